Context: an optimization exercise on an open-source flow, tuned for small area, a short achievable clock period and few clock cycles per item. The choices shown serve that exercise and are no tape-out recipe. Only simulation tests tie the RTL to the original design; equivalence was not proved. The runs stand in the order in which they began. Some may have run side by side, so a run need not build on the results above it, and the first need not be the original design. The series may have gaps, and a smaller design here may also do less where the tests do not look. Power figures rest on the tool's default switching activity, not on a simulated workload.

==> design/flow/design.v <==
module mul_s1 (
	input  [52:0] ma,
	input  [52:0] mb,
	output [407:0] cs
);
	wire one0 = mb[0] ^ 1'b0;
	wire two0 = (mb[1] & ~mb[0] & ~1'b0) | (~mb[1] & mb[0] & 1'b0);
	wire neg0 = mb[1];
	wire [53:0] pp0;
	assign pp0[0] = ((one0 & ma[0])) ^ neg0;
	assign pp0[1] = ((one0 & ma[1]) | (two0 & ma[0])) ^ neg0;
	assign pp0[2] = ((one0 & ma[2]) | (two0 & ma[1])) ^ neg0;
	assign pp0[3] = ((one0 & ma[3]) | (two0 & ma[2])) ^ neg0;
	assign pp0[4] = ((one0 & ma[4]) | (two0 & ma[3])) ^ neg0;
	assign pp0[5] = ((one0 & ma[5]) | (two0 & ma[4])) ^ neg0;
	assign pp0[6] = ((one0 & ma[6]) | (two0 & ma[5])) ^ neg0;
	assign pp0[7] = ((one0 & ma[7]) | (two0 & ma[6])) ^ neg0;
	assign pp0[8] = ((one0 & ma[8]) | (two0 & ma[7])) ^ neg0;
	assign pp0[9] = ((one0 & ma[9]) | (two0 & ma[8])) ^ neg0;
	assign pp0[10] = ((one0 & ma[10]) | (two0 & ma[9])) ^ neg0;
	assign pp0[11] = ((one0 & ma[11]) | (two0 & ma[10])) ^ neg0;
	assign pp0[12] = ((one0 & ma[12]) | (two0 & ma[11])) ^ neg0;
	assign pp0[13] = ((one0 & ma[13]) | (two0 & ma[12])) ^ neg0;
	assign pp0[14] = ((one0 & ma[14]) | (two0 & ma[13])) ^ neg0;
	assign pp0[15] = ((one0 & ma[15]) | (two0 & ma[14])) ^ neg0;
	assign pp0[16] = ((one0 & ma[16]) | (two0 & ma[15])) ^ neg0;
	assign pp0[17] = ((one0 & ma[17]) | (two0 & ma[16])) ^ neg0;
	assign pp0[18] = ((one0 & ma[18]) | (two0 & ma[17])) ^ neg0;
	assign pp0[19] = ((one0 & ma[19]) | (two0 & ma[18])) ^ neg0;
	assign pp0[20] = ((one0 & ma[20]) | (two0 & ma[19])) ^ neg0;
	assign pp0[21] = ((one0 & ma[21]) | (two0 & ma[20])) ^ neg0;
	assign pp0[22] = ((one0 & ma[22]) | (two0 & ma[21])) ^ neg0;
	assign pp0[23] = ((one0 & ma[23]) | (two0 & ma[22])) ^ neg0;
	assign pp0[24] = ((one0 & ma[24]) | (two0 & ma[23])) ^ neg0;
	assign pp0[25] = ((one0 & ma[25]) | (two0 & ma[24])) ^ neg0;
	assign pp0[26] = ((one0 & ma[26]) | (two0 & ma[25])) ^ neg0;
	assign pp0[27] = ((one0 & ma[27]) | (two0 & ma[26])) ^ neg0;
	assign pp0[28] = ((one0 & ma[28]) | (two0 & ma[27])) ^ neg0;
	assign pp0[29] = ((one0 & ma[29]) | (two0 & ma[28])) ^ neg0;
	assign pp0[30] = ((one0 & ma[30]) | (two0 & ma[29])) ^ neg0;
	assign pp0[31] = ((one0 & ma[31]) | (two0 & ma[30])) ^ neg0;
	assign pp0[32] = ((one0 & ma[32]) | (two0 & ma[31])) ^ neg0;
	assign pp0[33] = ((one0 & ma[33]) | (two0 & ma[32])) ^ neg0;
	assign pp0[34] = ((one0 & ma[34]) | (two0 & ma[33])) ^ neg0;
	assign pp0[35] = ((one0 & ma[35]) | (two0 & ma[34])) ^ neg0;
	assign pp0[36] = ((one0 & ma[36]) | (two0 & ma[35])) ^ neg0;
	assign pp0[37] = ((one0 & ma[37]) | (two0 & ma[36])) ^ neg0;
	assign pp0[38] = ((one0 & ma[38]) | (two0 & ma[37])) ^ neg0;
	assign pp0[39] = ((one0 & ma[39]) | (two0 & ma[38])) ^ neg0;
	assign pp0[40] = ((one0 & ma[40]) | (two0 & ma[39])) ^ neg0;
	assign pp0[41] = ((one0 & ma[41]) | (two0 & ma[40])) ^ neg0;
	assign pp0[42] = ((one0 & ma[42]) | (two0 & ma[41])) ^ neg0;
	assign pp0[43] = ((one0 & ma[43]) | (two0 & ma[42])) ^ neg0;
	assign pp0[44] = ((one0 & ma[44]) | (two0 & ma[43])) ^ neg0;
	assign pp0[45] = ((one0 & ma[45]) | (two0 & ma[44])) ^ neg0;
	assign pp0[46] = ((one0 & ma[46]) | (two0 & ma[45])) ^ neg0;
	assign pp0[47] = ((one0 & ma[47]) | (two0 & ma[46])) ^ neg0;
	assign pp0[48] = ((one0 & ma[48]) | (two0 & ma[47])) ^ neg0;
	assign pp0[49] = ((one0 & ma[49]) | (two0 & ma[48])) ^ neg0;
	assign pp0[50] = ((one0 & ma[50]) | (two0 & ma[49])) ^ neg0;
	assign pp0[51] = ((one0 & ma[51]) | (two0 & ma[50])) ^ neg0;
	assign pp0[52] = ((one0 & ma[52]) | (two0 & ma[51])) ^ neg0;
	assign pp0[53] = ((two0 & ma[52])) ^ neg0;
	wire one1 = mb[2] ^ mb[1];
	wire two1 = (mb[3] & ~mb[2] & ~mb[1]) | (~mb[3] & mb[2] & mb[1]);
	wire neg1 = mb[3];
	wire [53:0] pp1;
	assign pp1[0] = ((one1 & ma[0])) ^ neg1;
	assign pp1[1] = ((one1 & ma[1]) | (two1 & ma[0])) ^ neg1;
	assign pp1[2] = ((one1 & ma[2]) | (two1 & ma[1])) ^ neg1;
	assign pp1[3] = ((one1 & ma[3]) | (two1 & ma[2])) ^ neg1;
	assign pp1[4] = ((one1 & ma[4]) | (two1 & ma[3])) ^ neg1;
	assign pp1[5] = ((one1 & ma[5]) | (two1 & ma[4])) ^ neg1;
	assign pp1[6] = ((one1 & ma[6]) | (two1 & ma[5])) ^ neg1;
	assign pp1[7] = ((one1 & ma[7]) | (two1 & ma[6])) ^ neg1;
	assign pp1[8] = ((one1 & ma[8]) | (two1 & ma[7])) ^ neg1;
	assign pp1[9] = ((one1 & ma[9]) | (two1 & ma[8])) ^ neg1;
	assign pp1[10] = ((one1 & ma[10]) | (two1 & ma[9])) ^ neg1;
	assign pp1[11] = ((one1 & ma[11]) | (two1 & ma[10])) ^ neg1;
	assign pp1[12] = ((one1 & ma[12]) | (two1 & ma[11])) ^ neg1;
	assign pp1[13] = ((one1 & ma[13]) | (two1 & ma[12])) ^ neg1;
	assign pp1[14] = ((one1 & ma[14]) | (two1 & ma[13])) ^ neg1;
	assign pp1[15] = ((one1 & ma[15]) | (two1 & ma[14])) ^ neg1;
	assign pp1[16] = ((one1 & ma[16]) | (two1 & ma[15])) ^ neg1;
	assign pp1[17] = ((one1 & ma[17]) | (two1 & ma[16])) ^ neg1;
	assign pp1[18] = ((one1 & ma[18]) | (two1 & ma[17])) ^ neg1;
	assign pp1[19] = ((one1 & ma[19]) | (two1 & ma[18])) ^ neg1;
	assign pp1[20] = ((one1 & ma[20]) | (two1 & ma[19])) ^ neg1;
	assign pp1[21] = ((one1 & ma[21]) | (two1 & ma[20])) ^ neg1;
	assign pp1[22] = ((one1 & ma[22]) | (two1 & ma[21])) ^ neg1;
	assign pp1[23] = ((one1 & ma[23]) | (two1 & ma[22])) ^ neg1;
	assign pp1[24] = ((one1 & ma[24]) | (two1 & ma[23])) ^ neg1;
	assign pp1[25] = ((one1 & ma[25]) | (two1 & ma[24])) ^ neg1;
	assign pp1[26] = ((one1 & ma[26]) | (two1 & ma[25])) ^ neg1;
	assign pp1[27] = ((one1 & ma[27]) | (two1 & ma[26])) ^ neg1;
	assign pp1[28] = ((one1 & ma[28]) | (two1 & ma[27])) ^ neg1;
	assign pp1[29] = ((one1 & ma[29]) | (two1 & ma[28])) ^ neg1;
	assign pp1[30] = ((one1 & ma[30]) | (two1 & ma[29])) ^ neg1;
	assign pp1[31] = ((one1 & ma[31]) | (two1 & ma[30])) ^ neg1;
	assign pp1[32] = ((one1 & ma[32]) | (two1 & ma[31])) ^ neg1;
	assign pp1[33] = ((one1 & ma[33]) | (two1 & ma[32])) ^ neg1;
	assign pp1[34] = ((one1 & ma[34]) | (two1 & ma[33])) ^ neg1;
	assign pp1[35] = ((one1 & ma[35]) | (two1 & ma[34])) ^ neg1;
	assign pp1[36] = ((one1 & ma[36]) | (two1 & ma[35])) ^ neg1;
	assign pp1[37] = ((one1 & ma[37]) | (two1 & ma[36])) ^ neg1;
	assign pp1[38] = ((one1 & ma[38]) | (two1 & ma[37])) ^ neg1;
	assign pp1[39] = ((one1 & ma[39]) | (two1 & ma[38])) ^ neg1;
	assign pp1[40] = ((one1 & ma[40]) | (two1 & ma[39])) ^ neg1;
	assign pp1[41] = ((one1 & ma[41]) | (two1 & ma[40])) ^ neg1;
	assign pp1[42] = ((one1 & ma[42]) | (two1 & ma[41])) ^ neg1;
	assign pp1[43] = ((one1 & ma[43]) | (two1 & ma[42])) ^ neg1;
	assign pp1[44] = ((one1 & ma[44]) | (two1 & ma[43])) ^ neg1;
	assign pp1[45] = ((one1 & ma[45]) | (two1 & ma[44])) ^ neg1;
	assign pp1[46] = ((one1 & ma[46]) | (two1 & ma[45])) ^ neg1;
	assign pp1[47] = ((one1 & ma[47]) | (two1 & ma[46])) ^ neg1;
	assign pp1[48] = ((one1 & ma[48]) | (two1 & ma[47])) ^ neg1;
	assign pp1[49] = ((one1 & ma[49]) | (two1 & ma[48])) ^ neg1;
	assign pp1[50] = ((one1 & ma[50]) | (two1 & ma[49])) ^ neg1;
	assign pp1[51] = ((one1 & ma[51]) | (two1 & ma[50])) ^ neg1;
	assign pp1[52] = ((one1 & ma[52]) | (two1 & ma[51])) ^ neg1;
	assign pp1[53] = ((two1 & ma[52])) ^ neg1;
	wire one2 = mb[4] ^ mb[3];
	wire two2 = (mb[5] & ~mb[4] & ~mb[3]) | (~mb[5] & mb[4] & mb[3]);
	wire neg2 = mb[5];
	wire [53:0] pp2;
	assign pp2[0] = ((one2 & ma[0])) ^ neg2;
	assign pp2[1] = ((one2 & ma[1]) | (two2 & ma[0])) ^ neg2;
	assign pp2[2] = ((one2 & ma[2]) | (two2 & ma[1])) ^ neg2;
	assign pp2[3] = ((one2 & ma[3]) | (two2 & ma[2])) ^ neg2;
	assign pp2[4] = ((one2 & ma[4]) | (two2 & ma[3])) ^ neg2;
	assign pp2[5] = ((one2 & ma[5]) | (two2 & ma[4])) ^ neg2;
	assign pp2[6] = ((one2 & ma[6]) | (two2 & ma[5])) ^ neg2;
	assign pp2[7] = ((one2 & ma[7]) | (two2 & ma[6])) ^ neg2;
	assign pp2[8] = ((one2 & ma[8]) | (two2 & ma[7])) ^ neg2;
	assign pp2[9] = ((one2 & ma[9]) | (two2 & ma[8])) ^ neg2;
	assign pp2[10] = ((one2 & ma[10]) | (two2 & ma[9])) ^ neg2;
	assign pp2[11] = ((one2 & ma[11]) | (two2 & ma[10])) ^ neg2;
	assign pp2[12] = ((one2 & ma[12]) | (two2 & ma[11])) ^ neg2;
	assign pp2[13] = ((one2 & ma[13]) | (two2 & ma[12])) ^ neg2;
	assign pp2[14] = ((one2 & ma[14]) | (two2 & ma[13])) ^ neg2;
	assign pp2[15] = ((one2 & ma[15]) | (two2 & ma[14])) ^ neg2;
	assign pp2[16] = ((one2 & ma[16]) | (two2 & ma[15])) ^ neg2;
	assign pp2[17] = ((one2 & ma[17]) | (two2 & ma[16])) ^ neg2;
	assign pp2[18] = ((one2 & ma[18]) | (two2 & ma[17])) ^ neg2;
	assign pp2[19] = ((one2 & ma[19]) | (two2 & ma[18])) ^ neg2;
	assign pp2[20] = ((one2 & ma[20]) | (two2 & ma[19])) ^ neg2;
	assign pp2[21] = ((one2 & ma[21]) | (two2 & ma[20])) ^ neg2;
	assign pp2[22] = ((one2 & ma[22]) | (two2 & ma[21])) ^ neg2;
	assign pp2[23] = ((one2 & ma[23]) | (two2 & ma[22])) ^ neg2;
	assign pp2[24] = ((one2 & ma[24]) | (two2 & ma[23])) ^ neg2;
	assign pp2[25] = ((one2 & ma[25]) | (two2 & ma[24])) ^ neg2;
	assign pp2[26] = ((one2 & ma[26]) | (two2 & ma[25])) ^ neg2;
	assign pp2[27] = ((one2 & ma[27]) | (two2 & ma[26])) ^ neg2;
	assign pp2[28] = ((one2 & ma[28]) | (two2 & ma[27])) ^ neg2;
	assign pp2[29] = ((one2 & ma[29]) | (two2 & ma[28])) ^ neg2;
	assign pp2[30] = ((one2 & ma[30]) | (two2 & ma[29])) ^ neg2;
	assign pp2[31] = ((one2 & ma[31]) | (two2 & ma[30])) ^ neg2;
	assign pp2[32] = ((one2 & ma[32]) | (two2 & ma[31])) ^ neg2;
	assign pp2[33] = ((one2 & ma[33]) | (two2 & ma[32])) ^ neg2;
	assign pp2[34] = ((one2 & ma[34]) | (two2 & ma[33])) ^ neg2;
	assign pp2[35] = ((one2 & ma[35]) | (two2 & ma[34])) ^ neg2;
	assign pp2[36] = ((one2 & ma[36]) | (two2 & ma[35])) ^ neg2;
	assign pp2[37] = ((one2 & ma[37]) | (two2 & ma[36])) ^ neg2;
	assign pp2[38] = ((one2 & ma[38]) | (two2 & ma[37])) ^ neg2;
	assign pp2[39] = ((one2 & ma[39]) | (two2 & ma[38])) ^ neg2;
	assign pp2[40] = ((one2 & ma[40]) | (two2 & ma[39])) ^ neg2;
	assign pp2[41] = ((one2 & ma[41]) | (two2 & ma[40])) ^ neg2;
	assign pp2[42] = ((one2 & ma[42]) | (two2 & ma[41])) ^ neg2;
	assign pp2[43] = ((one2 & ma[43]) | (two2 & ma[42])) ^ neg2;
	assign pp2[44] = ((one2 & ma[44]) | (two2 & ma[43])) ^ neg2;
	assign pp2[45] = ((one2 & ma[45]) | (two2 & ma[44])) ^ neg2;
	assign pp2[46] = ((one2 & ma[46]) | (two2 & ma[45])) ^ neg2;
	assign pp2[47] = ((one2 & ma[47]) | (two2 & ma[46])) ^ neg2;
	assign pp2[48] = ((one2 & ma[48]) | (two2 & ma[47])) ^ neg2;
	assign pp2[49] = ((one2 & ma[49]) | (two2 & ma[48])) ^ neg2;
	assign pp2[50] = ((one2 & ma[50]) | (two2 & ma[49])) ^ neg2;
	assign pp2[51] = ((one2 & ma[51]) | (two2 & ma[50])) ^ neg2;
	assign pp2[52] = ((one2 & ma[52]) | (two2 & ma[51])) ^ neg2;
	assign pp2[53] = ((two2 & ma[52])) ^ neg2;
	wire one3 = mb[6] ^ mb[5];
	wire two3 = (mb[7] & ~mb[6] & ~mb[5]) | (~mb[7] & mb[6] & mb[5]);
	wire neg3 = mb[7];
	wire [53:0] pp3;
	assign pp3[0] = ((one3 & ma[0])) ^ neg3;
	assign pp3[1] = ((one3 & ma[1]) | (two3 & ma[0])) ^ neg3;
	assign pp3[2] = ((one3 & ma[2]) | (two3 & ma[1])) ^ neg3;
	assign pp3[3] = ((one3 & ma[3]) | (two3 & ma[2])) ^ neg3;
	assign pp3[4] = ((one3 & ma[4]) | (two3 & ma[3])) ^ neg3;
	assign pp3[5] = ((one3 & ma[5]) | (two3 & ma[4])) ^ neg3;
	assign pp3[6] = ((one3 & ma[6]) | (two3 & ma[5])) ^ neg3;
	assign pp3[7] = ((one3 & ma[7]) | (two3 & ma[6])) ^ neg3;
	assign pp3[8] = ((one3 & ma[8]) | (two3 & ma[7])) ^ neg3;
	assign pp3[9] = ((one3 & ma[9]) | (two3 & ma[8])) ^ neg3;
	assign pp3[10] = ((one3 & ma[10]) | (two3 & ma[9])) ^ neg3;
	assign pp3[11] = ((one3 & ma[11]) | (two3 & ma[10])) ^ neg3;
	assign pp3[12] = ((one3 & ma[12]) | (two3 & ma[11])) ^ neg3;
	assign pp3[13] = ((one3 & ma[13]) | (two3 & ma[12])) ^ neg3;
	assign pp3[14] = ((one3 & ma[14]) | (two3 & ma[13])) ^ neg3;
	assign pp3[15] = ((one3 & ma[15]) | (two3 & ma[14])) ^ neg3;
	assign pp3[16] = ((one3 & ma[16]) | (two3 & ma[15])) ^ neg3;
	assign pp3[17] = ((one3 & ma[17]) | (two3 & ma[16])) ^ neg3;
	assign pp3[18] = ((one3 & ma[18]) | (two3 & ma[17])) ^ neg3;
	assign pp3[19] = ((one3 & ma[19]) | (two3 & ma[18])) ^ neg3;
	assign pp3[20] = ((one3 & ma[20]) | (two3 & ma[19])) ^ neg3;
	assign pp3[21] = ((one3 & ma[21]) | (two3 & ma[20])) ^ neg3;
	assign pp3[22] = ((one3 & ma[22]) | (two3 & ma[21])) ^ neg3;
	assign pp3[23] = ((one3 & ma[23]) | (two3 & ma[22])) ^ neg3;
	assign pp3[24] = ((one3 & ma[24]) | (two3 & ma[23])) ^ neg3;
	assign pp3[25] = ((one3 & ma[25]) | (two3 & ma[24])) ^ neg3;
	assign pp3[26] = ((one3 & ma[26]) | (two3 & ma[25])) ^ neg3;
	assign pp3[27] = ((one3 & ma[27]) | (two3 & ma[26])) ^ neg3;
	assign pp3[28] = ((one3 & ma[28]) | (two3 & ma[27])) ^ neg3;
	assign pp3[29] = ((one3 & ma[29]) | (two3 & ma[28])) ^ neg3;
	assign pp3[30] = ((one3 & ma[30]) | (two3 & ma[29])) ^ neg3;
	assign pp3[31] = ((one3 & ma[31]) | (two3 & ma[30])) ^ neg3;
	assign pp3[32] = ((one3 & ma[32]) | (two3 & ma[31])) ^ neg3;
	assign pp3[33] = ((one3 & ma[33]) | (two3 & ma[32])) ^ neg3;
	assign pp3[34] = ((one3 & ma[34]) | (two3 & ma[33])) ^ neg3;
	assign pp3[35] = ((one3 & ma[35]) | (two3 & ma[34])) ^ neg3;
	assign pp3[36] = ((one3 & ma[36]) | (two3 & ma[35])) ^ neg3;
	assign pp3[37] = ((one3 & ma[37]) | (two3 & ma[36])) ^ neg3;
	assign pp3[38] = ((one3 & ma[38]) | (two3 & ma[37])) ^ neg3;
	assign pp3[39] = ((one3 & ma[39]) | (two3 & ma[38])) ^ neg3;
	assign pp3[40] = ((one3 & ma[40]) | (two3 & ma[39])) ^ neg3;
	assign pp3[41] = ((one3 & ma[41]) | (two3 & ma[40])) ^ neg3;
	assign pp3[42] = ((one3 & ma[42]) | (two3 & ma[41])) ^ neg3;
	assign pp3[43] = ((one3 & ma[43]) | (two3 & ma[42])) ^ neg3;
	assign pp3[44] = ((one3 & ma[44]) | (two3 & ma[43])) ^ neg3;
	assign pp3[45] = ((one3 & ma[45]) | (two3 & ma[44])) ^ neg3;
	assign pp3[46] = ((one3 & ma[46]) | (two3 & ma[45])) ^ neg3;
	assign pp3[47] = ((one3 & ma[47]) | (two3 & ma[46])) ^ neg3;
	assign pp3[48] = ((one3 & ma[48]) | (two3 & ma[47])) ^ neg3;
	assign pp3[49] = ((one3 & ma[49]) | (two3 & ma[48])) ^ neg3;
	assign pp3[50] = ((one3 & ma[50]) | (two3 & ma[49])) ^ neg3;
	assign pp3[51] = ((one3 & ma[51]) | (two3 & ma[50])) ^ neg3;
	assign pp3[52] = ((one3 & ma[52]) | (two3 & ma[51])) ^ neg3;
	assign pp3[53] = ((two3 & ma[52])) ^ neg3;
	wire one4 = mb[8] ^ mb[7];
	wire two4 = (mb[9] & ~mb[8] & ~mb[7]) | (~mb[9] & mb[8] & mb[7]);
	wire neg4 = mb[9];
	wire [53:0] pp4;
	assign pp4[0] = ((one4 & ma[0])) ^ neg4;
	assign pp4[1] = ((one4 & ma[1]) | (two4 & ma[0])) ^ neg4;
	assign pp4[2] = ((one4 & ma[2]) | (two4 & ma[1])) ^ neg4;
	assign pp4[3] = ((one4 & ma[3]) | (two4 & ma[2])) ^ neg4;
	assign pp4[4] = ((one4 & ma[4]) | (two4 & ma[3])) ^ neg4;
	assign pp4[5] = ((one4 & ma[5]) | (two4 & ma[4])) ^ neg4;
	assign pp4[6] = ((one4 & ma[6]) | (two4 & ma[5])) ^ neg4;
	assign pp4[7] = ((one4 & ma[7]) | (two4 & ma[6])) ^ neg4;
	assign pp4[8] = ((one4 & ma[8]) | (two4 & ma[7])) ^ neg4;
	assign pp4[9] = ((one4 & ma[9]) | (two4 & ma[8])) ^ neg4;
	assign pp4[10] = ((one4 & ma[10]) | (two4 & ma[9])) ^ neg4;
	assign pp4[11] = ((one4 & ma[11]) | (two4 & ma[10])) ^ neg4;
	assign pp4[12] = ((one4 & ma[12]) | (two4 & ma[11])) ^ neg4;
	assign pp4[13] = ((one4 & ma[13]) | (two4 & ma[12])) ^ neg4;
	assign pp4[14] = ((one4 & ma[14]) | (two4 & ma[13])) ^ neg4;
	assign pp4[15] = ((one4 & ma[15]) | (two4 & ma[14])) ^ neg4;
	assign pp4[16] = ((one4 & ma[16]) | (two4 & ma[15])) ^ neg4;
	assign pp4[17] = ((one4 & ma[17]) | (two4 & ma[16])) ^ neg4;
	assign pp4[18] = ((one4 & ma[18]) | (two4 & ma[17])) ^ neg4;
	assign pp4[19] = ((one4 & ma[19]) | (two4 & ma[18])) ^ neg4;
	assign pp4[20] = ((one4 & ma[20]) | (two4 & ma[19])) ^ neg4;
	assign pp4[21] = ((one4 & ma[21]) | (two4 & ma[20])) ^ neg4;
	assign pp4[22] = ((one4 & ma[22]) | (two4 & ma[21])) ^ neg4;
	assign pp4[23] = ((one4 & ma[23]) | (two4 & ma[22])) ^ neg4;
	assign pp4[24] = ((one4 & ma[24]) | (two4 & ma[23])) ^ neg4;
	assign pp4[25] = ((one4 & ma[25]) | (two4 & ma[24])) ^ neg4;
	assign pp4[26] = ((one4 & ma[26]) | (two4 & ma[25])) ^ neg4;
	assign pp4[27] = ((one4 & ma[27]) | (two4 & ma[26])) ^ neg4;
	assign pp4[28] = ((one4 & ma[28]) | (two4 & ma[27])) ^ neg4;
	assign pp4[29] = ((one4 & ma[29]) | (two4 & ma[28])) ^ neg4;
	assign pp4[30] = ((one4 & ma[30]) | (two4 & ma[29])) ^ neg4;
	assign pp4[31] = ((one4 & ma[31]) | (two4 & ma[30])) ^ neg4;
	assign pp4[32] = ((one4 & ma[32]) | (two4 & ma[31])) ^ neg4;
	assign pp4[33] = ((one4 & ma[33]) | (two4 & ma[32])) ^ neg4;
	assign pp4[34] = ((one4 & ma[34]) | (two4 & ma[33])) ^ neg4;
	assign pp4[35] = ((one4 & ma[35]) | (two4 & ma[34])) ^ neg4;
	assign pp4[36] = ((one4 & ma[36]) | (two4 & ma[35])) ^ neg4;
	assign pp4[37] = ((one4 & ma[37]) | (two4 & ma[36])) ^ neg4;
	assign pp4[38] = ((one4 & ma[38]) | (two4 & ma[37])) ^ neg4;
	assign pp4[39] = ((one4 & ma[39]) | (two4 & ma[38])) ^ neg4;
	assign pp4[40] = ((one4 & ma[40]) | (two4 & ma[39])) ^ neg4;
	assign pp4[41] = ((one4 & ma[41]) | (two4 & ma[40])) ^ neg4;
	assign pp4[42] = ((one4 & ma[42]) | (two4 & ma[41])) ^ neg4;
	assign pp4[43] = ((one4 & ma[43]) | (two4 & ma[42])) ^ neg4;
	assign pp4[44] = ((one4 & ma[44]) | (two4 & ma[43])) ^ neg4;
	assign pp4[45] = ((one4 & ma[45]) | (two4 & ma[44])) ^ neg4;
	assign pp4[46] = ((one4 & ma[46]) | (two4 & ma[45])) ^ neg4;
	assign pp4[47] = ((one4 & ma[47]) | (two4 & ma[46])) ^ neg4;
	assign pp4[48] = ((one4 & ma[48]) | (two4 & ma[47])) ^ neg4;
	assign pp4[49] = ((one4 & ma[49]) | (two4 & ma[48])) ^ neg4;
	assign pp4[50] = ((one4 & ma[50]) | (two4 & ma[49])) ^ neg4;
	assign pp4[51] = ((one4 & ma[51]) | (two4 & ma[50])) ^ neg4;
	assign pp4[52] = ((one4 & ma[52]) | (two4 & ma[51])) ^ neg4;
	assign pp4[53] = ((two4 & ma[52])) ^ neg4;
	wire one5 = mb[10] ^ mb[9];
	wire two5 = (mb[11] & ~mb[10] & ~mb[9]) | (~mb[11] & mb[10] & mb[9]);
	wire neg5 = mb[11];
	wire [53:0] pp5;
	assign pp5[0] = ((one5 & ma[0])) ^ neg5;
	assign pp5[1] = ((one5 & ma[1]) | (two5 & ma[0])) ^ neg5;
	assign pp5[2] = ((one5 & ma[2]) | (two5 & ma[1])) ^ neg5;
	assign pp5[3] = ((one5 & ma[3]) | (two5 & ma[2])) ^ neg5;
	assign pp5[4] = ((one5 & ma[4]) | (two5 & ma[3])) ^ neg5;
	assign pp5[5] = ((one5 & ma[5]) | (two5 & ma[4])) ^ neg5;
	assign pp5[6] = ((one5 & ma[6]) | (two5 & ma[5])) ^ neg5;
	assign pp5[7] = ((one5 & ma[7]) | (two5 & ma[6])) ^ neg5;
	assign pp5[8] = ((one5 & ma[8]) | (two5 & ma[7])) ^ neg5;
	assign pp5[9] = ((one5 & ma[9]) | (two5 & ma[8])) ^ neg5;
	assign pp5[10] = ((one5 & ma[10]) | (two5 & ma[9])) ^ neg5;
	assign pp5[11] = ((one5 & ma[11]) | (two5 & ma[10])) ^ neg5;
	assign pp5[12] = ((one5 & ma[12]) | (two5 & ma[11])) ^ neg5;
	assign pp5[13] = ((one5 & ma[13]) | (two5 & ma[12])) ^ neg5;
	assign pp5[14] = ((one5 & ma[14]) | (two5 & ma[13])) ^ neg5;
	assign pp5[15] = ((one5 & ma[15]) | (two5 & ma[14])) ^ neg5;
	assign pp5[16] = ((one5 & ma[16]) | (two5 & ma[15])) ^ neg5;
	assign pp5[17] = ((one5 & ma[17]) | (two5 & ma[16])) ^ neg5;
	assign pp5[18] = ((one5 & ma[18]) | (two5 & ma[17])) ^ neg5;
	assign pp5[19] = ((one5 & ma[19]) | (two5 & ma[18])) ^ neg5;
	assign pp5[20] = ((one5 & ma[20]) | (two5 & ma[19])) ^ neg5;
	assign pp5[21] = ((one5 & ma[21]) | (two5 & ma[20])) ^ neg5;
	assign pp5[22] = ((one5 & ma[22]) | (two5 & ma[21])) ^ neg5;
	assign pp5[23] = ((one5 & ma[23]) | (two5 & ma[22])) ^ neg5;
	assign pp5[24] = ((one5 & ma[24]) | (two5 & ma[23])) ^ neg5;
	assign pp5[25] = ((one5 & ma[25]) | (two5 & ma[24])) ^ neg5;
	assign pp5[26] = ((one5 & ma[26]) | (two5 & ma[25])) ^ neg5;
	assign pp5[27] = ((one5 & ma[27]) | (two5 & ma[26])) ^ neg5;
	assign pp5[28] = ((one5 & ma[28]) | (two5 & ma[27])) ^ neg5;
	assign pp5[29] = ((one5 & ma[29]) | (two5 & ma[28])) ^ neg5;
	assign pp5[30] = ((one5 & ma[30]) | (two5 & ma[29])) ^ neg5;
	assign pp5[31] = ((one5 & ma[31]) | (two5 & ma[30])) ^ neg5;
	assign pp5[32] = ((one5 & ma[32]) | (two5 & ma[31])) ^ neg5;
	assign pp5[33] = ((one5 & ma[33]) | (two5 & ma[32])) ^ neg5;
	assign pp5[34] = ((one5 & ma[34]) | (two5 & ma[33])) ^ neg5;
	assign pp5[35] = ((one5 & ma[35]) | (two5 & ma[34])) ^ neg5;
	assign pp5[36] = ((one5 & ma[36]) | (two5 & ma[35])) ^ neg5;
	assign pp5[37] = ((one5 & ma[37]) | (two5 & ma[36])) ^ neg5;
	assign pp5[38] = ((one5 & ma[38]) | (two5 & ma[37])) ^ neg5;
	assign pp5[39] = ((one5 & ma[39]) | (two5 & ma[38])) ^ neg5;
	assign pp5[40] = ((one5 & ma[40]) | (two5 & ma[39])) ^ neg5;
	assign pp5[41] = ((one5 & ma[41]) | (two5 & ma[40])) ^ neg5;
	assign pp5[42] = ((one5 & ma[42]) | (two5 & ma[41])) ^ neg5;
	assign pp5[43] = ((one5 & ma[43]) | (two5 & ma[42])) ^ neg5;
	assign pp5[44] = ((one5 & ma[44]) | (two5 & ma[43])) ^ neg5;
	assign pp5[45] = ((one5 & ma[45]) | (two5 & ma[44])) ^ neg5;
	assign pp5[46] = ((one5 & ma[46]) | (two5 & ma[45])) ^ neg5;
	assign pp5[47] = ((one5 & ma[47]) | (two5 & ma[46])) ^ neg5;
	assign pp5[48] = ((one5 & ma[48]) | (two5 & ma[47])) ^ neg5;
	assign pp5[49] = ((one5 & ma[49]) | (two5 & ma[48])) ^ neg5;
	assign pp5[50] = ((one5 & ma[50]) | (two5 & ma[49])) ^ neg5;
	assign pp5[51] = ((one5 & ma[51]) | (two5 & ma[50])) ^ neg5;
	assign pp5[52] = ((one5 & ma[52]) | (two5 & ma[51])) ^ neg5;
	assign pp5[53] = ((two5 & ma[52])) ^ neg5;
	wire one6 = mb[12] ^ mb[11];
	wire two6 = (mb[13] & ~mb[12] & ~mb[11]) | (~mb[13] & mb[12] & mb[11]);
	wire neg6 = mb[13];
	wire [53:0] pp6;
	assign pp6[0] = ((one6 & ma[0])) ^ neg6;
	assign pp6[1] = ((one6 & ma[1]) | (two6 & ma[0])) ^ neg6;
	assign pp6[2] = ((one6 & ma[2]) | (two6 & ma[1])) ^ neg6;
	assign pp6[3] = ((one6 & ma[3]) | (two6 & ma[2])) ^ neg6;
	assign pp6[4] = ((one6 & ma[4]) | (two6 & ma[3])) ^ neg6;
	assign pp6[5] = ((one6 & ma[5]) | (two6 & ma[4])) ^ neg6;
	assign pp6[6] = ((one6 & ma[6]) | (two6 & ma[5])) ^ neg6;
	assign pp6[7] = ((one6 & ma[7]) | (two6 & ma[6])) ^ neg6;
	assign pp6[8] = ((one6 & ma[8]) | (two6 & ma[7])) ^ neg6;
	assign pp6[9] = ((one6 & ma[9]) | (two6 & ma[8])) ^ neg6;
	assign pp6[10] = ((one6 & ma[10]) | (two6 & ma[9])) ^ neg6;
	assign pp6[11] = ((one6 & ma[11]) | (two6 & ma[10])) ^ neg6;
	assign pp6[12] = ((one6 & ma[12]) | (two6 & ma[11])) ^ neg6;
	assign pp6[13] = ((one6 & ma[13]) | (two6 & ma[12])) ^ neg6;
	assign pp6[14] = ((one6 & ma[14]) | (two6 & ma[13])) ^ neg6;
	assign pp6[15] = ((one6 & ma[15]) | (two6 & ma[14])) ^ neg6;
	assign pp6[16] = ((one6 & ma[16]) | (two6 & ma[15])) ^ neg6;
	assign pp6[17] = ((one6 & ma[17]) | (two6 & ma[16])) ^ neg6;
	assign pp6[18] = ((one6 & ma[18]) | (two6 & ma[17])) ^ neg6;
	assign pp6[19] = ((one6 & ma[19]) | (two6 & ma[18])) ^ neg6;
	assign pp6[20] = ((one6 & ma[20]) | (two6 & ma[19])) ^ neg6;
	assign pp6[21] = ((one6 & ma[21]) | (two6 & ma[20])) ^ neg6;
	assign pp6[22] = ((one6 & ma[22]) | (two6 & ma[21])) ^ neg6;
	assign pp6[23] = ((one6 & ma[23]) | (two6 & ma[22])) ^ neg6;
	assign pp6[24] = ((one6 & ma[24]) | (two6 & ma[23])) ^ neg6;
	assign pp6[25] = ((one6 & ma[25]) | (two6 & ma[24])) ^ neg6;
	assign pp6[26] = ((one6 & ma[26]) | (two6 & ma[25])) ^ neg6;
	assign pp6[27] = ((one6 & ma[27]) | (two6 & ma[26])) ^ neg6;
	assign pp6[28] = ((one6 & ma[28]) | (two6 & ma[27])) ^ neg6;
	assign pp6[29] = ((one6 & ma[29]) | (two6 & ma[28])) ^ neg6;
	assign pp6[30] = ((one6 & ma[30]) | (two6 & ma[29])) ^ neg6;
	assign pp6[31] = ((one6 & ma[31]) | (two6 & ma[30])) ^ neg6;
	assign pp6[32] = ((one6 & ma[32]) | (two6 & ma[31])) ^ neg6;
	assign pp6[33] = ((one6 & ma[33]) | (two6 & ma[32])) ^ neg6;
	assign pp6[34] = ((one6 & ma[34]) | (two6 & ma[33])) ^ neg6;
	assign pp6[35] = ((one6 & ma[35]) | (two6 & ma[34])) ^ neg6;
	assign pp6[36] = ((one6 & ma[36]) | (two6 & ma[35])) ^ neg6;
	assign pp6[37] = ((one6 & ma[37]) | (two6 & ma[36])) ^ neg6;
	assign pp6[38] = ((one6 & ma[38]) | (two6 & ma[37])) ^ neg6;
	assign pp6[39] = ((one6 & ma[39]) | (two6 & ma[38])) ^ neg6;
	assign pp6[40] = ((one6 & ma[40]) | (two6 & ma[39])) ^ neg6;
	assign pp6[41] = ((one6 & ma[41]) | (two6 & ma[40])) ^ neg6;
	assign pp6[42] = ((one6 & ma[42]) | (two6 & ma[41])) ^ neg6;
	assign pp6[43] = ((one6 & ma[43]) | (two6 & ma[42])) ^ neg6;
	assign pp6[44] = ((one6 & ma[44]) | (two6 & ma[43])) ^ neg6;
	assign pp6[45] = ((one6 & ma[45]) | (two6 & ma[44])) ^ neg6;
	assign pp6[46] = ((one6 & ma[46]) | (two6 & ma[45])) ^ neg6;
	assign pp6[47] = ((one6 & ma[47]) | (two6 & ma[46])) ^ neg6;
	assign pp6[48] = ((one6 & ma[48]) | (two6 & ma[47])) ^ neg6;
	assign pp6[49] = ((one6 & ma[49]) | (two6 & ma[48])) ^ neg6;
	assign pp6[50] = ((one6 & ma[50]) | (two6 & ma[49])) ^ neg6;
	assign pp6[51] = ((one6 & ma[51]) | (two6 & ma[50])) ^ neg6;
	assign pp6[52] = ((one6 & ma[52]) | (two6 & ma[51])) ^ neg6;
	assign pp6[53] = ((two6 & ma[52])) ^ neg6;
	wire one7 = mb[14] ^ mb[13];
	wire two7 = (mb[15] & ~mb[14] & ~mb[13]) | (~mb[15] & mb[14] & mb[13]);
	wire neg7 = mb[15];
	wire [53:0] pp7;
	assign pp7[0] = ((one7 & ma[0])) ^ neg7;
	assign pp7[1] = ((one7 & ma[1]) | (two7 & ma[0])) ^ neg7;
	assign pp7[2] = ((one7 & ma[2]) | (two7 & ma[1])) ^ neg7;
	assign pp7[3] = ((one7 & ma[3]) | (two7 & ma[2])) ^ neg7;
	assign pp7[4] = ((one7 & ma[4]) | (two7 & ma[3])) ^ neg7;
	assign pp7[5] = ((one7 & ma[5]) | (two7 & ma[4])) ^ neg7;
	assign pp7[6] = ((one7 & ma[6]) | (two7 & ma[5])) ^ neg7;
	assign pp7[7] = ((one7 & ma[7]) | (two7 & ma[6])) ^ neg7;
	assign pp7[8] = ((one7 & ma[8]) | (two7 & ma[7])) ^ neg7;
	assign pp7[9] = ((one7 & ma[9]) | (two7 & ma[8])) ^ neg7;
	assign pp7[10] = ((one7 & ma[10]) | (two7 & ma[9])) ^ neg7;
	assign pp7[11] = ((one7 & ma[11]) | (two7 & ma[10])) ^ neg7;
	assign pp7[12] = ((one7 & ma[12]) | (two7 & ma[11])) ^ neg7;
	assign pp7[13] = ((one7 & ma[13]) | (two7 & ma[12])) ^ neg7;
	assign pp7[14] = ((one7 & ma[14]) | (two7 & ma[13])) ^ neg7;
	assign pp7[15] = ((one7 & ma[15]) | (two7 & ma[14])) ^ neg7;
	assign pp7[16] = ((one7 & ma[16]) | (two7 & ma[15])) ^ neg7;
	assign pp7[17] = ((one7 & ma[17]) | (two7 & ma[16])) ^ neg7;
	assign pp7[18] = ((one7 & ma[18]) | (two7 & ma[17])) ^ neg7;
	assign pp7[19] = ((one7 & ma[19]) | (two7 & ma[18])) ^ neg7;
	assign pp7[20] = ((one7 & ma[20]) | (two7 & ma[19])) ^ neg7;
	assign pp7[21] = ((one7 & ma[21]) | (two7 & ma[20])) ^ neg7;
	assign pp7[22] = ((one7 & ma[22]) | (two7 & ma[21])) ^ neg7;
	assign pp7[23] = ((one7 & ma[23]) | (two7 & ma[22])) ^ neg7;
	assign pp7[24] = ((one7 & ma[24]) | (two7 & ma[23])) ^ neg7;
	assign pp7[25] = ((one7 & ma[25]) | (two7 & ma[24])) ^ neg7;
	assign pp7[26] = ((one7 & ma[26]) | (two7 & ma[25])) ^ neg7;
	assign pp7[27] = ((one7 & ma[27]) | (two7 & ma[26])) ^ neg7;
	assign pp7[28] = ((one7 & ma[28]) | (two7 & ma[27])) ^ neg7;
	assign pp7[29] = ((one7 & ma[29]) | (two7 & ma[28])) ^ neg7;
	assign pp7[30] = ((one7 & ma[30]) | (two7 & ma[29])) ^ neg7;
	assign pp7[31] = ((one7 & ma[31]) | (two7 & ma[30])) ^ neg7;
	assign pp7[32] = ((one7 & ma[32]) | (two7 & ma[31])) ^ neg7;
	assign pp7[33] = ((one7 & ma[33]) | (two7 & ma[32])) ^ neg7;
	assign pp7[34] = ((one7 & ma[34]) | (two7 & ma[33])) ^ neg7;
	assign pp7[35] = ((one7 & ma[35]) | (two7 & ma[34])) ^ neg7;
	assign pp7[36] = ((one7 & ma[36]) | (two7 & ma[35])) ^ neg7;
	assign pp7[37] = ((one7 & ma[37]) | (two7 & ma[36])) ^ neg7;
	assign pp7[38] = ((one7 & ma[38]) | (two7 & ma[37])) ^ neg7;
	assign pp7[39] = ((one7 & ma[39]) | (two7 & ma[38])) ^ neg7;
	assign pp7[40] = ((one7 & ma[40]) | (two7 & ma[39])) ^ neg7;
	assign pp7[41] = ((one7 & ma[41]) | (two7 & ma[40])) ^ neg7;
	assign pp7[42] = ((one7 & ma[42]) | (two7 & ma[41])) ^ neg7;
	assign pp7[43] = ((one7 & ma[43]) | (two7 & ma[42])) ^ neg7;
	assign pp7[44] = ((one7 & ma[44]) | (two7 & ma[43])) ^ neg7;
	assign pp7[45] = ((one7 & ma[45]) | (two7 & ma[44])) ^ neg7;
	assign pp7[46] = ((one7 & ma[46]) | (two7 & ma[45])) ^ neg7;
	assign pp7[47] = ((one7 & ma[47]) | (two7 & ma[46])) ^ neg7;
	assign pp7[48] = ((one7 & ma[48]) | (two7 & ma[47])) ^ neg7;
	assign pp7[49] = ((one7 & ma[49]) | (two7 & ma[48])) ^ neg7;
	assign pp7[50] = ((one7 & ma[50]) | (two7 & ma[49])) ^ neg7;
	assign pp7[51] = ((one7 & ma[51]) | (two7 & ma[50])) ^ neg7;
	assign pp7[52] = ((one7 & ma[52]) | (two7 & ma[51])) ^ neg7;
	assign pp7[53] = ((two7 & ma[52])) ^ neg7;
	wire one8 = mb[16] ^ mb[15];
	wire two8 = (mb[17] & ~mb[16] & ~mb[15]) | (~mb[17] & mb[16] & mb[15]);
	wire neg8 = mb[17];
	wire [53:0] pp8;
	assign pp8[0] = ((one8 & ma[0])) ^ neg8;
	assign pp8[1] = ((one8 & ma[1]) | (two8 & ma[0])) ^ neg8;
	assign pp8[2] = ((one8 & ma[2]) | (two8 & ma[1])) ^ neg8;
	assign pp8[3] = ((one8 & ma[3]) | (two8 & ma[2])) ^ neg8;
	assign pp8[4] = ((one8 & ma[4]) | (two8 & ma[3])) ^ neg8;
	assign pp8[5] = ((one8 & ma[5]) | (two8 & ma[4])) ^ neg8;
	assign pp8[6] = ((one8 & ma[6]) | (two8 & ma[5])) ^ neg8;
	assign pp8[7] = ((one8 & ma[7]) | (two8 & ma[6])) ^ neg8;
	assign pp8[8] = ((one8 & ma[8]) | (two8 & ma[7])) ^ neg8;
	assign pp8[9] = ((one8 & ma[9]) | (two8 & ma[8])) ^ neg8;
	assign pp8[10] = ((one8 & ma[10]) | (two8 & ma[9])) ^ neg8;
	assign pp8[11] = ((one8 & ma[11]) | (two8 & ma[10])) ^ neg8;
	assign pp8[12] = ((one8 & ma[12]) | (two8 & ma[11])) ^ neg8;
	assign pp8[13] = ((one8 & ma[13]) | (two8 & ma[12])) ^ neg8;
	assign pp8[14] = ((one8 & ma[14]) | (two8 & ma[13])) ^ neg8;
	assign pp8[15] = ((one8 & ma[15]) | (two8 & ma[14])) ^ neg8;
	assign pp8[16] = ((one8 & ma[16]) | (two8 & ma[15])) ^ neg8;
	assign pp8[17] = ((one8 & ma[17]) | (two8 & ma[16])) ^ neg8;
	assign pp8[18] = ((one8 & ma[18]) | (two8 & ma[17])) ^ neg8;
	assign pp8[19] = ((one8 & ma[19]) | (two8 & ma[18])) ^ neg8;
	assign pp8[20] = ((one8 & ma[20]) | (two8 & ma[19])) ^ neg8;
	assign pp8[21] = ((one8 & ma[21]) | (two8 & ma[20])) ^ neg8;
	assign pp8[22] = ((one8 & ma[22]) | (two8 & ma[21])) ^ neg8;
	assign pp8[23] = ((one8 & ma[23]) | (two8 & ma[22])) ^ neg8;
	assign pp8[24] = ((one8 & ma[24]) | (two8 & ma[23])) ^ neg8;
	assign pp8[25] = ((one8 & ma[25]) | (two8 & ma[24])) ^ neg8;
	assign pp8[26] = ((one8 & ma[26]) | (two8 & ma[25])) ^ neg8;
	assign pp8[27] = ((one8 & ma[27]) | (two8 & ma[26])) ^ neg8;
	assign pp8[28] = ((one8 & ma[28]) | (two8 & ma[27])) ^ neg8;
	assign pp8[29] = ((one8 & ma[29]) | (two8 & ma[28])) ^ neg8;
	assign pp8[30] = ((one8 & ma[30]) | (two8 & ma[29])) ^ neg8;
	assign pp8[31] = ((one8 & ma[31]) | (two8 & ma[30])) ^ neg8;
	assign pp8[32] = ((one8 & ma[32]) | (two8 & ma[31])) ^ neg8;
	assign pp8[33] = ((one8 & ma[33]) | (two8 & ma[32])) ^ neg8;
	assign pp8[34] = ((one8 & ma[34]) | (two8 & ma[33])) ^ neg8;
	assign pp8[35] = ((one8 & ma[35]) | (two8 & ma[34])) ^ neg8;
	assign pp8[36] = ((one8 & ma[36]) | (two8 & ma[35])) ^ neg8;
	assign pp8[37] = ((one8 & ma[37]) | (two8 & ma[36])) ^ neg8;
	assign pp8[38] = ((one8 & ma[38]) | (two8 & ma[37])) ^ neg8;
	assign pp8[39] = ((one8 & ma[39]) | (two8 & ma[38])) ^ neg8;
	assign pp8[40] = ((one8 & ma[40]) | (two8 & ma[39])) ^ neg8;
	assign pp8[41] = ((one8 & ma[41]) | (two8 & ma[40])) ^ neg8;
	assign pp8[42] = ((one8 & ma[42]) | (two8 & ma[41])) ^ neg8;
	assign pp8[43] = ((one8 & ma[43]) | (two8 & ma[42])) ^ neg8;
	assign pp8[44] = ((one8 & ma[44]) | (two8 & ma[43])) ^ neg8;
	assign pp8[45] = ((one8 & ma[45]) | (two8 & ma[44])) ^ neg8;
	assign pp8[46] = ((one8 & ma[46]) | (two8 & ma[45])) ^ neg8;
	assign pp8[47] = ((one8 & ma[47]) | (two8 & ma[46])) ^ neg8;
	assign pp8[48] = ((one8 & ma[48]) | (two8 & ma[47])) ^ neg8;
	assign pp8[49] = ((one8 & ma[49]) | (two8 & ma[48])) ^ neg8;
	assign pp8[50] = ((one8 & ma[50]) | (two8 & ma[49])) ^ neg8;
	assign pp8[51] = ((one8 & ma[51]) | (two8 & ma[50])) ^ neg8;
	assign pp8[52] = ((one8 & ma[52]) | (two8 & ma[51])) ^ neg8;
	assign pp8[53] = ((two8 & ma[52])) ^ neg8;
	wire one9 = mb[18] ^ mb[17];
	wire two9 = (mb[19] & ~mb[18] & ~mb[17]) | (~mb[19] & mb[18] & mb[17]);
	wire neg9 = mb[19];
	wire [53:0] pp9;
	assign pp9[0] = ((one9 & ma[0])) ^ neg9;
	assign pp9[1] = ((one9 & ma[1]) | (two9 & ma[0])) ^ neg9;
	assign pp9[2] = ((one9 & ma[2]) | (two9 & ma[1])) ^ neg9;
	assign pp9[3] = ((one9 & ma[3]) | (two9 & ma[2])) ^ neg9;
	assign pp9[4] = ((one9 & ma[4]) | (two9 & ma[3])) ^ neg9;
	assign pp9[5] = ((one9 & ma[5]) | (two9 & ma[4])) ^ neg9;
	assign pp9[6] = ((one9 & ma[6]) | (two9 & ma[5])) ^ neg9;
	assign pp9[7] = ((one9 & ma[7]) | (two9 & ma[6])) ^ neg9;
	assign pp9[8] = ((one9 & ma[8]) | (two9 & ma[7])) ^ neg9;
	assign pp9[9] = ((one9 & ma[9]) | (two9 & ma[8])) ^ neg9;
	assign pp9[10] = ((one9 & ma[10]) | (two9 & ma[9])) ^ neg9;
	assign pp9[11] = ((one9 & ma[11]) | (two9 & ma[10])) ^ neg9;
	assign pp9[12] = ((one9 & ma[12]) | (two9 & ma[11])) ^ neg9;
	assign pp9[13] = ((one9 & ma[13]) | (two9 & ma[12])) ^ neg9;
	assign pp9[14] = ((one9 & ma[14]) | (two9 & ma[13])) ^ neg9;
	assign pp9[15] = ((one9 & ma[15]) | (two9 & ma[14])) ^ neg9;
	assign pp9[16] = ((one9 & ma[16]) | (two9 & ma[15])) ^ neg9;
	assign pp9[17] = ((one9 & ma[17]) | (two9 & ma[16])) ^ neg9;
	assign pp9[18] = ((one9 & ma[18]) | (two9 & ma[17])) ^ neg9;
	assign pp9[19] = ((one9 & ma[19]) | (two9 & ma[18])) ^ neg9;
	assign pp9[20] = ((one9 & ma[20]) | (two9 & ma[19])) ^ neg9;
	assign pp9[21] = ((one9 & ma[21]) | (two9 & ma[20])) ^ neg9;
	assign pp9[22] = ((one9 & ma[22]) | (two9 & ma[21])) ^ neg9;
	assign pp9[23] = ((one9 & ma[23]) | (two9 & ma[22])) ^ neg9;
	assign pp9[24] = ((one9 & ma[24]) | (two9 & ma[23])) ^ neg9;
	assign pp9[25] = ((one9 & ma[25]) | (two9 & ma[24])) ^ neg9;
	assign pp9[26] = ((one9 & ma[26]) | (two9 & ma[25])) ^ neg9;
	assign pp9[27] = ((one9 & ma[27]) | (two9 & ma[26])) ^ neg9;
	assign pp9[28] = ((one9 & ma[28]) | (two9 & ma[27])) ^ neg9;
	assign pp9[29] = ((one9 & ma[29]) | (two9 & ma[28])) ^ neg9;
	assign pp9[30] = ((one9 & ma[30]) | (two9 & ma[29])) ^ neg9;
	assign pp9[31] = ((one9 & ma[31]) | (two9 & ma[30])) ^ neg9;
	assign pp9[32] = ((one9 & ma[32]) | (two9 & ma[31])) ^ neg9;
	assign pp9[33] = ((one9 & ma[33]) | (two9 & ma[32])) ^ neg9;
	assign pp9[34] = ((one9 & ma[34]) | (two9 & ma[33])) ^ neg9;
	assign pp9[35] = ((one9 & ma[35]) | (two9 & ma[34])) ^ neg9;
	assign pp9[36] = ((one9 & ma[36]) | (two9 & ma[35])) ^ neg9;
	assign pp9[37] = ((one9 & ma[37]) | (two9 & ma[36])) ^ neg9;
	assign pp9[38] = ((one9 & ma[38]) | (two9 & ma[37])) ^ neg9;
	assign pp9[39] = ((one9 & ma[39]) | (two9 & ma[38])) ^ neg9;
	assign pp9[40] = ((one9 & ma[40]) | (two9 & ma[39])) ^ neg9;
	assign pp9[41] = ((one9 & ma[41]) | (two9 & ma[40])) ^ neg9;
	assign pp9[42] = ((one9 & ma[42]) | (two9 & ma[41])) ^ neg9;
	assign pp9[43] = ((one9 & ma[43]) | (two9 & ma[42])) ^ neg9;
	assign pp9[44] = ((one9 & ma[44]) | (two9 & ma[43])) ^ neg9;
	assign pp9[45] = ((one9 & ma[45]) | (two9 & ma[44])) ^ neg9;
	assign pp9[46] = ((one9 & ma[46]) | (two9 & ma[45])) ^ neg9;
	assign pp9[47] = ((one9 & ma[47]) | (two9 & ma[46])) ^ neg9;
	assign pp9[48] = ((one9 & ma[48]) | (two9 & ma[47])) ^ neg9;
	assign pp9[49] = ((one9 & ma[49]) | (two9 & ma[48])) ^ neg9;
	assign pp9[50] = ((one9 & ma[50]) | (two9 & ma[49])) ^ neg9;
	assign pp9[51] = ((one9 & ma[51]) | (two9 & ma[50])) ^ neg9;
	assign pp9[52] = ((one9 & ma[52]) | (two9 & ma[51])) ^ neg9;
	assign pp9[53] = ((two9 & ma[52])) ^ neg9;
	wire one10 = mb[20] ^ mb[19];
	wire two10 = (mb[21] & ~mb[20] & ~mb[19]) | (~mb[21] & mb[20] & mb[19]);
	wire neg10 = mb[21];
	wire [53:0] pp10;
	assign pp10[0] = ((one10 & ma[0])) ^ neg10;
	assign pp10[1] = ((one10 & ma[1]) | (two10 & ma[0])) ^ neg10;
	assign pp10[2] = ((one10 & ma[2]) | (two10 & ma[1])) ^ neg10;
	assign pp10[3] = ((one10 & ma[3]) | (two10 & ma[2])) ^ neg10;
	assign pp10[4] = ((one10 & ma[4]) | (two10 & ma[3])) ^ neg10;
	assign pp10[5] = ((one10 & ma[5]) | (two10 & ma[4])) ^ neg10;
	assign pp10[6] = ((one10 & ma[6]) | (two10 & ma[5])) ^ neg10;
	assign pp10[7] = ((one10 & ma[7]) | (two10 & ma[6])) ^ neg10;
	assign pp10[8] = ((one10 & ma[8]) | (two10 & ma[7])) ^ neg10;
	assign pp10[9] = ((one10 & ma[9]) | (two10 & ma[8])) ^ neg10;
	assign pp10[10] = ((one10 & ma[10]) | (two10 & ma[9])) ^ neg10;
	assign pp10[11] = ((one10 & ma[11]) | (two10 & ma[10])) ^ neg10;
	assign pp10[12] = ((one10 & ma[12]) | (two10 & ma[11])) ^ neg10;
	assign pp10[13] = ((one10 & ma[13]) | (two10 & ma[12])) ^ neg10;
	assign pp10[14] = ((one10 & ma[14]) | (two10 & ma[13])) ^ neg10;
	assign pp10[15] = ((one10 & ma[15]) | (two10 & ma[14])) ^ neg10;
	assign pp10[16] = ((one10 & ma[16]) | (two10 & ma[15])) ^ neg10;
	assign pp10[17] = ((one10 & ma[17]) | (two10 & ma[16])) ^ neg10;
	assign pp10[18] = ((one10 & ma[18]) | (two10 & ma[17])) ^ neg10;
	assign pp10[19] = ((one10 & ma[19]) | (two10 & ma[18])) ^ neg10;
	assign pp10[20] = ((one10 & ma[20]) | (two10 & ma[19])) ^ neg10;
	assign pp10[21] = ((one10 & ma[21]) | (two10 & ma[20])) ^ neg10;
	assign pp10[22] = ((one10 & ma[22]) | (two10 & ma[21])) ^ neg10;
	assign pp10[23] = ((one10 & ma[23]) | (two10 & ma[22])) ^ neg10;
	assign pp10[24] = ((one10 & ma[24]) | (two10 & ma[23])) ^ neg10;
	assign pp10[25] = ((one10 & ma[25]) | (two10 & ma[24])) ^ neg10;
	assign pp10[26] = ((one10 & ma[26]) | (two10 & ma[25])) ^ neg10;
	assign pp10[27] = ((one10 & ma[27]) | (two10 & ma[26])) ^ neg10;
	assign pp10[28] = ((one10 & ma[28]) | (two10 & ma[27])) ^ neg10;
	assign pp10[29] = ((one10 & ma[29]) | (two10 & ma[28])) ^ neg10;
	assign pp10[30] = ((one10 & ma[30]) | (two10 & ma[29])) ^ neg10;
	assign pp10[31] = ((one10 & ma[31]) | (two10 & ma[30])) ^ neg10;
	assign pp10[32] = ((one10 & ma[32]) | (two10 & ma[31])) ^ neg10;
	assign pp10[33] = ((one10 & ma[33]) | (two10 & ma[32])) ^ neg10;
	assign pp10[34] = ((one10 & ma[34]) | (two10 & ma[33])) ^ neg10;
	assign pp10[35] = ((one10 & ma[35]) | (two10 & ma[34])) ^ neg10;
	assign pp10[36] = ((one10 & ma[36]) | (two10 & ma[35])) ^ neg10;
	assign pp10[37] = ((one10 & ma[37]) | (two10 & ma[36])) ^ neg10;
	assign pp10[38] = ((one10 & ma[38]) | (two10 & ma[37])) ^ neg10;
	assign pp10[39] = ((one10 & ma[39]) | (two10 & ma[38])) ^ neg10;
	assign pp10[40] = ((one10 & ma[40]) | (two10 & ma[39])) ^ neg10;
	assign pp10[41] = ((one10 & ma[41]) | (two10 & ma[40])) ^ neg10;
	assign pp10[42] = ((one10 & ma[42]) | (two10 & ma[41])) ^ neg10;
	assign pp10[43] = ((one10 & ma[43]) | (two10 & ma[42])) ^ neg10;
	assign pp10[44] = ((one10 & ma[44]) | (two10 & ma[43])) ^ neg10;
	assign pp10[45] = ((one10 & ma[45]) | (two10 & ma[44])) ^ neg10;
	assign pp10[46] = ((one10 & ma[46]) | (two10 & ma[45])) ^ neg10;
	assign pp10[47] = ((one10 & ma[47]) | (two10 & ma[46])) ^ neg10;
	assign pp10[48] = ((one10 & ma[48]) | (two10 & ma[47])) ^ neg10;
	assign pp10[49] = ((one10 & ma[49]) | (two10 & ma[48])) ^ neg10;
	assign pp10[50] = ((one10 & ma[50]) | (two10 & ma[49])) ^ neg10;
	assign pp10[51] = ((one10 & ma[51]) | (two10 & ma[50])) ^ neg10;
	assign pp10[52] = ((one10 & ma[52]) | (two10 & ma[51])) ^ neg10;
	assign pp10[53] = ((two10 & ma[52])) ^ neg10;
	wire one11 = mb[22] ^ mb[21];
	wire two11 = (mb[23] & ~mb[22] & ~mb[21]) | (~mb[23] & mb[22] & mb[21]);
	wire neg11 = mb[23];
	wire [53:0] pp11;
	assign pp11[0] = ((one11 & ma[0])) ^ neg11;
	assign pp11[1] = ((one11 & ma[1]) | (two11 & ma[0])) ^ neg11;
	assign pp11[2] = ((one11 & ma[2]) | (two11 & ma[1])) ^ neg11;
	assign pp11[3] = ((one11 & ma[3]) | (two11 & ma[2])) ^ neg11;
	assign pp11[4] = ((one11 & ma[4]) | (two11 & ma[3])) ^ neg11;
	assign pp11[5] = ((one11 & ma[5]) | (two11 & ma[4])) ^ neg11;
	assign pp11[6] = ((one11 & ma[6]) | (two11 & ma[5])) ^ neg11;
	assign pp11[7] = ((one11 & ma[7]) | (two11 & ma[6])) ^ neg11;
	assign pp11[8] = ((one11 & ma[8]) | (two11 & ma[7])) ^ neg11;
	assign pp11[9] = ((one11 & ma[9]) | (two11 & ma[8])) ^ neg11;
	assign pp11[10] = ((one11 & ma[10]) | (two11 & ma[9])) ^ neg11;
	assign pp11[11] = ((one11 & ma[11]) | (two11 & ma[10])) ^ neg11;
	assign pp11[12] = ((one11 & ma[12]) | (two11 & ma[11])) ^ neg11;
	assign pp11[13] = ((one11 & ma[13]) | (two11 & ma[12])) ^ neg11;
	assign pp11[14] = ((one11 & ma[14]) | (two11 & ma[13])) ^ neg11;
	assign pp11[15] = ((one11 & ma[15]) | (two11 & ma[14])) ^ neg11;
	assign pp11[16] = ((one11 & ma[16]) | (two11 & ma[15])) ^ neg11;
	assign pp11[17] = ((one11 & ma[17]) | (two11 & ma[16])) ^ neg11;
	assign pp11[18] = ((one11 & ma[18]) | (two11 & ma[17])) ^ neg11;
	assign pp11[19] = ((one11 & ma[19]) | (two11 & ma[18])) ^ neg11;
	assign pp11[20] = ((one11 & ma[20]) | (two11 & ma[19])) ^ neg11;
	assign pp11[21] = ((one11 & ma[21]) | (two11 & ma[20])) ^ neg11;
	assign pp11[22] = ((one11 & ma[22]) | (two11 & ma[21])) ^ neg11;
	assign pp11[23] = ((one11 & ma[23]) | (two11 & ma[22])) ^ neg11;
	assign pp11[24] = ((one11 & ma[24]) | (two11 & ma[23])) ^ neg11;
	assign pp11[25] = ((one11 & ma[25]) | (two11 & ma[24])) ^ neg11;
	assign pp11[26] = ((one11 & ma[26]) | (two11 & ma[25])) ^ neg11;
	assign pp11[27] = ((one11 & ma[27]) | (two11 & ma[26])) ^ neg11;
	assign pp11[28] = ((one11 & ma[28]) | (two11 & ma[27])) ^ neg11;
	assign pp11[29] = ((one11 & ma[29]) | (two11 & ma[28])) ^ neg11;
	assign pp11[30] = ((one11 & ma[30]) | (two11 & ma[29])) ^ neg11;
	assign pp11[31] = ((one11 & ma[31]) | (two11 & ma[30])) ^ neg11;
	assign pp11[32] = ((one11 & ma[32]) | (two11 & ma[31])) ^ neg11;
	assign pp11[33] = ((one11 & ma[33]) | (two11 & ma[32])) ^ neg11;
	assign pp11[34] = ((one11 & ma[34]) | (two11 & ma[33])) ^ neg11;
	assign pp11[35] = ((one11 & ma[35]) | (two11 & ma[34])) ^ neg11;
	assign pp11[36] = ((one11 & ma[36]) | (two11 & ma[35])) ^ neg11;
	assign pp11[37] = ((one11 & ma[37]) | (two11 & ma[36])) ^ neg11;
	assign pp11[38] = ((one11 & ma[38]) | (two11 & ma[37])) ^ neg11;
	assign pp11[39] = ((one11 & ma[39]) | (two11 & ma[38])) ^ neg11;
	assign pp11[40] = ((one11 & ma[40]) | (two11 & ma[39])) ^ neg11;
	assign pp11[41] = ((one11 & ma[41]) | (two11 & ma[40])) ^ neg11;
	assign pp11[42] = ((one11 & ma[42]) | (two11 & ma[41])) ^ neg11;
	assign pp11[43] = ((one11 & ma[43]) | (two11 & ma[42])) ^ neg11;
	assign pp11[44] = ((one11 & ma[44]) | (two11 & ma[43])) ^ neg11;
	assign pp11[45] = ((one11 & ma[45]) | (two11 & ma[44])) ^ neg11;
	assign pp11[46] = ((one11 & ma[46]) | (two11 & ma[45])) ^ neg11;
	assign pp11[47] = ((one11 & ma[47]) | (two11 & ma[46])) ^ neg11;
	assign pp11[48] = ((one11 & ma[48]) | (two11 & ma[47])) ^ neg11;
	assign pp11[49] = ((one11 & ma[49]) | (two11 & ma[48])) ^ neg11;
	assign pp11[50] = ((one11 & ma[50]) | (two11 & ma[49])) ^ neg11;
	assign pp11[51] = ((one11 & ma[51]) | (two11 & ma[50])) ^ neg11;
	assign pp11[52] = ((one11 & ma[52]) | (two11 & ma[51])) ^ neg11;
	assign pp11[53] = ((two11 & ma[52])) ^ neg11;
	wire one12 = mb[24] ^ mb[23];
	wire two12 = (mb[25] & ~mb[24] & ~mb[23]) | (~mb[25] & mb[24] & mb[23]);
	wire neg12 = mb[25];
	wire [53:0] pp12;
	assign pp12[0] = ((one12 & ma[0])) ^ neg12;
	assign pp12[1] = ((one12 & ma[1]) | (two12 & ma[0])) ^ neg12;
	assign pp12[2] = ((one12 & ma[2]) | (two12 & ma[1])) ^ neg12;
	assign pp12[3] = ((one12 & ma[3]) | (two12 & ma[2])) ^ neg12;
	assign pp12[4] = ((one12 & ma[4]) | (two12 & ma[3])) ^ neg12;
	assign pp12[5] = ((one12 & ma[5]) | (two12 & ma[4])) ^ neg12;
	assign pp12[6] = ((one12 & ma[6]) | (two12 & ma[5])) ^ neg12;
	assign pp12[7] = ((one12 & ma[7]) | (two12 & ma[6])) ^ neg12;
	assign pp12[8] = ((one12 & ma[8]) | (two12 & ma[7])) ^ neg12;
	assign pp12[9] = ((one12 & ma[9]) | (two12 & ma[8])) ^ neg12;
	assign pp12[10] = ((one12 & ma[10]) | (two12 & ma[9])) ^ neg12;
	assign pp12[11] = ((one12 & ma[11]) | (two12 & ma[10])) ^ neg12;
	assign pp12[12] = ((one12 & ma[12]) | (two12 & ma[11])) ^ neg12;
	assign pp12[13] = ((one12 & ma[13]) | (two12 & ma[12])) ^ neg12;
	assign pp12[14] = ((one12 & ma[14]) | (two12 & ma[13])) ^ neg12;
	assign pp12[15] = ((one12 & ma[15]) | (two12 & ma[14])) ^ neg12;
	assign pp12[16] = ((one12 & ma[16]) | (two12 & ma[15])) ^ neg12;
	assign pp12[17] = ((one12 & ma[17]) | (two12 & ma[16])) ^ neg12;
	assign pp12[18] = ((one12 & ma[18]) | (two12 & ma[17])) ^ neg12;
	assign pp12[19] = ((one12 & ma[19]) | (two12 & ma[18])) ^ neg12;
	assign pp12[20] = ((one12 & ma[20]) | (two12 & ma[19])) ^ neg12;
	assign pp12[21] = ((one12 & ma[21]) | (two12 & ma[20])) ^ neg12;
	assign pp12[22] = ((one12 & ma[22]) | (two12 & ma[21])) ^ neg12;
	assign pp12[23] = ((one12 & ma[23]) | (two12 & ma[22])) ^ neg12;
	assign pp12[24] = ((one12 & ma[24]) | (two12 & ma[23])) ^ neg12;
	assign pp12[25] = ((one12 & ma[25]) | (two12 & ma[24])) ^ neg12;
	assign pp12[26] = ((one12 & ma[26]) | (two12 & ma[25])) ^ neg12;
	assign pp12[27] = ((one12 & ma[27]) | (two12 & ma[26])) ^ neg12;
	assign pp12[28] = ((one12 & ma[28]) | (two12 & ma[27])) ^ neg12;
	assign pp12[29] = ((one12 & ma[29]) | (two12 & ma[28])) ^ neg12;
	assign pp12[30] = ((one12 & ma[30]) | (two12 & ma[29])) ^ neg12;
	assign pp12[31] = ((one12 & ma[31]) | (two12 & ma[30])) ^ neg12;
	assign pp12[32] = ((one12 & ma[32]) | (two12 & ma[31])) ^ neg12;
	assign pp12[33] = ((one12 & ma[33]) | (two12 & ma[32])) ^ neg12;
	assign pp12[34] = ((one12 & ma[34]) | (two12 & ma[33])) ^ neg12;
	assign pp12[35] = ((one12 & ma[35]) | (two12 & ma[34])) ^ neg12;
	assign pp12[36] = ((one12 & ma[36]) | (two12 & ma[35])) ^ neg12;
	assign pp12[37] = ((one12 & ma[37]) | (two12 & ma[36])) ^ neg12;
	assign pp12[38] = ((one12 & ma[38]) | (two12 & ma[37])) ^ neg12;
	assign pp12[39] = ((one12 & ma[39]) | (two12 & ma[38])) ^ neg12;
	assign pp12[40] = ((one12 & ma[40]) | (two12 & ma[39])) ^ neg12;
	assign pp12[41] = ((one12 & ma[41]) | (two12 & ma[40])) ^ neg12;
	assign pp12[42] = ((one12 & ma[42]) | (two12 & ma[41])) ^ neg12;
	assign pp12[43] = ((one12 & ma[43]) | (two12 & ma[42])) ^ neg12;
	assign pp12[44] = ((one12 & ma[44]) | (two12 & ma[43])) ^ neg12;
	assign pp12[45] = ((one12 & ma[45]) | (two12 & ma[44])) ^ neg12;
	assign pp12[46] = ((one12 & ma[46]) | (two12 & ma[45])) ^ neg12;
	assign pp12[47] = ((one12 & ma[47]) | (two12 & ma[46])) ^ neg12;
	assign pp12[48] = ((one12 & ma[48]) | (two12 & ma[47])) ^ neg12;
	assign pp12[49] = ((one12 & ma[49]) | (two12 & ma[48])) ^ neg12;
	assign pp12[50] = ((one12 & ma[50]) | (two12 & ma[49])) ^ neg12;
	assign pp12[51] = ((one12 & ma[51]) | (two12 & ma[50])) ^ neg12;
	assign pp12[52] = ((one12 & ma[52]) | (two12 & ma[51])) ^ neg12;
	assign pp12[53] = ((two12 & ma[52])) ^ neg12;
	wire one13 = mb[26] ^ mb[25];
	wire two13 = (mb[27] & ~mb[26] & ~mb[25]) | (~mb[27] & mb[26] & mb[25]);
	wire neg13 = mb[27];
	wire [53:0] pp13;
	assign pp13[0] = ((one13 & ma[0])) ^ neg13;
	assign pp13[1] = ((one13 & ma[1]) | (two13 & ma[0])) ^ neg13;
	assign pp13[2] = ((one13 & ma[2]) | (two13 & ma[1])) ^ neg13;
	assign pp13[3] = ((one13 & ma[3]) | (two13 & ma[2])) ^ neg13;
	assign pp13[4] = ((one13 & ma[4]) | (two13 & ma[3])) ^ neg13;
	assign pp13[5] = ((one13 & ma[5]) | (two13 & ma[4])) ^ neg13;
	assign pp13[6] = ((one13 & ma[6]) | (two13 & ma[5])) ^ neg13;
	assign pp13[7] = ((one13 & ma[7]) | (two13 & ma[6])) ^ neg13;
	assign pp13[8] = ((one13 & ma[8]) | (two13 & ma[7])) ^ neg13;
	assign pp13[9] = ((one13 & ma[9]) | (two13 & ma[8])) ^ neg13;
	assign pp13[10] = ((one13 & ma[10]) | (two13 & ma[9])) ^ neg13;
	assign pp13[11] = ((one13 & ma[11]) | (two13 & ma[10])) ^ neg13;
	assign pp13[12] = ((one13 & ma[12]) | (two13 & ma[11])) ^ neg13;
	assign pp13[13] = ((one13 & ma[13]) | (two13 & ma[12])) ^ neg13;
	assign pp13[14] = ((one13 & ma[14]) | (two13 & ma[13])) ^ neg13;
	assign pp13[15] = ((one13 & ma[15]) | (two13 & ma[14])) ^ neg13;
	assign pp13[16] = ((one13 & ma[16]) | (two13 & ma[15])) ^ neg13;
	assign pp13[17] = ((one13 & ma[17]) | (two13 & ma[16])) ^ neg13;
	assign pp13[18] = ((one13 & ma[18]) | (two13 & ma[17])) ^ neg13;
	assign pp13[19] = ((one13 & ma[19]) | (two13 & ma[18])) ^ neg13;
	assign pp13[20] = ((one13 & ma[20]) | (two13 & ma[19])) ^ neg13;
	assign pp13[21] = ((one13 & ma[21]) | (two13 & ma[20])) ^ neg13;
	assign pp13[22] = ((one13 & ma[22]) | (two13 & ma[21])) ^ neg13;
	assign pp13[23] = ((one13 & ma[23]) | (two13 & ma[22])) ^ neg13;
	assign pp13[24] = ((one13 & ma[24]) | (two13 & ma[23])) ^ neg13;
	assign pp13[25] = ((one13 & ma[25]) | (two13 & ma[24])) ^ neg13;
	assign pp13[26] = ((one13 & ma[26]) | (two13 & ma[25])) ^ neg13;
	assign pp13[27] = ((one13 & ma[27]) | (two13 & ma[26])) ^ neg13;
	assign pp13[28] = ((one13 & ma[28]) | (two13 & ma[27])) ^ neg13;
	assign pp13[29] = ((one13 & ma[29]) | (two13 & ma[28])) ^ neg13;
	assign pp13[30] = ((one13 & ma[30]) | (two13 & ma[29])) ^ neg13;
	assign pp13[31] = ((one13 & ma[31]) | (two13 & ma[30])) ^ neg13;
	assign pp13[32] = ((one13 & ma[32]) | (two13 & ma[31])) ^ neg13;
	assign pp13[33] = ((one13 & ma[33]) | (two13 & ma[32])) ^ neg13;
	assign pp13[34] = ((one13 & ma[34]) | (two13 & ma[33])) ^ neg13;
	assign pp13[35] = ((one13 & ma[35]) | (two13 & ma[34])) ^ neg13;
	assign pp13[36] = ((one13 & ma[36]) | (two13 & ma[35])) ^ neg13;
	assign pp13[37] = ((one13 & ma[37]) | (two13 & ma[36])) ^ neg13;
	assign pp13[38] = ((one13 & ma[38]) | (two13 & ma[37])) ^ neg13;
	assign pp13[39] = ((one13 & ma[39]) | (two13 & ma[38])) ^ neg13;
	assign pp13[40] = ((one13 & ma[40]) | (two13 & ma[39])) ^ neg13;
	assign pp13[41] = ((one13 & ma[41]) | (two13 & ma[40])) ^ neg13;
	assign pp13[42] = ((one13 & ma[42]) | (two13 & ma[41])) ^ neg13;
	assign pp13[43] = ((one13 & ma[43]) | (two13 & ma[42])) ^ neg13;
	assign pp13[44] = ((one13 & ma[44]) | (two13 & ma[43])) ^ neg13;
	assign pp13[45] = ((one13 & ma[45]) | (two13 & ma[44])) ^ neg13;
	assign pp13[46] = ((one13 & ma[46]) | (two13 & ma[45])) ^ neg13;
	assign pp13[47] = ((one13 & ma[47]) | (two13 & ma[46])) ^ neg13;
	assign pp13[48] = ((one13 & ma[48]) | (two13 & ma[47])) ^ neg13;
	assign pp13[49] = ((one13 & ma[49]) | (two13 & ma[48])) ^ neg13;
	assign pp13[50] = ((one13 & ma[50]) | (two13 & ma[49])) ^ neg13;
	assign pp13[51] = ((one13 & ma[51]) | (two13 & ma[50])) ^ neg13;
	assign pp13[52] = ((one13 & ma[52]) | (two13 & ma[51])) ^ neg13;
	assign pp13[53] = ((two13 & ma[52])) ^ neg13;
	wire one14 = mb[28] ^ mb[27];
	wire two14 = (mb[29] & ~mb[28] & ~mb[27]) | (~mb[29] & mb[28] & mb[27]);
	wire neg14 = mb[29];
	wire [53:0] pp14;
	assign pp14[0] = ((one14 & ma[0])) ^ neg14;
	assign pp14[1] = ((one14 & ma[1]) | (two14 & ma[0])) ^ neg14;
	assign pp14[2] = ((one14 & ma[2]) | (two14 & ma[1])) ^ neg14;
	assign pp14[3] = ((one14 & ma[3]) | (two14 & ma[2])) ^ neg14;
	assign pp14[4] = ((one14 & ma[4]) | (two14 & ma[3])) ^ neg14;
	assign pp14[5] = ((one14 & ma[5]) | (two14 & ma[4])) ^ neg14;
	assign pp14[6] = ((one14 & ma[6]) | (two14 & ma[5])) ^ neg14;
	assign pp14[7] = ((one14 & ma[7]) | (two14 & ma[6])) ^ neg14;
	assign pp14[8] = ((one14 & ma[8]) | (two14 & ma[7])) ^ neg14;
	assign pp14[9] = ((one14 & ma[9]) | (two14 & ma[8])) ^ neg14;
	assign pp14[10] = ((one14 & ma[10]) | (two14 & ma[9])) ^ neg14;
	assign pp14[11] = ((one14 & ma[11]) | (two14 & ma[10])) ^ neg14;
	assign pp14[12] = ((one14 & ma[12]) | (two14 & ma[11])) ^ neg14;
	assign pp14[13] = ((one14 & ma[13]) | (two14 & ma[12])) ^ neg14;
	assign pp14[14] = ((one14 & ma[14]) | (two14 & ma[13])) ^ neg14;
	assign pp14[15] = ((one14 & ma[15]) | (two14 & ma[14])) ^ neg14;
	assign pp14[16] = ((one14 & ma[16]) | (two14 & ma[15])) ^ neg14;
	assign pp14[17] = ((one14 & ma[17]) | (two14 & ma[16])) ^ neg14;
	assign pp14[18] = ((one14 & ma[18]) | (two14 & ma[17])) ^ neg14;
	assign pp14[19] = ((one14 & ma[19]) | (two14 & ma[18])) ^ neg14;
	assign pp14[20] = ((one14 & ma[20]) | (two14 & ma[19])) ^ neg14;
	assign pp14[21] = ((one14 & ma[21]) | (two14 & ma[20])) ^ neg14;
	assign pp14[22] = ((one14 & ma[22]) | (two14 & ma[21])) ^ neg14;
	assign pp14[23] = ((one14 & ma[23]) | (two14 & ma[22])) ^ neg14;
	assign pp14[24] = ((one14 & ma[24]) | (two14 & ma[23])) ^ neg14;
	assign pp14[25] = ((one14 & ma[25]) | (two14 & ma[24])) ^ neg14;
	assign pp14[26] = ((one14 & ma[26]) | (two14 & ma[25])) ^ neg14;
	assign pp14[27] = ((one14 & ma[27]) | (two14 & ma[26])) ^ neg14;
	assign pp14[28] = ((one14 & ma[28]) | (two14 & ma[27])) ^ neg14;
	assign pp14[29] = ((one14 & ma[29]) | (two14 & ma[28])) ^ neg14;
	assign pp14[30] = ((one14 & ma[30]) | (two14 & ma[29])) ^ neg14;
	assign pp14[31] = ((one14 & ma[31]) | (two14 & ma[30])) ^ neg14;
	assign pp14[32] = ((one14 & ma[32]) | (two14 & ma[31])) ^ neg14;
	assign pp14[33] = ((one14 & ma[33]) | (two14 & ma[32])) ^ neg14;
	assign pp14[34] = ((one14 & ma[34]) | (two14 & ma[33])) ^ neg14;
	assign pp14[35] = ((one14 & ma[35]) | (two14 & ma[34])) ^ neg14;
	assign pp14[36] = ((one14 & ma[36]) | (two14 & ma[35])) ^ neg14;
	assign pp14[37] = ((one14 & ma[37]) | (two14 & ma[36])) ^ neg14;
	assign pp14[38] = ((one14 & ma[38]) | (two14 & ma[37])) ^ neg14;
	assign pp14[39] = ((one14 & ma[39]) | (two14 & ma[38])) ^ neg14;
	assign pp14[40] = ((one14 & ma[40]) | (two14 & ma[39])) ^ neg14;
	assign pp14[41] = ((one14 & ma[41]) | (two14 & ma[40])) ^ neg14;
	assign pp14[42] = ((one14 & ma[42]) | (two14 & ma[41])) ^ neg14;
	assign pp14[43] = ((one14 & ma[43]) | (two14 & ma[42])) ^ neg14;
	assign pp14[44] = ((one14 & ma[44]) | (two14 & ma[43])) ^ neg14;
	assign pp14[45] = ((one14 & ma[45]) | (two14 & ma[44])) ^ neg14;
	assign pp14[46] = ((one14 & ma[46]) | (two14 & ma[45])) ^ neg14;
	assign pp14[47] = ((one14 & ma[47]) | (two14 & ma[46])) ^ neg14;
	assign pp14[48] = ((one14 & ma[48]) | (two14 & ma[47])) ^ neg14;
	assign pp14[49] = ((one14 & ma[49]) | (two14 & ma[48])) ^ neg14;
	assign pp14[50] = ((one14 & ma[50]) | (two14 & ma[49])) ^ neg14;
	assign pp14[51] = ((one14 & ma[51]) | (two14 & ma[50])) ^ neg14;
	assign pp14[52] = ((one14 & ma[52]) | (two14 & ma[51])) ^ neg14;
	assign pp14[53] = ((two14 & ma[52])) ^ neg14;
	wire one15 = mb[30] ^ mb[29];
	wire two15 = (mb[31] & ~mb[30] & ~mb[29]) | (~mb[31] & mb[30] & mb[29]);
	wire neg15 = mb[31];
	wire [53:0] pp15;
	assign pp15[0] = ((one15 & ma[0])) ^ neg15;
	assign pp15[1] = ((one15 & ma[1]) | (two15 & ma[0])) ^ neg15;
	assign pp15[2] = ((one15 & ma[2]) | (two15 & ma[1])) ^ neg15;
	assign pp15[3] = ((one15 & ma[3]) | (two15 & ma[2])) ^ neg15;
	assign pp15[4] = ((one15 & ma[4]) | (two15 & ma[3])) ^ neg15;
	assign pp15[5] = ((one15 & ma[5]) | (two15 & ma[4])) ^ neg15;
	assign pp15[6] = ((one15 & ma[6]) | (two15 & ma[5])) ^ neg15;
	assign pp15[7] = ((one15 & ma[7]) | (two15 & ma[6])) ^ neg15;
	assign pp15[8] = ((one15 & ma[8]) | (two15 & ma[7])) ^ neg15;
	assign pp15[9] = ((one15 & ma[9]) | (two15 & ma[8])) ^ neg15;
	assign pp15[10] = ((one15 & ma[10]) | (two15 & ma[9])) ^ neg15;
	assign pp15[11] = ((one15 & ma[11]) | (two15 & ma[10])) ^ neg15;
	assign pp15[12] = ((one15 & ma[12]) | (two15 & ma[11])) ^ neg15;
	assign pp15[13] = ((one15 & ma[13]) | (two15 & ma[12])) ^ neg15;
	assign pp15[14] = ((one15 & ma[14]) | (two15 & ma[13])) ^ neg15;
	assign pp15[15] = ((one15 & ma[15]) | (two15 & ma[14])) ^ neg15;
	assign pp15[16] = ((one15 & ma[16]) | (two15 & ma[15])) ^ neg15;
	assign pp15[17] = ((one15 & ma[17]) | (two15 & ma[16])) ^ neg15;
	assign pp15[18] = ((one15 & ma[18]) | (two15 & ma[17])) ^ neg15;
	assign pp15[19] = ((one15 & ma[19]) | (two15 & ma[18])) ^ neg15;
	assign pp15[20] = ((one15 & ma[20]) | (two15 & ma[19])) ^ neg15;
	assign pp15[21] = ((one15 & ma[21]) | (two15 & ma[20])) ^ neg15;
	assign pp15[22] = ((one15 & ma[22]) | (two15 & ma[21])) ^ neg15;
	assign pp15[23] = ((one15 & ma[23]) | (two15 & ma[22])) ^ neg15;
	assign pp15[24] = ((one15 & ma[24]) | (two15 & ma[23])) ^ neg15;
	assign pp15[25] = ((one15 & ma[25]) | (two15 & ma[24])) ^ neg15;
	assign pp15[26] = ((one15 & ma[26]) | (two15 & ma[25])) ^ neg15;
	assign pp15[27] = ((one15 & ma[27]) | (two15 & ma[26])) ^ neg15;
	assign pp15[28] = ((one15 & ma[28]) | (two15 & ma[27])) ^ neg15;
	assign pp15[29] = ((one15 & ma[29]) | (two15 & ma[28])) ^ neg15;
	assign pp15[30] = ((one15 & ma[30]) | (two15 & ma[29])) ^ neg15;
	assign pp15[31] = ((one15 & ma[31]) | (two15 & ma[30])) ^ neg15;
	assign pp15[32] = ((one15 & ma[32]) | (two15 & ma[31])) ^ neg15;
	assign pp15[33] = ((one15 & ma[33]) | (two15 & ma[32])) ^ neg15;
	assign pp15[34] = ((one15 & ma[34]) | (two15 & ma[33])) ^ neg15;
	assign pp15[35] = ((one15 & ma[35]) | (two15 & ma[34])) ^ neg15;
	assign pp15[36] = ((one15 & ma[36]) | (two15 & ma[35])) ^ neg15;
	assign pp15[37] = ((one15 & ma[37]) | (two15 & ma[36])) ^ neg15;
	assign pp15[38] = ((one15 & ma[38]) | (two15 & ma[37])) ^ neg15;
	assign pp15[39] = ((one15 & ma[39]) | (two15 & ma[38])) ^ neg15;
	assign pp15[40] = ((one15 & ma[40]) | (two15 & ma[39])) ^ neg15;
	assign pp15[41] = ((one15 & ma[41]) | (two15 & ma[40])) ^ neg15;
	assign pp15[42] = ((one15 & ma[42]) | (two15 & ma[41])) ^ neg15;
	assign pp15[43] = ((one15 & ma[43]) | (two15 & ma[42])) ^ neg15;
	assign pp15[44] = ((one15 & ma[44]) | (two15 & ma[43])) ^ neg15;
	assign pp15[45] = ((one15 & ma[45]) | (two15 & ma[44])) ^ neg15;
	assign pp15[46] = ((one15 & ma[46]) | (two15 & ma[45])) ^ neg15;
	assign pp15[47] = ((one15 & ma[47]) | (two15 & ma[46])) ^ neg15;
	assign pp15[48] = ((one15 & ma[48]) | (two15 & ma[47])) ^ neg15;
	assign pp15[49] = ((one15 & ma[49]) | (two15 & ma[48])) ^ neg15;
	assign pp15[50] = ((one15 & ma[50]) | (two15 & ma[49])) ^ neg15;
	assign pp15[51] = ((one15 & ma[51]) | (two15 & ma[50])) ^ neg15;
	assign pp15[52] = ((one15 & ma[52]) | (two15 & ma[51])) ^ neg15;
	assign pp15[53] = ((two15 & ma[52])) ^ neg15;
	wire one16 = mb[32] ^ mb[31];
	wire two16 = (mb[33] & ~mb[32] & ~mb[31]) | (~mb[33] & mb[32] & mb[31]);
	wire neg16 = mb[33];
	wire [53:0] pp16;
	assign pp16[0] = ((one16 & ma[0])) ^ neg16;
	assign pp16[1] = ((one16 & ma[1]) | (two16 & ma[0])) ^ neg16;
	assign pp16[2] = ((one16 & ma[2]) | (two16 & ma[1])) ^ neg16;
	assign pp16[3] = ((one16 & ma[3]) | (two16 & ma[2])) ^ neg16;
	assign pp16[4] = ((one16 & ma[4]) | (two16 & ma[3])) ^ neg16;
	assign pp16[5] = ((one16 & ma[5]) | (two16 & ma[4])) ^ neg16;
	assign pp16[6] = ((one16 & ma[6]) | (two16 & ma[5])) ^ neg16;
	assign pp16[7] = ((one16 & ma[7]) | (two16 & ma[6])) ^ neg16;
	assign pp16[8] = ((one16 & ma[8]) | (two16 & ma[7])) ^ neg16;
	assign pp16[9] = ((one16 & ma[9]) | (two16 & ma[8])) ^ neg16;
	assign pp16[10] = ((one16 & ma[10]) | (two16 & ma[9])) ^ neg16;
	assign pp16[11] = ((one16 & ma[11]) | (two16 & ma[10])) ^ neg16;
	assign pp16[12] = ((one16 & ma[12]) | (two16 & ma[11])) ^ neg16;
	assign pp16[13] = ((one16 & ma[13]) | (two16 & ma[12])) ^ neg16;
	assign pp16[14] = ((one16 & ma[14]) | (two16 & ma[13])) ^ neg16;
	assign pp16[15] = ((one16 & ma[15]) | (two16 & ma[14])) ^ neg16;
	assign pp16[16] = ((one16 & ma[16]) | (two16 & ma[15])) ^ neg16;
	assign pp16[17] = ((one16 & ma[17]) | (two16 & ma[16])) ^ neg16;
	assign pp16[18] = ((one16 & ma[18]) | (two16 & ma[17])) ^ neg16;
	assign pp16[19] = ((one16 & ma[19]) | (two16 & ma[18])) ^ neg16;
	assign pp16[20] = ((one16 & ma[20]) | (two16 & ma[19])) ^ neg16;
	assign pp16[21] = ((one16 & ma[21]) | (two16 & ma[20])) ^ neg16;
	assign pp16[22] = ((one16 & ma[22]) | (two16 & ma[21])) ^ neg16;
	assign pp16[23] = ((one16 & ma[23]) | (two16 & ma[22])) ^ neg16;
	assign pp16[24] = ((one16 & ma[24]) | (two16 & ma[23])) ^ neg16;
	assign pp16[25] = ((one16 & ma[25]) | (two16 & ma[24])) ^ neg16;
	assign pp16[26] = ((one16 & ma[26]) | (two16 & ma[25])) ^ neg16;
	assign pp16[27] = ((one16 & ma[27]) | (two16 & ma[26])) ^ neg16;
	assign pp16[28] = ((one16 & ma[28]) | (two16 & ma[27])) ^ neg16;
	assign pp16[29] = ((one16 & ma[29]) | (two16 & ma[28])) ^ neg16;
	assign pp16[30] = ((one16 & ma[30]) | (two16 & ma[29])) ^ neg16;
	assign pp16[31] = ((one16 & ma[31]) | (two16 & ma[30])) ^ neg16;
	assign pp16[32] = ((one16 & ma[32]) | (two16 & ma[31])) ^ neg16;
	assign pp16[33] = ((one16 & ma[33]) | (two16 & ma[32])) ^ neg16;
	assign pp16[34] = ((one16 & ma[34]) | (two16 & ma[33])) ^ neg16;
	assign pp16[35] = ((one16 & ma[35]) | (two16 & ma[34])) ^ neg16;
	assign pp16[36] = ((one16 & ma[36]) | (two16 & ma[35])) ^ neg16;
	assign pp16[37] = ((one16 & ma[37]) | (two16 & ma[36])) ^ neg16;
	assign pp16[38] = ((one16 & ma[38]) | (two16 & ma[37])) ^ neg16;
	assign pp16[39] = ((one16 & ma[39]) | (two16 & ma[38])) ^ neg16;
	assign pp16[40] = ((one16 & ma[40]) | (two16 & ma[39])) ^ neg16;
	assign pp16[41] = ((one16 & ma[41]) | (two16 & ma[40])) ^ neg16;
	assign pp16[42] = ((one16 & ma[42]) | (two16 & ma[41])) ^ neg16;
	assign pp16[43] = ((one16 & ma[43]) | (two16 & ma[42])) ^ neg16;
	assign pp16[44] = ((one16 & ma[44]) | (two16 & ma[43])) ^ neg16;
	assign pp16[45] = ((one16 & ma[45]) | (two16 & ma[44])) ^ neg16;
	assign pp16[46] = ((one16 & ma[46]) | (two16 & ma[45])) ^ neg16;
	assign pp16[47] = ((one16 & ma[47]) | (two16 & ma[46])) ^ neg16;
	assign pp16[48] = ((one16 & ma[48]) | (two16 & ma[47])) ^ neg16;
	assign pp16[49] = ((one16 & ma[49]) | (two16 & ma[48])) ^ neg16;
	assign pp16[50] = ((one16 & ma[50]) | (two16 & ma[49])) ^ neg16;
	assign pp16[51] = ((one16 & ma[51]) | (two16 & ma[50])) ^ neg16;
	assign pp16[52] = ((one16 & ma[52]) | (two16 & ma[51])) ^ neg16;
	assign pp16[53] = ((two16 & ma[52])) ^ neg16;
	wire one17 = mb[34] ^ mb[33];
	wire two17 = (mb[35] & ~mb[34] & ~mb[33]) | (~mb[35] & mb[34] & mb[33]);
	wire neg17 = mb[35];
	wire [53:0] pp17;
	assign pp17[0] = ((one17 & ma[0])) ^ neg17;
	assign pp17[1] = ((one17 & ma[1]) | (two17 & ma[0])) ^ neg17;
	assign pp17[2] = ((one17 & ma[2]) | (two17 & ma[1])) ^ neg17;
	assign pp17[3] = ((one17 & ma[3]) | (two17 & ma[2])) ^ neg17;
	assign pp17[4] = ((one17 & ma[4]) | (two17 & ma[3])) ^ neg17;
	assign pp17[5] = ((one17 & ma[5]) | (two17 & ma[4])) ^ neg17;
	assign pp17[6] = ((one17 & ma[6]) | (two17 & ma[5])) ^ neg17;
	assign pp17[7] = ((one17 & ma[7]) | (two17 & ma[6])) ^ neg17;
	assign pp17[8] = ((one17 & ma[8]) | (two17 & ma[7])) ^ neg17;
	assign pp17[9] = ((one17 & ma[9]) | (two17 & ma[8])) ^ neg17;
	assign pp17[10] = ((one17 & ma[10]) | (two17 & ma[9])) ^ neg17;
	assign pp17[11] = ((one17 & ma[11]) | (two17 & ma[10])) ^ neg17;
	assign pp17[12] = ((one17 & ma[12]) | (two17 & ma[11])) ^ neg17;
	assign pp17[13] = ((one17 & ma[13]) | (two17 & ma[12])) ^ neg17;
	assign pp17[14] = ((one17 & ma[14]) | (two17 & ma[13])) ^ neg17;
	assign pp17[15] = ((one17 & ma[15]) | (two17 & ma[14])) ^ neg17;
	assign pp17[16] = ((one17 & ma[16]) | (two17 & ma[15])) ^ neg17;
	assign pp17[17] = ((one17 & ma[17]) | (two17 & ma[16])) ^ neg17;
	assign pp17[18] = ((one17 & ma[18]) | (two17 & ma[17])) ^ neg17;
	assign pp17[19] = ((one17 & ma[19]) | (two17 & ma[18])) ^ neg17;
	assign pp17[20] = ((one17 & ma[20]) | (two17 & ma[19])) ^ neg17;
	assign pp17[21] = ((one17 & ma[21]) | (two17 & ma[20])) ^ neg17;
	assign pp17[22] = ((one17 & ma[22]) | (two17 & ma[21])) ^ neg17;
	assign pp17[23] = ((one17 & ma[23]) | (two17 & ma[22])) ^ neg17;
	assign pp17[24] = ((one17 & ma[24]) | (two17 & ma[23])) ^ neg17;
	assign pp17[25] = ((one17 & ma[25]) | (two17 & ma[24])) ^ neg17;
	assign pp17[26] = ((one17 & ma[26]) | (two17 & ma[25])) ^ neg17;
	assign pp17[27] = ((one17 & ma[27]) | (two17 & ma[26])) ^ neg17;
	assign pp17[28] = ((one17 & ma[28]) | (two17 & ma[27])) ^ neg17;
	assign pp17[29] = ((one17 & ma[29]) | (two17 & ma[28])) ^ neg17;
	assign pp17[30] = ((one17 & ma[30]) | (two17 & ma[29])) ^ neg17;
	assign pp17[31] = ((one17 & ma[31]) | (two17 & ma[30])) ^ neg17;
	assign pp17[32] = ((one17 & ma[32]) | (two17 & ma[31])) ^ neg17;
	assign pp17[33] = ((one17 & ma[33]) | (two17 & ma[32])) ^ neg17;
	assign pp17[34] = ((one17 & ma[34]) | (two17 & ma[33])) ^ neg17;
	assign pp17[35] = ((one17 & ma[35]) | (two17 & ma[34])) ^ neg17;
	assign pp17[36] = ((one17 & ma[36]) | (two17 & ma[35])) ^ neg17;
	assign pp17[37] = ((one17 & ma[37]) | (two17 & ma[36])) ^ neg17;
	assign pp17[38] = ((one17 & ma[38]) | (two17 & ma[37])) ^ neg17;
	assign pp17[39] = ((one17 & ma[39]) | (two17 & ma[38])) ^ neg17;
	assign pp17[40] = ((one17 & ma[40]) | (two17 & ma[39])) ^ neg17;
	assign pp17[41] = ((one17 & ma[41]) | (two17 & ma[40])) ^ neg17;
	assign pp17[42] = ((one17 & ma[42]) | (two17 & ma[41])) ^ neg17;
	assign pp17[43] = ((one17 & ma[43]) | (two17 & ma[42])) ^ neg17;
	assign pp17[44] = ((one17 & ma[44]) | (two17 & ma[43])) ^ neg17;
	assign pp17[45] = ((one17 & ma[45]) | (two17 & ma[44])) ^ neg17;
	assign pp17[46] = ((one17 & ma[46]) | (two17 & ma[45])) ^ neg17;
	assign pp17[47] = ((one17 & ma[47]) | (two17 & ma[46])) ^ neg17;
	assign pp17[48] = ((one17 & ma[48]) | (two17 & ma[47])) ^ neg17;
	assign pp17[49] = ((one17 & ma[49]) | (two17 & ma[48])) ^ neg17;
	assign pp17[50] = ((one17 & ma[50]) | (two17 & ma[49])) ^ neg17;
	assign pp17[51] = ((one17 & ma[51]) | (two17 & ma[50])) ^ neg17;
	assign pp17[52] = ((one17 & ma[52]) | (two17 & ma[51])) ^ neg17;
	assign pp17[53] = ((two17 & ma[52])) ^ neg17;
	wire one18 = mb[36] ^ mb[35];
	wire two18 = (mb[37] & ~mb[36] & ~mb[35]) | (~mb[37] & mb[36] & mb[35]);
	wire neg18 = mb[37];
	wire [53:0] pp18;
	assign pp18[0] = ((one18 & ma[0])) ^ neg18;
	assign pp18[1] = ((one18 & ma[1]) | (two18 & ma[0])) ^ neg18;
	assign pp18[2] = ((one18 & ma[2]) | (two18 & ma[1])) ^ neg18;
	assign pp18[3] = ((one18 & ma[3]) | (two18 & ma[2])) ^ neg18;
	assign pp18[4] = ((one18 & ma[4]) | (two18 & ma[3])) ^ neg18;
	assign pp18[5] = ((one18 & ma[5]) | (two18 & ma[4])) ^ neg18;
	assign pp18[6] = ((one18 & ma[6]) | (two18 & ma[5])) ^ neg18;
	assign pp18[7] = ((one18 & ma[7]) | (two18 & ma[6])) ^ neg18;
	assign pp18[8] = ((one18 & ma[8]) | (two18 & ma[7])) ^ neg18;
	assign pp18[9] = ((one18 & ma[9]) | (two18 & ma[8])) ^ neg18;
	assign pp18[10] = ((one18 & ma[10]) | (two18 & ma[9])) ^ neg18;
	assign pp18[11] = ((one18 & ma[11]) | (two18 & ma[10])) ^ neg18;
	assign pp18[12] = ((one18 & ma[12]) | (two18 & ma[11])) ^ neg18;
	assign pp18[13] = ((one18 & ma[13]) | (two18 & ma[12])) ^ neg18;
	assign pp18[14] = ((one18 & ma[14]) | (two18 & ma[13])) ^ neg18;
	assign pp18[15] = ((one18 & ma[15]) | (two18 & ma[14])) ^ neg18;
	assign pp18[16] = ((one18 & ma[16]) | (two18 & ma[15])) ^ neg18;
	assign pp18[17] = ((one18 & ma[17]) | (two18 & ma[16])) ^ neg18;
	assign pp18[18] = ((one18 & ma[18]) | (two18 & ma[17])) ^ neg18;
	assign pp18[19] = ((one18 & ma[19]) | (two18 & ma[18])) ^ neg18;
	assign pp18[20] = ((one18 & ma[20]) | (two18 & ma[19])) ^ neg18;
	assign pp18[21] = ((one18 & ma[21]) | (two18 & ma[20])) ^ neg18;
	assign pp18[22] = ((one18 & ma[22]) | (two18 & ma[21])) ^ neg18;
	assign pp18[23] = ((one18 & ma[23]) | (two18 & ma[22])) ^ neg18;
	assign pp18[24] = ((one18 & ma[24]) | (two18 & ma[23])) ^ neg18;
	assign pp18[25] = ((one18 & ma[25]) | (two18 & ma[24])) ^ neg18;
	assign pp18[26] = ((one18 & ma[26]) | (two18 & ma[25])) ^ neg18;
	assign pp18[27] = ((one18 & ma[27]) | (two18 & ma[26])) ^ neg18;
	assign pp18[28] = ((one18 & ma[28]) | (two18 & ma[27])) ^ neg18;
	assign pp18[29] = ((one18 & ma[29]) | (two18 & ma[28])) ^ neg18;
	assign pp18[30] = ((one18 & ma[30]) | (two18 & ma[29])) ^ neg18;
	assign pp18[31] = ((one18 & ma[31]) | (two18 & ma[30])) ^ neg18;
	assign pp18[32] = ((one18 & ma[32]) | (two18 & ma[31])) ^ neg18;
	assign pp18[33] = ((one18 & ma[33]) | (two18 & ma[32])) ^ neg18;
	assign pp18[34] = ((one18 & ma[34]) | (two18 & ma[33])) ^ neg18;
	assign pp18[35] = ((one18 & ma[35]) | (two18 & ma[34])) ^ neg18;
	assign pp18[36] = ((one18 & ma[36]) | (two18 & ma[35])) ^ neg18;
	assign pp18[37] = ((one18 & ma[37]) | (two18 & ma[36])) ^ neg18;
	assign pp18[38] = ((one18 & ma[38]) | (two18 & ma[37])) ^ neg18;
	assign pp18[39] = ((one18 & ma[39]) | (two18 & ma[38])) ^ neg18;
	assign pp18[40] = ((one18 & ma[40]) | (two18 & ma[39])) ^ neg18;
	assign pp18[41] = ((one18 & ma[41]) | (two18 & ma[40])) ^ neg18;
	assign pp18[42] = ((one18 & ma[42]) | (two18 & ma[41])) ^ neg18;
	assign pp18[43] = ((one18 & ma[43]) | (two18 & ma[42])) ^ neg18;
	assign pp18[44] = ((one18 & ma[44]) | (two18 & ma[43])) ^ neg18;
	assign pp18[45] = ((one18 & ma[45]) | (two18 & ma[44])) ^ neg18;
	assign pp18[46] = ((one18 & ma[46]) | (two18 & ma[45])) ^ neg18;
	assign pp18[47] = ((one18 & ma[47]) | (two18 & ma[46])) ^ neg18;
	assign pp18[48] = ((one18 & ma[48]) | (two18 & ma[47])) ^ neg18;
	assign pp18[49] = ((one18 & ma[49]) | (two18 & ma[48])) ^ neg18;
	assign pp18[50] = ((one18 & ma[50]) | (two18 & ma[49])) ^ neg18;
	assign pp18[51] = ((one18 & ma[51]) | (two18 & ma[50])) ^ neg18;
	assign pp18[52] = ((one18 & ma[52]) | (two18 & ma[51])) ^ neg18;
	assign pp18[53] = ((two18 & ma[52])) ^ neg18;
	wire one19 = mb[38] ^ mb[37];
	wire two19 = (mb[39] & ~mb[38] & ~mb[37]) | (~mb[39] & mb[38] & mb[37]);
	wire neg19 = mb[39];
	wire [53:0] pp19;
	assign pp19[0] = ((one19 & ma[0])) ^ neg19;
	assign pp19[1] = ((one19 & ma[1]) | (two19 & ma[0])) ^ neg19;
	assign pp19[2] = ((one19 & ma[2]) | (two19 & ma[1])) ^ neg19;
	assign pp19[3] = ((one19 & ma[3]) | (two19 & ma[2])) ^ neg19;
	assign pp19[4] = ((one19 & ma[4]) | (two19 & ma[3])) ^ neg19;
	assign pp19[5] = ((one19 & ma[5]) | (two19 & ma[4])) ^ neg19;
	assign pp19[6] = ((one19 & ma[6]) | (two19 & ma[5])) ^ neg19;
	assign pp19[7] = ((one19 & ma[7]) | (two19 & ma[6])) ^ neg19;
	assign pp19[8] = ((one19 & ma[8]) | (two19 & ma[7])) ^ neg19;
	assign pp19[9] = ((one19 & ma[9]) | (two19 & ma[8])) ^ neg19;
	assign pp19[10] = ((one19 & ma[10]) | (two19 & ma[9])) ^ neg19;
	assign pp19[11] = ((one19 & ma[11]) | (two19 & ma[10])) ^ neg19;
	assign pp19[12] = ((one19 & ma[12]) | (two19 & ma[11])) ^ neg19;
	assign pp19[13] = ((one19 & ma[13]) | (two19 & ma[12])) ^ neg19;
	assign pp19[14] = ((one19 & ma[14]) | (two19 & ma[13])) ^ neg19;
	assign pp19[15] = ((one19 & ma[15]) | (two19 & ma[14])) ^ neg19;
	assign pp19[16] = ((one19 & ma[16]) | (two19 & ma[15])) ^ neg19;
	assign pp19[17] = ((one19 & ma[17]) | (two19 & ma[16])) ^ neg19;
	assign pp19[18] = ((one19 & ma[18]) | (two19 & ma[17])) ^ neg19;
	assign pp19[19] = ((one19 & ma[19]) | (two19 & ma[18])) ^ neg19;
	assign pp19[20] = ((one19 & ma[20]) | (two19 & ma[19])) ^ neg19;
	assign pp19[21] = ((one19 & ma[21]) | (two19 & ma[20])) ^ neg19;
	assign pp19[22] = ((one19 & ma[22]) | (two19 & ma[21])) ^ neg19;
	assign pp19[23] = ((one19 & ma[23]) | (two19 & ma[22])) ^ neg19;
	assign pp19[24] = ((one19 & ma[24]) | (two19 & ma[23])) ^ neg19;
	assign pp19[25] = ((one19 & ma[25]) | (two19 & ma[24])) ^ neg19;
	assign pp19[26] = ((one19 & ma[26]) | (two19 & ma[25])) ^ neg19;
	assign pp19[27] = ((one19 & ma[27]) | (two19 & ma[26])) ^ neg19;
	assign pp19[28] = ((one19 & ma[28]) | (two19 & ma[27])) ^ neg19;
	assign pp19[29] = ((one19 & ma[29]) | (two19 & ma[28])) ^ neg19;
	assign pp19[30] = ((one19 & ma[30]) | (two19 & ma[29])) ^ neg19;
	assign pp19[31] = ((one19 & ma[31]) | (two19 & ma[30])) ^ neg19;
	assign pp19[32] = ((one19 & ma[32]) | (two19 & ma[31])) ^ neg19;
	assign pp19[33] = ((one19 & ma[33]) | (two19 & ma[32])) ^ neg19;
	assign pp19[34] = ((one19 & ma[34]) | (two19 & ma[33])) ^ neg19;
	assign pp19[35] = ((one19 & ma[35]) | (two19 & ma[34])) ^ neg19;
	assign pp19[36] = ((one19 & ma[36]) | (two19 & ma[35])) ^ neg19;
	assign pp19[37] = ((one19 & ma[37]) | (two19 & ma[36])) ^ neg19;
	assign pp19[38] = ((one19 & ma[38]) | (two19 & ma[37])) ^ neg19;
	assign pp19[39] = ((one19 & ma[39]) | (two19 & ma[38])) ^ neg19;
	assign pp19[40] = ((one19 & ma[40]) | (two19 & ma[39])) ^ neg19;
	assign pp19[41] = ((one19 & ma[41]) | (two19 & ma[40])) ^ neg19;
	assign pp19[42] = ((one19 & ma[42]) | (two19 & ma[41])) ^ neg19;
	assign pp19[43] = ((one19 & ma[43]) | (two19 & ma[42])) ^ neg19;
	assign pp19[44] = ((one19 & ma[44]) | (two19 & ma[43])) ^ neg19;
	assign pp19[45] = ((one19 & ma[45]) | (two19 & ma[44])) ^ neg19;
	assign pp19[46] = ((one19 & ma[46]) | (two19 & ma[45])) ^ neg19;
	assign pp19[47] = ((one19 & ma[47]) | (two19 & ma[46])) ^ neg19;
	assign pp19[48] = ((one19 & ma[48]) | (two19 & ma[47])) ^ neg19;
	assign pp19[49] = ((one19 & ma[49]) | (two19 & ma[48])) ^ neg19;
	assign pp19[50] = ((one19 & ma[50]) | (two19 & ma[49])) ^ neg19;
	assign pp19[51] = ((one19 & ma[51]) | (two19 & ma[50])) ^ neg19;
	assign pp19[52] = ((one19 & ma[52]) | (two19 & ma[51])) ^ neg19;
	assign pp19[53] = ((two19 & ma[52])) ^ neg19;
	wire one20 = mb[40] ^ mb[39];
	wire two20 = (mb[41] & ~mb[40] & ~mb[39]) | (~mb[41] & mb[40] & mb[39]);
	wire neg20 = mb[41];
	wire [53:0] pp20;
	assign pp20[0] = ((one20 & ma[0])) ^ neg20;
	assign pp20[1] = ((one20 & ma[1]) | (two20 & ma[0])) ^ neg20;
	assign pp20[2] = ((one20 & ma[2]) | (two20 & ma[1])) ^ neg20;
	assign pp20[3] = ((one20 & ma[3]) | (two20 & ma[2])) ^ neg20;
	assign pp20[4] = ((one20 & ma[4]) | (two20 & ma[3])) ^ neg20;
	assign pp20[5] = ((one20 & ma[5]) | (two20 & ma[4])) ^ neg20;
	assign pp20[6] = ((one20 & ma[6]) | (two20 & ma[5])) ^ neg20;
	assign pp20[7] = ((one20 & ma[7]) | (two20 & ma[6])) ^ neg20;
	assign pp20[8] = ((one20 & ma[8]) | (two20 & ma[7])) ^ neg20;
	assign pp20[9] = ((one20 & ma[9]) | (two20 & ma[8])) ^ neg20;
	assign pp20[10] = ((one20 & ma[10]) | (two20 & ma[9])) ^ neg20;
	assign pp20[11] = ((one20 & ma[11]) | (two20 & ma[10])) ^ neg20;
	assign pp20[12] = ((one20 & ma[12]) | (two20 & ma[11])) ^ neg20;
	assign pp20[13] = ((one20 & ma[13]) | (two20 & ma[12])) ^ neg20;
	assign pp20[14] = ((one20 & ma[14]) | (two20 & ma[13])) ^ neg20;
	assign pp20[15] = ((one20 & ma[15]) | (two20 & ma[14])) ^ neg20;
	assign pp20[16] = ((one20 & ma[16]) | (two20 & ma[15])) ^ neg20;
	assign pp20[17] = ((one20 & ma[17]) | (two20 & ma[16])) ^ neg20;
	assign pp20[18] = ((one20 & ma[18]) | (two20 & ma[17])) ^ neg20;
	assign pp20[19] = ((one20 & ma[19]) | (two20 & ma[18])) ^ neg20;
	assign pp20[20] = ((one20 & ma[20]) | (two20 & ma[19])) ^ neg20;
	assign pp20[21] = ((one20 & ma[21]) | (two20 & ma[20])) ^ neg20;
	assign pp20[22] = ((one20 & ma[22]) | (two20 & ma[21])) ^ neg20;
	assign pp20[23] = ((one20 & ma[23]) | (two20 & ma[22])) ^ neg20;
	assign pp20[24] = ((one20 & ma[24]) | (two20 & ma[23])) ^ neg20;
	assign pp20[25] = ((one20 & ma[25]) | (two20 & ma[24])) ^ neg20;
	assign pp20[26] = ((one20 & ma[26]) | (two20 & ma[25])) ^ neg20;
	assign pp20[27] = ((one20 & ma[27]) | (two20 & ma[26])) ^ neg20;
	assign pp20[28] = ((one20 & ma[28]) | (two20 & ma[27])) ^ neg20;
	assign pp20[29] = ((one20 & ma[29]) | (two20 & ma[28])) ^ neg20;
	assign pp20[30] = ((one20 & ma[30]) | (two20 & ma[29])) ^ neg20;
	assign pp20[31] = ((one20 & ma[31]) | (two20 & ma[30])) ^ neg20;
	assign pp20[32] = ((one20 & ma[32]) | (two20 & ma[31])) ^ neg20;
	assign pp20[33] = ((one20 & ma[33]) | (two20 & ma[32])) ^ neg20;
	assign pp20[34] = ((one20 & ma[34]) | (two20 & ma[33])) ^ neg20;
	assign pp20[35] = ((one20 & ma[35]) | (two20 & ma[34])) ^ neg20;
	assign pp20[36] = ((one20 & ma[36]) | (two20 & ma[35])) ^ neg20;
	assign pp20[37] = ((one20 & ma[37]) | (two20 & ma[36])) ^ neg20;
	assign pp20[38] = ((one20 & ma[38]) | (two20 & ma[37])) ^ neg20;
	assign pp20[39] = ((one20 & ma[39]) | (two20 & ma[38])) ^ neg20;
	assign pp20[40] = ((one20 & ma[40]) | (two20 & ma[39])) ^ neg20;
	assign pp20[41] = ((one20 & ma[41]) | (two20 & ma[40])) ^ neg20;
	assign pp20[42] = ((one20 & ma[42]) | (two20 & ma[41])) ^ neg20;
	assign pp20[43] = ((one20 & ma[43]) | (two20 & ma[42])) ^ neg20;
	assign pp20[44] = ((one20 & ma[44]) | (two20 & ma[43])) ^ neg20;
	assign pp20[45] = ((one20 & ma[45]) | (two20 & ma[44])) ^ neg20;
	assign pp20[46] = ((one20 & ma[46]) | (two20 & ma[45])) ^ neg20;
	assign pp20[47] = ((one20 & ma[47]) | (two20 & ma[46])) ^ neg20;
	assign pp20[48] = ((one20 & ma[48]) | (two20 & ma[47])) ^ neg20;
	assign pp20[49] = ((one20 & ma[49]) | (two20 & ma[48])) ^ neg20;
	assign pp20[50] = ((one20 & ma[50]) | (two20 & ma[49])) ^ neg20;
	assign pp20[51] = ((one20 & ma[51]) | (two20 & ma[50])) ^ neg20;
	assign pp20[52] = ((one20 & ma[52]) | (two20 & ma[51])) ^ neg20;
	assign pp20[53] = ((two20 & ma[52])) ^ neg20;
	wire one21 = mb[42] ^ mb[41];
	wire two21 = (mb[43] & ~mb[42] & ~mb[41]) | (~mb[43] & mb[42] & mb[41]);
	wire neg21 = mb[43];
	wire [53:0] pp21;
	assign pp21[0] = ((one21 & ma[0])) ^ neg21;
	assign pp21[1] = ((one21 & ma[1]) | (two21 & ma[0])) ^ neg21;
	assign pp21[2] = ((one21 & ma[2]) | (two21 & ma[1])) ^ neg21;
	assign pp21[3] = ((one21 & ma[3]) | (two21 & ma[2])) ^ neg21;
	assign pp21[4] = ((one21 & ma[4]) | (two21 & ma[3])) ^ neg21;
	assign pp21[5] = ((one21 & ma[5]) | (two21 & ma[4])) ^ neg21;
	assign pp21[6] = ((one21 & ma[6]) | (two21 & ma[5])) ^ neg21;
	assign pp21[7] = ((one21 & ma[7]) | (two21 & ma[6])) ^ neg21;
	assign pp21[8] = ((one21 & ma[8]) | (two21 & ma[7])) ^ neg21;
	assign pp21[9] = ((one21 & ma[9]) | (two21 & ma[8])) ^ neg21;
	assign pp21[10] = ((one21 & ma[10]) | (two21 & ma[9])) ^ neg21;
	assign pp21[11] = ((one21 & ma[11]) | (two21 & ma[10])) ^ neg21;
	assign pp21[12] = ((one21 & ma[12]) | (two21 & ma[11])) ^ neg21;
	assign pp21[13] = ((one21 & ma[13]) | (two21 & ma[12])) ^ neg21;
	assign pp21[14] = ((one21 & ma[14]) | (two21 & ma[13])) ^ neg21;
	assign pp21[15] = ((one21 & ma[15]) | (two21 & ma[14])) ^ neg21;
	assign pp21[16] = ((one21 & ma[16]) | (two21 & ma[15])) ^ neg21;
	assign pp21[17] = ((one21 & ma[17]) | (two21 & ma[16])) ^ neg21;
	assign pp21[18] = ((one21 & ma[18]) | (two21 & ma[17])) ^ neg21;
	assign pp21[19] = ((one21 & ma[19]) | (two21 & ma[18])) ^ neg21;
	assign pp21[20] = ((one21 & ma[20]) | (two21 & ma[19])) ^ neg21;
	assign pp21[21] = ((one21 & ma[21]) | (two21 & ma[20])) ^ neg21;
	assign pp21[22] = ((one21 & ma[22]) | (two21 & ma[21])) ^ neg21;
	assign pp21[23] = ((one21 & ma[23]) | (two21 & ma[22])) ^ neg21;
	assign pp21[24] = ((one21 & ma[24]) | (two21 & ma[23])) ^ neg21;
	assign pp21[25] = ((one21 & ma[25]) | (two21 & ma[24])) ^ neg21;
	assign pp21[26] = ((one21 & ma[26]) | (two21 & ma[25])) ^ neg21;
	assign pp21[27] = ((one21 & ma[27]) | (two21 & ma[26])) ^ neg21;
	assign pp21[28] = ((one21 & ma[28]) | (two21 & ma[27])) ^ neg21;
	assign pp21[29] = ((one21 & ma[29]) | (two21 & ma[28])) ^ neg21;
	assign pp21[30] = ((one21 & ma[30]) | (two21 & ma[29])) ^ neg21;
	assign pp21[31] = ((one21 & ma[31]) | (two21 & ma[30])) ^ neg21;
	assign pp21[32] = ((one21 & ma[32]) | (two21 & ma[31])) ^ neg21;
	assign pp21[33] = ((one21 & ma[33]) | (two21 & ma[32])) ^ neg21;
	assign pp21[34] = ((one21 & ma[34]) | (two21 & ma[33])) ^ neg21;
	assign pp21[35] = ((one21 & ma[35]) | (two21 & ma[34])) ^ neg21;
	assign pp21[36] = ((one21 & ma[36]) | (two21 & ma[35])) ^ neg21;
	assign pp21[37] = ((one21 & ma[37]) | (two21 & ma[36])) ^ neg21;
	assign pp21[38] = ((one21 & ma[38]) | (two21 & ma[37])) ^ neg21;
	assign pp21[39] = ((one21 & ma[39]) | (two21 & ma[38])) ^ neg21;
	assign pp21[40] = ((one21 & ma[40]) | (two21 & ma[39])) ^ neg21;
	assign pp21[41] = ((one21 & ma[41]) | (two21 & ma[40])) ^ neg21;
	assign pp21[42] = ((one21 & ma[42]) | (two21 & ma[41])) ^ neg21;
	assign pp21[43] = ((one21 & ma[43]) | (two21 & ma[42])) ^ neg21;
	assign pp21[44] = ((one21 & ma[44]) | (two21 & ma[43])) ^ neg21;
	assign pp21[45] = ((one21 & ma[45]) | (two21 & ma[44])) ^ neg21;
	assign pp21[46] = ((one21 & ma[46]) | (two21 & ma[45])) ^ neg21;
	assign pp21[47] = ((one21 & ma[47]) | (two21 & ma[46])) ^ neg21;
	assign pp21[48] = ((one21 & ma[48]) | (two21 & ma[47])) ^ neg21;
	assign pp21[49] = ((one21 & ma[49]) | (two21 & ma[48])) ^ neg21;
	assign pp21[50] = ((one21 & ma[50]) | (two21 & ma[49])) ^ neg21;
	assign pp21[51] = ((one21 & ma[51]) | (two21 & ma[50])) ^ neg21;
	assign pp21[52] = ((one21 & ma[52]) | (two21 & ma[51])) ^ neg21;
	assign pp21[53] = ((two21 & ma[52])) ^ neg21;
	wire one22 = mb[44] ^ mb[43];
	wire two22 = (mb[45] & ~mb[44] & ~mb[43]) | (~mb[45] & mb[44] & mb[43]);
	wire neg22 = mb[45];
	wire [53:0] pp22;
	assign pp22[0] = ((one22 & ma[0])) ^ neg22;
	assign pp22[1] = ((one22 & ma[1]) | (two22 & ma[0])) ^ neg22;
	assign pp22[2] = ((one22 & ma[2]) | (two22 & ma[1])) ^ neg22;
	assign pp22[3] = ((one22 & ma[3]) | (two22 & ma[2])) ^ neg22;
	assign pp22[4] = ((one22 & ma[4]) | (two22 & ma[3])) ^ neg22;
	assign pp22[5] = ((one22 & ma[5]) | (two22 & ma[4])) ^ neg22;
	assign pp22[6] = ((one22 & ma[6]) | (two22 & ma[5])) ^ neg22;
	assign pp22[7] = ((one22 & ma[7]) | (two22 & ma[6])) ^ neg22;
	assign pp22[8] = ((one22 & ma[8]) | (two22 & ma[7])) ^ neg22;
	assign pp22[9] = ((one22 & ma[9]) | (two22 & ma[8])) ^ neg22;
	assign pp22[10] = ((one22 & ma[10]) | (two22 & ma[9])) ^ neg22;
	assign pp22[11] = ((one22 & ma[11]) | (two22 & ma[10])) ^ neg22;
	assign pp22[12] = ((one22 & ma[12]) | (two22 & ma[11])) ^ neg22;
	assign pp22[13] = ((one22 & ma[13]) | (two22 & ma[12])) ^ neg22;
	assign pp22[14] = ((one22 & ma[14]) | (two22 & ma[13])) ^ neg22;
	assign pp22[15] = ((one22 & ma[15]) | (two22 & ma[14])) ^ neg22;
	assign pp22[16] = ((one22 & ma[16]) | (two22 & ma[15])) ^ neg22;
	assign pp22[17] = ((one22 & ma[17]) | (two22 & ma[16])) ^ neg22;
	assign pp22[18] = ((one22 & ma[18]) | (two22 & ma[17])) ^ neg22;
	assign pp22[19] = ((one22 & ma[19]) | (two22 & ma[18])) ^ neg22;
	assign pp22[20] = ((one22 & ma[20]) | (two22 & ma[19])) ^ neg22;
	assign pp22[21] = ((one22 & ma[21]) | (two22 & ma[20])) ^ neg22;
	assign pp22[22] = ((one22 & ma[22]) | (two22 & ma[21])) ^ neg22;
	assign pp22[23] = ((one22 & ma[23]) | (two22 & ma[22])) ^ neg22;
	assign pp22[24] = ((one22 & ma[24]) | (two22 & ma[23])) ^ neg22;
	assign pp22[25] = ((one22 & ma[25]) | (two22 & ma[24])) ^ neg22;
	assign pp22[26] = ((one22 & ma[26]) | (two22 & ma[25])) ^ neg22;
	assign pp22[27] = ((one22 & ma[27]) | (two22 & ma[26])) ^ neg22;
	assign pp22[28] = ((one22 & ma[28]) | (two22 & ma[27])) ^ neg22;
	assign pp22[29] = ((one22 & ma[29]) | (two22 & ma[28])) ^ neg22;
	assign pp22[30] = ((one22 & ma[30]) | (two22 & ma[29])) ^ neg22;
	assign pp22[31] = ((one22 & ma[31]) | (two22 & ma[30])) ^ neg22;
	assign pp22[32] = ((one22 & ma[32]) | (two22 & ma[31])) ^ neg22;
	assign pp22[33] = ((one22 & ma[33]) | (two22 & ma[32])) ^ neg22;
	assign pp22[34] = ((one22 & ma[34]) | (two22 & ma[33])) ^ neg22;
	assign pp22[35] = ((one22 & ma[35]) | (two22 & ma[34])) ^ neg22;
	assign pp22[36] = ((one22 & ma[36]) | (two22 & ma[35])) ^ neg22;
	assign pp22[37] = ((one22 & ma[37]) | (two22 & ma[36])) ^ neg22;
	assign pp22[38] = ((one22 & ma[38]) | (two22 & ma[37])) ^ neg22;
	assign pp22[39] = ((one22 & ma[39]) | (two22 & ma[38])) ^ neg22;
	assign pp22[40] = ((one22 & ma[40]) | (two22 & ma[39])) ^ neg22;
	assign pp22[41] = ((one22 & ma[41]) | (two22 & ma[40])) ^ neg22;
	assign pp22[42] = ((one22 & ma[42]) | (two22 & ma[41])) ^ neg22;
	assign pp22[43] = ((one22 & ma[43]) | (two22 & ma[42])) ^ neg22;
	assign pp22[44] = ((one22 & ma[44]) | (two22 & ma[43])) ^ neg22;
	assign pp22[45] = ((one22 & ma[45]) | (two22 & ma[44])) ^ neg22;
	assign pp22[46] = ((one22 & ma[46]) | (two22 & ma[45])) ^ neg22;
	assign pp22[47] = ((one22 & ma[47]) | (two22 & ma[46])) ^ neg22;
	assign pp22[48] = ((one22 & ma[48]) | (two22 & ma[47])) ^ neg22;
	assign pp22[49] = ((one22 & ma[49]) | (two22 & ma[48])) ^ neg22;
	assign pp22[50] = ((one22 & ma[50]) | (two22 & ma[49])) ^ neg22;
	assign pp22[51] = ((one22 & ma[51]) | (two22 & ma[50])) ^ neg22;
	assign pp22[52] = ((one22 & ma[52]) | (two22 & ma[51])) ^ neg22;
	assign pp22[53] = ((two22 & ma[52])) ^ neg22;
	wire one23 = mb[46] ^ mb[45];
	wire two23 = (mb[47] & ~mb[46] & ~mb[45]) | (~mb[47] & mb[46] & mb[45]);
	wire neg23 = mb[47];
	wire [53:0] pp23;
	assign pp23[0] = ((one23 & ma[0])) ^ neg23;
	assign pp23[1] = ((one23 & ma[1]) | (two23 & ma[0])) ^ neg23;
	assign pp23[2] = ((one23 & ma[2]) | (two23 & ma[1])) ^ neg23;
	assign pp23[3] = ((one23 & ma[3]) | (two23 & ma[2])) ^ neg23;
	assign pp23[4] = ((one23 & ma[4]) | (two23 & ma[3])) ^ neg23;
	assign pp23[5] = ((one23 & ma[5]) | (two23 & ma[4])) ^ neg23;
	assign pp23[6] = ((one23 & ma[6]) | (two23 & ma[5])) ^ neg23;
	assign pp23[7] = ((one23 & ma[7]) | (two23 & ma[6])) ^ neg23;
	assign pp23[8] = ((one23 & ma[8]) | (two23 & ma[7])) ^ neg23;
	assign pp23[9] = ((one23 & ma[9]) | (two23 & ma[8])) ^ neg23;
	assign pp23[10] = ((one23 & ma[10]) | (two23 & ma[9])) ^ neg23;
	assign pp23[11] = ((one23 & ma[11]) | (two23 & ma[10])) ^ neg23;
	assign pp23[12] = ((one23 & ma[12]) | (two23 & ma[11])) ^ neg23;
	assign pp23[13] = ((one23 & ma[13]) | (two23 & ma[12])) ^ neg23;
	assign pp23[14] = ((one23 & ma[14]) | (two23 & ma[13])) ^ neg23;
	assign pp23[15] = ((one23 & ma[15]) | (two23 & ma[14])) ^ neg23;
	assign pp23[16] = ((one23 & ma[16]) | (two23 & ma[15])) ^ neg23;
	assign pp23[17] = ((one23 & ma[17]) | (two23 & ma[16])) ^ neg23;
	assign pp23[18] = ((one23 & ma[18]) | (two23 & ma[17])) ^ neg23;
	assign pp23[19] = ((one23 & ma[19]) | (two23 & ma[18])) ^ neg23;
	assign pp23[20] = ((one23 & ma[20]) | (two23 & ma[19])) ^ neg23;
	assign pp23[21] = ((one23 & ma[21]) | (two23 & ma[20])) ^ neg23;
	assign pp23[22] = ((one23 & ma[22]) | (two23 & ma[21])) ^ neg23;
	assign pp23[23] = ((one23 & ma[23]) | (two23 & ma[22])) ^ neg23;
	assign pp23[24] = ((one23 & ma[24]) | (two23 & ma[23])) ^ neg23;
	assign pp23[25] = ((one23 & ma[25]) | (two23 & ma[24])) ^ neg23;
	assign pp23[26] = ((one23 & ma[26]) | (two23 & ma[25])) ^ neg23;
	assign pp23[27] = ((one23 & ma[27]) | (two23 & ma[26])) ^ neg23;
	assign pp23[28] = ((one23 & ma[28]) | (two23 & ma[27])) ^ neg23;
	assign pp23[29] = ((one23 & ma[29]) | (two23 & ma[28])) ^ neg23;
	assign pp23[30] = ((one23 & ma[30]) | (two23 & ma[29])) ^ neg23;
	assign pp23[31] = ((one23 & ma[31]) | (two23 & ma[30])) ^ neg23;
	assign pp23[32] = ((one23 & ma[32]) | (two23 & ma[31])) ^ neg23;
	assign pp23[33] = ((one23 & ma[33]) | (two23 & ma[32])) ^ neg23;
	assign pp23[34] = ((one23 & ma[34]) | (two23 & ma[33])) ^ neg23;
	assign pp23[35] = ((one23 & ma[35]) | (two23 & ma[34])) ^ neg23;
	assign pp23[36] = ((one23 & ma[36]) | (two23 & ma[35])) ^ neg23;
	assign pp23[37] = ((one23 & ma[37]) | (two23 & ma[36])) ^ neg23;
	assign pp23[38] = ((one23 & ma[38]) | (two23 & ma[37])) ^ neg23;
	assign pp23[39] = ((one23 & ma[39]) | (two23 & ma[38])) ^ neg23;
	assign pp23[40] = ((one23 & ma[40]) | (two23 & ma[39])) ^ neg23;
	assign pp23[41] = ((one23 & ma[41]) | (two23 & ma[40])) ^ neg23;
	assign pp23[42] = ((one23 & ma[42]) | (two23 & ma[41])) ^ neg23;
	assign pp23[43] = ((one23 & ma[43]) | (two23 & ma[42])) ^ neg23;
	assign pp23[44] = ((one23 & ma[44]) | (two23 & ma[43])) ^ neg23;
	assign pp23[45] = ((one23 & ma[45]) | (two23 & ma[44])) ^ neg23;
	assign pp23[46] = ((one23 & ma[46]) | (two23 & ma[45])) ^ neg23;
	assign pp23[47] = ((one23 & ma[47]) | (two23 & ma[46])) ^ neg23;
	assign pp23[48] = ((one23 & ma[48]) | (two23 & ma[47])) ^ neg23;
	assign pp23[49] = ((one23 & ma[49]) | (two23 & ma[48])) ^ neg23;
	assign pp23[50] = ((one23 & ma[50]) | (two23 & ma[49])) ^ neg23;
	assign pp23[51] = ((one23 & ma[51]) | (two23 & ma[50])) ^ neg23;
	assign pp23[52] = ((one23 & ma[52]) | (two23 & ma[51])) ^ neg23;
	assign pp23[53] = ((two23 & ma[52])) ^ neg23;
	wire one24 = mb[48] ^ mb[47];
	wire two24 = (mb[49] & ~mb[48] & ~mb[47]) | (~mb[49] & mb[48] & mb[47]);
	wire neg24 = mb[49];
	wire [53:0] pp24;
	assign pp24[0] = ((one24 & ma[0])) ^ neg24;
	assign pp24[1] = ((one24 & ma[1]) | (two24 & ma[0])) ^ neg24;
	assign pp24[2] = ((one24 & ma[2]) | (two24 & ma[1])) ^ neg24;
	assign pp24[3] = ((one24 & ma[3]) | (two24 & ma[2])) ^ neg24;
	assign pp24[4] = ((one24 & ma[4]) | (two24 & ma[3])) ^ neg24;
	assign pp24[5] = ((one24 & ma[5]) | (two24 & ma[4])) ^ neg24;
	assign pp24[6] = ((one24 & ma[6]) | (two24 & ma[5])) ^ neg24;
	assign pp24[7] = ((one24 & ma[7]) | (two24 & ma[6])) ^ neg24;
	assign pp24[8] = ((one24 & ma[8]) | (two24 & ma[7])) ^ neg24;
	assign pp24[9] = ((one24 & ma[9]) | (two24 & ma[8])) ^ neg24;
	assign pp24[10] = ((one24 & ma[10]) | (two24 & ma[9])) ^ neg24;
	assign pp24[11] = ((one24 & ma[11]) | (two24 & ma[10])) ^ neg24;
	assign pp24[12] = ((one24 & ma[12]) | (two24 & ma[11])) ^ neg24;
	assign pp24[13] = ((one24 & ma[13]) | (two24 & ma[12])) ^ neg24;
	assign pp24[14] = ((one24 & ma[14]) | (two24 & ma[13])) ^ neg24;
	assign pp24[15] = ((one24 & ma[15]) | (two24 & ma[14])) ^ neg24;
	assign pp24[16] = ((one24 & ma[16]) | (two24 & ma[15])) ^ neg24;
	assign pp24[17] = ((one24 & ma[17]) | (two24 & ma[16])) ^ neg24;
	assign pp24[18] = ((one24 & ma[18]) | (two24 & ma[17])) ^ neg24;
	assign pp24[19] = ((one24 & ma[19]) | (two24 & ma[18])) ^ neg24;
	assign pp24[20] = ((one24 & ma[20]) | (two24 & ma[19])) ^ neg24;
	assign pp24[21] = ((one24 & ma[21]) | (two24 & ma[20])) ^ neg24;
	assign pp24[22] = ((one24 & ma[22]) | (two24 & ma[21])) ^ neg24;
	assign pp24[23] = ((one24 & ma[23]) | (two24 & ma[22])) ^ neg24;
	assign pp24[24] = ((one24 & ma[24]) | (two24 & ma[23])) ^ neg24;
	assign pp24[25] = ((one24 & ma[25]) | (two24 & ma[24])) ^ neg24;
	assign pp24[26] = ((one24 & ma[26]) | (two24 & ma[25])) ^ neg24;
	assign pp24[27] = ((one24 & ma[27]) | (two24 & ma[26])) ^ neg24;
	assign pp24[28] = ((one24 & ma[28]) | (two24 & ma[27])) ^ neg24;
	assign pp24[29] = ((one24 & ma[29]) | (two24 & ma[28])) ^ neg24;
	assign pp24[30] = ((one24 & ma[30]) | (two24 & ma[29])) ^ neg24;
	assign pp24[31] = ((one24 & ma[31]) | (two24 & ma[30])) ^ neg24;
	assign pp24[32] = ((one24 & ma[32]) | (two24 & ma[31])) ^ neg24;
	assign pp24[33] = ((one24 & ma[33]) | (two24 & ma[32])) ^ neg24;
	assign pp24[34] = ((one24 & ma[34]) | (two24 & ma[33])) ^ neg24;
	assign pp24[35] = ((one24 & ma[35]) | (two24 & ma[34])) ^ neg24;
	assign pp24[36] = ((one24 & ma[36]) | (two24 & ma[35])) ^ neg24;
	assign pp24[37] = ((one24 & ma[37]) | (two24 & ma[36])) ^ neg24;
	assign pp24[38] = ((one24 & ma[38]) | (two24 & ma[37])) ^ neg24;
	assign pp24[39] = ((one24 & ma[39]) | (two24 & ma[38])) ^ neg24;
	assign pp24[40] = ((one24 & ma[40]) | (two24 & ma[39])) ^ neg24;
	assign pp24[41] = ((one24 & ma[41]) | (two24 & ma[40])) ^ neg24;
	assign pp24[42] = ((one24 & ma[42]) | (two24 & ma[41])) ^ neg24;
	assign pp24[43] = ((one24 & ma[43]) | (two24 & ma[42])) ^ neg24;
	assign pp24[44] = ((one24 & ma[44]) | (two24 & ma[43])) ^ neg24;
	assign pp24[45] = ((one24 & ma[45]) | (two24 & ma[44])) ^ neg24;
	assign pp24[46] = ((one24 & ma[46]) | (two24 & ma[45])) ^ neg24;
	assign pp24[47] = ((one24 & ma[47]) | (two24 & ma[46])) ^ neg24;
	assign pp24[48] = ((one24 & ma[48]) | (two24 & ma[47])) ^ neg24;
	assign pp24[49] = ((one24 & ma[49]) | (two24 & ma[48])) ^ neg24;
	assign pp24[50] = ((one24 & ma[50]) | (two24 & ma[49])) ^ neg24;
	assign pp24[51] = ((one24 & ma[51]) | (two24 & ma[50])) ^ neg24;
	assign pp24[52] = ((one24 & ma[52]) | (two24 & ma[51])) ^ neg24;
	assign pp24[53] = ((two24 & ma[52])) ^ neg24;
	wire one25 = mb[50] ^ mb[49];
	wire two25 = (mb[51] & ~mb[50] & ~mb[49]) | (~mb[51] & mb[50] & mb[49]);
	wire neg25 = mb[51];
	wire [53:0] pp25;
	assign pp25[0] = ((one25 & ma[0])) ^ neg25;
	assign pp25[1] = ((one25 & ma[1]) | (two25 & ma[0])) ^ neg25;
	assign pp25[2] = ((one25 & ma[2]) | (two25 & ma[1])) ^ neg25;
	assign pp25[3] = ((one25 & ma[3]) | (two25 & ma[2])) ^ neg25;
	assign pp25[4] = ((one25 & ma[4]) | (two25 & ma[3])) ^ neg25;
	assign pp25[5] = ((one25 & ma[5]) | (two25 & ma[4])) ^ neg25;
	assign pp25[6] = ((one25 & ma[6]) | (two25 & ma[5])) ^ neg25;
	assign pp25[7] = ((one25 & ma[7]) | (two25 & ma[6])) ^ neg25;
	assign pp25[8] = ((one25 & ma[8]) | (two25 & ma[7])) ^ neg25;
	assign pp25[9] = ((one25 & ma[9]) | (two25 & ma[8])) ^ neg25;
	assign pp25[10] = ((one25 & ma[10]) | (two25 & ma[9])) ^ neg25;
	assign pp25[11] = ((one25 & ma[11]) | (two25 & ma[10])) ^ neg25;
	assign pp25[12] = ((one25 & ma[12]) | (two25 & ma[11])) ^ neg25;
	assign pp25[13] = ((one25 & ma[13]) | (two25 & ma[12])) ^ neg25;
	assign pp25[14] = ((one25 & ma[14]) | (two25 & ma[13])) ^ neg25;
	assign pp25[15] = ((one25 & ma[15]) | (two25 & ma[14])) ^ neg25;
	assign pp25[16] = ((one25 & ma[16]) | (two25 & ma[15])) ^ neg25;
	assign pp25[17] = ((one25 & ma[17]) | (two25 & ma[16])) ^ neg25;
	assign pp25[18] = ((one25 & ma[18]) | (two25 & ma[17])) ^ neg25;
	assign pp25[19] = ((one25 & ma[19]) | (two25 & ma[18])) ^ neg25;
	assign pp25[20] = ((one25 & ma[20]) | (two25 & ma[19])) ^ neg25;
	assign pp25[21] = ((one25 & ma[21]) | (two25 & ma[20])) ^ neg25;
	assign pp25[22] = ((one25 & ma[22]) | (two25 & ma[21])) ^ neg25;
	assign pp25[23] = ((one25 & ma[23]) | (two25 & ma[22])) ^ neg25;
	assign pp25[24] = ((one25 & ma[24]) | (two25 & ma[23])) ^ neg25;
	assign pp25[25] = ((one25 & ma[25]) | (two25 & ma[24])) ^ neg25;
	assign pp25[26] = ((one25 & ma[26]) | (two25 & ma[25])) ^ neg25;
	assign pp25[27] = ((one25 & ma[27]) | (two25 & ma[26])) ^ neg25;
	assign pp25[28] = ((one25 & ma[28]) | (two25 & ma[27])) ^ neg25;
	assign pp25[29] = ((one25 & ma[29]) | (two25 & ma[28])) ^ neg25;
	assign pp25[30] = ((one25 & ma[30]) | (two25 & ma[29])) ^ neg25;
	assign pp25[31] = ((one25 & ma[31]) | (two25 & ma[30])) ^ neg25;
	assign pp25[32] = ((one25 & ma[32]) | (two25 & ma[31])) ^ neg25;
	assign pp25[33] = ((one25 & ma[33]) | (two25 & ma[32])) ^ neg25;
	assign pp25[34] = ((one25 & ma[34]) | (two25 & ma[33])) ^ neg25;
	assign pp25[35] = ((one25 & ma[35]) | (two25 & ma[34])) ^ neg25;
	assign pp25[36] = ((one25 & ma[36]) | (two25 & ma[35])) ^ neg25;
	assign pp25[37] = ((one25 & ma[37]) | (two25 & ma[36])) ^ neg25;
	assign pp25[38] = ((one25 & ma[38]) | (two25 & ma[37])) ^ neg25;
	assign pp25[39] = ((one25 & ma[39]) | (two25 & ma[38])) ^ neg25;
	assign pp25[40] = ((one25 & ma[40]) | (two25 & ma[39])) ^ neg25;
	assign pp25[41] = ((one25 & ma[41]) | (two25 & ma[40])) ^ neg25;
	assign pp25[42] = ((one25 & ma[42]) | (two25 & ma[41])) ^ neg25;
	assign pp25[43] = ((one25 & ma[43]) | (two25 & ma[42])) ^ neg25;
	assign pp25[44] = ((one25 & ma[44]) | (two25 & ma[43])) ^ neg25;
	assign pp25[45] = ((one25 & ma[45]) | (two25 & ma[44])) ^ neg25;
	assign pp25[46] = ((one25 & ma[46]) | (two25 & ma[45])) ^ neg25;
	assign pp25[47] = ((one25 & ma[47]) | (two25 & ma[46])) ^ neg25;
	assign pp25[48] = ((one25 & ma[48]) | (two25 & ma[47])) ^ neg25;
	assign pp25[49] = ((one25 & ma[49]) | (two25 & ma[48])) ^ neg25;
	assign pp25[50] = ((one25 & ma[50]) | (two25 & ma[49])) ^ neg25;
	assign pp25[51] = ((one25 & ma[51]) | (two25 & ma[50])) ^ neg25;
	assign pp25[52] = ((one25 & ma[52]) | (two25 & ma[51])) ^ neg25;
	assign pp25[53] = ((two25 & ma[52])) ^ neg25;
	wire one26 = mb[52] ^ mb[51];
	wire two26 = (1'b0 & ~mb[52] & ~mb[51]) | (~1'b0 & mb[52] & mb[51]);
	wire [53:0] pp26;
	assign pp26[0] = (one26 & ma[0]);
	assign pp26[1] = (one26 & ma[1]) | (two26 & ma[0]);
	assign pp26[2] = (one26 & ma[2]) | (two26 & ma[1]);
	assign pp26[3] = (one26 & ma[3]) | (two26 & ma[2]);
	assign pp26[4] = (one26 & ma[4]) | (two26 & ma[3]);
	assign pp26[5] = (one26 & ma[5]) | (two26 & ma[4]);
	assign pp26[6] = (one26 & ma[6]) | (two26 & ma[5]);
	assign pp26[7] = (one26 & ma[7]) | (two26 & ma[6]);
	assign pp26[8] = (one26 & ma[8]) | (two26 & ma[7]);
	assign pp26[9] = (one26 & ma[9]) | (two26 & ma[8]);
	assign pp26[10] = (one26 & ma[10]) | (two26 & ma[9]);
	assign pp26[11] = (one26 & ma[11]) | (two26 & ma[10]);
	assign pp26[12] = (one26 & ma[12]) | (two26 & ma[11]);
	assign pp26[13] = (one26 & ma[13]) | (two26 & ma[12]);
	assign pp26[14] = (one26 & ma[14]) | (two26 & ma[13]);
	assign pp26[15] = (one26 & ma[15]) | (two26 & ma[14]);
	assign pp26[16] = (one26 & ma[16]) | (two26 & ma[15]);
	assign pp26[17] = (one26 & ma[17]) | (two26 & ma[16]);
	assign pp26[18] = (one26 & ma[18]) | (two26 & ma[17]);
	assign pp26[19] = (one26 & ma[19]) | (two26 & ma[18]);
	assign pp26[20] = (one26 & ma[20]) | (two26 & ma[19]);
	assign pp26[21] = (one26 & ma[21]) | (two26 & ma[20]);
	assign pp26[22] = (one26 & ma[22]) | (two26 & ma[21]);
	assign pp26[23] = (one26 & ma[23]) | (two26 & ma[22]);
	assign pp26[24] = (one26 & ma[24]) | (two26 & ma[23]);
	assign pp26[25] = (one26 & ma[25]) | (two26 & ma[24]);
	assign pp26[26] = (one26 & ma[26]) | (two26 & ma[25]);
	assign pp26[27] = (one26 & ma[27]) | (two26 & ma[26]);
	assign pp26[28] = (one26 & ma[28]) | (two26 & ma[27]);
	assign pp26[29] = (one26 & ma[29]) | (two26 & ma[28]);
	assign pp26[30] = (one26 & ma[30]) | (two26 & ma[29]);
	assign pp26[31] = (one26 & ma[31]) | (two26 & ma[30]);
	assign pp26[32] = (one26 & ma[32]) | (two26 & ma[31]);
	assign pp26[33] = (one26 & ma[33]) | (two26 & ma[32]);
	assign pp26[34] = (one26 & ma[34]) | (two26 & ma[33]);
	assign pp26[35] = (one26 & ma[35]) | (two26 & ma[34]);
	assign pp26[36] = (one26 & ma[36]) | (two26 & ma[35]);
	assign pp26[37] = (one26 & ma[37]) | (two26 & ma[36]);
	assign pp26[38] = (one26 & ma[38]) | (two26 & ma[37]);
	assign pp26[39] = (one26 & ma[39]) | (two26 & ma[38]);
	assign pp26[40] = (one26 & ma[40]) | (two26 & ma[39]);
	assign pp26[41] = (one26 & ma[41]) | (two26 & ma[40]);
	assign pp26[42] = (one26 & ma[42]) | (two26 & ma[41]);
	assign pp26[43] = (one26 & ma[43]) | (two26 & ma[42]);
	assign pp26[44] = (one26 & ma[44]) | (two26 & ma[43]);
	assign pp26[45] = (one26 & ma[45]) | (two26 & ma[44]);
	assign pp26[46] = (one26 & ma[46]) | (two26 & ma[45]);
	assign pp26[47] = (one26 & ma[47]) | (two26 & ma[46]);
	assign pp26[48] = (one26 & ma[48]) | (two26 & ma[47]);
	assign pp26[49] = (one26 & ma[49]) | (two26 & ma[48]);
	assign pp26[50] = (one26 & ma[50]) | (two26 & ma[49]);
	assign pp26[51] = (one26 & ma[51]) | (two26 & ma[50]);
	assign pp26[52] = (one26 & ma[52]) | (two26 & ma[51]);
	assign pp26[53] = (two26 & ma[52]);
	wire t1 = pp0[36] ^ pp1[34];
	wire t2 = pp0[36] & pp1[34];
	wire t3 = pp0[37] ^ pp1[35];
	wire t4 = pp0[37] & pp1[35];
	wire t5 = pp0[38] ^ pp1[36] ^ pp2[34];
	wire t6 = (pp0[38] & pp1[36]) | (pp0[38] & pp2[34]) | (pp1[36] & pp2[34]);
	wire t7 = pp3[32] ^ pp4[30];
	wire t8 = pp3[32] & pp4[30];
	wire t9 = pp0[39] ^ pp1[37] ^ pp2[35];
	wire t10 = (pp0[39] & pp1[37]) | (pp0[39] & pp2[35]) | (pp1[37] & pp2[35]);
	wire t11 = pp3[33] ^ pp4[31];
	wire t12 = pp3[33] & pp4[31];
	wire t13 = pp0[40] ^ pp1[38] ^ pp2[36];
	wire t14 = (pp0[40] & pp1[38]) | (pp0[40] & pp2[36]) | (pp1[38] & pp2[36]);
	wire t15 = pp3[34] ^ pp4[32] ^ pp5[30];
	wire t16 = (pp3[34] & pp4[32]) | (pp3[34] & pp5[30]) | (pp4[32] & pp5[30]);
	wire t17 = pp6[28] ^ pp7[26];
	wire t18 = pp6[28] & pp7[26];
	wire t19 = pp0[41] ^ pp1[39] ^ pp2[37];
	wire t20 = (pp0[41] & pp1[39]) | (pp0[41] & pp2[37]) | (pp1[39] & pp2[37]);
	wire t21 = pp3[35] ^ pp4[33] ^ pp5[31];
	wire t22 = (pp3[35] & pp4[33]) | (pp3[35] & pp5[31]) | (pp4[33] & pp5[31]);
	wire t23 = pp6[29] ^ pp7[27];
	wire t24 = pp6[29] & pp7[27];
	wire t25 = pp0[42] ^ pp1[40] ^ pp2[38];
	wire t26 = (pp0[42] & pp1[40]) | (pp0[42] & pp2[38]) | (pp1[40] & pp2[38]);
	wire t27 = pp3[36] ^ pp4[34] ^ pp5[32];
	wire t28 = (pp3[36] & pp4[34]) | (pp3[36] & pp5[32]) | (pp4[34] & pp5[32]);
	wire t29 = pp6[30] ^ pp7[28] ^ pp8[26];
	wire t30 = (pp6[30] & pp7[28]) | (pp6[30] & pp8[26]) | (pp7[28] & pp8[26]);
	wire t31 = pp9[24] ^ pp10[22];
	wire t32 = pp9[24] & pp10[22];
	wire t33 = pp0[43] ^ pp1[41] ^ pp2[39];
	wire t34 = (pp0[43] & pp1[41]) | (pp0[43] & pp2[39]) | (pp1[41] & pp2[39]);
	wire t35 = pp3[37] ^ pp4[35] ^ pp5[33];
	wire t36 = (pp3[37] & pp4[35]) | (pp3[37] & pp5[33]) | (pp4[35] & pp5[33]);
	wire t37 = pp6[31] ^ pp7[29] ^ pp8[27];
	wire t38 = (pp6[31] & pp7[29]) | (pp6[31] & pp8[27]) | (pp7[29] & pp8[27]);
	wire t39 = pp9[25] ^ pp10[23];
	wire t40 = pp9[25] & pp10[23];
	wire t41 = pp0[44] ^ pp1[42] ^ pp2[40];
	wire t42 = (pp0[44] & pp1[42]) | (pp0[44] & pp2[40]) | (pp1[42] & pp2[40]);
	wire t43 = pp3[38] ^ pp4[36] ^ pp5[34];
	wire t44 = (pp3[38] & pp4[36]) | (pp3[38] & pp5[34]) | (pp4[36] & pp5[34]);
	wire t45 = pp6[32] ^ pp7[30] ^ pp8[28];
	wire t46 = (pp6[32] & pp7[30]) | (pp6[32] & pp8[28]) | (pp7[30] & pp8[28]);
	wire t47 = pp9[26] ^ pp10[24] ^ pp11[22];
	wire t48 = (pp9[26] & pp10[24]) | (pp9[26] & pp11[22]) | (pp10[24] & pp11[22]);
	wire t49 = pp12[20] ^ pp13[18];
	wire t50 = pp12[20] & pp13[18];
	wire t51 = pp0[45] ^ pp1[43] ^ pp2[41];
	wire t52 = (pp0[45] & pp1[43]) | (pp0[45] & pp2[41]) | (pp1[43] & pp2[41]);
	wire t53 = pp3[39] ^ pp4[37] ^ pp5[35];
	wire t54 = (pp3[39] & pp4[37]) | (pp3[39] & pp5[35]) | (pp4[37] & pp5[35]);
	wire t55 = pp6[33] ^ pp7[31] ^ pp8[29];
	wire t56 = (pp6[33] & pp7[31]) | (pp6[33] & pp8[29]) | (pp7[31] & pp8[29]);
	wire t57 = pp9[27] ^ pp10[25] ^ pp11[23];
	wire t58 = (pp9[27] & pp10[25]) | (pp9[27] & pp11[23]) | (pp10[25] & pp11[23]);
	wire t59 = pp12[21] ^ pp13[19];
	wire t60 = pp12[21] & pp13[19];
	wire t61 = pp0[46] ^ pp1[44] ^ pp2[42];
	wire t62 = (pp0[46] & pp1[44]) | (pp0[46] & pp2[42]) | (pp1[44] & pp2[42]);
	wire t63 = pp3[40] ^ pp4[38] ^ pp5[36];
	wire t64 = (pp3[40] & pp4[38]) | (pp3[40] & pp5[36]) | (pp4[38] & pp5[36]);
	wire t65 = pp6[34] ^ pp7[32] ^ pp8[30];
	wire t66 = (pp6[34] & pp7[32]) | (pp6[34] & pp8[30]) | (pp7[32] & pp8[30]);
	wire t67 = pp9[28] ^ pp10[26] ^ pp11[24];
	wire t68 = (pp9[28] & pp10[26]) | (pp9[28] & pp11[24]) | (pp10[26] & pp11[24]);
	wire t69 = pp12[22] ^ pp13[20] ^ pp14[18];
	wire t70 = (pp12[22] & pp13[20]) | (pp12[22] & pp14[18]) | (pp13[20] & pp14[18]);
	wire t71 = pp15[16] ^ pp16[14];
	wire t72 = pp15[16] & pp16[14];
	wire t73 = pp0[47] ^ pp1[45] ^ pp2[43];
	wire t74 = (pp0[47] & pp1[45]) | (pp0[47] & pp2[43]) | (pp1[45] & pp2[43]);
	wire t75 = pp3[41] ^ pp4[39] ^ pp5[37];
	wire t76 = (pp3[41] & pp4[39]) | (pp3[41] & pp5[37]) | (pp4[39] & pp5[37]);
	wire t77 = pp6[35] ^ pp7[33] ^ pp8[31];
	wire t78 = (pp6[35] & pp7[33]) | (pp6[35] & pp8[31]) | (pp7[33] & pp8[31]);
	wire t79 = pp9[29] ^ pp10[27] ^ pp11[25];
	wire t80 = (pp9[29] & pp10[27]) | (pp9[29] & pp11[25]) | (pp10[27] & pp11[25]);
	wire t81 = pp12[23] ^ pp13[21] ^ pp14[19];
	wire t82 = (pp12[23] & pp13[21]) | (pp12[23] & pp14[19]) | (pp13[21] & pp14[19]);
	wire t83 = pp15[17] ^ pp16[15];
	wire t84 = pp15[17] & pp16[15];
	wire t85 = pp0[48] ^ pp1[46] ^ pp2[44];
	wire t86 = (pp0[48] & pp1[46]) | (pp0[48] & pp2[44]) | (pp1[46] & pp2[44]);
	wire t87 = pp3[42] ^ pp4[40] ^ pp5[38];
	wire t88 = (pp3[42] & pp4[40]) | (pp3[42] & pp5[38]) | (pp4[40] & pp5[38]);
	wire t89 = pp6[36] ^ pp7[34] ^ pp8[32];
	wire t90 = (pp6[36] & pp7[34]) | (pp6[36] & pp8[32]) | (pp7[34] & pp8[32]);
	wire t91 = pp9[30] ^ pp10[28] ^ pp11[26];
	wire t92 = (pp9[30] & pp10[28]) | (pp9[30] & pp11[26]) | (pp10[28] & pp11[26]);
	wire t93 = pp12[24] ^ pp13[22] ^ pp14[20];
	wire t94 = (pp12[24] & pp13[22]) | (pp12[24] & pp14[20]) | (pp13[22] & pp14[20]);
	wire t95 = pp15[18] ^ pp16[16] ^ pp17[14];
	wire t96 = (pp15[18] & pp16[16]) | (pp15[18] & pp17[14]) | (pp16[16] & pp17[14]);
	wire t97 = pp18[12] ^ pp19[10];
	wire t98 = pp18[12] & pp19[10];
	wire t99 = pp0[49] ^ pp1[47] ^ pp2[45];
	wire t100 = (pp0[49] & pp1[47]) | (pp0[49] & pp2[45]) | (pp1[47] & pp2[45]);
	wire t101 = pp3[43] ^ pp4[41] ^ pp5[39];
	wire t102 = (pp3[43] & pp4[41]) | (pp3[43] & pp5[39]) | (pp4[41] & pp5[39]);
	wire t103 = pp6[37] ^ pp7[35] ^ pp8[33];
	wire t104 = (pp6[37] & pp7[35]) | (pp6[37] & pp8[33]) | (pp7[35] & pp8[33]);
	wire t105 = pp9[31] ^ pp10[29] ^ pp11[27];
	wire t106 = (pp9[31] & pp10[29]) | (pp9[31] & pp11[27]) | (pp10[29] & pp11[27]);
	wire t107 = pp12[25] ^ pp13[23] ^ pp14[21];
	wire t108 = (pp12[25] & pp13[23]) | (pp12[25] & pp14[21]) | (pp13[23] & pp14[21]);
	wire t109 = pp15[19] ^ pp16[17] ^ pp17[15];
	wire t110 = (pp15[19] & pp16[17]) | (pp15[19] & pp17[15]) | (pp16[17] & pp17[15]);
	wire t111 = pp18[13] ^ pp19[11];
	wire t112 = pp18[13] & pp19[11];
	wire t113 = pp0[50] ^ pp1[48] ^ pp2[46];
	wire t114 = (pp0[50] & pp1[48]) | (pp0[50] & pp2[46]) | (pp1[48] & pp2[46]);
	wire t115 = pp3[44] ^ pp4[42] ^ pp5[40];
	wire t116 = (pp3[44] & pp4[42]) | (pp3[44] & pp5[40]) | (pp4[42] & pp5[40]);
	wire t117 = pp6[38] ^ pp7[36] ^ pp8[34];
	wire t118 = (pp6[38] & pp7[36]) | (pp6[38] & pp8[34]) | (pp7[36] & pp8[34]);
	wire t119 = pp9[32] ^ pp10[30] ^ pp11[28];
	wire t120 = (pp9[32] & pp10[30]) | (pp9[32] & pp11[28]) | (pp10[30] & pp11[28]);
	wire t121 = pp12[26] ^ pp13[24] ^ pp14[22];
	wire t122 = (pp12[26] & pp13[24]) | (pp12[26] & pp14[22]) | (pp13[24] & pp14[22]);
	wire t123 = pp15[20] ^ pp16[18] ^ pp17[16];
	wire t124 = (pp15[20] & pp16[18]) | (pp15[20] & pp17[16]) | (pp16[18] & pp17[16]);
	wire t125 = pp18[14] ^ pp19[12] ^ pp20[10];
	wire t126 = (pp18[14] & pp19[12]) | (pp18[14] & pp20[10]) | (pp19[12] & pp20[10]);
	wire t127 = pp21[8] ^ pp22[6];
	wire t128 = pp21[8] & pp22[6];
	wire t129 = pp0[51] ^ pp1[49] ^ pp2[47];
	wire t130 = (pp0[51] & pp1[49]) | (pp0[51] & pp2[47]) | (pp1[49] & pp2[47]);
	wire t131 = pp3[45] ^ pp4[43] ^ pp5[41];
	wire t132 = (pp3[45] & pp4[43]) | (pp3[45] & pp5[41]) | (pp4[43] & pp5[41]);
	wire t133 = pp6[39] ^ pp7[37] ^ pp8[35];
	wire t134 = (pp6[39] & pp7[37]) | (pp6[39] & pp8[35]) | (pp7[37] & pp8[35]);
	wire t135 = pp9[33] ^ pp10[31] ^ pp11[29];
	wire t136 = (pp9[33] & pp10[31]) | (pp9[33] & pp11[29]) | (pp10[31] & pp11[29]);
	wire t137 = pp12[27] ^ pp13[25] ^ pp14[23];
	wire t138 = (pp12[27] & pp13[25]) | (pp12[27] & pp14[23]) | (pp13[25] & pp14[23]);
	wire t139 = pp15[21] ^ pp16[19] ^ pp17[17];
	wire t140 = (pp15[21] & pp16[19]) | (pp15[21] & pp17[17]) | (pp16[19] & pp17[17]);
	wire t141 = pp18[15] ^ pp19[13] ^ pp20[11];
	wire t142 = (pp18[15] & pp19[13]) | (pp18[15] & pp20[11]) | (pp19[13] & pp20[11]);
	wire t143 = pp21[9] ^ pp22[7];
	wire t144 = pp21[9] & pp22[7];
	wire t145 = pp0[52] ^ pp1[50] ^ pp2[48];
	wire t146 = (pp0[52] & pp1[50]) | (pp0[52] & pp2[48]) | (pp1[50] & pp2[48]);
	wire t147 = pp3[46] ^ pp4[44] ^ pp5[42];
	wire t148 = (pp3[46] & pp4[44]) | (pp3[46] & pp5[42]) | (pp4[44] & pp5[42]);
	wire t149 = pp6[40] ^ pp7[38] ^ pp8[36];
	wire t150 = (pp6[40] & pp7[38]) | (pp6[40] & pp8[36]) | (pp7[38] & pp8[36]);
	wire t151 = pp9[34] ^ pp10[32] ^ pp11[30];
	wire t152 = (pp9[34] & pp10[32]) | (pp9[34] & pp11[30]) | (pp10[32] & pp11[30]);
	wire t153 = pp12[28] ^ pp13[26] ^ pp14[24];
	wire t154 = (pp12[28] & pp13[26]) | (pp12[28] & pp14[24]) | (pp13[26] & pp14[24]);
	wire t155 = pp15[22] ^ pp16[20] ^ pp17[18];
	wire t156 = (pp15[22] & pp16[20]) | (pp15[22] & pp17[18]) | (pp16[20] & pp17[18]);
	wire t157 = pp18[16] ^ pp19[14] ^ pp20[12];
	wire t158 = (pp18[16] & pp19[14]) | (pp18[16] & pp20[12]) | (pp19[14] & pp20[12]);
	wire t159 = pp21[10] ^ pp22[8] ^ pp23[6];
	wire t160 = (pp21[10] & pp22[8]) | (pp21[10] & pp23[6]) | (pp22[8] & pp23[6]);
	wire t161 = pp0[53] ^ pp1[51] ^ pp2[49];
	wire t162 = (pp0[53] & pp1[51]) | (pp0[53] & pp2[49]) | (pp1[51] & pp2[49]);
	wire t163 = pp3[47] ^ pp4[45] ^ pp5[43];
	wire t164 = (pp3[47] & pp4[45]) | (pp3[47] & pp5[43]) | (pp4[45] & pp5[43]);
	wire t165 = pp6[41] ^ pp7[39] ^ pp8[37];
	wire t166 = (pp6[41] & pp7[39]) | (pp6[41] & pp8[37]) | (pp7[39] & pp8[37]);
	wire t167 = pp9[35] ^ pp10[33] ^ pp11[31];
	wire t168 = (pp9[35] & pp10[33]) | (pp9[35] & pp11[31]) | (pp10[33] & pp11[31]);
	wire t169 = pp12[29] ^ pp13[27] ^ pp14[25];
	wire t170 = (pp12[29] & pp13[27]) | (pp12[29] & pp14[25]) | (pp13[27] & pp14[25]);
	wire t171 = pp15[23] ^ pp16[21] ^ pp17[19];
	wire t172 = (pp15[23] & pp16[21]) | (pp15[23] & pp17[19]) | (pp16[21] & pp17[19]);
	wire t173 = pp18[17] ^ pp19[15] ^ pp20[13];
	wire t174 = (pp18[17] & pp19[15]) | (pp18[17] & pp20[13]) | (pp19[15] & pp20[13]);
	wire t175 = pp21[11] ^ pp22[9] ^ pp23[7];
	wire t176 = (pp21[11] & pp22[9]) | (pp21[11] & pp23[7]) | (pp22[9] & pp23[7]);
	wire t177 = neg0 ^ pp1[52] ^ pp2[50];
	wire t178 = (neg0 & pp1[52]) | (neg0 & pp2[50]) | (pp1[52] & pp2[50]);
	wire t179 = pp3[48] ^ pp4[46] ^ pp5[44];
	wire t180 = (pp3[48] & pp4[46]) | (pp3[48] & pp5[44]) | (pp4[46] & pp5[44]);
	wire t181 = pp6[42] ^ pp7[40] ^ pp8[38];
	wire t182 = (pp6[42] & pp7[40]) | (pp6[42] & pp8[38]) | (pp7[40] & pp8[38]);
	wire t183 = pp9[36] ^ pp10[34] ^ pp11[32];
	wire t184 = (pp9[36] & pp10[34]) | (pp9[36] & pp11[32]) | (pp10[34] & pp11[32]);
	wire t185 = pp12[30] ^ pp13[28] ^ pp14[26];
	wire t186 = (pp12[30] & pp13[28]) | (pp12[30] & pp14[26]) | (pp13[28] & pp14[26]);
	wire t187 = pp15[24] ^ pp16[22] ^ pp17[20];
	wire t188 = (pp15[24] & pp16[22]) | (pp15[24] & pp17[20]) | (pp16[22] & pp17[20]);
	wire t189 = pp18[18] ^ pp19[16] ^ pp20[14];
	wire t190 = (pp18[18] & pp19[16]) | (pp18[18] & pp20[14]) | (pp19[16] & pp20[14]);
	wire t191 = pp21[12] ^ pp22[10] ^ pp23[8];
	wire t192 = (pp21[12] & pp22[10]) | (pp21[12] & pp23[8]) | (pp22[10] & pp23[8]);
	wire t193 = neg0 ^ pp1[53] ^ pp2[51];
	wire t194 = (neg0 & pp1[53]) | (neg0 & pp2[51]) | (pp1[53] & pp2[51]);
	wire t195 = pp3[49] ^ pp4[47] ^ pp5[45];
	wire t196 = (pp3[49] & pp4[47]) | (pp3[49] & pp5[45]) | (pp4[47] & pp5[45]);
	wire t197 = pp6[43] ^ pp7[41] ^ pp8[39];
	wire t198 = (pp6[43] & pp7[41]) | (pp6[43] & pp8[39]) | (pp7[41] & pp8[39]);
	wire t199 = pp9[37] ^ pp10[35] ^ pp11[33];
	wire t200 = (pp9[37] & pp10[35]) | (pp9[37] & pp11[33]) | (pp10[35] & pp11[33]);
	wire t201 = pp12[31] ^ pp13[29] ^ pp14[27];
	wire t202 = (pp12[31] & pp13[29]) | (pp12[31] & pp14[27]) | (pp13[29] & pp14[27]);
	wire t203 = pp15[25] ^ pp16[23] ^ pp17[21];
	wire t204 = (pp15[25] & pp16[23]) | (pp15[25] & pp17[21]) | (pp16[23] & pp17[21]);
	wire t205 = pp18[19] ^ pp19[17] ^ pp20[15];
	wire t206 = (pp18[19] & pp19[17]) | (pp18[19] & pp20[15]) | (pp19[17] & pp20[15]);
	wire t207 = pp21[13] ^ pp22[11] ^ pp23[9];
	wire t208 = (pp21[13] & pp22[11]) | (pp21[13] & pp23[9]) | (pp22[11] & pp23[9]);
	wire t209 = ~neg0 ^ ~neg1 ^ pp2[52];
	wire t210 = (~neg0 & ~neg1) | (~neg0 & pp2[52]) | (~neg1 & pp2[52]);
	wire t211 = pp3[50] ^ pp4[48] ^ pp5[46];
	wire t212 = (pp3[50] & pp4[48]) | (pp3[50] & pp5[46]) | (pp4[48] & pp5[46]);
	wire t213 = pp6[44] ^ pp7[42] ^ pp8[40];
	wire t214 = (pp6[44] & pp7[42]) | (pp6[44] & pp8[40]) | (pp7[42] & pp8[40]);
	wire t215 = pp9[38] ^ pp10[36] ^ pp11[34];
	wire t216 = (pp9[38] & pp10[36]) | (pp9[38] & pp11[34]) | (pp10[36] & pp11[34]);
	wire t217 = pp12[32] ^ pp13[30] ^ pp14[28];
	wire t218 = (pp12[32] & pp13[30]) | (pp12[32] & pp14[28]) | (pp13[30] & pp14[28]);
	wire t219 = pp15[26] ^ pp16[24] ^ pp17[22];
	wire t220 = (pp15[26] & pp16[24]) | (pp15[26] & pp17[22]) | (pp16[24] & pp17[22]);
	wire t221 = pp18[20] ^ pp19[18] ^ pp20[16];
	wire t222 = (pp18[20] & pp19[18]) | (pp18[20] & pp20[16]) | (pp19[18] & pp20[16]);
	wire t223 = pp21[14] ^ pp22[12] ^ pp23[10];
	wire t224 = (pp21[14] & pp22[12]) | (pp21[14] & pp23[10]) | (pp22[12] & pp23[10]);
	wire t225 = ~(pp2[53] ^ pp3[51]);
	wire t226 = pp2[53] | pp3[51];
	wire t227 = pp4[49] ^ pp5[47] ^ pp6[45];
	wire t228 = (pp4[49] & pp5[47]) | (pp4[49] & pp6[45]) | (pp5[47] & pp6[45]);
	wire t229 = pp7[43] ^ pp8[41] ^ pp9[39];
	wire t230 = (pp7[43] & pp8[41]) | (pp7[43] & pp9[39]) | (pp8[41] & pp9[39]);
	wire t231 = pp10[37] ^ pp11[35] ^ pp12[33];
	wire t232 = (pp10[37] & pp11[35]) | (pp10[37] & pp12[33]) | (pp11[35] & pp12[33]);
	wire t233 = pp13[31] ^ pp14[29] ^ pp15[27];
	wire t234 = (pp13[31] & pp14[29]) | (pp13[31] & pp15[27]) | (pp14[29] & pp15[27]);
	wire t235 = pp16[25] ^ pp17[23] ^ pp18[21];
	wire t236 = (pp16[25] & pp17[23]) | (pp16[25] & pp18[21]) | (pp17[23] & pp18[21]);
	wire t237 = pp19[19] ^ pp20[17] ^ pp21[15];
	wire t238 = (pp19[19] & pp20[17]) | (pp19[19] & pp21[15]) | (pp20[17] & pp21[15]);
	wire t239 = pp22[13] ^ pp23[11];
	wire t240 = pp22[13] & pp23[11];
	wire t241 = ~neg2 ^ pp3[52] ^ pp4[50];
	wire t242 = (~neg2 & pp3[52]) | (~neg2 & pp4[50]) | (pp3[52] & pp4[50]);
	wire t243 = pp5[48] ^ pp6[46] ^ pp7[44];
	wire t244 = (pp5[48] & pp6[46]) | (pp5[48] & pp7[44]) | (pp6[46] & pp7[44]);
	wire t245 = pp8[42] ^ pp9[40] ^ pp10[38];
	wire t246 = (pp8[42] & pp9[40]) | (pp8[42] & pp10[38]) | (pp9[40] & pp10[38]);
	wire t247 = pp11[36] ^ pp12[34] ^ pp13[32];
	wire t248 = (pp11[36] & pp12[34]) | (pp11[36] & pp13[32]) | (pp12[34] & pp13[32]);
	wire t249 = pp14[30] ^ pp15[28] ^ pp16[26];
	wire t250 = (pp14[30] & pp15[28]) | (pp14[30] & pp16[26]) | (pp15[28] & pp16[26]);
	wire t251 = pp17[24] ^ pp18[22] ^ pp19[20];
	wire t252 = (pp17[24] & pp18[22]) | (pp17[24] & pp19[20]) | (pp18[22] & pp19[20]);
	wire t253 = pp20[18] ^ pp21[16] ^ pp22[14];
	wire t254 = (pp20[18] & pp21[16]) | (pp20[18] & pp22[14]) | (pp21[16] & pp22[14]);
	wire t255 = ~(pp3[53] ^ pp4[51]);
	wire t256 = pp3[53] | pp4[51];
	wire t257 = pp5[49] ^ pp6[47] ^ pp7[45];
	wire t258 = (pp5[49] & pp6[47]) | (pp5[49] & pp7[45]) | (pp6[47] & pp7[45]);
	wire t259 = pp8[43] ^ pp9[41] ^ pp10[39];
	wire t260 = (pp8[43] & pp9[41]) | (pp8[43] & pp10[39]) | (pp9[41] & pp10[39]);
	wire t261 = pp11[37] ^ pp12[35] ^ pp13[33];
	wire t262 = (pp11[37] & pp12[35]) | (pp11[37] & pp13[33]) | (pp12[35] & pp13[33]);
	wire t263 = pp14[31] ^ pp15[29] ^ pp16[27];
	wire t264 = (pp14[31] & pp15[29]) | (pp14[31] & pp16[27]) | (pp15[29] & pp16[27]);
	wire t265 = pp17[25] ^ pp18[23] ^ pp19[21];
	wire t266 = (pp17[25] & pp18[23]) | (pp17[25] & pp19[21]) | (pp18[23] & pp19[21]);
	wire t267 = pp20[19] ^ pp21[17];
	wire t268 = pp20[19] & pp21[17];
	wire t269 = ~neg3 ^ pp4[52] ^ pp5[50];
	wire t270 = (~neg3 & pp4[52]) | (~neg3 & pp5[50]) | (pp4[52] & pp5[50]);
	wire t271 = pp6[48] ^ pp7[46] ^ pp8[44];
	wire t272 = (pp6[48] & pp7[46]) | (pp6[48] & pp8[44]) | (pp7[46] & pp8[44]);
	wire t273 = pp9[42] ^ pp10[40] ^ pp11[38];
	wire t274 = (pp9[42] & pp10[40]) | (pp9[42] & pp11[38]) | (pp10[40] & pp11[38]);
	wire t275 = pp12[36] ^ pp13[34] ^ pp14[32];
	wire t276 = (pp12[36] & pp13[34]) | (pp12[36] & pp14[32]) | (pp13[34] & pp14[32]);
	wire t277 = pp15[30] ^ pp16[28] ^ pp17[26];
	wire t278 = (pp15[30] & pp16[28]) | (pp15[30] & pp17[26]) | (pp16[28] & pp17[26]);
	wire t279 = pp18[24] ^ pp19[22] ^ pp20[20];
	wire t280 = (pp18[24] & pp19[22]) | (pp18[24] & pp20[20]) | (pp19[22] & pp20[20]);
	wire t281 = ~(pp4[53] ^ pp5[51]);
	wire t282 = pp4[53] | pp5[51];
	wire t283 = pp6[49] ^ pp7[47] ^ pp8[45];
	wire t284 = (pp6[49] & pp7[47]) | (pp6[49] & pp8[45]) | (pp7[47] & pp8[45]);
	wire t285 = pp9[43] ^ pp10[41] ^ pp11[39];
	wire t286 = (pp9[43] & pp10[41]) | (pp9[43] & pp11[39]) | (pp10[41] & pp11[39]);
	wire t287 = pp12[37] ^ pp13[35] ^ pp14[33];
	wire t288 = (pp12[37] & pp13[35]) | (pp12[37] & pp14[33]) | (pp13[35] & pp14[33]);
	wire t289 = pp15[31] ^ pp16[29] ^ pp17[27];
	wire t290 = (pp15[31] & pp16[29]) | (pp15[31] & pp17[27]) | (pp16[29] & pp17[27]);
	wire t291 = pp18[25] ^ pp19[23];
	wire t292 = pp18[25] & pp19[23];
	wire t293 = ~neg4 ^ pp5[52] ^ pp6[50];
	wire t294 = (~neg4 & pp5[52]) | (~neg4 & pp6[50]) | (pp5[52] & pp6[50]);
	wire t295 = pp7[48] ^ pp8[46] ^ pp9[44];
	wire t296 = (pp7[48] & pp8[46]) | (pp7[48] & pp9[44]) | (pp8[46] & pp9[44]);
	wire t297 = pp10[42] ^ pp11[40] ^ pp12[38];
	wire t298 = (pp10[42] & pp11[40]) | (pp10[42] & pp12[38]) | (pp11[40] & pp12[38]);
	wire t299 = pp13[36] ^ pp14[34] ^ pp15[32];
	wire t300 = (pp13[36] & pp14[34]) | (pp13[36] & pp15[32]) | (pp14[34] & pp15[32]);
	wire t301 = pp16[30] ^ pp17[28] ^ pp18[26];
	wire t302 = (pp16[30] & pp17[28]) | (pp16[30] & pp18[26]) | (pp17[28] & pp18[26]);
	wire t303 = ~(pp5[53] ^ pp6[51]);
	wire t304 = pp5[53] | pp6[51];
	wire t305 = pp7[49] ^ pp8[47] ^ pp9[45];
	wire t306 = (pp7[49] & pp8[47]) | (pp7[49] & pp9[45]) | (pp8[47] & pp9[45]);
	wire t307 = pp10[43] ^ pp11[41] ^ pp12[39];
	wire t308 = (pp10[43] & pp11[41]) | (pp10[43] & pp12[39]) | (pp11[41] & pp12[39]);
	wire t309 = pp13[37] ^ pp14[35] ^ pp15[33];
	wire t310 = (pp13[37] & pp14[35]) | (pp13[37] & pp15[33]) | (pp14[35] & pp15[33]);
	wire t311 = pp16[31] ^ pp17[29];
	wire t312 = pp16[31] & pp17[29];
	wire t313 = ~neg5 ^ pp6[52] ^ pp7[50];
	wire t314 = (~neg5 & pp6[52]) | (~neg5 & pp7[50]) | (pp6[52] & pp7[50]);
	wire t315 = pp8[48] ^ pp9[46] ^ pp10[44];
	wire t316 = (pp8[48] & pp9[46]) | (pp8[48] & pp10[44]) | (pp9[46] & pp10[44]);
	wire t317 = pp11[42] ^ pp12[40] ^ pp13[38];
	wire t318 = (pp11[42] & pp12[40]) | (pp11[42] & pp13[38]) | (pp12[40] & pp13[38]);
	wire t319 = pp14[36] ^ pp15[34] ^ pp16[32];
	wire t320 = (pp14[36] & pp15[34]) | (pp14[36] & pp16[32]) | (pp15[34] & pp16[32]);
	wire t321 = ~(pp6[53] ^ pp7[51]);
	wire t322 = pp6[53] | pp7[51];
	wire t323 = pp8[49] ^ pp9[47] ^ pp10[45];
	wire t324 = (pp8[49] & pp9[47]) | (pp8[49] & pp10[45]) | (pp9[47] & pp10[45]);
	wire t325 = pp11[43] ^ pp12[41] ^ pp13[39];
	wire t326 = (pp11[43] & pp12[41]) | (pp11[43] & pp13[39]) | (pp12[41] & pp13[39]);
	wire t327 = pp14[37] ^ pp15[35];
	wire t328 = pp14[37] & pp15[35];
	wire t329 = ~neg6 ^ pp7[52] ^ pp8[50];
	wire t330 = (~neg6 & pp7[52]) | (~neg6 & pp8[50]) | (pp7[52] & pp8[50]);
	wire t331 = pp9[48] ^ pp10[46] ^ pp11[44];
	wire t332 = (pp9[48] & pp10[46]) | (pp9[48] & pp11[44]) | (pp10[46] & pp11[44]);
	wire t333 = pp12[42] ^ pp13[40] ^ pp14[38];
	wire t334 = (pp12[42] & pp13[40]) | (pp12[42] & pp14[38]) | (pp13[40] & pp14[38]);
	wire t335 = ~(pp7[53] ^ pp8[51]);
	wire t336 = pp7[53] | pp8[51];
	wire t337 = pp9[49] ^ pp10[47] ^ pp11[45];
	wire t338 = (pp9[49] & pp10[47]) | (pp9[49] & pp11[45]) | (pp10[47] & pp11[45]);
	wire t339 = pp12[43] ^ pp13[41];
	wire t340 = pp12[43] & pp13[41];
	wire t341 = ~neg7 ^ pp8[52] ^ pp9[50];
	wire t342 = (~neg7 & pp8[52]) | (~neg7 & pp9[50]) | (pp8[52] & pp9[50]);
	wire t343 = pp10[48] ^ pp11[46] ^ pp12[44];
	wire t344 = (pp10[48] & pp11[46]) | (pp10[48] & pp12[44]) | (pp11[46] & pp12[44]);
	wire t345 = ~(pp8[53] ^ pp9[51]);
	wire t346 = pp8[53] | pp9[51];
	wire t347 = pp10[49] ^ pp11[47];
	wire t348 = pp10[49] & pp11[47];
	wire t349 = ~neg8 ^ pp9[52] ^ pp10[50];
	wire t350 = (~neg8 & pp9[52]) | (~neg8 & pp10[50]) | (pp9[52] & pp10[50]);
	wire t351 = ~pp9[53];
	wire t352 = pp0[24] ^ pp1[22];
	wire t353 = pp0[24] & pp1[22];
	wire t354 = pp0[25] ^ pp1[23];
	wire t355 = pp0[25] & pp1[23];
	wire t356 = pp0[26] ^ pp1[24] ^ pp2[22];
	wire t357 = (pp0[26] & pp1[24]) | (pp0[26] & pp2[22]) | (pp1[24] & pp2[22]);
	wire t358 = pp3[20] ^ pp4[18];
	wire t359 = pp3[20] & pp4[18];
	wire t360 = pp0[27] ^ pp1[25] ^ pp2[23];
	wire t361 = (pp0[27] & pp1[25]) | (pp0[27] & pp2[23]) | (pp1[25] & pp2[23]);
	wire t362 = pp3[21] ^ pp4[19];
	wire t363 = pp3[21] & pp4[19];
	wire t364 = pp0[28] ^ pp1[26] ^ pp2[24];
	wire t365 = (pp0[28] & pp1[26]) | (pp0[28] & pp2[24]) | (pp1[26] & pp2[24]);
	wire t366 = pp3[22] ^ pp4[20] ^ pp5[18];
	wire t367 = (pp3[22] & pp4[20]) | (pp3[22] & pp5[18]) | (pp4[20] & pp5[18]);
	wire t368 = pp6[16] ^ pp7[14];
	wire t369 = pp6[16] & pp7[14];
	wire t370 = pp0[29] ^ pp1[27] ^ pp2[25];
	wire t371 = (pp0[29] & pp1[27]) | (pp0[29] & pp2[25]) | (pp1[27] & pp2[25]);
	wire t372 = pp3[23] ^ pp4[21] ^ pp5[19];
	wire t373 = (pp3[23] & pp4[21]) | (pp3[23] & pp5[19]) | (pp4[21] & pp5[19]);
	wire t374 = pp6[17] ^ pp7[15];
	wire t375 = pp6[17] & pp7[15];
	wire t376 = pp0[30] ^ pp1[28] ^ pp2[26];
	wire t377 = (pp0[30] & pp1[28]) | (pp0[30] & pp2[26]) | (pp1[28] & pp2[26]);
	wire t378 = pp3[24] ^ pp4[22] ^ pp5[20];
	wire t379 = (pp3[24] & pp4[22]) | (pp3[24] & pp5[20]) | (pp4[22] & pp5[20]);
	wire t380 = pp6[18] ^ pp7[16] ^ pp8[14];
	wire t381 = (pp6[18] & pp7[16]) | (pp6[18] & pp8[14]) | (pp7[16] & pp8[14]);
	wire t382 = pp9[12] ^ pp10[10];
	wire t383 = pp9[12] & pp10[10];
	wire t384 = pp0[31] ^ pp1[29] ^ pp2[27];
	wire t385 = (pp0[31] & pp1[29]) | (pp0[31] & pp2[27]) | (pp1[29] & pp2[27]);
	wire t386 = pp3[25] ^ pp4[23] ^ pp5[21];
	wire t387 = (pp3[25] & pp4[23]) | (pp3[25] & pp5[21]) | (pp4[23] & pp5[21]);
	wire t388 = pp6[19] ^ pp7[17] ^ pp8[15];
	wire t389 = (pp6[19] & pp7[17]) | (pp6[19] & pp8[15]) | (pp7[17] & pp8[15]);
	wire t390 = pp9[13] ^ pp10[11];
	wire t391 = pp9[13] & pp10[11];
	wire t392 = pp0[32] ^ pp1[30] ^ pp2[28];
	wire t393 = (pp0[32] & pp1[30]) | (pp0[32] & pp2[28]) | (pp1[30] & pp2[28]);
	wire t394 = pp3[26] ^ pp4[24] ^ pp5[22];
	wire t395 = (pp3[26] & pp4[24]) | (pp3[26] & pp5[22]) | (pp4[24] & pp5[22]);
	wire t396 = pp6[20] ^ pp7[18] ^ pp8[16];
	wire t397 = (pp6[20] & pp7[18]) | (pp6[20] & pp8[16]) | (pp7[18] & pp8[16]);
	wire t398 = pp9[14] ^ pp10[12] ^ pp11[10];
	wire t399 = (pp9[14] & pp10[12]) | (pp9[14] & pp11[10]) | (pp10[12] & pp11[10]);
	wire t400 = pp12[8] ^ pp13[6];
	wire t401 = pp12[8] & pp13[6];
	wire t402 = pp0[33] ^ pp1[31] ^ pp2[29];
	wire t403 = (pp0[33] & pp1[31]) | (pp0[33] & pp2[29]) | (pp1[31] & pp2[29]);
	wire t404 = pp3[27] ^ pp4[25] ^ pp5[23];
	wire t405 = (pp3[27] & pp4[25]) | (pp3[27] & pp5[23]) | (pp4[25] & pp5[23]);
	wire t406 = pp6[21] ^ pp7[19] ^ pp8[17];
	wire t407 = (pp6[21] & pp7[19]) | (pp6[21] & pp8[17]) | (pp7[19] & pp8[17]);
	wire t408 = pp9[15] ^ pp10[13] ^ pp11[11];
	wire t409 = (pp9[15] & pp10[13]) | (pp9[15] & pp11[11]) | (pp10[13] & pp11[11]);
	wire t410 = pp12[9] ^ pp13[7];
	wire t411 = pp12[9] & pp13[7];
	wire t412 = pp0[34] ^ pp1[32] ^ pp2[30];
	wire t413 = (pp0[34] & pp1[32]) | (pp0[34] & pp2[30]) | (pp1[32] & pp2[30]);
	wire t414 = pp3[28] ^ pp4[26] ^ pp5[24];
	wire t415 = (pp3[28] & pp4[26]) | (pp3[28] & pp5[24]) | (pp4[26] & pp5[24]);
	wire t416 = pp6[22] ^ pp7[20] ^ pp8[18];
	wire t417 = (pp6[22] & pp7[20]) | (pp6[22] & pp8[18]) | (pp7[20] & pp8[18]);
	wire t418 = pp9[16] ^ pp10[14] ^ pp11[12];
	wire t419 = (pp9[16] & pp10[14]) | (pp9[16] & pp11[12]) | (pp10[14] & pp11[12]);
	wire t420 = pp12[10] ^ pp13[8] ^ pp14[6];
	wire t421 = (pp12[10] & pp13[8]) | (pp12[10] & pp14[6]) | (pp13[8] & pp14[6]);
	wire t422 = pp15[4] ^ pp16[2];
	wire t423 = pp15[4] & pp16[2];
	wire t424 = pp0[35] ^ pp1[33] ^ pp2[31];
	wire t425 = (pp0[35] & pp1[33]) | (pp0[35] & pp2[31]) | (pp1[33] & pp2[31]);
	wire t426 = pp3[29] ^ pp4[27] ^ pp5[25];
	wire t427 = (pp3[29] & pp4[27]) | (pp3[29] & pp5[25]) | (pp4[27] & pp5[25]);
	wire t428 = pp6[23] ^ pp7[21] ^ pp8[19];
	wire t429 = (pp6[23] & pp7[21]) | (pp6[23] & pp8[19]) | (pp7[21] & pp8[19]);
	wire t430 = pp9[17] ^ pp10[15] ^ pp11[13];
	wire t431 = (pp9[17] & pp10[15]) | (pp9[17] & pp11[13]) | (pp10[15] & pp11[13]);
	wire t432 = pp12[11] ^ pp13[9] ^ pp14[7];
	wire t433 = (pp12[11] & pp13[9]) | (pp12[11] & pp14[7]) | (pp13[9] & pp14[7]);
	wire t434 = pp15[5] ^ pp16[3];
	wire t435 = pp15[5] & pp16[3];
	wire t436 = pp2[32] ^ pp3[30] ^ pp4[28];
	wire t437 = (pp2[32] & pp3[30]) | (pp2[32] & pp4[28]) | (pp3[30] & pp4[28]);
	wire t438 = pp5[26] ^ pp6[24] ^ pp7[22];
	wire t439 = (pp5[26] & pp6[24]) | (pp5[26] & pp7[22]) | (pp6[24] & pp7[22]);
	wire t440 = pp8[20] ^ pp9[18] ^ pp10[16];
	wire t441 = (pp8[20] & pp9[18]) | (pp8[20] & pp10[16]) | (pp9[18] & pp10[16]);
	wire t442 = pp11[14] ^ pp12[12] ^ pp13[10];
	wire t443 = (pp11[14] & pp12[12]) | (pp11[14] & pp13[10]) | (pp12[12] & pp13[10]);
	wire t444 = pp14[8] ^ pp15[6] ^ pp16[4];
	wire t445 = (pp14[8] & pp15[6]) | (pp14[8] & pp16[4]) | (pp15[6] & pp16[4]);
	wire t446 = pp17[2] ^ pp18[0] ^ neg18;
	wire t447 = (pp17[2] & pp18[0]) | (pp17[2] & neg18) | (pp18[0] & neg18);
	wire t448 = pp2[33] ^ pp3[31] ^ pp4[29];
	wire t449 = (pp2[33] & pp3[31]) | (pp2[33] & pp4[29]) | (pp3[31] & pp4[29]);
	wire t450 = pp5[27] ^ pp6[25] ^ pp7[23];
	wire t451 = (pp5[27] & pp6[25]) | (pp5[27] & pp7[23]) | (pp6[25] & pp7[23]);
	wire t452 = pp8[21] ^ pp9[19] ^ pp10[17];
	wire t453 = (pp8[21] & pp9[19]) | (pp8[21] & pp10[17]) | (pp9[19] & pp10[17]);
	wire t454 = pp11[15] ^ pp12[13] ^ pp13[11];
	wire t455 = (pp11[15] & pp12[13]) | (pp11[15] & pp13[11]) | (pp12[13] & pp13[11]);
	wire t456 = pp14[9] ^ pp15[7] ^ pp16[5];
	wire t457 = (pp14[9] & pp15[7]) | (pp14[9] & pp16[5]) | (pp15[7] & pp16[5]);
	wire t458 = pp17[3] ^ pp18[1] ^ t2;
	wire t459 = (pp17[3] & pp18[1]) | (pp17[3] & t2) | (pp18[1] & t2);
	wire t460 = pp5[28] ^ pp6[26] ^ pp7[24];
	wire t461 = (pp5[28] & pp6[26]) | (pp5[28] & pp7[24]) | (pp6[26] & pp7[24]);
	wire t462 = pp8[22] ^ pp9[20] ^ pp10[18];
	wire t463 = (pp8[22] & pp9[20]) | (pp8[22] & pp10[18]) | (pp9[20] & pp10[18]);
	wire t464 = pp11[16] ^ pp12[14] ^ pp13[12];
	wire t465 = (pp11[16] & pp12[14]) | (pp11[16] & pp13[12]) | (pp12[14] & pp13[12]);
	wire t466 = pp14[10] ^ pp15[8] ^ pp16[6];
	wire t467 = (pp14[10] & pp15[8]) | (pp14[10] & pp16[6]) | (pp15[8] & pp16[6]);
	wire t468 = pp17[4] ^ pp18[2] ^ pp19[0];
	wire t469 = (pp17[4] & pp18[2]) | (pp17[4] & pp19[0]) | (pp18[2] & pp19[0]);
	wire t470 = neg19 ^ t4 ^ t5;
	wire t471 = (neg19 & t4) | (neg19 & t5) | (t4 & t5);
	wire t472 = pp5[29] ^ pp6[27] ^ pp7[25];
	wire t473 = (pp5[29] & pp6[27]) | (pp5[29] & pp7[25]) | (pp6[27] & pp7[25]);
	wire t474 = pp8[23] ^ pp9[21] ^ pp10[19];
	wire t475 = (pp8[23] & pp9[21]) | (pp8[23] & pp10[19]) | (pp9[21] & pp10[19]);
	wire t476 = pp11[17] ^ pp12[15] ^ pp13[13];
	wire t477 = (pp11[17] & pp12[15]) | (pp11[17] & pp13[13]) | (pp12[15] & pp13[13]);
	wire t478 = pp14[11] ^ pp15[9] ^ pp16[7];
	wire t479 = (pp14[11] & pp15[9]) | (pp14[11] & pp16[7]) | (pp15[9] & pp16[7]);
	wire t480 = pp17[5] ^ pp18[3] ^ pp19[1];
	wire t481 = (pp17[5] & pp18[3]) | (pp17[5] & pp19[1]) | (pp18[3] & pp19[1]);
	wire t482 = t6 ^ t8 ^ t9;
	wire t483 = (t6 & t8) | (t6 & t9) | (t8 & t9);
	wire t484 = pp8[24] ^ pp9[22] ^ pp10[20];
	wire t485 = (pp8[24] & pp9[22]) | (pp8[24] & pp10[20]) | (pp9[22] & pp10[20]);
	wire t486 = pp11[18] ^ pp12[16] ^ pp13[14];
	wire t487 = (pp11[18] & pp12[16]) | (pp11[18] & pp13[14]) | (pp12[16] & pp13[14]);
	wire t488 = pp14[12] ^ pp15[10] ^ pp16[8];
	wire t489 = (pp14[12] & pp15[10]) | (pp14[12] & pp16[8]) | (pp15[10] & pp16[8]);
	wire t490 = pp17[6] ^ pp18[4] ^ pp19[2];
	wire t491 = (pp17[6] & pp18[4]) | (pp17[6] & pp19[2]) | (pp18[4] & pp19[2]);
	wire t492 = pp20[0] ^ neg20 ^ t10;
	wire t493 = (pp20[0] & neg20) | (pp20[0] & t10) | (neg20 & t10);
	wire t494 = t12 ^ t13 ^ t15;
	wire t495 = (t12 & t13) | (t12 & t15) | (t13 & t15);
	wire t496 = pp8[25] ^ pp9[23] ^ pp10[21];
	wire t497 = (pp8[25] & pp9[23]) | (pp8[25] & pp10[21]) | (pp9[23] & pp10[21]);
	wire t498 = pp11[19] ^ pp12[17] ^ pp13[15];
	wire t499 = (pp11[19] & pp12[17]) | (pp11[19] & pp13[15]) | (pp12[17] & pp13[15]);
	wire t500 = pp14[13] ^ pp15[11] ^ pp16[9];
	wire t501 = (pp14[13] & pp15[11]) | (pp14[13] & pp16[9]) | (pp15[11] & pp16[9]);
	wire t502 = pp17[7] ^ pp18[5] ^ pp19[3];
	wire t503 = (pp17[7] & pp18[5]) | (pp17[7] & pp19[3]) | (pp18[5] & pp19[3]);
	wire t504 = pp20[1] ^ t14 ^ t16;
	wire t505 = (pp20[1] & t14) | (pp20[1] & t16) | (t14 & t16);
	wire t506 = t18 ^ t19 ^ t21;
	wire t507 = (t18 & t19) | (t18 & t21) | (t19 & t21);
	wire t508 = pp11[20] ^ pp12[18] ^ pp13[16];
	wire t509 = (pp11[20] & pp12[18]) | (pp11[20] & pp13[16]) | (pp12[18] & pp13[16]);
	wire t510 = pp14[14] ^ pp15[12] ^ pp16[10];
	wire t511 = (pp14[14] & pp15[12]) | (pp14[14] & pp16[10]) | (pp15[12] & pp16[10]);
	wire t512 = pp17[8] ^ pp18[6] ^ pp19[4];
	wire t513 = (pp17[8] & pp18[6]) | (pp17[8] & pp19[4]) | (pp18[6] & pp19[4]);
	wire t514 = pp20[2] ^ pp21[0] ^ neg21;
	wire t515 = (pp20[2] & pp21[0]) | (pp20[2] & neg21) | (pp21[0] & neg21);
	wire t516 = t20 ^ t22 ^ t24;
	wire t517 = (t20 & t22) | (t20 & t24) | (t22 & t24);
	wire t518 = t25 ^ t27 ^ t29;
	wire t519 = (t25 & t27) | (t25 & t29) | (t27 & t29);
	wire t520 = pp11[21] ^ pp12[19] ^ pp13[17];
	wire t521 = (pp11[21] & pp12[19]) | (pp11[21] & pp13[17]) | (pp12[19] & pp13[17]);
	wire t522 = pp14[15] ^ pp15[13] ^ pp16[11];
	wire t523 = (pp14[15] & pp15[13]) | (pp14[15] & pp16[11]) | (pp15[13] & pp16[11]);
	wire t524 = pp17[9] ^ pp18[7] ^ pp19[5];
	wire t525 = (pp17[9] & pp18[7]) | (pp17[9] & pp19[5]) | (pp18[7] & pp19[5]);
	wire t526 = pp20[3] ^ pp21[1] ^ t26;
	wire t527 = (pp20[3] & pp21[1]) | (pp20[3] & t26) | (pp21[1] & t26);
	wire t528 = t28 ^ t30 ^ t32;
	wire t529 = (t28 & t30) | (t28 & t32) | (t30 & t32);
	wire t530 = t33 ^ t35 ^ t37;
	wire t531 = (t33 & t35) | (t33 & t37) | (t35 & t37);
	wire t532 = pp14[16] ^ pp15[14] ^ pp16[12];
	wire t533 = (pp14[16] & pp15[14]) | (pp14[16] & pp16[12]) | (pp15[14] & pp16[12]);
	wire t534 = pp17[10] ^ pp18[8] ^ pp19[6];
	wire t535 = (pp17[10] & pp18[8]) | (pp17[10] & pp19[6]) | (pp18[8] & pp19[6]);
	wire t536 = pp20[4] ^ pp21[2] ^ pp22[0];
	wire t537 = (pp20[4] & pp21[2]) | (pp20[4] & pp22[0]) | (pp21[2] & pp22[0]);
	wire t538 = neg22 ^ t34 ^ t36;
	wire t539 = (neg22 & t34) | (neg22 & t36) | (t34 & t36);
	wire t540 = t38 ^ t40 ^ t41;
	wire t541 = (t38 & t40) | (t38 & t41) | (t40 & t41);
	wire t542 = t43 ^ t45 ^ t47;
	wire t543 = (t43 & t45) | (t43 & t47) | (t45 & t47);
	wire t544 = pp14[17] ^ pp15[15] ^ pp16[13];
	wire t545 = (pp14[17] & pp15[15]) | (pp14[17] & pp16[13]) | (pp15[15] & pp16[13]);
	wire t546 = pp17[11] ^ pp18[9] ^ pp19[7];
	wire t547 = (pp17[11] & pp18[9]) | (pp17[11] & pp19[7]) | (pp18[9] & pp19[7]);
	wire t548 = pp20[5] ^ pp21[3] ^ pp22[1];
	wire t549 = (pp20[5] & pp21[3]) | (pp20[5] & pp22[1]) | (pp21[3] & pp22[1]);
	wire t550 = t42 ^ t44 ^ t46;
	wire t551 = (t42 & t44) | (t42 & t46) | (t44 & t46);
	wire t552 = t48 ^ t50 ^ t51;
	wire t553 = (t48 & t50) | (t48 & t51) | (t50 & t51);
	wire t554 = t53 ^ t55 ^ t57;
	wire t555 = (t53 & t55) | (t53 & t57) | (t55 & t57);
	wire t556 = pp17[12] ^ pp18[10] ^ pp19[8];
	wire t557 = (pp17[12] & pp18[10]) | (pp17[12] & pp19[8]) | (pp18[10] & pp19[8]);
	wire t558 = pp20[6] ^ pp21[4] ^ pp22[2];
	wire t559 = (pp20[6] & pp21[4]) | (pp20[6] & pp22[2]) | (pp21[4] & pp22[2]);
	wire t560 = pp23[0] ^ neg23 ^ t52;
	wire t561 = (pp23[0] & neg23) | (pp23[0] & t52) | (neg23 & t52);
	wire t562 = t54 ^ t56 ^ t58;
	wire t563 = (t54 & t56) | (t54 & t58) | (t56 & t58);
	wire t564 = t60 ^ t61 ^ t63;
	wire t565 = (t60 & t61) | (t60 & t63) | (t61 & t63);
	wire t566 = t65 ^ t67 ^ t69;
	wire t567 = (t65 & t67) | (t65 & t69) | (t67 & t69);
	wire t568 = pp17[13] ^ pp18[11] ^ pp19[9];
	wire t569 = (pp17[13] & pp18[11]) | (pp17[13] & pp19[9]) | (pp18[11] & pp19[9]);
	wire t570 = pp20[7] ^ pp21[5] ^ pp22[3];
	wire t571 = (pp20[7] & pp21[5]) | (pp20[7] & pp22[3]) | (pp21[5] & pp22[3]);
	wire t572 = pp23[1] ^ t62 ^ t64;
	wire t573 = (pp23[1] & t62) | (pp23[1] & t64) | (t62 & t64);
	wire t574 = t66 ^ t68 ^ t70;
	wire t575 = (t66 & t68) | (t66 & t70) | (t68 & t70);
	wire t576 = t72 ^ t73 ^ t75;
	wire t577 = (t72 & t73) | (t72 & t75) | (t73 & t75);
	wire t578 = t77 ^ t79 ^ t81;
	wire t579 = (t77 & t79) | (t77 & t81) | (t79 & t81);
	wire t580 = pp20[8] ^ pp21[6] ^ pp22[4];
	wire t581 = (pp20[8] & pp21[6]) | (pp20[8] & pp22[4]) | (pp21[6] & pp22[4]);
	wire t582 = pp23[2] ^ pp24[0] ^ neg24;
	wire t583 = (pp23[2] & pp24[0]) | (pp23[2] & neg24) | (pp24[0] & neg24);
	wire t584 = t74 ^ t76 ^ t78;
	wire t585 = (t74 & t76) | (t74 & t78) | (t76 & t78);
	wire t586 = t80 ^ t82 ^ t84;
	wire t587 = (t80 & t82) | (t80 & t84) | (t82 & t84);
	wire t588 = t85 ^ t87 ^ t89;
	wire t589 = (t85 & t87) | (t85 & t89) | (t87 & t89);
	wire t590 = t91 ^ t93 ^ t95;
	wire t591 = (t91 & t93) | (t91 & t95) | (t93 & t95);
	wire t592 = pp20[9] ^ pp21[7] ^ pp22[5];
	wire t593 = (pp20[9] & pp21[7]) | (pp20[9] & pp22[5]) | (pp21[7] & pp22[5]);
	wire t594 = pp23[3] ^ pp24[1] ^ t86;
	wire t595 = (pp23[3] & pp24[1]) | (pp23[3] & t86) | (pp24[1] & t86);
	wire t596 = t88 ^ t90 ^ t92;
	wire t597 = (t88 & t90) | (t88 & t92) | (t90 & t92);
	wire t598 = t94 ^ t96 ^ t98;
	wire t599 = (t94 & t96) | (t94 & t98) | (t96 & t98);
	wire t600 = t99 ^ t101 ^ t103;
	wire t601 = (t99 & t101) | (t99 & t103) | (t101 & t103);
	wire t602 = t105 ^ t107 ^ t109;
	wire t603 = (t105 & t107) | (t105 & t109) | (t107 & t109);
	wire t604 = pp23[4] ^ pp24[2] ^ pp25[0];
	wire t605 = (pp23[4] & pp24[2]) | (pp23[4] & pp25[0]) | (pp24[2] & pp25[0]);
	wire t606 = neg25 ^ t100 ^ t102;
	wire t607 = (neg25 & t100) | (neg25 & t102) | (t100 & t102);
	wire t608 = t104 ^ t106 ^ t108;
	wire t609 = (t104 & t106) | (t104 & t108) | (t106 & t108);
	wire t610 = t110 ^ t112 ^ t113;
	wire t611 = (t110 & t112) | (t110 & t113) | (t112 & t113);
	wire t612 = t115 ^ t117 ^ t119;
	wire t613 = (t115 & t117) | (t115 & t119) | (t117 & t119);
	wire t614 = t121 ^ t123 ^ t125;
	wire t615 = (t121 & t123) | (t121 & t125) | (t123 & t125);
	wire t616 = pp23[5] ^ pp24[3] ^ pp25[1];
	wire t617 = (pp23[5] & pp24[3]) | (pp23[5] & pp25[1]) | (pp24[3] & pp25[1]);
	wire t618 = t114 ^ t116 ^ t118;
	wire t619 = (t114 & t116) | (t114 & t118) | (t116 & t118);
	wire t620 = t120 ^ t122 ^ t124;
	wire t621 = (t120 & t122) | (t120 & t124) | (t122 & t124);
	wire t622 = t126 ^ t128 ^ t129;
	wire t623 = (t126 & t128) | (t126 & t129) | (t128 & t129);
	wire t624 = t131 ^ t133 ^ t135;
	wire t625 = (t131 & t133) | (t131 & t135) | (t133 & t135);
	wire t626 = t137 ^ t139 ^ t141;
	wire t627 = (t137 & t139) | (t137 & t141) | (t139 & t141);
	wire t628 = pp24[4] ^ pp25[2] ^ pp26[0];
	wire t629 = (pp24[4] & pp25[2]) | (pp24[4] & pp26[0]) | (pp25[2] & pp26[0]);
	wire t630 = t130 ^ t132 ^ t134;
	wire t631 = (t130 & t132) | (t130 & t134) | (t132 & t134);
	wire t632 = t136 ^ t138 ^ t140;
	wire t633 = (t136 & t138) | (t136 & t140) | (t138 & t140);
	wire t634 = t142 ^ t144 ^ t145;
	wire t635 = (t142 & t144) | (t142 & t145) | (t144 & t145);
	wire t636 = t147 ^ t149 ^ t151;
	wire t637 = (t147 & t149) | (t147 & t151) | (t149 & t151);
	wire t638 = t153 ^ t155 ^ t157;
	wire t639 = (t153 & t155) | (t153 & t157) | (t155 & t157);
	wire t640 = pp24[5] ^ pp25[3] ^ pp26[1];
	wire t641 = (pp24[5] & pp25[3]) | (pp24[5] & pp26[1]) | (pp25[3] & pp26[1]);
	wire t642 = t146 ^ t148 ^ t150;
	wire t643 = (t146 & t148) | (t146 & t150) | (t148 & t150);
	wire t644 = t152 ^ t154 ^ t156;
	wire t645 = (t152 & t154) | (t152 & t156) | (t154 & t156);
	wire t646 = t158 ^ t160 ^ t161;
	wire t647 = (t158 & t160) | (t158 & t161) | (t160 & t161);
	wire t648 = t163 ^ t165 ^ t167;
	wire t649 = (t163 & t165) | (t163 & t167) | (t165 & t167);
	wire t650 = t169 ^ t171 ^ t173;
	wire t651 = (t169 & t171) | (t169 & t173) | (t171 & t173);
	wire t652 = pp24[6] ^ pp25[4] ^ pp26[2];
	wire t653 = (pp24[6] & pp25[4]) | (pp24[6] & pp26[2]) | (pp25[4] & pp26[2]);
	wire t654 = t162 ^ t164 ^ t166;
	wire t655 = (t162 & t164) | (t162 & t166) | (t164 & t166);
	wire t656 = t168 ^ t170 ^ t172;
	wire t657 = (t168 & t170) | (t168 & t172) | (t170 & t172);
	wire t658 = t174 ^ t176 ^ t177;
	wire t659 = (t174 & t176) | (t174 & t177) | (t176 & t177);
	wire t660 = t179 ^ t181 ^ t183;
	wire t661 = (t179 & t181) | (t179 & t183) | (t181 & t183);
	wire t662 = t185 ^ t187 ^ t189;
	wire t663 = (t185 & t187) | (t185 & t189) | (t187 & t189);
	wire t664 = pp24[7] ^ pp25[5] ^ pp26[3];
	wire t665 = (pp24[7] & pp25[5]) | (pp24[7] & pp26[3]) | (pp25[5] & pp26[3]);
	wire t666 = t178 ^ t180 ^ t182;
	wire t667 = (t178 & t180) | (t178 & t182) | (t180 & t182);
	wire t668 = t184 ^ t186 ^ t188;
	wire t669 = (t184 & t186) | (t184 & t188) | (t186 & t188);
	wire t670 = t190 ^ t192 ^ t193;
	wire t671 = (t190 & t192) | (t190 & t193) | (t192 & t193);
	wire t672 = t195 ^ t197 ^ t199;
	wire t673 = (t195 & t197) | (t195 & t199) | (t197 & t199);
	wire t674 = t201 ^ t203 ^ t205;
	wire t675 = (t201 & t203) | (t201 & t205) | (t203 & t205);
	wire t676 = pp24[8] ^ pp25[6] ^ pp26[4];
	wire t677 = (pp24[8] & pp25[6]) | (pp24[8] & pp26[4]) | (pp25[6] & pp26[4]);
	wire t678 = t194 ^ t196 ^ t198;
	wire t679 = (t194 & t196) | (t194 & t198) | (t196 & t198);
	wire t680 = t200 ^ t202 ^ t204;
	wire t681 = (t200 & t202) | (t200 & t204) | (t202 & t204);
	wire t682 = t206 ^ t208 ^ t209;
	wire t683 = (t206 & t208) | (t206 & t209) | (t208 & t209);
	wire t684 = t211 ^ t213 ^ t215;
	wire t685 = (t211 & t213) | (t211 & t215) | (t213 & t215);
	wire t686 = t217 ^ t219 ^ t221;
	wire t687 = (t217 & t219) | (t217 & t221) | (t219 & t221);
	wire t688 = pp24[9] ^ pp25[7] ^ pp26[5];
	wire t689 = (pp24[9] & pp25[7]) | (pp24[9] & pp26[5]) | (pp25[7] & pp26[5]);
	wire t690 = t210 ^ t212 ^ t214;
	wire t691 = (t210 & t212) | (t210 & t214) | (t212 & t214);
	wire t692 = t216 ^ t218 ^ t220;
	wire t693 = (t216 & t218) | (t216 & t220) | (t218 & t220);
	wire t694 = t222 ^ t224 ^ t225;
	wire t695 = (t222 & t224) | (t222 & t225) | (t224 & t225);
	wire t696 = t227 ^ t229 ^ t231;
	wire t697 = (t227 & t229) | (t227 & t231) | (t229 & t231);
	wire t698 = t233 ^ t235 ^ t237;
	wire t699 = (t233 & t235) | (t233 & t237) | (t235 & t237);
	wire t700 = pp23[12] ^ pp24[10] ^ pp25[8];
	wire t701 = (pp23[12] & pp24[10]) | (pp23[12] & pp25[8]) | (pp24[10] & pp25[8]);
	wire t702 = pp26[6] ^ t226 ^ t228;
	wire t703 = (pp26[6] & t226) | (pp26[6] & t228) | (t226 & t228);
	wire t704 = t230 ^ t232 ^ t234;
	wire t705 = (t230 & t232) | (t230 & t234) | (t232 & t234);
	wire t706 = t236 ^ t238 ^ t240;
	wire t707 = (t236 & t238) | (t236 & t240) | (t238 & t240);
	wire t708 = t241 ^ t243 ^ t245;
	wire t709 = (t241 & t243) | (t241 & t245) | (t243 & t245);
	wire t710 = t247 ^ t249 ^ t251;
	wire t711 = (t247 & t249) | (t247 & t251) | (t249 & t251);
	wire t712 = pp22[15] ^ pp23[13] ^ pp24[11];
	wire t713 = (pp22[15] & pp23[13]) | (pp22[15] & pp24[11]) | (pp23[13] & pp24[11]);
	wire t714 = pp25[9] ^ pp26[7] ^ t242;
	wire t715 = (pp25[9] & pp26[7]) | (pp25[9] & t242) | (pp26[7] & t242);
	wire t716 = t244 ^ t246 ^ t248;
	wire t717 = (t244 & t246) | (t244 & t248) | (t246 & t248);
	wire t718 = t250 ^ t252 ^ t254;
	wire t719 = (t250 & t252) | (t250 & t254) | (t252 & t254);
	wire t720 = t255 ^ t257 ^ t259;
	wire t721 = (t255 & t257) | (t255 & t259) | (t257 & t259);
	wire t722 = t261 ^ t263 ^ t265;
	wire t723 = (t261 & t263) | (t261 & t265) | (t263 & t265);
	wire t724 = pp21[18] ^ pp22[16] ^ pp23[14];
	wire t725 = (pp21[18] & pp22[16]) | (pp21[18] & pp23[14]) | (pp22[16] & pp23[14]);
	wire t726 = pp24[12] ^ pp25[10] ^ pp26[8];
	wire t727 = (pp24[12] & pp25[10]) | (pp24[12] & pp26[8]) | (pp25[10] & pp26[8]);
	wire t728 = t256 ^ t258 ^ t260;
	wire t729 = (t256 & t258) | (t256 & t260) | (t258 & t260);
	wire t730 = t262 ^ t264 ^ t266;
	wire t731 = (t262 & t264) | (t262 & t266) | (t264 & t266);
	wire t732 = t268 ^ t269 ^ t271;
	wire t733 = (t268 & t269) | (t268 & t271) | (t269 & t271);
	wire t734 = t273 ^ t275 ^ t277;
	wire t735 = (t273 & t275) | (t273 & t277) | (t275 & t277);
	wire t736 = pp20[21] ^ pp21[19] ^ pp22[17];
	wire t737 = (pp20[21] & pp21[19]) | (pp20[21] & pp22[17]) | (pp21[19] & pp22[17]);
	wire t738 = pp23[15] ^ pp24[13] ^ pp25[11];
	wire t739 = (pp23[15] & pp24[13]) | (pp23[15] & pp25[11]) | (pp24[13] & pp25[11]);
	wire t740 = pp26[9] ^ t270 ^ t272;
	wire t741 = (pp26[9] & t270) | (pp26[9] & t272) | (t270 & t272);
	wire t742 = t274 ^ t276 ^ t278;
	wire t743 = (t274 & t276) | (t274 & t278) | (t276 & t278);
	wire t744 = t280 ^ t281 ^ t283;
	wire t745 = (t280 & t281) | (t280 & t283) | (t281 & t283);
	wire t746 = t285 ^ t287 ^ t289;
	wire t747 = (t285 & t287) | (t285 & t289) | (t287 & t289);
	wire t748 = pp19[24] ^ pp20[22] ^ pp21[20];
	wire t749 = (pp19[24] & pp20[22]) | (pp19[24] & pp21[20]) | (pp20[22] & pp21[20]);
	wire t750 = pp22[18] ^ pp23[16] ^ pp24[14];
	wire t751 = (pp22[18] & pp23[16]) | (pp22[18] & pp24[14]) | (pp23[16] & pp24[14]);
	wire t752 = pp25[12] ^ pp26[10] ^ t282;
	wire t753 = (pp25[12] & pp26[10]) | (pp25[12] & t282) | (pp26[10] & t282);
	wire t754 = t284 ^ t286 ^ t288;
	wire t755 = (t284 & t286) | (t284 & t288) | (t286 & t288);
	wire t756 = t290 ^ t292 ^ t293;
	wire t757 = (t290 & t292) | (t290 & t293) | (t292 & t293);
	wire t758 = t295 ^ t297 ^ t299;
	wire t759 = (t295 & t297) | (t295 & t299) | (t297 & t299);
	wire t760 = pp18[27] ^ pp19[25] ^ pp20[23];
	wire t761 = (pp18[27] & pp19[25]) | (pp18[27] & pp20[23]) | (pp19[25] & pp20[23]);
	wire t762 = pp21[21] ^ pp22[19] ^ pp23[17];
	wire t763 = (pp21[21] & pp22[19]) | (pp21[21] & pp23[17]) | (pp22[19] & pp23[17]);
	wire t764 = pp24[15] ^ pp25[13] ^ pp26[11];
	wire t765 = (pp24[15] & pp25[13]) | (pp24[15] & pp26[11]) | (pp25[13] & pp26[11]);
	wire t766 = t294 ^ t296 ^ t298;
	wire t767 = (t294 & t296) | (t294 & t298) | (t296 & t298);
	wire t768 = t300 ^ t302 ^ t303;
	wire t769 = (t300 & t302) | (t300 & t303) | (t302 & t303);
	wire t770 = t305 ^ t307 ^ t309;
	wire t771 = (t305 & t307) | (t305 & t309) | (t307 & t309);
	wire t772 = pp17[30] ^ pp18[28] ^ pp19[26];
	wire t773 = (pp17[30] & pp18[28]) | (pp17[30] & pp19[26]) | (pp18[28] & pp19[26]);
	wire t774 = pp20[24] ^ pp21[22] ^ pp22[20];
	wire t775 = (pp20[24] & pp21[22]) | (pp20[24] & pp22[20]) | (pp21[22] & pp22[20]);
	wire t776 = pp23[18] ^ pp24[16] ^ pp25[14];
	wire t777 = (pp23[18] & pp24[16]) | (pp23[18] & pp25[14]) | (pp24[16] & pp25[14]);
	wire t778 = pp26[12] ^ t304 ^ t306;
	wire t779 = (pp26[12] & t304) | (pp26[12] & t306) | (t304 & t306);
	wire t780 = t308 ^ t310 ^ t312;
	wire t781 = (t308 & t310) | (t308 & t312) | (t310 & t312);
	wire t782 = t313 ^ t315 ^ t317;
	wire t783 = (t313 & t315) | (t313 & t317) | (t315 & t317);
	wire t784 = pp16[33] ^ pp17[31] ^ pp18[29];
	wire t785 = (pp16[33] & pp17[31]) | (pp16[33] & pp18[29]) | (pp17[31] & pp18[29]);
	wire t786 = pp19[27] ^ pp20[25] ^ pp21[23];
	wire t787 = (pp19[27] & pp20[25]) | (pp19[27] & pp21[23]) | (pp20[25] & pp21[23]);
	wire t788 = pp22[21] ^ pp23[19] ^ pp24[17];
	wire t789 = (pp22[21] & pp23[19]) | (pp22[21] & pp24[17]) | (pp23[19] & pp24[17]);
	wire t790 = pp25[15] ^ pp26[13] ^ t314;
	wire t791 = (pp25[15] & pp26[13]) | (pp25[15] & t314) | (pp26[13] & t314);
	wire t792 = t316 ^ t318 ^ t320;
	wire t793 = (t316 & t318) | (t316 & t320) | (t318 & t320);
	wire t794 = t321 ^ t323 ^ t325;
	wire t795 = (t321 & t323) | (t321 & t325) | (t323 & t325);
	wire t796 = pp15[36] ^ pp16[34] ^ pp17[32];
	wire t797 = (pp15[36] & pp16[34]) | (pp15[36] & pp17[32]) | (pp16[34] & pp17[32]);
	wire t798 = pp18[30] ^ pp19[28] ^ pp20[26];
	wire t799 = (pp18[30] & pp19[28]) | (pp18[30] & pp20[26]) | (pp19[28] & pp20[26]);
	wire t800 = pp21[24] ^ pp22[22] ^ pp23[20];
	wire t801 = (pp21[24] & pp22[22]) | (pp21[24] & pp23[20]) | (pp22[22] & pp23[20]);
	wire t802 = pp24[18] ^ pp25[16] ^ pp26[14];
	wire t803 = (pp24[18] & pp25[16]) | (pp24[18] & pp26[14]) | (pp25[16] & pp26[14]);
	wire t804 = t322 ^ t324 ^ t326;
	wire t805 = (t322 & t324) | (t322 & t326) | (t324 & t326);
	wire t806 = t328 ^ t329 ^ t331;
	wire t807 = (t328 & t329) | (t328 & t331) | (t329 & t331);
	wire t808 = pp14[39] ^ pp15[37] ^ pp16[35];
	wire t809 = (pp14[39] & pp15[37]) | (pp14[39] & pp16[35]) | (pp15[37] & pp16[35]);
	wire t810 = pp17[33] ^ pp18[31] ^ pp19[29];
	wire t811 = (pp17[33] & pp18[31]) | (pp17[33] & pp19[29]) | (pp18[31] & pp19[29]);
	wire t812 = pp20[27] ^ pp21[25] ^ pp22[23];
	wire t813 = (pp20[27] & pp21[25]) | (pp20[27] & pp22[23]) | (pp21[25] & pp22[23]);
	wire t814 = pp23[21] ^ pp24[19] ^ pp25[17];
	wire t815 = (pp23[21] & pp24[19]) | (pp23[21] & pp25[17]) | (pp24[19] & pp25[17]);
	wire t816 = pp26[15] ^ t330 ^ t332;
	wire t817 = (pp26[15] & t330) | (pp26[15] & t332) | (t330 & t332);
	wire t818 = t334 ^ t335 ^ t337;
	wire t819 = (t334 & t335) | (t334 & t337) | (t335 & t337);
	wire t820 = pp13[42] ^ pp14[40] ^ pp15[38];
	wire t821 = (pp13[42] & pp14[40]) | (pp13[42] & pp15[38]) | (pp14[40] & pp15[38]);
	wire t822 = pp16[36] ^ pp17[34] ^ pp18[32];
	wire t823 = (pp16[36] & pp17[34]) | (pp16[36] & pp18[32]) | (pp17[34] & pp18[32]);
	wire t824 = pp19[30] ^ pp20[28] ^ pp21[26];
	wire t825 = (pp19[30] & pp20[28]) | (pp19[30] & pp21[26]) | (pp20[28] & pp21[26]);
	wire t826 = pp22[24] ^ pp23[22] ^ pp24[20];
	wire t827 = (pp22[24] & pp23[22]) | (pp22[24] & pp24[20]) | (pp23[22] & pp24[20]);
	wire t828 = pp25[18] ^ pp26[16] ^ t336;
	wire t829 = (pp25[18] & pp26[16]) | (pp25[18] & t336) | (pp26[16] & t336);
	wire t830 = t338 ^ t340 ^ t341;
	wire t831 = (t338 & t340) | (t338 & t341) | (t340 & t341);
	wire t832 = pp12[45] ^ pp13[43] ^ pp14[41];
	wire t833 = (pp12[45] & pp13[43]) | (pp12[45] & pp14[41]) | (pp13[43] & pp14[41]);
	wire t834 = pp15[39] ^ pp16[37] ^ pp17[35];
	wire t835 = (pp15[39] & pp16[37]) | (pp15[39] & pp17[35]) | (pp16[37] & pp17[35]);
	wire t836 = pp18[33] ^ pp19[31] ^ pp20[29];
	wire t837 = (pp18[33] & pp19[31]) | (pp18[33] & pp20[29]) | (pp19[31] & pp20[29]);
	wire t838 = pp21[27] ^ pp22[25] ^ pp23[23];
	wire t839 = (pp21[27] & pp22[25]) | (pp21[27] & pp23[23]) | (pp22[25] & pp23[23]);
	wire t840 = pp24[21] ^ pp25[19] ^ pp26[17];
	wire t841 = (pp24[21] & pp25[19]) | (pp24[21] & pp26[17]) | (pp25[19] & pp26[17]);
	wire t842 = t342 ^ t344 ^ t345;
	wire t843 = (t342 & t344) | (t342 & t345) | (t344 & t345);
	wire t844 = pp11[48] ^ pp12[46] ^ pp13[44];
	wire t845 = (pp11[48] & pp12[46]) | (pp11[48] & pp13[44]) | (pp12[46] & pp13[44]);
	wire t846 = pp14[42] ^ pp15[40] ^ pp16[38];
	wire t847 = (pp14[42] & pp15[40]) | (pp14[42] & pp16[38]) | (pp15[40] & pp16[38]);
	wire t848 = pp17[36] ^ pp18[34] ^ pp19[32];
	wire t849 = (pp17[36] & pp18[34]) | (pp17[36] & pp19[32]) | (pp18[34] & pp19[32]);
	wire t850 = pp20[30] ^ pp21[28] ^ pp22[26];
	wire t851 = (pp20[30] & pp21[28]) | (pp20[30] & pp22[26]) | (pp21[28] & pp22[26]);
	wire t852 = pp23[24] ^ pp24[22] ^ pp25[20];
	wire t853 = (pp23[24] & pp24[22]) | (pp23[24] & pp25[20]) | (pp24[22] & pp25[20]);
	wire t854 = pp26[18] ^ t346 ^ t348;
	wire t855 = (pp26[18] & t346) | (pp26[18] & t348) | (t346 & t348);
	wire t856 = pp10[51] ^ pp11[49] ^ pp12[47];
	wire t857 = (pp10[51] & pp11[49]) | (pp10[51] & pp12[47]) | (pp11[49] & pp12[47]);
	wire t858 = pp13[45] ^ pp14[43] ^ pp15[41];
	wire t859 = (pp13[45] & pp14[43]) | (pp13[45] & pp15[41]) | (pp14[43] & pp15[41]);
	wire t860 = pp16[39] ^ pp17[37] ^ pp18[35];
	wire t861 = (pp16[39] & pp17[37]) | (pp16[39] & pp18[35]) | (pp17[37] & pp18[35]);
	wire t862 = pp19[33] ^ pp20[31] ^ pp21[29];
	wire t863 = (pp19[33] & pp20[31]) | (pp19[33] & pp21[29]) | (pp20[31] & pp21[29]);
	wire t864 = pp22[27] ^ pp23[25] ^ pp24[23];
	wire t865 = (pp22[27] & pp23[25]) | (pp22[27] & pp24[23]) | (pp23[25] & pp24[23]);
	wire t866 = pp25[21] ^ pp26[19] ^ t350;
	wire t867 = (pp25[21] & pp26[19]) | (pp25[21] & t350) | (pp26[19] & t350);
	wire t868 = ~neg9 ^ pp10[52] ^ pp11[50];
	wire t869 = (~neg9 & pp10[52]) | (~neg9 & pp11[50]) | (pp10[52] & pp11[50]);
	wire t870 = pp12[48] ^ pp13[46] ^ pp14[44];
	wire t871 = (pp12[48] & pp13[46]) | (pp12[48] & pp14[44]) | (pp13[46] & pp14[44]);
	wire t872 = pp15[42] ^ pp16[40] ^ pp17[38];
	wire t873 = (pp15[42] & pp16[40]) | (pp15[42] & pp17[38]) | (pp16[40] & pp17[38]);
	wire t874 = pp18[36] ^ pp19[34] ^ pp20[32];
	wire t875 = (pp18[36] & pp19[34]) | (pp18[36] & pp20[32]) | (pp19[34] & pp20[32]);
	wire t876 = pp21[30] ^ pp22[28] ^ pp23[26];
	wire t877 = (pp21[30] & pp22[28]) | (pp21[30] & pp23[26]) | (pp22[28] & pp23[26]);
	wire t878 = pp24[24] ^ pp25[22] ^ pp26[20];
	wire t879 = (pp24[24] & pp25[22]) | (pp24[24] & pp26[20]) | (pp25[22] & pp26[20]);
	wire t880 = ~(pp10[53] ^ pp11[51]);
	wire t881 = pp10[53] | pp11[51];
	wire t882 = pp12[49] ^ pp13[47] ^ pp14[45];
	wire t883 = (pp12[49] & pp13[47]) | (pp12[49] & pp14[45]) | (pp13[47] & pp14[45]);
	wire t884 = pp15[43] ^ pp16[41] ^ pp17[39];
	wire t885 = (pp15[43] & pp16[41]) | (pp15[43] & pp17[39]) | (pp16[41] & pp17[39]);
	wire t886 = pp18[37] ^ pp19[35] ^ pp20[33];
	wire t887 = (pp18[37] & pp19[35]) | (pp18[37] & pp20[33]) | (pp19[35] & pp20[33]);
	wire t888 = pp21[31] ^ pp22[29] ^ pp23[27];
	wire t889 = (pp21[31] & pp22[29]) | (pp21[31] & pp23[27]) | (pp22[29] & pp23[27]);
	wire t890 = pp24[25] ^ pp25[23];
	wire t891 = pp24[25] & pp25[23];
	wire t892 = ~neg10 ^ pp11[52] ^ pp12[50];
	wire t893 = (~neg10 & pp11[52]) | (~neg10 & pp12[50]) | (pp11[52] & pp12[50]);
	wire t894 = pp13[48] ^ pp14[46] ^ pp15[44];
	wire t895 = (pp13[48] & pp14[46]) | (pp13[48] & pp15[44]) | (pp14[46] & pp15[44]);
	wire t896 = pp16[42] ^ pp17[40] ^ pp18[38];
	wire t897 = (pp16[42] & pp17[40]) | (pp16[42] & pp18[38]) | (pp17[40] & pp18[38]);
	wire t898 = pp19[36] ^ pp20[34] ^ pp21[32];
	wire t899 = (pp19[36] & pp20[34]) | (pp19[36] & pp21[32]) | (pp20[34] & pp21[32]);
	wire t900 = pp22[30] ^ pp23[28] ^ pp24[26];
	wire t901 = (pp22[30] & pp23[28]) | (pp22[30] & pp24[26]) | (pp23[28] & pp24[26]);
	wire t902 = ~(pp11[53] ^ pp12[51]);
	wire t903 = pp11[53] | pp12[51];
	wire t904 = pp13[49] ^ pp14[47] ^ pp15[45];
	wire t905 = (pp13[49] & pp14[47]) | (pp13[49] & pp15[45]) | (pp14[47] & pp15[45]);
	wire t906 = pp16[43] ^ pp17[41] ^ pp18[39];
	wire t907 = (pp16[43] & pp17[41]) | (pp16[43] & pp18[39]) | (pp17[41] & pp18[39]);
	wire t908 = pp19[37] ^ pp20[35] ^ pp21[33];
	wire t909 = (pp19[37] & pp20[35]) | (pp19[37] & pp21[33]) | (pp20[35] & pp21[33]);
	wire t910 = pp22[31] ^ pp23[29];
	wire t911 = pp22[31] & pp23[29];
	wire t912 = ~neg11 ^ pp12[52] ^ pp13[50];
	wire t913 = (~neg11 & pp12[52]) | (~neg11 & pp13[50]) | (pp12[52] & pp13[50]);
	wire t914 = pp14[48] ^ pp15[46] ^ pp16[44];
	wire t915 = (pp14[48] & pp15[46]) | (pp14[48] & pp16[44]) | (pp15[46] & pp16[44]);
	wire t916 = pp17[42] ^ pp18[40] ^ pp19[38];
	wire t917 = (pp17[42] & pp18[40]) | (pp17[42] & pp19[38]) | (pp18[40] & pp19[38]);
	wire t918 = pp20[36] ^ pp21[34] ^ pp22[32];
	wire t919 = (pp20[36] & pp21[34]) | (pp20[36] & pp22[32]) | (pp21[34] & pp22[32]);
	wire t920 = ~(pp12[53] ^ pp13[51]);
	wire t921 = pp12[53] | pp13[51];
	wire t922 = pp14[49] ^ pp15[47] ^ pp16[45];
	wire t923 = (pp14[49] & pp15[47]) | (pp14[49] & pp16[45]) | (pp15[47] & pp16[45]);
	wire t924 = pp17[43] ^ pp18[41] ^ pp19[39];
	wire t925 = (pp17[43] & pp18[41]) | (pp17[43] & pp19[39]) | (pp18[41] & pp19[39]);
	wire t926 = pp20[37] ^ pp21[35];
	wire t927 = pp20[37] & pp21[35];
	wire t928 = ~neg12 ^ pp13[52] ^ pp14[50];
	wire t929 = (~neg12 & pp13[52]) | (~neg12 & pp14[50]) | (pp13[52] & pp14[50]);
	wire t930 = pp15[48] ^ pp16[46] ^ pp17[44];
	wire t931 = (pp15[48] & pp16[46]) | (pp15[48] & pp17[44]) | (pp16[46] & pp17[44]);
	wire t932 = pp18[42] ^ pp19[40] ^ pp20[38];
	wire t933 = (pp18[42] & pp19[40]) | (pp18[42] & pp20[38]) | (pp19[40] & pp20[38]);
	wire t934 = ~(pp13[53] ^ pp14[51]);
	wire t935 = pp13[53] | pp14[51];
	wire t936 = pp15[49] ^ pp16[47] ^ pp17[45];
	wire t937 = (pp15[49] & pp16[47]) | (pp15[49] & pp17[45]) | (pp16[47] & pp17[45]);
	wire t938 = pp18[43] ^ pp19[41];
	wire t939 = pp18[43] & pp19[41];
	wire t940 = ~neg13 ^ pp14[52] ^ pp15[50];
	wire t941 = (~neg13 & pp14[52]) | (~neg13 & pp15[50]) | (pp14[52] & pp15[50]);
	wire t942 = pp16[48] ^ pp17[46] ^ pp18[44];
	wire t943 = (pp16[48] & pp17[46]) | (pp16[48] & pp18[44]) | (pp17[46] & pp18[44]);
	wire t944 = ~(pp14[53] ^ pp15[51]);
	wire t945 = pp14[53] | pp15[51];
	wire t946 = pp16[49] ^ pp17[47];
	wire t947 = pp16[49] & pp17[47];
	wire t948 = ~neg14 ^ pp15[52] ^ pp16[50];
	wire t949 = (~neg14 & pp15[52]) | (~neg14 & pp16[50]) | (pp15[52] & pp16[50]);
	wire t950 = ~pp15[53];
	wire t951 = pp0[16] ^ pp1[14];
	wire t952 = pp0[16] & pp1[14];
	wire t953 = pp0[17] ^ pp1[15];
	wire t954 = pp0[17] & pp1[15];
	wire t955 = pp0[18] ^ pp1[16] ^ pp2[14];
	wire t956 = (pp0[18] & pp1[16]) | (pp0[18] & pp2[14]) | (pp1[16] & pp2[14]);
	wire t957 = pp3[12] ^ pp4[10];
	wire t958 = pp3[12] & pp4[10];
	wire t959 = pp0[19] ^ pp1[17] ^ pp2[15];
	wire t960 = (pp0[19] & pp1[17]) | (pp0[19] & pp2[15]) | (pp1[17] & pp2[15]);
	wire t961 = pp3[13] ^ pp4[11];
	wire t962 = pp3[13] & pp4[11];
	wire t963 = pp0[20] ^ pp1[18] ^ pp2[16];
	wire t964 = (pp0[20] & pp1[18]) | (pp0[20] & pp2[16]) | (pp1[18] & pp2[16]);
	wire t965 = pp3[14] ^ pp4[12] ^ pp5[10];
	wire t966 = (pp3[14] & pp4[12]) | (pp3[14] & pp5[10]) | (pp4[12] & pp5[10]);
	wire t967 = pp6[8] ^ pp7[6];
	wire t968 = pp6[8] & pp7[6];
	wire t969 = pp0[21] ^ pp1[19] ^ pp2[17];
	wire t970 = (pp0[21] & pp1[19]) | (pp0[21] & pp2[17]) | (pp1[19] & pp2[17]);
	wire t971 = pp3[15] ^ pp4[13] ^ pp5[11];
	wire t972 = (pp3[15] & pp4[13]) | (pp3[15] & pp5[11]) | (pp4[13] & pp5[11]);
	wire t973 = pp6[9] ^ pp7[7];
	wire t974 = pp6[9] & pp7[7];
	wire t975 = pp0[22] ^ pp1[20] ^ pp2[18];
	wire t976 = (pp0[22] & pp1[20]) | (pp0[22] & pp2[18]) | (pp1[20] & pp2[18]);
	wire t977 = pp3[16] ^ pp4[14] ^ pp5[12];
	wire t978 = (pp3[16] & pp4[14]) | (pp3[16] & pp5[12]) | (pp4[14] & pp5[12]);
	wire t979 = pp6[10] ^ pp7[8] ^ pp8[6];
	wire t980 = (pp6[10] & pp7[8]) | (pp6[10] & pp8[6]) | (pp7[8] & pp8[6]);
	wire t981 = pp9[4] ^ pp10[2];
	wire t982 = pp9[4] & pp10[2];
	wire t983 = pp0[23] ^ pp1[21] ^ pp2[19];
	wire t984 = (pp0[23] & pp1[21]) | (pp0[23] & pp2[19]) | (pp1[21] & pp2[19]);
	wire t985 = pp3[17] ^ pp4[15] ^ pp5[13];
	wire t986 = (pp3[17] & pp4[15]) | (pp3[17] & pp5[13]) | (pp4[15] & pp5[13]);
	wire t987 = pp6[11] ^ pp7[9] ^ pp8[7];
	wire t988 = (pp6[11] & pp7[9]) | (pp6[11] & pp8[7]) | (pp7[9] & pp8[7]);
	wire t989 = pp9[5] ^ pp10[3];
	wire t990 = pp9[5] & pp10[3];
	wire t991 = pp2[20] ^ pp3[18] ^ pp4[16];
	wire t992 = (pp2[20] & pp3[18]) | (pp2[20] & pp4[16]) | (pp3[18] & pp4[16]);
	wire t993 = pp5[14] ^ pp6[12] ^ pp7[10];
	wire t994 = (pp5[14] & pp6[12]) | (pp5[14] & pp7[10]) | (pp6[12] & pp7[10]);
	wire t995 = pp8[8] ^ pp9[6] ^ pp10[4];
	wire t996 = (pp8[8] & pp9[6]) | (pp8[8] & pp10[4]) | (pp9[6] & pp10[4]);
	wire t997 = pp11[2] ^ pp12[0] ^ neg12;
	wire t998 = (pp11[2] & pp12[0]) | (pp11[2] & neg12) | (pp12[0] & neg12);
	wire t999 = pp2[21] ^ pp3[19] ^ pp4[17];
	wire t1000 = (pp2[21] & pp3[19]) | (pp2[21] & pp4[17]) | (pp3[19] & pp4[17]);
	wire t1001 = pp5[15] ^ pp6[13] ^ pp7[11];
	wire t1002 = (pp5[15] & pp6[13]) | (pp5[15] & pp7[11]) | (pp6[13] & pp7[11]);
	wire t1003 = pp8[9] ^ pp9[7] ^ pp10[5];
	wire t1004 = (pp8[9] & pp9[7]) | (pp8[9] & pp10[5]) | (pp9[7] & pp10[5]);
	wire t1005 = pp11[3] ^ pp12[1] ^ t353;
	wire t1006 = (pp11[3] & pp12[1]) | (pp11[3] & t353) | (pp12[1] & t353);
	wire t1007 = pp5[16] ^ pp6[14] ^ pp7[12];
	wire t1008 = (pp5[16] & pp6[14]) | (pp5[16] & pp7[12]) | (pp6[14] & pp7[12]);
	wire t1009 = pp8[10] ^ pp9[8] ^ pp10[6];
	wire t1010 = (pp8[10] & pp9[8]) | (pp8[10] & pp10[6]) | (pp9[8] & pp10[6]);
	wire t1011 = pp11[4] ^ pp12[2] ^ pp13[0];
	wire t1012 = (pp11[4] & pp12[2]) | (pp11[4] & pp13[0]) | (pp12[2] & pp13[0]);
	wire t1013 = neg13 ^ t355 ^ t356;
	wire t1014 = (neg13 & t355) | (neg13 & t356) | (t355 & t356);
	wire t1015 = pp5[17] ^ pp6[15] ^ pp7[13];
	wire t1016 = (pp5[17] & pp6[15]) | (pp5[17] & pp7[13]) | (pp6[15] & pp7[13]);
	wire t1017 = pp8[11] ^ pp9[9] ^ pp10[7];
	wire t1018 = (pp8[11] & pp9[9]) | (pp8[11] & pp10[7]) | (pp9[9] & pp10[7]);
	wire t1019 = pp11[5] ^ pp12[3] ^ pp13[1];
	wire t1020 = (pp11[5] & pp12[3]) | (pp11[5] & pp13[1]) | (pp12[3] & pp13[1]);
	wire t1021 = t357 ^ t359 ^ t360;
	wire t1022 = (t357 & t359) | (t357 & t360) | (t359 & t360);
	wire t1023 = pp8[12] ^ pp9[10] ^ pp10[8];
	wire t1024 = (pp8[12] & pp9[10]) | (pp8[12] & pp10[8]) | (pp9[10] & pp10[8]);
	wire t1025 = pp11[6] ^ pp12[4] ^ pp13[2];
	wire t1026 = (pp11[6] & pp12[4]) | (pp11[6] & pp13[2]) | (pp12[4] & pp13[2]);
	wire t1027 = pp14[0] ^ neg14 ^ t361;
	wire t1028 = (pp14[0] & neg14) | (pp14[0] & t361) | (neg14 & t361);
	wire t1029 = t363 ^ t364 ^ t366;
	wire t1030 = (t363 & t364) | (t363 & t366) | (t364 & t366);
	wire t1031 = pp8[13] ^ pp9[11] ^ pp10[9];
	wire t1032 = (pp8[13] & pp9[11]) | (pp8[13] & pp10[9]) | (pp9[11] & pp10[9]);
	wire t1033 = pp11[7] ^ pp12[5] ^ pp13[3];
	wire t1034 = (pp11[7] & pp12[5]) | (pp11[7] & pp13[3]) | (pp12[5] & pp13[3]);
	wire t1035 = pp14[1] ^ t365 ^ t367;
	wire t1036 = (pp14[1] & t365) | (pp14[1] & t367) | (t365 & t367);
	wire t1037 = t369 ^ t370 ^ t372;
	wire t1038 = (t369 & t370) | (t369 & t372) | (t370 & t372);
	wire t1039 = pp11[8] ^ pp12[6] ^ pp13[4];
	wire t1040 = (pp11[8] & pp12[6]) | (pp11[8] & pp13[4]) | (pp12[6] & pp13[4]);
	wire t1041 = pp14[2] ^ pp15[0] ^ neg15;
	wire t1042 = (pp14[2] & pp15[0]) | (pp14[2] & neg15) | (pp15[0] & neg15);
	wire t1043 = t371 ^ t373 ^ t375;
	wire t1044 = (t371 & t373) | (t371 & t375) | (t373 & t375);
	wire t1045 = t376 ^ t378 ^ t380;
	wire t1046 = (t376 & t378) | (t376 & t380) | (t378 & t380);
	wire t1047 = pp11[9] ^ pp12[7] ^ pp13[5];
	wire t1048 = (pp11[9] & pp12[7]) | (pp11[9] & pp13[5]) | (pp12[7] & pp13[5]);
	wire t1049 = pp14[3] ^ pp15[1] ^ t377;
	wire t1050 = (pp14[3] & pp15[1]) | (pp14[3] & t377) | (pp15[1] & t377);
	wire t1051 = t379 ^ t381 ^ t383;
	wire t1052 = (t379 & t381) | (t379 & t383) | (t381 & t383);
	wire t1053 = t384 ^ t386 ^ t388;
	wire t1054 = (t384 & t386) | (t384 & t388) | (t386 & t388);
	wire t1055 = pp14[4] ^ pp15[2] ^ pp16[0];
	wire t1056 = (pp14[4] & pp15[2]) | (pp14[4] & pp16[0]) | (pp15[2] & pp16[0]);
	wire t1057 = neg16 ^ t385 ^ t387;
	wire t1058 = (neg16 & t385) | (neg16 & t387) | (t385 & t387);
	wire t1059 = t389 ^ t391 ^ t392;
	wire t1060 = (t389 & t391) | (t389 & t392) | (t391 & t392);
	wire t1061 = t394 ^ t396 ^ t398;
	wire t1062 = (t394 & t396) | (t394 & t398) | (t396 & t398);
	wire t1063 = pp14[5] ^ pp15[3] ^ pp16[1];
	wire t1064 = (pp14[5] & pp15[3]) | (pp14[5] & pp16[1]) | (pp15[3] & pp16[1]);
	wire t1065 = t393 ^ t395 ^ t397;
	wire t1066 = (t393 & t395) | (t393 & t397) | (t395 & t397);
	wire t1067 = t399 ^ t401 ^ t402;
	wire t1068 = (t399 & t401) | (t399 & t402) | (t401 & t402);
	wire t1069 = t404 ^ t406 ^ t408;
	wire t1070 = (t404 & t406) | (t404 & t408) | (t406 & t408);
	wire t1071 = pp17[0] ^ neg17 ^ t403;
	wire t1072 = (pp17[0] & neg17) | (pp17[0] & t403) | (neg17 & t403);
	wire t1073 = t405 ^ t407 ^ t409;
	wire t1074 = (t405 & t407) | (t405 & t409) | (t407 & t409);
	wire t1075 = t411 ^ t412 ^ t414;
	wire t1076 = (t411 & t412) | (t411 & t414) | (t412 & t414);
	wire t1077 = t416 ^ t418 ^ t420;
	wire t1078 = (t416 & t418) | (t416 & t420) | (t418 & t420);
	wire t1079 = pp17[1] ^ t413 ^ t415;
	wire t1080 = (pp17[1] & t413) | (pp17[1] & t415) | (t413 & t415);
	wire t1081 = t417 ^ t419 ^ t421;
	wire t1082 = (t417 & t419) | (t417 & t421) | (t419 & t421);
	wire t1083 = t423 ^ t424 ^ t426;
	wire t1084 = (t423 & t424) | (t423 & t426) | (t424 & t426);
	wire t1085 = t428 ^ t430 ^ t432;
	wire t1086 = (t428 & t430) | (t428 & t432) | (t430 & t432);
	wire t1087 = t425 ^ t427 ^ t429;
	wire t1088 = (t425 & t427) | (t425 & t429) | (t427 & t429);
	wire t1089 = t431 ^ t433 ^ t435;
	wire t1090 = (t431 & t433) | (t431 & t435) | (t433 & t435);
	wire t1091 = t436 ^ t438 ^ t440;
	wire t1092 = (t436 & t438) | (t436 & t440) | (t438 & t440);
	wire t1093 = t442 ^ t444 ^ t446;
	wire t1094 = (t442 & t444) | (t442 & t446) | (t444 & t446);
	wire t1095 = t437 ^ t439 ^ t441;
	wire t1096 = (t437 & t439) | (t437 & t441) | (t439 & t441);
	wire t1097 = t443 ^ t445 ^ t447;
	wire t1098 = (t443 & t445) | (t443 & t447) | (t445 & t447);
	wire t1099 = t448 ^ t450 ^ t452;
	wire t1100 = (t448 & t450) | (t448 & t452) | (t450 & t452);
	wire t1101 = t454 ^ t456 ^ t3;
	wire t1102 = (t454 & t456) | (t454 & t3) | (t456 & t3);
	wire t1103 = t449 ^ t451 ^ t453;
	wire t1104 = (t449 & t451) | (t449 & t453) | (t451 & t453);
	wire t1105 = t455 ^ t457 ^ t460;
	wire t1106 = (t455 & t457) | (t455 & t460) | (t457 & t460);
	wire t1107 = t462 ^ t464 ^ t466;
	wire t1108 = (t462 & t464) | (t462 & t466) | (t464 & t466);
	wire t1109 = t468 ^ t7 ^ t459;
	wire t1110 = (t468 & t7) | (t468 & t459) | (t7 & t459);
	wire t1111 = t461 ^ t463 ^ t465;
	wire t1112 = (t461 & t463) | (t461 & t465) | (t463 & t465);
	wire t1113 = t467 ^ t469 ^ t472;
	wire t1114 = (t467 & t469) | (t467 & t472) | (t469 & t472);
	wire t1115 = t474 ^ t476 ^ t478;
	wire t1116 = (t474 & t476) | (t474 & t478) | (t476 & t478);
	wire t1117 = t480 ^ t11 ^ t471;
	wire t1118 = (t480 & t11) | (t480 & t471) | (t11 & t471);
	wire t1119 = t473 ^ t475 ^ t477;
	wire t1120 = (t473 & t475) | (t473 & t477) | (t475 & t477);
	wire t1121 = t479 ^ t481 ^ t484;
	wire t1122 = (t479 & t481) | (t479 & t484) | (t481 & t484);
	wire t1123 = t486 ^ t488 ^ t490;
	wire t1124 = (t486 & t488) | (t486 & t490) | (t488 & t490);
	wire t1125 = t17 ^ t483 ^ t492;
	wire t1126 = (t17 & t483) | (t17 & t492) | (t483 & t492);
	wire t1127 = t485 ^ t487 ^ t489;
	wire t1128 = (t485 & t487) | (t485 & t489) | (t487 & t489);
	wire t1129 = t491 ^ t496 ^ t498;
	wire t1130 = (t491 & t496) | (t491 & t498) | (t496 & t498);
	wire t1131 = t500 ^ t502 ^ t23;
	wire t1132 = (t500 & t502) | (t500 & t23) | (t502 & t23);
	wire t1133 = t493 ^ t495 ^ t504;
	wire t1134 = (t493 & t495) | (t493 & t504) | (t495 & t504);
	wire t1135 = t497 ^ t499 ^ t501;
	wire t1136 = (t497 & t499) | (t497 & t501) | (t499 & t501);
	wire t1137 = t503 ^ t508 ^ t510;
	wire t1138 = (t503 & t508) | (t503 & t510) | (t508 & t510);
	wire t1139 = t512 ^ t514 ^ t31;
	wire t1140 = (t512 & t514) | (t512 & t31) | (t514 & t31);
	wire t1141 = t505 ^ t507 ^ t516;
	wire t1142 = (t505 & t507) | (t505 & t516) | (t507 & t516);
	wire t1143 = t509 ^ t511 ^ t513;
	wire t1144 = (t509 & t511) | (t509 & t513) | (t511 & t513);
	wire t1145 = t515 ^ t520 ^ t522;
	wire t1146 = (t515 & t520) | (t515 & t522) | (t520 & t522);
	wire t1147 = t524 ^ t39 ^ t517;
	wire t1148 = (t524 & t39) | (t524 & t517) | (t39 & t517);
	wire t1149 = t519 ^ t526 ^ t528;
	wire t1150 = (t519 & t526) | (t519 & t528) | (t526 & t528);
	wire t1151 = t521 ^ t523 ^ t525;
	wire t1152 = (t521 & t523) | (t521 & t525) | (t523 & t525);
	wire t1153 = t532 ^ t534 ^ t536;
	wire t1154 = (t532 & t534) | (t532 & t536) | (t534 & t536);
	wire t1155 = t49 ^ t527 ^ t529;
	wire t1156 = (t49 & t527) | (t49 & t529) | (t527 & t529);
	wire t1157 = t531 ^ t538 ^ t540;
	wire t1158 = (t531 & t538) | (t531 & t540) | (t538 & t540);
	wire t1159 = t533 ^ t535 ^ t537;
	wire t1160 = (t533 & t535) | (t533 & t537) | (t535 & t537);
	wire t1161 = t544 ^ t546 ^ t548;
	wire t1162 = (t544 & t546) | (t544 & t548) | (t546 & t548);
	wire t1163 = t59 ^ t539 ^ t541;
	wire t1164 = (t59 & t539) | (t59 & t541) | (t539 & t541);
	wire t1165 = t543 ^ t550 ^ t552;
	wire t1166 = (t543 & t550) | (t543 & t552) | (t550 & t552);
	wire t1167 = t545 ^ t547 ^ t549;
	wire t1168 = (t545 & t547) | (t545 & t549) | (t547 & t549);
	wire t1169 = t556 ^ t558 ^ t71;
	wire t1170 = (t556 & t558) | (t556 & t71) | (t558 & t71);
	wire t1171 = t551 ^ t553 ^ t555;
	wire t1172 = (t551 & t553) | (t551 & t555) | (t553 & t555);
	wire t1173 = t560 ^ t562 ^ t564;
	wire t1174 = (t560 & t562) | (t560 & t564) | (t562 & t564);
	wire t1175 = t557 ^ t559 ^ t568;
	wire t1176 = (t557 & t559) | (t557 & t568) | (t559 & t568);
	wire t1177 = t570 ^ t83 ^ t561;
	wire t1178 = (t570 & t83) | (t570 & t561) | (t83 & t561);
	wire t1179 = t563 ^ t565 ^ t567;
	wire t1180 = (t563 & t565) | (t563 & t567) | (t565 & t567);
	wire t1181 = t572 ^ t574 ^ t576;
	wire t1182 = (t572 & t574) | (t572 & t576) | (t574 & t576);
	wire t1183 = t569 ^ t571 ^ t580;
	wire t1184 = (t569 & t571) | (t569 & t580) | (t571 & t580);
	wire t1185 = t582 ^ t97 ^ t573;
	wire t1186 = (t582 & t97) | (t582 & t573) | (t97 & t573);
	wire t1187 = t575 ^ t577 ^ t579;
	wire t1188 = (t575 & t577) | (t575 & t579) | (t577 & t579);
	wire t1189 = t584 ^ t586 ^ t588;
	wire t1190 = (t584 & t586) | (t584 & t588) | (t586 & t588);
	wire t1191 = t581 ^ t583 ^ t592;
	wire t1192 = (t581 & t583) | (t581 & t592) | (t583 & t592);
	wire t1193 = t111 ^ t585 ^ t587;
	wire t1194 = (t111 & t585) | (t111 & t587) | (t585 & t587);
	wire t1195 = t589 ^ t591 ^ t594;
	wire t1196 = (t589 & t591) | (t589 & t594) | (t591 & t594);
	wire t1197 = t596 ^ t598 ^ t600;
	wire t1198 = (t596 & t598) | (t596 & t600) | (t598 & t600);
	wire t1199 = t593 ^ t604 ^ t127;
	wire t1200 = (t593 & t604) | (t593 & t127) | (t604 & t127);
	wire t1201 = t595 ^ t597 ^ t599;
	wire t1202 = (t595 & t597) | (t595 & t599) | (t597 & t599);
	wire t1203 = t601 ^ t603 ^ t606;
	wire t1204 = (t601 & t603) | (t601 & t606) | (t603 & t606);
	wire t1205 = t608 ^ t610 ^ t612;
	wire t1206 = (t608 & t610) | (t608 & t612) | (t610 & t612);
	wire t1207 = t605 ^ t616 ^ t143;
	wire t1208 = (t605 & t616) | (t605 & t143) | (t616 & t143);
	wire t1209 = t607 ^ t609 ^ t611;
	wire t1210 = (t607 & t609) | (t607 & t611) | (t609 & t611);
	wire t1211 = t613 ^ t615 ^ t618;
	wire t1212 = (t613 & t615) | (t613 & t618) | (t615 & t618);
	wire t1213 = t620 ^ t622 ^ t624;
	wire t1214 = (t620 & t622) | (t620 & t624) | (t622 & t624);
	wire t1215 = t617 ^ t628 ^ t159;
	wire t1216 = (t617 & t628) | (t617 & t159) | (t628 & t159);
	wire t1217 = t619 ^ t621 ^ t623;
	wire t1218 = (t619 & t621) | (t619 & t623) | (t621 & t623);
	wire t1219 = t625 ^ t627 ^ t630;
	wire t1220 = (t625 & t627) | (t625 & t630) | (t627 & t630);
	wire t1221 = t632 ^ t634 ^ t636;
	wire t1222 = (t632 & t634) | (t632 & t636) | (t634 & t636);
	wire t1223 = t629 ^ t640 ^ t175;
	wire t1224 = (t629 & t640) | (t629 & t175) | (t640 & t175);
	wire t1225 = t631 ^ t633 ^ t635;
	wire t1226 = (t631 & t633) | (t631 & t635) | (t633 & t635);
	wire t1227 = t637 ^ t639 ^ t642;
	wire t1228 = (t637 & t639) | (t637 & t642) | (t639 & t642);
	wire t1229 = t644 ^ t646 ^ t648;
	wire t1230 = (t644 & t646) | (t644 & t648) | (t646 & t648);
	wire t1231 = t641 ^ t652 ^ t191;
	wire t1232 = (t641 & t652) | (t641 & t191) | (t652 & t191);
	wire t1233 = t643 ^ t645 ^ t647;
	wire t1234 = (t643 & t645) | (t643 & t647) | (t645 & t647);
	wire t1235 = t649 ^ t651 ^ t654;
	wire t1236 = (t649 & t651) | (t649 & t654) | (t651 & t654);
	wire t1237 = t656 ^ t658 ^ t660;
	wire t1238 = (t656 & t658) | (t656 & t660) | (t658 & t660);
	wire t1239 = t653 ^ t664 ^ t207;
	wire t1240 = (t653 & t664) | (t653 & t207) | (t664 & t207);
	wire t1241 = t655 ^ t657 ^ t659;
	wire t1242 = (t655 & t657) | (t655 & t659) | (t657 & t659);
	wire t1243 = t661 ^ t663 ^ t666;
	wire t1244 = (t661 & t663) | (t661 & t666) | (t663 & t666);
	wire t1245 = t668 ^ t670 ^ t672;
	wire t1246 = (t668 & t670) | (t668 & t672) | (t670 & t672);
	wire t1247 = t665 ^ t676 ^ t223;
	wire t1248 = (t665 & t676) | (t665 & t223) | (t676 & t223);
	wire t1249 = t667 ^ t669 ^ t671;
	wire t1250 = (t667 & t669) | (t667 & t671) | (t669 & t671);
	wire t1251 = t673 ^ t675 ^ t678;
	wire t1252 = (t673 & t675) | (t673 & t678) | (t675 & t678);
	wire t1253 = t680 ^ t682 ^ t684;
	wire t1254 = (t680 & t682) | (t680 & t684) | (t682 & t684);
	wire t1255 = t677 ^ t688 ^ t239;
	wire t1256 = (t677 & t688) | (t677 & t239) | (t688 & t239);
	wire t1257 = t679 ^ t681 ^ t683;
	wire t1258 = (t679 & t681) | (t679 & t683) | (t681 & t683);
	wire t1259 = t685 ^ t687 ^ t690;
	wire t1260 = (t685 & t687) | (t685 & t690) | (t687 & t690);
	wire t1261 = t692 ^ t694 ^ t696;
	wire t1262 = (t692 & t694) | (t692 & t696) | (t694 & t696);
	wire t1263 = t689 ^ t700 ^ t253;
	wire t1264 = (t689 & t700) | (t689 & t253) | (t700 & t253);
	wire t1265 = t691 ^ t693 ^ t695;
	wire t1266 = (t691 & t693) | (t691 & t695) | (t693 & t695);
	wire t1267 = t697 ^ t699 ^ t702;
	wire t1268 = (t697 & t699) | (t697 & t702) | (t699 & t702);
	wire t1269 = t704 ^ t706 ^ t708;
	wire t1270 = (t704 & t706) | (t704 & t708) | (t706 & t708);
	wire t1271 = t701 ^ t712 ^ t267;
	wire t1272 = (t701 & t712) | (t701 & t267) | (t712 & t267);
	wire t1273 = t703 ^ t705 ^ t707;
	wire t1274 = (t703 & t705) | (t703 & t707) | (t705 & t707);
	wire t1275 = t709 ^ t711 ^ t714;
	wire t1276 = (t709 & t711) | (t709 & t714) | (t711 & t714);
	wire t1277 = t716 ^ t718 ^ t720;
	wire t1278 = (t716 & t718) | (t716 & t720) | (t718 & t720);
	wire t1279 = t713 ^ t724 ^ t726;
	wire t1280 = (t713 & t724) | (t713 & t726) | (t724 & t726);
	wire t1281 = t279 ^ t715 ^ t717;
	wire t1282 = (t279 & t715) | (t279 & t717) | (t715 & t717);
	wire t1283 = t719 ^ t721 ^ t723;
	wire t1284 = (t719 & t721) | (t719 & t723) | (t721 & t723);
	wire t1285 = t728 ^ t730 ^ t732;
	wire t1286 = (t728 & t730) | (t728 & t732) | (t730 & t732);
	wire t1287 = t725 ^ t727 ^ t736;
	wire t1288 = (t725 & t727) | (t725 & t736) | (t727 & t736);
	wire t1289 = t738 ^ t291 ^ t729;
	wire t1290 = (t738 & t291) | (t738 & t729) | (t291 & t729);
	wire t1291 = t731 ^ t733 ^ t735;
	wire t1292 = (t731 & t733) | (t731 & t735) | (t733 & t735);
	wire t1293 = t740 ^ t742 ^ t744;
	wire t1294 = (t740 & t742) | (t740 & t744) | (t742 & t744);
	wire t1295 = t737 ^ t739 ^ t748;
	wire t1296 = (t737 & t739) | (t737 & t748) | (t739 & t748);
	wire t1297 = t750 ^ t301 ^ t741;
	wire t1298 = (t750 & t301) | (t750 & t741) | (t301 & t741);
	wire t1299 = t743 ^ t745 ^ t747;
	wire t1300 = (t743 & t745) | (t743 & t747) | (t745 & t747);
	wire t1301 = t752 ^ t754 ^ t756;
	wire t1302 = (t752 & t754) | (t752 & t756) | (t754 & t756);
	wire t1303 = t749 ^ t751 ^ t760;
	wire t1304 = (t749 & t751) | (t749 & t760) | (t751 & t760);
	wire t1305 = t762 ^ t764 ^ t311;
	wire t1306 = (t762 & t764) | (t762 & t311) | (t764 & t311);
	wire t1307 = t753 ^ t755 ^ t757;
	wire t1308 = (t753 & t755) | (t753 & t757) | (t755 & t757);
	wire t1309 = t759 ^ t766 ^ t768;
	wire t1310 = (t759 & t766) | (t759 & t768) | (t766 & t768);
	wire t1311 = t761 ^ t763 ^ t765;
	wire t1312 = (t761 & t763) | (t761 & t765) | (t763 & t765);
	wire t1313 = t772 ^ t774 ^ t776;
	wire t1314 = (t772 & t774) | (t772 & t776) | (t774 & t776);
	wire t1315 = t319 ^ t767 ^ t769;
	wire t1316 = (t319 & t767) | (t319 & t769) | (t767 & t769);
	wire t1317 = t771 ^ t778 ^ t780;
	wire t1318 = (t771 & t778) | (t771 & t780) | (t778 & t780);
	wire t1319 = t773 ^ t775 ^ t777;
	wire t1320 = (t773 & t775) | (t773 & t777) | (t775 & t777);
	wire t1321 = t784 ^ t786 ^ t788;
	wire t1322 = (t784 & t786) | (t784 & t788) | (t786 & t788);
	wire t1323 = t327 ^ t779 ^ t781;
	wire t1324 = (t327 & t779) | (t327 & t781) | (t779 & t781);
	wire t1325 = t783 ^ t790 ^ t792;
	wire t1326 = (t783 & t790) | (t783 & t792) | (t790 & t792);
	wire t1327 = t785 ^ t787 ^ t789;
	wire t1328 = (t785 & t787) | (t785 & t789) | (t787 & t789);
	wire t1329 = t796 ^ t798 ^ t800;
	wire t1330 = (t796 & t798) | (t796 & t800) | (t798 & t800);
	wire t1331 = t802 ^ t333 ^ t791;
	wire t1332 = (t802 & t333) | (t802 & t791) | (t333 & t791);
	wire t1333 = t793 ^ t795 ^ t804;
	wire t1334 = (t793 & t795) | (t793 & t804) | (t795 & t804);
	wire t1335 = t797 ^ t799 ^ t801;
	wire t1336 = (t797 & t799) | (t797 & t801) | (t799 & t801);
	wire t1337 = t803 ^ t808 ^ t810;
	wire t1338 = (t803 & t808) | (t803 & t810) | (t808 & t810);
	wire t1339 = t812 ^ t814 ^ t339;
	wire t1340 = (t812 & t814) | (t812 & t339) | (t814 & t339);
	wire t1341 = t805 ^ t807 ^ t816;
	wire t1342 = (t805 & t807) | (t805 & t816) | (t807 & t816);
	wire t1343 = t809 ^ t811 ^ t813;
	wire t1344 = (t809 & t811) | (t809 & t813) | (t811 & t813);
	wire t1345 = t815 ^ t820 ^ t822;
	wire t1346 = (t815 & t820) | (t815 & t822) | (t820 & t822);
	wire t1347 = t824 ^ t826 ^ t343;
	wire t1348 = (t824 & t826) | (t824 & t343) | (t826 & t343);
	wire t1349 = t817 ^ t819 ^ t828;
	wire t1350 = (t817 & t819) | (t817 & t828) | (t819 & t828);
	wire t1351 = t821 ^ t823 ^ t825;
	wire t1352 = (t821 & t823) | (t821 & t825) | (t823 & t825);
	wire t1353 = t827 ^ t832 ^ t834;
	wire t1354 = (t827 & t832) | (t827 & t834) | (t832 & t834);
	wire t1355 = t836 ^ t838 ^ t840;
	wire t1356 = (t836 & t838) | (t836 & t840) | (t838 & t840);
	wire t1357 = t347 ^ t829 ^ t831;
	wire t1358 = (t347 & t829) | (t347 & t831) | (t829 & t831);
	wire t1359 = t833 ^ t835 ^ t837;
	wire t1360 = (t833 & t835) | (t833 & t837) | (t835 & t837);
	wire t1361 = t839 ^ t841 ^ t844;
	wire t1362 = (t839 & t841) | (t839 & t844) | (t841 & t844);
	wire t1363 = t846 ^ t848 ^ t850;
	wire t1364 = (t846 & t848) | (t846 & t850) | (t848 & t850);
	wire t1365 = t852 ^ t349 ^ t843;
	wire t1366 = (t852 & t349) | (t852 & t843) | (t349 & t843);
	wire t1367 = t845 ^ t847 ^ t849;
	wire t1368 = (t845 & t847) | (t845 & t849) | (t847 & t849);
	wire t1369 = t851 ^ t853 ^ t856;
	wire t1370 = (t851 & t853) | (t851 & t856) | (t853 & t856);
	wire t1371 = t858 ^ t860 ^ t862;
	wire t1372 = (t858 & t860) | (t858 & t862) | (t860 & t862);
	wire t1373 = t864 ^ t351 ^ t855;
	wire t1374 = (t864 & t351) | (t864 & t855) | (t351 & t855);
	wire t1375 = t857 ^ t859 ^ t861;
	wire t1376 = (t857 & t859) | (t857 & t861) | (t859 & t861);
	wire t1377 = t863 ^ t865 ^ t868;
	wire t1378 = (t863 & t865) | (t863 & t868) | (t865 & t868);
	wire t1379 = t870 ^ t872 ^ t874;
	wire t1380 = (t870 & t872) | (t870 & t874) | (t872 & t874);
	wire t1381 = t876 ^ t878 ^ pp9[53];
	wire t1382 = (t876 & t878) | (t876 & pp9[53]) | (t878 & pp9[53]);
	wire t1383 = pp26[21] ^ t869 ^ t871;
	wire t1384 = (pp26[21] & t869) | (pp26[21] & t871) | (t869 & t871);
	wire t1385 = t873 ^ t875 ^ t877;
	wire t1386 = (t873 & t875) | (t873 & t877) | (t875 & t877);
	wire t1387 = t879 ^ t880 ^ t882;
	wire t1388 = (t879 & t880) | (t879 & t882) | (t880 & t882);
	wire t1389 = t884 ^ t886 ^ t888;
	wire t1390 = (t884 & t886) | (t884 & t888) | (t886 & t888);
	wire t1391 = pp25[24] ^ pp26[22] ^ t881;
	wire t1392 = (pp25[24] & pp26[22]) | (pp25[24] & t881) | (pp26[22] & t881);
	wire t1393 = t883 ^ t885 ^ t887;
	wire t1394 = (t883 & t885) | (t883 & t887) | (t885 & t887);
	wire t1395 = t889 ^ t891 ^ t892;
	wire t1396 = (t889 & t891) | (t889 & t892) | (t891 & t892);
	wire t1397 = t894 ^ t896 ^ t898;
	wire t1398 = (t894 & t896) | (t894 & t898) | (t896 & t898);
	wire t1399 = pp24[27] ^ pp25[25] ^ pp26[23];
	wire t1400 = (pp24[27] & pp25[25]) | (pp24[27] & pp26[23]) | (pp25[25] & pp26[23]);
	wire t1401 = t893 ^ t895 ^ t897;
	wire t1402 = (t893 & t895) | (t893 & t897) | (t895 & t897);
	wire t1403 = t899 ^ t901 ^ t902;
	wire t1404 = (t899 & t901) | (t899 & t902) | (t901 & t902);
	wire t1405 = t904 ^ t906 ^ t908;
	wire t1406 = (t904 & t906) | (t904 & t908) | (t906 & t908);
	wire t1407 = pp23[30] ^ pp24[28] ^ pp25[26];
	wire t1408 = (pp23[30] & pp24[28]) | (pp23[30] & pp25[26]) | (pp24[28] & pp25[26]);
	wire t1409 = pp26[24] ^ t903 ^ t905;
	wire t1410 = (pp26[24] & t903) | (pp26[24] & t905) | (t903 & t905);
	wire t1411 = t907 ^ t909 ^ t911;
	wire t1412 = (t907 & t909) | (t907 & t911) | (t909 & t911);
	wire t1413 = t912 ^ t914 ^ t916;
	wire t1414 = (t912 & t914) | (t912 & t916) | (t914 & t916);
	wire t1415 = pp22[33] ^ pp23[31] ^ pp24[29];
	wire t1416 = (pp22[33] & pp23[31]) | (pp22[33] & pp24[29]) | (pp23[31] & pp24[29]);
	wire t1417 = pp25[27] ^ pp26[25] ^ t913;
	wire t1418 = (pp25[27] & pp26[25]) | (pp25[27] & t913) | (pp26[25] & t913);
	wire t1419 = t915 ^ t917 ^ t919;
	wire t1420 = (t915 & t917) | (t915 & t919) | (t917 & t919);
	wire t1421 = t920 ^ t922 ^ t924;
	wire t1422 = (t920 & t922) | (t920 & t924) | (t922 & t924);
	wire t1423 = pp21[36] ^ pp22[34] ^ pp23[32];
	wire t1424 = (pp21[36] & pp22[34]) | (pp21[36] & pp23[32]) | (pp22[34] & pp23[32]);
	wire t1425 = pp24[30] ^ pp25[28] ^ pp26[26];
	wire t1426 = (pp24[30] & pp25[28]) | (pp24[30] & pp26[26]) | (pp25[28] & pp26[26]);
	wire t1427 = t921 ^ t923 ^ t925;
	wire t1428 = (t921 & t923) | (t921 & t925) | (t923 & t925);
	wire t1429 = t927 ^ t928 ^ t930;
	wire t1430 = (t927 & t928) | (t927 & t930) | (t928 & t930);
	wire t1431 = pp20[39] ^ pp21[37] ^ pp22[35];
	wire t1432 = (pp20[39] & pp21[37]) | (pp20[39] & pp22[35]) | (pp21[37] & pp22[35]);
	wire t1433 = pp23[33] ^ pp24[31] ^ pp25[29];
	wire t1434 = (pp23[33] & pp24[31]) | (pp23[33] & pp25[29]) | (pp24[31] & pp25[29]);
	wire t1435 = pp26[27] ^ t929 ^ t931;
	wire t1436 = (pp26[27] & t929) | (pp26[27] & t931) | (t929 & t931);
	wire t1437 = t933 ^ t934 ^ t936;
	wire t1438 = (t933 & t934) | (t933 & t936) | (t934 & t936);
	wire t1439 = pp19[42] ^ pp20[40] ^ pp21[38];
	wire t1440 = (pp19[42] & pp20[40]) | (pp19[42] & pp21[38]) | (pp20[40] & pp21[38]);
	wire t1441 = pp22[36] ^ pp23[34] ^ pp24[32];
	wire t1442 = (pp22[36] & pp23[34]) | (pp22[36] & pp24[32]) | (pp23[34] & pp24[32]);
	wire t1443 = pp25[30] ^ pp26[28] ^ t935;
	wire t1444 = (pp25[30] & pp26[28]) | (pp25[30] & t935) | (pp26[28] & t935);
	wire t1445 = t937 ^ t939 ^ t940;
	wire t1446 = (t937 & t939) | (t937 & t940) | (t939 & t940);
	wire t1447 = pp18[45] ^ pp19[43] ^ pp20[41];
	wire t1448 = (pp18[45] & pp19[43]) | (pp18[45] & pp20[41]) | (pp19[43] & pp20[41]);
	wire t1449 = pp21[39] ^ pp22[37] ^ pp23[35];
	wire t1450 = (pp21[39] & pp22[37]) | (pp21[39] & pp23[35]) | (pp22[37] & pp23[35]);
	wire t1451 = pp24[33] ^ pp25[31] ^ pp26[29];
	wire t1452 = (pp24[33] & pp25[31]) | (pp24[33] & pp26[29]) | (pp25[31] & pp26[29]);
	wire t1453 = t941 ^ t943 ^ t944;
	wire t1454 = (t941 & t943) | (t941 & t944) | (t943 & t944);
	wire t1455 = pp17[48] ^ pp18[46] ^ pp19[44];
	wire t1456 = (pp17[48] & pp18[46]) | (pp17[48] & pp19[44]) | (pp18[46] & pp19[44]);
	wire t1457 = pp20[42] ^ pp21[40] ^ pp22[38];
	wire t1458 = (pp20[42] & pp21[40]) | (pp20[42] & pp22[38]) | (pp21[40] & pp22[38]);
	wire t1459 = pp23[36] ^ pp24[34] ^ pp25[32];
	wire t1460 = (pp23[36] & pp24[34]) | (pp23[36] & pp25[32]) | (pp24[34] & pp25[32]);
	wire t1461 = pp26[30] ^ t945 ^ t947;
	wire t1462 = (pp26[30] & t945) | (pp26[30] & t947) | (t945 & t947);
	wire t1463 = pp16[51] ^ pp17[49] ^ pp18[47];
	wire t1464 = (pp16[51] & pp17[49]) | (pp16[51] & pp18[47]) | (pp17[49] & pp18[47]);
	wire t1465 = pp19[45] ^ pp20[43] ^ pp21[41];
	wire t1466 = (pp19[45] & pp20[43]) | (pp19[45] & pp21[41]) | (pp20[43] & pp21[41]);
	wire t1467 = pp22[39] ^ pp23[37] ^ pp24[35];
	wire t1468 = (pp22[39] & pp23[37]) | (pp22[39] & pp24[35]) | (pp23[37] & pp24[35]);
	wire t1469 = pp25[33] ^ pp26[31] ^ t949;
	wire t1470 = (pp25[33] & pp26[31]) | (pp25[33] & t949) | (pp26[31] & t949);
	wire t1471 = ~neg15 ^ pp16[52] ^ pp17[50];
	wire t1472 = (~neg15 & pp16[52]) | (~neg15 & pp17[50]) | (pp16[52] & pp17[50]);
	wire t1473 = pp18[48] ^ pp19[46] ^ pp20[44];
	wire t1474 = (pp18[48] & pp19[46]) | (pp18[48] & pp20[44]) | (pp19[46] & pp20[44]);
	wire t1475 = pp21[42] ^ pp22[40] ^ pp23[38];
	wire t1476 = (pp21[42] & pp22[40]) | (pp21[42] & pp23[38]) | (pp22[40] & pp23[38]);
	wire t1477 = pp24[36] ^ pp25[34] ^ pp26[32];
	wire t1478 = (pp24[36] & pp25[34]) | (pp24[36] & pp26[32]) | (pp25[34] & pp26[32]);
	wire t1479 = ~(pp16[53] ^ pp17[51]);
	wire t1480 = pp16[53] | pp17[51];
	wire t1481 = pp18[49] ^ pp19[47] ^ pp20[45];
	wire t1482 = (pp18[49] & pp19[47]) | (pp18[49] & pp20[45]) | (pp19[47] & pp20[45]);
	wire t1483 = pp21[43] ^ pp22[41] ^ pp23[39];
	wire t1484 = (pp21[43] & pp22[41]) | (pp21[43] & pp23[39]) | (pp22[41] & pp23[39]);
	wire t1485 = pp24[37] ^ pp25[35];
	wire t1486 = pp24[37] & pp25[35];
	wire t1487 = ~neg16 ^ pp17[52] ^ pp18[50];
	wire t1488 = (~neg16 & pp17[52]) | (~neg16 & pp18[50]) | (pp17[52] & pp18[50]);
	wire t1489 = pp19[48] ^ pp20[46] ^ pp21[44];
	wire t1490 = (pp19[48] & pp20[46]) | (pp19[48] & pp21[44]) | (pp20[46] & pp21[44]);
	wire t1491 = pp22[42] ^ pp23[40] ^ pp24[38];
	wire t1492 = (pp22[42] & pp23[40]) | (pp22[42] & pp24[38]) | (pp23[40] & pp24[38]);
	wire t1493 = ~(pp17[53] ^ pp18[51]);
	wire t1494 = pp17[53] | pp18[51];
	wire t1495 = pp19[49] ^ pp20[47] ^ pp21[45];
	wire t1496 = (pp19[49] & pp20[47]) | (pp19[49] & pp21[45]) | (pp20[47] & pp21[45]);
	wire t1497 = pp22[43] ^ pp23[41];
	wire t1498 = pp22[43] & pp23[41];
	wire t1499 = ~neg17 ^ pp18[52] ^ pp19[50];
	wire t1500 = (~neg17 & pp18[52]) | (~neg17 & pp19[50]) | (pp18[52] & pp19[50]);
	wire t1501 = pp20[48] ^ pp21[46] ^ pp22[44];
	wire t1502 = (pp20[48] & pp21[46]) | (pp20[48] & pp22[44]) | (pp21[46] & pp22[44]);
	wire t1503 = ~(pp18[53] ^ pp19[51]);
	wire t1504 = pp18[53] | pp19[51];
	wire t1505 = pp20[49] ^ pp21[47];
	wire t1506 = pp20[49] & pp21[47];
	wire t1507 = ~neg18 ^ pp19[52] ^ pp20[50];
	wire t1508 = (~neg18 & pp19[52]) | (~neg18 & pp20[50]) | (pp19[52] & pp20[50]);
	wire t1509 = ~pp19[53];
	wire t1510 = pp0[10] ^ pp1[8];
	wire t1511 = pp0[10] & pp1[8];
	wire t1512 = pp0[11] ^ pp1[9];
	wire t1513 = pp0[11] & pp1[9];
	wire t1514 = pp0[12] ^ pp1[10] ^ pp2[8];
	wire t1515 = (pp0[12] & pp1[10]) | (pp0[12] & pp2[8]) | (pp1[10] & pp2[8]);
	wire t1516 = pp3[6] ^ pp4[4];
	wire t1517 = pp3[6] & pp4[4];
	wire t1518 = pp0[13] ^ pp1[11] ^ pp2[9];
	wire t1519 = (pp0[13] & pp1[11]) | (pp0[13] & pp2[9]) | (pp1[11] & pp2[9]);
	wire t1520 = pp3[7] ^ pp4[5];
	wire t1521 = pp3[7] & pp4[5];
	wire t1522 = pp0[14] ^ pp1[12] ^ pp2[10];
	wire t1523 = (pp0[14] & pp1[12]) | (pp0[14] & pp2[10]) | (pp1[12] & pp2[10]);
	wire t1524 = pp3[8] ^ pp4[6] ^ pp5[4];
	wire t1525 = (pp3[8] & pp4[6]) | (pp3[8] & pp5[4]) | (pp4[6] & pp5[4]);
	wire t1526 = pp6[2] ^ pp7[0];
	wire t1527 = pp6[2] & pp7[0];
	wire t1528 = pp0[15] ^ pp1[13] ^ pp2[11];
	wire t1529 = (pp0[15] & pp1[13]) | (pp0[15] & pp2[11]) | (pp1[13] & pp2[11]);
	wire t1530 = pp3[9] ^ pp4[7] ^ pp5[5];
	wire t1531 = (pp3[9] & pp4[7]) | (pp3[9] & pp5[5]) | (pp4[7] & pp5[5]);
	wire t1532 = pp6[3] ^ pp7[1];
	wire t1533 = pp6[3] & pp7[1];
	wire t1534 = pp2[12] ^ pp3[10] ^ pp4[8];
	wire t1535 = (pp2[12] & pp3[10]) | (pp2[12] & pp4[8]) | (pp3[10] & pp4[8]);
	wire t1536 = pp5[6] ^ pp6[4] ^ pp7[2];
	wire t1537 = (pp5[6] & pp6[4]) | (pp5[6] & pp7[2]) | (pp6[4] & pp7[2]);
	wire t1538 = pp8[0] ^ neg8 ^ t951;
	wire t1539 = (pp8[0] & neg8) | (pp8[0] & t951) | (neg8 & t951);
	wire t1540 = pp2[13] ^ pp3[11] ^ pp4[9];
	wire t1541 = (pp2[13] & pp3[11]) | (pp2[13] & pp4[9]) | (pp3[11] & pp4[9]);
	wire t1542 = pp5[7] ^ pp6[5] ^ pp7[3];
	wire t1543 = (pp5[7] & pp6[5]) | (pp5[7] & pp7[3]) | (pp6[5] & pp7[3]);
	wire t1544 = pp8[1] ^ t952 ^ t953;
	wire t1545 = (pp8[1] & t952) | (pp8[1] & t953) | (t952 & t953);
	wire t1546 = pp5[8] ^ pp6[6] ^ pp7[4];
	wire t1547 = (pp5[8] & pp6[6]) | (pp5[8] & pp7[4]) | (pp6[6] & pp7[4]);
	wire t1548 = pp8[2] ^ pp9[0] ^ neg9;
	wire t1549 = (pp8[2] & pp9[0]) | (pp8[2] & neg9) | (pp9[0] & neg9);
	wire t1550 = t954 ^ t955 ^ t957;
	wire t1551 = (t954 & t955) | (t954 & t957) | (t955 & t957);
	wire t1552 = pp5[9] ^ pp6[7] ^ pp7[5];
	wire t1553 = (pp5[9] & pp6[7]) | (pp5[9] & pp7[5]) | (pp6[7] & pp7[5]);
	wire t1554 = pp8[3] ^ pp9[1] ^ t956;
	wire t1555 = (pp8[3] & pp9[1]) | (pp8[3] & t956) | (pp9[1] & t956);
	wire t1556 = t958 ^ t959 ^ t961;
	wire t1557 = (t958 & t959) | (t958 & t961) | (t959 & t961);
	wire t1558 = pp8[4] ^ pp9[2] ^ pp10[0];
	wire t1559 = (pp8[4] & pp9[2]) | (pp8[4] & pp10[0]) | (pp9[2] & pp10[0]);
	wire t1560 = neg10 ^ t960 ^ t962;
	wire t1561 = (neg10 & t960) | (neg10 & t962) | (t960 & t962);
	wire t1562 = t963 ^ t965 ^ t967;
	wire t1563 = (t963 & t965) | (t963 & t967) | (t965 & t967);
	wire t1564 = pp8[5] ^ pp9[3] ^ pp10[1];
	wire t1565 = (pp8[5] & pp9[3]) | (pp8[5] & pp10[1]) | (pp9[3] & pp10[1]);
	wire t1566 = t964 ^ t966 ^ t968;
	wire t1567 = (t964 & t966) | (t964 & t968) | (t966 & t968);
	wire t1568 = t969 ^ t971 ^ t973;
	wire t1569 = (t969 & t971) | (t969 & t973) | (t971 & t973);
	wire t1570 = pp11[0] ^ neg11 ^ t970;
	wire t1571 = (pp11[0] & neg11) | (pp11[0] & t970) | (neg11 & t970);
	wire t1572 = t972 ^ t974 ^ t975;
	wire t1573 = (t972 & t974) | (t972 & t975) | (t974 & t975);
	wire t1574 = t977 ^ t979 ^ t981;
	wire t1575 = (t977 & t979) | (t977 & t981) | (t979 & t981);
	wire t1576 = pp11[1] ^ t976 ^ t978;
	wire t1577 = (pp11[1] & t976) | (pp11[1] & t978) | (t976 & t978);
	wire t1578 = t980 ^ t982 ^ t983;
	wire t1579 = (t980 & t982) | (t980 & t983) | (t982 & t983);
	wire t1580 = t985 ^ t987 ^ t989;
	wire t1581 = (t985 & t987) | (t985 & t989) | (t987 & t989);
	wire t1582 = t984 ^ t986 ^ t988;
	wire t1583 = (t984 & t986) | (t984 & t988) | (t986 & t988);
	wire t1584 = t990 ^ t991 ^ t993;
	wire t1585 = (t990 & t991) | (t990 & t993) | (t991 & t993);
	wire t1586 = t995 ^ t997 ^ t352;
	wire t1587 = (t995 & t997) | (t995 & t352) | (t997 & t352);
	wire t1588 = t992 ^ t994 ^ t996;
	wire t1589 = (t992 & t994) | (t992 & t996) | (t994 & t996);
	wire t1590 = t998 ^ t999 ^ t1001;
	wire t1591 = (t998 & t999) | (t998 & t1001) | (t999 & t1001);
	wire t1592 = t1003 ^ t354 ^ t1005;
	wire t1593 = (t1003 & t354) | (t1003 & t1005) | (t354 & t1005);
	wire t1594 = t1000 ^ t1002 ^ t1004;
	wire t1595 = (t1000 & t1002) | (t1000 & t1004) | (t1002 & t1004);
	wire t1596 = t1007 ^ t1009 ^ t1011;
	wire t1597 = (t1007 & t1009) | (t1007 & t1011) | (t1009 & t1011);
	wire t1598 = t358 ^ t1006 ^ t1013;
	wire t1599 = (t358 & t1006) | (t358 & t1013) | (t1006 & t1013);
	wire t1600 = t1008 ^ t1010 ^ t1012;
	wire t1601 = (t1008 & t1010) | (t1008 & t1012) | (t1010 & t1012);
	wire t1602 = t1015 ^ t1017 ^ t1019;
	wire t1603 = (t1015 & t1017) | (t1015 & t1019) | (t1017 & t1019);
	wire t1604 = t362 ^ t1014 ^ t1021;
	wire t1605 = (t362 & t1014) | (t362 & t1021) | (t1014 & t1021);
	wire t1606 = t1016 ^ t1018 ^ t1020;
	wire t1607 = (t1016 & t1018) | (t1016 & t1020) | (t1018 & t1020);
	wire t1608 = t1023 ^ t1025 ^ t368;
	wire t1609 = (t1023 & t1025) | (t1023 & t368) | (t1025 & t368);
	wire t1610 = t1022 ^ t1027 ^ t1029;
	wire t1611 = (t1022 & t1027) | (t1022 & t1029) | (t1027 & t1029);
	wire t1612 = t1024 ^ t1026 ^ t1031;
	wire t1613 = (t1024 & t1026) | (t1024 & t1031) | (t1026 & t1031);
	wire t1614 = t1033 ^ t374 ^ t1028;
	wire t1615 = (t1033 & t374) | (t1033 & t1028) | (t374 & t1028);
	wire t1616 = t1030 ^ t1035 ^ t1037;
	wire t1617 = (t1030 & t1035) | (t1030 & t1037) | (t1035 & t1037);
	wire t1618 = t1032 ^ t1034 ^ t1039;
	wire t1619 = (t1032 & t1034) | (t1032 & t1039) | (t1034 & t1039);
	wire t1620 = t1041 ^ t382 ^ t1036;
	wire t1621 = (t1041 & t382) | (t1041 & t1036) | (t382 & t1036);
	wire t1622 = t1038 ^ t1043 ^ t1045;
	wire t1623 = (t1038 & t1043) | (t1038 & t1045) | (t1043 & t1045);
	wire t1624 = t1040 ^ t1042 ^ t1047;
	wire t1625 = (t1040 & t1042) | (t1040 & t1047) | (t1042 & t1047);
	wire t1626 = t390 ^ t1044 ^ t1046;
	wire t1627 = (t390 & t1044) | (t390 & t1046) | (t1044 & t1046);
	wire t1628 = t1049 ^ t1051 ^ t1053;
	wire t1629 = (t1049 & t1051) | (t1049 & t1053) | (t1051 & t1053);
	wire t1630 = t1048 ^ t1055 ^ t400;
	wire t1631 = (t1048 & t1055) | (t1048 & t400) | (t1055 & t400);
	wire t1632 = t1050 ^ t1052 ^ t1054;
	wire t1633 = (t1050 & t1052) | (t1050 & t1054) | (t1052 & t1054);
	wire t1634 = t1057 ^ t1059 ^ t1061;
	wire t1635 = (t1057 & t1059) | (t1057 & t1061) | (t1059 & t1061);
	wire t1636 = t1056 ^ t1063 ^ t410;
	wire t1637 = (t1056 & t1063) | (t1056 & t410) | (t1063 & t410);
	wire t1638 = t1058 ^ t1060 ^ t1062;
	wire t1639 = (t1058 & t1060) | (t1058 & t1062) | (t1060 & t1062);
	wire t1640 = t1065 ^ t1067 ^ t1069;
	wire t1641 = (t1065 & t1067) | (t1065 & t1069) | (t1067 & t1069);
	wire t1642 = t1064 ^ t422 ^ t1066;
	wire t1643 = (t1064 & t422) | (t1064 & t1066) | (t422 & t1066);
	wire t1644 = t1068 ^ t1070 ^ t1071;
	wire t1645 = (t1068 & t1070) | (t1068 & t1071) | (t1070 & t1071);
	wire t1646 = t1073 ^ t1075 ^ t1077;
	wire t1647 = (t1073 & t1075) | (t1073 & t1077) | (t1075 & t1077);
	wire t1648 = t434 ^ t1072 ^ t1074;
	wire t1649 = (t434 & t1072) | (t434 & t1074) | (t1072 & t1074);
	wire t1650 = t1076 ^ t1078 ^ t1079;
	wire t1651 = (t1076 & t1078) | (t1076 & t1079) | (t1078 & t1079);
	wire t1652 = t1081 ^ t1083 ^ t1085;
	wire t1653 = (t1081 & t1083) | (t1081 & t1085) | (t1083 & t1085);
	wire t1654 = t1 ^ t1080 ^ t1082;
	wire t1655 = (t1 & t1080) | (t1 & t1082) | (t1080 & t1082);
	wire t1656 = t1084 ^ t1086 ^ t1087;
	wire t1657 = (t1084 & t1086) | (t1084 & t1087) | (t1086 & t1087);
	wire t1658 = t1089 ^ t1091 ^ t1093;
	wire t1659 = (t1089 & t1091) | (t1089 & t1093) | (t1091 & t1093);
	wire t1660 = t1088 ^ t1090 ^ t1092;
	wire t1661 = (t1088 & t1090) | (t1088 & t1092) | (t1090 & t1092);
	wire t1662 = t1094 ^ t1095 ^ t1097;
	wire t1663 = (t1094 & t1095) | (t1094 & t1097) | (t1095 & t1097);
	wire t1664 = t1099 ^ t1101 ^ t458;
	wire t1665 = (t1099 & t1101) | (t1099 & t458) | (t1101 & t458);
	wire t1666 = t1096 ^ t1098 ^ t1100;
	wire t1667 = (t1096 & t1098) | (t1096 & t1100) | (t1098 & t1100);
	wire t1668 = t1102 ^ t1103 ^ t1105;
	wire t1669 = (t1102 & t1103) | (t1102 & t1105) | (t1103 & t1105);
	wire t1670 = t1107 ^ t470 ^ t1109;
	wire t1671 = (t1107 & t470) | (t1107 & t1109) | (t470 & t1109);
	wire t1672 = t1104 ^ t1106 ^ t1108;
	wire t1673 = (t1104 & t1106) | (t1104 & t1108) | (t1106 & t1108);
	wire t1674 = t1111 ^ t1113 ^ t1115;
	wire t1675 = (t1111 & t1113) | (t1111 & t1115) | (t1113 & t1115);
	wire t1676 = t482 ^ t1110 ^ t1117;
	wire t1677 = (t482 & t1110) | (t482 & t1117) | (t1110 & t1117);
	wire t1678 = t1112 ^ t1114 ^ t1116;
	wire t1679 = (t1112 & t1114) | (t1112 & t1116) | (t1114 & t1116);
	wire t1680 = t1119 ^ t1121 ^ t1123;
	wire t1681 = (t1119 & t1121) | (t1119 & t1123) | (t1121 & t1123);
	wire t1682 = t494 ^ t1118 ^ t1125;
	wire t1683 = (t494 & t1118) | (t494 & t1125) | (t1118 & t1125);
	wire t1684 = t1120 ^ t1122 ^ t1124;
	wire t1685 = (t1120 & t1122) | (t1120 & t1124) | (t1122 & t1124);
	wire t1686 = t1127 ^ t1129 ^ t1131;
	wire t1687 = (t1127 & t1129) | (t1127 & t1131) | (t1129 & t1131);
	wire t1688 = t506 ^ t1126 ^ t1133;
	wire t1689 = (t506 & t1126) | (t506 & t1133) | (t1126 & t1133);
	wire t1690 = t1128 ^ t1130 ^ t1132;
	wire t1691 = (t1128 & t1130) | (t1128 & t1132) | (t1130 & t1132);
	wire t1692 = t1135 ^ t1137 ^ t1139;
	wire t1693 = (t1135 & t1137) | (t1135 & t1139) | (t1137 & t1139);
	wire t1694 = t518 ^ t1134 ^ t1141;
	wire t1695 = (t518 & t1134) | (t518 & t1141) | (t1134 & t1141);
	wire t1696 = t1136 ^ t1138 ^ t1140;
	wire t1697 = (t1136 & t1138) | (t1136 & t1140) | (t1138 & t1140);
	wire t1698 = t1143 ^ t1145 ^ t530;
	wire t1699 = (t1143 & t1145) | (t1143 & t530) | (t1145 & t530);
	wire t1700 = t1142 ^ t1147 ^ t1149;
	wire t1701 = (t1142 & t1147) | (t1142 & t1149) | (t1147 & t1149);
	wire t1702 = t1144 ^ t1146 ^ t1151;
	wire t1703 = (t1144 & t1146) | (t1144 & t1151) | (t1146 & t1151);
	wire t1704 = t1153 ^ t542 ^ t1148;
	wire t1705 = (t1153 & t542) | (t1153 & t1148) | (t542 & t1148);
	wire t1706 = t1150 ^ t1155 ^ t1157;
	wire t1707 = (t1150 & t1155) | (t1150 & t1157) | (t1155 & t1157);
	wire t1708 = t1152 ^ t1154 ^ t1159;
	wire t1709 = (t1152 & t1154) | (t1152 & t1159) | (t1154 & t1159);
	wire t1710 = t1161 ^ t554 ^ t1156;
	wire t1711 = (t1161 & t554) | (t1161 & t1156) | (t554 & t1156);
	wire t1712 = t1158 ^ t1163 ^ t1165;
	wire t1713 = (t1158 & t1163) | (t1158 & t1165) | (t1163 & t1165);
	wire t1714 = t1160 ^ t1162 ^ t1167;
	wire t1715 = (t1160 & t1162) | (t1160 & t1167) | (t1162 & t1167);
	wire t1716 = t1169 ^ t566 ^ t1164;
	wire t1717 = (t1169 & t566) | (t1169 & t1164) | (t566 & t1164);
	wire t1718 = t1166 ^ t1171 ^ t1173;
	wire t1719 = (t1166 & t1171) | (t1166 & t1173) | (t1171 & t1173);
	wire t1720 = t1168 ^ t1170 ^ t1175;
	wire t1721 = (t1168 & t1170) | (t1168 & t1175) | (t1170 & t1175);
	wire t1722 = t578 ^ t1172 ^ t1174;
	wire t1723 = (t578 & t1172) | (t578 & t1174) | (t1172 & t1174);
	wire t1724 = t1177 ^ t1179 ^ t1181;
	wire t1725 = (t1177 & t1179) | (t1177 & t1181) | (t1179 & t1181);
	wire t1726 = t1176 ^ t1183 ^ t590;
	wire t1727 = (t1176 & t1183) | (t1176 & t590) | (t1183 & t590);
	wire t1728 = t1178 ^ t1180 ^ t1182;
	wire t1729 = (t1178 & t1180) | (t1178 & t1182) | (t1180 & t1182);
	wire t1730 = t1185 ^ t1187 ^ t1189;
	wire t1731 = (t1185 & t1187) | (t1185 & t1189) | (t1187 & t1189);
	wire t1732 = t1184 ^ t1191 ^ t602;
	wire t1733 = (t1184 & t1191) | (t1184 & t602) | (t1191 & t602);
	wire t1734 = t1186 ^ t1188 ^ t1190;
	wire t1735 = (t1186 & t1188) | (t1186 & t1190) | (t1188 & t1190);
	wire t1736 = t1193 ^ t1195 ^ t1197;
	wire t1737 = (t1193 & t1195) | (t1193 & t1197) | (t1195 & t1197);
	wire t1738 = t1192 ^ t1199 ^ t614;
	wire t1739 = (t1192 & t1199) | (t1192 & t614) | (t1199 & t614);
	wire t1740 = t1194 ^ t1196 ^ t1198;
	wire t1741 = (t1194 & t1196) | (t1194 & t1198) | (t1196 & t1198);
	wire t1742 = t1201 ^ t1203 ^ t1205;
	wire t1743 = (t1201 & t1203) | (t1201 & t1205) | (t1203 & t1205);
	wire t1744 = t1200 ^ t1207 ^ t626;
	wire t1745 = (t1200 & t1207) | (t1200 & t626) | (t1207 & t626);
	wire t1746 = t1202 ^ t1204 ^ t1206;
	wire t1747 = (t1202 & t1204) | (t1202 & t1206) | (t1204 & t1206);
	wire t1748 = t1209 ^ t1211 ^ t1213;
	wire t1749 = (t1209 & t1211) | (t1209 & t1213) | (t1211 & t1213);
	wire t1750 = t1208 ^ t1215 ^ t638;
	wire t1751 = (t1208 & t1215) | (t1208 & t638) | (t1215 & t638);
	wire t1752 = t1210 ^ t1212 ^ t1214;
	wire t1753 = (t1210 & t1212) | (t1210 & t1214) | (t1212 & t1214);
	wire t1754 = t1217 ^ t1219 ^ t1221;
	wire t1755 = (t1217 & t1219) | (t1217 & t1221) | (t1219 & t1221);
	wire t1756 = t1216 ^ t1223 ^ t650;
	wire t1757 = (t1216 & t1223) | (t1216 & t650) | (t1223 & t650);
	wire t1758 = t1218 ^ t1220 ^ t1222;
	wire t1759 = (t1218 & t1220) | (t1218 & t1222) | (t1220 & t1222);
	wire t1760 = t1225 ^ t1227 ^ t1229;
	wire t1761 = (t1225 & t1227) | (t1225 & t1229) | (t1227 & t1229);
	wire t1762 = t1224 ^ t1231 ^ t662;
	wire t1763 = (t1224 & t1231) | (t1224 & t662) | (t1231 & t662);
	wire t1764 = t1226 ^ t1228 ^ t1230;
	wire t1765 = (t1226 & t1228) | (t1226 & t1230) | (t1228 & t1230);
	wire t1766 = t1233 ^ t1235 ^ t1237;
	wire t1767 = (t1233 & t1235) | (t1233 & t1237) | (t1235 & t1237);
	wire t1768 = t1232 ^ t1239 ^ t674;
	wire t1769 = (t1232 & t1239) | (t1232 & t674) | (t1239 & t674);
	wire t1770 = t1234 ^ t1236 ^ t1238;
	wire t1771 = (t1234 & t1236) | (t1234 & t1238) | (t1236 & t1238);
	wire t1772 = t1241 ^ t1243 ^ t1245;
	wire t1773 = (t1241 & t1243) | (t1241 & t1245) | (t1243 & t1245);
	wire t1774 = t1240 ^ t1247 ^ t686;
	wire t1775 = (t1240 & t1247) | (t1240 & t686) | (t1247 & t686);
	wire t1776 = t1242 ^ t1244 ^ t1246;
	wire t1777 = (t1242 & t1244) | (t1242 & t1246) | (t1244 & t1246);
	wire t1778 = t1249 ^ t1251 ^ t1253;
	wire t1779 = (t1249 & t1251) | (t1249 & t1253) | (t1251 & t1253);
	wire t1780 = t1248 ^ t1255 ^ t698;
	wire t1781 = (t1248 & t1255) | (t1248 & t698) | (t1255 & t698);
	wire t1782 = t1250 ^ t1252 ^ t1254;
	wire t1783 = (t1250 & t1252) | (t1250 & t1254) | (t1252 & t1254);
	wire t1784 = t1257 ^ t1259 ^ t1261;
	wire t1785 = (t1257 & t1259) | (t1257 & t1261) | (t1259 & t1261);
	wire t1786 = t1256 ^ t1263 ^ t710;
	wire t1787 = (t1256 & t1263) | (t1256 & t710) | (t1263 & t710);
	wire t1788 = t1258 ^ t1260 ^ t1262;
	wire t1789 = (t1258 & t1260) | (t1258 & t1262) | (t1260 & t1262);
	wire t1790 = t1265 ^ t1267 ^ t1269;
	wire t1791 = (t1265 & t1267) | (t1265 & t1269) | (t1267 & t1269);
	wire t1792 = t1264 ^ t1271 ^ t722;
	wire t1793 = (t1264 & t1271) | (t1264 & t722) | (t1271 & t722);
	wire t1794 = t1266 ^ t1268 ^ t1270;
	wire t1795 = (t1266 & t1268) | (t1266 & t1270) | (t1268 & t1270);
	wire t1796 = t1273 ^ t1275 ^ t1277;
	wire t1797 = (t1273 & t1275) | (t1273 & t1277) | (t1275 & t1277);
	wire t1798 = t1272 ^ t1279 ^ t734;
	wire t1799 = (t1272 & t1279) | (t1272 & t734) | (t1279 & t734);
	wire t1800 = t1274 ^ t1276 ^ t1278;
	wire t1801 = (t1274 & t1276) | (t1274 & t1278) | (t1276 & t1278);
	wire t1802 = t1281 ^ t1283 ^ t1285;
	wire t1803 = (t1281 & t1283) | (t1281 & t1285) | (t1283 & t1285);
	wire t1804 = t1280 ^ t1287 ^ t746;
	wire t1805 = (t1280 & t1287) | (t1280 & t746) | (t1287 & t746);
	wire t1806 = t1282 ^ t1284 ^ t1286;
	wire t1807 = (t1282 & t1284) | (t1282 & t1286) | (t1284 & t1286);
	wire t1808 = t1289 ^ t1291 ^ t1293;
	wire t1809 = (t1289 & t1291) | (t1289 & t1293) | (t1291 & t1293);
	wire t1810 = t1288 ^ t1295 ^ t758;
	wire t1811 = (t1288 & t1295) | (t1288 & t758) | (t1295 & t758);
	wire t1812 = t1290 ^ t1292 ^ t1294;
	wire t1813 = (t1290 & t1292) | (t1290 & t1294) | (t1292 & t1294);
	wire t1814 = t1297 ^ t1299 ^ t1301;
	wire t1815 = (t1297 & t1299) | (t1297 & t1301) | (t1299 & t1301);
	wire t1816 = t1296 ^ t1303 ^ t1305;
	wire t1817 = (t1296 & t1303) | (t1296 & t1305) | (t1303 & t1305);
	wire t1818 = t770 ^ t1298 ^ t1300;
	wire t1819 = (t770 & t1298) | (t770 & t1300) | (t1298 & t1300);
	wire t1820 = t1302 ^ t1307 ^ t1309;
	wire t1821 = (t1302 & t1307) | (t1302 & t1309) | (t1307 & t1309);
	wire t1822 = t1304 ^ t1306 ^ t1311;
	wire t1823 = (t1304 & t1306) | (t1304 & t1311) | (t1306 & t1311);
	wire t1824 = t1313 ^ t782 ^ t1308;
	wire t1825 = (t1313 & t782) | (t1313 & t1308) | (t782 & t1308);
	wire t1826 = t1310 ^ t1315 ^ t1317;
	wire t1827 = (t1310 & t1315) | (t1310 & t1317) | (t1315 & t1317);
	wire t1828 = t1312 ^ t1314 ^ t1319;
	wire t1829 = (t1312 & t1314) | (t1312 & t1319) | (t1314 & t1319);
	wire t1830 = t1321 ^ t794 ^ t1316;
	wire t1831 = (t1321 & t794) | (t1321 & t1316) | (t794 & t1316);
	wire t1832 = t1318 ^ t1323 ^ t1325;
	wire t1833 = (t1318 & t1323) | (t1318 & t1325) | (t1323 & t1325);
	wire t1834 = t1320 ^ t1322 ^ t1327;
	wire t1835 = (t1320 & t1322) | (t1320 & t1327) | (t1322 & t1327);
	wire t1836 = t1329 ^ t806 ^ t1324;
	wire t1837 = (t1329 & t806) | (t1329 & t1324) | (t806 & t1324);
	wire t1838 = t1326 ^ t1331 ^ t1333;
	wire t1839 = (t1326 & t1331) | (t1326 & t1333) | (t1331 & t1333);
	wire t1840 = t1328 ^ t1330 ^ t1335;
	wire t1841 = (t1328 & t1330) | (t1328 & t1335) | (t1330 & t1335);
	wire t1842 = t1337 ^ t1339 ^ t818;
	wire t1843 = (t1337 & t1339) | (t1337 & t818) | (t1339 & t818);
	wire t1844 = t1332 ^ t1334 ^ t1341;
	wire t1845 = (t1332 & t1334) | (t1332 & t1341) | (t1334 & t1341);
	wire t1846 = t1336 ^ t1338 ^ t1340;
	wire t1847 = (t1336 & t1338) | (t1336 & t1340) | (t1338 & t1340);
	wire t1848 = t1343 ^ t1345 ^ t1347;
	wire t1849 = (t1343 & t1345) | (t1343 & t1347) | (t1345 & t1347);
	wire t1850 = t830 ^ t1342 ^ t1349;
	wire t1851 = (t830 & t1342) | (t830 & t1349) | (t1342 & t1349);
	wire t1852 = t1344 ^ t1346 ^ t1348;
	wire t1853 = (t1344 & t1346) | (t1344 & t1348) | (t1346 & t1348);
	wire t1854 = t1351 ^ t1353 ^ t1355;
	wire t1855 = (t1351 & t1353) | (t1351 & t1355) | (t1353 & t1355);
	wire t1856 = t842 ^ t1350 ^ t1357;
	wire t1857 = (t842 & t1350) | (t842 & t1357) | (t1350 & t1357);
	wire t1858 = t1352 ^ t1354 ^ t1356;
	wire t1859 = (t1352 & t1354) | (t1352 & t1356) | (t1354 & t1356);
	wire t1860 = t1359 ^ t1361 ^ t1363;
	wire t1861 = (t1359 & t1361) | (t1359 & t1363) | (t1361 & t1363);
	wire t1862 = t854 ^ t1358 ^ t1365;
	wire t1863 = (t854 & t1358) | (t854 & t1365) | (t1358 & t1365);
	wire t1864 = t1360 ^ t1362 ^ t1364;
	wire t1865 = (t1360 & t1362) | (t1360 & t1364) | (t1362 & t1364);
	wire t1866 = t1367 ^ t1369 ^ t1371;
	wire t1867 = (t1367 & t1369) | (t1367 & t1371) | (t1369 & t1371);
	wire t1868 = t866 ^ t1366 ^ t1373;
	wire t1869 = (t866 & t1366) | (t866 & t1373) | (t1366 & t1373);
	wire t1870 = t1368 ^ t1370 ^ t1372;
	wire t1871 = (t1368 & t1370) | (t1368 & t1372) | (t1370 & t1372);
	wire t1872 = t1375 ^ t1377 ^ t1379;
	wire t1873 = (t1375 & t1377) | (t1375 & t1379) | (t1377 & t1379);
	wire t1874 = t1381 ^ t867 ^ t1374;
	wire t1875 = (t1381 & t867) | (t1381 & t1374) | (t867 & t1374);
	wire t1876 = t890 ^ t1376 ^ t1378;
	wire t1877 = (t890 & t1376) | (t890 & t1378) | (t1376 & t1378);
	wire t1878 = t1380 ^ t1382 ^ t1383;
	wire t1879 = (t1380 & t1382) | (t1380 & t1383) | (t1382 & t1383);
	wire t1880 = t1385 ^ t1387 ^ t1389;
	wire t1881 = (t1385 & t1387) | (t1385 & t1389) | (t1387 & t1389);
	wire t1882 = t900 ^ t1384 ^ t1386;
	wire t1883 = (t900 & t1384) | (t900 & t1386) | (t1384 & t1386);
	wire t1884 = t1388 ^ t1390 ^ t1391;
	wire t1885 = (t1388 & t1390) | (t1388 & t1391) | (t1390 & t1391);
	wire t1886 = t1393 ^ t1395 ^ t1397;
	wire t1887 = (t1393 & t1395) | (t1393 & t1397) | (t1395 & t1397);
	wire t1888 = t1399 ^ t910 ^ t1392;
	wire t1889 = (t1399 & t910) | (t1399 & t1392) | (t910 & t1392);
	wire t1890 = t1394 ^ t1396 ^ t1398;
	wire t1891 = (t1394 & t1396) | (t1394 & t1398) | (t1396 & t1398);
	wire t1892 = t1401 ^ t1403 ^ t1405;
	wire t1893 = (t1401 & t1403) | (t1401 & t1405) | (t1403 & t1405);
	wire t1894 = t1400 ^ t1407 ^ t918;
	wire t1895 = (t1400 & t1407) | (t1400 & t918) | (t1407 & t918);
	wire t1896 = t1402 ^ t1404 ^ t1406;
	wire t1897 = (t1402 & t1404) | (t1402 & t1406) | (t1404 & t1406);
	wire t1898 = t1409 ^ t1411 ^ t1413;
	wire t1899 = (t1409 & t1411) | (t1409 & t1413) | (t1411 & t1413);
	wire t1900 = t1408 ^ t1415 ^ t926;
	wire t1901 = (t1408 & t1415) | (t1408 & t926) | (t1415 & t926);
	wire t1902 = t1410 ^ t1412 ^ t1414;
	wire t1903 = (t1410 & t1412) | (t1410 & t1414) | (t1412 & t1414);
	wire t1904 = t1417 ^ t1419 ^ t1421;
	wire t1905 = (t1417 & t1419) | (t1417 & t1421) | (t1419 & t1421);
	wire t1906 = t1416 ^ t1423 ^ t1425;
	wire t1907 = (t1416 & t1423) | (t1416 & t1425) | (t1423 & t1425);
	wire t1908 = t932 ^ t1418 ^ t1420;
	wire t1909 = (t932 & t1418) | (t932 & t1420) | (t1418 & t1420);
	wire t1910 = t1422 ^ t1427 ^ t1429;
	wire t1911 = (t1422 & t1427) | (t1422 & t1429) | (t1427 & t1429);
	wire t1912 = t1424 ^ t1426 ^ t1431;
	wire t1913 = (t1424 & t1426) | (t1424 & t1431) | (t1426 & t1431);
	wire t1914 = t1433 ^ t938 ^ t1428;
	wire t1915 = (t1433 & t938) | (t1433 & t1428) | (t938 & t1428);
	wire t1916 = t1430 ^ t1435 ^ t1437;
	wire t1917 = (t1430 & t1435) | (t1430 & t1437) | (t1435 & t1437);
	wire t1918 = t1432 ^ t1434 ^ t1439;
	wire t1919 = (t1432 & t1434) | (t1432 & t1439) | (t1434 & t1439);
	wire t1920 = t1441 ^ t942 ^ t1436;
	wire t1921 = (t1441 & t942) | (t1441 & t1436) | (t942 & t1436);
	wire t1922 = t1438 ^ t1443 ^ t1445;
	wire t1923 = (t1438 & t1443) | (t1438 & t1445) | (t1443 & t1445);
	wire t1924 = t1440 ^ t1442 ^ t1447;
	wire t1925 = (t1440 & t1442) | (t1440 & t1447) | (t1442 & t1447);
	wire t1926 = t1449 ^ t1451 ^ t946;
	wire t1927 = (t1449 & t1451) | (t1449 & t946) | (t1451 & t946);
	wire t1928 = t1444 ^ t1446 ^ t1453;
	wire t1929 = (t1444 & t1446) | (t1444 & t1453) | (t1446 & t1453);
	wire t1930 = t1448 ^ t1450 ^ t1452;
	wire t1931 = (t1448 & t1450) | (t1448 & t1452) | (t1450 & t1452);
	wire t1932 = t1455 ^ t1457 ^ t1459;
	wire t1933 = (t1455 & t1457) | (t1455 & t1459) | (t1457 & t1459);
	wire t1934 = t948 ^ t1454 ^ t1461;
	wire t1935 = (t948 & t1454) | (t948 & t1461) | (t1454 & t1461);
	wire t1936 = t1456 ^ t1458 ^ t1460;
	wire t1937 = (t1456 & t1458) | (t1456 & t1460) | (t1458 & t1460);
	wire t1938 = t1463 ^ t1465 ^ t1467;
	wire t1939 = (t1463 & t1465) | (t1463 & t1467) | (t1465 & t1467);
	wire t1940 = t950 ^ t1462 ^ t1469;
	wire t1941 = (t950 & t1462) | (t950 & t1469) | (t1462 & t1469);
	wire t1942 = t1464 ^ t1466 ^ t1468;
	wire t1943 = (t1464 & t1466) | (t1464 & t1468) | (t1466 & t1468);
	wire t1944 = t1471 ^ t1473 ^ t1475;
	wire t1945 = (t1471 & t1473) | (t1471 & t1475) | (t1473 & t1475);
	wire t1946 = t1477 ^ pp15[53] ^ t1470;
	wire t1947 = (t1477 & pp15[53]) | (t1477 & t1470) | (pp15[53] & t1470);
	wire t1948 = pp26[33] ^ t1472 ^ t1474;
	wire t1949 = (pp26[33] & t1472) | (pp26[33] & t1474) | (t1472 & t1474);
	wire t1950 = t1476 ^ t1478 ^ t1479;
	wire t1951 = (t1476 & t1478) | (t1476 & t1479) | (t1478 & t1479);
	wire t1952 = t1481 ^ t1483 ^ t1485;
	wire t1953 = (t1481 & t1483) | (t1481 & t1485) | (t1483 & t1485);
	wire t1954 = pp25[36] ^ pp26[34] ^ t1480;
	wire t1955 = (pp25[36] & pp26[34]) | (pp25[36] & t1480) | (pp26[34] & t1480);
	wire t1956 = t1482 ^ t1484 ^ t1486;
	wire t1957 = (t1482 & t1484) | (t1482 & t1486) | (t1484 & t1486);
	wire t1958 = t1487 ^ t1489 ^ t1491;
	wire t1959 = (t1487 & t1489) | (t1487 & t1491) | (t1489 & t1491);
	wire t1960 = pp24[39] ^ pp25[37] ^ pp26[35];
	wire t1961 = (pp24[39] & pp25[37]) | (pp24[39] & pp26[35]) | (pp25[37] & pp26[35]);
	wire t1962 = t1488 ^ t1490 ^ t1492;
	wire t1963 = (t1488 & t1490) | (t1488 & t1492) | (t1490 & t1492);
	wire t1964 = t1493 ^ t1495 ^ t1497;
	wire t1965 = (t1493 & t1495) | (t1493 & t1497) | (t1495 & t1497);
	wire t1966 = pp23[42] ^ pp24[40] ^ pp25[38];
	wire t1967 = (pp23[42] & pp24[40]) | (pp23[42] & pp25[38]) | (pp24[40] & pp25[38]);
	wire t1968 = pp26[36] ^ t1494 ^ t1496;
	wire t1969 = (pp26[36] & t1494) | (pp26[36] & t1496) | (t1494 & t1496);
	wire t1970 = t1498 ^ t1499 ^ t1501;
	wire t1971 = (t1498 & t1499) | (t1498 & t1501) | (t1499 & t1501);
	wire t1972 = pp22[45] ^ pp23[43] ^ pp24[41];
	wire t1973 = (pp22[45] & pp23[43]) | (pp22[45] & pp24[41]) | (pp23[43] & pp24[41]);
	wire t1974 = pp25[39] ^ pp26[37] ^ t1500;
	wire t1975 = (pp25[39] & pp26[37]) | (pp25[39] & t1500) | (pp26[37] & t1500);
	wire t1976 = t1502 ^ t1503 ^ t1505;
	wire t1977 = (t1502 & t1503) | (t1502 & t1505) | (t1503 & t1505);
	wire t1978 = pp21[48] ^ pp22[46] ^ pp23[44];
	wire t1979 = (pp21[48] & pp22[46]) | (pp21[48] & pp23[44]) | (pp22[46] & pp23[44]);
	wire t1980 = pp24[42] ^ pp25[40] ^ pp26[38];
	wire t1981 = (pp24[42] & pp25[40]) | (pp24[42] & pp26[38]) | (pp25[40] & pp26[38]);
	wire t1982 = t1504 ^ t1506 ^ t1507;
	wire t1983 = (t1504 & t1506) | (t1504 & t1507) | (t1506 & t1507);
	wire t1984 = pp20[51] ^ pp21[49] ^ pp22[47];
	wire t1985 = (pp20[51] & pp21[49]) | (pp20[51] & pp22[47]) | (pp21[49] & pp22[47]);
	wire t1986 = pp23[45] ^ pp24[43] ^ pp25[41];
	wire t1987 = (pp23[45] & pp24[43]) | (pp23[45] & pp25[41]) | (pp24[43] & pp25[41]);
	wire t1988 = pp26[39] ^ t1508 ^ t1509;
	wire t1989 = (pp26[39] & t1508) | (pp26[39] & t1509) | (t1508 & t1509);
	wire t1990 = ~neg19 ^ pp20[52] ^ pp21[50];
	wire t1991 = (~neg19 & pp20[52]) | (~neg19 & pp21[50]) | (pp20[52] & pp21[50]);
	wire t1992 = pp22[48] ^ pp23[46] ^ pp24[44];
	wire t1993 = (pp22[48] & pp23[46]) | (pp22[48] & pp24[44]) | (pp23[46] & pp24[44]);
	wire t1994 = pp25[42] ^ pp26[40] ^ pp19[53];
	wire t1995 = (pp25[42] & pp26[40]) | (pp25[42] & pp19[53]) | (pp26[40] & pp19[53]);
	wire t1996 = ~(pp20[53] ^ pp21[51]);
	wire t1997 = pp20[53] | pp21[51];
	wire t1998 = pp22[49] ^ pp23[47] ^ pp24[45];
	wire t1999 = (pp22[49] & pp23[47]) | (pp22[49] & pp24[45]) | (pp23[47] & pp24[45]);
	wire t2000 = pp25[43] ^ pp26[41];
	wire t2001 = pp25[43] & pp26[41];
	wire t2002 = ~neg20 ^ pp21[52] ^ pp22[50];
	wire t2003 = (~neg20 & pp21[52]) | (~neg20 & pp22[50]) | (pp21[52] & pp22[50]);
	wire t2004 = pp23[48] ^ pp24[46] ^ pp25[44];
	wire t2005 = (pp23[48] & pp24[46]) | (pp23[48] & pp25[44]) | (pp24[46] & pp25[44]);
	wire t2006 = ~(pp21[53] ^ pp22[51]);
	wire t2007 = pp21[53] | pp22[51];
	wire t2008 = pp23[49] ^ pp24[47];
	wire t2009 = pp23[49] & pp24[47];
	wire t2010 = ~neg21 ^ pp22[52] ^ pp23[50];
	wire t2011 = (~neg21 & pp22[52]) | (~neg21 & pp23[50]) | (pp22[52] & pp23[50]);
	wire t2012 = ~pp22[53];
	wire t2013 = pp0[6] ^ pp1[4];
	wire t2014 = pp0[6] & pp1[4];
	wire t2015 = pp0[7] ^ pp1[5];
	wire t2016 = pp0[7] & pp1[5];
	wire t2017 = pp0[8] ^ pp1[6] ^ pp2[4];
	wire t2018 = (pp0[8] & pp1[6]) | (pp0[8] & pp2[4]) | (pp1[6] & pp2[4]);
	wire t2019 = pp3[2] ^ pp4[0];
	wire t2020 = pp3[2] & pp4[0];
	wire t2021 = pp0[9] ^ pp1[7] ^ pp2[5];
	wire t2022 = (pp0[9] & pp1[7]) | (pp0[9] & pp2[5]) | (pp1[7] & pp2[5]);
	wire t2023 = pp3[3] ^ pp4[1];
	wire t2024 = pp3[3] & pp4[1];
	wire t2025 = pp2[6] ^ pp3[4] ^ pp4[2];
	wire t2026 = (pp2[6] & pp3[4]) | (pp2[6] & pp4[2]) | (pp3[4] & pp4[2]);
	wire t2027 = pp5[0] ^ neg5 ^ t1510;
	wire t2028 = (pp5[0] & neg5) | (pp5[0] & t1510) | (neg5 & t1510);
	wire t2029 = pp2[7] ^ pp3[5] ^ pp4[3];
	wire t2030 = (pp2[7] & pp3[5]) | (pp2[7] & pp4[3]) | (pp3[5] & pp4[3]);
	wire t2031 = pp5[1] ^ t1511 ^ t1512;
	wire t2032 = (pp5[1] & t1511) | (pp5[1] & t1512) | (t1511 & t1512);
	wire t2033 = pp5[2] ^ pp6[0] ^ neg6;
	wire t2034 = (pp5[2] & pp6[0]) | (pp5[2] & neg6) | (pp6[0] & neg6);
	wire t2035 = t1513 ^ t1514 ^ t1516;
	wire t2036 = (t1513 & t1514) | (t1513 & t1516) | (t1514 & t1516);
	wire t2037 = pp5[3] ^ pp6[1] ^ t1515;
	wire t2038 = (pp5[3] & pp6[1]) | (pp5[3] & t1515) | (pp6[1] & t1515);
	wire t2039 = t1517 ^ t1518 ^ t1520;
	wire t2040 = (t1517 & t1518) | (t1517 & t1520) | (t1518 & t1520);
	wire t2041 = neg7 ^ t1519 ^ t1521;
	wire t2042 = (neg7 & t1519) | (neg7 & t1521) | (t1519 & t1521);
	wire t2043 = t1522 ^ t1524 ^ t1526;
	wire t2044 = (t1522 & t1524) | (t1522 & t1526) | (t1524 & t1526);
	wire t2045 = t1523 ^ t1525 ^ t1527;
	wire t2046 = (t1523 & t1525) | (t1523 & t1527) | (t1525 & t1527);
	wire t2047 = t1528 ^ t1530 ^ t1532;
	wire t2048 = (t1528 & t1530) | (t1528 & t1532) | (t1530 & t1532);
	wire t2049 = t1529 ^ t1531 ^ t1533;
	wire t2050 = (t1529 & t1531) | (t1529 & t1533) | (t1531 & t1533);
	wire t2051 = t1534 ^ t1536 ^ t1538;
	wire t2052 = (t1534 & t1536) | (t1534 & t1538) | (t1536 & t1538);
	wire t2053 = t1535 ^ t1537 ^ t1540;
	wire t2054 = (t1535 & t1537) | (t1535 & t1540) | (t1537 & t1540);
	wire t2055 = t1542 ^ t1539 ^ t1544;
	wire t2056 = (t1542 & t1539) | (t1542 & t1544) | (t1539 & t1544);
	wire t2057 = t1541 ^ t1543 ^ t1546;
	wire t2058 = (t1541 & t1543) | (t1541 & t1546) | (t1543 & t1546);
	wire t2059 = t1548 ^ t1545 ^ t1550;
	wire t2060 = (t1548 & t1545) | (t1548 & t1550) | (t1545 & t1550);
	wire t2061 = t1547 ^ t1549 ^ t1552;
	wire t2062 = (t1547 & t1549) | (t1547 & t1552) | (t1549 & t1552);
	wire t2063 = t1551 ^ t1554 ^ t1556;
	wire t2064 = (t1551 & t1554) | (t1551 & t1556) | (t1554 & t1556);
	wire t2065 = t1553 ^ t1558 ^ t1555;
	wire t2066 = (t1553 & t1558) | (t1553 & t1555) | (t1558 & t1555);
	wire t2067 = t1557 ^ t1560 ^ t1562;
	wire t2068 = (t1557 & t1560) | (t1557 & t1562) | (t1560 & t1562);
	wire t2069 = t1559 ^ t1564 ^ t1561;
	wire t2070 = (t1559 & t1564) | (t1559 & t1561) | (t1564 & t1561);
	wire t2071 = t1563 ^ t1566 ^ t1568;
	wire t2072 = (t1563 & t1566) | (t1563 & t1568) | (t1566 & t1568);
	wire t2073 = t1565 ^ t1567 ^ t1569;
	wire t2074 = (t1565 & t1567) | (t1565 & t1569) | (t1567 & t1569);
	wire t2075 = t1570 ^ t1572 ^ t1574;
	wire t2076 = (t1570 & t1572) | (t1570 & t1574) | (t1572 & t1574);
	wire t2077 = t1571 ^ t1573 ^ t1575;
	wire t2078 = (t1571 & t1573) | (t1571 & t1575) | (t1573 & t1575);
	wire t2079 = t1576 ^ t1578 ^ t1580;
	wire t2080 = (t1576 & t1578) | (t1576 & t1580) | (t1578 & t1580);
	wire t2081 = t1577 ^ t1579 ^ t1581;
	wire t2082 = (t1577 & t1579) | (t1577 & t1581) | (t1579 & t1581);
	wire t2083 = t1582 ^ t1584 ^ t1586;
	wire t2084 = (t1582 & t1584) | (t1582 & t1586) | (t1584 & t1586);
	wire t2085 = t1583 ^ t1585 ^ t1587;
	wire t2086 = (t1583 & t1585) | (t1583 & t1587) | (t1585 & t1587);
	wire t2087 = t1588 ^ t1590 ^ t1592;
	wire t2088 = (t1588 & t1590) | (t1588 & t1592) | (t1590 & t1592);
	wire t2089 = t1589 ^ t1591 ^ t1594;
	wire t2090 = (t1589 & t1591) | (t1589 & t1594) | (t1591 & t1594);
	wire t2091 = t1596 ^ t1593 ^ t1598;
	wire t2092 = (t1596 & t1593) | (t1596 & t1598) | (t1593 & t1598);
	wire t2093 = t1595 ^ t1597 ^ t1600;
	wire t2094 = (t1595 & t1597) | (t1595 & t1600) | (t1597 & t1600);
	wire t2095 = t1602 ^ t1599 ^ t1604;
	wire t2096 = (t1602 & t1599) | (t1602 & t1604) | (t1599 & t1604);
	wire t2097 = t1601 ^ t1603 ^ t1606;
	wire t2098 = (t1601 & t1603) | (t1601 & t1606) | (t1603 & t1606);
	wire t2099 = t1608 ^ t1605 ^ t1610;
	wire t2100 = (t1608 & t1605) | (t1608 & t1610) | (t1605 & t1610);
	wire t2101 = t1607 ^ t1609 ^ t1612;
	wire t2102 = (t1607 & t1609) | (t1607 & t1612) | (t1609 & t1612);
	wire t2103 = t1611 ^ t1614 ^ t1616;
	wire t2104 = (t1611 & t1614) | (t1611 & t1616) | (t1614 & t1616);
	wire t2105 = t1613 ^ t1618 ^ t1615;
	wire t2106 = (t1613 & t1618) | (t1613 & t1615) | (t1618 & t1615);
	wire t2107 = t1617 ^ t1620 ^ t1622;
	wire t2108 = (t1617 & t1620) | (t1617 & t1622) | (t1620 & t1622);
	wire t2109 = t1619 ^ t1624 ^ t1621;
	wire t2110 = (t1619 & t1624) | (t1619 & t1621) | (t1624 & t1621);
	wire t2111 = t1623 ^ t1626 ^ t1628;
	wire t2112 = (t1623 & t1626) | (t1623 & t1628) | (t1626 & t1628);
	wire t2113 = t1625 ^ t1630 ^ t1627;
	wire t2114 = (t1625 & t1630) | (t1625 & t1627) | (t1630 & t1627);
	wire t2115 = t1629 ^ t1632 ^ t1634;
	wire t2116 = (t1629 & t1632) | (t1629 & t1634) | (t1632 & t1634);
	wire t2117 = t1631 ^ t1636 ^ t1633;
	wire t2118 = (t1631 & t1636) | (t1631 & t1633) | (t1636 & t1633);
	wire t2119 = t1635 ^ t1638 ^ t1640;
	wire t2120 = (t1635 & t1638) | (t1635 & t1640) | (t1638 & t1640);
	wire t2121 = t1637 ^ t1639 ^ t1641;
	wire t2122 = (t1637 & t1639) | (t1637 & t1641) | (t1639 & t1641);
	wire t2123 = t1642 ^ t1644 ^ t1646;
	wire t2124 = (t1642 & t1644) | (t1642 & t1646) | (t1644 & t1646);
	wire t2125 = t1643 ^ t1645 ^ t1647;
	wire t2126 = (t1643 & t1645) | (t1643 & t1647) | (t1645 & t1647);
	wire t2127 = t1648 ^ t1650 ^ t1652;
	wire t2128 = (t1648 & t1650) | (t1648 & t1652) | (t1650 & t1652);
	wire t2129 = t1649 ^ t1651 ^ t1653;
	wire t2130 = (t1649 & t1651) | (t1649 & t1653) | (t1651 & t1653);
	wire t2131 = t1654 ^ t1656 ^ t1658;
	wire t2132 = (t1654 & t1656) | (t1654 & t1658) | (t1656 & t1658);
	wire t2133 = t1655 ^ t1657 ^ t1659;
	wire t2134 = (t1655 & t1657) | (t1655 & t1659) | (t1657 & t1659);
	wire t2135 = t1660 ^ t1662 ^ t1664;
	wire t2136 = (t1660 & t1662) | (t1660 & t1664) | (t1662 & t1664);
	wire t2137 = t1661 ^ t1663 ^ t1665;
	wire t2138 = (t1661 & t1663) | (t1661 & t1665) | (t1663 & t1665);
	wire t2139 = t1666 ^ t1668 ^ t1670;
	wire t2140 = (t1666 & t1668) | (t1666 & t1670) | (t1668 & t1670);
	wire t2141 = t1667 ^ t1669 ^ t1672;
	wire t2142 = (t1667 & t1669) | (t1667 & t1672) | (t1669 & t1672);
	wire t2143 = t1674 ^ t1671 ^ t1676;
	wire t2144 = (t1674 & t1671) | (t1674 & t1676) | (t1671 & t1676);
	wire t2145 = t1673 ^ t1675 ^ t1678;
	wire t2146 = (t1673 & t1675) | (t1673 & t1678) | (t1675 & t1678);
	wire t2147 = t1680 ^ t1677 ^ t1682;
	wire t2148 = (t1680 & t1677) | (t1680 & t1682) | (t1677 & t1682);
	wire t2149 = t1679 ^ t1681 ^ t1684;
	wire t2150 = (t1679 & t1681) | (t1679 & t1684) | (t1681 & t1684);
	wire t2151 = t1686 ^ t1683 ^ t1688;
	wire t2152 = (t1686 & t1683) | (t1686 & t1688) | (t1683 & t1688);
	wire t2153 = t1685 ^ t1687 ^ t1690;
	wire t2154 = (t1685 & t1687) | (t1685 & t1690) | (t1687 & t1690);
	wire t2155 = t1692 ^ t1689 ^ t1694;
	wire t2156 = (t1692 & t1689) | (t1692 & t1694) | (t1689 & t1694);
	wire t2157 = t1691 ^ t1693 ^ t1696;
	wire t2158 = (t1691 & t1693) | (t1691 & t1696) | (t1693 & t1696);
	wire t2159 = t1698 ^ t1695 ^ t1700;
	wire t2160 = (t1698 & t1695) | (t1698 & t1700) | (t1695 & t1700);
	wire t2161 = t1697 ^ t1699 ^ t1702;
	wire t2162 = (t1697 & t1699) | (t1697 & t1702) | (t1699 & t1702);
	wire t2163 = t1701 ^ t1704 ^ t1706;
	wire t2164 = (t1701 & t1704) | (t1701 & t1706) | (t1704 & t1706);
	wire t2165 = t1703 ^ t1708 ^ t1705;
	wire t2166 = (t1703 & t1708) | (t1703 & t1705) | (t1708 & t1705);
	wire t2167 = t1707 ^ t1710 ^ t1712;
	wire t2168 = (t1707 & t1710) | (t1707 & t1712) | (t1710 & t1712);
	wire t2169 = t1709 ^ t1714 ^ t1711;
	wire t2170 = (t1709 & t1714) | (t1709 & t1711) | (t1714 & t1711);
	wire t2171 = t1713 ^ t1716 ^ t1718;
	wire t2172 = (t1713 & t1716) | (t1713 & t1718) | (t1716 & t1718);
	wire t2173 = t1715 ^ t1720 ^ t1717;
	wire t2174 = (t1715 & t1720) | (t1715 & t1717) | (t1720 & t1717);
	wire t2175 = t1719 ^ t1722 ^ t1724;
	wire t2176 = (t1719 & t1722) | (t1719 & t1724) | (t1722 & t1724);
	wire t2177 = t1721 ^ t1726 ^ t1723;
	wire t2178 = (t1721 & t1726) | (t1721 & t1723) | (t1726 & t1723);
	wire t2179 = t1725 ^ t1728 ^ t1730;
	wire t2180 = (t1725 & t1728) | (t1725 & t1730) | (t1728 & t1730);
	wire t2181 = t1727 ^ t1732 ^ t1729;
	wire t2182 = (t1727 & t1732) | (t1727 & t1729) | (t1732 & t1729);
	wire t2183 = t1731 ^ t1734 ^ t1736;
	wire t2184 = (t1731 & t1734) | (t1731 & t1736) | (t1734 & t1736);
	wire t2185 = t1733 ^ t1738 ^ t1735;
	wire t2186 = (t1733 & t1738) | (t1733 & t1735) | (t1738 & t1735);
	wire t2187 = t1737 ^ t1740 ^ t1742;
	wire t2188 = (t1737 & t1740) | (t1737 & t1742) | (t1740 & t1742);
	wire t2189 = t1739 ^ t1744 ^ t1741;
	wire t2190 = (t1739 & t1744) | (t1739 & t1741) | (t1744 & t1741);
	wire t2191 = t1743 ^ t1746 ^ t1748;
	wire t2192 = (t1743 & t1746) | (t1743 & t1748) | (t1746 & t1748);
	wire t2193 = t1745 ^ t1750 ^ t1747;
	wire t2194 = (t1745 & t1750) | (t1745 & t1747) | (t1750 & t1747);
	wire t2195 = t1749 ^ t1752 ^ t1754;
	wire t2196 = (t1749 & t1752) | (t1749 & t1754) | (t1752 & t1754);
	wire t2197 = t1751 ^ t1756 ^ t1753;
	wire t2198 = (t1751 & t1756) | (t1751 & t1753) | (t1756 & t1753);
	wire t2199 = t1755 ^ t1758 ^ t1760;
	wire t2200 = (t1755 & t1758) | (t1755 & t1760) | (t1758 & t1760);
	wire t2201 = t1757 ^ t1762 ^ t1759;
	wire t2202 = (t1757 & t1762) | (t1757 & t1759) | (t1762 & t1759);
	wire t2203 = t1761 ^ t1764 ^ t1766;
	wire t2204 = (t1761 & t1764) | (t1761 & t1766) | (t1764 & t1766);
	wire t2205 = t1763 ^ t1768 ^ t1765;
	wire t2206 = (t1763 & t1768) | (t1763 & t1765) | (t1768 & t1765);
	wire t2207 = t1767 ^ t1770 ^ t1772;
	wire t2208 = (t1767 & t1770) | (t1767 & t1772) | (t1770 & t1772);
	wire t2209 = t1769 ^ t1774 ^ t1771;
	wire t2210 = (t1769 & t1774) | (t1769 & t1771) | (t1774 & t1771);
	wire t2211 = t1773 ^ t1776 ^ t1778;
	wire t2212 = (t1773 & t1776) | (t1773 & t1778) | (t1776 & t1778);
	wire t2213 = t1775 ^ t1780 ^ t1777;
	wire t2214 = (t1775 & t1780) | (t1775 & t1777) | (t1780 & t1777);
	wire t2215 = t1779 ^ t1782 ^ t1784;
	wire t2216 = (t1779 & t1782) | (t1779 & t1784) | (t1782 & t1784);
	wire t2217 = t1781 ^ t1786 ^ t1783;
	wire t2218 = (t1781 & t1786) | (t1781 & t1783) | (t1786 & t1783);
	wire t2219 = t1785 ^ t1788 ^ t1790;
	wire t2220 = (t1785 & t1788) | (t1785 & t1790) | (t1788 & t1790);
	wire t2221 = t1787 ^ t1792 ^ t1789;
	wire t2222 = (t1787 & t1792) | (t1787 & t1789) | (t1792 & t1789);
	wire t2223 = t1791 ^ t1794 ^ t1796;
	wire t2224 = (t1791 & t1794) | (t1791 & t1796) | (t1794 & t1796);
	wire t2225 = t1793 ^ t1798 ^ t1795;
	wire t2226 = (t1793 & t1798) | (t1793 & t1795) | (t1798 & t1795);
	wire t2227 = t1797 ^ t1800 ^ t1802;
	wire t2228 = (t1797 & t1800) | (t1797 & t1802) | (t1800 & t1802);
	wire t2229 = t1799 ^ t1804 ^ t1801;
	wire t2230 = (t1799 & t1804) | (t1799 & t1801) | (t1804 & t1801);
	wire t2231 = t1803 ^ t1806 ^ t1808;
	wire t2232 = (t1803 & t1806) | (t1803 & t1808) | (t1806 & t1808);
	wire t2233 = t1805 ^ t1810 ^ t1807;
	wire t2234 = (t1805 & t1810) | (t1805 & t1807) | (t1810 & t1807);
	wire t2235 = t1809 ^ t1812 ^ t1814;
	wire t2236 = (t1809 & t1812) | (t1809 & t1814) | (t1812 & t1814);
	wire t2237 = t1811 ^ t1816 ^ t1813;
	wire t2238 = (t1811 & t1816) | (t1811 & t1813) | (t1816 & t1813);
	wire t2239 = t1815 ^ t1818 ^ t1820;
	wire t2240 = (t1815 & t1818) | (t1815 & t1820) | (t1818 & t1820);
	wire t2241 = t1817 ^ t1822 ^ t1819;
	wire t2242 = (t1817 & t1822) | (t1817 & t1819) | (t1822 & t1819);
	wire t2243 = t1821 ^ t1824 ^ t1826;
	wire t2244 = (t1821 & t1824) | (t1821 & t1826) | (t1824 & t1826);
	wire t2245 = t1823 ^ t1828 ^ t1825;
	wire t2246 = (t1823 & t1828) | (t1823 & t1825) | (t1828 & t1825);
	wire t2247 = t1827 ^ t1830 ^ t1832;
	wire t2248 = (t1827 & t1830) | (t1827 & t1832) | (t1830 & t1832);
	wire t2249 = t1829 ^ t1834 ^ t1831;
	wire t2250 = (t1829 & t1834) | (t1829 & t1831) | (t1834 & t1831);
	wire t2251 = t1833 ^ t1836 ^ t1838;
	wire t2252 = (t1833 & t1836) | (t1833 & t1838) | (t1836 & t1838);
	wire t2253 = t1835 ^ t1840 ^ t1842;
	wire t2254 = (t1835 & t1840) | (t1835 & t1842) | (t1840 & t1842);
	wire t2255 = t1837 ^ t1839 ^ t1844;
	wire t2256 = (t1837 & t1839) | (t1837 & t1844) | (t1839 & t1844);
	wire t2257 = t1841 ^ t1843 ^ t1846;
	wire t2258 = (t1841 & t1843) | (t1841 & t1846) | (t1843 & t1846);
	wire t2259 = t1848 ^ t1845 ^ t1850;
	wire t2260 = (t1848 & t1845) | (t1848 & t1850) | (t1845 & t1850);
	wire t2261 = t1847 ^ t1849 ^ t1852;
	wire t2262 = (t1847 & t1849) | (t1847 & t1852) | (t1849 & t1852);
	wire t2263 = t1854 ^ t1851 ^ t1856;
	wire t2264 = (t1854 & t1851) | (t1854 & t1856) | (t1851 & t1856);
	wire t2265 = t1853 ^ t1855 ^ t1858;
	wire t2266 = (t1853 & t1855) | (t1853 & t1858) | (t1855 & t1858);
	wire t2267 = t1860 ^ t1857 ^ t1862;
	wire t2268 = (t1860 & t1857) | (t1860 & t1862) | (t1857 & t1862);
	wire t2269 = t1859 ^ t1861 ^ t1864;
	wire t2270 = (t1859 & t1861) | (t1859 & t1864) | (t1861 & t1864);
	wire t2271 = t1866 ^ t1863 ^ t1868;
	wire t2272 = (t1866 & t1863) | (t1866 & t1868) | (t1863 & t1868);
	wire t2273 = t1865 ^ t1867 ^ t1870;
	wire t2274 = (t1865 & t1867) | (t1865 & t1870) | (t1867 & t1870);
	wire t2275 = t1872 ^ t1869 ^ t1874;
	wire t2276 = (t1872 & t1869) | (t1872 & t1874) | (t1869 & t1874);
	wire t2277 = t1871 ^ t1873 ^ t1876;
	wire t2278 = (t1871 & t1873) | (t1871 & t1876) | (t1873 & t1876);
	wire t2279 = t1878 ^ t1880 ^ t1875;
	wire t2280 = (t1878 & t1880) | (t1878 & t1875) | (t1880 & t1875);
	wire t2281 = t1877 ^ t1879 ^ t1881;
	wire t2282 = (t1877 & t1879) | (t1877 & t1881) | (t1879 & t1881);
	wire t2283 = t1882 ^ t1884 ^ t1886;
	wire t2284 = (t1882 & t1884) | (t1882 & t1886) | (t1884 & t1886);
	wire t2285 = t1883 ^ t1885 ^ t1887;
	wire t2286 = (t1883 & t1885) | (t1883 & t1887) | (t1885 & t1887);
	wire t2287 = t1888 ^ t1890 ^ t1892;
	wire t2288 = (t1888 & t1890) | (t1888 & t1892) | (t1890 & t1892);
	wire t2289 = t1894 ^ t1889 ^ t1891;
	wire t2290 = (t1894 & t1889) | (t1894 & t1891) | (t1889 & t1891);
	wire t2291 = t1893 ^ t1896 ^ t1898;
	wire t2292 = (t1893 & t1896) | (t1893 & t1898) | (t1896 & t1898);
	wire t2293 = t1895 ^ t1900 ^ t1897;
	wire t2294 = (t1895 & t1900) | (t1895 & t1897) | (t1900 & t1897);
	wire t2295 = t1899 ^ t1902 ^ t1904;
	wire t2296 = (t1899 & t1902) | (t1899 & t1904) | (t1902 & t1904);
	wire t2297 = t1901 ^ t1906 ^ t1903;
	wire t2298 = (t1901 & t1906) | (t1901 & t1903) | (t1906 & t1903);
	wire t2299 = t1905 ^ t1908 ^ t1910;
	wire t2300 = (t1905 & t1908) | (t1905 & t1910) | (t1908 & t1910);
	wire t2301 = t1907 ^ t1912 ^ t1909;
	wire t2302 = (t1907 & t1912) | (t1907 & t1909) | (t1912 & t1909);
	wire t2303 = t1911 ^ t1914 ^ t1916;
	wire t2304 = (t1911 & t1914) | (t1911 & t1916) | (t1914 & t1916);
	wire t2305 = t1913 ^ t1918 ^ t1915;
	wire t2306 = (t1913 & t1918) | (t1913 & t1915) | (t1918 & t1915);
	wire t2307 = t1917 ^ t1920 ^ t1922;
	wire t2308 = (t1917 & t1920) | (t1917 & t1922) | (t1920 & t1922);
	wire t2309 = t1919 ^ t1924 ^ t1926;
	wire t2310 = (t1919 & t1924) | (t1919 & t1926) | (t1924 & t1926);
	wire t2311 = t1921 ^ t1923 ^ t1928;
	wire t2312 = (t1921 & t1923) | (t1921 & t1928) | (t1923 & t1928);
	wire t2313 = t1925 ^ t1927 ^ t1930;
	wire t2314 = (t1925 & t1927) | (t1925 & t1930) | (t1927 & t1930);
	wire t2315 = t1932 ^ t1929 ^ t1934;
	wire t2316 = (t1932 & t1929) | (t1932 & t1934) | (t1929 & t1934);
	wire t2317 = t1931 ^ t1933 ^ t1936;
	wire t2318 = (t1931 & t1933) | (t1931 & t1936) | (t1933 & t1936);
	wire t2319 = t1938 ^ t1935 ^ t1940;
	wire t2320 = (t1938 & t1935) | (t1938 & t1940) | (t1935 & t1940);
	wire t2321 = t1937 ^ t1939 ^ t1942;
	wire t2322 = (t1937 & t1939) | (t1937 & t1942) | (t1939 & t1942);
	wire t2323 = t1944 ^ t1941 ^ t1946;
	wire t2324 = (t1944 & t1941) | (t1944 & t1946) | (t1941 & t1946);
	wire t2325 = t1943 ^ t1945 ^ t1948;
	wire t2326 = (t1943 & t1945) | (t1943 & t1948) | (t1945 & t1948);
	wire t2327 = t1950 ^ t1952 ^ t1947;
	wire t2328 = (t1950 & t1952) | (t1950 & t1947) | (t1952 & t1947);
	wire t2329 = t1949 ^ t1951 ^ t1953;
	wire t2330 = (t1949 & t1951) | (t1949 & t1953) | (t1951 & t1953);
	wire t2331 = t1954 ^ t1956 ^ t1958;
	wire t2332 = (t1954 & t1956) | (t1954 & t1958) | (t1956 & t1958);
	wire t2333 = t1960 ^ t1955 ^ t1957;
	wire t2334 = (t1960 & t1955) | (t1960 & t1957) | (t1955 & t1957);
	wire t2335 = t1959 ^ t1962 ^ t1964;
	wire t2336 = (t1959 & t1962) | (t1959 & t1964) | (t1962 & t1964);
	wire t2337 = t1961 ^ t1966 ^ t1963;
	wire t2338 = (t1961 & t1966) | (t1961 & t1963) | (t1966 & t1963);
	wire t2339 = t1965 ^ t1968 ^ t1970;
	wire t2340 = (t1965 & t1968) | (t1965 & t1970) | (t1968 & t1970);
	wire t2341 = t1967 ^ t1972 ^ t1969;
	wire t2342 = (t1967 & t1972) | (t1967 & t1969) | (t1972 & t1969);
	wire t2343 = t1971 ^ t1974 ^ t1976;
	wire t2344 = (t1971 & t1974) | (t1971 & t1976) | (t1974 & t1976);
	wire t2345 = t1973 ^ t1978 ^ t1980;
	wire t2346 = (t1973 & t1978) | (t1973 & t1980) | (t1978 & t1980);
	wire t2347 = t1975 ^ t1977 ^ t1982;
	wire t2348 = (t1975 & t1977) | (t1975 & t1982) | (t1977 & t1982);
	wire t2349 = t1979 ^ t1981 ^ t1984;
	wire t2350 = (t1979 & t1981) | (t1979 & t1984) | (t1981 & t1984);
	wire t2351 = t1986 ^ t1983 ^ t1988;
	wire t2352 = (t1986 & t1983) | (t1986 & t1988) | (t1983 & t1988);
	wire t2353 = t1985 ^ t1987 ^ t1990;
	wire t2354 = (t1985 & t1987) | (t1985 & t1990) | (t1987 & t1990);
	wire t2355 = t1992 ^ t1989 ^ t1994;
	wire t2356 = (t1992 & t1989) | (t1992 & t1994) | (t1989 & t1994);
	wire t2357 = t1991 ^ t1993 ^ t1996;
	wire t2358 = (t1991 & t1993) | (t1991 & t1996) | (t1993 & t1996);
	wire t2359 = t1998 ^ t2000 ^ t1995;
	wire t2360 = (t1998 & t2000) | (t1998 & t1995) | (t2000 & t1995);
	wire t2361 = pp26[42] ^ t1997 ^ t1999;
	wire t2362 = (pp26[42] & t1997) | (pp26[42] & t1999) | (t1997 & t1999);
	wire t2363 = t2001 ^ t2002 ^ t2004;
	wire t2364 = (t2001 & t2002) | (t2001 & t2004) | (t2002 & t2004);
	wire t2365 = pp25[45] ^ pp26[43] ^ t2003;
	wire t2366 = (pp25[45] & pp26[43]) | (pp25[45] & t2003) | (pp26[43] & t2003);
	wire t2367 = t2005 ^ t2006 ^ t2008;
	wire t2368 = (t2005 & t2006) | (t2005 & t2008) | (t2006 & t2008);
	wire t2369 = pp24[48] ^ pp25[46] ^ pp26[44];
	wire t2370 = (pp24[48] & pp25[46]) | (pp24[48] & pp26[44]) | (pp25[46] & pp26[44]);
	wire t2371 = t2007 ^ t2009 ^ t2010;
	wire t2372 = (t2007 & t2009) | (t2007 & t2010) | (t2009 & t2010);
	wire t2373 = pp23[51] ^ pp24[49] ^ pp25[47];
	wire t2374 = (pp23[51] & pp24[49]) | (pp23[51] & pp25[47]) | (pp24[49] & pp25[47]);
	wire t2375 = pp26[45] ^ t2011 ^ t2012;
	wire t2376 = (pp26[45] & t2011) | (pp26[45] & t2012) | (t2011 & t2012);
	wire t2377 = ~neg22 ^ pp23[52] ^ pp24[50];
	wire t2378 = (~neg22 & pp23[52]) | (~neg22 & pp24[50]) | (pp23[52] & pp24[50]);
	wire t2379 = pp25[48] ^ pp26[46] ^ pp22[53];
	wire t2380 = (pp25[48] & pp26[46]) | (pp25[48] & pp22[53]) | (pp26[46] & pp22[53]);
	wire t2381 = ~(pp23[53] ^ pp24[51]);
	wire t2382 = pp23[53] | pp24[51];
	wire t2383 = pp25[49] ^ pp26[47];
	wire t2384 = pp25[49] & pp26[47];
	wire t2385 = ~neg23 ^ pp24[52] ^ pp25[50];
	wire t2386 = (~neg23 & pp24[52]) | (~neg23 & pp25[50]) | (pp24[52] & pp25[50]);
	wire t2387 = ~pp24[53];
	assign cs[0] = pp0[0];  
	assign cs[1] = neg0;  
	assign cs[2] = pp0[1];  
	assign cs[3] = pp0[2];  
	assign cs[4] = pp1[0];  
	assign cs[5] = neg1;  
	assign cs[6] = pp0[3];  
	assign cs[7] = pp1[1];  
	assign cs[8] = pp0[4];  
	assign cs[9] = pp1[2];  
	assign cs[10] = pp2[0];  
	assign cs[11] = neg2;  
	assign cs[12] = pp0[5];  
	assign cs[13] = pp1[3];  
	assign cs[14] = pp2[1];  
	assign cs[15] = t2013;  
	assign cs[16] = pp2[2];  
	assign cs[17] = pp3[0];  
	assign cs[18] = neg3;  
	assign cs[19] = t2014;  
	assign cs[20] = t2015;  
	assign cs[21] = pp2[3];  
	assign cs[22] = pp3[1];  
	assign cs[23] = t2016;  
	assign cs[24] = t2017;  
	assign cs[25] = t2019;  
	assign cs[26] = neg4;  
	assign cs[27] = t2018;  
	assign cs[28] = t2020;  
	assign cs[29] = t2021;  
	assign cs[30] = t2023;  
	assign cs[31] = t2022;  
	assign cs[32] = t2024;  
	assign cs[33] = t2025;  
	assign cs[34] = t2027;  
	assign cs[35] = t2026;  
	assign cs[36] = t2028;  
	assign cs[37] = t2029;  
	assign cs[38] = t2031;  
	assign cs[39] = t2030;  
	assign cs[40] = t2032;  
	assign cs[41] = t2033;  
	assign cs[42] = t2035;  
	assign cs[43] = t2034;  
	assign cs[44] = t2036;  
	assign cs[45] = t2037;  
	assign cs[46] = t2039;  
	assign cs[47] = t2038;  
	assign cs[48] = t2040;  
	assign cs[49] = t2041;  
	assign cs[50] = t2043;  
	assign cs[51] = t2042;  
	assign cs[52] = t2044;  
	assign cs[53] = t2045;  
	assign cs[54] = t2047;  
	assign cs[55] = t2046;  
	assign cs[56] = t2048;  
	assign cs[57] = t2049;  
	assign cs[58] = t2051;  
	assign cs[59] = t2050;  
	assign cs[60] = t2052;  
	assign cs[61] = t2053;  
	assign cs[62] = t2055;  
	assign cs[63] = t2054;  
	assign cs[64] = t2056;  
	assign cs[65] = t2057;  
	assign cs[66] = t2059;  
	assign cs[67] = t2058;  
	assign cs[68] = t2060;  
	assign cs[69] = t2061;  
	assign cs[70] = t2063;  
	assign cs[71] = t2062;  
	assign cs[72] = t2064;  
	assign cs[73] = t2065;  
	assign cs[74] = t2067;  
	assign cs[75] = t2066;  
	assign cs[76] = t2068;  
	assign cs[77] = t2069;  
	assign cs[78] = t2071;  
	assign cs[79] = t2070;  
	assign cs[80] = t2072;  
	assign cs[81] = t2073;  
	assign cs[82] = t2075;  
	assign cs[83] = t2074;  
	assign cs[84] = t2076;  
	assign cs[85] = t2077;  
	assign cs[86] = t2079;  
	assign cs[87] = t2078;  
	assign cs[88] = t2080;  
	assign cs[89] = t2081;  
	assign cs[90] = t2083;  
	assign cs[91] = t2082;  
	assign cs[92] = t2084;  
	assign cs[93] = t2085;  
	assign cs[94] = t2087;  
	assign cs[95] = t2086;  
	assign cs[96] = t2088;  
	assign cs[97] = t2089;  
	assign cs[98] = t2091;  
	assign cs[99] = t2090;  
	assign cs[100] = t2092;  
	assign cs[101] = t2093;  
	assign cs[102] = t2095;  
	assign cs[103] = t2094;  
	assign cs[104] = t2096;  
	assign cs[105] = t2097;  
	assign cs[106] = t2099;  
	assign cs[107] = t2098;  
	assign cs[108] = t2100;  
	assign cs[109] = t2101;  
	assign cs[110] = t2103;  
	assign cs[111] = t2102;  
	assign cs[112] = t2104;  
	assign cs[113] = t2105;  
	assign cs[114] = t2107;  
	assign cs[115] = t2106;  
	assign cs[116] = t2108;  
	assign cs[117] = t2109;  
	assign cs[118] = t2111;  
	assign cs[119] = t2110;  
	assign cs[120] = t2112;  
	assign cs[121] = t2113;  
	assign cs[122] = t2115;  
	assign cs[123] = t2114;  
	assign cs[124] = t2116;  
	assign cs[125] = t2117;  
	assign cs[126] = t2119;  
	assign cs[127] = t2118;  
	assign cs[128] = t2120;  
	assign cs[129] = t2121;  
	assign cs[130] = t2123;  
	assign cs[131] = t2122;  
	assign cs[132] = t2124;  
	assign cs[133] = t2125;  
	assign cs[134] = t2127;  
	assign cs[135] = t2126;  
	assign cs[136] = t2128;  
	assign cs[137] = t2129;  
	assign cs[138] = t2131;  
	assign cs[139] = t2130;  
	assign cs[140] = t2132;  
	assign cs[141] = t2133;  
	assign cs[142] = t2135;  
	assign cs[143] = t2134;  
	assign cs[144] = t2136;  
	assign cs[145] = t2137;  
	assign cs[146] = t2139;  
	assign cs[147] = t2138;  
	assign cs[148] = t2140;  
	assign cs[149] = t2141;  
	assign cs[150] = t2143;  
	assign cs[151] = t2142;  
	assign cs[152] = t2144;  
	assign cs[153] = t2145;  
	assign cs[154] = t2147;  
	assign cs[155] = t2146;  
	assign cs[156] = t2148;  
	assign cs[157] = t2149;  
	assign cs[158] = t2151;  
	assign cs[159] = t2150;  
	assign cs[160] = t2152;  
	assign cs[161] = t2153;  
	assign cs[162] = t2155;  
	assign cs[163] = t2154;  
	assign cs[164] = t2156;  
	assign cs[165] = t2157;  
	assign cs[166] = t2159;  
	assign cs[167] = t2158;  
	assign cs[168] = t2160;  
	assign cs[169] = t2161;  
	assign cs[170] = t2163;  
	assign cs[171] = t2162;  
	assign cs[172] = t2164;  
	assign cs[173] = t2165;  
	assign cs[174] = t2167;  
	assign cs[175] = t2166;  
	assign cs[176] = t2168;  
	assign cs[177] = t2169;  
	assign cs[178] = t2171;  
	assign cs[179] = t2170;  
	assign cs[180] = t2172;  
	assign cs[181] = t2173;  
	assign cs[182] = t2175;  
	assign cs[183] = t2174;  
	assign cs[184] = t2176;  
	assign cs[185] = t2177;  
	assign cs[186] = t2179;  
	assign cs[187] = t2178;  
	assign cs[188] = t2180;  
	assign cs[189] = t2181;  
	assign cs[190] = t2183;  
	assign cs[191] = t2182;  
	assign cs[192] = t2184;  
	assign cs[193] = t2185;  
	assign cs[194] = t2187;  
	assign cs[195] = t2186;  
	assign cs[196] = t2188;  
	assign cs[197] = t2189;  
	assign cs[198] = t2191;  
	assign cs[199] = t2190;  
	assign cs[200] = t2192;  
	assign cs[201] = t2193;  
	assign cs[202] = t2195;  
	assign cs[203] = t2194;  
	assign cs[204] = t2196;  
	assign cs[205] = t2197;  
	assign cs[206] = t2199;  
	assign cs[207] = t2198;  
	assign cs[208] = t2200;  
	assign cs[209] = t2201;  
	assign cs[210] = t2203;  
	assign cs[211] = t2202;  
	assign cs[212] = t2204;  
	assign cs[213] = t2205;  
	assign cs[214] = t2207;  
	assign cs[215] = t2206;  
	assign cs[216] = t2208;  
	assign cs[217] = t2209;  
	assign cs[218] = t2211;  
	assign cs[219] = t2210;  
	assign cs[220] = t2212;  
	assign cs[221] = t2213;  
	assign cs[222] = t2215;  
	assign cs[223] = t2214;  
	assign cs[224] = t2216;  
	assign cs[225] = t2217;  
	assign cs[226] = t2219;  
	assign cs[227] = t2218;  
	assign cs[228] = t2220;  
	assign cs[229] = t2221;  
	assign cs[230] = t2223;  
	assign cs[231] = t2222;  
	assign cs[232] = t2224;  
	assign cs[233] = t2225;  
	assign cs[234] = t2227;  
	assign cs[235] = t2226;  
	assign cs[236] = t2228;  
	assign cs[237] = t2229;  
	assign cs[238] = t2231;  
	assign cs[239] = t2230;  
	assign cs[240] = t2232;  
	assign cs[241] = t2233;  
	assign cs[242] = t2235;  
	assign cs[243] = t2234;  
	assign cs[244] = t2236;  
	assign cs[245] = t2237;  
	assign cs[246] = t2239;  
	assign cs[247] = t2238;  
	assign cs[248] = t2240;  
	assign cs[249] = t2241;  
	assign cs[250] = t2243;  
	assign cs[251] = t2242;  
	assign cs[252] = t2244;  
	assign cs[253] = t2245;  
	assign cs[254] = t2247;  
	assign cs[255] = t2246;  
	assign cs[256] = t2248;  
	assign cs[257] = t2249;  
	assign cs[258] = t2251;  
	assign cs[259] = t2250;  
	assign cs[260] = t2252;  
	assign cs[261] = t2253;  
	assign cs[262] = t2255;  
	assign cs[263] = t2254;  
	assign cs[264] = t2256;  
	assign cs[265] = t2257;  
	assign cs[266] = t2259;  
	assign cs[267] = t2258;  
	assign cs[268] = t2260;  
	assign cs[269] = t2261;  
	assign cs[270] = t2263;  
	assign cs[271] = t2262;  
	assign cs[272] = t2264;  
	assign cs[273] = t2265;  
	assign cs[274] = t2267;  
	assign cs[275] = t2266;  
	assign cs[276] = t2268;  
	assign cs[277] = t2269;  
	assign cs[278] = t2271;  
	assign cs[279] = t2270;  
	assign cs[280] = t2272;  
	assign cs[281] = t2273;  
	assign cs[282] = t2275;  
	assign cs[283] = t2274;  
	assign cs[284] = t2276;  
	assign cs[285] = t2277;  
	assign cs[286] = t2279;  
	assign cs[287] = t2278;  
	assign cs[288] = t2280;  
	assign cs[289] = t2281;  
	assign cs[290] = t2283;  
	assign cs[291] = t2282;  
	assign cs[292] = t2284;  
	assign cs[293] = t2285;  
	assign cs[294] = t2287;  
	assign cs[295] = t2286;  
	assign cs[296] = t2288;  
	assign cs[297] = t2289;  
	assign cs[298] = t2291;  
	assign cs[299] = t2290;  
	assign cs[300] = t2292;  
	assign cs[301] = t2293;  
	assign cs[302] = t2295;  
	assign cs[303] = t2294;  
	assign cs[304] = t2296;  
	assign cs[305] = t2297;  
	assign cs[306] = t2299;  
	assign cs[307] = t2298;  
	assign cs[308] = t2300;  
	assign cs[309] = t2301;  
	assign cs[310] = t2303;  
	assign cs[311] = t2302;  
	assign cs[312] = t2304;  
	assign cs[313] = t2305;  
	assign cs[314] = t2307;  
	assign cs[315] = t2306;  
	assign cs[316] = t2308;  
	assign cs[317] = t2309;  
	assign cs[318] = t2311;  
	assign cs[319] = t2310;  
	assign cs[320] = t2312;  
	assign cs[321] = t2313;  
	assign cs[322] = t2315;  
	assign cs[323] = t2314;  
	assign cs[324] = t2316;  
	assign cs[325] = t2317;  
	assign cs[326] = t2319;  
	assign cs[327] = t2318;  
	assign cs[328] = t2320;  
	assign cs[329] = t2321;  
	assign cs[330] = t2323;  
	assign cs[331] = t2322;  
	assign cs[332] = t2324;  
	assign cs[333] = t2325;  
	assign cs[334] = t2327;  
	assign cs[335] = t2326;  
	assign cs[336] = t2328;  
	assign cs[337] = t2329;  
	assign cs[338] = t2331;  
	assign cs[339] = t2330;  
	assign cs[340] = t2332;  
	assign cs[341] = t2333;  
	assign cs[342] = t2335;  
	assign cs[343] = t2334;  
	assign cs[344] = t2336;  
	assign cs[345] = t2337;  
	assign cs[346] = t2339;  
	assign cs[347] = t2338;  
	assign cs[348] = t2340;  
	assign cs[349] = t2341;  
	assign cs[350] = t2343;  
	assign cs[351] = t2342;  
	assign cs[352] = t2344;  
	assign cs[353] = t2345;  
	assign cs[354] = t2347;  
	assign cs[355] = t2346;  
	assign cs[356] = t2348;  
	assign cs[357] = t2349;  
	assign cs[358] = t2351;  
	assign cs[359] = t2350;  
	assign cs[360] = t2352;  
	assign cs[361] = t2353;  
	assign cs[362] = t2355;  
	assign cs[363] = t2354;  
	assign cs[364] = t2356;  
	assign cs[365] = t2357;  
	assign cs[366] = t2359;  
	assign cs[367] = t2358;  
	assign cs[368] = t2360;  
	assign cs[369] = t2361;  
	assign cs[370] = t2363;  
	assign cs[371] = t2362;  
	assign cs[372] = t2364;  
	assign cs[373] = t2365;  
	assign cs[374] = t2367;  
	assign cs[375] = t2366;  
	assign cs[376] = t2368;  
	assign cs[377] = t2369;  
	assign cs[378] = t2371;  
	assign cs[379] = t2370;  
	assign cs[380] = t2372;  
	assign cs[381] = t2373;  
	assign cs[382] = t2375;  
	assign cs[383] = t2374;  
	assign cs[384] = t2376;  
	assign cs[385] = t2377;  
	assign cs[386] = t2379;  
	assign cs[387] = t2378;  
	assign cs[388] = t2380;  
	assign cs[389] = t2381;  
	assign cs[390] = t2383;  
	assign cs[391] = t2382;  
	assign cs[392] = t2384;  
	assign cs[393] = t2385;  
	assign cs[394] = pp26[48];  
	assign cs[395] = t2386;  
	assign cs[396] = t2387;  
	assign cs[397] = pp25[51];  
	assign cs[398] = pp26[49];  
	assign cs[399] = pp24[53];  
	assign cs[400] = ~neg24;  
	assign cs[401] = pp25[52];  
	assign cs[402] = pp26[50];  
	assign cs[403] = pp25[53];  
	assign cs[404] = pp26[51];  
	assign cs[405] = ~neg25;  
	assign cs[406] = pp26[52];  
	assign cs[407] = pp26[53];  
endmodule
module mul_s2 (
	input  [407:0] cs,
	output [53:0] phi
);
	wire u1 = cs[8] ^ cs[9];
	wire u2 = cs[8] & cs[9];
	wire u3 = cs[12] ^ cs[13];
	wire u4 = cs[12] & cs[13];
	wire u5 = cs[15] ^ cs[16] ^ cs[17];
	wire u6 = (cs[15] & cs[16]) | (cs[15] & cs[17]) | (cs[16] & cs[17]);
	wire u7 = cs[19] ^ cs[20] ^ cs[21];
	wire u8 = (cs[19] & cs[20]) | (cs[19] & cs[21]) | (cs[20] & cs[21]);
	wire u9 = cs[23] ^ cs[24] ^ cs[25];
	wire u10 = (cs[23] & cs[24]) | (cs[23] & cs[25]) | (cs[24] & cs[25]);
	wire u11 = cs[27] ^ cs[28] ^ cs[29];
	wire u12 = (cs[27] & cs[28]) | (cs[27] & cs[29]) | (cs[28] & cs[29]);
	wire u13 = cs[31] ^ cs[32] ^ cs[33];
	wire u14 = (cs[31] & cs[32]) | (cs[31] & cs[33]) | (cs[32] & cs[33]);
	wire u15 = cs[35] ^ cs[36] ^ cs[37];
	wire u16 = (cs[35] & cs[36]) | (cs[35] & cs[37]) | (cs[36] & cs[37]);
	wire u17 = cs[39] ^ cs[40] ^ cs[41];
	wire u18 = (cs[39] & cs[40]) | (cs[39] & cs[41]) | (cs[40] & cs[41]);
	wire u19 = cs[43] ^ cs[44] ^ cs[45];
	wire u20 = (cs[43] & cs[44]) | (cs[43] & cs[45]) | (cs[44] & cs[45]);
	wire u21 = cs[47] ^ cs[48] ^ cs[49];
	wire u22 = (cs[47] & cs[48]) | (cs[47] & cs[49]) | (cs[48] & cs[49]);
	wire u23 = cs[51] ^ cs[52] ^ cs[53];
	wire u24 = (cs[51] & cs[52]) | (cs[51] & cs[53]) | (cs[52] & cs[53]);
	wire u25 = cs[55] ^ cs[56] ^ cs[57];
	wire u26 = (cs[55] & cs[56]) | (cs[55] & cs[57]) | (cs[56] & cs[57]);
	wire u27 = cs[59] ^ cs[60] ^ cs[61];
	wire u28 = (cs[59] & cs[60]) | (cs[59] & cs[61]) | (cs[60] & cs[61]);
	wire u29 = cs[63] ^ cs[64] ^ cs[65];
	wire u30 = (cs[63] & cs[64]) | (cs[63] & cs[65]) | (cs[64] & cs[65]);
	wire u31 = cs[67] ^ cs[68] ^ cs[69];
	wire u32 = (cs[67] & cs[68]) | (cs[67] & cs[69]) | (cs[68] & cs[69]);
	wire u33 = cs[71] ^ cs[72] ^ cs[73];
	wire u34 = (cs[71] & cs[72]) | (cs[71] & cs[73]) | (cs[72] & cs[73]);
	wire u35 = cs[75] ^ cs[76] ^ cs[77];
	wire u36 = (cs[75] & cs[76]) | (cs[75] & cs[77]) | (cs[76] & cs[77]);
	wire u37 = cs[79] ^ cs[80] ^ cs[81];
	wire u38 = (cs[79] & cs[80]) | (cs[79] & cs[81]) | (cs[80] & cs[81]);
	wire u39 = cs[83] ^ cs[84] ^ cs[85];
	wire u40 = (cs[83] & cs[84]) | (cs[83] & cs[85]) | (cs[84] & cs[85]);
	wire u41 = cs[87] ^ cs[88] ^ cs[89];
	wire u42 = (cs[87] & cs[88]) | (cs[87] & cs[89]) | (cs[88] & cs[89]);
	wire u43 = cs[91] ^ cs[92] ^ cs[93];
	wire u44 = (cs[91] & cs[92]) | (cs[91] & cs[93]) | (cs[92] & cs[93]);
	wire u45 = cs[95] ^ cs[96] ^ cs[97];
	wire u46 = (cs[95] & cs[96]) | (cs[95] & cs[97]) | (cs[96] & cs[97]);
	wire u47 = cs[99] ^ cs[100] ^ cs[101];
	wire u48 = (cs[99] & cs[100]) | (cs[99] & cs[101]) | (cs[100] & cs[101]);
	wire u49 = cs[103] ^ cs[104] ^ cs[105];
	wire u50 = (cs[103] & cs[104]) | (cs[103] & cs[105]) | (cs[104] & cs[105]);
	wire u51 = cs[107] ^ cs[108] ^ cs[109];
	wire u52 = (cs[107] & cs[108]) | (cs[107] & cs[109]) | (cs[108] & cs[109]);
	wire u53 = cs[111] ^ cs[112] ^ cs[113];
	wire u54 = (cs[111] & cs[112]) | (cs[111] & cs[113]) | (cs[112] & cs[113]);
	wire u55 = cs[115] ^ cs[116] ^ cs[117];
	wire u56 = (cs[115] & cs[116]) | (cs[115] & cs[117]) | (cs[116] & cs[117]);
	wire u57 = cs[119] ^ cs[120] ^ cs[121];
	wire u58 = (cs[119] & cs[120]) | (cs[119] & cs[121]) | (cs[120] & cs[121]);
	wire u59 = cs[123] ^ cs[124] ^ cs[125];
	wire u60 = (cs[123] & cs[124]) | (cs[123] & cs[125]) | (cs[124] & cs[125]);
	wire u61 = cs[127] ^ cs[128] ^ cs[129];
	wire u62 = (cs[127] & cs[128]) | (cs[127] & cs[129]) | (cs[128] & cs[129]);
	wire u63 = cs[131] ^ cs[132] ^ cs[133];
	wire u64 = (cs[131] & cs[132]) | (cs[131] & cs[133]) | (cs[132] & cs[133]);
	wire u65 = cs[135] ^ cs[136] ^ cs[137];
	wire u66 = (cs[135] & cs[136]) | (cs[135] & cs[137]) | (cs[136] & cs[137]);
	wire u67 = cs[139] ^ cs[140] ^ cs[141];
	wire u68 = (cs[139] & cs[140]) | (cs[139] & cs[141]) | (cs[140] & cs[141]);
	wire u69 = cs[143] ^ cs[144] ^ cs[145];
	wire u70 = (cs[143] & cs[144]) | (cs[143] & cs[145]) | (cs[144] & cs[145]);
	wire u71 = cs[147] ^ cs[148] ^ cs[149];
	wire u72 = (cs[147] & cs[148]) | (cs[147] & cs[149]) | (cs[148] & cs[149]);
	wire u73 = cs[151] ^ cs[152] ^ cs[153];
	wire u74 = (cs[151] & cs[152]) | (cs[151] & cs[153]) | (cs[152] & cs[153]);
	wire u75 = cs[155] ^ cs[156] ^ cs[157];
	wire u76 = (cs[155] & cs[156]) | (cs[155] & cs[157]) | (cs[156] & cs[157]);
	wire u77 = cs[159] ^ cs[160] ^ cs[161];
	wire u78 = (cs[159] & cs[160]) | (cs[159] & cs[161]) | (cs[160] & cs[161]);
	wire u79 = cs[163] ^ cs[164] ^ cs[165];
	wire u80 = (cs[163] & cs[164]) | (cs[163] & cs[165]) | (cs[164] & cs[165]);
	wire u81 = cs[167] ^ cs[168] ^ cs[169];
	wire u82 = (cs[167] & cs[168]) | (cs[167] & cs[169]) | (cs[168] & cs[169]);
	wire u83 = cs[171] ^ cs[172] ^ cs[173];
	wire u84 = (cs[171] & cs[172]) | (cs[171] & cs[173]) | (cs[172] & cs[173]);
	wire u85 = cs[175] ^ cs[176] ^ cs[177];
	wire u86 = (cs[175] & cs[176]) | (cs[175] & cs[177]) | (cs[176] & cs[177]);
	wire u87 = cs[179] ^ cs[180] ^ cs[181];
	wire u88 = (cs[179] & cs[180]) | (cs[179] & cs[181]) | (cs[180] & cs[181]);
	wire u89 = cs[183] ^ cs[184] ^ cs[185];
	wire u90 = (cs[183] & cs[184]) | (cs[183] & cs[185]) | (cs[184] & cs[185]);
	wire u91 = cs[187] ^ cs[188] ^ cs[189];
	wire u92 = (cs[187] & cs[188]) | (cs[187] & cs[189]) | (cs[188] & cs[189]);
	wire u93 = cs[191] ^ cs[192] ^ cs[193];
	wire u94 = (cs[191] & cs[192]) | (cs[191] & cs[193]) | (cs[192] & cs[193]);
	wire u95 = cs[195] ^ cs[196] ^ cs[197];
	wire u96 = (cs[195] & cs[196]) | (cs[195] & cs[197]) | (cs[196] & cs[197]);
	wire u97 = cs[199] ^ cs[200] ^ cs[201];
	wire u98 = (cs[199] & cs[200]) | (cs[199] & cs[201]) | (cs[200] & cs[201]);
	wire u99 = cs[203] ^ cs[204] ^ cs[205];
	wire u100 = (cs[203] & cs[204]) | (cs[203] & cs[205]) | (cs[204] & cs[205]);
	wire u101 = cs[207] ^ cs[208] ^ cs[209];
	wire u102 = (cs[207] & cs[208]) | (cs[207] & cs[209]) | (cs[208] & cs[209]);
	wire u103 = cs[211] ^ cs[212] ^ cs[213];
	wire u104 = (cs[211] & cs[212]) | (cs[211] & cs[213]) | (cs[212] & cs[213]);
	wire u105 = cs[215] ^ cs[216] ^ cs[217];
	wire u106 = (cs[215] & cs[216]) | (cs[215] & cs[217]) | (cs[216] & cs[217]);
	wire u107 = cs[219] ^ cs[220] ^ cs[221];
	wire u108 = (cs[219] & cs[220]) | (cs[219] & cs[221]) | (cs[220] & cs[221]);
	wire u109 = cs[223] ^ cs[224] ^ cs[225];
	wire u110 = (cs[223] & cs[224]) | (cs[223] & cs[225]) | (cs[224] & cs[225]);
	wire u111 = cs[227] ^ cs[228] ^ cs[229];
	wire u112 = (cs[227] & cs[228]) | (cs[227] & cs[229]) | (cs[228] & cs[229]);
	wire u113 = cs[231] ^ cs[232] ^ cs[233];
	wire u114 = (cs[231] & cs[232]) | (cs[231] & cs[233]) | (cs[232] & cs[233]);
	wire u115 = cs[235] ^ cs[236] ^ cs[237];
	wire u116 = (cs[235] & cs[236]) | (cs[235] & cs[237]) | (cs[236] & cs[237]);
	wire u117 = cs[239] ^ cs[240] ^ cs[241];
	wire u118 = (cs[239] & cs[240]) | (cs[239] & cs[241]) | (cs[240] & cs[241]);
	wire u119 = cs[243] ^ cs[244] ^ cs[245];
	wire u120 = (cs[243] & cs[244]) | (cs[243] & cs[245]) | (cs[244] & cs[245]);
	wire u121 = cs[247] ^ cs[248] ^ cs[249];
	wire u122 = (cs[247] & cs[248]) | (cs[247] & cs[249]) | (cs[248] & cs[249]);
	wire u123 = cs[251] ^ cs[252] ^ cs[253];
	wire u124 = (cs[251] & cs[252]) | (cs[251] & cs[253]) | (cs[252] & cs[253]);
	wire u125 = cs[255] ^ cs[256] ^ cs[257];
	wire u126 = (cs[255] & cs[256]) | (cs[255] & cs[257]) | (cs[256] & cs[257]);
	wire u127 = cs[259] ^ cs[260] ^ cs[261];
	wire u128 = (cs[259] & cs[260]) | (cs[259] & cs[261]) | (cs[260] & cs[261]);
	wire u129 = cs[263] ^ cs[264] ^ cs[265];
	wire u130 = (cs[263] & cs[264]) | (cs[263] & cs[265]) | (cs[264] & cs[265]);
	wire u131 = cs[267] ^ cs[268] ^ cs[269];
	wire u132 = (cs[267] & cs[268]) | (cs[267] & cs[269]) | (cs[268] & cs[269]);
	wire u133 = cs[271] ^ cs[272] ^ cs[273];
	wire u134 = (cs[271] & cs[272]) | (cs[271] & cs[273]) | (cs[272] & cs[273]);
	wire u135 = cs[275] ^ cs[276] ^ cs[277];
	wire u136 = (cs[275] & cs[276]) | (cs[275] & cs[277]) | (cs[276] & cs[277]);
	wire u137 = cs[279] ^ cs[280] ^ cs[281];
	wire u138 = (cs[279] & cs[280]) | (cs[279] & cs[281]) | (cs[280] & cs[281]);
	wire u139 = cs[283] ^ cs[284] ^ cs[285];
	wire u140 = (cs[283] & cs[284]) | (cs[283] & cs[285]) | (cs[284] & cs[285]);
	wire u141 = cs[287] ^ cs[288] ^ cs[289];
	wire u142 = (cs[287] & cs[288]) | (cs[287] & cs[289]) | (cs[288] & cs[289]);
	wire u143 = cs[291] ^ cs[292] ^ cs[293];
	wire u144 = (cs[291] & cs[292]) | (cs[291] & cs[293]) | (cs[292] & cs[293]);
	wire u145 = cs[295] ^ cs[296] ^ cs[297];
	wire u146 = (cs[295] & cs[296]) | (cs[295] & cs[297]) | (cs[296] & cs[297]);
	wire u147 = cs[299] ^ cs[300] ^ cs[301];
	wire u148 = (cs[299] & cs[300]) | (cs[299] & cs[301]) | (cs[300] & cs[301]);
	wire u149 = cs[303] ^ cs[304] ^ cs[305];
	wire u150 = (cs[303] & cs[304]) | (cs[303] & cs[305]) | (cs[304] & cs[305]);
	wire u151 = cs[307] ^ cs[308] ^ cs[309];
	wire u152 = (cs[307] & cs[308]) | (cs[307] & cs[309]) | (cs[308] & cs[309]);
	wire u153 = cs[311] ^ cs[312] ^ cs[313];
	wire u154 = (cs[311] & cs[312]) | (cs[311] & cs[313]) | (cs[312] & cs[313]);
	wire u155 = cs[315] ^ cs[316] ^ cs[317];
	wire u156 = (cs[315] & cs[316]) | (cs[315] & cs[317]) | (cs[316] & cs[317]);
	wire u157 = cs[319] ^ cs[320] ^ cs[321];
	wire u158 = (cs[319] & cs[320]) | (cs[319] & cs[321]) | (cs[320] & cs[321]);
	wire u159 = cs[323] ^ cs[324] ^ cs[325];
	wire u160 = (cs[323] & cs[324]) | (cs[323] & cs[325]) | (cs[324] & cs[325]);
	wire u161 = cs[327] ^ cs[328] ^ cs[329];
	wire u162 = (cs[327] & cs[328]) | (cs[327] & cs[329]) | (cs[328] & cs[329]);
	wire u163 = cs[331] ^ cs[332] ^ cs[333];
	wire u164 = (cs[331] & cs[332]) | (cs[331] & cs[333]) | (cs[332] & cs[333]);
	wire u165 = cs[335] ^ cs[336] ^ cs[337];
	wire u166 = (cs[335] & cs[336]) | (cs[335] & cs[337]) | (cs[336] & cs[337]);
	wire u167 = cs[339] ^ cs[340] ^ cs[341];
	wire u168 = (cs[339] & cs[340]) | (cs[339] & cs[341]) | (cs[340] & cs[341]);
	wire u169 = cs[343] ^ cs[344] ^ cs[345];
	wire u170 = (cs[343] & cs[344]) | (cs[343] & cs[345]) | (cs[344] & cs[345]);
	wire u171 = cs[347] ^ cs[348] ^ cs[349];
	wire u172 = (cs[347] & cs[348]) | (cs[347] & cs[349]) | (cs[348] & cs[349]);
	wire u173 = cs[351] ^ cs[352] ^ cs[353];
	wire u174 = (cs[351] & cs[352]) | (cs[351] & cs[353]) | (cs[352] & cs[353]);
	wire u175 = cs[355] ^ cs[356] ^ cs[357];
	wire u176 = (cs[355] & cs[356]) | (cs[355] & cs[357]) | (cs[356] & cs[357]);
	wire u177 = cs[359] ^ cs[360] ^ cs[361];
	wire u178 = (cs[359] & cs[360]) | (cs[359] & cs[361]) | (cs[360] & cs[361]);
	wire u179 = cs[363] ^ cs[364] ^ cs[365];
	wire u180 = (cs[363] & cs[364]) | (cs[363] & cs[365]) | (cs[364] & cs[365]);
	wire u181 = cs[367] ^ cs[368] ^ cs[369];
	wire u182 = (cs[367] & cs[368]) | (cs[367] & cs[369]) | (cs[368] & cs[369]);
	wire u183 = cs[371] ^ cs[372] ^ cs[373];
	wire u184 = (cs[371] & cs[372]) | (cs[371] & cs[373]) | (cs[372] & cs[373]);
	wire u185 = cs[375] ^ cs[376] ^ cs[377];
	wire u186 = (cs[375] & cs[376]) | (cs[375] & cs[377]) | (cs[376] & cs[377]);
	wire u187 = cs[379] ^ cs[380] ^ cs[381];
	wire u188 = (cs[379] & cs[380]) | (cs[379] & cs[381]) | (cs[380] & cs[381]);
	wire u189 = cs[383] ^ cs[384] ^ cs[385];
	wire u190 = (cs[383] & cs[384]) | (cs[383] & cs[385]) | (cs[384] & cs[385]);
	wire u191 = cs[387] ^ cs[388] ^ cs[389];
	wire u192 = (cs[387] & cs[388]) | (cs[387] & cs[389]) | (cs[388] & cs[389]);
	wire u193 = cs[391] ^ cs[392] ^ cs[393];
	wire u194 = (cs[391] & cs[392]) | (cs[391] & cs[393]) | (cs[392] & cs[393]);
	wire u195 = cs[395] ^ cs[396] ^ cs[397];
	wire u196 = (cs[395] & cs[396]) | (cs[395] & cs[397]) | (cs[396] & cs[397]);
	wire u197 = cs[399] ^ cs[400] ^ cs[401];
	wire u198 = (cs[399] & cs[400]) | (cs[399] & cs[401]) | (cs[400] & cs[401]);
	wire u199 = ~cs[403];
	wire u200 = cs[3] ^ cs[4];
	wire u201 = cs[3] & cs[4];
	wire u202 = cs[6] ^ cs[7];
	wire u203 = cs[6] & cs[7];
	wire u204 = cs[10] ^ cs[11] ^ u1;
	wire u205 = (cs[10] & cs[11]) | (cs[10] & u1) | (cs[11] & u1);
	wire u206 = cs[14] ^ u2 ^ u3;
	wire u207 = (cs[14] & u2) | (cs[14] & u3) | (u2 & u3);
	wire u208 = cs[18] ^ u4 ^ u5;
	wire u209 = (cs[18] & u4) | (cs[18] & u5) | (u4 & u5);
	wire u210 = cs[22] ^ u6 ^ u7;
	wire u211 = (cs[22] & u6) | (cs[22] & u7) | (u6 & u7);
	wire u212 = cs[26] ^ u8 ^ u9;
	wire u213 = (cs[26] & u8) | (cs[26] & u9) | (u8 & u9);
	wire u214 = cs[30] ^ u10 ^ u11;
	wire u215 = (cs[30] & u10) | (cs[30] & u11) | (u10 & u11);
	wire u216 = cs[34] ^ u12 ^ u13;
	wire u217 = (cs[34] & u12) | (cs[34] & u13) | (u12 & u13);
	wire u218 = cs[38] ^ u14 ^ u15;
	wire u219 = (cs[38] & u14) | (cs[38] & u15) | (u14 & u15);
	wire u220 = cs[42] ^ u16 ^ u17;
	wire u221 = (cs[42] & u16) | (cs[42] & u17) | (u16 & u17);
	wire u222 = cs[46] ^ u18 ^ u19;
	wire u223 = (cs[46] & u18) | (cs[46] & u19) | (u18 & u19);
	wire u224 = cs[50] ^ u20 ^ u21;
	wire u225 = (cs[50] & u20) | (cs[50] & u21) | (u20 & u21);
	wire u226 = cs[54] ^ u22 ^ u23;
	wire u227 = (cs[54] & u22) | (cs[54] & u23) | (u22 & u23);
	wire u228 = cs[58] ^ u24 ^ u25;
	wire u229 = (cs[58] & u24) | (cs[58] & u25) | (u24 & u25);
	wire u230 = cs[62] ^ u26 ^ u27;
	wire u231 = (cs[62] & u26) | (cs[62] & u27) | (u26 & u27);
	wire u232 = cs[66] ^ u28 ^ u29;
	wire u233 = (cs[66] & u28) | (cs[66] & u29) | (u28 & u29);
	wire u234 = cs[70] ^ u30 ^ u31;
	wire u235 = (cs[70] & u30) | (cs[70] & u31) | (u30 & u31);
	wire u236 = cs[74] ^ u32 ^ u33;
	wire u237 = (cs[74] & u32) | (cs[74] & u33) | (u32 & u33);
	wire u238 = cs[78] ^ u34 ^ u35;
	wire u239 = (cs[78] & u34) | (cs[78] & u35) | (u34 & u35);
	wire u240 = cs[82] ^ u36 ^ u37;
	wire u241 = (cs[82] & u36) | (cs[82] & u37) | (u36 & u37);
	wire u242 = cs[86] ^ u38 ^ u39;
	wire u243 = (cs[86] & u38) | (cs[86] & u39) | (u38 & u39);
	wire u244 = cs[90] ^ u40 ^ u41;
	wire u245 = (cs[90] & u40) | (cs[90] & u41) | (u40 & u41);
	wire u246 = cs[94] ^ u42 ^ u43;
	wire u247 = (cs[94] & u42) | (cs[94] & u43) | (u42 & u43);
	wire u248 = cs[98] ^ u44 ^ u45;
	wire u249 = (cs[98] & u44) | (cs[98] & u45) | (u44 & u45);
	wire u250 = cs[102] ^ u46 ^ u47;
	wire u251 = (cs[102] & u46) | (cs[102] & u47) | (u46 & u47);
	wire u252 = cs[106] ^ u48 ^ u49;
	wire u253 = (cs[106] & u48) | (cs[106] & u49) | (u48 & u49);
	wire u254 = cs[110] ^ u50 ^ u51;
	wire u255 = (cs[110] & u50) | (cs[110] & u51) | (u50 & u51);
	wire u256 = cs[114] ^ u52 ^ u53;
	wire u257 = (cs[114] & u52) | (cs[114] & u53) | (u52 & u53);
	wire u258 = cs[118] ^ u54 ^ u55;
	wire u259 = (cs[118] & u54) | (cs[118] & u55) | (u54 & u55);
	wire u260 = cs[122] ^ u56 ^ u57;
	wire u261 = (cs[122] & u56) | (cs[122] & u57) | (u56 & u57);
	wire u262 = cs[126] ^ u58 ^ u59;
	wire u263 = (cs[126] & u58) | (cs[126] & u59) | (u58 & u59);
	wire u264 = cs[130] ^ u60 ^ u61;
	wire u265 = (cs[130] & u60) | (cs[130] & u61) | (u60 & u61);
	wire u266 = cs[134] ^ u62 ^ u63;
	wire u267 = (cs[134] & u62) | (cs[134] & u63) | (u62 & u63);
	wire u268 = cs[138] ^ u64 ^ u65;
	wire u269 = (cs[138] & u64) | (cs[138] & u65) | (u64 & u65);
	wire u270 = cs[142] ^ u66 ^ u67;
	wire u271 = (cs[142] & u66) | (cs[142] & u67) | (u66 & u67);
	wire u272 = cs[146] ^ u68 ^ u69;
	wire u273 = (cs[146] & u68) | (cs[146] & u69) | (u68 & u69);
	wire u274 = cs[150] ^ u70 ^ u71;
	wire u275 = (cs[150] & u70) | (cs[150] & u71) | (u70 & u71);
	wire u276 = cs[154] ^ u72 ^ u73;
	wire u277 = (cs[154] & u72) | (cs[154] & u73) | (u72 & u73);
	wire u278 = cs[158] ^ u74 ^ u75;
	wire u279 = (cs[158] & u74) | (cs[158] & u75) | (u74 & u75);
	wire u280 = cs[162] ^ u76 ^ u77;
	wire u281 = (cs[162] & u76) | (cs[162] & u77) | (u76 & u77);
	wire u282 = cs[166] ^ u78 ^ u79;
	wire u283 = (cs[166] & u78) | (cs[166] & u79) | (u78 & u79);
	wire u284 = cs[170] ^ u80 ^ u81;
	wire u285 = (cs[170] & u80) | (cs[170] & u81) | (u80 & u81);
	wire u286 = cs[174] ^ u82 ^ u83;
	wire u287 = (cs[174] & u82) | (cs[174] & u83) | (u82 & u83);
	wire u288 = cs[178] ^ u84 ^ u85;
	wire u289 = (cs[178] & u84) | (cs[178] & u85) | (u84 & u85);
	wire u290 = cs[182] ^ u86 ^ u87;
	wire u291 = (cs[182] & u86) | (cs[182] & u87) | (u86 & u87);
	wire u292 = cs[186] ^ u88 ^ u89;
	wire u293 = (cs[186] & u88) | (cs[186] & u89) | (u88 & u89);
	wire u294 = cs[190] ^ u90 ^ u91;
	wire u295 = (cs[190] & u90) | (cs[190] & u91) | (u90 & u91);
	wire u296 = cs[194] ^ u92 ^ u93;
	wire u297 = (cs[194] & u92) | (cs[194] & u93) | (u92 & u93);
	wire u298 = cs[198] ^ u94 ^ u95;
	wire u299 = (cs[198] & u94) | (cs[198] & u95) | (u94 & u95);
	wire u300 = cs[202] ^ u96 ^ u97;
	wire u301 = (cs[202] & u96) | (cs[202] & u97) | (u96 & u97);
	wire u302 = cs[206] ^ u98 ^ u99;
	wire u303 = (cs[206] & u98) | (cs[206] & u99) | (u98 & u99);
	wire u304 = cs[210] ^ u100 ^ u101;
	wire u305 = (cs[210] & u100) | (cs[210] & u101) | (u100 & u101);
	wire u306 = cs[214] ^ u102 ^ u103;
	wire u307 = (cs[214] & u102) | (cs[214] & u103) | (u102 & u103);
	wire u308 = cs[218] ^ u104 ^ u105;
	wire u309 = (cs[218] & u104) | (cs[218] & u105) | (u104 & u105);
	wire u310 = cs[222] ^ u106 ^ u107;
	wire u311 = (cs[222] & u106) | (cs[222] & u107) | (u106 & u107);
	wire u312 = cs[226] ^ u108 ^ u109;
	wire u313 = (cs[226] & u108) | (cs[226] & u109) | (u108 & u109);
	wire u314 = cs[230] ^ u110 ^ u111;
	wire u315 = (cs[230] & u110) | (cs[230] & u111) | (u110 & u111);
	wire u316 = cs[234] ^ u112 ^ u113;
	wire u317 = (cs[234] & u112) | (cs[234] & u113) | (u112 & u113);
	wire u318 = cs[238] ^ u114 ^ u115;
	wire u319 = (cs[238] & u114) | (cs[238] & u115) | (u114 & u115);
	wire u320 = cs[242] ^ u116 ^ u117;
	wire u321 = (cs[242] & u116) | (cs[242] & u117) | (u116 & u117);
	wire u322 = cs[246] ^ u118 ^ u119;
	wire u323 = (cs[246] & u118) | (cs[246] & u119) | (u118 & u119);
	wire u324 = cs[250] ^ u120 ^ u121;
	wire u325 = (cs[250] & u120) | (cs[250] & u121) | (u120 & u121);
	wire u326 = cs[254] ^ u122 ^ u123;
	wire u327 = (cs[254] & u122) | (cs[254] & u123) | (u122 & u123);
	wire u328 = cs[258] ^ u124 ^ u125;
	wire u329 = (cs[258] & u124) | (cs[258] & u125) | (u124 & u125);
	wire u330 = cs[262] ^ u126 ^ u127;
	wire u331 = (cs[262] & u126) | (cs[262] & u127) | (u126 & u127);
	wire u332 = cs[266] ^ u128 ^ u129;
	wire u333 = (cs[266] & u128) | (cs[266] & u129) | (u128 & u129);
	wire u334 = cs[270] ^ u130 ^ u131;
	wire u335 = (cs[270] & u130) | (cs[270] & u131) | (u130 & u131);
	wire u336 = cs[274] ^ u132 ^ u133;
	wire u337 = (cs[274] & u132) | (cs[274] & u133) | (u132 & u133);
	wire u338 = cs[278] ^ u134 ^ u135;
	wire u339 = (cs[278] & u134) | (cs[278] & u135) | (u134 & u135);
	wire u340 = cs[282] ^ u136 ^ u137;
	wire u341 = (cs[282] & u136) | (cs[282] & u137) | (u136 & u137);
	wire u342 = cs[286] ^ u138 ^ u139;
	wire u343 = (cs[286] & u138) | (cs[286] & u139) | (u138 & u139);
	wire u344 = cs[290] ^ u140 ^ u141;
	wire u345 = (cs[290] & u140) | (cs[290] & u141) | (u140 & u141);
	wire u346 = cs[294] ^ u142 ^ u143;
	wire u347 = (cs[294] & u142) | (cs[294] & u143) | (u142 & u143);
	wire u348 = cs[298] ^ u144 ^ u145;
	wire u349 = (cs[298] & u144) | (cs[298] & u145) | (u144 & u145);
	wire u350 = cs[302] ^ u146 ^ u147;
	wire u351 = (cs[302] & u146) | (cs[302] & u147) | (u146 & u147);
	wire u352 = cs[306] ^ u148 ^ u149;
	wire u353 = (cs[306] & u148) | (cs[306] & u149) | (u148 & u149);
	wire u354 = cs[310] ^ u150 ^ u151;
	wire u355 = (cs[310] & u150) | (cs[310] & u151) | (u150 & u151);
	wire u356 = cs[314] ^ u152 ^ u153;
	wire u357 = (cs[314] & u152) | (cs[314] & u153) | (u152 & u153);
	wire u358 = cs[318] ^ u154 ^ u155;
	wire u359 = (cs[318] & u154) | (cs[318] & u155) | (u154 & u155);
	wire u360 = cs[322] ^ u156 ^ u157;
	wire u361 = (cs[322] & u156) | (cs[322] & u157) | (u156 & u157);
	wire u362 = cs[326] ^ u158 ^ u159;
	wire u363 = (cs[326] & u158) | (cs[326] & u159) | (u158 & u159);
	wire u364 = cs[330] ^ u160 ^ u161;
	wire u365 = (cs[330] & u160) | (cs[330] & u161) | (u160 & u161);
	wire u366 = cs[334] ^ u162 ^ u163;
	wire u367 = (cs[334] & u162) | (cs[334] & u163) | (u162 & u163);
	wire u368 = cs[338] ^ u164 ^ u165;
	wire u369 = (cs[338] & u164) | (cs[338] & u165) | (u164 & u165);
	wire u370 = cs[342] ^ u166 ^ u167;
	wire u371 = (cs[342] & u166) | (cs[342] & u167) | (u166 & u167);
	wire u372 = cs[346] ^ u168 ^ u169;
	wire u373 = (cs[346] & u168) | (cs[346] & u169) | (u168 & u169);
	wire u374 = cs[350] ^ u170 ^ u171;
	wire u375 = (cs[350] & u170) | (cs[350] & u171) | (u170 & u171);
	wire u376 = cs[354] ^ u172 ^ u173;
	wire u377 = (cs[354] & u172) | (cs[354] & u173) | (u172 & u173);
	wire u378 = cs[358] ^ u174 ^ u175;
	wire u379 = (cs[358] & u174) | (cs[358] & u175) | (u174 & u175);
	wire u380 = cs[362] ^ u176 ^ u177;
	wire u381 = (cs[362] & u176) | (cs[362] & u177) | (u176 & u177);
	wire u382 = cs[366] ^ u178 ^ u179;
	wire u383 = (cs[366] & u178) | (cs[366] & u179) | (u178 & u179);
	wire u384 = cs[370] ^ u180 ^ u181;
	wire u385 = (cs[370] & u180) | (cs[370] & u181) | (u180 & u181);
	wire u386 = cs[374] ^ u182 ^ u183;
	wire u387 = (cs[374] & u182) | (cs[374] & u183) | (u182 & u183);
	wire u388 = cs[378] ^ u184 ^ u185;
	wire u389 = (cs[378] & u184) | (cs[378] & u185) | (u184 & u185);
	wire u390 = cs[382] ^ u186 ^ u187;
	wire u391 = (cs[382] & u186) | (cs[382] & u187) | (u186 & u187);
	wire u392 = cs[386] ^ u188 ^ u189;
	wire u393 = (cs[386] & u188) | (cs[386] & u189) | (u188 & u189);
	wire u394 = cs[390] ^ u190 ^ u191;
	wire u395 = (cs[390] & u190) | (cs[390] & u191) | (u190 & u191);
	wire u396 = cs[394] ^ u192 ^ u193;
	wire u397 = (cs[394] & u192) | (cs[394] & u193) | (u192 & u193);
	wire u398 = cs[398] ^ u194 ^ u195;
	wire u399 = (cs[398] & u194) | (cs[398] & u195) | (u194 & u195);
	wire u400 = cs[402] ^ u196 ^ u197;
	wire u401 = (cs[402] & u196) | (cs[402] & u197) | (u196 & u197);
	wire u402 = cs[404] ^ u198 ^ u199;
	wire u403 = (cs[404] & u198) | (cs[404] & u199) | (u198 & u199);
	wire u404 = cs[405] ^ cs[406] ^ cs[403];
	wire u405 = (cs[405] & cs[406]) | (cs[405] & cs[403]) | (cs[406] & cs[403]);
	wire u406 = ~cs[407];
	wire [105:0] r0 = {u405, u403, u401, u399, u397, u395, u393, u391, u389, u387, u385, u383, u381, u379, u377, u375, u373, u371, u369, u367, u365, u363, u361, u359, u357, u355, u353, u351, u349, u347, u345, u343, u341, u339, u337, u335, u333, u331, u329, u327, u325, u323, u321, u319, u317, u315, u313, u311, u309, u307, u305, u303, u301, u299, u297, u295, u293, u291, u289, u287, u285, u283, u281, u279, u277, u275, u273, u271, u269, u267, u265, u263, u261, u259, u257, u255, u253, u251, u249, u247, u245, u243, u241, u239, u237, u235, u233, u231, u229, u227, u225, u223, u221, u219, u217, u215, u213, u211, u209, u207, u205, u203, u201, u200, cs[2], cs[0]};
	wire [105:0] r1 = {u406, u404, u402, u400, u398, u396, u394, u392, u390, u388, u386, u384, u382, u380, u378, u376, u374, u372, u370, u368, u366, u364, u362, u360, u358, u356, u354, u352, u350, u348, u346, u344, u342, u340, u338, u336, u334, u332, u330, u328, u326, u324, u322, u320, u318, u316, u314, u312, u310, u308, u306, u304, u302, u300, u298, u296, u294, u292, u290, u288, u286, u284, u282, u280, u278, u276, u274, u272, u270, u268, u266, u264, u262, u260, u258, u256, u254, u252, u250, u248, u246, u244, u242, u240, u238, u236, u234, u232, u230, u228, u226, u224, u222, u220, u218, u216, u214, u212, u210, u208, u206, u204, u202, cs[5], 1'b0, cs[1]};
	wire [105:0] p = r0 + r1;
	assign phi = p[105:52];
endmodule
`timescale 1ns / 1ps
module floating_carpma #(
	parameter N_BIT 		= 64,
	parameter EXPONENT 		= 11,
	parameter FRACTION      = 52,
	parameter DURUM_UST_BIT = 105,
	parameter BIAS 			= 1023,
	parameter CSW           = 408   
	)
    (
	input 		clk,
	input 		rst,
	input 		start,
	input 		[N_BIT-1:0] carpan,
	input 		[N_BIT-1:0] carpilan,
	output 		[N_BIT-1:0] sonuc,
	output 		ready,
	output 		done
    );
	reg [N_BIT-1:0] a_r;
	reg [N_BIT-1:0] b_r;
	reg             v0;
	always @(posedge clk) begin
		a_r <= carpan;
		b_r <= carpilan;
		v0  <= start & ~rst;
	end
	wire               isaret  = a_r[N_BIT-1] ^ b_r[N_BIT-1];
	wire [EXPONENT-1:0] us_a   = a_r[N_BIT-2:FRACTION];
	wire [EXPONENT-1:0] us_b   = b_r[N_BIT-2:FRACTION];
	wire [FRACTION-1:0] fr_a   = a_r[FRACTION-1:0];
	wire [FRACTION-1:0] fr_b   = b_r[FRACTION-1:0];
	wire a_us1   = (us_a == {EXPONENT{1'b1}});
	wire b_us1   = (us_b == {EXPONENT{1'b1}});
	wire a_fr0   = (fr_a == {FRACTION{1'b0}});
	wire b_fr0   = (fr_b == {FRACTION{1'b0}});
	wire a_sifir = (us_a == {EXPONENT{1'b0}}) && a_fr0;
	wire b_sifir = (us_b == {EXPONENT{1'b0}}) && b_fr0;
	wire a_sonsuz = a_us1 && a_fr0;
	wire b_sonsuz = b_us1 && b_fr0;
	reg ozel_sifir, ozel_nan, ozel_sonsuz;
	always @(*) begin
		ozel_sifir  = 1'b0;
		ozel_nan    = 1'b0;
		ozel_sonsuz = 1'b0;
		if (a_sifir && b_sifir)                  ozel_sifir  = 1'b1;   
		else if (a_sonsuz && b_sifir)            ozel_nan    = 1'b1;   
		else if (a_sifir && b_sonsuz)            ozel_nan    = 1'b1;   
		else if (a_sonsuz && b_sonsuz)           ozel_sonsuz = 1'b1;   
		else if (a_sonsuz && !b_us1)             ozel_sonsuz = 1'b1;   
		else if (b_sonsuz && !a_us1)             ozel_sonsuz = 1'b1;   
		else if (a_sifir && !b_us1)              ozel_sifir  = 1'b1;   
		else if (b_sifir && !a_us1)              ozel_sifir  = 1'b1;   
		else if ((a_us1 && !a_fr0) || (b_us1 && !b_fr0)) ozel_nan = 1'b1;  
	end
	wire [EXPONENT-1:0] us_toplam = us_a + us_b - BIAS[EXPONENT-1:0];
	wire [CSW-1:0] cs1;
	mul_s1 u_s1 (
		.ma({1'b1, fr_a}),
		.mb({1'b1, fr_b}),
		.cs(cs1)
	);
	reg [CSW-1:0]       cs_r;
	reg [EXPONENT-1:0]  us_r;
	reg                 isaret_r, sifir_r, nan_r, sonsuz_r;
	reg                 v1;
	always @(posedge clk) begin
		cs_r     <= cs1;
		us_r     <= us_toplam;
		isaret_r <= isaret;
		sifir_r  <= ozel_sifir;
		nan_r    <= ozel_nan;
		sonsuz_r <= ozel_sonsuz;
		v1       <= v0 & ~rst;
	end
	wire [53:0] phi;    
	mul_s2 u_s2 (
		.cs(cs_r),
		.phi(phi)
	);
	wire [EXPONENT-1:0] us_son = phi[53] ? us_r + 1'b1 : us_r;
	wire [FRACTION-1:0] fr_son = phi[53] ? phi[52:1] : phi[51:0];
	reg [N_BIT-1:0] sonuc_;
	reg             done_;
	always @(posedge clk) begin
		if (nan_r)
			sonuc_ <= {1'b0, {EXPONENT{1'b1}}, {FRACTION{1'b1}}};
		else if (sonsuz_r)
			sonuc_ <= {isaret_r, {EXPONENT{1'b1}}, {FRACTION{1'b0}}};
		else if (sifir_r)
			sonuc_ <= {N_BIT{1'b0}};
		else
			sonuc_ <= {isaret_r, us_son, fr_son};
		done_ <= v1 & ~rst;
	end
	assign sonuc = sonuc_;
	assign ready = 1'b1;
	assign done  = done_;
endmodule
==> design/flow/run.sh <==
#!/bin/bash
# synth_recipe.tcl (not shown) runs the flow's synth.tcl, then flattens the netlist and writes it again
# the make line also repeats each setting of config.mk as NAME=value (left out here)
make -C /OpenROAD-flow-scripts/flow DESIGN_CONFIG=/design/flow/config.mk WORK_HOME=/design/flow/orfs CLKGATE_MAP_FILE= SYNTH_SCRIPT=/design/flow/synth_recipe.tcl finish
==> design/flow/config.mk <==
export PLATFORM = sky130hd
export DESIGN_NAME = floating_carpma
export DESIGN_NICKNAME = floating_carpma
export VERILOG_FILES = /design/flow/design.v
export SDC_FILE = /design/flow/constraint.sdc
export NUM_CORES = 4
export LEC_CHECK = 0
export CAP_MARGIN = 20
export CORE_MARGIN = 2
export CORE_UTILIZATION = 40
export SLEW_MARGIN = 20
==> design/flow/constraint.sdc <==
create_clock -name core_clock -period 6.0 [get_ports {clk}]
set_input_delay 1.2000 -clock core_clock [delete_from_list [all_inputs] [get_ports {clk}]]
set_output_delay 1.2000 -clock core_clock [all_outputs]
set_load 0.01 [all_outputs]
==> metrics.log, run 1 <==
INFO  metric setup.worst_path.end_class = flop
INFO  metric gp_congestion = ~1.0
INFO  metric synthesis.area = 108000 sq um
INFO  metric clock_sinks = 618
INFO  metric cts_setup_buffers = 0
INFO  metric synthToLayoutAreaGrowth = 5.82%
INFO  metric detail_route.drc_violations = 0
INFO  metric fin_worst_hold_slack = approximately 0.42 ns
INFO  metric placement_rows = 190
INFO  metric library_cell_occupying_the_most_area_in_the_post_synthesis_netlist = sky130_fd_sc_hd__fa_1
INFO  metric dr_vias = 113000
INFO  metric chipHeight = 522 um
INFO  metric worst_ep_arrival_time = 6.14 ns
INFO  metric drtIter0Drc = 19200
INFO  metric crit_type = flop to flop
INFO  metric rsz0062_at_grt = false
INFO  metric cts-resized-gates = 0
INFO  metric ctsHoldBuffers = 0
INFO  metric ys_seq_area_share = a little under an eighth
INFO  metric level_count_of_the_clock_h_tree = 3
INFO  metric worst_pin_slew = 1.25 ns
INFO  metric async_reset_ff_share = 0%
INFO  metric place_ws = approximately 0.56 ns
INFO  metric synth.ff_latch_count = 618
INFO  metric numPortBuffers = 195
INFO  metric worst-path-max-fanout = 8
INFO  metric cts_buffers = 81
INFO  metric cts-root-buf = sky130_fd_sc_hd__clkbuf_16
INFO  metric cpMaxStageDelayCell = sky130_fd_sc_hd__nor4_1
INFO  metric maxClockFrequency = 183 MHz
INFO  metric syn_inst = ~15000
INFO  metric layout-drive-gt1-share = 5.86%
INFO  metric finalWorstSetupSlack = 0.544 ns
INFO  metric cts_tree = built
INFO  metric worst-endpoint-required = 6.68 ns
INFO  metric global_routing_usage_summed_across_all_routing_layers = 36.1%
INFO  metric post-route-util = 42.5%
INFO  metric global_route.overflow_total = 0
INFO  metric synth_enable_flop_cells = 0
INFO  metric fp.coreArea = between 200000 and 300000 sq um
INFO  metric outcome = finished clean
INFO  metric top_cells_by_area_synth = sky130_fd_sc_hd__fa_1 24%, sky130_fd_sc_hd__dfxtp_1 12%, sky130_fd_sc_hd__a21oi_1 8.6%, sky130_fd_sc_hd__inv_1 5.5%, sky130_fd_sc_hd__clkbuf_1 5.2%
INFO  metric fin_worst_skew = 0.0916 ns
INFO  metric design.die.area = 273000 sq um
INFO  metric min_period_over_period = 90.9%
INFO  metric synth-main-ff-cell = sky130_fd_sc_hd__dfxtp_1
INFO  metric wirelength = a little over 500000 um
INFO  metric netlist.area_leader.share = 24.1%
INFO  metric floorplan.die.width = 522 um
INFO  metric timing.final.max_slew_violations = 0
INFO  metric synthesized_area_per_cell = between 7 and 8 sq um
INFO  metric clk_pin_slew_worst_paths = 0.07 ns
INFO  metric largest_net_degree_at_the_start_of_global_routing = 164
INFO  metric finalSetupViolations = 0
INFO  metric detailed_place_hpwl = 372000 um
INFO  metric crit_buf_inv = 4
INFO  metric max_cap_viol_count = 0
INFO  metric firstDrtPassIters = 10
INFO  metric timing.critical_path.cells = inv_1, fa_1, fa_1, inv_1, ha_1, nand4_1, nor4_1, buf_4, and3_1, and3b_1, a41oi_1, buf_4, a21oi_1, o31ai_1, a21oi_1, a21oi_1, xnor2_1, a221o_1
INFO  metric initial_utilization = 40.2%
INFO  metric number_of_antenna_violations_at_the_first_check_in_global_routing = 46
INFO  metric worst_path_dominant_cell_family = simple AND/OR/NAND/NOR gates
INFO  metric vias_per_cell = 6.50
INFO  metric post-route-min-period = 5.46 ns
INFO  metric cp_slowest_stage_delay = 0.91 ns
INFO  metric cp_common_cell = sky130_fd_sc_hd__a21oi_1
INFO  metric synthesis.yosys.warnings = 1
INFO  metric wl_cell = 29.3 um
INFO  metric hold_viol_final = 0
INFO  metric top_level_ports = a little under 200
INFO  metric yosys.cell_types.count = 88
INFO  metric finish.net_count = 15400
INFO  metric worst_slew_margin_rel = approximately 16%
INFO  metric fin_tns_setup = 0 ns
INFO  metric hold_path_class = flop to flop
INFO  metric cts_max_path_buffers = 3
INFO  metric first_global_vias = 101000
INFO  metric n_fill_cell = 27600
INFO  metric first_pass_grt_wire_length = between 700000 and 800000 um
INFO  metric ant_nets = 0
INFO  metric critical_path.startpoint_type = flop
INFO  metric worstSkewPairLatency = 0.79 ns
==> state kept, by name, indices dropped and copies added, names as in the netlist, 11 cells and up <==
name    count
b_r        64
sonuc_     64
cs_r      408
us_r       11
a_r        64
==> worst register-to-register path: cells and delay by family, from the launching register on <==
family          cells  cell delay, ns
compound gates      6            1.30
xor+xnor            1            0.17
fa+ha+maj           3            1.44
buf+inv             4            0.59
flops               1            0.39
simple gates        4            1.54
==> cells in the final DEF (no fill, tap or decap), types with 19 or more instances in the layout <==
cell type,synthesis,final
sky130_fd_sc_hd__a221o_1,19,19
sky130_fd_sc_hd__buf_12,0,26
sky130_fd_sc_hd__nand2b_1,19,19
sky130_fd_sc_hd__inv_2,8,25
sky130_fd_sc_hd__ha_1,209,209
sky130_fd_sc_hd__o221ai_1,83,83
sky130_fd_sc_hd__a221oi_1,274,274
sky130_fd_sc_hd__o211ai_1,105,105
sky130_fd_sc_hd__a21o_1,47,47
sky130_fd_sc_hd__nand2_1,1414,1406
sky130_fd_sc_hd__a211oi_1,532,532
sky130_fd_sc_hd__maj3_1,330,330
sky130_fd_sc_hd__buf_4,3,425
sky130_fd_sc_hd__and2_1,56,41
sky130_fd_sc_hd__xnor2_1,79,79
sky130_fd_sc_hd__dfxtp_4,0,89
sky130_fd_sc_hd__o21ai_0,903,903
sky130_fd_sc_hd__clkbuf_16,0,83
sky130_fd_sc_hd__nand3_1,58,58
sky130_fd_sc_hd__nor4_1,34,33
sky130_fd_sc_hd__a22oi_1,426,426
sky130_fd_sc_hd__o21ai_1,50,50
sky130_fd_sc_hd__inv_1,1589,1575
sky130_fd_sc_hd__o31ai_1,227,227
sky130_fd_sc_hd__o21a_1,30,30
sky130_fd_sc_hd__o311a_1,196,196
sky130_fd_sc_hd__clkdlybuf4s50_1,0,195
sky130_fd_sc_hd__mux2i_1,53,53
sky130_fd_sc_hd__a31oi_1,28,28
sky130_fd_sc_hd__a21oi_1,1842,1842
sky130_fd_sc_hd__nor2_1,1322,1301
sky130_fd_sc_hd__nor2b_1,239,239
sky130_fd_sc_hd__o21bai_1,20,20
sky130_fd_sc_hd__o22ai_1,563,563
sky130_fd_sc_hd__nand4_1,62,62
sky130_fd_sc_hd__xor2_1,91,91
sky130_fd_sc_hd__nor3_1,62,60
sky130_fd_sc_hd__dfxtp_1,618,517
sky130_fd_sc_hd__fa_1,1294,1294
==> cell type report <==
type	instances	area (sq um)	share of cell area, %
Antenna cell	18	45.0	0.0396
Clock buffer	96	2180	1.91
Clock inverter	54	614	0.540
Inverter	1611	6050	5.32
Multi-Input combinational cell	10800	82100	72.1
Sequential cell	618	12700	11.2
Tap cell	3552	4440	3.91
Timing Repair Buffer	646	5660	4.98
==> per-stage QoR <==
step                instances  cell area, sq um
finish                  17400            114000
detailed placement      17200            111000
global route            17400            114000
global placement        17200            111000
floorplan               14900            108000
CTS                     17400            114000
==> layer usage <==
layer / track usage [%] / part of all wire, %
met1: 48.2 / 39
met2: 48.6 / 39
met3: 17.2 / 17
met4: 15.9 / 5.4
met5: 1.12 / 0.13
==> worst paths after layout <==
| check | start | to | slack, ns | cells past startpoint |
|---|---|---|---|---|
| setup / recovery | cs_r[204] | sonuc_[38] | 0.54 | 18 |
| hold / removal | b_r[63] | isaret_r | 0.42 | 1 |
| setup reg to reg | cs_r[204] | sonuc_[38] | 0.54 | 18 |
| hold reg to reg | b_r[63] | isaret_r | 0.42 | 1 |
==> cells in the mapped netlist, types with 58 or more instances <==
master and instances:
sky130_fd_sc_hd__nand4_1 62, sky130_fd_sc_hd__o221ai_1 83, sky130_fd_sc_hd__o31ai_1 227, sky130_fd_sc_hd__o311a_1 196
sky130_fd_sc_hd__nor2b_1 239, sky130_fd_sc_hd__nor3_1 62, sky130_fd_sc_hd__xnor2_1 79, sky130_fd_sc_hd__o22ai_1 563
sky130_fd_sc_hd__a21oi_1 1842, sky130_fd_sc_hd__o211ai_1 105, sky130_fd_sc_hd__xor2_1 91, sky130_fd_sc_hd__ha_1 209
sky130_fd_sc_hd__nor2_1 1322, sky130_fd_sc_hd__fa_1 1294, sky130_fd_sc_hd__nand3_1 58, sky130_fd_sc_hd__buf_1 403
sky130_fd_sc_hd__dfxtp_1 618, sky130_fd_sc_hd__o21ai_0 903, sky130_fd_sc_hd__a22oi_1 426, sky130_fd_sc_hd__a211oi_1 532
sky130_fd_sc_hd__clkbuf_1 1501, sky130_fd_sc_hd__inv_1 1589, sky130_fd_sc_hd__nand2_1 1414, sky130_fd_sc_hd__a221oi_1 274
sky130_fd_sc_hd__maj3_1 330
==> cell families (layout without fill, tap and decap cells) <==
group	after synthesis	count (layout)	synth area share [%]
buffers and inverters	3524	2407	12.3
adders and majority gates	1833	1833	29.6
other	1	19	0.00349
muxes	69	69	0.661
AOI/OAI and AO/OA	5406	5406	31.6
and+or+nand+nor	3325	3325	12.9
DFF	618	618	11.5
xor gates and xnor gates	170	170	1.38
Testbench counts, summed over its fixed seeds: cycles 3,216, ops 3,200.
Power of run 1 is not shown: the default activity estimate is doubtful for this run.
==> run 2: changes to the inputs <==
--- a/design/flow/config.mk
+++ b/design/flow/config.mk
@@ -5,7 +5,9 @@
 export SDC_FILE = /design/flow/constraint.sdc
 export NUM_CORES = 4
 export LEC_CHECK = 0
+export ABC_CLOCK_PERIOD_IN_PS = 3000
 export CAP_MARGIN = 20
 export CORE_MARGIN = 2
-export CORE_UTILIZATION = 40
+export CORE_UTILIZATION = 55
+export SETUP_SLACK_MARGIN = 2.5
 export SLEW_MARGIN = 20
==> run 2 against run 1 <==
Against the previous run:
- synthesized area unchanged
- synthesized cell count unchanged
- the flow now stops in global routing
==> metrics.log, run 2 <==
INFO  metric placement_rows = 162
INFO  metric floorplan.die.width = 446 um
INFO  metric detailed_place_hpwl = approximately 380000 um
INFO  metric gp_congestion = 1.10
INFO  metric chipHeight = 446 um
INFO  metric netlist.area_leader.share = 24.1%
INFO  metric cts_buffers = 78
INFO  metric post-synth-top-count-cell = sky130_fd_sc_hd__a21oi_1
INFO  metric cts-root-buf = sky130_fd_sc_hd__clkbuf_16
INFO  metric synth-main-ff-cell = sky130_fd_sc_hd__dfxtp_1
INFO  metric ys_seq_area_share = 11.5%
INFO  metric top_cells_by_area_synth = sky130_fd_sc_hd__fa_1 24%, sky130_fd_sc_hd__dfxtp_1 12%, sky130_fd_sc_hd__a21oi_1 8.6%, sky130_fd_sc_hd__inv_1 5.5%, sky130_fd_sc_hd__clkbuf_1 5.2%
INFO  metric library_cell_occupying_the_most_area_in_the_post_synthesis_netlist = sky130_fd_sc_hd__fa_1
INFO  metric clock_sinks = between 600 and 700
INFO  metric initial_utilization = 55.3%
INFO  metric largest_net_degree_at_the_start_of_global_routing = 99
INFO  metric failed_at = global routing
INFO  metric synthesis.area = 108000 sq um
INFO  metric synth_enable_flop_cells = 0
INFO  metric synth.ff_latch_count = 618
INFO  metric synthesized_area_per_cell = between 7 and 8 sq um
INFO  metric yosys.cell_types.count = 88
INFO  metric async_reset_ff_share = 0%
INFO  metric top_level_ports = 197
INFO  metric synth.top_cells.by_count = 1842 x sky130_fd_sc_hd__a21oi_1, 1589 x sky130_fd_sc_hd__inv_1, 1501 x sky130_fd_sc_hd__clkbuf_1, 1414 x sky130_fd_sc_hd__nand2_1, 1322 x sky130_fd_sc_hd__nor2_1
INFO  metric syn_inst = 14900
INFO  metric cts_max_path_buffers = 3
INFO  metric numPortBuffers = 195
INFO  metric outcome = aborted with a tool error
INFO  metric synthesis.yosys.warnings = 1
INFO  metric firstError = [ERROR GRT-0116] Global routing finished with congestion. Check the congestion regions in the DRC Viewer.
INFO  metric level_count_of_the_clock_h_tree = 3
-- run 2: worst min-delay path by stage --
| stage | startpoint | to | cells past startpoint |
|---|---|---|---|
| after CTS | v1 | done_ | 1 |
| after detailed placement | v0 | v1 | 1 |
| after global placement | v1 | done_ | 1 |
| after floorplan | b_r[1] | cs_r[1] | 0 |
-- run 2: through the flow --
step / setup WS, ns / instances / cell area, sq um / util, %
after floorplan: 1.93 / 14900 / 112000 / -
after global placement: 0.416 / 16200 / 111000 / 56.8
after detailed placement: 0.687 / 16200 / 111000 / 56.8
after CTS: 1.45 / 17400 / 135000 / 69.5
-- run 2: what timing repair did --
action / in CTS
buffers inserted: 888
hold buffers: 0
pin swaps: 669
resized for setup: 2403
endpoints found under the setup margin: 375
gates cloned: 157
-- run 2: kinds of logic after synthesis --
logic type	count (synthesis)	share of synthesized area [%]
xor+xnor	170	1.38
buf+inv	3524	12.3
mux	69	0.661
fa+ha+maj	1833	29.6
other cells	1	0.00349
flops	618	11.5
compound gates	5406	31.6
simple gates	3325	12.9
--- run 3: outline of the changes from run 2 ---
design/flow/design.v: 4880 -> 4914 lines; modules unchanged: 1
  mul_s1: edited, 4366 -> 4392 lines, not shown
  mul_s2: edited, 415 -> 415 lines, not shown
  fa_hucre: new, 4 lines
  ha_hucre: new, 4 lines
==> module fa_hucre as of run 3 <==
module fa_hucre (input a, input b, input c, output s, output co);
	assign s  = a ^ b ^ c;
	assign co = (a & b) | (a & c) | (b & c);
endmodule
==> module ha_hucre as of run 3 <==
module ha_hucre (input a, input b, output s, output co);
	assign s  = a ^ b;
	assign co = a & b;
endmodule
==> design/flow/config.mk (replaced) <==
export PLATFORM = sky130hd
export DESIGN_NAME = floating_carpma
export DESIGN_NICKNAME = floating_carpma
export VERILOG_FILES = /design/flow/design.v
export SDC_FILE = /design/flow/constraint.sdc
export NUM_CORES = 4
export LEC_CHECK = 0
export CAP_MARGIN = 20
export CORE_MARGIN = 2
export CORE_UTILIZATION = 40
export SETUP_SLACK_MARGIN = 1.5
export SLEW_MARGIN = 20
export SYNTH_HIERARCHICAL = 1
export SYNTH_MINIMUM_KEEP_SIZE = 0
==> run 3 against run 2 <==
Against the previous run:
- now clean on timing, DRC and antenna
- synthesized area down 27%
- synthesized cell count down 50%
==> metrics.log, run 3 <==
INFO  metric vias_per_cell = 6.62
INFO  metric end_point_of_the_critical_path = sonuc_[22]
INFO  metric n_fill_cell = approximately 18000
INFO  metric area_of_all_placed_cells_without_fillers = 84400 sq um
INFO  metric fin_worst_skew = 0.0770 ns
INFO  metric hold_path_class = flop to flop
INFO  metric detailed_place_hpwl = between 200000 and 300000 um
INFO  metric async_reset_ff_share = 0%
INFO  metric numPortBuffers = 195
INFO  metric floorplan.die.width = roughly 450 um
INFO  metric chipHeight = 446 um
INFO  metric crit_start = cs_r[219]
INFO  metric critical_path_cell_count = 20
INFO  metric holdPathStages = 1
INFO  metric crit_buf_inv = 7
INFO  metric timing.reg2reg.setup_slack = 0.87 ns
INFO  metric signal_buffers = 575
INFO  metric cts_max_path_buffers = 3
INFO  metric synthesis.area = 78200 sq um
INFO  metric clk_pin_slew_worst_paths = 0.06 ns
INFO  metric cts_buffers = 80
INFO  metric hold_viol_final = 0
INFO  metric dr_vias = 64300
INFO  metric post-route-min-period = 5.13 ns
INFO  metric crit-reg2reg-capture = sonuc_[22]
INFO  metric min_from = a_r[63]
INFO  metric largest_net_degree_at_the_start_of_global_routing = 59
INFO  metric maxClockFrequency = between 150 and 200 MHz
INFO  metric gp_congestion = 1.03
INFO  metric clock_sinks = approximately 620
INFO  metric worst-path-max-fanout = 10
INFO  metric wirelength = 350000 um
INFO  metric finalWorstSetupSlack = 0.866 ns
INFO  metric ctsHoldBuffers = 0
INFO  metric placedCellCount = 9461
INFO  metric max_cap_viol_count = 0
INFO  metric layout-drive-gt1-share = between 10% and 20%
INFO  metric n_multi_input_combinational_cell = 5688
INFO  metric place_ws = 0.187 ns
INFO  metric initial_utilization = roughly two fifths
INFO  metric worst_path_dominant_cell_family = adder cells
INFO  metric rsz0062_at_grt = true
INFO  metric clock_area_share = around 3.4%
INFO  metric fin_tns_setup = 0 ns
INFO  metric syn_inst = 7449
INFO  metric global_routing_usage_summed_across_all_routing_layers = 34.8%
INFO  metric synth.top_cells.by_count = 1360 x sky130_fd_sc_hd__xnor2_1, 1309 x sky130_fd_sc_hd__o22ai_1, 1308 x sky130_fd_sc_hd__fa_1, 618 x sky130_fd_sc_hd__dfxtp_1, 551 x sky130_fd_sc_hd__buf_4
INFO  metric buffer_area_share = 6.53%
INFO  metric level_count_of_the_clock_h_tree = 3
INFO  metric first_pass_grt_wire_length = roughly 490000 um
INFO  metric timing.critical_path.cells = fa_1, fa_1, ha_2, nand4_1, nor2_1, nand4_1, buf_6, or3_4, o2111ai_2, buf_6, nand4_4, buf_6, a21o_1, a211oi_4, buf_12, buf_12, buf_12, buf_16, mux2i_2, o21bai_1
INFO  metric drtIter0Drc = about 9600
INFO  metric min_period_over_period = between 80% and 90%
INFO  metric yosys.cell_types.count = 102
INFO  metric crit_type = flop to flop
INFO  metric wl_cell = 36.1 um
INFO  metric r2r-start = cs_r[219]
INFO  metric worst_ep_arrival_time = 5.74 ns
INFO  metric critical_path.startpoint_type = flop
INFO  metric flip_flop_and_latch_share_of_the_layout_cell_area = between 10% and 20%
INFO  metric synthesis.yosys.warnings = 7
INFO  metric number_of_antenna_violations_at_the_first_check_in_global_routing = 14
INFO  metric mostFrequentLayoutCell = sky130_fd_sc_hd__xnor2_1
INFO  metric worstSkewPairLatency = 0.79 ns
INFO  metric multi_input_area_share = 70.5%
INFO  metric outcome = finished clean
INFO  metric regMostFlops = cs_r
INFO  metric first_global_vias = 65700
INFO  metric largest_class = multi-input combinational cells
INFO  metric design.die.area = roughly 200000 sq um
INFO  metric hold_end = isaret_r
run 3: cell count changes after synthesis, sizes merged, moves of 1216 or more:
cell    change
nor2     -1216
inv      -1488
clkbuf   -1318
xnor2    +1281
nand2    -1226
a21oi    -1676
run 3: routing by layer:
metal	track usage (%)	vias up	routed length (um)
met5	1.25	-	359
met2	48.6	5538	142000
met3	15.3	1421	52100
met4	23.8	12	29500
met1	42.7	32200	127000
li1	-	25200	-
run 3: timing repair:
action                     4_1_cts  5_1_grt
gates resized for setup        165      136
pin swaps                       13       17
setup buffers                   41       17
setup endpoints to repair      269      145
cloned                          19        4
run 3: per-stage QoR:
step | hold WS [ns] | util (%)
floorplan | 0.406 | -
global placement | 0.416 | 40.6
detailed placement | 0.427 | 40.7
CTS | 0.445 | 42.9
global route | 0.451 | 43.4
finish | 0.435 | 43.4
run 3: Yosys stat by module, one instance, submodules excluded:
module / cells inside / copies in the design
fa_hucre: 1 / 1307
mul_s1: 4265 / 1
floating_carpma: 915 / 1
ha_hucre: 1 / 68
mul_s2: 894 / 1
run 3: cell families (layout without fill, tap and decap cells):
| logic type | Yosys count | count (layout) | synth area share (%) |
|---|---|---|---|
| buffers and inverters | 1156 | 837 | 9.61 |
| adders and majority gates | 1543 | 1543 | 37.3 |
| other | 1 | 26 | 0.00480 |
| DFF | 618 | 618 | 15.8 |
| muxes | 53 | 53 | 0.679 |
| xor gates and xnor gates | 1395 | 1395 | 15.6 |
| and+or+nand+nor | 732 | 732 | 5.07 |
| AOI/OAI and AO/OA | 1951 | 1961 | 15.9 |
Testbench counts for the RTL of run 3, summed over its fixed seeds: cycles 3,216, ops 3,200.
Power of run 3 is not shown: default switching activity piles up to over one toggle a cycle in this logic, so the estimate is an artifact.
--- run 4: outline of the changes from run 3 ---
design/flow/design.v: 4914 -> 5229 lines; modules unchanged: 2
  booth_kod: new, 19 lines, not shown
  mul_s1: edited, 4392 -> 4145 lines, not shown
  mul_s2: edited, 415 -> 899 lines, not shown
  mul_s3: new, 9 lines, not shown
  booth_xnor: new, 3 lines
  booth_sec: new, 3 lines
  floating_carpma: edited, 98 -> 142 lines, not shown
==> module booth_xnor as of run 4 <==
module booth_xnor (input [52:0] ma, input neg, output [52:0] axn);
	assign axn = ~(ma ^ {53{neg}});
endmodule
==> module booth_sec as of run 4 <==
module booth_sec (input x1n, input x0n, input onen, input twon, output pp);
	assign pp = ~((onen | x1n) & (twon | x0n));
endmodule
--- a/design/flow/config.mk
+++ b/design/flow/config.mk
@@ -7,8 +7,8 @@
 export LEC_CHECK = 0
 export CAP_MARGIN = 20
 export CORE_MARGIN = 2
-export CORE_UTILIZATION = 40
-export SETUP_SLACK_MARGIN = 1.5
+export CORE_UTILIZATION = 45
+export SETUP_SLACK_MARGIN = 2.5
 export SLEW_MARGIN = 20
 export SYNTH_HIERARCHICAL = 1
 export SYNTH_MINIMUM_KEEP_SIZE = 0
==> run 4 against run 3 <==
Against the previous run:
- via count is 5.4% lower
- critical path depth decreased by 10
- global-route usage fell by 3.6 points
- sequential share of layout area up 6.9 points
- maximum frequency up 34%
- first-iteration DRC count down 12%
- wire length fell by 13%
- cell count is 1.8% lower
- critical path type unchanged
==> metrics.log, run 4 <==
INFO  metric outcome = finished clean
INFO  metric worst-path-max-fanout = 3
INFO  metric detailed_place_hpwl = 221000 um
INFO  metric maxClockFrequency = ~260 MHz
INFO  metric synth_enable_flop_cells = 0
INFO  metric async_reset_ff_share = 0%
INFO  metric wl_cell = 31.9 um
INFO  metric clock_sinks = 942
INFO  metric timing.reg2reg.setup_slack = 2.17 ns
INFO  metric hold_path_class = flop to flop
INFO  metric post-route-util = around 48%
INFO  metric initial_utilization = roughly 45%
INFO  metric ant_nets = 0
INFO  metric global_routing_usage_summed_across_all_routing_layers = 31.2%
INFO  metric level_count_of_the_clock_h_tree = 3
INFO  metric design.die.area = around 190000 sq um
INFO  metric first_pass_grt_wire_length = 434000 um
INFO  metric drtIter0Drc = 8401
INFO  metric numPortBuffers = 195
INFO  metric post-synth-top-count-cell = sky130_fd_sc_hd__o22ai_1
INFO  metric synthToLayoutAreaGrowth = 5.78%
INFO  metric synth.ff_latch_count = 942
INFO  metric regMostFlops = cs1_r
INFO  metric fin_tns_setup = 0 ns
INFO  metric postPlaceCellArea = 82700 sq um
INFO  metric gp_congestion = 0.985
INFO  metric wirelength = 304000 um
INFO  metric end_point_of_the_critical_path = c52_r
INFO  metric first_global_vias = 62200
INFO  metric cp_common_cell = sky130_fd_sc_hd__fa_1
INFO  metric post-route-min-period = 3.83 ns
INFO  metric setup.worst_path.end_class = flop
INFO  metric hold_end = inf2_r
INFO  metric critical_path.startpoint_type = flop
INFO  metric layout-drive-gt1-share = 10.9%
INFO  metric top_cells_by_area_synth = sky130_fd_sc_hd__fa_1 31%, sky130_fd_sc_hd__dfxtp_1 22%, sky130_fd_sc_hd__xnor2_1 14%, sky130_fd_sc_hd__o22ai_1 11%, sky130_fd_sc_hd__buf_4 6.2%
INFO  metric fin_worst_skew = 0.0877 ns
INFO  metric mostFrequentLayoutCells = 1461 x sky130_fd_sc_hd__o22ai_1, 1312 x sky130_fd_sc_hd__xnor2_1, 1306 x sky130_fd_sc_hd__fa_1, 805 x sky130_fd_sc_hd__dfxtp_1, 229 x sky130_fd_sc_hd__ha_1
INFO  metric rsz0062_at_grt = true
INFO  metric worst_r2r_path_depth = 10
INFO  metric r2r-start = cs1_r[91]
INFO  metric synth-main-ff-cell = sky130_fd_sc_hd__dfxtp_1
INFO  metric placement_rows = 158
INFO  metric worst_pin_slew = 1.02 ns
INFO  metric critical_path_cell_count = 10
INFO  metric fp.coreArea = 185000 sq um
INFO  metric min_from = inf1_r
INFO  metric cp_slowest_stage_delay = 0.61 ns
INFO  metric yosys.cell_types.count = 77
[run 4: Yosys stat by module, one instance, submodules excluded]
module	flip-flops and latches	times used	cells	area (sq um)
mul_s2	0	1	244	1920
booth_kod	0	1	156	1040
fa_hucre	0	1307	1	20.0
booth_sec	0	1458	1	6.26
mul_s3	0	1	493	3320
mul_s1	0	1	753	5170
ha_hucre	0	68	1	12.5
floating_carpma	942	1	1235	21100
booth_xnor	0	26	59	586
[run 4: cell type report]
class / count / area, sq um
diodes: 2 / 5.00
clock buffers: 136 / 2960
clock inverters: 65 / 965
fillers: 16800 / 96500
inverters: 215 / 812
multi-input cells: 5226 / 56800
flip-flops and latches: 942 / 19200
well taps: 2480 / 3100
repair buffers: 468 / 4810
[run 4: metrics by stage]
step                      total power, mW  setup WS, ns
after CTS                            53.7          2.25
after global placement               44.9          1.20
final                                54.6          2.17
after detailed placement             45.3          1.15
after floorplan                      41.4          2.49
after global routing                 58.6          2.02
[run 4: kinds of logic after synthesis]
group / share of synthesized area (%)
compound gates: 13.5
xor+xnor: 16.0
fa+ha+maj: 34.8
buf+inv: 10.2
flops: 22.5
mux: 0.633
other cells: 0.00895
simple gates: 2.41
[run 4: layer usage]
| metal | vias to the layer above | wire length, um | global-route usage [%] | share of wire, % |
|---|---|---|---|---|
| li1 | 24400 | - | - | - |
| met1 | 30700 | 118000 | 41.1 | 39 |
| met2 | 4779 | 126000 | 45.1 | 41 |
| met3 | 944 | 40900 | 10.9 | 13 |
| met4 | 10 | 18900 | 16.2 | 6.2 |
| met5 | - | 111 | 0.252 | 0.037 |
[run 4: timing repair]
action	CTS	global route
pin swaps	14	32
endpoints found under the setup margin	236	140
gates resized for setup	83	63
setup buffers	40	73
gates cloned	3	3
Testbench counts for the RTL of run 4, summed over its fixed seeds: cycles 3,224, ops 3,200.
## Run 5: large edit since run 4, in outline
design/flow/design.v: 5229 -> 5049 lines; modules unchanged: 6
  mul_s1: edited, 4145 -> 4340 lines, not shown
  mul_s2: edited, 899 -> 524 lines, not shown
  floating_carpma: edited, 142 -> 142 lines
==> module floating_carpma, changes in run 5 <==
@@ -4,7 +4,7 @@
 	parameter FRACTION      = 52,
 	parameter DURUM_UST_BIT = 105,
 	parameter BIAS 			= 1023,
-	parameter CS1W          = 588,   
+	parameter CS1W          = 408,   
 	parameter UPW           = 108
 	)
     (
==> run 5 against run 4 <==
Against the previous run:
- largest cell class unchanged
- synthesized cell count decreased by 5.0%
- combinational power decreased by 1%
- highest routed layer unchanged
- design area increased by 4.7%
- clock power decreased by 18%
- first-iteration DRC count increased by 18%
- worst setup slack improved by 0.016 ns
- global-route usage increased by 4.0 points
==> metrics.log, run 5 <==
INFO  metric synth_enable_flop_cells = 0
INFO  metric chipHeight = 423 um
INFO  metric first_global_vias = 63100
INFO  metric detailed_place_hpwl = between 200000 and 250000 um
INFO  metric main_combinational_cell_family_by_area_after_synthesis = adder cells
INFO  metric global_route.overflow_total = 0
INFO  metric synth.ff_latch_count = 762
INFO  metric dr_vias = 63100
INFO  metric yosys.cell_types.count = 78
INFO  metric design.die.area = 179000 sq um
INFO  metric placement_rows = around 150
INFO  metric clk_pin_slew_worst_paths = 0.07 ns
INFO  metric vias_per_cell = approximately 6.7
INFO  metric maxClockFrequency = 262 MHz
INFO  metric outcome = finished clean
INFO  metric syn_inst = ~7000
INFO  metric cts-root-buf = sky130_fd_sc_hd__clkbuf_16
INFO  metric finalSetupViolations = 0
INFO  metric timing.reg2reg.setup_slack = 2.19 ns
INFO  metric finish.net_count = 8747
INFO  metric worst-endpoint-required = 6.62 ns
INFO  metric fp.coreArea = 174000 sq um
INFO  metric hold_viol_final = 0
INFO  metric rsz0062_at_grt = true
INFO  metric floorplan.die.width = between 400 and 500 um
INFO  metric placedCellCount = between 8000 and 9000
INFO  metric synthesis.yosys.warnings = 7
INFO  metric route.top_layer_used = met5
INFO  metric drtIter0Drc = 9907
INFO  metric global_routing_usage_summed_across_all_routing_layers = about a third
INFO  metric gp_congestion = roughly 0.94
INFO  metric crit_type = flop to flop
INFO  metric wirelength = 330000 um
INFO  metric post-synth-top-count-cell = sky130_fd_sc_hd__o22ai_1
INFO  metric hold_path_class = flop to flop
INFO  metric firstDrtPassIters = 10
INFO  metric cts_buffers = 89
INFO  metric yosys.area_share.simple = 2.57%
INFO  metric wl_cell = 34.8 um
INFO  metric synthesized_area_per_cell = 11.5 sq um
INFO  metric end_point_of_the_critical_path = cs1_r[258]
INFO  metric sequential_cell_area = 15700 sq um
INFO  metric detail_route.drc_violations = 0
INFO  metric post-layout-total-power = 51.0 mW
INFO  metric area_of_all_placed_cells_without_fillers = 92900 sq um
INFO  metric mux_cell_area_share_after_synthesis = 0.672%
INFO  metric cts_max_path_buffers = 3
INFO  metric netlist.area_leader.share = 33.2%
INFO  metric worst_slew_margin_rel = a little over a quarter
## run 5: what timing repair did
action,CTS,global route
hold buffers,0,0
pin swaps,62,136
setup endpoints to repair,304,242
gates resized for setup,272,474
buffers inserted,358,112
cloned,3,18
## run 5: worst max-delay path, cell delays in order, from the launching register on
cell and delay [ns]:
sky130_fd_sc_hd__dfxtp_4 0.41, sky130_fd_sc_hd__clkbuf_16 0.26, sky130_fd_sc_hd__xnor2_1 0.33, sky130_fd_sc_hd__o22ai_1 0.18, sky130_fd_sc_hd__fa_1 0.47, sky130_fd_sc_hd__fa_2 0.59
sky130_fd_sc_hd__fa_1 0.45, sky130_fd_sc_hd__fa_1 0.52, sky130_fd_sc_hd__fa_2 0.43
## run 5: final cells by class
class	count	area share [%]
antenna	6	0.0162
clock buffer	117	2.66
clock inverter	48	0.804
inverter	215	0.873
multi-input combinational	5225	64.8
sequential	762	16.9
tap	2325	3.13
timing repair buffer	779	10.8
## run 5: how the worst min path moves through the flow
stage	from	endpoint	cells past startpoint
after CTS	us0_r[6]	us1_r[6]	0
after global routing	us0_r[6]	us1_r[6]	0
final	us0_r[6]	us1_r[6]	0
after global placement	us0_r[6]	us1_r[6]	0
after floorplan	inf0_r	inf1_r	0
after detailed placement	sf1_r	sf2_r	0
## run 5: cell families (layout without fill, tap and decap cells)
logic type / after synthesis / in the layout
AOI/OAI and AO/OA: 1786 / 1786
adders and majority gates: 1544 / 1544
xor gates and xnor gates: 1443 / 1443
buffers and inverters: 931 / 1159
DFF: 762 / 762
and+or+nand+nor: 368 / 368
muxes: 53 / 53
other: 2 / 37
## run 5: per-layer routing
layer / GRT usage, % / vias up
li1: - / 24500
met1: 44.8 / 31500
met2: 48.8 / 5771
met3: 15.9 / 1374
met4: 20.7 / 16
met5: 2.04 / -
Testbench counts for the RTL of run 5, summed over its fixed seeds: cycles 3,224, ops 3,200.
==> run 6: changes to the inputs <==
==> design/flow/design.v: back to that of run 4 <==
--- a/design/flow/config.mk
+++ b/design/flow/config.mk
@@ -5,10 +5,11 @@
 export SDC_FILE = /design/flow/constraint.sdc
 export NUM_CORES = 4
 export LEC_CHECK = 0
+export ABC_CLOCK_PERIOD_IN_PS = 3000
 export CAP_MARGIN = 20
 export CORE_MARGIN = 2
 export CORE_UTILIZATION = 45
-export SETUP_SLACK_MARGIN = 2.5
+export SETUP_SLACK_MARGIN = 3.0
 export SLEW_MARGIN = 20
 export SYNTH_HIERARCHICAL = 1
 export SYNTH_MINIMUM_KEEP_SIZE = 0
==> run 6 against run 5 <==
Against the previous run:
- still clean
- hold slack improved by 0.0024 ns
- synthesized area rose by 6.3%
- non-clock buffer count rose by 203
- sequential share of layout area rose by 1.4 points
- die area rose by 6.2%
- wire length rose by 12%
- core utilization rose by 3.6 points
- maximum frequency rose by 1.9%
- register-to-register slack improved by 0.07 ns
- worst setup slack improved by 0.070 ns
- critical path depth rose by 2
- synthesized cell count rose by 5.2%
==> metrics.log, run 6 <==
INFO  metric outcome = finished clean
INFO  metric clk_pin_slew_worst_paths = 0.07 ns
INFO  metric max_cap_viol_count = 0
INFO  metric sequential_cell_area = 19300 sq um
INFO  metric worst-endpoint-required = between 6 and 7 ns
INFO  metric synth.ff_latch_count = 942
INFO  metric worstSkewPairLatency = 0.83 ns
INFO  metric synth-main-ff-cell = sky130_fd_sc_hd__dfxtp_1
INFO  metric global_routing_usage_summed_across_all_routing_layers = 35.9%
INFO  metric level_count_of_the_clock_h_tree = 3
INFO  metric n_tap_cell = 2480
INFO  metric rsz0062_at_grt = true
INFO  metric clock_area_share = 3.50%
INFO  metric library_cell_occupying_the_most_area_in_the_post_synthesis_netlist = sky130_fd_sc_hd__fa_1
INFO  metric diodes = 4
INFO  metric buffer_area_share = between 10% and 20%
INFO  metric crit_type = flop to flop
INFO  metric synth_enable_flop_cells = 0
INFO  metric cts_tree = built
INFO  metric dr_vias = 68800
INFO  metric largest_reg_flops = 588
INFO  metric holdPathStages = 0
INFO  metric ys_seq_area_share = between 20 and 25%
INFO  metric netlist.area_leader.share = 31.3%
INFO  metric wirelength = 371000 um
INFO  metric flip_flop_and_latch_share_of_the_layout_cell_area = 18.3%
INFO  metric placement_rows = between 150 and 200
INFO  metric initial_utilization = between 40% and 50%
INFO  metric chipHeight = around 440 um
INFO  metric layout.non_clock_inverters = 215
INFO  metric area_of_all_placed_cells_without_fillers = roughly 110000 sq um
INFO  metric detailed_place_hpwl = 210000 um
INFO  metric cts_buffers = between 100 and 150
INFO  metric signal_buffers = 982
INFO  metric layout-drive-gt1-share = about a third
INFO  metric clockBufferCount = 147
INFO  metric vias_per_cell = 6.85
INFO  metric final_cells = 10000
INFO  metric placedCellCount = ~9200
INFO  metric clock_sinks = 942
INFO  metric seq_cells = 942
INFO  metric route.top_layer_used = met5
INFO  metric mostFrequentLayoutCell = sky130_fd_sc_hd__o22ai_1
INFO  metric synthesized_area_per_cell = 11.6 sq um
INFO  metric r2r-start = cs1_r[59]
INFO  metric synth.top_cells.by_count = 1461 x sky130_fd_sc_hd__o22ai_1, 1314 x sky130_fd_sc_hd__xnor2_1, 1310 x sky130_fd_sc_hd__fa_1, 942 x sky130_fd_sc_hd__dfxtp_1, 695 x sky130_fd_sc_hd__buf_4
INFO  metric largest_class = multi-input combinational cells
INFO  metric worst_ep_arrival_time = 4.38 ns
INFO  metric ant_nets = 0
[run 6: worst paths after layout]
path / endpoint / slack, ns
setup / recovery: c52_r / 2.26
hold / removal: nan2_r / 0.32
setup reg to reg: c52_r / 2.26
hold reg to reg: nan2_r / 0.32
[run 6: routing by layer]
layer	up-vias	GRT usage, %
li1	25500	-
met1	34100	43.3
met2	6935	49.3
met3	2150	17.9
met4	45	25.2
met5	-	2.04
[run 6: logic make-up (layout without fill, tap and decap cells)]
kind of cell / count (synthesis) / in the layout / synth area share (%)
mux: 53 / 53 / 0.633
simple gates: 368 / 368 / 2.41
xor+xnor: 1443 / 1443 / 16.0
other cells: 2 / 35 / 0.00895
fa+ha+maj: 1544 / 1544 / 34.8
flops: 942 / 942 / 22.5
buf+inv: 1109 / 1392 / 10.2
compound gates: 1787 / 1787 / 13.5
[run 6: through the flow]
stage                     total power, mW  util, %
final                                58.5     56.9
after global routing                 61.9     56.9
after CTS                            55.4     52.9
after detailed placement             45.2     44.9
after global placement               44.7     44.9
after floorplan                      41.6        -
[run 6: critical path, cell delays in order (launching register included)]
cell                       delay [ns]
sky130_fd_sc_hd__dfxtp_1         0.32
sky130_fd_sc_hd__fa_1            0.45
sky130_fd_sc_hd__fa_1            0.56
sky130_fd_sc_hd__fa_1            0.42
sky130_fd_sc_hd__ha_1            0.30
sky130_fd_sc_hd__a21oi_1         0.15
sky130_fd_sc_hd__nor2_1          0.06
sky130_fd_sc_hd__a311oi_1        0.25
sky130_fd_sc_hd__o211ai_1        0.37
sky130_fd_sc_hd__a311oi_2        0.52
sky130_fd_sc_hd__o211ai_1        0.14
[run 6: where the power goes]
| part | switching, mW | internal, mW |
|---|---|---|
| Combinational | 22.4 | 18.2 |
| Sequential | 1.76 | 9.25 |
| Clock | 2.94 | 3.94 |
| Total | 27.1 | 31.4 |
Testbench counts for the RTL of run 6, summed over its fixed seeds: cycles 3,224, ops 3,200.
## Run 7: large edit since run 6, in outline
design/flow/design.v: 5229 -> 5592 lines; modules unchanged: 5
  mul_s1: edited, 4145 -> 3882 lines, not shown
  mul_s2: edited, 899 -> 1500 lines, not shown
  mul_s3: edited, 9 -> 13 lines, not shown
  floating_carpma: edited, 142 -> 163 lines, not shown
--- a/design/flow/config.mk
+++ b/design/flow/config.mk
@@ -5,7 +5,6 @@
 export SDC_FILE = /design/flow/constraint.sdc
 export NUM_CORES = 4
 export LEC_CHECK = 0
-export ABC_CLOCK_PERIOD_IN_PS = 3000
 export CAP_MARGIN = 20
 export CORE_MARGIN = 2
 export CORE_UTILIZATION = 45
==> run 7 against run 6 <==
Against the previous run:
- critical path type unchanged
- non-clock buffer count decreased by 490
- clock skew decreased by 0.022 ns
- critical path depth increased by 5
- synthesized cell count increased by 16%
- largest cell class unchanged
- synthesized area increased by 17%
- cell count increased by 7.5%
- core utilization decreased by 9.5 points
- register-to-register slack improved by 0.05 ns
- highest routed layer unchanged
==> metrics.log, run 7 <==
INFO  metric multi_input_comb_area = 59500 sq um
INFO  metric hold_viol_final = 0
INFO  metric detailed_place_hpwl = between 200000 and 250000 um
INFO  metric cpMaxStageDelayCell = sky130_fd_sc_hd__a221o_2
INFO  metric synthesized_area_per_cell = 11.7 sq um
INFO  metric hold_path_class = flop to flop
INFO  metric layout-drive-gt1-share = 12.5%
INFO  metric synth_enable_flop_cells = 0
INFO  metric crit_type = flop to flop
INFO  metric timing.final.max_slew_violations = 0
INFO  metric drtIter0Drc = 9793
INFO  metric synthesis.yosys.warnings = 7
INFO  metric chipHeight = 471 um
INFO  metric vias_per_cell = around 6.2
INFO  metric sequential_cell_area = between 20000 and 30000 sq um
INFO  metric fin_worst_hold_slack = around 0.32 ns
INFO  metric mostFrequentLayoutCell = sky130_fd_sc_hd__o22ai_1
INFO  metric largest_reg_flops = 828
INFO  metric fp.coreArea = 217000 sq um
INFO  metric rsz0062_at_grt = true
INFO  metric mostFrequentLayoutCells = 1459 x sky130_fd_sc_hd__o22ai_1, 1323 x sky130_fd_sc_hd__xnor2_1, 1308 x sky130_fd_sc_hd__fa_1, 1274 x sky130_fd_sc_hd__dfxtp_1, 222 x sky130_fd_sc_hd__ha_1
INFO  metric ctsHoldBuffers = 0
INFO  metric largest_registers = cs1_r: 828 flops, cs2_r: 211 flops, sonuc_: 64 flops
INFO  metric top_cells_by_area_synth = sky130_fd_sc_hd__dfxtp_1 29%, sky130_fd_sc_hd__fa_1 27%, sky130_fd_sc_hd__xnor2_1 12%, sky130_fd_sc_hd__o22ai_1 9.3%, sky130_fd_sc_hd__buf_4 8.0%
INFO  metric top_level_ports = 197
INFO  metric firstDrtPassIters = 7
INFO  metric global_route.overflow_total = 0
INFO  metric synthToLayoutAreaGrowth = 4.91%
INFO  metric worst-endpoint-required = 6.74 ns
INFO  metric worstSkewPairLatency = 0.86 ns
INFO  metric finalSetupViolations = 0
INFO  metric clock_sinks = around 1400
INFO  metric numPortBuffers = 195
INFO  metric level_count_of_the_clock_h_tree = 4
INFO  metric regMostFlops = cs1_r
INFO  metric outcome = finished clean
INFO  metric ys_seq_area_share = 28.8%
INFO  metric post-route-min-period = around 3.7 ns
INFO  metric library_cell_occupying_the_most_area_in_the_post_synthesis_netlist = sky130_fd_sc_hd__dfxtp_1
INFO  metric worst_slew_margin_rel = 32.1%
INFO  metric maxClockFrequency = 271 MHz
INFO  metric ant_nets = 0
INFO  metric cts_tree = built
INFO  metric cts-resized-gates = approximately 150
INFO  metric initial_utilization = between 40% and 50%
INFO  metric number_of_antenna_violations_at_the_first_check_in_global_routing = 21
INFO  metric synth-main-ff-cell = sky130_fd_sc_hd__dfxtp_1
INFO  metric netlist.area_leader.share = 28.8%
INFO  metric synthesis.area = 98000 sq um
-- run 7: cells by family after synthesis --
| group | share of synthesized area, % |
|---|---|
| simple gates | 3.10 |
| other cells | 0.00766 |
| fa+ha+maj | 29.7 |
| mux | 0.680 |
| buf+inv | 11.5 |
| xor+xnor | 14.2 |
| flops | 28.8 |
| compound gates | 12.0 |
-- run 7: through the flow --
| step | setup WS, ns | std cells | utilization [%] | area (sq um) |
|---|---|---|---|---|
| 6_report | 2.31 | 10800 | 47.4 | 103000 |
| 3_5_place_dp | 1.87 | 10400 | 43.7 | 94900 |
| 5_1_grt | 2.18 | 10800 | 47.4 | 103000 |
| 4_1_cts | 2.32 | 10700 | 47.0 | 102000 |
| 3_3_place_gp | 1.65 | 10400 | 43.7 | 94900 |
| 2_1_floorplan | 2.52 | 8405 | - | 98300 |
-- run 7: cell type report --
type | instances | share of cell area, %
Inverter | 220 | 0.803
Multi-Input combinational cell | 5525 | 57.8
Clock buffer | 209 | 4.35
Clock inverter | 81 | 0.905
Sequential cell | 1412 | 27.9
Tap cell | 2854 | 3.47
Timing Repair Buffer | 492 | 4.79
Antenna cell | 4 | 0.00973
-- run 7: path summary, 6_finish.rpt --
path                                start  endpoint  slack (ns)  cells after the start
worst min-delay path             us2_r[2]  us3_r[2]        0.32                      0
worst max-delay path            cs2_r[52]  s1_r[38]        2.31                     15
worst min register to register   us2_r[2]  us3_r[2]        0.32                      0
worst max register to register  cs2_r[52]  s1_r[38]        2.31                     15
-- run 7: metal layers --
layer,vias to the layer above,global-route usage (%),part of all wire (%)
met5,-,1.04,0.12
met4,24,15.3,6.3
met3,1140,11.7,14
met2,5005,42.1,41
met1,33600,39.1,39
li1,27200,-,-
Testbench counts for the RTL of run 7, summed over its fixed seeds: cycles 3,232, ops 3,200.
Power of run 7 is not shown: the default activity estimate is doubtful for this run.
==> run 8: too many edits to list; what changed since run 7 <==
design/flow/design.v: 5592 -> 5297 lines; modules unchanged: 5
  mul_s1: edited, 3882 -> 4087 lines, not shown
  mul_s2: edited, 1500 -> 1000 lines, not shown
  mul_s3: edited, 13 -> 13 lines, not shown
  floating_carpma: edited, 163 -> 163 lines
==> module floating_carpma, changes in run 8 <==
@@ -4,8 +4,8 @@
 	parameter FRACTION      = 52,
 	parameter DURUM_UST_BIT = 105,
 	parameter BIAS 			= 1023,
-	parameter CS1W          = 828,   
-	parameter CS2W          = 211
+	parameter CS1W          = 530,   
+	parameter CS2W          = 207
 	)
     (
 	input 		clk,
==> run 8 against run 7 <==
Against the previous run:
- critical path type unchanged
- still clean on timing, DRC and antenna
- clock skew is 0.013 ns lower
- non-clock buffer count is 110 higher
- design area is 4.7% lower
==> metrics.log, run 8 <==
INFO  metric dr_vias = 68900
INFO  metric netlist.area_leader.share = a little under 30%
INFO  metric mux_cell_area_share_after_synthesis = 0.717%
INFO  metric worst-path-max-fanout = 6
INFO  metric regMostFlops = cs1_r
INFO  metric route.top_layer_used = met5
INFO  metric r2r-start = cs2_r[52]
INFO  metric detail_route.drc_violations = 0
INFO  metric max_cap_viol_count = 0
INFO  metric outcome = finished clean
INFO  metric first_global_vias = 68300
INFO  metric final_cells = 10400
INFO  metric design.die.area = approximately 200000 sq um
INFO  metric yosys.area_share.adder = between 30% and 40%
INFO  metric top_level_ports = 197
INFO  metric maxClockFrequency = 263 MHz
INFO  metric route.layer.met1.wl = 128000 um
INFO  metric finish.net_count = 9316
INFO  metric cp_common_cell = sky130_fd_sc_hd__buf_4
INFO  metric number_of_antenna_violations_at_the_first_check_in_global_routing = 22
INFO  metric first_pass_grt_wire_length = 506000 um
INFO  metric worst-endpoint-required = 6.71 ns
INFO  metric largest_registers = cs1_r: 530 flops, cs2_r: 207 flops, sonuc_: 64 flops
INFO  metric chipHeight = 451 um
INFO  metric ctsHoldBuffers = 0
INFO  metric ys_seq_area_share = 24.7%
INFO  metric synthToLayoutAreaGrowth = 8.87%
INFO  metric post-synth-top-count-cell = sky130_fd_sc_hd__o22ai_1
INFO  metric n_fill_cell = 17600
INFO  metric cpMaxStageDelayCell = sky130_fd_sc_hd__or4_4
INFO  metric clk_pin_slew_worst_paths = 0.06 ns
INFO  metric critical_path.startpoint_type = flop
INFO  metric hold_path_class = flop to flop
INFO  metric multi_input_comb_area = 59800 sq um
INFO  metric global_routing_usage_summed_across_all_routing_layers = 34.5%
INFO  metric cts_max_path_buffers = 3
INFO  metric library_cell_occupying_the_most_area_in_the_post_synthesis_netlist = sky130_fd_sc_hd__fa_1
INFO  metric global_routing_met3_resource_utilization = between 10% and 20%
INFO  metric worst_slew_margin_rel = 11.1%
INFO  metric synthesis.area = 90100 sq um
INFO  metric min_period_over_period = 63.3%
INFO  metric async_reset_ff_share = 0%
INFO  metric drtIter0Drc = 11100
INFO  metric synthesis.yosys.warnings = 7
INFO  metric finalSetupViolations = 0
INFO  metric seq_power_share = 22.2%
INFO  metric largest_net_degree_at_the_start_of_global_routing = 59
INFO  metric fin_tns_setup = 0 ns
INFO  metric cts_tree = built
run 8: cell count changes after synthesis, sizes merged, moves of 9 or more:
| cell | change |
|---|---|
| nor2 | +11 |
| a21oi | +11 |
| dfxtp | -302 |
| and3 | -11 |
| inv | +21 |
| nor3 | +19 |
| nand3 | +16 |
| and2 | -9 |
| buf | -290 |
run 8: power groups by stage:
stage,clock network (mW),registers [mW],logic [mW]
after global placement,0,14.2,36.7
after global routing,8.39,14.1,43.1
after floorplan,0,13.5,34.1
after detailed placement,0,14.3,36.5
after CTS,8.09,13.7,38.7
final,7.98,13.8,40.4
run 8: Yosys stat by module, one instance, submodules excluded:
| module | cells | area [sq um] |
|---|---|---|
| mul_s1 | 731 | 4950 |
| floating_carpma | 1551 | 25300 |
| ha_hucre | 1 | 12.5 |
| booth_kod | 156 | 1040 |
| booth_sec | 1 | 6.26 |
| mul_s2 | 207 | 1550 |
| mul_s3 | 824 | 5880 |
| fa_hucre | 1 | 20.0 |
| booth_xnor | 59 | 586 |
run 8: area by class of cell:
cell class              instances  share of cell area, %
multi-input cells            5561                   60.9
well taps                    2656                   3.39
repair buffers                602                   7.22
flip-flops and latches       1110                   23.1
inverters                     241                  0.922
clock inverters                54                  0.720
diodes                         15                 0.0383
clock buffers                 172                   3.62
run 8: worst max-delay path by stage:
| stage | from | to | slack [ns] | cells past startpoint |
|---|---|---|---|---|
| floorplan | cs2_r[52] | s1_r[40] | 2.61 | 13 |
| global placement | cs2_r[65] | s1_r[40] | 1.70 | 12 |
| detailed placement | cs2_r[167] | s1_r[40] | 1.72 | 12 |
| CTS | cs2_r[154] | s1_r[40] | 2.13 | 14 |
| global route | cs2_r[52] | s1_r[42] | 2.03 | 15 |
| finish | cs2_r[52] | s1_r[42] | 2.20 | 15 |
Testbench counts for the RTL of run 8, summed over its fixed seeds: cycles 3,232, ops 3,200.
## Run 9: large edit since run 8, in outline
design/flow/design.v: 5297 -> 6286 lines; modules unchanged: 8
  mul_s3: edited, 13 -> 995 lines, shown in part
  gp_hucre: new, 4 lines
  g_hucre: new, 3 lines
==> module mul_s3 as of run 9, first 7 of 995 lines <==
module mul_s3 (
	input  [206:0] rw,
	output        c52,
	output [53:0] s0,
	output [53:0] s1
);
	wire [105:0] r0 = {rw[105], rw[104], rw[103], rw[102], rw[101], rw[100], rw[99], rw[98], rw[97], rw[96], rw[95], rw[94], rw[93], rw[92], rw[91], rw[90], rw[89], rw[88], rw[87], rw[86], rw[85], rw[84], rw[83], rw[82], rw[81], rw[80], rw[79], rw[78], rw[77], rw[76], rw[75], rw[74], rw[73], rw[72], rw[71], rw[70], rw[69], rw[68], rw[67], rw[66], rw[65], rw[64], rw[63], rw[62], rw[61], rw[60], rw[59], rw[58], rw[57], rw[56], rw[55], rw[54], rw[53], rw[52], rw[51], rw[50], rw[49], rw[48], rw[47], rw[46], rw[45], rw[44], rw[43], rw[42], rw[41], rw[40], rw[39], rw[38], rw[37], rw[36], rw[35], rw[34], rw[33], rw[32], rw[31], rw[30], rw[29], rw[28], rw[27], rw[26], rw[25], rw[24], rw[23], rw[22], rw[21], rw[20], rw[19], rw[18], rw[17], rw[16], rw[15], rw[14], rw[13], rw[12], rw[11], rw[10], rw[9], rw[8], rw[7], rw[6], rw[5], rw[4], rw[3], rw[2], rw[1], rw[0]};
==> module gp_hucre as of run 9 <==
module gp_hucre (input gh, input ph, input gl, input pl, output g, output p);
	assign g = gh | (ph & gl);
	assign p = ph & pl;
endmodule
==> module g_hucre as of run 9 <==
module g_hucre (input gh, input ph, input gl, output g);
	assign g = gh | (ph & gl);
endmodule
==> run 9 against run 8 <==
Against the previous run:
- synthesized area is 1.8% higher
- core utilization is 1.1 points lower
- sequential power is 3% lower
- total power is 9.2% lower
- wire length is 5.5% lower
- hold slack better by 0.0035 ns
- register-to-register slack better by 0.70 ns
- largest cell class unchanged
- largest power group unchanged
- combinational power is 13% lower
==> metrics.log, run 9 <==
INFO  metric worst_slew_margin_rel = around 28%
INFO  metric timing.critical_path.cells = buf_4, xnor2_1, o22ai_1, fa_1, fa_1, fa_1
INFO  metric clock_power_share = 14.2%
INFO  metric timing.final.max_slew_violations = 0
INFO  metric power.switching_fraction = 44.3%
INFO  metric synthesis.area = 91700 sq um
INFO  metric postPlaceCellArea = between 80000 and 90000 sq um
INFO  metric global_route.overflow_total = 0
INFO  metric crit_type = flop to flop
INFO  metric numPortBuffers = 195
INFO  metric synthToLayoutAreaGrowth = 6.18%
INFO  metric detail_route.drc_violations = 0
INFO  metric worst_ep_arrival_time = between 3 and 4 ns
INFO  metric hold_path_class = flop to flop
INFO  metric mostFrequentLayoutCell = sky130_fd_sc_hd__o22ai_1
INFO  metric worst-path-max-fanout = 9
INFO  metric layout-drive-gt1-share = 11.6%
INFO  metric power.internal = 31.4 mW
INFO  metric worst-endpoint-required = 6.69 ns
INFO  metric multi_input_comb_area = between 60000 and 70000 sq um
INFO  metric timing.reg2reg.setup_slack = 2.90 ns
INFO  metric rsz0062_at_grt = false
INFO  metric n_fill_cell = 18100
INFO  metric outcome = finished clean
INFO  metric hold_end = us3_r[9]
INFO  metric number_of_antenna_violations_at_the_first_check_in_global_routing = 20
INFO  metric crit-reg2reg-capture = cs1_r[346]
INFO  metric worst_r2r_path_depth = 6
INFO  metric global_routing_usage_summed_across_all_routing_layers = 32.4%
INFO  metric syn_inst = between 7000 and 8000
INFO  metric area_of_all_placed_cells_without_fillers = 97300 sq um
INFO  metric clock_sinks = 1110
INFO  metric initial_utilization = 45.3%
INFO  metric placement_rows = 165
INFO  metric detailed_place_hpwl = 237000 um
INFO  metric min_from = us2_r[9]
INFO  metric wirelength = 342000 um
INFO  metric largest_net_degree_at_the_start_of_global_routing = 59
INFO  metric cpMaxStageDelayCell = sky130_fd_sc_hd__fa_1
INFO  metric vias_per_cell = 6.27
INFO  metric ctsHoldBuffers = 0
INFO  metric p_sw = 25.0 mW
INFO  metric cp_slowest_stage_delay = 0.55 ns
INFO  metric holdPathStages = 0
INFO  metric setup.worst_path.end_class = flop
INFO  metric cts-root-buf = sky130_fd_sc_hd__clkbuf_16
INFO  metric gp_congestion = 0.984
INFO  metric sequential_cell_area = 22700 sq um
INFO  metric regMostFlops = cs1_r
run 9: layer usage:
layer	global-route usage [%]	routed length (um)
met5	0.115	119
met4	23.2	30700
met3	11.0	42400
met2	47.7	144000
met1	39.5	125000
run 9: what timing repair did:
action                                  4_1_cts  5_1_grt
resized for setup                           155       40
endpoints found under the setup margin      438      117
setup buffers                               155       44
gates cloned                                  0        1
run 9: cell type report:
| class | instances | share of cell area [%] |
|---|---|---|
| multi-input cells | 5653 | 61.7 |
| flip-flops and latches | 1110 | 23.3 |
| repair buffers | 537 | 6.39 |
| clock buffers | 165 | 3.54 |
| well taps | 2672 | 3.43 |
| clock inverters | 62 | 0.856 |
| inverters | 209 | 0.806 |
| diodes | 10 | 0.0257 |
run 9: worst max path at each step:
stage / start / cells past startpoint / slack, ns / to
floorplan: one_r[26] / 5 / 3.01 / cs1_r[332]
detailed placement: neg_r[8] / 6 / 2.35 / cs1_r[299]
CTS: fa_r[14] / 6 / 3.00 / cs1_r[155]
global route: neg_r[18] / 6 / 2.99 / cs1_r[274]
global placement: carpan[38] / 4 / 0.75 / a_fr0_r
finish: fa_r[46] / 6 / 2.90 / cs1_r[346]
run 9: power groups by stage:
stage | Clock [mW] | Sequential (mW) | Combinational (mW)
detailed placement | 0 | 13.9 | 33.4
finish | 7.98 | 13.4 | 35.0
global route | 8.40 | 13.8 | 38.2
CTS | 8.10 | 13.5 | 34.4
floorplan | 0 | 13.5 | 35.8
global placement | 0 | 13.8 | 33.1
run 9: metrics by stage:
stage,util [%],power (mW),hold WS [ns],setup WS (ns)
floorplan,-,49.3,0.310,3.01
global placement,44.3,46.9,0.310,0.750
detailed placement,44.3,47.4,0.312,2.35
CTS,47.8,56.0,0.321,3.00
global route,48.1,60.4,0.325,2.99
finish,48.1,56.4,0.319,2.90
Testbench counts for the RTL of run 9, summed over its fixed seeds: cycles 3,232, ops 3,200.
==> run 10: changes to the inputs <==
--- a/design/flow/config.mk
+++ b/design/flow/config.mk
@@ -7,7 +7,7 @@
 export LEC_CHECK = 0
 export CAP_MARGIN = 20
 export CORE_MARGIN = 2
-export CORE_UTILIZATION = 45
+export CORE_UTILIZATION = 55
 export SETUP_SLACK_MARGIN = 3.0
 export SLEW_MARGIN = 20
 export SYNTH_HIERARCHICAL = 1
==> run 10 against run 9 <==
Against the previous run:
- still clean on timing, DRC and antenna
- total power increased by 0.16%
- critical path depth is the same
- synthesized cell count stayed put
- non-clock buffer count up 46
- combinational power shrank 1%
- clock power grew 2.6%
- wire length rose by 3.1%
- cell count decreased by 4.1%
- global-route usage rose by 8.0 points
- sequential cell count unchanged
- critical endpoint is now cs1_r[274]
- largest power group unchanged
==> metrics.log, run 10 <==
INFO  metric fin_tns_setup = 0 ns
INFO  metric initial_utilization = a little under three fifths
INFO  metric firstDrtPassIters = 12
INFO  metric layout-drive-gt1-share = 11.9%
INFO  metric met1_usage = 51.5%
INFO  metric critical_path.startpoint_type = flop
INFO  metric worst_ep_arrival_time = 3.74 ns
INFO  metric first_global_vias = 67600
INFO  metric chipHeight = 412 um
INFO  metric mostFrequentLayoutCell = sky130_fd_sc_hd__o22ai_1
INFO  metric hold_end = us3_r[9]
INFO  metric synthesized_area_per_cell = approximately 11 sq um
INFO  metric floorplan.die.width = 412 um
INFO  metric number_of_antenna_violations_at_the_first_check_in_global_routing = 19
INFO  metric cpMaxStageDelayCell = sky130_fd_sc_hd__fa_1
INFO  metric gp_congestion = between 1 and 1.5
INFO  metric post-route-util = 59.0%
INFO  metric rsz0062_at_grt = true
INFO  metric hold_viol_final = 0
INFO  metric finalSetupViolations = 0
INFO  metric cp_slowest_stage_delay = 0.61 ns
INFO  metric synthToLayoutAreaGrowth = 6.31%
INFO  metric worst-endpoint-required = ~6.7 ns
INFO  metric wirelength = approximately 350000 um
INFO  metric layer_carrying_the_most_global_route_usage = met2
INFO  metric vias_per_cell = 6.76
INFO  metric first_pass_grt_wire_length = roughly 500000 um
INFO  metric detailed_place_hpwl = 233000 um
INFO  metric dr_vias = slightly below 70000
INFO  metric cts-root-buf = sky130_fd_sc_hd__clkbuf_16
INFO  metric worst_r2r_path_depth = 6
INFO  metric worst-path-max-fanout = 9
INFO  metric crit-reg2reg-capture = cs1_r[274]
INFO  metric syn_inst = 7979
INFO  metric detail_route.drc_violations = 0
INFO  metric worst_slew_margin_rel = 26.6%
INFO  metric setup.worst_path.end_class = flop
INFO  metric max_cap_viol_count = 0
INFO  metric top_level_ports = 197
INFO  metric largest_net_degree_at_the_start_of_global_routing = 59
INFO  metric met3RoutedLength = 53600 um
INFO  metric min_period_over_period = 50.9%
INFO  metric regMostFlops = cs1_r
INFO  metric power.switching_fraction = 44.1%
INFO  metric r2r-start = fa_r[44]
INFO  metric finish.net_count = 9365
INFO  metric largest_reg_flops = 530
INFO  metric timing.critical_path.cells = buf_12, xnor2_1, o22ai_1, fa_1, fa_1, fa_1
INFO  metric worstSkewPairLatency = 0.81 ns
INFO  metric fp.coreArea = roughly 170000 sq um
INFO  metric largest_registers = cs1_r: 530 flops, cs2_r: 207 flops, sonuc_: 64 flops
INFO  metric outcome = finished clean
INFO  metric worst_pin_slew = 1.10 ns
INFO  metric comb_power_share = 61.3%
INFO  metric area_of_all_placed_cells_without_fillers = approximately 100000 sq um
INFO  metric globalRouteMet2Util = 56.1%
INFO  metric clock_sinks = 1110
INFO  metric holdPathStages = 0
INFO  metric global_route.overflow_total = 0
INFO  metric hold_path_class = flop to flop
INFO  metric ctsHoldBuffers = 0
INFO  metric global_routing_met3_resource_utilization = 18.1%
INFO  metric design.die.area = ~170000 sq um
INFO  metric timing.final.max_slew_violations = 0
INFO  metric maxClockFrequency = 327 MHz
INFO  metric numPortBuffers = ~200
INFO  metric cts_tree = built
INFO  metric min_from = us2_r[9]
INFO  metric ant_nets = 0
INFO  metric clk_pin_slew_worst_paths = approximately 0.060 ns
INFO  metric fin_worst_skew = 0.0379 ns
run 10: what timing repair did:
action | 4_1_cts | 5_1_grt
pin swaps | 0 | 0
gates resized for setup | 139 | 39
setup buffers | 162 | 111
endpoints found under the setup margin | 453 | 195
run 10: per-stage QoR:
step	setup WS [ns]	std cells	hold WS (ns)	total power, mW
2_1_floorplan	3.01	8009	0.310	49.3
3_3_place_gp	2.27	9471	0.310	46.5
3_5_place_dp	2.37	9471	0.312	46.9
4_1_cts	3.00	9869	0.323	55.7
5_1_grt	3.00	9980	0.327	60.3
6_report	2.95	9990	0.317	56.5
run 10: layout make-up:
cell class / count / area (sq um)
Tap cell: 2189 / 2740
Fill cell: 13800 / 67700
Inverter: 209 / 785
Clock inverter: 63 / 774
Timing Repair Buffer: 583 / 6840
Antenna cell: 10 / 25.0
Sequential cell: 1110 / 22700
Multi-Input combinational cell: 5653 / 59900
Clock buffer: 173 / 3650
run 10: how the worst max path moves through the flow:
| stage | from | end | slack [ns] | cells past startpoint |
|---|---|---|---|---|
| 6_report | fa_r[44] | cs1_r[274] | 2.95 | 6 |
| 5_1_grt | fa_r[36] | cs1_r[149] | 3.00 | 6 |
| 4_1_cts | fa_r[15] | cs1_r[41] | 3.00 | 6 |
| 3_5_place_dp | neg_r[18] | cs1_r[265] | 2.37 | 6 |
| 3_3_place_gp | carpilan[52] | us0_r[9] | 2.27 | 11 |
| 2_1_floorplan | one_r[26] | cs1_r[332] | 3.01 | 5 |
run 10: power by group through the flow:
stage	combinational (mW)	sequential, mW	clock, mW
after floorplan	35.8	13.5	0
after global routing	37.7	13.9	8.61
after CTS	33.7	13.7	8.30
after detailed placement	32.7	14.2	0
after global placement	32.4	14.1	0
final	34.6	13.6	8.19
==> run 11: changes to the inputs <==
--- a/design/flow/config.mk
+++ b/design/flow/config.mk
@@ -7,7 +7,8 @@
 export LEC_CHECK = 0
 export CAP_MARGIN = 20
 export CORE_MARGIN = 2
-export CORE_UTILIZATION = 55
+export CORE_UTILIZATION = 45
+export CTS_BUF_LIST = sky130_fd_sc_hd__clkbuf_8 sky130_fd_sc_hd__clkbuf_4
 export SETUP_SLACK_MARGIN = 3.0
 export SLEW_MARGIN = 20
 export SYNTH_HIERARCHICAL = 1
==> run 11 against run 10 <==
Against the previous run:
- count of clock-buffer cells in the layout rose by 103
- clock power shrank 4.4%
- register-to-register slack is essentially flat
- total power is 0.77% lower
- via count decreased by 2.4%
- clock skew grew 0.035 ns
- combinational power about the same
- sequential power about the same
==> metrics.log, run 11 <==
INFO  metric outcome = finished clean
INFO  metric setup.worst_path.end_class = flop
INFO  metric cp_common_cell = sky130_fd_sc_hd__fa_1
INFO  metric detailed_place_hpwl = 237000 um
INFO  metric synthesized_area_per_cell = 11.5 sq um
INFO  metric power.switching_fraction = 44.6%
INFO  metric largest_net_degree_at_the_start_of_global_routing = 59
INFO  metric clk-power = 7.83 mW
INFO  metric cts-root-buf = sky130_fd_sc_hd__clkbuf_8
INFO  metric largest_reg_flops = 530
INFO  metric syn_inst = 7979
INFO  metric initial_utilization = 45.3%
INFO  metric post-route-util = 48.1%
INFO  metric comb_power_share = around 62%
INFO  metric ant_nets = 0
INFO  metric layout-drive-gt1-share = 13.2%
INFO  metric design.die.area = 207000 sq um
INFO  metric finalSetupViolations = 0
INFO  metric cts_buffers = 190
INFO  metric cp_slowest_stage_delay = approximately 0.54 ns
INFO  metric worst-path-max-fanout = 21
INFO  metric firstDrtPassIters = 9
INFO  metric level_count_of_the_clock_h_tree = 4
INFO  metric vias_per_cell = 6.25
INFO  metric top_level_ports = a little under 200
INFO  metric clock_power_share = 14.0%
INFO  metric layer_carrying_the_most_global_route_usage = met2
INFO  metric worst_pin_slew = 1.22 ns
INFO  metric rsz0062_at_grt = false
INFO  metric met1_usage = 39.4%
INFO  metric pg_seq = 13.4 mW
INFO  metric comb_power = 34.8 mW
INFO  metric p_sw = about 25 mW
INFO  metric drtIter0Drc = 9283
INFO  metric dr_vias = roughly 66000
INFO  metric synthesis.yosys.warnings = 7
INFO  metric dominant_power_group = combinational logic
INFO  metric fin_tns_setup = 0 ns
INFO  metric final_cells = 10500
INFO  metric maxClockFrequency = 326 MHz
INFO  metric clk_pin_slew_worst_paths = 0.07 ns
INFO  metric worst_slew_margin_rel = 18.1%
INFO  metric hold_path_class = flop to flop
INFO  metric post-layout-total-power = approximately 56 mW
INFO  metric gp_congestion = between 0.9 and 1
INFO  metric timing.final.max_slew_violations = 0
INFO  metric largest_registers = cs1_r: 530 flops, cs2_r: 207 flops, sonuc_: 64 flops
INFO  metric timing.critical_path.cells = buf_6, xnor2_1, o22ai_1, fa_1, fa_1, fa_1
INFO  metric power.internal = 31.1 mW
INFO  metric cts_tree = built
INFO  metric crit_type = flop to flop
INFO  metric synthesis.area = 91700 sq um
INFO  metric globalRouteMet2Util = 47.7%
INFO  metric cpMaxStageDelayCell = sky130_fd_sc_hd__fa_1
INFO  metric finish.net_count = approximately 9400
INFO  metric min_period_over_period = roughly half
INFO  metric critical_path.startpoint_type = flop
INFO  metric fin_worst_skew = 0.0729 ns
INFO  metric mostFrequentLayoutCell = sky130_fd_sc_hd__o22ai_1
INFO  metric wl_cell = 32.6 um
INFO  metric global_routing_usage_summed_across_all_routing_layers = 32.5%
INFO  metric n_fill_cell = 18300
INFO  metric number_of_antenna_violations_at_the_first_check_in_global_routing = 22
INFO  metric hold_viol_final = 0
INFO  metric mostFrequentLayoutCells = 1455 x sky130_fd_sc_hd__o22ai_1, 1330 x sky130_fd_sc_hd__xnor2_1, 1303 x sky130_fd_sc_hd__fa_1, 974 x sky130_fd_sc_hd__dfxtp_1, 336 x sky130_fd_sc_hd__a21o_1
INFO  metric worst-endpoint-required = 6.85 ns
INFO  metric chipHeight = 455 um
INFO  metric max_cap_viol_count = 0
INFO  metric cts_max_path_buffers = 3
INFO  metric detail_route.drc_violations = 0
INFO  metric fp.coreArea = 202000 sq um
## run 11: final cells by class
| type | instances | area (sq um) | area share, % |
|---|---|---|---|
| Antenna cell | 6 | 15.0 | 0.0154 |
| Clock buffer | 276 | 3540 | 3.63 |
| Clock inverter | 64 | 823 | 0.846 |
| Inverter | 209 | 785 | 0.806 |
| Multi-Input combinational cell | 5653 | 60000 | 61.7 |
| Sequential cell | 1110 | 22700 | 23.3 |
| Tap cell | 2672 | 3340 | 3.44 |
| Timing Repair Buffer | 548 | 6090 | 6.26 |
## run 11: timing repair
action                                  4_1_cts  5_1_grt
setup buffers                               150       60
resized for setup                           221       40
gates cloned                                  0        1
pin swaps                                     0        0
endpoints found under the setup margin      506      118
## run 11: metal layers
metal / wire (um) / vias up
met3: 43200 / 1430
met2: 144000 / 5143
met5: 124 / -
met4: 31200 / 18
li1: - / 26600
met1: 125000 / 32700
## run 11: critical path, delay by kind of cell, from the launching register on
kind	cells	cell delay, ns
fa+ha+maj	3	1.54
buf+inv	1	0.21
flops	1	0.36
xor+xnor	1	0.51
compound gates	1	0.26
## run 11: final timing paths
path / end / slack, ns / cells after the start / startpoint
max reg2reg: cs1_r[346] / 2.93 / 6 / neg_r[8]
min reg2reg: us3_r[8] / 0.32 / 0 / us2_r[8]
min: us3_r[8] / 0.32 / 0 / us2_r[8]
max: cs1_r[346] / 2.93 / 6 / neg_r[8]
## run 11: through the flow
step                setup slack (ns)  instance area, sq um
global placement               0.750                 89600
floorplan                       3.01                 91900
global route                    3.00                 97300
detailed placement              2.35                 89600
finish                          2.93                 97300
CTS                             2.99                 96500
--- run 12: outline of the changes from run 11 ---
design/flow/design.v: 6286 -> 6262 lines; modules unchanged: 8
  mul_s2: edited, 1000 -> 1202 lines, not shown
  mul_s3: edited, 995 -> 776 lines, not shown
  floating_carpma: edited, 163 -> 156 lines, not shown
--- a/design/flow/config.mk
+++ b/design/flow/config.mk
@@ -8,7 +8,6 @@
 export CAP_MARGIN = 20
 export CORE_MARGIN = 2
 export CORE_UTILIZATION = 45
-export CTS_BUF_LIST = sky130_fd_sc_hd__clkbuf_8 sky130_fd_sc_hd__clkbuf_4
 export SETUP_SLACK_MARGIN = 3.0
 export SLEW_MARGIN = 20
 export SYNTH_HIERARCHICAL = 1
==> run 12 against run 11 <==
Against the previous run:
- synthesized area fell by 3.0%
- synthesized cell count fell by 3.8%
- count of clock-buffer cells in the layout fell by 115
- core utilization rose by 0.092 points
- cell count fell by 3.5%
- die area fell by 3.0%
- maximum frequency fell by 1.7%
- via count fell by 1.9%
- sequential cell count fell by 56
- first-iteration DRC count fell by 2.5%
- clock power fell by 7.2%
- largest power group unchanged
- highest routed layer unchanged
==> metrics.log, run 12 <==
INFO  metric cp_common_cell = sky130_fd_sc_hd__fa_1
INFO  metric worst-endpoint-required = 6.63 ns
INFO  metric top_level_ports = 197
INFO  metric initial_utilization = 45.2%
INFO  metric cp_slowest_stage_delay = approximately 0.68 ns
INFO  metric outcome = finished clean
INFO  metric layer_carrying_the_most_global_route_usage = met2
INFO  metric detail_route.drc_violations = 0
INFO  metric ctsHoldBuffers = 0
INFO  metric synthesis.area = approximately 90000 sq um
INFO  metric first_pass_grt_wire_length = 477000 um
INFO  metric crit-reg2reg-capture = cs1_r[390]
INFO  metric finish.net_count = between 9000 and 10000
INFO  metric detailed_place_hpwl = 228000 um
INFO  metric largest_registers = cs1_r: 530 flops, cs2_r: 206 flops, sonuc_: 64 flops
INFO  metric timing.final.max_slew_violations = 0
INFO  metric r2r-start = neg_r[10]
INFO  metric synthToLayoutAreaGrowth = 6.67%
INFO  metric layout-drive-gt1-share = between 10% and 20%
INFO  metric n_multi_input_combinational_cell = ~5500
INFO  metric multi_input_area_share = 62.0%
INFO  metric worst_r2r_path_depth = 7
INFO  metric critical_path_cell_count = 7
INFO  metric largest_class = multi-input combinational cells
INFO  metric post-route-min-period = 3.12 ns
INFO  metric worstSkewPairLatency = 0.81 ns
INFO  metric firstDrtPassIters = 9
INFO  metric placedCellCount = 9696
INFO  metric number_of_antenna_violations_at_the_first_check_in_global_routing = 13
INFO  metric vias_per_cell = around 6.4
INFO  metric clockBufferCount = 161
INFO  metric n_tap_cell = 2640
INFO  metric seq_cells = 1054
INFO  metric synthesis.yosys.warnings = 7
INFO  metric worst_ep_arrival_time = between 3 and 4 ns
INFO  metric maxClockFrequency = 320 MHz
INFO  metric level_count_of_the_clock_h_tree = 3
INFO  metric flip_flop_and_latch_share_of_the_layout_cell_area = a little under a quarter
INFO  metric post-layout-total-power = 57.9 mW
INFO  metric route.top_layer_used = met5
INFO  metric min_from = us2_r[9]
INFO  metric syn_inst = roughly 7700
INFO  metric sequential_cell_area = 21600 sq um
INFO  metric largest_reg_flops = 530
INFO  metric fin_worst_skew = 0.0799 ns
INFO  metric synthesized_area_per_cell = about 12 sq um
INFO  metric layout.non_clock_inverters = 208
INFO  metric global_routing_met3_resource_utilization = 12.8%
INFO  metric clock_sinks = about 1100
## run 12: cell types whose count changed in the layout (fill, tap and decap cells not counted), sizes merged, moves of 29 or more
| cell | before | now |
|---|---|---|
| dlygate4sd2 | 65 | 0 |
| clkbuf | 280 | 165 |
| clkdlybuf4s50 | 130 | 195 |
| nand2 | 51 | 10 |
| xnor2 | 1442 | 1390 |
| nor2b | 62 | 33 |
| o21bai | 2 | 54 |
| dfxtp | 1110 | 1054 |
| nor2 | 80 | 29 |
## run 12: where the power goes
group / leakage, nW / total (mW) / switching, mW / internal (mW)
registers: 8.89 / 13.4 / 2.26 / 11.1
logic: 27.2 / 37.3 / 21.1 / 16.2
clock network: 1.90 / 7.27 / 3.18 / 4.09
## run 12: metrics by stage
stage | cell area [sq um] | hold WS, ns | setup WS, ns | util [%]
final | 94800 | 0.323 | 2.88 | 48.2
after CTS | 93600 | 0.324 | 3.00 | 47.5
after global routing | 94800 | 0.328 | 3.00 | 48.2
after global placement | 87100 | 0.310 | 2.25 | 44.3
after detailed placement | 87100 | 0.312 | 2.34 | 44.3
after floorplan | 89200 | 0.310 | 3.01 | -
## run 12: timing repair
action	CTS	global route
setup endpoints to repair	463	154
resized for setup	150	63
buffers inserted	145	105
cloned	0	1
pin swaps	0	1
## run 12: how the worst min path moves through the flow
| stage | depth (start not counted) | endpoint | slack (ns) |
|---|---|---|---|
| 5_1_grt | 0 | us3_r[9] | 0.33 |
| 3_5_place_dp | 0 | us1_r[10] | 0.31 |
| 6_report | 0 | us3_r[9] | 0.32 |
| 4_1_cts | 0 | us3_r[8] | 0.32 |
| 2_1_floorplan | 0 | inf2_r | 0.31 |
| 3_3_place_gp | 0 | sf3_r | 0.31 |
Testbench counts for the RTL of run 12, summed over its fixed seeds: cycles 3,232, ops 3,200.
## Run 13: large edit since run 12, in outline
design/flow/design.v: 6262 -> 6038 lines; modules unchanged: 10
  mul_s3: edited, 776 -> 552 lines, shown in part
==> module mul_s3, changes in run 13, first 20 of 976 lines <==
@@ -105,672 +105,448 @@
 	wire v100, v101;
 	gp_hucre nv100 (.gh(rw[102]), .ph(rw[103]), .gl(rw[100]), .pl(rw[101]), .g(v100), .p(v101));
 	wire v102, v103;
-	gp_hucre nv102 (.gh(rw[104]), .ph(rw[105]), .gl(rw[102]), .pl(rw[103]), .g(v102), .p(v103));
+	gp_hucre nv102 (.gh(rw[106]), .ph(rw[107]), .gl(rw[104]), .pl(rw[105]), .g(v102), .p(v103));
 	wire v104, v105;
-	gp_hucre nv104 (.gh(rw[106]), .ph(rw[107]), .gl(rw[104]), .pl(rw[105]), .g(v104), .p(v105));
+	gp_hucre nv104 (.gh(rw[110]), .ph(rw[111]), .gl(rw[108]), .pl(rw[109]), .g(v104), .p(v105));
 	wire v106, v107;
-	gp_hucre nv106 (.gh(rw[108]), .ph(rw[109]), .gl(rw[106]), .pl(rw[107]), .g(v106), .p(v107));
+	gp_hucre nv106 (.gh(rw[114]), .ph(rw[115]), .gl(rw[112]), .pl(rw[113]), .g(v106), .p(v107));
 	wire v108, v109;
-	gp_hucre nv108 (.gh(rw[110]), .ph(rw[111]), .gl(rw[108]), .pl(rw[109]), .g(v108), .p(v109));
+	gp_hucre nv108 (.gh(rw[118]), .ph(rw[119]), .gl(rw[116]), .pl(rw[117]), .g(v108), .p(v109));
 	wire v110, v111;
-	gp_hucre nv110 (.gh(rw[112]), .ph(rw[113]), .gl(rw[110]), .pl(rw[111]), .g(v110), .p(v111));
+	gp_hucre nv110 (.gh(rw[122]), .ph(rw[123]), .gl(rw[120]), .pl(rw[121]), .g(v110), .p(v111));
 	wire v112, v113;
-	gp_hucre nv112 (.gh(rw[114]), .ph(rw[115]), .gl(rw[112]), .pl(rw[113]), .g(v112), .p(v113));
--- a/design/flow/config.mk
+++ b/design/flow/config.mk
@@ -8,6 +8,7 @@
 export CAP_MARGIN = 20
 export CORE_MARGIN = 2
 export CORE_UTILIZATION = 45
+export CTS_BUF_LIST = sky130_fd_sc_hd__clkbuf_8 sky130_fd_sc_hd__clkbuf_4
 export SETUP_SLACK_MARGIN = 3.0
 export SLEW_MARGIN = 20
 export SYNTH_HIERARCHICAL = 1
==> run 13 against run 12 <==
Against the previous run:
- design area is 1.4% lower
- maximum frequency rose by 0.80%
- total power fell by 8.8%
- largest cell class unchanged
- largest power group unchanged
==> metrics.log, run 13 <==
INFO  metric cts_tree = built
INFO  metric met1_usage = 38.6%
INFO  metric wl_cell = 33.3 um
INFO  metric synthesized_area_per_cell = 11.7 sq um
INFO  metric globalRouteMet2Util = 46.4%
INFO  metric detailed_place_hpwl = 212000 um
INFO  metric cts-root-buf = sky130_fd_sc_hd__clkbuf_8
INFO  metric worstSkewPairLatency = 1.07 ns
INFO  metric detail_route.drc_violations = 0
INFO  metric synthToLayoutAreaGrowth = 7.02%
INFO  metric hold_viol_final = 0
INFO  metric chipHeight = 445 um
INFO  metric syn_inst = 7453
INFO  metric max_cap_viol_count = 0
INFO  metric placedCellCount = between 9000 and 10000
INFO  metric cts_max_path_buffers = 3
INFO  metric ctsHoldBuffers = 0
INFO  metric numPortBuffers = between 150 and 200
INFO  metric synthesis.yosys.warnings = 7
INFO  metric worst_pin_slew = 1.06 ns
INFO  metric dr_vias = 64100
INFO  metric timing.critical_path.cells = buf_4, o22ai_1, fa_1, fa_1, fa_1
INFO  metric mostFrequentLayoutCells = 1458 x sky130_fd_sc_hd__o22ai_1, 1301 x sky130_fd_sc_hd__fa_1, 1285 x sky130_fd_sc_hd__xnor2_1, 920 x sky130_fd_sc_hd__dfxtp_1, 242 x sky130_fd_sc_hd__a21o_1
INFO  metric final_cells = 9952
INFO  metric critical_path.startpoint_type = flop
INFO  metric worst-path-max-fanout = between 50 and 60
INFO  metric clock_power_share = 14.9%
INFO  metric power.switching_fraction = 42.8%
INFO  metric finish.net_count = 8935
INFO  metric crit_type = flop to flop
INFO  metric gp_congestion = 1.01
INFO  metric clk-power = 7.86 mW
INFO  metric drtIter0Drc = 10000
INFO  metric mostFrequentLayoutCell = sky130_fd_sc_hd__o22ai_1
INFO  metric worst_ep_arrival_time = 3.95 ns
INFO  metric fin_worst_hold_slack = 0.300 ns
INFO  metric vias_per_cell = between 6 and 7
INFO  metric layer_carrying_the_most_global_route_usage = met2
INFO  metric initial_utilization = 45.3%
INFO  metric global_routing_usage_summed_across_all_routing_layers = 33.0%
INFO  metric clk_pin_slew_worst_paths = 0.06 ns
INFO  metric fp.coreArea = 193000 sq um
INFO  metric level_count_of_the_clock_h_tree = 4
INFO  metric fin_worst_skew = about 0.11 ns
INFO  metric first_pass_grt_wire_length = between 400000 and 500000 um
INFO  metric first_global_vias = 66200
INFO  metric synthesis.area = between 80000 and 90000 sq um
INFO  metric finalSetupViolations = 0
INFO  metric largest_net_degree_at_the_start_of_global_routing = 56
INFO  metric cp_common_cell = sky130_fd_sc_hd__fa_1
INFO  metric global_route.overflow_total = 0
INFO  metric fin_tns_setup = 0 ns
INFO  metric largest_registers = cs1_r: 530 flops, cs2_r: 206 flops, sonuc_: 64 flops
INFO  metric layout-drive-gt1-share = roughly an eighth
INFO  metric post-route-util = 48.5%
INFO  metric global_routing_met3_resource_utilization = between 15 and 20%
INFO  metric worst-endpoint-required = roughly 6.9 ns
INFO  metric ant_nets = 0
INFO  metric number_of_antenna_violations_at_the_first_check_in_global_routing = 19
INFO  metric placement_rows = 161
INFO  metric clock_sinks = ~1100
INFO  metric multi_input_comb_area = between 50000 and 60000 sq um
INFO  metric outcome = finished clean
INFO  metric maxClockFrequency = 323 MHz
INFO  metric cp_slowest_stage_delay = ~0.66 ns
INFO  metric pg_seq = roughly 13 mW
INFO  metric wirelength = 332000 um
INFO  metric p_sw = 22.6 mW
INFO  metric setup.worst_path.end_class = flop
INFO  metric comb_power = 31.8 mW
INFO  metric top_level_ports = 197
run 13: cell types whose count changed in the layout (fill, tap and decap cells not counted), sizes merged, moves of 5 or more:
cell           delta
a21o            -111
and2            -112
buf              -16
bufinv           +11
clkbuf          +118
clkdlybuf4s50    -65
diode            +10
dlygate4sd2      +65
inv               -5
run 13: area by class of cell:
type                            count  share of cell area [%]
Antenna cell                       15                  0.0401
Clock buffer                      282                    3.80
Clock inverter                     64                   0.929
Inverter                          208                   0.835
Multi-Input combinational cell   5254                    61.2
Sequential cell                  1054                    23.1
Tap cell                         2526                    3.38
Timing Repair Buffer              549                    6.71
run 13: path summary, 6_finish.rpt:
check             slack (ns)         end       from  cells after the start
setup / recovery        2.90  cs1_r[299]  two_r[13]                      5
hold / removal          0.30      inf3_r     inf2_r                      0
setup reg to reg        2.90  cs1_r[299]  two_r[13]                      5
hold reg to reg         0.30      inf3_r     inf2_r                      0
run 13: repair_timing:
action,4_1_cts,5_1_grt
setup endpoints to repair,564,228
pin swaps,0,1
gates cloned,0,1
buffers inserted,158,73
gates resized for setup,212,46
endpoints found under the hold margin,0,0
run 13: stage by stage:
step / area, sq um / setup WS (ns)
2_1_floorplan: 87600 / 3.01
3_3_place_gp: 85400 / 2.29
3_5_place_dp: 85400 / 2.36
4_1_cts: 92500 / 2.95
5_1_grt: 93500 / 2.97
6_report: 93500 / 2.90
run 13: metal layers:
| metal | part of all wire [%] | wire length, um | vias to the layer above |
|---|---|---|---|
| met5 | 0.21 | 691 | - |
| met3 | 15 | 50400 | 1613 |
| li1 | - | - | 25000 |
| met2 | 40 | 133000 | 6002 |
| met4 | 9.9 | 32700 | 28 |
| met1 | 35 | 114000 | 31500 |
Testbench counts for the RTL of run 13, summed over its fixed seeds: cycles 3,232, ops 3,200.
==> run 14: changes to the inputs <==
==> design/flow/design.v: back to that of run 12 <==
--- a/design/flow/config.mk
+++ b/design/flow/config.mk
@@ -13,3 +13,4 @@
 export SLEW_MARGIN = 20
 export SYNTH_HIERARCHICAL = 1
 export SYNTH_MINIMUM_KEEP_SIZE = 0
+export TNS_END_PERCENT = 5
==> run 14 against run 13 <==
Against the previous run:
- count of clock-buffer cells in the layout decreased by 15
- combinational power increased by 15%
- synthesized area increased by 1.8%
- core utilization decreased by 0.59 points
- clock skew about the same
- critical path depth unchanged
- worst setup slack got worse by 0.092 ns
- sequential share of layout area decreased by 0.24 points
- die area increased by 1.7%
- non-clock buffer count decreased by 37
- hold slack improved by 0.024 ns
==> metrics.log, run 14 <==
INFO  metric cts-root-buf = sky130_fd_sc_hd__clkbuf_8
INFO  metric vias_per_cell = 6.28
INFO  metric timing.critical_path.cells = buf_4, o22ai_1, fa_1, fa_1, fa_1
INFO  metric multi_input_area_share = 62.3%
INFO  metric gp_congestion = around 0.95
INFO  metric worst_pin_slew = 1.09 ns
INFO  metric worst-endpoint-required = 6.83 ns
INFO  metric global_routing_usage_summed_across_all_routing_layers = approximately a third
INFO  metric n_tap_cell = 2640
INFO  metric drtIter0Drc = 8230
INFO  metric synthesis.area = about 89000 sq um
INFO  metric maxClockFrequency = 313 MHz
INFO  metric mostFrequentLayoutCells = 1458 x sky130_fd_sc_hd__o22ai_1, 1304 x sky130_fd_sc_hd__fa_1, 1286 x sky130_fd_sc_hd__xnor2_1, 920 x sky130_fd_sc_hd__dfxtp_1, 356 x sky130_fd_sc_hd__a21o_1
INFO  metric design.die.area = 201000 sq um
INFO  metric global_route.overflow_total = 0
INFO  metric initial_utilization = 45.2%
INFO  metric fin_worst_skew = 0.113 ns
INFO  metric syn_inst = 7677
INFO  metric layout-drive-gt1-share = 11.9%
INFO  metric ant_nets = 0
INFO  metric worst_slew_margin_rel = between 20% and 30%
INFO  metric firstDrtPassIters = 7
INFO  metric largest_class = multi-input combinational cells
INFO  metric clock_area_share = 4.56%
INFO  metric seq_cells = between 1000 and 1500
INFO  metric post-route-util = 47.9%
INFO  metric clk_pin_slew_worst_paths = 0.08 ns
INFO  metric worst-path-max-fanout = 28
INFO  metric finish.net_count = 9115
INFO  metric buffer_area_share = 5.98%
INFO  metric synthToLayoutAreaGrowth = 6.06%
INFO  metric floorplan.die.width = 448 um
INFO  metric cts_max_path_buffers = 3
INFO  metric post-route-min-period = 3.19 ns
INFO  metric number_of_antenna_violations_at_the_first_check_in_global_routing = 12
INFO  metric outcome = finished clean
INFO  metric finalSetupViolations = 0
INFO  metric cts_tree = built
INFO  metric crit_buf_inv = 1
INFO  metric sequential_cell_area = 21500 sq um
INFO  metric min_period_over_period = between 50% and 60%
INFO  metric cp_common_cell = sky130_fd_sc_hd__fa_1
INFO  metric first_pass_grt_wire_length = 470000 um
INFO  metric detail_route.drc_violations = 0
INFO  metric first_global_vias = roughly 68000
INFO  metric wirelength = 331000 um
INFO  metric signal_buffers = 512
INFO  metric n_fill_cell = 17800
INFO  metric regMostFlops = cs1_r
INFO  metric wl_cell = 32.4 um
INFO  metric worst_path_dominant_cell_family = adder cells
INFO  metric largest_net_degree_at_the_start_of_global_routing = 56
INFO  metric diodes = 5
INFO  metric clockBufferCount = 267
INFO  metric worst_ep_arrival_time = 4.03 ns
INFO  metric cts_buffers = ~180
INFO  metric critical_path.startpoint_type = flop
INFO  metric largest_reg_flops = 530
INFO  metric n_multi_input_combinational_cell = 5477
INFO  metric hold_viol_final = 0
INFO  metric cp_slowest_stage_delay = 0.68 ns
INFO  metric max_cap_viol_count = 0
INFO  metric numPortBuffers = 195
INFO  metric timing.final.max_slew_violations = 0
INFO  metric setup.worst_path.end_class = flop
INFO  metric mostFrequentLayoutCell = sky130_fd_sc_hd__o22ai_1
INFO  metric multi_input_comb_area = 58700 sq um
INFO  metric fin_tns_setup = 0 ns
INFO  metric chipHeight = between 400 and 500 um
INFO  metric hold_path_class = flop to flop
INFO  metric crit_type = flop to flop
## run 14: cell types whose count changed in the layout (fill, tap and decap cells not counted), sizes merged, moves of 2 or more
cell,change
and2,+112
a21o,+111
dlygate4sd2,-65
clkdlybuf4s50,+64
buf,-37
clkbuf,-15
diode,-10
clkinv,+7
inv,+2
## run 14: final timing paths
kind             from          to  slack [ns]  cells after the start
max          two_r[7]  cs1_r[257]        2.81                      5
min            nan1_r      nan2_r        0.32                      0
max reg2reg  two_r[7]  cs1_r[257]        2.81                      5
min reg2reg    nan1_r      nan2_r        0.32                      0
## run 14: where the power goes
group / internal (mW) / switching, mW / total, mW / leakage, nW
Combinational: 16.0 / 20.7 / 36.7 / 26.7
Clock: 4.39 / 3.28 / 7.67 / 2.24
Sequential: 11.1 / 2.26 / 13.4 / 8.89
## run 14: repair_timing
item                                    CTS  global route
gates resized for setup                 121            30
hold endpoints to repair                  0             0
hold buffers                              0             0
buffers inserted                        103            92
cloned                                    0             1
endpoints found under the setup margin  522           396
## run 14: metrics by stage
step           setup WS, ns  power, mW  area (sq um)  hold WS (ns)  cells
5_1_grt                2.84       62.5         94300         0.329  10200
4_1_cts                2.80       57.3         93300         0.326  10100
6_report               2.81       57.8         94300         0.325  10200
3_3_place_gp           2.29       48.2         87100         0.311   9695
3_5_place_dp           2.33       48.8         87100         0.312   9695
2_1_floorplan          2.94       50.6         89200         0.310   7707
## run 14: metal layers
| metal | track usage [%] | wire length [um] | up-vias |
|---|---|---|---|
| met2 | 49.9 | 145000 | 4951 |
| met4 | 22.8 | 27800 | 14 |
| met3 | 11.9 | 41500 | 1469 |
| li1 | - | - | 25700 |
| met1 | 37.8 | 117000 | 32100 |
| met5 | 0.313 | 136 | - |
Testbench counts for the RTL of run 14, summed over its fixed seeds: cycles 3,232, ops 3,200.
==> run 15: changes to the inputs <==
==> design/flow/design.v: back to that of run 13 <==
--- a/design/flow/config.mk
+++ b/design/flow/config.mk
@@ -9,8 +9,7 @@
 export CORE_MARGIN = 2
 export CORE_UTILIZATION = 45
 export CTS_BUF_LIST = sky130_fd_sc_hd__clkbuf_8 sky130_fd_sc_hd__clkbuf_4
-export SETUP_SLACK_MARGIN = 3.0
+export SETUP_SLACK_MARGIN = 2.7
 export SLEW_MARGIN = 20
 export SYNTH_HIERARCHICAL = 1
 export SYNTH_MINIMUM_KEEP_SIZE = 0
-export TNS_END_PERCENT = 5
==> run 15 against run 14 <==
Against the previous run:
- still clean on timing, DRC and antenna
- cell count fell by 4.5%
- maximum frequency fell by 3.3%
- count of clock-buffer cells in the layout grew 9
- global-route usage fell by 1.3 points
- core utilization shrank 0.86 points
- non-clock buffer count decreased by 124
- clock power decreased by 5.1%
- hold slack worse by 0.0070 ns
- sequential cell count stayed put
- sequential share of layout area grew 0.89 points
- largest cell class unchanged
==> metrics.log, run 15 <==
INFO  metric outcome = finished clean
INFO  metric numPortBuffers = ~200
INFO  metric worst-endpoint-required = 6.84 ns
INFO  metric first_global_vias = 65300
INFO  metric min_period_over_period = 55.0%
INFO  metric maxClockFrequency = 303 MHz
INFO  metric clk_pin_slew_worst_paths = roughly 0.060 ns
INFO  metric largest_registers = cs1_r: 530 flops, cs2_r: 206 flops, sonuc_: 64 flops
INFO  metric fin_worst_hold_slack = 0.318 ns
INFO  metric level_count_of_the_clock_h_tree = 4
INFO  metric rsz0062_at_grt = true
INFO  metric clock_sinks = 1054
INFO  metric gp_congestion = 0.975
INFO  metric finish.net_count = slightly below 9000
INFO  metric timing.reg2reg.setup_slack = between 2 and 3 ns
INFO  metric chipHeight = approximately 440 um
INFO  metric hold_viol_final = 0
INFO  metric mostFrequentLayoutCells = 1458 x sky130_fd_sc_hd__o22ai_1, 1305 x sky130_fd_sc_hd__fa_1, 1286 x sky130_fd_sc_hd__xnor2_1, 920 x sky130_fd_sc_hd__dfxtp_1, 244 x sky130_fd_sc_hd__a21o_1
INFO  metric layout-drive-gt1-share = 10.7%
INFO  metric vias_per_cell = 6.36
INFO  metric mostFrequentLayoutCell = sky130_fd_sc_hd__o22ai_1
INFO  metric finalWorstSetupSlack = ~2.7 ns
INFO  metric number_of_antenna_violations_at_the_first_check_in_global_routing = 17
INFO  metric largest_net_degree_at_the_start_of_global_routing = 61
INFO  metric crit-reg2reg-capture = cs1_r[266]
INFO  metric timing.final.max_slew_violations = 0
INFO  metric global_routing_usage_summed_across_all_routing_layers = a little under a third
INFO  metric synthesized_area_per_cell = 11.7 sq um
INFO  metric postPlaceCellArea = 85400 sq um
INFO  metric top_level_ports = 197
INFO  metric crit_start = neg_r[17]
INFO  metric synthesis.area = 87400 sq um
INFO  metric post-layout-total-power = 52.0 mW
INFO  metric worst-path-max-fanout = 19
INFO  metric critical_path.startpoint_type = flop
INFO  metric detailed_place_hpwl = 214000 um
INFO  metric post-route-min-period = 3.30 ns
INFO  metric cts_tree = built
INFO  metric ant_nets = 0
INFO  metric worstSkewPairLatency = ~1.0 ns
INFO  metric syn_inst = 7453
INFO  metric holdPathStages = 0
INFO  metric placement_rows = 161
INFO  metric dr_vias = 62100
INFO  metric fp.coreArea = 193000 sq um
INFO  metric setup.worst_path.end_class = flop
INFO  metric global_route.overflow_total = 0
INFO  metric r2r-start = neg_r[17]
INFO  metric place_ws = roughly 2.2 ns
-- run 15: critical path, cell delays in order (launching register included) --
cell	delay, ns
sky130_fd_sc_hd__dfxtp_4	0.63
sky130_fd_sc_hd__buf_4	0.45
sky130_fd_sc_hd__xnor2_1	0.18
sky130_fd_sc_hd__o22ai_1	0.27
sky130_fd_sc_hd__fa_1	0.48
sky130_fd_sc_hd__fa_1	0.63
sky130_fd_sc_hd__fa_1	0.46
-- run 15: worst max path at each step --
stage / end / cells after the start / slack (ns)
floorplan: cs1_r[143] / 6 / 2.79
global placement: b_fr0_r / 4 / 1.45
detailed placement: us0_r[9] / 9 / 2.24
CTS: cs1_r[184] / 5 / 2.70
global route: cs1_r[376] / 6 / 2.70
finish: cs1_r[266] / 6 / 2.70
-- run 15: report_power, final --
part / leakage, nW / internal [mW] / switching [mW]
logic: 24.6 / 14.5 / 16.7
registers: 8.88 / 11.1 / 2.40
clock network: 2.15 / 4.03 / 3.25
total: 35.6 / 29.7 / 22.4
-- run 15: metal layers --
metal | GRT usage, % | wire, um | part of all wire, %
met2 | 45.7 | 132000 | 42
met3 | 11.5 | 42000 | 13
met4 | 21.5 | 26500 | 8.4
met5 | 0.171 | 310 | 0.098
met1 | 38.3 | 114000 | 36
-- run 15: timing repair --
item                                    4_1_cts  5_1_grt
hold buffers                                  0        0
endpoints found under the setup margin      331      133
setup buffers                                25       50
resized for setup                            42       32
-- run 15: final cells by class --
type	count	area [sq um]	share of cell area (%)
diodes	12	30.0	0.0331
well taps	2526	3160	3.48
flip-flops and latches	1054	21500	23.7
inverters	208	781	0.861
multi-input cells	5253	57200	63.1
repair buffers	388	3970	4.38
clock buffers	276	3450	3.80
clock inverters	59	612	0.675
Testbench counts for the RTL of run 15, summed over its fixed seeds: cycles 3,232, ops 3,200.
--- run 16: outline of the changes from run 15 ---
design/flow/design.v: 6038 -> 6038 lines; modules unchanged: 9
  mul_s1: edited, 4087 -> 4087 lines, not shown
  booth_xnor: edited, 3 -> 3 lines
==> module booth_xnor as of run 16 <==
module booth_xnor (input [51:0] ma, input neg, output [51:0] axn);
	assign axn = ~(ma ^ {52{neg}});
endmodule
--- a/design/flow/config.mk
+++ b/design/flow/config.mk
@@ -9,7 +9,7 @@
 export CORE_MARGIN = 2
 export CORE_UTILIZATION = 45
 export CTS_BUF_LIST = sky130_fd_sc_hd__clkbuf_8 sky130_fd_sc_hd__clkbuf_4
-export SETUP_SLACK_MARGIN = 2.7
+export SETUP_SLACK_MARGIN = 3.0
 export SLEW_MARGIN = 20
 export SYNTH_HIERARCHICAL = 1
 export SYNTH_MINIMUM_KEEP_SIZE = 0
==> run 16 against run 15 <==
Against the previous run:
- wire length is 2.5% higher
- design area rose by 2.7%
- still clean on timing, DRC and antenna
- synthesized area shrank 0.28%
- critical path depth increased by 3
- highest routed layer unchanged
- sequential power about the same
- combinational power grew 2%
- global-route usage is 0.50 points higher
- maximum frequency is 4.5% higher
- register-to-register slack improved by 0.14 ns
- sequential cell count unchanged
- worst setup slack improved by 0.14 ns
- clock power is 8.0% higher
- largest power group unchanged
==> metrics.log, run 16 <==
INFO  metric outcome = finished clean
INFO  metric end_point_of_the_critical_path = phi_r[17]
INFO  metric post-route-min-period = 3.16 ns
INFO  metric cpMaxStageDelayCell = sky130_fd_sc_hd__xor2_1
INFO  metric regMostFlops = cs1_r
INFO  metric ant_nets = 0
INFO  metric global_routing_met3_resource_utilization = 14.0%
INFO  metric worst_slew_margin_rel = 27.2%
INFO  metric crit_start = cs2_r[0]
INFO  metric max_cap_viol_count = 0
INFO  metric r2r-start = cs2_r[0]
INFO  metric finalSetupViolations = 0
INFO  metric timing.critical_path.cells = a21o_1, a21o_1, a21o_1, a21o_1, a21o_1, a21o_2, clkbuf_8, a21o_1, xor2_1
INFO  metric cts-root-buf = sky130_fd_sc_hd__clkbuf_8
INFO  metric worst_r2r_path_depth = 9
INFO  metric hold_end = cs2_r[5]
INFO  metric ctsHoldBuffers = 0
INFO  metric globalRouteMet2Util = approximately 45%
INFO  metric wirelength = 323000 um
INFO  metric first_global_vias = 65400
INFO  metric firstDrtPassIters = 11
INFO  metric critical_path_cell_count = 9
INFO  metric fp.coreArea = slightly below 200000 sq um
INFO  metric timing.final.max_slew_violations = 0
INFO  metric met1_usage = 38.6%
INFO  metric number_of_antenna_violations_at_the_first_check_in_global_routing = 12
INFO  metric n_fill_cell = roughly 17000
INFO  metric fin_tns_setup = 0 ns
INFO  metric wl_cell = 32.6 um
INFO  metric min_period_over_period = between 50% and 60%
INFO  metric synthToLayoutAreaGrowth = 6.93%
INFO  metric min_from = cs1_r[5]
INFO  metric detail_route.drc_violations = 0
INFO  metric maxClockFrequency = 317 MHz
INFO  metric level_count_of_the_clock_h_tree = 4
INFO  metric drtIter0Drc = 10100
INFO  metric cts_max_path_buffers = 3
INFO  metric cts_buffers = 190
INFO  metric timing.reg2reg.setup_slack = 2.84 ns
INFO  metric top_level_ports = 197
INFO  metric clk_pin_slew_worst_paths = 0.06 ns
INFO  metric design.die.area = 197000 sq um
INFO  metric vias_per_cell = 6.40
INFO  metric crit_type = flop to flop
INFO  metric cp_common_cell = sky130_fd_sc_hd__a21o_1
INFO  metric clock_sinks = 1054
INFO  metric worst-path-max-fanout = 54
INFO  metric layer_carrying_the_most_global_route_usage = met2
INFO  metric mostFrequentLayoutCell = sky130_fd_sc_hd__o22ai_1
-- run 16: cell count changes in the layout (fill, tap and decap cells not counted), sizes merged, moves of 9 or more --
cell	previous run	this run
clkbuf	276	300
dlygate4sd2	0	65
buf	193	361
clkinv	35	26
xnor2	1390	1363
conb	33	4
clkdlybuf4s50	195	130
-- run 16: power by group --
part | total, mW | internal [mW] | switching [mW]
Combinational | 32.0 | 14.6 | 17.4
Sequential | 13.2 | 11.1 | 2.08
Clock | 7.86 | 4.53 | 3.33
Total | 53.0 | 30.3 | 22.8
-- run 16: routing by layer --
| layer | part of all wire, % | wire [um] |
|---|---|---|
| met4 | 8.7 | 28200 |
| met3 | 15 | 48600 |
| met5 | 0.22 | 705 |
| met2 | 40 | 129000 |
| met1 | 36 | 116000 |
-- run 16: per-stage QoR --
| step | hold slack (ns) | area, sq um | power (mW) | util [%] | instances |
|---|---|---|---|---|---|
| after floorplan | 0.310 | 87300 | 49.9 | - | 7426 |
| after global placement | 0.310 | 85100 | 43.8 | 44.3 | 9310 |
| after detailed placement | 0.312 | 85100 | 44.7 | 44.3 | 9310 |
| after CTS | 0.312 | 92200 | 53.1 | 47.9 | 9829 |
| after global routing | 0.321 | 93100 | 58.0 | 48.4 | 9903 |
| final | 0.307 | 93200 | 53.0 | 48.4 | 9905 |
-- run 16: area by class of cell --
| class | instances | area (sq um) | area share, % |
|---|---|---|---|
| diodes | 6 | 15.0 | 0.0161 |
| clock buffers | 291 | 3640 | 3.90 |
| clock inverters | 58 | 807 | 0.866 |
| inverters | 207 | 777 | 0.834 |
| multi-input cells | 5197 | 56900 | 61.1 |
| flip-flops and latches | 1054 | 21500 | 23.1 |
| well taps | 2526 | 3160 | 3.39 |
| repair buffers | 566 | 6300 | 6.77 |
Testbench counts for the RTL of run 16, summed over its fixed seeds: cycles 3,232, ops 3,200.
## Run 17: large edit since run 16, in outline
design/flow/design.v: 6038 -> 6171 lines; modules unchanged: 7
  booth_kod: edited, 19 -> 22 lines, not shown
  mul_s1: edited, 4087 -> 4197 lines, not shown
  satir_xnor27: new, 3 lines
  satir_xor27: new, 3 lines
  satir_xnor26: new, 3 lines
  satir_xor26: new, 3 lines
  floating_carpma: edited, 156 -> 167 lines, not shown
  removed: booth_xnor
==> module satir_xnor27 as of run 17 <==
module satir_xnor27 (input [26:0] a, input n, output [26:0] y);
	assign y = ~(a ^ {27{n}});
endmodule
==> module satir_xor27 as of run 17 <==
module satir_xor27 (input [26:0] a, input n, output [26:0] y);
	assign y = a ^ {27{n}};
endmodule
==> module satir_xnor26 as of run 17 <==
module satir_xnor26 (input [25:0] a, input n, output [25:0] y);
	assign y = ~(a ^ {26{n}});
endmodule
==> module satir_xor26 as of run 17 <==
module satir_xor26 (input [25:0] a, input n, output [25:0] y);
	assign y = a ^ {26{n}};
endmodule
==> run 17 against run 16 <==
Against the previous run:
- non-clock buffer count down 236
- synthesized area up 3.5%
- count of clock-buffer cells in the layout up 18
- critical path depth down 4
- critical endpoint is now cs1_r[282]
==> metrics.log, run 17 <==
INFO  metric outcome = finished clean
INFO  metric dr_vias = 63500
INFO  metric syn_inst = 7669
INFO  metric largest_net_degree_at_the_start_of_global_routing = 56
INFO  metric worst-path-max-fanout = 27
INFO  metric ctsHoldBuffers = 0
INFO  metric post-layout-total-power = 53.8 mW
INFO  metric crit-reg2reg-capture = cs1_r[282]
INFO  metric rsz0062_at_grt = true
INFO  metric initial_utilization = roughly 45%
INFO  metric synthesized_area_per_cell = 11.8 sq um
INFO  metric clock_sinks = 1186
INFO  metric ant_nets = 0
INFO  metric fin_tns_setup = 0 ns
INFO  metric end_point_of_the_critical_path = cs1_r[282]
INFO  metric mostFrequentLayoutCells = 1472 x sky130_fd_sc_hd__o22ai_1, 1302 x sky130_fd_sc_hd__fa_1, 1022 x sky130_fd_sc_hd__dfxtp_1, 752 x sky130_fd_sc_hd__xor2_1, 675 x sky130_fd_sc_hd__xnor2_1
INFO  metric finalWorstSetupSlack = 2.83 ns
INFO  metric largest_registers = cs1_r: 530 flops, cs2_r: 206 flops, sonuc_: 64 flops
INFO  metric worst_pin_slew = 1.04 ns
INFO  metric first_pass_grt_wire_length = 461000 um
INFO  metric cp_slowest_stage_delay = 0.60 ns
INFO  metric min_period_over_period = a little over half
INFO  metric cts-root-buf = sky130_fd_sc_hd__clkbuf_8
INFO  metric gp_congestion = 1.03
INFO  metric global_route.overflow_total = 0
INFO  metric r2r-start = one_r[4]
INFO  metric synthesis.yosys.warnings = 7
INFO  metric global_routing_usage_summed_across_all_routing_layers = 31.3%
INFO  metric hold_viol_final = 0
INFO  metric hold_end = us3_r[9]
INFO  metric detail_route.drc_violations = 0
INFO  metric finalSetupViolations = 0
INFO  metric finish.net_count = 8925
INFO  metric cpMaxStageDelayCell = sky130_fd_sc_hd__fa_1
INFO  metric regMostFlops = cs1_r
INFO  metric hold_path_class = flop to flop
INFO  metric placement_rows = 164
INFO  metric fp.coreArea = 199000 sq um
INFO  metric timing.critical_path.cells = clkinvlp_4, o22ai_1, fa_1, fa_1, fa_1
INFO  metric vias_per_cell = 6.29
INFO  metric post-route-min-period = approximately 3.2 ns
INFO  metric sequential_cell_area = 24200 sq um
INFO  metric cp_common_cell = sky130_fd_sc_hd__fa_1
INFO  metric worstSkewPairLatency = approximately 1.1 ns
INFO  metric cts_tree = built
INFO  metric critical_path.startpoint_type = flop
INFO  metric numPortBuffers = 195
INFO  metric setup.worst_path.end_class = flop
INFO  metric worst_ep_arrival_time = 3.98 ns
INFO  metric crit_type = flop to flop
INFO  metric top_level_ports = between 150 and 200
INFO  metric crit_start = one_r[4]
INFO  metric timing.reg2reg.setup_slack = 2.83 ns
INFO  metric place_ws = ~2.5 ns
INFO  metric first_global_vias = between 60000 and 70000
INFO  metric synthToLayoutAreaGrowth = 3.96%
INFO  metric drtIter0Drc = 9447
INFO  metric design.die.area = 204000 sq um
INFO  metric wirelength = 327000 um
INFO  metric min_from = us2_r[9]
INFO  metric wl_cell = 32.4 um
INFO  metric chipHeight = around 450 um
INFO  metric holdPathStages = 0
INFO  metric mostFrequentLayoutCell = sky130_fd_sc_hd__o22ai_1
INFO  metric cts_max_path_buffers = 3
INFO  metric max_cap_viol_count = 0
INFO  metric detailed_place_hpwl = 236000 um
INFO  metric layout-drive-gt1-share = 10.5%
INFO  metric firstDrtPassIters = 19
INFO  metric synthesis.area = 90100 sq um
INFO  metric worst-endpoint-required = 6.82 ns
==> run 17: critical path: cells and delay by family, from the launching register on <==
family | cells | cell delay [ns]
adders and majority gates | 3 | 1.63
buffers and inverters | 1 | 0.48
AOI/OAI and AO/OA | 1 | 0.45
DFF | 1 | 0.36
==> run 17: routing by layer <==
layer	GRT usage, %	up-vias	wire length (um)	part of all wire (%)
met4	23.7	4	29900	9.1
li1	-	25200	-	-
met5	0	-	19	0.0058
met3	11.6	1574	43900	13
met1	37.7	31500	117000	36
met2	45.5	5305	137000	42
==> run 17: what timing repair did <==
item,CTS,global route
gates resized for setup,241,56
gates cloned,1,7
endpoints found under the setup margin,482,213
setup buffers,3,21
==> run 17: through the flow <==
step / hold WS [ns] / area [sq um] / util [%] / cells
floorplan: 0.310 / 90100 / - / 7672
global placement: 0.311 / 87700 / 44.0 / 9663
detailed placement: 0.312 / 87800 / 44.0 / 9664
CTS: 0.311 / 93100 / 46.7 / 10000
global route: 0.308 / 93700 / 47.0 / 10100
finish: 0.319 / 93700 / 47.0 / 10100
==> run 17: cell type report <==
type	instances	share of cell area (%)
tap	2656	3.55
inverter	266	1.22
clock buffer	309	4.16
multi-input combinational	5250	60.6
timing repair inverter	8	0.0641
antenna	17	0.0454
timing repair buffer	330	3.41
clock inverter	72	1.09
sequential	1186	25.9
==> run 17: report_power, final <==
| group | internal [mW] | total (mW) | switching (mW) |
|---|---|---|---|
| clock | 4.93 | 8.60 | 3.67 |
| sequential | 12.0 | 14.4 | 2.37 |
| combinational | 14.2 | 30.8 | 16.6 |
Testbench counts for the RTL of run 17, summed over its fixed seeds: cycles 3,232, ops 3,200.
==> run 18: too many edits to list; what changed since run 17 <==
design/flow/design.v: 6171 -> 6120 lines; modules unchanged: 13
  mul_s1: edited, 4197 -> 4143 lines, not shown
  booth_sec_t: new, 3 lines
==> module booth_sec_t as of run 18 <==
module booth_sec_t (input x1, input x0, input one, input two, output pp);
	assign pp = (one & x1) | (two & x0);
endmodule
==> run 18 against run 17 <==
Against the previous run:
- still clean on timing, DRC and antenna
- sequential power is essentially flat
- core utilization rose by 1.1 points
- cell count increased by 1.2%
- worst setup slack better by 0.11 ns
- design area increased by 3.8%
- global-route usage grew 0.89 points
- combinational power up 1%
- critical path depth increased by 1
- clock power grew 2.9%
- count of clock-buffer cells in the layout increased by 8
- first-iteration DRC count is 9.7% lower
- largest power group unchanged
==> metrics.log, run 18 <==
INFO  metric outcome = finished clean
INFO  metric number_of_antenna_violations_at_the_first_check_in_global_routing = 22
INFO  metric layout-drive-gt1-share = roughly an eighth
INFO  metric finalSetupViolations = 0
INFO  metric synthesis.area = about 92000 sq um
INFO  metric postPlaceCellArea = 89700 sq um
INFO  metric first_global_vias = 66300
INFO  metric n_multi_input_combinational_cell = 5250
INFO  metric placement_rows = about 170
INFO  metric detailed_place_hpwl = 244000 um
INFO  metric fin_tns_setup = 0 ns
INFO  metric crit_start = neg_r[24]
INFO  metric n_fill_cell = 18200
INFO  metric synthToLayoutAreaGrowth = 5.98%
INFO  metric sequential_cell_area = 24200 sq um
INFO  metric wl_cell = 33.6 um
INFO  metric wirelength = 343000 um
INFO  metric ant_nets = 0
INFO  metric signal_buffers = 488
INFO  metric crit_type = flop to flop
INFO  metric worst_pin_slew = 1.04 ns
INFO  metric global_routing_usage_summed_across_all_routing_layers = 32.2%
INFO  metric layout.non_clock_inverters = 212
INFO  metric n_tap_cell = 2672
INFO  metric worst_ep_arrival_time = 3.96 ns
INFO  metric diodes = 22
INFO  metric multi_input_comb_area = 58600 sq um
INFO  metric regMostFlops = cs1_r
INFO  metric rsz0062_at_grt = false
INFO  metric clock_area_share = 5.19%
INFO  metric design.die.area = 208000 sq um
INFO  metric global_route.overflow_total = 0
INFO  metric largest_class = multi-input combinational cells
INFO  metric clockBufferCount = 317
INFO  metric cts-root-buf = sky130_fd_sc_hd__clkbuf_8
INFO  metric max_cap_viol_count = 0
INFO  metric fp.coreArea = slightly above 200000 sq um
INFO  metric largest_reg_flops = 530
INFO  metric hold_path_class = flop to flop
INFO  metric seq_cells = ~1200
INFO  metric worstSkewPairLatency = 1.06 ns
INFO  metric top_level_ports = 197
INFO  metric synthesized_area_per_cell = 12.0 sq um
INFO  metric firstDrtPassIters = 9
INFO  metric flip_flop_and_latch_share_of_the_layout_cell_area = between 20% and 30%
INFO  metric dr_vias = around 64000
INFO  metric detail_route.drc_violations = 0
INFO  metric worst-endpoint-required = 6.91 ns
INFO  metric cts_max_path_buffers = 3
run 18: stage by stage:
stage	power [mW]	cells	utilization [%]	setup WS, ns
2_1_floorplan	50.9	7618	-	3.01
3_3_place_gp	44.8	9671	44.4	2.19
3_5_place_dp	45.5	9671	44.4	2.28
4_1_cts	54.7	10100	47.2	2.95
5_1_grt	59.7	10200	48.0	3.00
6_report	54.3	10200	48.1	2.94
run 18: metal layers:
metal / up-vias / GRT usage [%] / routed length (um)
met3: 1411 / 11.7 / 44000
li1: 25300 / - / -
met2: 5059 / 46.0 / 142000
met1: 32400 / 39.6 / 127000
met4: 8 / 24.2 / 30000
met5: - / 0.161 / 258
run 18: worst max-delay path, cell delays in order (launching register included):
cell	delay, ns
sky130_fd_sc_hd__dfxtp_2	0.31
sky130_fd_sc_hd__buf_6	0.25
sky130_fd_sc_hd__xnor2_1	0.60
sky130_fd_sc_hd__o22ai_1	0.23
sky130_fd_sc_hd__fa_1	0.49
sky130_fd_sc_hd__fa_1	0.58
sky130_fd_sc_hd__fa_1	0.42
run 18: where the power goes:
part | internal, mW | switching [mW]
Combinational | 14.4 | 16.8
Sequential | 12.0 | 2.21
Clock | 5.05 | 3.80
Total | 31.5 | 22.8
run 18: worst min path at each step:
stage               from   endpoint  slack, ns  depth (start not counted)
6_report        cs1_r[4]   cs2_r[4]       0.32                          0
5_1_grt         us2_r[0]   us3_r[0]       0.32                          0
4_1_cts         us2_r[0]   us3_r[0]       0.32                          0
3_5_place_dp       is1_r      is2_r       0.31                          0
3_3_place_gp   us2_r[10]  us3_r[10]       0.31                          0
2_1_floorplan     inf1_r     inf2_r       0.31                          0
run 18: repair_timing:
action	4_1_cts	5_1_grt
endpoints found under the setup margin	459	106
gates resized for setup	217	52
pin swaps	0	1
setup buffers	23	113
cloned	0	1
Testbench counts for the RTL of run 18, summed over its fixed seeds: cycles 3,232, ops 3,200.
==> run 19: changes to the inputs <==
--- a/design/flow/config.mk
+++ b/design/flow/config.mk
@@ -9,7 +9,7 @@
 export CORE_MARGIN = 2
 export CORE_UTILIZATION = 45
 export CTS_BUF_LIST = sky130_fd_sc_hd__clkbuf_8 sky130_fd_sc_hd__clkbuf_4
-export SETUP_SLACK_MARGIN = 3.0
+export SETUP_SLACK_MARGIN = 3.15
 export SLEW_MARGIN = 20
 export SYNTH_HIERARCHICAL = 1
 export SYNTH_MINIMUM_KEEP_SIZE = 0
==> run 19 against run 18 <==
Against the previous run:
- worst setup slack improved by 0.12 ns
- critical path depth decreased by 2
- first-iteration DRC count increased by 12%
- combinational power increased by 3%
- maximum frequency increased by 4.1%
- critical path type unchanged
- register-to-register slack improved by 0.12 ns
- non-clock buffer count increased by 163
- critical endpoint is now cs1_r[312]
- via count increased by 1.8%
- sequential share of layout area decreased by 0.71 points
- core utilization increased by 1.5 points
- hold slack got worse by 0.0066 ns
- still clean on timing, DRC and antenna
- wire length increased by 2.3%
==> metrics.log, run 19 <==
INFO  metric wl_cell = 33.8 um
INFO  metric cts_tree = built
INFO  metric cp_slowest_stage_delay = between 0.9 and 1 ns
INFO  metric globalRouteMet2Util = 47.5%
INFO  metric clk_pin_slew_worst_paths = 0.07 ns
INFO  metric route.met2.wl = 147000 um
INFO  metric met3RoutedLength = ~47000 um
INFO  metric setup.worst_path.end_class = flop
INFO  metric route.top_layer_used = met5
INFO  metric max_cap_viol_count = 0
INFO  metric wirelength = 351000 um
INFO  metric drtIter0Drc = 9518
INFO  metric numPortBuffers = 195
INFO  metric outcome = finished clean
INFO  metric cp_common_cell = sky130_fd_sc_hd__fa_1
INFO  metric number_of_antenna_violations_at_the_first_check_in_global_routing = 22
INFO  metric global_routing_met3_resource_utilization = 12.4%
INFO  metric largest_registers = cs1_r: 530 flops, cs2_r: 206 flops, sonuc_: 64 flops
INFO  metric initial_utilization = 45.3%
INFO  metric global_route.overflow_total = 0
INFO  metric route.layer.met1.wl = between 100000 and 150000 um
INFO  metric synthesis.area = around 90000 sq um
INFO  metric detailed_place_hpwl = approximately 240000 um
INFO  metric synthesized_area_per_cell = 12.0 sq um
INFO  metric worstSkewPairLatency = 1.06 ns
INFO  metric met1_usage = 40.2%
INFO  metric worst_slew_margin_rel = 30.1%
INFO  metric cts-resized-gates = 400
INFO  metric level_count_of_the_clock_h_tree = 4
INFO  metric rsz0062_at_grt = true
INFO  metric placement_rows = 165
INFO  metric worst_pin_slew = 1.05 ns
INFO  metric r2r-start = twon_r[17]
INFO  metric timing.critical_path.cells = o22ai_1, fa_1, fa_1, fa_1
INFO  metric vias_per_cell = 6.29
INFO  metric regMostFlops = cs1_r
INFO  metric hold_end = cs2_r[206]
INFO  metric layer_carrying_the_most_global_route_usage = met2
INFO  metric fp.coreArea = 202000 sq um
INFO  metric fin_worst_skew = between 0.1 and 0.15 ns
INFO  metric largest_net_degree_at_the_start_of_global_routing = 55
INFO  metric global_routing_usage_summed_across_all_routing_layers = 32.7%
INFO  metric design.die.area = a little over 200000 sq um
INFO  metric cts_max_path_buffers = 3
INFO  metric fin_worst_hold_slack = between 0.3 and 0.4 ns
INFO  metric mostFrequentLayoutCell = sky130_fd_sc_hd__fa_1
INFO  metric crit-reg2reg-capture = cs1_r[312]
INFO  metric timing.reg2reg.setup_slack = 3.07 ns
INFO  metric critical_path_cell_count = 4
==> run 19: cell types whose count changed in the layout (fill, tap and decap cells not counted), moves of 11 or more <==
cell	previous run	this run
sky130_fd_sc_hd__buf_6	39	17
sky130_fd_sc_hd__buf_12	68	175
sky130_fd_sc_hd__xor2_2	3	14
sky130_fd_sc_hd__xor2_1	748	736
sky130_fd_sc_hd__dlygate4sd2_1	65	8
sky130_fd_sc_hd__dfxtp_2	67	52
sky130_fd_sc_hd__clkdlybuf4s15_1	0	36
sky130_fd_sc_hd__clkdlybuf4s15_2	0	15
sky130_fd_sc_hd__buf_4	178	238
sky130_fd_sc_hd__dfxtp_4	103	118
==> run 19: stage by stage <==
stage	power, mW	setup slack (ns)	area (sq um)	util, %
after global placement	44.7	2.13	89800	44.4
final	54.9	3.07	100000	49.5
after global routing	60.1	3.13	100000	49.5
after CTS	55.1	3.14	98400	48.6
after floorplan	50.9	3.16	91800	-
after detailed placement	45.4	2.16	89800	44.4
==> run 19: worst register-to-register path: stages, from the launching register on <==
cell and delay, ns:
sky130_fd_sc_hd__dfxtp_2 0.91, sky130_fd_sc_hd__o22ai_1 0.30, sky130_fd_sc_hd__fa_1 0.52, sky130_fd_sc_hd__fa_1 0.53, sky130_fd_sc_hd__fa_1 0.50
==> run 19: power breakdown <==
group          switching (mW)  internal, mW
logic                    17.3          14.7
clock network            3.75          5.24
registers                1.90          12.0
==> run 19: cell type report <==
type	instances	area, sq um
Sequential cell	1186	24300
Clock buffer	310	4000
Fill cell	17900	102000
Clock inverter	76	1100
Tap cell	2672	3340
Antenna cell	17	42.5
Multi-Input combinational cell	5250	58800
Timing Repair Buffer	651	7920
Inverter	212	796
==> run 20: changes to the inputs <==
==> design/flow/design.v: back to that of run 13 <==
--- a/design/flow/config.mk
+++ b/design/flow/config.mk
@@ -9,7 +9,8 @@
 export CORE_MARGIN = 2
 export CORE_UTILIZATION = 45
 export CTS_BUF_LIST = sky130_fd_sc_hd__clkbuf_8 sky130_fd_sc_hd__clkbuf_4
-export SETUP_SLACK_MARGIN = 3.15
+export PLACE_DENSITY = 0.75
+export SETUP_SLACK_MARGIN = 3.0
 export SLEW_MARGIN = 20
 export SYNTH_HIERARCHICAL = 1
 export SYNTH_MINIMUM_KEEP_SIZE = 0
==> run 20 against run 19 <==
Against the previous run:
- hold slack gained 0.011 ns
- core utilization shrank 0.89 points
- via count grew 1.3%
- sequential power shrank 6%
- first-iteration DRC count grew 13%
- global-route usage grew 0.91 points
- clock skew shrank 0.0034 ns
==> metrics.log, run 20 <==
INFO  metric outcome = finished clean
INFO  metric layout-drive-gt1-share = 13.4%
INFO  metric gp_congestion = 1.05
INFO  metric largest_net_degree_at_the_start_of_global_routing = 56
INFO  metric max_cap_viol_count = 0
INFO  metric floorplan.die.width = 445 um
INFO  metric cp_slowest_stage_delay = ~0.57 ns
INFO  metric synthesized_area_per_cell = roughly 12 sq um
INFO  metric crit_start = neg_r[3]
INFO  metric placedCellCount = 9360
INFO  metric largest_reg_flops = 530
INFO  metric r2r-start = neg_r[3]
INFO  metric clock_sinks = 1054
INFO  metric dr_vias = 66100
INFO  metric synthToLayoutAreaGrowth = 7.36%
INFO  metric fp.coreArea = 193000 sq um
INFO  metric design.die.area = just under 200000 sq um
INFO  metric mostFrequentLayoutCell = sky130_fd_sc_hd__o22ai_1
INFO  metric global_routing_usage_summed_across_all_routing_layers = 33.6%
INFO  metric top_level_ports = 197
INFO  metric min_from = cs1_r[2]
INFO  metric setup.worst_path.end_class = flop
INFO  metric final_cells = 9975
INFO  metric post-route-min-period = between 3 and 4 ns
INFO  metric finalSetupViolations = 0
INFO  metric timing.critical_path.cells = buf_4, buf_12, xnor2_1, o22ai_1, fa_1, fa_1, fa_1
INFO  metric synthesis.yosys.warnings = 7
INFO  metric place_ws = 2.07 ns
INFO  metric initial_utilization = 45.3%
INFO  metric clk_pin_slew_worst_paths = 0.06 ns
INFO  metric fin_worst_skew = 0.0986 ns
INFO  metric number_of_antenna_violations_at_the_first_check_in_global_routing = 22
INFO  metric worstSkewPairLatency = 1.06 ns
INFO  metric min_period_over_period = a little over half
INFO  metric ctsHoldBuffers = 0
INFO  metric post-route-util = 48.7%
INFO  metric wirelength = 342000 um
INFO  metric largest_registers = cs1_r: 530 flops, cs2_r: 206 flops, sonuc_: 64 flops
INFO  metric worst_ep_arrival_time = 4.03 ns
INFO  metric numPortBuffers = 195
INFO  metric hold_viol_final = 0
INFO  metric vias_per_cell = 6.63
INFO  metric worst-endpoint-required = 6.90 ns
INFO  metric maxClockFrequency = between 300 and 400 MHz
INFO  metric syn_inst = 7453
INFO  metric hold_path_class = flop to flop
INFO  metric global_route.overflow_total = 0
INFO  metric regMostFlops = cs1_r
INFO  metric chipHeight = 445 um
INFO  metric cts_max_path_buffers = 3
INFO  metric detail_route.drc_violations = 0
INFO  metric ant_nets = 0
INFO  metric placement_rows = between 150 and 200
INFO  metric wl_cell = between 30 and 40 um
INFO  metric worst_pin_slew = 1.31 ns
INFO  metric first_global_vias = about 67000
INFO  metric timing.final.max_slew_violations = 0
INFO  metric crit_buf_inv = 2
INFO  metric cts_tree = built
INFO  metric cts-root-buf = sky130_fd_sc_hd__clkbuf_8
INFO  metric area_of_all_placed_cells_without_fillers = 93800 sq um
INFO  metric drtIter0Drc = approximately 11000
INFO  metric critical_path.startpoint_type = flop
INFO  metric rsz0062_at_grt = true
INFO  metric postPlaceCellArea = between 80000 and 90000 sq um
INFO  metric fin_tns_setup = 0 ns
INFO  metric firstDrtPassIters = 13
INFO  metric cp_common_cell = sky130_fd_sc_hd__fa_1
INFO  metric worst_path_dominant_cell_family = adder cells
INFO  metric cts_buffers = 181
INFO  metric synthesis.area = 87400 sq um
run 20: worst paths after layout:
| path | to | slack [ns] | depth (start not counted) |
|---|---|---|---|
| worst max-delay path | cs1_r[41] | 2.87 | 7 |
| worst min-delay path | cs2_r[2] | 0.32 | 0 |
| worst max register to register | cs1_r[41] | 2.87 | 7 |
| worst min register to register | cs2_r[2] | 0.32 | 0 |
run 20: repair_timing:
item | 4_1_cts | 5_1_grt
gates cloned | 0 | 3
gates resized for setup | 193 | 70
endpoints found under the setup margin | 527 | 221
setup buffers | 153 | 105
run 20: power breakdown:
group / internal (mW) / switching (mW) / total, mW
Sequential: 11.1 / 2.02 / 13.1
Clock: 4.29 / 3.32 / 7.61
Combinational: 14.8 / 17.7 / 32.4
run 20: through the flow:
step / hold WS, ns / total power, mW
after floorplan: 0.310 / 50.0
after global placement: 0.310 / 42.9
after detailed placement: 0.312 / 44.3
after CTS: 0.325 / 52.5
after global routing: 0.329 / 57.5
final: 0.324 / 53.2
run 20: area by class of cell:
class / count / area, sq um
antenna: 14 / 35.0
clock buffer: 270 / 3430
clock inverter: 67 / 825
fill: 16700 / 99000
inverter: 208 / 788
multi-input combinational: 5253 / 57300
sequential: 1054 / 21600
tap: 2526 / 3160
timing repair buffer: 583 / 6670
run 20: layer usage:
| metal | global-route usage (%) | routed length [um] |
|---|---|---|
| met5 | 0.977 | 638 |
| met4 | 28.8 | 38900 |
| met3 | 17.9 | 56700 |
| met2 | 47.5 | 138000 |
| met1 | 36.5 | 108000 |
Testbench counts for the RTL of run 20, summed over its fixed seeds: cycles 3,232, ops 3,200.
==> run 21: changes to the inputs <==
--- a/design/flow/config.mk
+++ b/design/flow/config.mk
@@ -8,8 +8,7 @@
 export CAP_MARGIN = 20
 export CORE_MARGIN = 2
 export CORE_UTILIZATION = 45
-export CTS_BUF_LIST = sky130_fd_sc_hd__clkbuf_8 sky130_fd_sc_hd__clkbuf_4
-export PLACE_DENSITY = 0.75
+export CTS_BUF_LIST = sky130_fd_sc_hd__clkbuf_4 sky130_fd_sc_hd__clkbuf_2
 export SETUP_SLACK_MARGIN = 3.0
 export SLEW_MARGIN = 20
 export SYNTH_HIERARCHICAL = 1
==> run 21 against run 20 <==
Against the previous run:
- register-to-register slack improved by 0.02 ns
- clock power is 14% lower
- global-route usage down 0.27 points
- sequential power is essentially flat
- core utilization shrank 0.40 points
- clock skew increased by 0.091 ns
- hold slack got worse by 0.11 ns
- synthesized cell count stayed put
- first-iteration DRC count is 2.2% lower
- critical path type unchanged
- largest power group unchanged
==> metrics.log, run 21 <==
INFO  metric hold_end = fa_r[11]
INFO  metric multi_input_comb_area = 57300 sq um
INFO  metric rsz0062_at_grt = true
INFO  metric ant_nets = 0
INFO  metric timing.reg2reg.setup_slack = roughly 2.9 ns
INFO  metric maxClockFrequency = 322 MHz
INFO  metric crit_type = flop to flop
INFO  metric cpMaxStageDelayCell = sky130_fd_sc_hd__dfxtp_4
INFO  metric largest_net_degree_at_the_start_of_global_routing = 56
INFO  metric detailed_place_hpwl = 212000 um
INFO  metric placedCellCount = 9359
INFO  metric mostFrequentLayoutCells = 1458 x sky130_fd_sc_hd__o22ai_1, 1302 x sky130_fd_sc_hd__fa_1, 1282 x sky130_fd_sc_hd__xnor2_1, 892 x sky130_fd_sc_hd__dfxtp_1, 416 x sky130_fd_sc_hd__clkbuf_4
INFO  metric cts-root-buf = sky130_fd_sc_hd__clkbuf_4
INFO  metric chipHeight = 445 um
INFO  metric fin_worst_skew = 0.189 ns
INFO  metric first_pass_grt_wire_length = 473000 um
INFO  metric timing.final.max_slew_violations = 0
INFO  metric syn_inst = 7453
INFO  metric drtIter0Drc = 10500
INFO  metric largest_reg_flops = between 500 and 600
INFO  metric timing.critical_path.cells = o22ai_1, fa_1, fa_1, fa_1
INFO  metric finish.net_count = 9066
INFO  metric synthesis.area = 87400 sq um
INFO  metric dr_vias = 65600
INFO  metric max_cap_viol_count = 0
INFO  metric synthesis.yosys.warnings = 7
INFO  metric worstSkewPairLatency = roughly 1.5 ns
INFO  metric worst-endpoint-required = 7.27 ns
INFO  metric min_period_over_period = 51.7%
INFO  metric first_global_vias = 67400
INFO  metric crit-reg2reg-capture = cs1_r[233]
INFO  metric numPortBuffers = 195
INFO  metric largest_registers = cs1_r: 530 flops, cs2_r: 206 flops, sonuc_: 64 flops
INFO  metric cp_slowest_stage_delay = 0.99 ns
INFO  metric worst_slew_margin_rel = a little under a quarter
INFO  metric final_cells = 10100
INFO  metric end_point_of_the_critical_path = cs1_r[233]
INFO  metric post-route-util = 48.3%
INFO  metric initial_utilization = 45.3%
INFO  metric global_routing_usage_summed_across_all_routing_layers = 33.3%
INFO  metric crit_buf_inv = 0
INFO  metric hold_path_class = input pin to flop
INFO  metric hold_viol_final = 0
INFO  metric worst-path-max-fanout = 54
INFO  metric mostFrequentLayoutCell = sky130_fd_sc_hd__o22ai_1
INFO  metric wl_cell = 33.5 um
INFO  metric cts_tree = built
INFO  metric min_from = carpan[11]
INFO  metric synthToLayoutAreaGrowth = 6.49%
INFO  metric fp.coreArea = 193000 sq um
INFO  metric cts_buffers = ~310
INFO  metric fin_tns_setup = 0 ns
INFO  metric placement_rows = 161
INFO  metric setup.worst_path.end_class = flop
INFO  metric regMostFlops = cs1_r
INFO  metric outcome = finished clean
INFO  metric critical_path.startpoint_type = flop
INFO  metric crit_start = one_r[5]
INFO  metric worst_pin_slew = 1.15 ns
INFO  metric wirelength = 339000 um
INFO  metric cts_max_path_buffers = 4
INFO  metric clock_sinks = 1054
INFO  metric layout-drive-gt1-share = 15.3%
INFO  metric clk_pin_slew_worst_paths = ~0.08 ns
INFO  metric firstDrtPassIters = 10
INFO  metric worst_path_dominant_cell_family = adder cells
INFO  metric global_route.overflow_total = 0
INFO  metric cp_common_cell = sky130_fd_sc_hd__fa_1
INFO  metric level_count_of_the_clock_h_tree = 5
INFO  metric detail_route.drc_violations = 0
INFO  metric r2r-start = one_r[5]
## run 21: changes by cell type in the layout (fill, tap and decap cells not counted), sizes merged
cell           before  now
bufinv             13    3
clkinvlp            7    1
dlygate4sd2        65    0
a21o              248  249
buf               386  427
inv               218  212
clkinv             37   73
diode              14   24
clkdlybuf4s50     129  130
clkbuf            273  417
## run 21: what timing repair did
item / 4_1_cts / 5_1_grt
resized for setup: 444 / 86
setup buffers: 184 / 56
hold buffers: 0 / 0
pin swaps: 0 / 1
endpoints found under the setup margin: 566 / 252
gates cloned: 0 / 1
## run 21: through the flow
step                power, mW  hold WS (ns)  setup WS [ns]  instance area, sq um
floorplan                50.0         0.310           3.01                 87600
global placement         43.3         0.310           2.29                 85400
detailed placement       44.0         0.312           2.36                 85400
CTS                      51.4         0.120           2.81                 91800
global route             56.8         0.172           2.83                 93000
finish                   51.8         0.215           2.90                 93000
## run 21: metal layers
metal | global-route usage, % | part of all wire, % | vias up | wire length, um
li1 | - | - | 25400 | -
met1 | 39.1 | 34 | 32100 | 117000
met2 | 46.9 | 40 | 6228 | 136000
met3 | 15.6 | 15 | 1847 | 52200
met4 | 25.8 | 9.9 | 7 | 33700
met5 | 0.342 | 0.040 | - | 135
## run 21: final cells by class
type / count / area share (%)
sequential: 1054 / 23.2
timing repair buffer: 558 / 7.10
clock inverter: 81 / 0.445
multi-input combinational: 5254 / 61.6
tap: 2526 / 3.40
antenna: 24 / 0.0646
clock buffer: 416 / 3.36
inverter: 208 / 0.839
## run 21: power by group
| part | internal [mW] | switching [mW] |
|---|---|---|
| clock | 3.32 | 3.25 |
| combinational | 14.7 | 17.4 |
| sequential | 11.1 | 2.03 |

port drivers added, routing unchanged:
The flow's constraints put no driver on any port. The routed layouts listed below were extracted and timed again, unchanged, in two steps.
Step 1 sets driving cells, clkbuf_16 on the clock port and buf_2 on the other inputs (assumed; they add their load-dependent delay and slew).
Step 2 adds t to the input delays and takes it off the output delays; t is the mean of the earliest and latest rising clock arrival at the registers after step 1. Input paths then give back, and output paths get back, about the clock's delay inside the block.
Three values: ideal ports, drivers, drivers and shift; two values: the first two.
| run | t, ns | setup WS [ns] | hold slack, ns | latest minus earliest clock arrival (ns) |
|---|---|---|---|---|
| run 1 | 0.835 | 0.544 / 0.544 / 0.544 | 0.424 / 0.424 / 0.424 | 0.093 / 0.093 |
| run 3 | 0.844 | 0.866 / 0.866 / 0.866 | 0.435 / 0.435 / 0.435 | 0.078 / 0.078 |
| run 4 | 0.880 | 2.170 / 2.170 / 1.751 | 0.325 / 0.325 / 0.325 | 0.090 / 0.090 |
| run 5 | 0.845 | 2.186 / 2.186 / 1.782 | 0.321 / 0.321 / 0.321 | 0.080 / 0.080 |
| run 6 | 0.879 | 2.256 / 2.256 / 2.198 | 0.324 / 0.324 / 0.324 | 0.084 / 0.084 |
| run 7 | 0.927 | 2.310 / 2.310 / 2.082 | 0.325 / 0.325 / 0.325 | 0.062 / 0.061 |
| run 8 | 0.910 | 2.199 / 2.199 / 2.199 | 0.315 / 0.315 / 0.315 | 0.049 / 0.050 |
| run 9 | 0.922 | 2.903 / 2.903 / 2.383 | 0.319 / 0.319 / 0.319 | 0.044 / 0.043 |
| run 10 | 0.883 | 2.945 / 2.945 / 2.363 | 0.317 / 0.317 / 0.317 | 0.042 / 0.042 |
| run 11 | 1.099 | 2.930 / 2.930 / 2.352 | 0.319 / 0.319 / 0.319 | 0.077 / 0.077 |
| run 12 | 0.876 | 2.877 / 2.877 / 2.135 | 0.323 / 0.323 / 0.323 | 0.086 / 0.086 |
| run 13 | 1.107 | 2.902 / 2.902 / 2.286 | 0.300 / 0.300 / 0.300 | 0.120 / 0.121 |
| run 14 | 1.095 | 2.809 / 2.809 / 1.971 | 0.325 / 0.325 / 0.325 | 0.120 / 0.121 |
| run 15 | 1.075 | 2.700 / 2.700 / 2.177 | 0.318 / 0.318 / 0.318 | 0.090 / 0.089 |
| run 16 | 1.056 | 2.841 / 2.841 / 2.320 | 0.307 / 0.307 / 0.307 | 0.096 / 0.096 |
| run 17 | 1.091 | 2.832 / 2.832 / 2.505 | 0.319 / 0.319 / 0.319 | 0.114 / 0.115 |
| run 18 | 1.115 | 2.944 / 2.944 / 2.444 | 0.319 / 0.319 / 0.319 | 0.082 / 0.082 |
| run 19 | 1.100 | 3.066 / 3.066 / 2.437 | 0.312 / 0.312 / 0.312 | 0.103 / 0.102 |
| run 20 | 1.101 | 2.872 / 2.872 / 2.298 | 0.324 / 0.324 / 0.324 | 0.105 / 0.105 |
| run 21 | 1.519 | 2.895 / 2.856 / 2.280 | 0.215 / 0.145 / 0.305 | 0.196 / 0.196 |
After both steps every run listed still meets setup and hold. The setup slack of run 14, which loses most, moves by 0.000 ns with the drivers and by -0.838 ns with both steps.
